From an optimization exercise on the open Yosys and OpenROAD flow, aimed at small area; shortcuts taken in it are not production practice. Only simulation tests tie the RTL to the original design; equivalence was not proved. Runs are listed by start time; runs that overlapped did not see each other's results, and the first one shown may already differ from the original design. Some runs may be left out. An edit can pass the tests and still lose a function that they never use. The clock port is modelled as an ideal driver; clocking choices that lean on that would not hold on a real chip.

<file path="design/flow/run.sh">
#!/bin/bash
# synth_recipe.tcl (not shown) runs the flow's synth.tcl, then flattens the netlist and writes it again
# the make line also repeats each setting of config.mk as NAME=value (left out here)
make -C /OpenROAD-flow-scripts/flow DESIGN_CONFIG=/design/flow/config.mk WORK_HOME=/design/flow/orfs CLKGATE_MAP_FILE= SYNTH_SCRIPT=/design/flow/synth_recipe.tcl finish
</file>
<file path="design/flow/config.mk">
export PLATFORM = sky130hd
export DESIGN_NAME = cordic
export DESIGN_NICKNAME = cordic
export VERILOG_FILES = /design/flow/design.v
export SDC_FILE = /design/flow/constraint.sdc
export NUM_CORES = 4
export LEC_CHECK = 0
export CAP_MARGIN = 20
export CORE_MARGIN = 2
export CORE_UTILIZATION = 40
export SLEW_MARGIN = 20
</file>
<file path="design/flow/constraint.sdc">
create_clock -name core_clock -period 10.0 [get_ports {clk}]
set_input_delay 2.0000 -clock core_clock [delete_from_list [all_inputs] [get_ports {clk}]]
set_output_delay 2.0000 -clock core_clock [all_outputs]
set_load 0.01 [all_outputs]
</file>
<file path="design/flow/design.v">
`timescale 1ns / 1ps
module cordic(input clk ,
              input signed [7:0] x_in ,
              input signed [7:0] y_in ,
              output signed [31:0] r ,
              output signed [31:0] phi , 
              output signed [31:0] dummy1,
              output signed [31:0] dummy2,
              output signed [31:0] dummy3);
    wire signed [31:0] xc [15:0];
    wire signed [31:0] yc [15:0];
    wire signed [31:0] zc [15:0];
    wire signed [31:0] x_sh ,y_sh;
    wire signed [31:0] x_s,z_s;
    reg signed [7:0] x,y;
    wire signed [31:0] x_rot,y_rot,z_rot;          
    wire signed [31:0] atan0, atan1, atan2, atan3, atan4, atan5, atan6, atan7;
    wire signed [31:0] atan8, atan9, atan10, atan11, atan12, atan13, atan14, atan15;
      assign atan0 = 32'd450000;
	  assign atan1 = 32'd265650;
	  assign atan2 = 32'd140362;
	  assign atan3 = 32'd71250;
	  assign atan4 = 32'd35763;
	  assign atan5 = 32'd17899;
	  assign atan6 = 32'd8951;
	  assign atan7 = 32'd4476;
	  assign atan8 = 32'd2238;
	  assign atan9 = 32'd1119;
	  assign atan10 = 32'd559;
	  assign atan11 = 32'd279;
	  assign atan12 = 32'd140;
	  assign atan13 = 32'd70;
	  assign atan14 = 32'd35;
	  assign atan15 = 32'd17;
	always @(posedge clk)
	   begin
	       x <= x_in;
	       y <= y_in;
	   end
    reg signed [7:0] x_d [16:0];
    reg signed [7:0] y_d [16:0];
    integer k;
    always @(posedge clk)
	   begin
	       x_d[0] <= x;
	       y_d[0] <= y;
	       for (k = 1; k < 17; k = k + 1)
	           begin
	               x_d[k] <= x_d[k-1];
	               y_d[k] <= y_d[k-1];
	           end
	   end
	cordic_rotate rotation(.clk(clk), .x(x), .y(y), .x_rot(x_rot), .y_rot(y_rot), .z_rot(z_rot));   
	cordic_update  cordic0(.clk(clk), .i(5'd0), .x(x_rot), .y(y_rot), .z(z_rot), .atan(atan0), .x_next(xc[0]), .y_next(yc[0]), .z_next(zc[0]));
	cordic_update  cordic1(.clk(clk), .i(5'd1), .x(xc[0]), .y(yc[0]), .z(zc[0]), .atan(atan1), .x_next(xc[1]), .y_next(yc[1]), .z_next(zc[1]));
	cordic_update  cordic2(.clk(clk), .i(5'd2), .x(xc[1]), .y(yc[1]), .z(zc[1]), .atan(atan2), .x_next(xc[2]), .y_next(yc[2]), .z_next(zc[2]));
	cordic_update  cordic3(.clk(clk), .i(5'd3), .x(xc[2]), .y(yc[2]), .z(zc[2]), .atan(atan3), .x_next(xc[3]), .y_next(yc[3]), .z_next(zc[3]));
	cordic_update  cordic4(.clk(clk), .i(5'd4), .x(xc[3]), .y(yc[3]), .z(zc[3]), .atan(atan4), .x_next(xc[4]), .y_next(yc[4]), .z_next(zc[4]));
	cordic_update  cordic5(.clk(clk), .i(5'd5), .x(xc[4]), .y(yc[4]), .z(zc[4]), .atan(atan5), .x_next(xc[5]), .y_next(yc[5]), .z_next(zc[5]));
	cordic_update  cordic6(.clk(clk), .i(5'd6), .x(xc[5]), .y(yc[5]), .z(zc[5]), .atan(atan6), .x_next(xc[6]), .y_next(yc[6]), .z_next(zc[6]));
	cordic_update  cordic7(.clk(clk), .i(5'd7), .x(xc[6]), .y(yc[6]), .z(zc[6]), .atan(atan7), .x_next(xc[7]), .y_next(yc[7]), .z_next(zc[7]));
	cordic_update  cordic8(.clk(clk), .i(5'd8), .x(xc[7]), .y(yc[7]), .z(zc[7]), .atan(atan8), .x_next(xc[8]), .y_next(yc[8]), .z_next(zc[8]));
	cordic_update  cordic9(.clk(clk), .i(5'd9), .x(xc[8]), .y(yc[8]), .z(zc[8]), .atan(atan9), .x_next(xc[9]), .y_next(yc[9]), .z_next(zc[9]));
	cordic_update  cordic10(.clk(clk), .i(5'd10), .x(xc[9]), .y(yc[9]), .z(zc[9]), .atan(atan10), .x_next(xc[10]), .y_next(yc[10]), .z_next(zc[10]));
	cordic_update  cordic11(.clk(clk), .i(5'd11), .x(xc[10]), .y(yc[10]), .z(zc[10]), .atan(atan11), .x_next(xc[11]), .y_next(yc[11]), .z_next(zc[11]));
	cordic_update  cordic12(.clk(clk), .i(5'd12), .x(xc[11]), .y(yc[11]), .z(zc[11]), .atan(atan12), .x_next(xc[12]), .y_next(yc[12]), .z_next(zc[12]));
	cordic_update  cordic13(.clk(clk), .i(5'd13), .x(xc[12]), .y(yc[12]), .z(zc[12]), .atan(atan13), .x_next(xc[13]), .y_next(yc[13]), .z_next(zc[13]));
	cordic_update  cordic14(.clk(clk), .i(5'd14), .x(xc[13]), .y(yc[13]), .z(zc[13]), .atan(atan14), .x_next(xc[14]), .y_next(yc[14]), .z_next(zc[14]));
    cordic_update  cordic15(.clk(clk), .i(5'd15), .x(xc[14]), .y(yc[14]), .z(zc[14]), .atan(atan15), .x_next(xc[15]), .y_next(yc[15]), .z_next(zc[15]));
    multiplier m1(.clk(clk), .x(xc[15]), .x_s(x_s));
    angle_adder a1(.clk(clk), .x(x_d[16]), .y(y_d[16]), .z(zc[15]), .z_s(z_s));
    assign dummy1 = xc[15];
    assign dummy2 = yc[15];
    assign dummy3 = zc[15];
    assign r = x_s;
	assign phi = z_s;
endmodule
module cordic_rotate(input clk ,
                     input signed [7:0] x,
                     input signed [7:0] y,
                     output reg signed [31:0] x_rot,
                     output reg signed [31:0] y_rot,
                     output reg signed [31:0] z_rot);
    always @(posedge clk)
        begin
            if( x < 0 && y >= 0 )
                begin
                    x_rot <= y*10000;
                    y_rot <= -x*10000;
                    z_rot <= -900000;
                end
            else if( x < 0 && y < 0 )
                begin
                    x_rot <= -y*10000;
                    y_rot <= x*10000;
                    z_rot <= 900000;                    
                end
            else
                begin
                    x_rot <= x*10000;
                    y_rot <= y*10000;
                    z_rot <= 0;                                        
                end
        end
endmodule
module cordic_update(input clk ,
                     input signed [4:0] i,
                     input signed [31:0] x,
                     input signed [31:0] y,
                     input signed [31:0] z,
                     input signed [31:0] atan,
                     output reg signed [31:0] x_next,
                     output reg signed [31:0] y_next,
                     output reg signed [31:0] z_next);
    always @(posedge clk)
        begin
            x_next <= x +{ y > 0 ? (y >>> i) : -(y >>> i)};
            y_next <= y +{ y > 0 ? -(x >>> i) : (x >>> i)};
            z_next <= z +{ y > 0 ? atan : -atan};
        end
endmodule
module multiplier(input clk,
                  input signed [31:0] x, 
                  output reg signed [31:0] x_s);
    always @(*) 
        begin
            x_s = {x[31],x[31:1]} + {{3{x[31]}},x[31:3]} - {{6{x[31]}},x[31:6]} - {{9{x[31]}},x[31:9]};
        end
endmodule
module angle_adder(input clk ,
             input signed [7:0] x,
             input signed [7:0] y,
             input signed [31:0] z,
             output reg signed [31:0] z_s);
    always @(*)
        begin
            if( x < 0 && y >= 0 )
                begin
                    z_s = z+1800000;
                end
            else if( x < 0 && y < 0 )
                begin
                    z_s = z-1800000;                    
                end
            else
                begin
                    z_s = z;                                        
                end
        end
endmodule
</file>
==> impl_metrics.py, run 1 <==
metrics = {
    "status": {
        "outcome": "no timing/DRC/antenna violations",
    },
    "global_routing": {
        "grt_overflow": 0,
        "grt_max_degree": 64,
        "use_met1": 0.2679,
        "grt_pass1_vias": 100300,
        "grtUsageMet2": 0.3490,
        "grt_pass1_wl_um": 538600,
        "antenna_found_initial": 14,
        "use_met3": 0.01965,
        "grt_usage": 0.2025,
        "grt_busiest_layer": "met2",
    },
    "floorplan": {
        "die_w_um": 567.8,
        "coreArea_mm2": 0.3155,
        "io_pins": 177,
        "start_util": 0.4030,
        "die_h_um": 567.8,
        "die-area_mm2": 0.3223,
        "std_cell_rows": 206,
    },
    "synth": {
        "synth_warnings": 9,
        "synth.ff_latch_count": 1600,
        "synth_edf_count": 0,
        "synthCells": 14710,
        "ys_types": 99,
        "async_reset_ff_frac": 0,
        "yosysTopAreaCellShare": 0.2520,
        "syn_area_mm2": 0.1271,
        "ys_top_cells_by_area": "dfxtp_1 (25%), ha_1 (18%), xnor2_1 (10%), a21oi_1 (5.5%), xor2_1 (4.5%)",
        "syn_area_per_cell_um2": 8.641,
        "yosysTopAreaCell": "dfxtp_1",
        "synthFlopType": "dfxtp_1",
        "yosysSeqAreaShare": 0.2520,
    },
    "worst_setup_path": {
        "cp.depth": 18,
        "path_buf_inv": 4,
        "crit_type": "reg -> out",
        "startpoint": "cordic15.x_next[9]$_DFF_P_",
        "r2r_start": "y[0]$_DFF_P_",
        "worstSetupEndpointType": "output pin",
        "rrSetupSlack_ns": 2.48,
        "cp_slowest_cell": "a2111oi_1",
        "crit_chain": "inv_1, fa_1, inv_1, fa_1, inv_1, ha_1, a21o_1, a21oi_1, o21bai_1, a2111oi_1, nor4_1, o41ai_1, o21ai_0, a41o_1, nor2_1, o21ai_0, a21oi_1, clkdlybuf4s50_1",
        "endpoint": "r[31]",
        "cp_common_cell": "inv_1",
        "ff2ff_path_depth": 26,
        "critical-path-max-stage-delay_ns": 0.86,
        "reg2reg_to": "rotation.x_rot[30]$_DFF_P_",
        "critPathTopFamily": "compound AO/OA/AOI/OAI gates",
        "worstSetupStartpointType": "flop",
        "cp.arrival_ns": 6.22,
        "crit_required_ns": 8.00,
        "cp_max_fo": 4,
    },
    "cts": {
        "numClockSinks": 1600,
        "clock_latency_ns": 0.90,
        "cts_resized": 0,
        "cts_root_buffer": "clkbuf_16",
        "htreeDepth": 4,
        "cts_tree": "built",
        "post-cts-setup-buffers": 0,
        "clk_path_buf_depth": 4,
        "cts_hold_buf": 0,
        "clkSlewWorstSetupHoldPaths_ns": 0.06,
        "numCtsBuffers": 196,
    },
    "layout": {
        "multi_input_area_mm2": 0.09151,
        "fillers": 31210,
        "final_layout_size_suffix_gt1_frac": 0.03616,
        "layout_commonest_cell": "ha_1",
        "syn2layout_area_growth_pct": 10.58,
        "regArea_mm2": 0.03203,
        "layout_common_cells": "ha_1 (1794), dfxtp_1 (1598), xnor2_1 (1486), a21oi_1 (1394), nor2_1 (1021)",
        "finalNetCount": 17050,
    },
    "timing": {
        "finalSetupViolCount": 0,
        "slew_headroom": 0.2425,
        "finalCritPeriodShare": 0.8218,
        "rsz0062_at_grt": "no",
        "slew_violations": 0,
        "tns_ns": 0,
        "hold_viol_final": 0,
        "worstMarginPinSlew_ns": 1.126,
        "fmax_mhz": 121.7,
        "period_needed_ns": 8.218,
        "skew_ns": 0.08883,
    },
    "place": {
        "io_buffers": 174,
        "hpwl_um": 273000,
        "place.gp.congestion": 0.9238,
    },
    "route": {
        "drt-total-wl_um": 335500,
        "first_pass_iters": 6,
        "ant_nets": 0,
        "wire_per_inst_um": 17.37,
        "vias_per_cell": 5.382,
        "num_vias": 104000,
        "drc_errors": 0,
        "initialDrtViolationCount": 6423,
    },
    "hold_path": {
        "hp-class": "reg -> reg",
    },
    "flow_run": {
        "drv_cap": 0,
    },
}
[worst min path at each step]
stage                     cells after the start  slack, ns                  startpoint                          to
final                                         0       0.32           y_d[7][7]$_DFF_P_           y_d[8][7]$_DFF_P_
after global routing                          0       0.33           x_d[4][7]$_DFF_P_           x_d[5][7]$_DFF_P_
after CTS                                     0       0.32           y_d[7][7]$_DFF_P_           y_d[8][7]$_DFF_P_
after detailed placement                      0       0.31           y_d[6][7]$_DFF_P_           y_d[7][7]$_DFF_P_
after global placement                        0       0.31          y_d[15][7]$_DFF_P_          y_d[16][7]$_DFF_P_
after floorplan                               0       0.31  cordic11.z_next[1]$_DFF_P_  cordic12.z_next[1]$_DFF_P_
[synth_stat cells, types with 18 or more instances]
cell type,n
a211oi_1,108
o21a_1,216
nand4_1,73
nand3_1,259
ha_1,1794
a21oi_1,1394
nand3b_1,22
or2_2,51
a211o_1,30
a31o_2,31
nand2_1,873
o31a_1,33
xor2_1,648
and4_1,30
o31ai_1,196
o211ai_1,55
or4_1,73
and2_1,68
buf_2,28
nand2b_1,224
a221oi_1,32
a21boi_0,43
o21ai_0,825
a41oi_1,18
a21o_1,642
fa_1,239
o21bai_1,230
a31oi_1,107
mux2_2,23
nor3_1,330
a221o_1,18
dfxtp_1,1600
o41ai_1,88
inv_1,789
a2111oi_0,25
xnor2_1,1486
nor4_1,104
nor2_1,1021
clkbuf_1,128
or3_1,109
and3_1,115
nor2b_1,197
[through the flow]
| step | std cells | setup WS, ns | cell area, um2 | hold WS, ns | utilization |
|---|---|---|---|---|---|
| floorplan | 14770 | 3.134 | 127300 | 0.3096 | - |
| global placement | 18960 | 2.403 | 133800 | 0.3106 | 0.4240 |
| detailed placement | 18960 | 2.419 | 133800 | 0.3121 | 0.4240 |
| CTS | 19310 | 1.612 | 140600 | 0.3177 | 0.4456 |
| global route | 19310 | 1.389 | 140600 | 0.3256 | 0.4456 |
| finish | 19320 | 1.782 | 140600 | 0.3165 | 0.4456 |
[layout make-up]
cell class	count	share of cell area
multi-input cells	12190	0.6509
flip-flops and latches	1600	0.2279
clock buffers	252	0.03833
well taps	4160	0.03702
inverters	802	0.02141
repair buffers	211	0.01436
clock inverters	102	0.009986
diodes	5	0.00008900
[layer usage]
layer	share of wire	routed length, um
met5	0.00013	45
met4	0.026	8743
met3	0.041	13680
met2	0.47	156400
met1	0.47	156600
[kinds of logic (layout without fill, tap and decap cells)]
logic type               Yosys count  in the layout  share of synthesized area
other                              1             63                 0.00002950
multiplexers                      40             40                   0.003376
flip-flops                      1600           1600                     0.2520
AND/OR/NAND/NOR                 3635           3635                     0.1394
XOR/XNOR                        2134           2134                     0.1470
adder cells (fa/ha/maj)         2033           2033                     0.2142
AO/OA/AOI/OAI                   4286           4286                     0.2141
buffers and inverters            984           1367                    0.02998
Power of run 1 is not shown: default switching activity piles up to over one toggle a cycle in this logic, so the estimate is an artifact.
==> run 2: too many edits to list; what changed since run 1 <==
design/flow/design.v: 150 -> 2923 lines; modules unchanged: 0
  cordic: edited, 76 -> 2923 lines, shown in part
  removed: cordic_rotate, cordic_update, multiplier, angle_adder
  code outside the modules changed too, not shown
==> module cordic, changes in run 2, first 56 of 2996 lines <==
@@ -1,6 +1,6 @@
-module cordic(input clk ,
-              input signed [7:0] x_in ,
-              input signed [7:0] y_in ,
-              output signed [31:0] r ,
-              output signed [31:0] phi , 
+module cordic(input clk,
+              input signed [7:0] x_in,
+              input signed [7:0] y_in,
+              output signed [31:0] r,
+              output signed [31:0] phi,
               output signed [31:0] dummy1,
@@ -8,69 +8,2916 @@
               output signed [31:0] dummy3);
-    wire signed [31:0] xc [15:0];
-    wire signed [31:0] yc [15:0];
-    wire signed [31:0] zc [15:0];
-    wire signed [31:0] x_sh ,y_sh;
-    wire signed [31:0] x_s,z_s;
-    reg signed [7:0] x,y;
-    wire signed [31:0] x_rot,y_rot,z_rot;          
-    wire signed [31:0] atan0, atan1, atan2, atan3, atan4, atan5, atan6, atan7;
-    wire signed [31:0] atan8, atan9, atan10, atan11, atan12, atan13, atan14, atan15;
-      assign atan0 = 32'd450000;
-	  assign atan1 = 32'd265650;
-	  assign atan2 = 32'd140362;
-	  assign atan3 = 32'd71250;
-	  assign atan4 = 32'd35763;
-	  assign atan5 = 32'd17899;
-	  assign atan6 = 32'd8951;
-	  assign atan7 = 32'd4476;
-	  assign atan8 = 32'd2238;
-	  assign atan9 = 32'd1119;
-	  assign atan10 = 32'd559;
-	  assign atan11 = 32'd279;
-	  assign atan12 = 32'd140;
-	  assign atan13 = 32'd70;
-	  assign atan14 = 32'd35;
-	  assign atan15 = 32'd17;
-	always @(posedge clk)
-	   begin
-	       x <= x_in;
-	       y <= y_in;
-	   end
-    reg signed [7:0] x_d [16:0];
-    reg signed [7:0] y_d [16:0];
-    integer k;
-    always @(posedge clk)
-	   begin
-	       x_d[0] <= x;
-	       y_d[0] <= y;
-	       for (k = 1; k < 17; k = k + 1)
-	           begin
-	               x_d[k] <= x_d[k-1];
-	               y_d[k] <= y_d[k-1];
-	           end
==> run 2 against run 1 <==
  * Via count is 83% lower
  * Critical path depth is 6 higher
  * Cell area is 71% lower
  * Clock skew is 0.061 ns lower
  * Setup slack worse by 0.59 ns
  * Sequential share of layout area is 16 points higher
  * Flip-flop and latch count is 800 lower
  * Area after synthesis is 71% lower
  * Non-clock buffer count is 42 lower
  * Critical path type is now reg -> reg
==> impl_metrics.py, run 2 <==
metrics = {
    "worst_setup_path": {
        "cp_max_fo": 22,
        "crit_chain": "buf_4, fa_1, inv_1, fa_1, fa_1, inv_1, fa_1, fa_1, fa_1, fa_1, fa_1, fa_1, or4_1, nor3_1, a31o_2, xor2_1, fa_1, fa_1, fa_1, fa_1, fa_1, fa_1, inv_1, fa_1",
        "worstSetupEndpointType": "flop",
        "crit_type": "reg -> reg",
        "worstSetupStartpointType": "flop",
        "critical-path-max-stage-delay_ns": 0.57,
        "cp.arrival_ns": 9.33,
        "cp_common_cell": "fa_1",
        "crit_required_ns": 10.52,
        "cp_slowest_cell": "fa_1",
    },
    "timing": {
        "tns_ns": 0,
        "worstMarginPinSlew_ns": 0.9766,
        "fmax_mhz": 113.5,
        "hold_viol_final": 0,
        "skew_ns": 0.02760,
        "worst_slack_ns": 1.190,
        "finalSetupViolCount": 0,
        "slew_violations": 0,
        "slew_headroom": 0.3489,
        "period_needed_ns": 8.810,
        "finalCritPeriodShare": 0.8810,
        "rsz0062_at_grt": "no",
    },
    "global_routing": {
        "grt_usage": 0.1341,
        "antenna_found_initial": 0,
        "grt_pass1_vias": 19160,
        "grt_overflow": 0,
        "grt_pass1_wl_um": 99280,
        "grt_max_degree": 26,
    },
    "cts": {
        "cts_resized": 0,
        "cts_hold_buf": 0,
        "post-cts-setup-buffers": 0,
        "clkSlewWorstSetupHoldPaths_ns": 0.06,
        "clock_latency_ns": 0.64,
        "cts_root_buffer": "clkbuf_16",
        "htreeDepth": 3,
        "clk_path_buf_depth": 3,
        "cts_tree": "built",
        "numCtsBuffers": 82,
        "numClockSinks": 800,
    },
    "place": {
        "place.gp.congestion": 0.8076,
        "post-place-ws_ns": 0.9510,
        "io_buffers": 153,
        "hpwl_um": 48750,
    },
    "floorplan": {
        "die-area_mm2": 0.09411,
        "io_pins": 177,
        "start_util": 0.4019,
        "die_w_um": 306.8,
        "die_h_um": 306.8,
        "std_cell_rows": 111,
        "coreArea_mm2": 0.09125,
    },
    "layout": {
        "regArea_mm2": 0.01602,
        "fillers": 8343,
        "multi_input_area_mm2": 0.01699,
        "antenna_cells": 0,
        "layout_common_cells": "dfxtp_1 (800), inv_1 (633), fa_1 (464), ha_1 (220), xnor2_1 (212)",
        "layout_commonest_cell": "dfxtp_1",
        "finalNetCount": 3689,
        "syn2layout_area_growth_pct": 12.96,
        "final_layout_size_suffix_gt1_frac": 0.05599,
    },
    "synth": {
        "yosysTopAreaCellShare": 0.4368,
        "yosysTopAreaCell": "dfxtp_1",
        "syn_area_mm2": 0.03667,
        "synth.ff_latch_count": 800,
        "synthCells": 2909,
        "ys_types": 52,
        "yosysSeqAreaShare": 0.4368,
        "synthFlopType": "dfxtp_1",
        "yosys-top-cells-count": "dfxtp_1 (800), inv_1 (633), fa_1 (464)",
        "synth_edf_count": 0,
        "syn_area_per_cell_um2": 12.61,
        "async_reset_ff_frac": 0,
        "yosysMostFrequentCell": "dfxtp_1",
        "synth_warnings": 1,
        "ys_top_cells_by_area": "dfxtp_1 (44%), fa_1 (25%), ha_1 (7.5%), inv_1 (6.5%), xnor2_1 (5.1%)",
    },
    "hold_path": {
        "hp-class": "reg -> reg",
    },
    "route": {
        "first_pass_iters": 4,
        "ant_nets": 0,
        "drt-total-wl_um": 59850,
        "vias_per_cell": 4.102,
        "num_vias": 17390,
        "drc_errors": 0,
        "initialDrtViolationCount": 549,
        "wire_per_inst_um": 14.12,
    },
    "flow_run": {
        "drv_cap": 0,
    },
    "status": {
        "outcome": "no timing/DRC/antenna violations",
    },
}
run 2: changes by cell type after synthesis, sizes merged, moves of 828 or more:
cell / previous run / this run
xnor2: 1486 / 214
o21ai: 834 / 6
ha: 1794 / 220
nor2: 1022 / 17
a21oi: 1398 / 11
nand2: 873 / 16
run 2: critical path: cells and delay by family, from the launching register on:
family | cells | cell delay, ns
adders and majority gates | 16 | 6.64
and+or+nand+nor | 2 | 0.68
buffers and inverters | 4 | 0.54
AOI/OAI and AO/OA | 1 | 0.37
DFF | 1 | 0.30
xor gates and xnor gates | 1 | 0.14
run 2: worst paths after layout:
| path | startpoint | end | slack (ns) | cells after the start |
|---|---|---|---|---|
| worst max register to register | n321_s3$_DFF_P_ | n871_s4$_DFF_P_ | 1.19 | 24 |
| worst max-delay path | n321_s3$_DFF_P_ | n871_s4$_DFF_P_ | 1.19 | 24 |
| worst min register to register | n149_s7$_DFF_P_ | n149_s8$_DFF_P_ | 0.32 | 0 |
| worst min-delay path | n149_s7$_DFF_P_ | n149_s8$_DFF_P_ | 0.32 | 0 |
run 2: kinds of logic after synthesis:
family	share of synthesized area
buffers and inverters	0.1025
flip-flops	0.4368
adder cells (fa/ha/maj)	0.3284
XOR/XNOR	0.09810
AND/OR/NAND/NOR	0.02088
AO/OA/AOI/OAI	0.006108
multiplexers	0.007131
other	0.0001023
run 2: metal layers:
layer  routed length [um]  share of wire  vias up  global-route usage
li1                     -              -     8567                   -
met1                24890           0.42     8512              0.1592
met2                31560           0.53      221              0.2457
met3                 1896          0.032       93             0.02488
met4                 1503          0.025        0             0.03933
met5                    0              0        -                   0
run 2: layout make-up:
| cell class | instances | share of cell area |
|---|---|---|
| clock inverter | 34 | 0.01362 |
| tap | 1186 | 0.03583 |
| clock buffer | 116 | 0.05625 |
| inverter | 636 | 0.05764 |
| sequential | 800 | 0.3867 |
| timing repair buffer | 169 | 0.03987 |
| multi-input combinational | 1299 | 0.4101 |
run 2: stage by stage:
stage	instances	area (um2)	utilization	hold slack [ns]
final	4240	41420	0.4539	0.3215
after floorplan	2931	36750	-	0.3096
after global placement	4090	38520	0.4222	0.3097
after global routing	4240	41420	0.4539	0.3291
after detailed placement	4090	38520	0.4222	0.3121
after CTS	4240	41420	0.4539	0.3259
Power of run 2 is left out for the same reason.
==> run 3, diff against run 2 <==
--- a/design/flow/config.mk
+++ b/design/flow/config.mk
@@ -10,2 +10,3 @@
 export CORE_UTILIZATION = 40
+export CTS_BUF_LIST = sky130_fd_sc_hd__clkbuf_2 sky130_fd_sc_hd__clkbuf_4 sky130_fd_sc_hd__clkbuf_8
 export SLEW_MARGIN = 20
==> run 3 against run 2 <==
  * Still clean
  * Setup slack worse by 0.029 ns
  * Area after synthesis is the same
  * Fmax decreased by 0.33%
  * Die area did not move
  * Clock-buffer cell count grew 80
  * Via count increased by 2.0%
  * Cell count increased by 1.7%
  * Flip-flop and latch count stayed put
  * Register-to-register slack got worse by 0.03 ns
==> impl_metrics.py, run 3 <==
metrics = {
    "place": {
        "placed_area_mm2": 0.03852,
        "hpwl_um": 48750,
        "io_buffers": 153,
        "dp.cells": 4090,
        "place.gp.congestion": 0.8076,
    },
    "status": {
        "outcome": "no timing/DRC/antenna violations",
    },
    "floorplan": {
        "start_util": 0.4019,
        "coreArea_mm2": 0.09125,
        "die_w_um": 306.8,
        "io_pins": 177,
        "std_cell_rows": 111,
        "die-area_mm2": 0.09411,
        "die_h_um": 306.8,
    },
    "synth": {
        "yosysTopAreaCell": "dfxtp_1",
        "ys_types": 52,
        "syn_area_mm2": 0.03667,
        "synth_warnings": 1,
        "syn_area_per_cell_um2": 12.61,
        "ys_top_cells_by_area": "dfxtp_1 (44%), fa_1 (25%), ha_1 (7.5%), inv_1 (6.5%), xnor2_1 (5.1%)",
        "async_reset_ff_frac": 0,
        "synthCells": 2909,
        "synthFlopType": "dfxtp_1",
        "synth.ff_latch_count": 800,
        "yosysTopAreaCellShare": 0.4368,
        "yosysSeqAreaShare": 0.4368,
        "synth_edf_count": 0,
        "yosysMostFrequentCell": "dfxtp_1",
        "yosys-top-cells-count": "dfxtp_1 (800), inv_1 (633), fa_1 (464)",
    },
    "layout": {
        "fillers": 8411,
        "syn2layout_area_growth_pct": 12.47,
        "fin_cells": 4314,
        "layout_common_cells": "dfxtp_1 (800), inv_1 (633), fa_1 (464), ha_1 (220), xnor2_1 (212)",
        "layout_commonest_cell": "dfxtp_1",
        "finalNetCount": 3740,
        "final_layout_size_suffix_gt1_frac": 0.08411,
        "design_area_mm2": 0.04124,
    },
    "route": {
        "ant_nets": 0,
        "num_vias": 17740,
        "vias_per_cell": 4.111,
        "wire_per_inst_um": 14.05,
        "drc_errors": 0,
        "drt-total-wl_um": 60610,
        "initialDrtViolationCount": 556,
        "first_pass_iters": 4,
    },
    "cts": {
        "cts_resized": 0,
        "clkSlewWorstSetupHoldPaths_ns": 0.06,
        "numCtsBuffers": 133,
        "htreeDepth": 4,
        "cts_root_buffer": "clkbuf_8",
        "clock_latency_ns": 0.78,
        "post-cts-setup-buffers": 0,
        "numClockSinks": 800,
        "cts_tree": "built",
        "cts_hold_buf": 0,
        "clk_path_buf_depth": 3,
    },
    "worst_setup_path": {
        "ff2ff_path_depth": 24,
        "cp.arrival_ns": 9.47,
        "reg2reg_to": "n871_s4$_DFF_P_",
        "r2r_start": "n321_s3$_DFF_P_",
        "worstSetupEndpointType": "flop",
        "crit_required_ns": 10.64,
        "crit_type": "reg -> reg",
        "cp_max_fo": 22,
        "rrSetupSlack_ns": 1.16,
        "worstSetupStartpointType": "flop",
    },
    "global_routing": {
        "antenna_found_initial": 1,
        "grt_max_degree": 26,
        "grt_usage": 0.1371,
        "grt_pass1_wl_um": 100700,
        "grt_pass1_vias": 19690,
        "grt_overflow": 0,
    },
    "timing": {
        "slew_violations": 0,
        "finalCritPeriodShare": 0.8839,
        "finalSetupViolCount": 0,
        "period_needed_ns": 8.839,
        "fmax_mhz": 113.1,
        "rsz0062_at_grt": "no",
        "slew_headroom": 0.3443,
        "hold_viol_final": 0,
        "skew_ns": 0.04649,
        "tns_ns": 0,
        "worstMarginPinSlew_ns": 0.9836,
    },
    "hold_path": {
        "hp-class": "reg -> reg",
        "hp-start": "n1514_s10$_DFF_P_",
        "holdPathStages": 0,
        "min_to": "n1514_s11$_DFF_P_",
    },
    "flow_run": {
        "drv_cap": 0,
    },
}
[run 3: cell counts after synthesis]
No cell type changed its count.
[run 3: worst max-delay path: stages, from the launching register on]
cell,delay (ns)
dfxtp_1,0.30
buf_4,0.31
fa_1,0.47
inv_1,0.08
fa_1,0.43
fa_1,0.57
inv_1,0.08
fa_1,0.43
fa_1,0.40
fa_1,0.40
fa_1,0.39
fa_1,0.39
fa_1,0.46
or4_1,0.49
nor3_1,0.20
a31o_2,0.37
xor2_1,0.14
fa_1,0.42
fa_1,0.39
fa_1,0.38
fa_1,0.38
fa_1,0.38
fa_1,0.37
inv_1,0.07
fa_1,0.39
[run 3: area by class of cell]
cell class / count / area, um2 / share of cell area
well taps: 1186 / 1484 / 0.03598
inverters: 636 / 2387 / 0.05788
multi-input cells: 1299 / 16990 / 0.4119
repair buffers: 169 / 1652 / 0.04004
clock buffers: 196 / 2454 / 0.05949
flip-flops and latches: 800 / 16020 / 0.3883
clock inverters: 27 / 261.5 / 0.006340
diodes: 1 / 2.502 / 0.00006067
[run 3: logic make-up after synthesis]
family	count (synthesis)	synth area share
other cells	1	0.0001023
flops	800	0.4368
buf+inv	832	0.1025
fa+ha+maj	684	0.3284
mux	25	0.007131
simple gates	131	0.02088
compound gates	33	0.006108
xor+xnor	403	0.09810
[run 3: worst max path at each step]
stage | from | end | slack (ns) | cells after the start
floorplan | n40_s1$_DFF_P_ | n281_s2$_DFF_P_ | 1.51 | 28
global placement | n40_s1$_DFF_P_ | n280_s2$_DFF_P_ | 1.13 | 24
detailed placement | n9_s1$_DFF_P_ | n282_s2$_DFF_P_ | 0.95 | 25
CTS | n9_s1$_DFF_P_ | n281_s2$_DFF_P_ | 0.93 | 25
global route | n1360_s8$_DFF_P_ | n1708_s9$_DFF_P_ | 0.71 | 21
finish | n321_s3$_DFF_P_ | n871_s4$_DFF_P_ | 1.16 | 24
[run 3: metal layers]
layer,share of wire,GRT usage,vias up
li1,-,-,8673
met1,0.41,0.1574,8660
met2,0.53,0.2493,295
met3,0.038,0.02991,108
met4,0.024,0.04993,0
met5,0,0,-
[run 3: through the flow]
stage	utilization	setup slack [ns]	hold slack, ns
2_1_floorplan	-	1.513	0.3096
3_3_place_gp	0.4222	1.132	0.3097
3_5_place_dp	0.4222	0.9510	0.3121
4_1_cts	0.4519	0.9300	0.2994
5_1_grt	0.4520	0.7103	0.3172
6_report	0.4520	1.161	0.3042
Power of run 3 is left out for the same reason.
==> run 4, diff against run 3 <==
--- a/design/flow/config.mk
+++ b/design/flow/config.mk
@@ -10,3 +10,3 @@
 export CORE_UTILIZATION = 40
-export CTS_BUF_LIST = sky130_fd_sc_hd__clkbuf_2 sky130_fd_sc_hd__clkbuf_4 sky130_fd_sc_hd__clkbuf_8
+export CTS_BUF_LIST = sky130_fd_sc_hd__clkbuf_4
 export SLEW_MARGIN = 20
==> run 4 against run 3 <==
  * Area after synthesis is the same
  * Via count grew 2.1%
  * Critical endpoint unchanged
  * Critical path depth is the same
  * Setup slack gained 0.035 ns
  * Hold slack lost 0.0045 ns
  * Core utilization shrank 0.15 points
  * Clock-buffer cell count grew 88
  * Cell area shrank 0.34%
  * Non-clock buffer count is the same
  * Die area is the same
  * First-iteration DRC count shrank 19%
==> impl_metrics.py, run 4 <==
metrics = {
    "status": {
        "outcome": "no timing/DRC/antenna violations",
    },
    "timing": {
        "hold_viol_final": 0,
        "slew_violations": 0,
        "rsz0062_at_grt": "no",
        "skew_ns": 0.06920,
        "period_needed_ns": 8.804,
        "fmax_mhz": 113.6,
        "worstMarginPinSlew_ns": 0.9834,
        "slew_headroom": 0.3444,
        "finalCritPeriodShare": 0.8804,
        "tns_ns": 0,
        "finalSetupViolCount": 0,
    },
    "floorplan": {
        "start_util": 0.4019,
        "io_pins": 177,
        "die-area_mm2": 0.09411,
        "std_cell_rows": 111,
        "die_h_um": 306.8,
        "coreArea_mm2": 0.09125,
        "die_w_um": 306.8,
    },
    "cts": {
        "cts_hold_buf": 0,
        "clk_path_buf_depth": 3,
        "post-cts-setup-buffers": 0,
        "clkSlewWorstSetupHoldPaths_ns": 0.06,
        "cts_root_buffer": "clkbuf_4",
        "cts_tree": "built",
        "cts_resized": 0,
        "numClockSinks": 800,
        "clock_latency_ns": 1.07,
        "htreeDepth": 4,
        "numCtsBuffers": 197,
    },
    "worst_setup_path": {
        "ff2ff_path_depth": 24,
        "rrSetupSlack_ns": 1.20,
        "crit_required_ns": 10.95,
        "reg2reg_to": "n871_s4$_DFF_P_",
        "cp_max_fo": 22,
        "worstSetupStartpointType": "flop",
        "cp.arrival_ns": 9.75,
        "worstSetupEndpointType": "flop",
        "crit_type": "reg -> reg",
        "r2r_start": "n321_s3$_DFF_P_",
    },
    "hold_path": {
        "holdPathStages": 0,
        "hp-start": "n1514_s10$_DFF_P_",
        "hp-class": "reg -> reg",
        "min_to": "n1514_s11$_DFF_P_",
    },
    "synth": {
        "synth_warnings": 1,
        "ys_top_cells_by_area": "dfxtp_1 (44%), fa_1 (25%), ha_1 (7.5%), inv_1 (6.5%), xnor2_1 (5.1%)",
        "syn_area_mm2": 0.03667,
        "yosysTopAreaCell": "dfxtp_1",
        "synth.ff_latch_count": 800,
        "syn_area_per_cell_um2": 12.61,
        "async_reset_ff_frac": 0,
        "synthFlopType": "dfxtp_1",
        "yosysSeqAreaShare": 0.4368,
        "yosysTopAreaCellShare": 0.4368,
        "ys_types": 52,
        "yosysMostFrequentCell": "dfxtp_1",
        "synthCells": 2909,
        "synth_edf_count": 0,
        "yosys-top-cells-count": "dfxtp_1 (800), inv_1 (633), fa_1 (464)",
    },
    "global_routing": {
        "grt_overflow": 0,
        "use_met3": 0.03046,
        "grt_busiest_layer": "met2",
        "use_met1": 0.1551,
        "antenna_found_initial": 2,
        "grt_pass1_wl_um": 101000,
        "grt_usage": 0.1373,
        "grt_pass1_vias": 20130,
        "grtUsageMet2": 0.2466,
        "grt_max_degree": 26,
    },
    "route": {
        "num_vias": 18120,
        "drc_errors": 0,
        "drt-total-wl_um": 60650,
        "vias_per_cell": 4.086,
        "wire_per_inst_um": 13.68,
        "ant_nets": 0,
        "initialDrtViolationCount": 453,
        "first_pass_iters": 4,
    },
    "layout": {
        "finalNetCount": 3804,
        "fillers": 8493,
        "layout_common_cells": "dfxtp_1 (800), inv_1 (633), fa_1 (464), clkbuf_4 (284), ha_1 (220)",
        "fin_cells": 4434,
        "syn2layout_area_growth_pct": 12.09,
        "layout_commonest_cell": "dfxtp_1",
        "final_layout_size_suffix_gt1_frac": 0.1075,
    },
    "place": {
        "place.gp.congestion": 0.8076,
        "hpwl_um": 48750,
        "io_buffers": 153,
        "dp.cells": 4090,
    },
    "flow_run": {
        "drv_cap": 0,
    },
}
==> run 4: cell counts after synthesis <==
Identical to the previous run, type by type.
==> run 4: cell type report <==
class / instances / area (um2) / share of cell area
diodes: 2 / 5.005 / 0.0001218
clock buffers: 284 / 2132 / 0.05187
clock inverters: 58 / 440.4 / 0.01072
inverters: 636 / 2387 / 0.05808
multi-input cells: 1299 / 16990 / 0.4133
flip-flops and latches: 800 / 16020 / 0.3896
well taps: 1186 / 1484 / 0.03610
repair buffers: 169 / 1652 / 0.04018
==> run 4: layer usage <==
| layer | wire, um | part of all wire | up-vias |
|---|---|---|---|
| li1 | - | - | 8917 |
| met1 | 24540 | 0.40 | 8784 |
| met2 | 32180 | 0.53 | 305 |
| met3 | 2374 | 0.039 | 111 |
| met4 | 1554 | 0.026 | 0 |
| met5 | 0 | 0 | - |
==> run 4: cell families after synthesis <==
group	Yosys count	synth area share
multiplexers	25	0.007131
other	1	0.0001023
buffers and inverters	832	0.1025
AND/OR/NAND/NOR	131	0.02088
adder cells (fa/ha/maj)	684	0.3284
AO/OA/AOI/OAI	33	0.006108
flip-flops	800	0.4368
XOR/XNOR	403	0.09810
==> run 4: per-stage QoR <==
stage                       util  hold WS (ns)  setup WS (ns)  instance area (um2)
after floorplan                -        0.3096          1.513                36750
after global placement    0.4222        0.3097          1.132                38520
after detailed placement  0.4222        0.3121         0.9510                38520
after CTS                 0.4504        0.2665         0.9258                41090
after global routing      0.4505        0.2792         0.6844                41100
final                     0.4505        0.2998          1.196                41100
==> run 4: worst max-delay path by stage <==
stage	slack [ns]	from	endpoint	cells past startpoint
finish	1.20	n321_s3$_DFF_P_	n871_s4$_DFF_P_	24
global route	0.68	n1360_s8$_DFF_P_	n1708_s9$_DFF_P_	21
global placement	1.13	n40_s1$_DFF_P_	n280_s2$_DFF_P_	24
detailed placement	0.95	n9_s1$_DFF_P_	n282_s2$_DFF_P_	25
floorplan	1.51	n40_s1$_DFF_P_	n281_s2$_DFF_P_	28
CTS	0.93	n9_s1$_DFF_P_	n282_s2$_DFF_P_	25
==> run 4: worst max-delay path, stage by stage, from the launching register on <==
cell	delay, ns
dfxtp_1	0.30
buf_4	0.31
fa_1	0.47
inv_1	0.08
fa_1	0.43
fa_1	0.57
inv_1	0.08
fa_1	0.43
fa_1	0.39
fa_1	0.39
fa_1	0.39
fa_1	0.39
fa_1	0.46
or4_1	0.49
nor3_1	0.20
a31o_2	0.37
xor2_1	0.14
fa_1	0.42
fa_1	0.39
fa_1	0.38
fa_1	0.38
fa_1	0.38
fa_1	0.37
inv_1	0.07
fa_1	0.39
Power of run 4 is left out for the same reason.
==> run 5: too many edits to list; what changed since run 4 <==
design/flow/design.v: 2923 -> 2842 lines; modules unchanged: 0
  cordic: edited, 2923 -> 2842 lines, shown in part
==> module cordic as of run 5, first 8 of 2842 lines <==
module cordic(input clk,
              input signed [7:0] x_in,
              input signed [7:0] y_in,
              output signed [31:0] r,
              output signed [31:0] phi,
              output signed [31:0] dummy1,
              output signed [31:0] dummy2,
              output signed [31:0] dummy3);
==> run 5 against run 4 <==
  * Hold slack better by 0.013 ns
  * Synthesized cell count down 5.0%
  * Critical path type is now reg -> out
  * Sequential share of layout area down 4.3 points
  * Cell count down 7.0%
  * Wire length down 4.1%
  * Core utilization about the same
  * Fmax down 8.8%
  * Die area down 7.9%
==> impl_metrics.py, run 5 <==
metrics = {
    "status": {
        "outcome": "no timing/DRC/antenna violations",
    },
    "floorplan": {
        "coreArea_mm2": 0.08356,
        "io_pins": 177,
        "die_h_um": 294.4,
        "start_util": 0.4037,
        "die-area_mm2": 0.08666,
        "std_cell_rows": 106,
        "die_w_um": 294.4,
    },
    "global_routing": {
        "grt_overflow": 0,
        "grt_max_degree": 26,
        "grt_pass1_vias": 20210,
        "antenna_found_initial": 3,
        "grt_pass1_wl_um": 98770,
        "grt_usage": 0.1446,
    },
    "layout": {
        "final_layout_size_suffix_gt1_frac": 0.09908,
        "utilization": 0.4503,
        "layout_common_cells": "inv_1 (675), dfxtp_1 (650), fa_1 (461), ha_1 (267), clkbuf_4 (235)",
        "finalNetCount": 3669,
        "syn2layout_area_growth_pct": 11.54,
        "fin_cells": 4122,
        "layout_commonest_cell": "inv_1",
    },
    "cts": {
        "clkSlewWorstSetupHoldPaths_ns": 0.06,
        "clk_path_buf_depth": 3,
        "cts_root_buffer": "clkbuf_4",
        "htreeDepth": 4,
        "cts_tree": "built",
        "numCtsBuffers": 167,
        "clock_latency_ns": 1.02,
        "numClockSinks": 651,
    },
    "route": {
        "num_vias": 17250,
        "wl_met3_um": 2503,
        "ant_nets": 0,
        "vias_per_cell": 4.184,
        "dr.max_layer_used": "met4",
        "drt-total-wl_um": 58190,
        "initialDrtViolationCount": 361,
        "wire_per_inst_um": 14.12,
        "drc_errors": 0,
        "first_pass_iters": 4,
        "m1WireLength_um": 23270,
        "wl_met2_um": 30800,
    },
    "synth": {
        "yosysTopAreaCell": "dfxtp_1",
        "synth_edf_count": 0,
        "syn_area_mm2": 0.03373,
        "yosys-top-cells-count": "inv_1 (677), dfxtp_1 (651), fa_1 (462)",
        "yosysTopAreaCellShare": 0.3864,
        "syn_area_per_cell_um2": 12.21,
        "synthFlopType": "dfxtp_1",
        "ys_top_cells_by_area": "dfxtp_1 (39%), fa_1 (27%), ha_1 (9.9%), inv_1 (7.5%), xnor2_1 (5.5%)",
        "async_reset_ff_frac": 0,
        "yosysMostFrequentCell": "inv_1",
        "synth_warnings": 1,
        "yosysSeqAreaShare": 0.3864,
        "synth.ff_latch_count": 651,
        "synthCells": 2763,
        "ys_types": 51,
    },
    "timing": {
        "slew_headroom": 0.3191,
        "worstMarginPinSlew_ns": 1.021,
        "period_needed_ns": 9.651,
        "slew_violations": 0,
        "finalCritPeriodShare": 0.9651,
        "skew_ns": 0.04930,
        "tns_ns": 0,
        "hold_viol_final": 0,
        "fmax_mhz": 103.6,
        "finalSetupViolCount": 0,
        "holdWs_ns": 0.3129,
    },
    "place": {
        "io_buffers": 153,
        "place.gp.congestion": 0.8504,
        "dp.cells": 3833,
        "hpwl_um": 48020,
    },
    "worst_setup_path": {
        "crit_required_ns": 8.00,
        "worstSetupEndpointType": "output pin",
        "cp_max_fo": 2,
        "crit_type": "reg -> out",
        "worstSetupStartpointType": "flop",
        "cp.arrival_ns": 7.65,
    },
    "hold_path": {
        "hp-class": "reg -> reg",
    },
    "flow_run": {
        "drv_cap": 0,
    },
}
[run 5: cell types whose count changed after synthesis, moves of 4 or more]
cell and change:
a21oi_1 +5, a41oi_1 +4, and2_1 -18, and3_1 -14, dfxtp_1 -149, ha_1 +47, inv_1 +44, maj3_1 +5
nand3_1 -4, nor4_1 +7, xor2_1 -50
[run 5: cell type report]
class                   instances  area (um2)
inverters                     679        2557
flip-flops and latches        651       13040
multi-input cells            1259       16900
repair buffers                165        1622
well taps                    1080        1351
clock buffers                 235        1764
fillers                      7759       45930
diodes                          4       10.01
clock inverters                49       379.1
[run 5: worst max-delay path: stages (launching register included)]
cell	delay, ns
dfxtp_1	0.33
fa_1	0.55
fa_1	0.45
fa_2	0.39
fa_1	0.46
fa_1	0.46
fa_1	0.46
fa_1	0.46
fa_1	0.42
inv_1	0.08
fa_1	0.20
fa_1	0.21
fa_1	0.18
inv_1	0.06
fa_1	0.41
inv_1	0.09
fa_1	0.17
inv_1	0.06
fa_1	0.41
ha_1	0.29
clkdlybuf4s50_1	0.53
[run 5: through the flow]
stage,worst slack [ns],area (um2)
5_1_grt,-0.01203,37620
3_3_place_gp,0.7827,35440
6_report,0.3489,37620
4_1_cts,0.006600,37580
2_1_floorplan,1.132,33810
3_5_place_dp,0.4239,35440
[run 5: layer usage]
metal | global-route usage | vias up
li1 | - | 8364
met1 | 0.1604 | 8450
met2 | 0.2634 | 315
met3 | 0.03469 | 119
met4 | 0.06023 | 0
met5 | 0 | -
[run 5: logic make-up (layout without fill, tap and decap cells)]
kind of cell	count (synthesis)	count (layout)	share of synthesized area
buffers and inverters	875	1128	0.1169
adders and majority gates	734	734	0.3747
DFF	651	651	0.3864
xor gates and xnor gates	351	351	0.09185
and+or+nand+nor	90	90	0.01502
AOI/OAI and AO/OA	40	40	0.008420
muxes	21	21	0.006529
other	1	27	0.0001112
[run 5: repair_timing]
item                       4_1_cts  5_1_grt
hold endpoints to repair         0        0
hold buffers                     0        0
setup buffers                    0        1
gates resized for setup          3        5
setup endpoints to repair       25       25
cloned                           0        0
[run 5: final timing paths]
kind	slack (ns)	to	depth (start not counted)	startpoint
setup / recovery	0.35	r[19]	20	n2164_r17$_DFF_P_
hold / removal	0.31	n239_r15$_DFF_P_	0	n239_r14$_DFF_P_
setup reg to reg	0.68	n225_r6$_DFF_P_	29	n40_r5$_DFF_P_
hold reg to reg	0.31	n239_r15$_DFF_P_	0	n239_r14$_DFF_P_
Power of run 5 is left out for the same reason.
==> run 6, diff against run 5 <==
--- a/design/flow/config.mk
+++ b/design/flow/config.mk
@@ -10,3 +10,5 @@
 export CORE_UTILIZATION = 40
-export CTS_BUF_LIST = sky130_fd_sc_hd__clkbuf_4
+export CTS_BUF_LIST = sky130_fd_sc_hd__clkbuf_8
+export CTS_CLUSTER_DIAMETER = 60
+export CTS_CLUSTER_SIZE = 20
 export SLEW_MARGIN = 20
==> run 6 against run 5 <==
  * Global-route usage fell by 0.51 points
  * Cell area down 2.3%
  * Via count shrank 4.4%
  * Setup slack better by 0.16 ns
  * Cell count shrank 4.7%
  * Critical path depth rose by 4
  * Clock-buffer cell count down 179
  * Still clean on timing, DRC and antenna
  * Die area unchanged
  * Synthesized cell count unchanged
  * Clock skew fell by 0.0040 ns
  * First-iteration DRC count fell by 5.0%
  * Critical path type unchanged
==> impl_metrics.py, run 6 <==
metrics = {
    "status": {
        "outcome": "no timing/DRC/antenna violations",
    },
    "place": {
        "io_buffers": 153,
        "place.gp.congestion": 0.8504,
        "hpwl_um": 48020,
    },
    "synth": {
        "ys_top_cells_by_area": "dfxtp_1 (39%), fa_1 (27%), ha_1 (9.9%), inv_1 (7.5%), xnor2_1 (5.5%)",
        "yosys-top-cells-count": "inv_1 (677), dfxtp_1 (651), fa_1 (462)",
        "synth_warnings": 1,
        "synth_edf_count": 0,
        "yosysMostFrequentCell": "inv_1",
        "syn_area_per_cell_um2": 12.21,
        "yosysTopAreaCellShare": 0.3864,
        "synthCells": 2763,
        "synth.ff_latch_count": 651,
        "synthFlopType": "dfxtp_1",
        "async_reset_ff_frac": 0,
        "yosysSeqAreaShare": 0.3864,
        "yosysTopAreaCell": "dfxtp_1",
        "ys_types": 51,
        "syn_area_mm2": 0.03373,
    },
    "worst_setup_path": {
        "worstSetupEndpointType": "output pin",
        "cp_max_fo": 12,
        "cp.arrival_ns": 7.49,
        "worstSetupStartpointType": "flop",
        "crit_type": "reg -> out",
        "crit_required_ns": 8.00,
    },
    "timing": {
        "fmax_mhz": 105.4,
        "finalCritPeriodShare": 0.9491,
        "rsz0062_at_grt": "no",
        "finalSetupViolCount": 0,
        "tns_ns": 0,
        "slew_violations": 0,
        "slew_headroom": 0.3230,
        "hold_viol_final": 0,
        "period_needed_ns": 9.491,
        "worstMarginPinSlew_ns": 1.016,
        "skew_ns": 0.04532,
    },
    "route": {
        "drt-total-wl_um": 56780,
        "vias_per_cell": 4.196,
        "first_pass_iters": 4,
        "ant_nets": 0,
        "num_vias": 16490,
        "wire_per_inst_um": 14.45,
        "drc_errors": 0,
        "initialDrtViolationCount": 343,
    },
    "layout": {
        "layout_common_cells": "inv_1 (678), dfxtp_1 (650), fa_1 (462), ha_1 (267), xnor2_1 (211)",
        "finalNetCount": 3556,
        "syn2layout_area_growth_pct": 9.014,
        "final_layout_size_suffix_gt1_frac": 0.04739,
        "fillers": 7773,
        "layout_commonest_cell": "inv_1",
    },
    "floorplan": {
        "die_h_um": 294.4,
        "die-area_mm2": 0.08666,
        "io_pins": 177,
        "die_w_um": 294.4,
        "coreArea_mm2": 0.08356,
        "std_cell_rows": 106,
        "start_util": 0.4037,
    },
    "global_routing": {
        "grt_max_degree": 26,
        "antenna_found_initial": 1,
        "grt_usage": 0.1394,
        "grt_overflow": 0,
        "grt_pass1_vias": 19110,
        "grt_pass1_wl_um": 96370,
    },
    "cts": {
        "cts_tree": "built",
        "cts_root_buffer": "clkbuf_8",
        "clkSlewWorstSetupHoldPaths_ns": 0.11,
        "clk_path_buf_depth": 3,
        "post-cts-setup-buffers": 0,
        "htreeDepth": 2,
        "numClockSinks": 651,
        "numCtsBuffers": 55,
        "clock_latency_ns": 0.71,
    },
    "hold_path": {
        "hp-class": "reg -> reg",
    },
    "flow_run": {
        "drv_cap": 0,
    },
}
run 6: cell counts after synthesis:
Identical to the previous run, type by type.
run 6: area by class of cell:
class / count / area, um2 / area share
Clock buffer: 56 / 770.7 / 0.02096
Tap cell: 1080 / 1351 / 0.03675
Inverter: 679 / 2554 / 0.06945
Clock inverter: 40 / 541.8 / 0.01473
Sequential cell: 651 / 13030 / 0.3545
Antenna cell: 1 / 2.502 / 0.00006806
Timing Repair Buffer: 164 / 1617 / 0.04397
Multi-Input combinational cell: 1259 / 16900 / 0.4596
run 6: worst paths after layout:
path         cells past startpoint       startpoint  slack [ns]               to
max                             24  n40_r17$_DFF_P_        0.51       dummy3[25]
max reg2reg                     29   n40_r5$_DFF_P_        0.67  n225_r6$_DFF_P_
min reg2reg                      0   n16_r1$_DFF_P_        0.31   n16_r2$_DFF_P_
min                              0   n16_r1$_DFF_P_        0.31   n16_r2$_DFF_P_
run 6: cells by family (layout without fill, tap and decap cells):
family | after synthesis | after routing | synth area share
flops | 651 | 651 | 0.3864
compound gates | 40 | 40 | 0.008420
buf+inv | 875 | 939 | 0.1169
xor+xnor | 351 | 351 | 0.09185
fa+ha+maj | 734 | 734 | 0.3747
simple gates | 90 | 90 | 0.01502
mux | 21 | 21 | 0.006529
other cells | 1 | 24 | 0.0001112
run 6: timing repair:
item | CTS | global route
hold buffers | 0 | 0
endpoints found under the setup margin | 0 | 25
resized for setup | 0 | 3
run 6: layer usage:
metal,vias to the layer above,wire length (um),track usage
met5,-,0,0
met4,0,1457,0.04131
met3,89,2061,0.02240
met2,224,30070,0.2614
met1,8156,23190,0.1623
li1,8020,-,-
run 6: critical path: stages (launching register included):
cell and delay [ns]:
dfxtp_2 0.54, inv_1 0.26, fa_1 0.46, inv_1 0.11
fa_1 0.18, inv_1 0.05, fa_1 0.37, fa_1 0.38
ha_1 0.23, fa_1 0.38, inv_1 0.08, fa_1 0.16
inv_1 0.06, fa_1 0.44, fa_1 0.44, ha_1 0.20
inv_1 0.07, fa_1 0.19, fa_1 0.17, inv_1 0.05
fa_1 0.38, fa_1 0.39, fa_1 0.36, inv_1 0.25
clkdlybuf4s50_1 0.61
run 6: through the flow:
step | area, um2 | cells | util | setup slack (ns) | hold WS (ns)
floorplan | 33810 | 2785 | - | 1.132 | 0.3096
global placement | 35440 | 3833 | 0.4241 | 0.7827 | 0.3106
detailed placement | 35440 | 3833 | 0.4241 | 0.4239 | 0.3121
CTS | 36750 | 3929 | 0.4398 | 0.02888 | 0.3204
global route | 36770 | 3930 | 0.4401 | 0.05196 | 0.3193
finish | 36770 | 3930 | 0.4401 | 0.5089 | 0.3127
Power of run 6 is left out for the same reason.
==> run 7, diff against run 6 <==
--- a/design/flow/config.mk
+++ b/design/flow/config.mk
@@ -10,5 +10,5 @@
 export CORE_UTILIZATION = 40
-export CTS_BUF_LIST = sky130_fd_sc_hd__clkbuf_8
-export CTS_CLUSTER_DIAMETER = 60
-export CTS_CLUSTER_SIZE = 20
+export CTS_BUF_LIST = sky130_fd_sc_hd__clkbuf_16
+export CTS_CLUSTER_DIAMETER = 80
+export CTS_CLUSTER_SIZE = 30
 export SLEW_MARGIN = 20
==> run 7 against run 6 <==
  * Setup slack got worse by 0.092 ns
  * Critical path depth fell by 2
  * Via count fell by 0.65%
  * Die area unchanged
  * Wire length decreased by 0.80%
  * Cell count fell by 0.84%
  * Core utilization is the same
  * Sequential share of layout area unchanged
  * First-iteration DRC count grew 14%
  * Synthesized cell count stayed put
  * Cell area stayed put
  * Non-clock buffer count did not move
  * Largest cell class unchanged
==> impl_metrics.py, run 7 <==
metrics = {
    "timing": {
        "skew_ns": 0.04270,
        "finalCritPeriodShare": 0.9583,
        "fmax_mhz": 104.4,
        "rsz0062_at_grt": "no",
        "period_needed_ns": 9.583,
        "worstMarginPinSlew_ns": 1.036,
        "tns_ns": 0,
        "slew_headroom": 0.3093,
        "finalSetupViolCount": 0,
        "hold_viol_final": 0,
        "slew_violations": 0,
    },
    "layout": {
        "layout_commonest_cell": "inv_1",
        "final_layout_size_suffix_gt1_frac": 0.03550,
        "antenna_cells": 0,
        "layout_common_cells": "inv_1 (679), dfxtp_1 (650), fa_1 (462), ha_1 (267), xnor2_1 (212)",
        "finalNetCount": 3538,
        "syn2layout_area_growth_pct": 9.014,
        "fin_cells": 3897,
    },
    "synth": {
        "syn_area_per_cell_um2": 12.21,
        "yosys-top-cells-count": "inv_1 (677), dfxtp_1 (651), fa_1 (462)",
        "yosysTopAreaCell": "dfxtp_1",
        "ys_types": 51,
        "async_reset_ff_frac": 0,
        "synth_edf_count": 0,
        "ys_top_cells_by_area": "dfxtp_1 (39%), fa_1 (27%), ha_1 (9.9%), inv_1 (7.5%), xnor2_1 (5.5%)",
        "synthCells": 2763,
        "synth.ff_latch_count": 651,
        "yosysMostFrequentCell": "inv_1",
        "syn_area_mm2": 0.03373,
        "synth_warnings": 1,
        "yosysTopAreaCellShare": 0.3864,
        "synthFlopType": "dfxtp_1",
        "yosysSeqAreaShare": 0.3864,
    },
    "worst_setup_path": {
        "cp_common_cell": "fa_1",
        "crit_required_ns": 8.00,
        "cp_slowest_cell": "fa_1",
        "cp_max_fo": 2,
        "crit_chain": "fa_1, fa_1, fa_1, fa_1, fa_1, fa_1, fa_1, fa_1, inv_1, fa_1, fa_1, fa_1, inv_1, fa_1, inv_1, fa_1, inv_1, fa_1, ha_1, xnor2_1, xnor2_1, clkdlybuf4s50_1",
        "critical-path-max-stage-delay_ns": 0.55,
        "worstSetupEndpointType": "output pin",
        "cp.arrival_ns": 7.58,
        "crit_type": "reg -> out",
        "worstSetupStartpointType": "flop",
    },
    "cts": {
        "htreeDepth": 2,
        "clkSlewWorstSetupHoldPaths_ns": 0.10,
        "cts_hold_buf": 0,
        "cts_tree": "built",
        "cts_resized": 0,
        "numCtsBuffers": 37,
        "cts_root_buffer": "clkbuf_16",
        "clock_latency_ns": 0.59,
        "clk_path_buf_depth": 3,
        "numClockSinks": 651,
        "post-cts-setup-buffers": 0,
    },
    "global_routing": {
        "grt_pass1_wl_um": 95790,
        "antenna_found_initial": 0,
        "grt_max_degree": 31,
        "grt_overflow": 0,
        "grt_pass1_vias": 19010,
        "grt_usage": 0.1383,
    },
    "route": {
        "ant_nets": 0,
        "num_vias": 16380,
        "drc_errors": 0,
        "drt-total-wl_um": 56330,
        "vias_per_cell": 4.203,
        "initialDrtViolationCount": 391,
        "wire_per_inst_um": 14.45,
        "first_pass_iters": 4,
    },
    "floorplan": {
        "die_w_um": 294.4,
        "std_cell_rows": 106,
        "die-area_mm2": 0.08666,
        "die_h_um": 294.4,
        "start_util": 0.4037,
        "io_pins": 177,
        "coreArea_mm2": 0.08356,
    },
    "hold_path": {
        "hp-class": "reg -> reg",
    },
    "flow_run": {
        "drv_cap": 0,
    },
    "status": {
        "outcome": "no timing/DRC/antenna violations",
    },
    "place": {
        "io_buffers": 153,
        "hpwl_um": 48020,
        "place.gp.congestion": 0.8504,
        "dp.cells": 3833,
    },
}
-- run 7: cell types whose count changed in the layout (fill, tap and decap cells not counted), sizes merged --
cell           before  now
clkinvlp            4    0
clkinv             14   17
dlymetal6s2s        1    0
inv               698  687
bufinv              3    2
diode               1    0
clkbuf             56   37
clkdlybuf4s50     152  153
-- run 7: cell type report --
cell class	count	area, um2
Fill cell	7736	46790
Multi-Input combinational cell	1259	16890
Sequential cell	651	13030
Inverter	679	2554
Timing Repair Buffer	164	1614
Tap cell	1080	1351
Clock buffer	37	925.9
Clock inverter	27	399.1
-- run 7: cells by family (layout without fill, tap and decap cells) --
family | after synthesis | after routing | share of synthesized area
and+or+nand+nor | 90 | 90 | 0.01502
other | 1 | 23 | 0.0001112
AOI/OAI and AO/OA | 40 | 40 | 0.008420
buffers and inverters | 875 | 907 | 0.1169
adders and majority gates | 734 | 734 | 0.3747
xor gates and xnor gates | 351 | 351 | 0.09185
DFF | 651 | 651 | 0.3864
muxes | 21 | 21 | 0.006529
-- run 7: per-layer routing --
layer / up-vias / wire [um] / GRT usage
met3: 72 / 2095 / 0.01946
met5: - / 0 / 0
li1: 7966 / - / -
met2: 232 / 30040 / 0.2616
met1: 8111 / 22910 / 0.1624
met4: 0 / 1287 / 0.03708
-- run 7: worst paths after layout --
check / end / slack [ns] / cells past startpoint / from
worst max-delay path: r[20] / 0.42 / 22 / n2164_r17$_DFF_P_
worst min-delay path: n13_r2$_DFF_P_ / 0.33 / 0 / n13_r1$_DFF_P_
worst max register to register: n225_r6$_DFF_P_ / 0.66 / 29 / n40_r5$_DFF_P_
worst min register to register: n13_r2$_DFF_P_ / 0.33 / 0 / n13_r1$_DFF_P_
-- run 7: critical path: cells and delay by family (launching register included) --
kind                     cells  cell delay, ns
adder cells (fa/ha/maj)     15            5.51
XOR/XNOR                     2            0.33
flip-flops                   1            0.33
buffers and inverters        5            0.84
-- run 7: per-stage QoR --
stage / instance area (um2) / setup WS [ns] / hold WS (ns) / util
after global placement: 35440 / 0.7827 / 0.3106 / 0.4241
after global routing: 36770 / 0.06583 / 0.3333 / 0.4401
after floorplan: 33810 / 1.132 / 0.3096 / -
after detailed placement: 35440 / 0.4239 / 0.3121 / 0.4241
after CTS: 36760 / 0.1664 / 0.3334 / 0.4400
final: 36770 / 0.4170 / 0.3286 / 0.4401
Power of run 7 is left out for the same reason.
## Run 8: large edit since run 7, in outline
design/flow/design.v: 2842 -> 2842 lines; modules unchanged: 0
  cordic: edited, 2842 -> 2842 lines, shown in part
==> module cordic, changes in run 8, first 46 of 2319 lines <==
@@ -206,7 +206,7 @@
     assign n228 = n141 ^ n149 ^ n226;
-    assign n230 = ~n228_r6;
-    assign n231 = n201 | n204_r6;
-    assign n232 = n207_r6 | n210_r6;
-    assign n233 = n213_r6 | n216_r6;
-    assign n234 = n219_r6 | n222_r6;
+    assign n230 = ~(~n228_r6);
+    assign n231 = n201 | (~n204_r6);
+    assign n232 = (~n207_r6) | (~n210_r6);
+    assign n233 = (~n213_r6) | (~n216_r6);
+    assign n234 = (~n219_r6) | (~n222_r6);
     assign n235 = n231 | n232;
@@ -214,15 +214,15 @@
     assign n237 = n235 | n236;
-    assign n238 = n225_r6 | n237;
+    assign n238 = (~n225_r6) | n237;
     assign n239 = n230 & n238;
-    assign n240 = n201 ^ n228_r6;
-    assign n241 = n204_r6 ^ n228_r6;
-    assign n242 = n207_r6 ^ n228_r6;
-    assign n243 = n210_r6 ^ n228_r6;
-    assign n244 = n213_r6 ^ n228_r6;
-    assign n245 = n216_r6 ^ n228_r6;
-    assign n246 = n219_r6 ^ n228_r6;
-    assign n247 = n222_r6 ^ n228_r6;
-    assign n248 = n225_r6 ^ n228_r6;
-    assign n249 = n228_r6 ^ n240;
-    assign n250 = n228_r6 & n240;
+    assign n240 = n201 ^ (~n228_r6);
+    assign n241 = (~n204_r6) ^ (~n228_r6);
+    assign n242 = (~n207_r6) ^ (~n228_r6);
+    assign n243 = (~n210_r6) ^ (~n228_r6);
+    assign n244 = (~n213_r6) ^ (~n228_r6);
+    assign n245 = (~n216_r6) ^ (~n228_r6);
+    assign n246 = (~n219_r6) ^ (~n228_r6);
+    assign n247 = (~n222_r6) ^ (~n228_r6);
+    assign n248 = (~n225_r6) ^ (~n228_r6);
+    assign n249 = (~n228_r6) ^ n240;
+    assign n250 = (~n228_r6) & n240;
     assign n251 = n241 ^ n250;
@@ -231,16 +231,16 @@
     assign n255 = (n165 & n242) | (n165 & n252) | (n242 & n252);
-    assign n257 = n168_r6 ^ n243 ^ n255;
-    assign n258 = (n168_r6 & n243) | (n168_r6 & n255) | (n243 & n255);
-    assign n260 = n171_r6 ^ n244 ^ n258;
==> run 8 against run 7 <==
  * Critical endpoint is now phi[30]
  * Hold slack got worse by 0.0037 ns
  * Setup slack improved by 0.23 ns
  * Largest cell class unchanged
  * Die area fell by 2.8%
  * Global-route usage fell by 0.090 points
  * Fmax rose by 2.4%
  * Via count fell by 5.2%
  * Area after synthesis fell by 2.9%
  * Clock skew fell by 0.010 ns
  * Core utilization rose by 0.20 points
  * Critical path type unchanged
  * Highest routed layer unchanged
==> impl_metrics.py, run 8 <==
metrics = {
    "status": {
        "outcome": "no timing/DRC/antenna violations",
    },
    "route": {
        "drt-total-wl_um": 54960,
        "vias_per_cell": 4.271,
        "first_pass_iters": 4,
        "initialDrtViolationCount": 409,
        "num_vias": 15530,
        "wire_per_inst_um": 15.11,
        "drc_errors": 0,
        "ant_nets": 0,
    },
    "cts": {
        "cts_tree": "built",
        "clk_path_buf_depth": 3,
        "numClockSinks": 651,
        "numCtsBuffers": 34,
        "clkSlewWorstSetupHoldPaths_ns": 0.10,
        "cts_root_buffer": "clkbuf_16",
        "clock_latency_ns": 0.57,
        "htreeDepth": 2,
    },
    "worst_setup_path": {
        "cp_max_fo": 11,
        "crit_required_ns": 8.00,
        "crit_type": "reg -> out",
        "worstSetupStartpointType": "flop",
        "worstSetupEndpointType": "output pin",
        "ff2ff_path_depth": 33,
        "cp.arrival_ns": 7.36,
    },
    "synth": {
        "yosysTopAreaCell": "dfxtp_1",
        "ys_types": 48,
        "synth.ff_latch_count": 651,
        "synth_warnings": 1,
        "synth_edf_count": 0,
        "synthCells": 2518,
        "syn_area_mm2": 0.03276,
        "synthFlopType": "dfxtp_1",
        "yosysSeqAreaShare": 0.3978,
        "syn_area_per_cell_um2": 13.01,
        "yosys-top-cells-count": "dfxtp_1 (651), fa_1 (462), inv_1 (427)",
        "yosysMostFrequentCell": "dfxtp_1",
        "yosysTopAreaCellShare": 0.3978,
        "async_reset_ff_frac": 0,
        "ys_top_cells_by_area": "dfxtp_1 (40%), fa_1 (28%), ha_1 (10%), xnor2_1 (5.2%), inv_1 (4.9%)",
    },
    "layout": {
        "syn2layout_area_growth_pct": 9.028,
        "finalNetCount": 3303,
        "antenna_cells": 0,
        "final_layout_size_suffix_gt1_frac": 0.03725,
        "layout_common_cells": "dfxtp_1 (651), fa_1 (462), inv_1 (429), ha_1 (268), xnor2_1 (193)",
        "layout_commonest_cell": "dfxtp_1",
    },
    "place": {
        "hpwl_um": 46840,
        "io_buffers": 153,
        "place.gp.congestion": 0.8503,
    },
    "timing": {
        "skew_ns": 0.03241,
        "hold_viol_final": 0,
        "rsz0062_at_grt": "no",
        "finalSetupViolCount": 0,
        "fmax_mhz": 106.9,
        "slew_violations": 0,
        "tns_ns": 0,
        "finalCritPeriodShare": 0.9356,
        "slew_headroom": 0.5752,
        "worstMarginPinSlew_ns": 0.6363,
        "period_needed_ns": 9.356,
    },
    "global_routing": {
        "grt_max_degree": 31,
        "grt_usage": 0.1374,
        "grt_overflow": 0,
        "grt_pass1_wl_um": 93100,
        "antenna_found_initial": 1,
        "grt_pass1_vias": 17900,
    },
    "hold_path": {
        "hp-class": "reg -> reg",
        "holdPathStages": 0,
    },
    "flow_run": {
        "drv_cap": 0,
    },
    "floorplan": {
        "std_cell_rows": 104,
        "die_w_um": 290.2,
        "die_h_um": 290.2,
        "io_pins": 177,
        "die-area_mm2": 0.08421,
        "coreArea_mm2": 0.08081,
        "start_util": 0.4054,
    },
}
[run 8: changes by cell type in the layout (fill, tap and decap cells not counted), moves of 3 or more]
cell / before / now
inv_12: 3 / 0
xor2_1: 136 / 156
inv_1: 679 / 429
or4_1: 4 / 0
inv_2: 0 / 11
nor3_1: 4 / 8
and4_1: 0 / 4
nand4_1: 6 / 27
clkinv_8: 6 / 1
nor4_1: 33 / 6
xnor2_1: 212 / 193
nand3_1: 2 / 7
[run 8: worst paths after layout]
path                      from  slack [ns]                 to
min             n15_r3$_DFF_P_        0.32     n15_r4$_DFF_P_
min reg2reg     n15_r3$_DFF_P_        0.32     n15_r4$_DFF_P_
max reg2reg  n2044_r16$_DFF_P_        0.89  n2370_r17$_DFF_P_
max            n40_r17$_DFF_P_        0.64            phi[30]
[run 8: cell type report]
cell class              count  area (um2)
clock inverters            21       250.2
repair buffers            166        1629
flip-flops and latches    651       13030
clock buffers              37       925.9
well taps                1060        1326
inverters                 439        1653
fillers                  7308       45090
multi-input cells        1263       16900
[run 8: kinds of logic after synthesis]
logic type	count (synthesis)	share of synthesized area
adders and majority gates	736	0.3866
DFF	651	0.3978
buffers and inverters	626	0.09013
xor gates and xnor gates	352	0.09452
and+or+nand+nor	92	0.01543
AOI/OAI and AO/OA	39	0.008745
muxes	21	0.006721
other	1	0.0001145
[run 8: critical path, cell delays in order (launching register included)]
cell and delay, ns:
dfxtp_1 0.60, inv_1 0.35, ha_2 0.54, inv_1 0.10, fa_1 0.37, ha_1 0.19, inv_1 0.06, fa_1 0.15
inv_1 0.05, fa_1 0.37, fa_1 0.39, fa_1 0.39, fa_1 0.38, fa_1 0.37, ha_1 0.19, inv_1 0.07
fa_1 0.16, inv_1 0.04, ha_1 0.17, ha_1 0.18, ha_1 0.18, ha_1 0.18, inv_1 0.06, fa_1 0.21
xor2_2 0.38, clkdlybuf4s50_1 0.63
[run 8: routing by layer]
| metal | share of wire | vias up | global-route usage |
|---|---|---|---|
| li1 | - | 7483 | - |
| met1 | 0.42 | 7802 | 0.1642 |
| met2 | 0.53 | 185 | 0.2579 |
| met3 | 0.029 | 62 | 0.01790 |
| met4 | 0.021 | 0 | 0.03697 |
| met5 | 0 | - | 0 |
[run 8: metrics by stage]
stage | hold slack, ns | setup slack [ns] | cell area (um2) | cells | utilization
6_report | 0.3249 | 0.6443 | 35720 | 3637 | 0.4420
5_1_grt | 0.3330 | 0.1031 | 35720 | 3637 | 0.4420
4_1_cts | 0.3261 | 0.2118 | 35710 | 3637 | 0.4419
3_5_place_dp | 0.3121 | 0.8529 | 34530 | 3579 | 0.4274
3_3_place_gp | 0.3103 | 1.040 | 34530 | 3579 | 0.4274
2_1_floorplan | 0.3096 | 1.361 | 32850 | 2540 | -
[run 8: timing repair]
action / 4_1_cts / 5_1_grt
hold buffers: 0 / 0
gates resized for setup: 0 / 2
setup endpoints to repair: 0 / 11
setup buffers: 0 / 0
Power of run 8 is left out for the same reason.
==> run 9, diff against run 8 <==
==> design/flow/flow/run.sh (new file) <==
#!/bin/bash
set -euo pipefail
export BUFFER_PORTS_ARGS="-buffer_cell sky130_fd_sc_hd__buf_1"
bash standard.sh > standard_flow.log 2>&1
==> design/flow/standard.sh (new file) <==
#!/bin/bash
# synth_recipe.tcl (not shown) runs the flow's synth.tcl, then flattens the netlist and writes it again
# the make line also repeats each setting of config.mk as NAME=value (left out here)
make -C /OpenROAD-flow-scripts/flow DESIGN_CONFIG=/design/flow/config.mk WORK_HOME=/design/flow/orfs CLKGATE_MAP_FILE= SYNTH_SCRIPT=/design/flow/synth_recipe.tcl "${@:-finish}"
removed: design/flow/run.sh
==> run 9 against run 8 <==
  * Still clean
  * Critical path type unchanged
  * Core utilization shrank 1.1 points
  * Highest routed layer unchanged
  * Area after synthesis is the same
  * Register-to-register slack lost 0.04 ns
  * Setup slack gained 0.17 ns
  * Cell area shrank 2.4%
==> impl_metrics.py, run 9 <==
metrics = {
    "status": {
        "outcome": "no timing/DRC/antenna violations",
    },
    "cts": {
        "numClockSinks": 651,
        "clkSlewWorstSetupHoldPaths_ns": 0.10,
        "clock_latency_ns": 0.59,
        "cts_resized": 0,
        "htreeDepth": 2,
        "cts_root_buffer": "clkbuf_16",
        "post-cts-setup-buffers": 0,
        "numCtsBuffers": 35,
        "clk_path_buf_depth": 3,
        "cts_tree": "built",
        "cts_hold_buf": 0,
    },
    "place": {
        "hpwl_um": 47080,
        "place.gp.congestion": 0.8414,
        "io_buffers": 153,
        "placed_area_mm2": 0.03358,
    },
    "worst_setup_path": {
        "rrSetupSlack_ns": 0.85,
        "crit_type": "reg -> out",
        "worstSetupStartpointType": "flop",
        "cp_max_fo": 11,
        "crit_required_ns": 8.00,
        "reg2reg_to": "n2370_r17$_DFF_P_",
        "cp.arrival_ns": 7.19,
        "r2r_start": "n2044_r16$_DFF_P_",
        "worstSetupEndpointType": "output pin",
        "endpoint": "phi[22]",
        "ff2ff_path_depth": 33,
        "startpoint": "n40_r17$_DFF_P_",
    },
    "layout": {
        "antenna_cells": 0,
        "layout_commonest_cell": "dfxtp_1",
        "final_layout_size_suffix_gt1_frac": 0.03876,
        "syn2layout_area_growth_pct": 6.397,
        "regArea_mm2": 0.01303,
        "layout_common_cells": "dfxtp_1 (651), fa_1 (462), inv_1 (427), ha_1 (269), xnor2_1 (193)",
        "multi_input_area_mm2": 0.01689,
        "fillers": 7440,
        "design_area_mm2": 0.03486,
        "finalNetCount": 3304,
    },
    "global_routing": {
        "grt_usage": 0.1394,
        "antenna_found_initial": 1,
        "grt_pass1_wl_um": 94030,
        "grt_max_degree": 31,
        "grt_overflow": 0,
        "grt_pass1_vias": 18020,
    },
    "synth": {
        "yosys.area_share.simple": 0.01543,
        "ys_top_cells_by_area": "dfxtp_1 (40%), fa_1 (28%), ha_1 (10%), xnor2_1 (5.2%), inv_1 (4.9%)",
        "synth_compound_area_frac": 0.008745,
        "yosysSeqAreaShare": 0.3978,
        "synth_warnings": 1,
        "synthCells": 2518,
        "syn_area_per_cell_um2": 13.01,
        "yosysMostFrequentCell": "dfxtp_1",
        "synth_edf_count": 0,
        "synthAdderAreaFrac": 0.3866,
        "async_reset_ff_frac": 0,
        "yosysTopAreaCellShare": 0.3978,
        "syn_area_mm2": 0.03276,
        "synthFlopType": "dfxtp_1",
        "yosysTopAreaCell": "dfxtp_1",
        "synth_xor_area_frac": 0.09452,
        "yosys-top-cells-count": "dfxtp_1 (651), fa_1 (462), inv_1 (427)",
        "synth_top_family_by_area": "adder cells",
        "ys_types": 48,
        "synth.ff_latch_count": 651,
        "synth.area.mux_share": 0.006721,
    },
    "timing": {
        "hold_viol_final": 0,
        "period_needed_ns": 9.188,
        "slew_headroom": 0.5405,
        "tns_ns": 0,
        "fmax_mhz": 108.8,
        "finalSetupViolCount": 0,
        "skew_ns": 0.03021,
        "rsz0062_at_grt": "no",
        "slew_violations": 0,
        "worstMarginPinSlew_ns": 0.6883,
        "finalCritPeriodShare": 0.9188,
    },
    "route": {
        "drc_errors": 0,
        "dr.max_layer_used": "met4",
        "first_pass_iters": 4,
        "initialDrtViolationCount": 471,
        "wire_per_inst_um": 15.27,
        "m1WireLength_um": 22790,
        "vias_per_cell": 4.283,
        "wl_met2_um": 29850,
        "wl_met3_um": 1563,
        "drt-total-wl_um": 55580,
        "ant_nets": 0,
        "num_vias": 15590,
    },
    "floorplan": {
        "std_cell_rows": 104,
        "die_w_um": 290.2,
        "coreArea_mm2": 0.08081,
        "start_util": 0.4054,
        "die_h_um": 290.2,
        "die-area_mm2": 0.08421,
        "io_pins": 177,
    },
    "hold_path": {
        "hp-class": "reg -> reg",
    },
    "flow_run": {
        "drv_cap": 0,
    },
}
-- run 9: cell counts after synthesis --
No cell type changed its count.
-- run 9: how the worst min path moves through the flow --
stage,endpoint,cells past startpoint,from
after floorplan,n1085_r12$_DFF_P_,0,n1085_r11$_DFF_P_
after global placement,n239_r8$_DFF_P_,0,n239_r7$_DFF_P_
after detailed placement,n149_r16$_DFF_P_,0,n149_r15$_DFF_P_
after CTS,n22_r4$_DFF_P_,0,n22_r3$_DFF_P_
after global routing,n239_r12$_DFF_P_,0,n239_r11$_DFF_P_
final,n22_r3$_DFF_P_,0,n22_r2$_DFF_P_
-- run 9: cells by family after synthesis --
group	after synthesis
simple gates	92
mux	21
other cells	1
xor+xnor	352
buf+inv	626
flops	651
fa+ha+maj	736
compound gates	39
-- run 9: final cells by class --
cell class | instances | area share
clock inverter | 25 | 0.01091
inverter | 439 | 0.04742
sequential | 651 | 0.3739
multi-input combinational | 1263 | 0.4846
timing repair buffer | 166 | 0.01927
clock buffer | 36 | 0.02584
tap | 1060 | 0.03805
-- run 9: critical path: stages (launching register included) --
cell and delay, ns:
dfxtp_1 0.61, inv_1 0.35, ha_1 0.60, inv_1 0.10, fa_1 0.38, ha_1 0.19, inv_1 0.06, fa_1 0.16
inv_1 0.05, fa_1 0.39, fa_1 0.40, fa_1 0.39, fa_1 0.38, fa_1 0.37, ha_1 0.19, inv_1 0.06
fa_1 0.15, inv_1 0.05, ha_1 0.18, ha_1 0.20, ha_1 0.20, ha_1 0.18, inv_1 0.06, fa_1 0.17
xor2_1 0.53, buf_1 0.22
-- run 9: per-stage QoR --
step / utilization / hold slack, ns / instances / setup WS [ns]
4_1_cts: 0.4314 / 0.3349 / 3640 / 0.6272
6_report: 0.4314 / 0.3324 / 3640 / 0.8118
3_5_place_dp: 0.4155 / 0.3121 / 3579 / 0.8310
3_3_place_gp: 0.4155 / 0.3103 / 3579 / 1.060
2_1_floorplan: - / 0.3096 / 2540 / 1.361
5_1_grt: 0.4314 / 0.3392 / 3640 / 0.1385
-- run 9: per-layer routing --
layer	global-route usage	vias to the layer above
li1	-	7485
met1	0.1636	7818
met2	0.2634	200
met3	0.01881	88
met4	0.03976	0
met5	0	-
Power of run 9 is left out for the same reason.
==> run 10, diff against run 9 <==
==> design/flow/flow/run.sh (replaced) <==
#!/bin/bash
set -euo pipefail
export BUFFER_PORTS_ARGS="-buffer_cell sky130_fd_sc_hd__buf_1"
export CTS_ARGS="-sink_clustering_enable -repair_clock_nets -dont_use_dummy_load -buf_list sky130_fd_sc_hd__clkbuf_16 -sink_clustering_size 30 -sink_clustering_max_diameter 80"
bash standard.sh > standard_flow.log 2>&1
==> run 10 against run 9 <==
  * Area after synthesis stayed put
  * Critical path depth stayed put
  * Critical path type unchanged
  * Flip-flop and latch count stayed put
  * Synthesized cell count stayed put
  * Still clean
  * Critical endpoint unchanged
==> impl_metrics.py, run 10 <==
metrics = {
    "synth": {
        "yosysSeqAreaShare": 0.3978,
        "synth_warnings": 1,
        "yosys-top-cells-count": "dfxtp_1 (651), fa_1 (462), inv_1 (427)",
        "syn_area_mm2": 0.03276,
        "synth_edf_count": 0,
        "yosysTopAreaCell": "dfxtp_1",
        "ys_types": 48,
        "synthCells": 2518,
        "syn_area_per_cell_um2": 13.01,
        "synth.ff_latch_count": 651,
        "yosysMostFrequentCell": "dfxtp_1",
        "async_reset_ff_frac": 0,
        "synthFlopType": "dfxtp_1",
        "ys_top_cells_by_area": "dfxtp_1 (40%), fa_1 (28%), ha_1 (10%), xnor2_1 (5.2%), inv_1 (4.9%)",
        "yosysTopAreaCellShare": 0.3978,
    },
    "layout": {
        "syn2layout_area_growth_pct": 5.159,
        "layout_common_cells": "dfxtp_1 (651), fa_1 (462), inv_1 (427), ha_1 (269), xnor2_1 (193)",
        "layout_commonest_cell": "dfxtp_1",
        "design_area_mm2": 0.03445,
        "antenna_cells": 0,
        "fillers": 7474,
        "final_layout_size_suffix_gt1_frac": 0.02937,
        "finalNetCount": 3304,
    },
    "hold_path": {
        "min_to": "n12_r4$_DFF_P_",
        "hp-start": "n12_r3$_DFF_P_",
        "holdPathStages": 0,
        "hp-class": "reg -> reg",
    },
    "route": {
        "vias_per_cell": 4.296,
        "num_vias": 15530,
        "drc_errors": 0,
        "ant_nets": 0,
        "first_pass_iters": 5,
        "wire_per_inst_um": 15.33,
        "initialDrtViolationCount": 506,
        "drt-total-wl_um": 55410,
    },
    "global_routing": {
        "use_met3": 0.01843,
        "grt_pass1_wl_um": 93580,
        "grt_usage": 0.1388,
        "grt_pass1_vias": 17990,
        "grt_overflow": 0,
        "use_met1": 0.1625,
        "grt_busiest_layer": "met2",
        "antenna_found_initial": 1,
        "grtUsageMet2": 0.2626,
        "grt_max_degree": 31,
    },
    "worst_setup_path": {
        "reg2reg_to": "n2370_r17$_DFF_P_",
        "cp.arrival_ns": 7.16,
        "worstSetupStartpointType": "flop",
        "worstSetupEndpointType": "output pin",
        "rrSetupSlack_ns": 0.86,
        "r2r_start": "n2044_r16$_DFF_P_",
        "crit_required_ns": 8.00,
        "startpoint": "n40_r17$_DFF_P_",
        "cp_max_fo": 11,
        "ff2ff_path_depth": 33,
        "crit_type": "reg -> out",
    },
    "floorplan": {
        "start_util": 0.4054,
        "die-area_mm2": 0.08421,
        "io_pins": 177,
        "die_h_um": 290.2,
        "std_cell_rows": 104,
        "coreArea_mm2": 0.08081,
        "die_w_um": 290.2,
    },
    "timing": {
        "slew_violations": 0,
        "skew_ns": 0.08634,
        "holdWs_ns": 0.3035,
        "rsz0062_at_grt": "no",
        "slew_headroom": 0.5406,
        "finalCritPeriodShare": 0.9155,
        "finalSetupViolCount": 0,
        "fmax_mhz": 109.2,
        "period_needed_ns": 9.155,
        "worstMarginPinSlew_ns": 0.6881,
        "tns_ns": 0,
        "hold_viol_final": 0,
    },
    "cts": {
        "numClockSinks": 651,
        "cts_hold_buf": 0,
        "htreeDepth": 2,
        "clkSlewWorstSetupHoldPaths_ns": 0.09,
        "clock_latency_ns": 0.59,
        "numCtsBuffers": 35,
        "cts_root_buffer": "clkbuf_16",
        "cts_resized": 0,
        "post-cts-setup-buffers": 0,
        "cts_tree": "built",
        "clk_path_buf_depth": 3,
    },
    "place": {
        "hpwl_um": 47080,
        "placed_area_mm2": 0.03358,
        "place.gp.congestion": 0.8414,
        "io_buffers": 153,
    },
    "flow_run": {
        "drv_cap": 0,
    },
    "status": {
        "outcome": "no timing/DRC/antenna violations",
    },
}
## run 10: final cells by class
cell class	count	area [um2]	share of cell area
inverter	439	1653	0.04797
tap	1060	1326	0.03850
clock buffer	35	875.8	0.02542
timing repair buffer	166	671.9	0.01950
multi-input combinational	1263	16890	0.4903
sequential	651	13030	0.3783
## run 10: worst max path at each step
stage | slack (ns) | end
detailed placement | 0.83 | n2370_r17$_DFF_P_
finish | 0.84 | phi[22]
global placement | 1.06 | n2370_r17$_DFF_P_
CTS | 0.68 | phi[22]
global route | 0.19 | phi[22]
floorplan | 1.36 | n2370_r17$_DFF_P_
## run 10: per-stage QoR
| stage | std cells | worst slack, ns | util |
|---|---|---|---|
| after floorplan | 2540 | 1.361 | - |
| after global placement | 3579 | 1.060 | 0.4155 |
| after detailed placement | 3579 | 0.8310 | 0.4155 |
| after CTS | 3614 | 0.6759 | 0.4264 |
| after global routing | 3614 | 0.1913 | 0.4264 |
| final | 3614 | 0.8449 | 0.4264 |
## run 10: cells by family after synthesis
family / synth area share
AOI/OAI and AO/OA: 0.008745
xor gates and xnor gates: 0.09452
adders and majority gates: 0.3866
buffers and inverters: 0.09013
DFF: 0.3978
muxes: 0.006721
other: 0.0001145
and+or+nand+nor: 0.01543
## run 10: worst max-delay path: stages, from the launching register on
cell and delay (ns):
dfxtp_1 0.61, inv_1 0.36, ha_1 0.61, inv_1 0.10, fa_1 0.38, ha_1 0.19, inv_1 0.06, fa_1 0.16
inv_1 0.05, fa_1 0.39, fa_1 0.40, fa_1 0.38, fa_1 0.38, fa_1 0.37, ha_1 0.19, inv_1 0.06
fa_1 0.15, inv_1 0.05, ha_1 0.18, ha_1 0.20, ha_1 0.20, ha_1 0.18, inv_1 0.06, fa_1 0.17
xor2_1 0.53, buf_1 0.22
## run 10: metal layers
metal  up-vias  wire [um]
li1       7456          -
met1      7778      22740
met2       211      29710
met3        81       1513
met4         0       1441
met5         -          0
Power of run 10 is left out for the same reason.
==> run 11, diff against run 10 <==
==> design/flow/flow/run.sh (replaced) <==
#!/bin/bash
set -euo pipefail
export BUFFER_PORTS_ARGS="-buffer_cell sky130_fd_sc_hd__buf_1"
export CTS_ARGS='-sink_clustering_enable -repair_clock_nets -dont_use_dummy_load -buf_list {sky130_fd_sc_hd__clkbuf_8 sky130_fd_sc_hd__clkbuf_16} -sink_clustering_size 20 -sink_clustering_max_diameter 60'
bash standard.sh > standard_flow.log 2>&1
==> run 11 against run 10 <==
  * Via count rose by 0.46%
  * First-iteration DRC count fell by 0.40%
  * Area after synthesis did not move
  * Non-clock buffer count did not move
  * Die area did not move
  * Global-route usage rose by 0.12 points
  * Hold slack got worse by 0.024 ns
  * Critical path depth rose by 8
  * Clock skew fell by 0.0022 ns
  * Setup slack got worse by 0.028 ns
  * Largest cell class unchanged
==> impl_metrics.py, run 11 <==
metrics = {
    "status": {
        "outcome": "no timing/DRC/antenna violations",
    },
    "synth": {
        "synthFlopType": "dfxtp_1",
        "yosys-top-cells-count": "dfxtp_1 (651), fa_1 (462), inv_1 (427)",
        "synth_warnings": 1,
        "synth.ff_latch_count": 651,
        "yosysMostFrequentCell": "dfxtp_1",
        "yosysSeqAreaShare": 0.3978,
        "yosysTopAreaCellShare": 0.3978,
        "synthCells": 2518,
        "syn_area_per_cell_um2": 13.01,
        "synth_edf_count": 0,
        "async_reset_ff_frac": 0,
        "syn_area_mm2": 0.03276,
        "yosysTopAreaCell": "dfxtp_1",
        "ys_types": 48,
        "ys_top_cells_by_area": "dfxtp_1 (40%), fa_1 (28%), ha_1 (10%), xnor2_1 (5.2%), inv_1 (4.9%)",
    },
    "layout": {
        "antenna_cells": 0,
        "finalNetCount": 3321,
        "utilization": 0.4316,
        "fillers": 7436,
        "layout_commonest_cell": "dfxtp_1",
        "final_layout_size_suffix_gt1_frac": 0.03578,
        "layout_common_cells": "dfxtp_1 (651), fa_1 (462), inv_1 (427), ha_1 (269), xnor2_1 (193)",
        "syn2layout_area_growth_pct": 6.458,
    },
    "worst_setup_path": {
        "cp_max_fo": 10,
        "r2r_start": "n2044_r16$_DFF_P_",
        "worstSetupEndpointType": "flop",
        "cp_common_cell": "ha_1",
        "worstSetupStartpointType": "flop",
        "cp_slowest_cell": "fa_1",
        "crit_required_ns": 10.44,
        "critical-path-max-stage-delay_ns": 0.55,
        "startpoint": "n2044_r16$_DFF_P_",
        "cp.arrival_ns": 9.62,
        "crit_type": "reg -> reg",
    },
    "route": {
        "num_vias": 15600,
        "ant_nets": 0,
        "drt-total-wl_um": 55720,
        "first_pass_iters": 4,
        "vias_per_cell": 4.296,
        "initialDrtViolationCount": 504,
        "wire_per_inst_um": 15.35,
        "drc_errors": 0,
    },
    "cts": {
        "clock_latency_ns": 0.61,
        "numClockSinks": 651,
        "post-cts-setup-buffers": 0,
        "clk_path_buf_depth": 3,
        "cts_tree": "built",
        "cts_resized": 0,
        "clkSlewWorstSetupHoldPaths_ns": 0.07,
        "numCtsBuffers": 52,
        "cts_hold_buf": 0,
        "cts_root_buffer": "clkbuf_16",
        "htreeDepth": 2,
    },
    "floorplan": {
        "die-area_mm2": 0.08421,
        "start_util": 0.4054,
        "die_h_um": 290.2,
        "coreArea_mm2": 0.08081,
        "die_w_um": 290.2,
        "std_cell_rows": 104,
        "io_pins": 177,
    },
    "timing": {
        "skew_ns": 0.08411,
        "period_needed_ns": 9.183,
        "worstMarginPinSlew_ns": 0.6846,
        "finalSetupViolCount": 0,
        "tns_ns": 0,
        "rsz0062_at_grt": "no",
        "fmax_mhz": 108.9,
        "slew_headroom": 0.5430,
        "hold_viol_final": 0,
        "slew_violations": 0,
        "finalCritPeriodShare": 0.9183,
    },
    "global_routing": {
        "grt_max_degree": 26,
        "grt_overflow": 0,
        "grt_pass1_vias": 18200,
        "grt_usage": 0.1400,
        "grt_pass1_wl_um": 94410,
        "antenna_found_initial": 1,
    },
    "hold_path": {
        "hp-start": "n40_r6$_DFF_P_",
        "hp-class": "reg -> reg",
    },
    "place": {
        "hpwl_um": 47080,
        "place.gp.congestion": 0.8414,
        "io_buffers": 153,
    },
    "flow_run": {
        "drv_cap": 0,
    },
}
[run 11: cell counts after synthesis]
No cell type changed its count.
[run 11: final timing paths]
check                       to  slack (ns)  cells after the start
max          n2370_r17$_DFF_P_        0.82                     33
min             n40_r7$_DFF_P_        0.28                      0
max reg2reg  n2370_r17$_DFF_P_        0.82                     33
min reg2reg     n40_r7$_DFF_P_        0.28                      0
[run 11: cell type report]
| cell class | instances | area, um2 | share of cell area |
|---|---|---|---|
| multi-input cells | 1263 | 16890 | 0.4844 |
| inverters | 439 | 1653 | 0.04739 |
| repair buffers | 166 | 671.9 | 0.01926 |
| well taps | 1060 | 1326 | 0.03803 |
| flip-flops and latches | 651 | 13030 | 0.3737 |
| clock buffers | 52 | 1301 | 0.03731 |
[run 11: per-layer routing]
layer  routed length (um)  global-route usage
met2                29830              0.2638
met1                22640              0.1632
met4                 1463             0.04332
met3                 1787             0.01973
met5                    0                   0
[run 11: logic make-up (layout without fill, tap and decap cells)]
| logic type | count (synthesis) | count (layout) | synth area share |
|---|---|---|---|
| AND/OR/NAND/NOR | 92 | 92 | 0.01543 |
| flip-flops | 651 | 651 | 0.3978 |
| buffers and inverters | 626 | 657 | 0.09013 |
| other | 1 | 23 | 0.0001145 |
| XOR/XNOR | 352 | 352 | 0.09452 |
| AO/OA/AOI/OAI | 39 | 39 | 0.008745 |
| adder cells (fa/ha/maj) | 736 | 736 | 0.3866 |
| multiplexers | 21 | 21 | 0.006721 |
[run 11: critical path: cells and delay by family (launching register included)]
family | cells | cell delay, ns
adder cells (fa/ha/maj) | 23 | 6.93
buffers and inverters | 5 | 0.53
XOR/XNOR | 1 | 0.45
flip-flops | 1 | 0.32
AO/OA/AOI/OAI | 2 | 0.29
multiplexers | 1 | 0.27
AND/OR/NAND/NOR | 1 | 0.25
[run 11: through the flow]
| step | area (um2) | hold slack, ns | std cells | setup WS (ns) |
|---|---|---|---|---|
| final | 34880 | 0.2794 | 3631 | 0.8170 |
| after floorplan | 32850 | 0.3096 | 2540 | 1.361 |
| after CTS | 34880 | 0.2751 | 3631 | 0.6227 |
| after global placement | 33580 | 0.3103 | 3579 | 1.060 |
| after detailed placement | 33580 | 0.3121 | 3579 | 0.8310 |
| after global routing | 34880 | 0.2699 | 3631 | 0.1399 |
Power of run 11 is left out for the same reason.
==> run 12: too many edits to list; what changed since run 11 <==
design/flow/design.v: 2842 -> 2824 lines; modules unchanged: 0
  cordic: edited, 2842 -> 2824 lines, shown in part
==> module cordic as of run 12, first 8 of 2824 lines <==
module cordic(input clk,
              input signed [7:0] x_in,
              input signed [7:0] y_in,
              output signed [31:0] r,
              output signed [31:0] phi,
              output signed [31:0] dummy1,
              output signed [31:0] dummy2,
              output signed [31:0] dummy3);
==> design/flow/flow/run.sh (replaced) <==
#!/bin/bash
set -euo pipefail
export BUFFER_PORTS_ARGS="-buffer_cell sky130_fd_sc_hd__buf_1"
export CTS_ARGS="-sink_clustering_enable -repair_clock_nets -dont_use_dummy_load -buf_list sky130_fd_sc_hd__clkbuf_16 -sink_clustering_size 30 -sink_clustering_max_diameter 80"
bash standard.sh > standard_flow.log 2>&1
==> run 12 against run 11 <==
  * Critical endpoint is now n1861_r15$_DFF_P_
  * Critical path depth down 10
  * Cell count down 1.1%
  * Largest cell class unchanged
  * Non-clock buffer count grew 1
  * Setup slack got worse by 0.26 ns
  * Register-to-register slack worse by 0.26 ns
  * Core utilization shrank 0.72 points
==> impl_metrics.py, run 12 <==
metrics = {
    "status": {
        "outcome": "no timing/DRC/antenna violations",
    },
    "worst_setup_path": {
        "endpoint": "n1861_r15$_DFF_P_",
        "critical-path-max-stage-delay_ns": 0.60,
        "cp.depth": 23,
        "worstSetupEndpointType": "flop",
        "startpoint": "n1639_r14$_DFF_P_",
        "crit_chain": "xnor2_1, fa_1, fa_1, fa_1, fa_1, fa_1, fa_1, fa_1, nand4_1, o31ai_2, xor2_1, fa_1, fa_1, fa_1, fa_1, fa_1, fa_1, fa_1, fa_1, fa_1, fa_1, nand2_1, or4_1",
        "crit_required_ns": 10.48,
        "cp.arrival_ns": 9.92,
        "cp_max_fo": 9,
        "path_buf_inv": 0,
        "reg2reg_to": "n1861_r15$_DFF_P_",
        "cp_slowest_cell": "dfxtp_1",
        "r2r_start": "n1639_r14$_DFF_P_",
        "rrSetupSlack_ns": 0.55,
        "crit_type": "reg -> reg",
        "critPathTopFamily": "adder cells",
        "ff2ff_path_depth": 23,
        "cp_common_cell": "fa_1",
        "worstSetupStartpointType": "flop",
    },
    "route": {
        "ant_nets": 0,
        "num_vias": 15300,
        "wire_per_inst_um": 15.59,
        "first_pass_iters": 4,
        "drc_errors": 0,
        "drt-total-wl_um": 55980,
        "initialDrtViolationCount": 406,
        "vias_per_cell": 4.260,
    },
    "cts": {
        "cts_root_buffer": "clkbuf_16",
        "cts_tree": "built",
        "htreeDepth": 2,
        "clkSlewWorstSetupHoldPaths_ns": 0.10,
        "clock_latency_ns": 0.59,
        "post-cts-setup-buffers": 0,
        "clk_path_buf_depth": 3,
        "numClockSinks": 632,
        "cts_hold_buf": 0,
        "cts_resized": 0,
        "numCtsBuffers": 34,
    },
    "floorplan": {
        "start_util": 0.4031,
        "die_w_um": 288.7,
        "die-area_mm2": 0.08334,
        "std_cell_rows": 104,
        "die_h_um": 288.7,
        "io_pins": 177,
        "coreArea_mm2": 0.08042,
    },
    "synth": {
        "yosysMostFrequentCell": "dfxtp_1",
        "yosysSeqAreaShare": 0.3903,
        "synth.ff_latch_count": 632,
        "synthCells": 2490,
        "synth_edf_count": 0,
        "async_reset_ff_frac": 0,
        "synthFlopType": "dfxtp_1",
        "synth_warnings": 1,
        "yosys-top-cells-count": "dfxtp_1 (632), fa_1 (463), inv_1 (451)",
        "ys_top_cells_by_area": "dfxtp_1 (39%), fa_1 (29%), ha_1 (10%), inv_1 (5.2%), xnor2_1 (5.2%)",
        "yosysTopAreaCellShare": 0.3903,
        "ys_types": 50,
        "syn_area_per_cell_um2": 13.02,
        "syn_area_mm2": 0.03242,
        "yosysTopAreaCell": "dfxtp_1",
    },
    "timing": {
        "finalSetupViolCount": 0,
        "skew_ns": 0.1043,
        "rsz0062_at_grt": "no",
        "fmax_mhz": 105.9,
        "worstMarginPinSlew_ns": 0.8081,
        "hold_viol_final": 0,
        "worst_slack_ns": 0.5541,
        "slew_violations": 0,
        "slew_headroom": 0.4605,
        "tns_ns": 0,
        "finalCritPeriodShare": 0.9446,
        "period_needed_ns": 9.446,
    },
    "global_routing": {
        "grt_usage": 0.1403,
        "antenna_found_initial": 0,
        "grt_max_degree": 31,
        "grt_pass1_wl_um": 92140,
        "grt_pass1_vias": 17700,
        "grt_overflow": 0,
    },
    "flow_run": {
        "drv_cap": 0,
    },
    "layout": {
        "fin_cells": 3592,
        "layout_commonest_cell": "dfxtp_1",
        "layout_common_cells": "dfxtp_1 (632), fa_1 (463), inv_1 (451), ha_1 (270), xnor2_1 (191)",
        "syn2layout_area_growth_pct": 5.295,
        "final_layout_size_suffix_gt1_frac": 0.02962,
        "fillers": 7454,
        "finalNetCount": 3284,
        "antenna_cells": 0,
    },
    "place": {
        "post-place-ws_ns": 0.5839,
        "hpwl_um": 47930,
        "place.gp.congestion": 0.8564,
        "io_buffers": 153,
        "dp.cells": 3558,
    },
    "hold_path": {
        "hp-class": "reg -> reg",
    },
}
[run 12: cell type report]
class / instances / area, um2 / share of cell area
repair buffers: 167 / 679.4 / 0.01990
clock buffers: 34 / 850.8 / 0.02493
flip-flops and latches: 632 / 12650 / 0.3707
well taps: 1060 / 1326 / 0.03885
inverters: 452 / 1702 / 0.04985
multi-input cells: 1247 / 16920 / 0.4958
[run 12: how the worst min path moves through the flow]
stage | from | end | slack [ns] | cells after the start
finish | n14_r0$_DFF_P_ | n14_r1$_DFF_P_ | 0.26 | 0
global route | n14_r0$_DFF_P_ | n14_r1$_DFF_P_ | 0.26 | 0
CTS | n14_r0$_DFF_P_ | n14_r1$_DFF_P_ | 0.27 | 0
detailed placement | n149_r8$_DFF_P_ | n149_r9$_DFF_P_ | 0.31 | 0
global placement | n9_r16$_DFF_P_ | n9_r17$_DFF_P_ | 0.31 | 0
floorplan | n1085_r12$_DFF_P_ | n1085_r13$_DFF_P_ | 0.31 | 0
[run 12: stage by stage]
| step | hold slack, ns | utilization | area, um2 |
|---|---|---|---|
| 2_1_floorplan | 0.3096 | - | 32500 |
| 3_3_place_gp | 0.3097 | 0.4138 | 33270 |
| 3_5_place_dp | 0.3121 | 0.4138 | 33270 |
| 4_1_cts | 0.2682 | 0.4244 | 34130 |
| 5_1_grt | 0.2570 | 0.4245 | 34130 |
| 6_report | 0.2627 | 0.4245 | 34130 |
[run 12: worst reg2reg max path, cell delays in order (launching register included)]
cell     delay (ns)
dfxtp_1        0.60
xnor2_1        0.17
fa_1           0.43
fa_1           0.41
fa_1           0.40
fa_1           0.41
fa_1           0.39
fa_1           0.39
fa_1           0.60
nand4_1        0.14
o31ai_2        0.55
xor2_1         0.19
fa_1           0.45
fa_1           0.39
fa_1           0.41
fa_1           0.39
fa_1           0.40
fa_1           0.39
fa_1           0.40
fa_1           0.39
fa_1           0.40
fa_1           0.51
nand2_1        0.05
or4_1          0.50
[run 12: cell families (layout without fill, tap and decap cells)]
logic type,after synthesis,in the layout,synth area share
buffers and inverters,633,653,0.09136
other,1,23,0.0001157
AOI/OAI and AO/OA,26,26,0.006021
xor gates and xnor gates,352,352,0.09680
adders and majority gates,738,738,0.3917
and+or+nand+nor,79,79,0.01424
muxes,29,29,0.009495
DFF,632,632,0.3903
[run 12: per-layer routing]
layer,global-route usage,share of wire,vias to the layer above
met5,0,0,-
met3,0.02196,0.030,70
met2,0.2555,0.52,196
li1,-,-,7368
met4,0.03376,0.021,0
met1,0.1737,0.43,7667
Power of run 12 is left out for the same reason.
==> run 13, diff against run 12 <==
--- a/design/flow/design.v
+++ b/design/flow/design.v
@@ -8,4 +8,4 @@
               output signed [31:0] dummy3);
-    wire n2, n3, n4, n5, n6, n7, n8, n9, n10, n11, n12, n13, n14, n15, n16, n17, n18, n19, n20, n21, n22, n23, n24, n25, n26, n27, n28, n29, n30, n31, n32, n33, n34, n35, n36, n37, n38, n39, n40, n42, n43, n45, n46, n48, n49, n51, n52, n54, n55, n57, n58, n60, n61, n62, n63, n64, n65, n66, n67, n68, n69, n70, n71, n72, n73, n74, n75, n76, n77, n78, n79, n80, n81, n82, n83, n84, n85, n86, n87, n88, n89, n90, n91, n92, n93, n94, n95, n96, n97, n98, n99, n100, n101, n103, n104, n106, n107, n109, n110, n112, n113, n115, n116, n118, n119, n121, n122, n123, n124, n125, n126, n127, n128, n129, n130, n131, n132, n133, n134, n135, n136, n137, n138, n139, n140, n141, n142, n143, n144, n145, n146, n147, n148, n149, n150, n151, n152, n153, n154, n155, n156, n157, n158, n159, n160, n161, n162, n163, n164, n165, n166, n168, n169, n171, n172, n174, n175, n177, n178, n180, n181, n183, n184, n186, n187, n188, n189, n190, n192, n193, n194, n195, n196, n197, n198, n199, n200, n201, n202, n204, n205, n207, n208, n210, n211, n213, n214, n216, n217, n219, n220, n222, n223, n225, n226, n228, n230, n231, n232, n233, n234, n235, n236, n237, n238, n239, n240, n241, n242, n243, n244, n245, n246, n247, n248, n249, n250, n251, n252, n254, n255, n257, n258, n260, n261, n263, n264, n266, n267, n269, n270, n272, n273, n274, n275, n276, n277, n278, n280, n281, n282, n283, n284, n285, n286, n287, n288, n289, n290, n291, n292, n293, n294, n295, n297, n298, n300, n301, n303, n304, n306, n307, n309, n310, n312, n313, n315, n316, n318, n319, n321, n323, n324, n325, n326, n327, n328, n329, n330, n331, n332, n333, n334, n335, n336, n337, n338, n339, n340, n341, n342, n343, n344, n345, n346, n348, n350, n351, n353, n354, n356, n357, n359, n360, n362, n363, n365, n366, n368, n369, n371, n372, n374, n375, n376, n377, n378, n379, n380, n381, n382, n383, n384, n386, n387, n389, n390, n392, n393, n395, n396, n397, n398, n399, n401, n402, n404, n405, n406, n410, n411, n413, n414, n416, n417, n419, n420, n422, n423, n425, n426, n427, n428, n430, n431, n432, n433, n435, n436, n438, n439, n440, n441, n442, n443, n444, n445, n446, n447, n448, n449, n450, n451, n452, n453, n455, n456, n457, n460, n461, n462, n463, n464, n465, n466, n467, n468, n469, n470, n471, n473, n474, n476, n477, n479, n480, n482, n483, n485, n486, n488, n489, n491, n492, n494, n495, n497, n498, n500, n501, n503, n504, n506, n507, n509, n510, n512, n513, n515, n516, n518, n519, n521, n522, n524, n525, n527, n528, n530, n531, n533, n534, n536, n537, n538, n539, n541, n542, n543, n544, n546, n547, n549, n550, n552, n553, n555, n556, n558, n559, n561, n562, n564, n565, n567, n568, n570, n571, n573, n575, n576, n577, n578, n579, n580, n581, n582, n583, n584, n585, n586, n587, n588, n589, n590, n591, n592, n593, n594, n595, n597, n598, n600, n601, n603, n604, n606, n607, n609, n610, n612, n613, n615, n616, n618, n619, n621, n622, n624, n625, n627, n628, n630, n631, n633, n634, n636, n637, n639, n640, n642, n643, n645, n646, n647, n648, n649, n650, n651, n652, n653, n656, n657, n658, n659, n660, n661, n662, n663, n664, n665, n666, n667, n668, n669, n670, n671, n672, n673, n674, n675, n676, n677, n679, n680, n682, n683, n685, n686, n688, n689, n691, n692, n694, n695, n697, n698, n700, n701, n703, n704, n706, n707, n709, n710, n712, n713, n715, n716, n718, n719, n721, n722, n724, n725, n727, n728, n730, n731, n733, n735, n736, n737, n738, n739, n740, n741, n742, n743, n744, n745, n746, n747, n748, n749, n750, n751, n752, n753, n754, n755, n756, n757, n758, n759, n760, n761, n762, n763, n764, n765, n766, n767, n768, n769, n771, n772, n774, n775, n777, n778, n780, n781, n783, n784, n786, n787, n789, n790, n792, n793, n795, n796, n798, n799, n801, n802, n804, n805, n807, n808, n810, n811, n813, n814, n815, n816, n817, n818, n819, n820, n821, n822, n823, n824, n825, n826, n827, n830, n831, n832, n833, n834, n835, n836, n837, n838, n839, n840, n841, n842, n843, n844, n845, n846, n847, n848, n850, n851, n853, n854, n856, n857, n859, n860, n862, n863, n865, n866, n868, n869, n871, n872, n874, n875, n877, n878, n880, n881, n883, n884, n886, n887, n889, n890, n892, n893, n895, n896, n898, n899, n901, n902, n904, n906, n907, n908, n909, n910, n911, n912, n913, n914, n915, n916, n917, n918, n919, n920, n921, n922, n923, n924, n925, n926, n927, n928, n929, n930, n931, n932, n933, n934, n935, n936, n937, n939, n940, n942, n943, n945, n946, n948, n949, n951, n952, n954, n955, n957, n958, n960, n961, n963, n964, n966, n967, n969, n970, n972, n973, n975, n976, n977, n978, n979, n980, n981, n982, n983, n984, n985, n986, n987, n988, n989, n990, n991, n992, n993, n996, n997, n998, n999, n1000, n1001, n1002, n1003, n1004, n1005, n1006, n1007, n1008, n1009, n1010, n1011, n1012, n1013, n1015, n1016, n1018, n1019, n1021, n1022, n1024, n1025, n1027, n1028, n1030, n1031, n1033, n1034, n1036, n1037, n1039, n1040, n1042, n1043, n1045, n1046, n1048, n1049, n1051, n1052, n1054, n1055, n1057, n1058, n1060, n1061, n1063, n1064, n1066, n1068, n1069, n1070, n1071, n1072, n1073, n1074, n1075, n1076, n1077, n1078, n1079, n1080, n1081, n1082, n1083, n1084, n1085, n1086, n1087, n1088, n1089, n1090, n1091, n1092, n1093, n1094, n1095, n1096, n1098, n1099, n1101, n1102, n1104, n1105, n1107, n1108, n1110, n1111, n1113, n1114, n1116, n1117, n1119, n1120, n1122, n1123, n1125, n1126, n1128, n1129, n1130, n1131, n1132, n1133, n1134, n1135, n1136, n1137, n1138, n1139, n1140, n1141, n1142, n1143, n1144, n1145, n1146, n1147, n1148, n1149, n1150, n1153, n1154, n1155, n1156, n1157, n1158, n1159, n1160, n1161, n1162, n1163, n1164, n1165, n1166, n1167, n1168, n1169, n1171, n1172, n1174, n1175, n1177, n1178, n1180, n1181, n1183, n1184, n1186, n1187, n1189, n1190, n1192, n1193, n1195, n1196, n1198, n1199, n1201, n1202, n1204, n1205, n1207, n1208, n1210, n1211, n1213, n1214, n1216, n1217, n1219, n1221, n1222, n1223, n1224, n1225, n1226, n1227, n1228, n1229, n1230, n1231, n1232, n1233, n1234, n1235, n1236, n1237, n1238, n1239, n1240, n1241, n1242, n1243, n1244, n1245, n1246, n1248, n1249, n1251, n1252, n1254, n1255, n1257, n1258, n1260, n1261, n1263, n1264, n1266, n1267, n1269, n1270, n1272, n1273, n1274, n1275, n1276, n1277, n1278, n1279, n1280, n1281, n1282, n1283, n1284, n1285, n1286, n1287, n1288, n1289, n1290, n1291, n1292, n1293, n1294, n1295, n1296, n1297, n1298, n1301, n1302, n1303, n1304, n1305, n1306, n1307, n1308, n1309, n1310, n1311, n1312, n1313, n1314, n1315, n1316, n1318, n1319, n1321, n1322, n1324, n1325, n1327, n1328, n1330, n1331, n1333, n1334, n1336, n1337, n1339, n1340, n1342, n1343, n1345, n1346, n1348, n1349, n1351, n1352, n1354, n1355, n1357, n1358, n1360, n1361, n1363, n1365, n1366, n1367, n1368, n1369, n1370, n1371, n1372, n1373, n1374, n1375, n1376, n1377, n1378, n1379, n1380, n1381, n1382, n1383, n1384, n1385, n1386, n1387, n1389, n1390, n1392, n1393, n1395, n1396, n1398, n1399, n1401, n1402, n1404, n1405, n1407, n1408, n1409, n1410, n1411, n1412, n1413, n1414, n1415, n1416, n1417, n1418, n1419, n1420, n1421, n1422, n1423, n1424, n1425, n1426, n1427, n1428, n1429, n1430, n1431, n1432, n1433, n1434, n1435, n1436, n1437, n1440, n1441, n1442, n1443, n1444, n1445, n1446, n1447, n1448, n1449, n1450, n1451, n1452, n1453, n1454, n1456, n1457, n1459, n1460, n1462, n1463, n1465, n1466, n1468, n1469, n1471, n1472, n1474, n1475, n1477, n1478, n1480, n1481, n1483, n1484, n1486, n1487, n1489, n1490, n1492, n1493, n1495, n1496, n1498, n1500, n1501, n1502, n1503, n1504, n1505, n1506, n1507, n1508, n1509, n1510, n1511, n1512, n1513, n1514, n1515, n1516, n1517, n1518, n1519, n1521, n1522, n1524, n1525, n1527, n1528, n1530, n1531, n1533, n1534, n1535, n1536, n1537, n1538, n1539, n1540, n1541, n1542, n1543, n1544, n1545, n1546, n1547, n1548, n1549, n1550, n1551, n1552, n1553, n1554, n1555, n1556, n1557, n1558, n1559, n1560, n1561, n1562, n1563, n1564, n1565, n1566, n1567, n1570, n1571, n1572, n1573, n1574, n1575, n1576, n1577, n1578, n1579, n1580, n1581, n1582, n1583, n1585, n1586, n1588, n1589, n1591, n1592, n1594, n1595, n1597, n1598, n1600, n1601, n1603, n1604, n1606, n1607, n1609, n1610, n1612, n1613, n1615, n1616, n1618, n1619, n1621, n1622, n1624, n1626, n1627, n1628, n1629, n1630, n1631, n1632, n1633, n1634, n1635, n1636, n1637, n1638, n1639, n1640, n1641, n1642, n1644, n1645, n1647, n1648, n1650, n1651, n1652, n1653, n1654, n1655, n1656, n1657, n1658, n1659, n1660, n1661, n1662, n1663, n1664, n1665, n1666, n1667, n1668, n1669, n1670, n1671, n1672, n1673, n1674, n1675, n1676, n1677, n1678, n1679, n1680, n1681, n1682, n1683, n1684, n1685, n1686, n1687, n1688, n1691, n1692, n1693, n1694, n1695, n1696, n1697, n1698, n1699, n1700, n1701, n1702, n1703, n1705, n1706, n1708, n1709, n1711, n1712, n1714, n1715, n1717, n1718, n1720, n1721, n1723, n1724, n1726, n1727, n1729, n1730, n1732, n1733, n1735, n1736, n1738, n1739, n1741, n1743, n1744, n1745, n1746, n1747, n1748, n1749, n1750, n1751, n1752, n1753, n1754, n1755, n1756, n1758, n1759, n1760, n1761, n1762, n1763, n1764, n1765, n1766, n1767, n1768, n1769, n1770, n1771, n1772, n1773, n1774, n1775, n1776, n1777, n1778, n1779, n1780, n1781, n1782, n1783, n1784, n1785, n1786, n1787, n1788, n1789, n1790, n1791, n1792, n1793, n1794, n1795, n1796, n1797, n1798, n1799, n1800, n1803, n1804, n1805, n1806, n1807, n1808, n1809, n1810, n1811, n1812, n1813, n1814, n1816, n1817, n1819, n1820, n1822, n1823, n1825, n1826, n1828, n1829, n1831, n1832, n1834, n1835, n1837, n1838, n1840, n1841, n1843, n1844, n1846, n1847, n1849, n1851, n1852, n1853, n1854, n1855, n1856, n1857, n1858, n1859, n1860, n1861, n1862, n1863, n1864, n1865, n1866, n1867, n1868, n1869, n1870, n1871, n1872, n1873, n1874, n1875, n1876, n1877, n1878, n1879, n1880, n1881, n1882, n1883, n1884, n1885, n1886, n1887, n1888, n1889, n1890, n1891, n1892, n1893, n1894, n1895, n1896, n1897, n1898, n1899, n1900, n1901, n1902, n1903, n1904, n1905, n1908, n1909, n1910, n1911, n1912, n1913, n1914, n1915, n1916, n1917, n1918, n1920, n1921, n1923, n1924, n1926, n1927, n1929, n1930, n1932, n1933, n1935, n1936, n1938, n1939, n1941, n1942, n1944, n1945, n1947, n1948, n1950, n1952, n1953, n1954, n1955, n1956, n1957, n1958, n1959, n1960, n1961, n1962, n1963, n1964, n1965, n1966, n1967, n1968, n1969, n1970, n1971, n1972, n1973, n1974, n1975, n1976, n1977, n1978, n1979, n1980, n1981, n1982, n1983, n1984, n1985, n1986, n1987, n1988, n1989, n1990, n1991, n1992, n1993, n1994, n1995, n1996, n1997, n1998, n1999, n2000, n2001, n2002, n2003, n2004, n2005, n2008, n2009, n2010, n2011, n2012, n2013, n2014, n2015, n2016, n2017, n2019, n2020, n2022, n2023, n2025, n2026, n2028, n2029, n2031, n2032, n2034, n2035, n2037, n2038, n2040, n2041, n2043, n2044, n2046, n2048, n2049, n2050, n2051, n2052, n2053, n2054, n2055, n2056, n2057, n2058, n2059, n2060, n2061, n2062, n2063, n2064, n2065, n2066, n2067, n2068, n2069, n2070, n2071, n2072, n2073, n2074, n2075, n2076, n2077, n2078, n2079, n2080, n2081, n2082, n2083, n2084, n2085, n2086, n2087, n2088, n2089, n2090, n2091, n2092, n2093, n2094, n2095, n2096, n2097, n2098, n2099, n2100, n2103, n2104, n2105, n2106, n2107, n2108, n2109, n2110, n2111, n2113, n2114, n2116, n2117, n2119, n2120, n2122, n2123, n2125, n2126, n2128, n2129, n2131, n2132, n2134, n2135, n2137, n2139, n2140, n2141, n2142, n2143, n2144, n2145, n2146, n2147, n2148, n2149, n2150, n2151, n2152, n2153, n2154, n2155, n2156, n2157, n2158, n2159, n2160, n2161, n2162, n2163, n2164, n2165, n2166, n2167, n2168, n2169, n2170, n2171, n2172, n2173, n2174, n2175, n2176, n2177, n2178, n2179, n2180, n2181, n2182, n2183, n2184, n2185, n2186, n2187, n2188, n2189, n2190, n2191, n2193, n2194, n2195, n2196, n2197, n2198, n2199, n2200, n2202, n2203, n2205, n2206, n2208, n2209, n2211, n2212, n2214, n2215, n2217, n2218, n2220, n2221, n2223, n2234, n2235, n2236, n2237, n2238, n2239, n2240, n2241, n2242, n2243, n2244, n2245, n2246, n2247, n2248, n2250, n2251, n2253, n2254, n2256, n2257, n2259, n2260, n2262, n2263, n2265, n2266, n2268, n2269, n2271, n2272, n2274, n2275, n2277, n2278, n2280, n2281, n2283, n2284, n2286, n2287, n2289, n2290, n2292, n2293, n2295, n2296, n2297, n2298, n2299, n2300, n2302, n2304, n2305, n2307, n2308, n2310, n2311, n2313, n2314, n2316, n2317, n2319, n2320, n2322, n2323, n2325, n2326, n2328, n2329, n2331, n2332, n2334, n2335, n2337, n2338, n2339, n2340, n2341, n2342, n2343, n2344, n2345, n2346, n2347, n2349, n2350, n2351, n2352, n2353, n2354, n2357, n2358, n2359, n2360, n2361, n2362, n2364, n2365, n2367, n2368, n2370, n2371, n2373, n2374, n2376, n2377, n2379, n2380, n2382, n2383, n2385, n2386, n2388, n2389, n2391, n2392, n2394, n2395, n2397, n2398, n2400, n2401, n2403, n2404, n2406, n2407, n2409, n2410, n2412, n2413, n2414, n2415, n2416, n2417, n2420, n2421, n2423, n2424, n2426, n2427, n2429, n2430, n2432, n2433, n2435, n2436, n2438, n2439, n2441, n2442, n2444, n2445, n2447, n2448, n2450, n2451, n2453, n2454, n2456, n2457, n2459, n2460, n2462, n2463, n2465, n2466, n2468, n2469, n2471, n2472, n2474, n2475, n2477, n2478, n2480, n2481, n2483, n2484, n2486, n2487, n2489, n2490, n2492, n2493, n2495, n2496, n2498, n2499, n2501, n2502, n2504, n2505, n2507, n2508, n2510, n2511, n2513, n2514, n2516, n2517, n2519, n2520, n2522, n2523, n2525, n2526, n2528, n2529, n2531, n2532, n2534, n2535, n2537, n2538, n2540, n2541, n2543, n2544, n2546, n2547, n2549, n2550, n2552, n2553, n2555, n2556, n2558, n2559, n2561, n2562, n2564, n2565, n2567, n2568, n2570, n2571, n2573, n2574, n2576, n2577, n2579, n2580, n2581, n2582, n2583, n2584, n2586, n2587, n2589, n2590, n2592, n2593, n2595, n2596, n2598, n2599, n2600, n2601, n2602, n2603, n2604, n2605, n2606, n2607, n2608, n2609, n2611, n2612, n2614, n2615, n2617, n2618, n2620, n2621, n2623, n2624, n2625, n2626, n2627, n2629, n2630, n2632, n2633, n2635, n2636, n2638, n2639, n2640, n2641, n2642, n2644, n2645, n2647, n2648, n2650, n2651, n2653, n2654, n2656, n2657, n2658, n2659, n2660, n2661, n2662, n2663, n2664, n2665, n2667, n2668, n2670, n2671, n2673, n2674, n2676, n2677, n2679, n2680, n2682, n2683, n2685, n2686, n2688, n2689, n2691, n2692, n2694, n2695, n2697, n2698, n2700, n2701, n2703, n2704, n2705, n2706, n2708, n2709, n2711, n2712, n2714, n2715, n2717, n2718, n2720, n2721, n2723, n2724, n2725, n2726, n2728, n2729, n2730, n2731, n2732, n2733, n2734, n2735, n2736, n2737, n2739, n2740, n2741;
-    reg n9_r0, n9_r1, n9_r2, n9_r3, n9_r4, n9_r5, n9_r6, n9_r7, n9_r8, n9_r9, n9_r10, n9_r11, n9_r12, n9_r13, n9_r14, n9_r15, n9_r16, n9_r17, n10_r0, n10_r1, n10_r2, n10_r3, n10_r4, n10_r5, n11_r0, n11_r1, n11_r2, n11_r3, n11_r4, n11_r5, n11_r6, n12_r0, n12_r1, n12_r2, n12_r3, n12_r4, n12_r5, n13_r0, n13_r1, n13_r2, n13_r3, n13_r4, n13_r5, n14_r0, n14_r1, n14_r2, n14_r3, n14_r4, n14_r5, n15_r0, n15_r1, n15_r2, n15_r3, n15_r4, n15_r5, n15_r6, n16_r0, n16_r1, n16_r2, n16_r3, n16_r4, n16_r5, n17_r0, n17_r1, n17_r2, n17_r3, n17_r4, n17_r5, n17_r6, n18_r0, n18_r1, n18_r2, n18_r3, n18_r4, n18_r5, n18_r6, n19_r0, n19_r1, n19_r2, n19_r3, n19_r4, n19_r5, n19_r6, n20_r0, n20_r1, n20_r2, n20_r3, n20_r4, n20_r5, n20_r6, n21_r0, n21_r1, n21_r2, n21_r3, n21_r4, n21_r5, n21_r6, n22_r0, n22_r1, n22_r2, n22_r3, n22_r4, n22_r5, n22_r6, n23_r0, n23_r1, n23_r2, n23_r3, n23_r4, n23_r5, n23_r6, n24_r0, n24_r1, n24_r2, n24_r3, n24_r4, n24_r5, n24_r6, n25_r6, n27_r6, n28_r6, n29_r6, n31_r6, n40_r6, n40_r7, n40_r8, n40_r9, n40_r10, n40_r11, n40_r12, n40_r13, n40_r14, n40_r15, n40_r16, n40_r17, n149_r7, n149_r8, n149_r9, n149_r10, n149_r11, n149_r12, n149_r13, n149_r14, n149_r15, n149_r16, n149_r17, n164_r7, n168_r7, n171_r7, n174_r7, n177_r7, n180_r7, n183_r7, n186_r7, n188_r7, n190_r7, n192_r7, n204_r7, n207_r7, n210_r7, n213_r7, n216_r7, n219_r7, n222_r7, n225_r7, n228_r7, n239_r8, n239_r9, n239_r10, n239_r11, n239_r12, n239_r13, n239_r14, n239_r15, n239_r16, n239_r17, n249_r8, n251_r8, n254_r8, n257_r8, n260_r8, n263_r8, n266_r8, n269_r8, n272_r8, n274_r8, n276_r8, n278_r8, n291_r8, n292_r8, n294_r8, n297_r8, n300_r8, n303_r8, n306_r8, n309_r8, n312_r8, n315_r8, n318_r8, n321_r8, n323_r8, n333_r8, n333_r9, n333_r10, n333_r11, n333_r12, n333_r13, n333_r14, n333_r15, n333_r16, n333_r17, n594_r9, n597_r9, n600_r9, n603_r9, n606_r9, n609_r9, n612_r9, n615_r9, n618_r9, n621_r9, n624_r9, n627_r9, n630_r9, n633_r9, n636_r9, n639_r9, n642_r9, n645_r9, n647_r9, n649_r9, n651_r9, n653_r9, n656_r8, n679_r9, n682_r9, n685_r9, n688_r9, n691_r9, n694_r9, n697_r9, n700_r9, n703_r9, n706_r9, n709_r9, n712_r9, n715_r9, n718_r9, n721_r9, n724_r9, n727_r9, n730_r9, n733_r9, n754_r9, n754_r10, n754_r11, n754_r12, n754_r13, n754_r14, n754_r15, n754_r16, n754_r17, n771_r10, n774_r10, n777_r10, n780_r10, n783_r10, n786_r10, n789_r10, n792_r10, n795_r10, n798_r10, n801_r10, n804_r10, n807_r10, n810_r10, n813_r10, n815_r10, n817_r10, n819_r10, n821_r10, n823_r10, n825_r10, n827_r10, n831_r9, n850_r9, n851_r9, n859_r10, n862_r10, n865_r10, n868_r10, n871_r10, n874_r10, n877_r10, n880_r10, n883_r10, n886_r10, n889_r10, n892_r10, n895_r10, n898_r10, n901_r10, n904_r10, n924_r10, n924_r11, n924_r12, n924_r13, n924_r14, n924_r15, n924_r16, n924_r17, n939_r11, n942_r11, n945_r11, n948_r11, n951_r11, n954_r11, n957_r11, n960_r11, n963_r11, n966_r11, n969_r11, n972_r11, n975_r11, n977_r11, n979_r11, n981_r11, n983_r11, n985_r11, n987_r11, n989_r11, n991_r11, n993_r11, n999_r10, n1015_r10, n1018_r10, n1021_r10, n1022_r10, n1033_r11, n1036_r11, n1039_r11, n1042_r11, n1045_r11, n1048_r11, n1051_r11, n1054_r11, n1057_r11, n1060_r11, n1063_r11, n1066_r11, n1085_r11, n1085_r12, n1085_r13, n1085_r14, n1085_r15, n1085_r16, n1130_r12, n1132_r12, n1134_r12, n1136_r12, n1138_r12, n1140_r12, n1142_r12, n1144_r12, n1146_r12, n1148_r12, n1150_r12, n1171_r11, n1174_r11, n1177_r11, n1180_r11, n1183_r11, n1186_r11, n1187_r11, n1198_r12, n1201_r12, n1204_r12, n1207_r12, n1210_r12, n1213_r12, n1216_r12, n1237_r12, n1237_r13, n1237_r14, n1237_r15, n1237_r16, n1248_r12, n1251_r12, n1254_r12, n1257_r12, n1260_r12, n1263_r12, n1266_r12, n1269_r12, n1272_r12, n1274_r12, n1276_r12, n1277_r12, n1310_r12, n1318_r12, n1321_r12, n1324_r12, n1327_r12, n1330_r12, n1333_r12, n1336_r12, n1339_r12, n1342_r12, n1343_r12, n1360_r13, n1380_r13, n1380_r14, n1380_r15, n1380_r16, n1389_r13, n1392_r13, n1395_r13, n1398_r13, n1401_r13, n1404_r13, n1407_r13, n1409_r13, n1411_r13, n1413_r13, n1415_r13, n1417_r13, n1419_r13, n1421_r13, n1423_r13, n1425_r13, n1427_r13, n1429_r13, n1431_r13, n1433_r13, n1435_r13, n1437_r13, n1456_r13, n1459_r13, n1462_r13, n1465_r13, n1468_r13, n1471_r13, n1474_r13, n1477_r13, n1480_r13, n1483_r13, n1486_r13, n1489_r13, n1492_r13, n1495_r13, n1496_r13, n1514_r14, n1514_r15, n1514_r16, n1530_r14, n1533_r14, n1535_r14, n1537_r14, n1539_r14, n1541_r14, n1543_r14, n1545_r14, n1547_r14, n1549_r14, n1551_r14, n1553_r14, n1555_r14, n1557_r14, n1559_r14, n1561_r14, n1563_r14, n1565_r14, n1567_r14, n1597_r14, n1600_r14, n1603_r14, n1606_r14, n1609_r14, n1612_r14, n1615_r14, n1618_r14, n1621_r14, n1639_r14, n1639_r15, n1639_r16, n1644_r14, n1647_r14, n1650_r14, n1651_r14, n1695_r14, n1705_r14, n1708_r14, n1711_r14, n1714_r14, n1715_r14, n1755_r15, n1755_r16, n1758_r15, n1760_r15, n1762_r15, n1764_r15, n1766_r15, n1768_r15, n1770_r15, n1772_r15, n1774_r15, n1776_r15, n1778_r15, n1780_r15, n1782_r15, n1784_r15, n1786_r15, n1788_r15, n1790_r15, n1792_r15, n1794_r15, n1796_r15, n1798_r15, n1800_r15, n1816_r15, n1819_r15, n1822_r15, n1825_r15, n1828_r15, n1831_r15, n1834_r15, n1837_r15, n1840_r15, n1843_r15, n1846_r15, n1849_r15, n1861_r15, n1862_r16, n1947_r16, n1962_r16, n1963_r16, n1965_r16, n1967_r16, n1969_r16, n1971_r16, n1973_r16, n1975_r16, n1977_r16, n1979_r16, n1981_r16, n1983_r16, n1985_r16, n1987_r16, n1989_r16, n1991_r16, n1993_r16, n1995_r16, n1997_r16, n1999_r16, n2001_r16, n2003_r16, n2005_r16, n2019_r16, n2022_r16, n2025_r16, n2028_r16, n2031_r16, n2034_r16, n2037_r16, n2040_r16, n2043_r16, n2044_r16, n2148_r17, n2150_r17, n2152_r17, n2154_r17, n2156_r17, n2158_r17, n2160_r17, n2162_r17, n2164_r17, n2166_r17, n2168_r17, n2170_r17, n2172_r17, n2174_r17, n2176_r17, n2178_r17, n2180_r17, n2182_r17, n2184_r17, n2186_r17, n2188_r17, n2190_r17, n2202_r17, n2205_r17, n2208_r17, n2211_r17, n2214_r17, n2217_r17, n2220_r17, n2223_r17, n2241_r17, n2242_r17, n2266_r17, n2268_r17, n2269_r17, n2317_r17, n2358_r17, n2361_r17, n2364_r17, n2367_r17, n2370_r17, n2373_r17, n2374_r17, n2507_r17, n2537_r17, n2538_r17, n2540_r17, n2541_r17, n2543_r17, n2544_r17, n2561_r17, n2565_r17, n2570_r17, n2571_r17, n2573_r17, n2574_r17, n2576_r17, n2579_r17, n2580_r17, n2586_r17, n2587_r17, n2603_r17, n2605_r17, n2608_r17, n2611_r17, n2612_r17;
+    wire n2, n3, n4, n5, n6, n7, n8, n9, n10, n11, n12, n13, n14, n15, n16, n17, n18, n19, n20, n21, n22, n23, n24, n25, n26, n27, n28, n29, n30, n31, n32, n33, n34, n35, n36, n37, n38, n39, n40, n42, n43, n45, n46, n48, n49, n51, n52, n54, n55, n57, n58, n60, n61, n62, n63, n64, n65, n66, n67, n68, n69, n70, n71, n72, n73, n74, n75, n76, n77, n78, n79, n80, n81, n82, n83, n84, n85, n86, n87, n88, n89, n90, n91, n92, n93, n94, n95, n96, n97, n98, n99, n100, n101, n103, n104, n106, n107, n109, n110, n112, n113, n115, n116, n118, n119, n121, n122, n123, n124, n125, n126, n127, n128, n129, n130, n131, n132, n133, n134, n135, n136, n137, n138, n139, n140, n141, n142, n143, n144, n145, n146, n147, n148, n149, n150, n151, n152, n153, n154, n155, n156, n157, n158, n159, n160, n161, n162, n163, n164, n165, n166, n168, n169, n171, n172, n174, n175, n177, n178, n180, n181, n183, n184, n186, n187, n188, n189, n190, n192, n193, n194, n195, n196, n197, n198, n199, n200, n201, n202, n204, n205, n207, n208, n210, n211, n213, n214, n216, n217, n219, n220, n222, n223, n225, n226, n228, n230, n231, n232, n233, n234, n235, n236, n237, n238, n239, n240, n241, n242, n243, n244, n245, n246, n247, n248, n249, n250, n251, n252, n254, n255, n257, n258, n260, n261, n263, n264, n266, n267, n269, n270, n272, n273, n274, n275, n276, n277, n278, n280, n281, n282, n283, n284, n285, n286, n287, n288, n289, n290, n291, n292, n293, n294, n295, n297, n298, n300, n301, n303, n304, n306, n307, n309, n310, n312, n313, n315, n316, n318, n319, n321, n323, n324, n325, n326, n327, n328, n329, n330, n331, n332, n333, n334, n335, n336, n337, n338, n339, n340, n341, n342, n343, n344, n345, n346, n348, n350, n351, n353, n354, n356, n357, n359, n360, n362, n363, n365, n366, n368, n369, n371, n372, n374, n375, n376, n377, n378, n379, n380, n381, n382, n383, n384, n386, n387, n389, n390, n392, n393, n395, n396, n397, n398, n399, n401, n402, n404, n405, n406, n410, n411, n413, n414, n416, n417, n419, n420, n422, n423, n425, n426, n427, n428, n430, n431, n432, n433, n435, n436, n438, n439, n440, n441, n442, n443, n444, n445, n446, n447, n448, n449, n450, n451, n452, n453, n455, n456, n457, n460, n461, n462, n463, n464, n465, n466, n467, n468, n469, n470, n471, n473, n474, n476, n477, n479, n480, n482, n483, n485, n486, n488, n489, n491, n492, n494, n495, n497, n498, n500, n501, n503, n504, n506, n507, n509, n510, n512, n513, n515, n516, n518, n519, n521, n522, n524, n525, n527, n528, n530, n531, n533, n534, n536, n537, n538, n539, n541, n542, n543, n544, n546, n547, n549, n550, n552, n553, n555, n556, n558, n559, n561, n562, n564, n565, n567, n568, n570, n571, n573, n575, n576, n577, n578, n579, n580, n581, n582, n583, n584, n585, n586, n587, n588, n589, n590, n591, n592, n593, n594, n595, n597, n598, n600, n601, n603, n604, n606, n607, n609, n610, n612, n613, n615, n616, n618, n619, n621, n622, n624, n625, n627, n628, n630, n631, n633, n634, n636, n637, n639, n640, n642, n643, n645, n646, n647, n648, n649, n650, n651, n652, n653, n656, n657, n658, n659, n660, n661, n662, n663, n664, n665, n666, n667, n668, n669, n670, n671, n672, n673, n674, n675, n676, n677, n679, n680, n682, n683, n685, n686, n688, n689, n691, n692, n694, n695, n697, n698, n700, n701, n703, n704, n706, n707, n709, n710, n712, n713, n715, n716, n718, n719, n721, n722, n724, n725, n727, n728, n730, n731, n733, n735, n736, n737, n738, n739, n740, n741, n742, n743, n744, n745, n746, n747, n748, n749, n750, n751, n752, n753, n754, n755, n756, n757, n758, n759, n760, n761, n762, n763, n764, n765, n766, n767, n768, n769, n771, n772, n774, n775, n777, n778, n780, n781, n783, n784, n786, n787, n789, n790, n792, n793, n795, n796, n798, n799, n801, n802, n804, n805, n807, n808, n810, n811, n813, n814, n815, n816, n817, n818, n819, n820, n821, n822, n823, n824, n825, n826, n827, n830, n831, n832, n833, n834, n835, n836, n837, n838, n839, n840, n841, n842, n843, n844, n845, n846, n847, n848, n850, n851, n853, n854, n856, n857, n859, n860, n862, n863, n865, n866, n868, n869, n871, n872, n874, n875, n877, n878, n880, n881, n883, n884, n886, n887, n889, n890, n892, n893, n895, n896, n898, n899, n901, n902, n904, n906, n907, n908, n909, n910, n911, n912, n913, n914, n915, n916, n917, n918, n919, n920, n921, n922, n923, n924, n925, n926, n927, n928, n929, n930, n931, n932, n933, n934, n935, n936, n937, n939, n940, n942, n943, n945, n946, n948, n949, n951, n952, n954, n955, n957, n958, n960, n961, n963, n964, n966, n967, n969, n970, n972, n973, n975, n976, n977, n978, n979, n980, n981, n982, n983, n984, n985, n986, n987, n988, n989, n990, n991, n992, n993, n996, n997, n998, n999, n1000, n1001, n1002, n1003, n1004, n1005, n1006, n1007, n1008, n1009, n1010, n1011, n1012, n1013, n1015, n1016, n1018, n1019, n1021, n1022, n1024, n1025, n1027, n1028, n1030, n1031, n1033, n1034, n1036, n1037, n1039, n1040, n1042, n1043, n1045, n1046, n1048, n1049, n1051, n1052, n1054, n1055, n1057, n1058, n1060, n1061, n1063, n1064, n1066, n1068, n1069, n1070, n1071, n1072, n1073, n1074, n1075, n1076, n1077, n1078, n1079, n1080, n1081, n1082, n1083, n1084, n1085, n1086, n1087, n1088, n1089, n1090, n1091, n1092, n1093, n1094, n1095, n1096, n1098, n1099, n1101, n1102, n1104, n1105, n1107, n1108, n1110, n1111, n1113, n1114, n1116, n1117, n1119, n1120, n1122, n1123, n1125, n1126, n1128, n1129, n1130, n1131, n1132, n1133, n1134, n1135, n1136, n1137, n1138, n1139, n1140, n1141, n1142, n1143, n1144, n1145, n1146, n1147, n1148, n1149, n1150, n1153, n1154, n1155, n1156, n1157, n1158, n1159, n1160, n1161, n1162, n1163, n1164, n1165, n1166, n1167, n1168, n1169, n1171, n1172, n1174, n1175, n1177, n1178, n1180, n1181, n1183, n1184, n1186, n1187, n1189, n1190, n1192, n1193, n1195, n1196, n1198, n1199, n1201, n1202, n1204, n1205, n1207, n1208, n1210, n1211, n1213, n1214, n1216, n1217, n1219, n1221, n1222, n1223, n1224, n1225, n1226, n1227, n1228, n1229, n1230, n1231, n1232, n1233, n1234, n1235, n1236, n1237, n1238, n1239, n1240, n1241, n1242, n1243, n1244, n1245, n1246, n1248, n1249, n1251, n1252, n1254, n1255, n1257, n1258, n1260, n1261, n1263, n1264, n1266, n1267, n1269, n1270, n1272, n1273, n1274, n1275, n1276, n1277, n1278, n1279, n1280, n1281, n1282, n1283, n1284, n1285, n1286, n1287, n1288, n1289, n1290, n1291, n1292, n1293, n1294, n1295, n1296, n1297, n1298, n1301, n1302, n1303, n1304, n1305, n1306, n1307, n1308, n1309, n1310, n1311, n1312, n1313, n1314, n1315, n1316, n1318, n1319, n1321, n1322, n1324, n1325, n1327, n1328, n1330, n1331, n1333, n1334, n1336, n1337, n1339, n1340, n1342, n1343, n1345, n1346, n1348, n1349, n1351, n1352, n1354, n1355, n1357, n1358, n1360, n1361, n1363, n1365, n1366, n1367, n1368, n1369, n1370, n1371, n1372, n1373, n1374, n1375, n1376, n1377, n1378, n1379, n1380, n1381, n1382, n1383, n1384, n1385, n1386, n1387, n1389, n1390, n1392, n1393, n1395, n1396, n1398, n1399, n1401, n1402, n1404, n1405, n1407, n1408, n1409, n1410, n1411, n1412, n1413, n1414, n1415, n1416, n1417, n1418, n1419, n1420, n1421, n1422, n1423, n1424, n1425, n1426, n1427, n1428, n1429, n1430, n1431, n1432, n1433, n1434, n1435, n1436, n1437, n1440, n1441, n1442, n1443, n1444, n1445, n1446, n1447, n1448, n1449, n1450, n1451, n1452, n1453, n1454, n1456, n1457, n1459, n1460, n1462, n1463, n1465, n1466, n1468, n1469, n1471, n1472, n1474, n1475, n1477, n1478, n1480, n1481, n1483, n1484, n1486, n1487, n1489, n1490, n1492, n1493, n1495, n1496, n1498, n1500, n1501, n1502, n1503, n1504, n1505, n1506, n1507, n1508, n1509, n1510, n1511, n1512, n1513, n1514, n1515, n1516, n1517, n1518, n1519, n1521, n1522, n1524, n1525, n1527, n1528, n1530, n1531, n1533, n1534, n1535, n1536, n1537, n1538, n1539, n1540, n1541, n1542, n1543, n1544, n1545, n1546, n1547, n1548, n1549, n1550, n1551, n1552, n1553, n1554, n1555, n1556, n1557, n1558, n1559, n1560, n1561, n1562, n1563, n1564, n1565, n1566, n1567, n1570, n1571, n1572, n1573, n1574, n1575, n1576, n1577, n1578, n1579, n1580, n1581, n1582, n1583, n1585, n1586, n1588, n1589, n1591, n1592, n1594, n1595, n1597, n1598, n1600, n1601, n1603, n1604, n1606, n1607, n1609, n1610, n1612, n1613, n1615, n1616, n1618, n1619, n1621, n1622, n1624, n1626, n1627, n1628, n1629, n1630, n1631, n1632, n1633, n1634, n1635, n1636, n1637, n1638, n1639, n1640, n1641, n1642, n1644, n1645, n1647, n1648, n1650, n1651, n1652, n1653, n1654, n1655, n1656, n1657, n1658, n1659, n1660, n1661, n1662, n1663, n1664, n1665, n1666, n1667, n1668, n1669, n1670, n1671, n1672, n1673, n1674, n1675, n1676, n1677, n1678, n1679, n1680, n1681, n1682, n1683, n1684, n1685, n1686, n1687, n1688, n1691, n1692, n1693, n1694, n1695, n1696, n1697, n1698, n1699, n1700, n1701, n1702, n1703, n1705, n1706, n1708, n1709, n1711, n1712, n1714, n1715, n1717, n1718, n1720, n1721, n1723, n1724, n1726, n1727, n1729, n1730, n1732, n1733, n1735, n1736, n1738, n1739, n1741, n1743, n1744, n1745, n1746, n1747, n1748, n1749, n1750, n1751, n1752, n1753, n1754, n1755, n1756, n1758, n1759, n1760, n1761, n1762, n1763, n1764, n1765, n1766, n1767, n1768, n1769, n1770, n1771, n1772, n1773, n1774, n1775, n1776, n1777, n1778, n1779, n1780, n1781, n1782, n1783, n1784, n1785, n1786, n1787, n1788, n1789, n1790, n1791, n1792, n1793, n1794, n1795, n1796, n1797, n1798, n1799, n1800, n1803, n1804, n1805, n1806, n1807, n1808, n1809, n1810, n1811, n1812, n1813, n1814, n1816, n1817, n1819, n1820, n1822, n1823, n1825, n1826, n1828, n1829, n1831, n1832, n1834, n1835, n1837, n1838, n1840, n1841, n1843, n1844, n1846, n1847, n1849, n1851, n1852, n1853, n1854, n1855, n1856, n1857, n1858, n1859, n1860, n1861, n1862, n1863, n1864, n1865, n1866, n1867, n1868, n1869, n1870, n1871, n1872, n1873, n1874, n1875, n1876, n1877, n1878, n1879, n1880, n1881, n1882, n1883, n1884, n1885, n1886, n1887, n1888, n1889, n1890, n1891, n1892, n1893, n1894, n1895, n1896, n1897, n1898, n1899, n1900, n1901, n1902, n1903, n1904, n1905, n1908, n1909, n1910, n1911, n1912, n1913, n1914, n1915, n1916, n1917, n1918, n1920, n1921, n1923, n1924, n1926, n1927, n1929, n1930, n1932, n1933, n1935, n1936, n1938, n1939, n1941, n1942, n1944, n1945, n1947, n1948, n1950, n1952, n1953, n1954, n1955, n1956, n1957, n1958, n1959, n1960, n1961, n1962, n1963, n1964, n1965, n1966, n1967, n1968, n1969, n1970, n1971, n1972, n1973, n1974, n1975, n1976, n1977, n1978, n1979, n1980, n1981, n1982, n1983, n1984, n1985, n1986, n1987, n1988, n1989, n1990, n1991, n1992, n1993, n1994, n1995, n1996, n1997, n1998, n1999, n2000, n2001, n2002, n2003, n2004, n2005, n2008, n2009, n2010, n2011, n2012, n2013, n2014, n2015, n2016, n2017, n2019, n2020, n2022, n2023, n2025, n2026, n2028, n2029, n2031, n2032, n2034, n2035, n2037, n2038, n2040, n2041, n2043, n2044, n2046, n2048, n2049, n2050, n2051, n2052, n2053, n2054, n2055, n2056, n2057, n2058, n2059, n2060, n2061, n2062, n2063, n2064, n2065, n2066, n2067, n2068, n2069, n2070, n2071, n2072, n2073, n2074, n2075, n2076, n2077, n2078, n2079, n2080, n2081, n2082, n2083, n2084, n2085, n2086, n2087, n2088, n2089, n2090, n2091, n2092, n2093, n2094, n2095, n2096, n2097, n2098, n2099, n2100, n2103, n2104, n2105, n2106, n2107, n2108, n2109, n2110, n2111, n2113, n2114, n2116, n2117, n2119, n2120, n2122, n2123, n2125, n2126, n2128, n2129, n2131, n2132, n2134, n2135, n2137, n2139, n2140, n2141, n2142, n2143, n2144, n2145, n2146, n2147, n2148, n2149, n2150, n2151, n2152, n2153, n2154, n2155, n2156, n2157, n2158, n2159, n2160, n2161, n2162, n2163, n2164, n2165, n2166, n2167, n2168, n2169, n2170, n2171, n2172, n2173, n2174, n2175, n2176, n2177, n2178, n2179, n2180, n2181, n2182, n2183, n2184, n2185, n2186, n2187, n2188, n2189, n2190, n2191, n2193, n2194, n2195, n2196, n2197, n2198, n2199, n2200, n2202, n2203, n2205, n2206, n2208, n2209, n2211, n2212, n2214, n2215, n2217, n2218, n2220, n2221, n2223, n2234, n2235, n2236, n2237, n2238, n2239, n2240, n2241, n2242, n2243, n2244, n2245, n2246, n2247, n2248, n2250, n2251, n2253, n2254, n2256, n2257, n2259, n2260, n2262, n2263, n2265, n2266, n2268, n2269, n2271, n2272, n2274, n2275, n2277, n2278, n2280, n2281, n2283, n2284, n2286, n2287, n2289, n2290, n2292, n2293, n2295, n2296, n2297, n2298, n2299, n2300, n2302, n2304, n2305, n2307, n2308, n2310, n2311, n2313, n2314, n2316, n2317, n2319, n2320, n2322, n2323, n2325, n2326, n2328, n2329, n2331, n2332, n2334, n2335, n2337, n2338, n2339, n2340, n2341, n2342, n2343, n2344, n2345, n2346, n2347, n2349, n2350, n2351, n2352, n2353, n2354, n2357, n2358, n2359, n2360, n2361, n2362, n2364, n2365, n2367, n2368, n2370, n2371, n2373, n2374, n2376, n2377, n2379, n2380, n2382, n2383, n2385, n2386, n2388, n2389, n2391, n2392, n2394, n2395, n2397, n2398, n2400, n2401, n2403, n2404, n2406, n2407, n2409, n2410, n2412, n2413, n2414, n2415, n2416, n2417, n2419, n2420, n2421, n2422, n2423, n2424, n2425, n2426, n2427, n2428, n2429, n2430, n2431, n2433, n2434, n2436, n2437, n2439, n2440, n2442, n2443, n2445, n2446, n2448, n2449, n2451, n2452, n2454, n2455, n2457, n2458, n2460, n2461, n2463, n2464, n2466, n2467, n2469, n2470, n2472, n2473, n2475, n2476, n2478, n2479, n2481, n2482, n2484, n2485, n2487, n2488, n2490, n2491, n2493, n2494, n2496, n2497, n2499, n2500, n2502, n2503, n2505, n2506, n2508, n2509, n2511, n2512, n2514, n2515, n2517, n2518, n2520, n2521, n2523, n2524, n2526, n2527, n2529, n2530, n2532, n2533, n2535, n2536, n2538, n2539, n2541, n2542, n2544, n2545, n2547, n2548, n2550, n2551, n2553, n2554, n2555, n2556, n2557, n2558, n2559, n2560, n2561, n2563, n2564, n2566, n2567, n2568, n2569, n2570, n2572, n2573, n2574, n2575, n2576, n2577, n2578, n2579, n2580, n2581, n2582, n2583, n2584, n2585, n2587, n2588, n2589, n2590, n2591, n2593, n2594, n2596, n2597, n2599, n2600, n2602, n2603, n2605, n2606, n2607, n2608, n2609, n2611, n2612, n2614, n2615, n2617, n2618, n2620, n2621, n2623, n2624, n2626, n2627, n2629, n2630, n2631, n2632, n2633, n2634, n2635, n2636, n2637, n2639, n2640, n2642, n2643, n2645, n2646, n2648, n2649, n2651, n2652, n2654, n2655, n2656, n2657, n2659, n2660, n2661, n2662, n2663, n2664, n2665, n2666, n2667, n2668, n2670, n2671, n2673, n2674, n2676, n2677, n2679, n2680, n2682, n2683, n2685, n2686, n2688, n2689, n2691, n2692, n2693, n2694, n2695, n2696;
+    reg n9_r0, n9_r1, n9_r2, n9_r3, n9_r4, n9_r5, n9_r6, n9_r7, n9_r8, n9_r9, n9_r10, n9_r11, n9_r12, n9_r13, n9_r14, n9_r15, n9_r16, n9_r17, n10_r0, n10_r1, n10_r2, n10_r3, n10_r4, n10_r5, n11_r0, n11_r1, n11_r2, n11_r3, n11_r4, n11_r5, n12_r0, n12_r1, n12_r2, n12_r3, n12_r4, n12_r5, n12_r6, n13_r0, n13_r1, n13_r2, n13_r3, n13_r4, n13_r5, n13_r6, n14_r0, n14_r1, n14_r2, n14_r3, n14_r4, n14_r5, n14_r6, n15_r0, n15_r1, n15_r2, n15_r3, n15_r4, n15_r5, n15_r6, n16_r0, n16_r1, n16_r2, n16_r3, n16_r4, n16_r5, n16_r6, n17_r0, n17_r1, n17_r2, n17_r3, n17_r4, n17_r5, n17_r6, n18_r0, n18_r1, n18_r2, n18_r3, n18_r4, n18_r5, n18_r6, n19_r0, n19_r1, n19_r2, n19_r3, n19_r4, n19_r5, n19_r6, n20_r0, n20_r1, n20_r2, n20_r3, n20_r4, n20_r5, n20_r6, n21_r0, n21_r1, n21_r2, n21_r3, n21_r4, n21_r5, n21_r6, n22_r0, n22_r1, n22_r2, n22_r3, n22_r4, n22_r5, n22_r6, n23_r0, n23_r1, n23_r2, n23_r3, n23_r4, n23_r5, n23_r6, n24_r0, n24_r1, n24_r2, n24_r3, n24_r4, n24_r5, n24_r6, n25_r6, n26_r6, n40_r6, n40_r7, n40_r8, n40_r9, n40_r10, n40_r11, n40_r12, n40_r13, n40_r14, n40_r15, n40_r16, n40_r17, n149_r7, n149_r8, n149_r9, n149_r10, n149_r11, n149_r12, n149_r13, n149_r14, n149_r15, n149_r16, n149_r17, n164_r7, n168_r7, n171_r7, n174_r7, n177_r7, n180_r7, n183_r7, n186_r7, n188_r7, n190_r7, n201_r7, n204_r7, n207_r7, n210_r7, n213_r7, n216_r7, n219_r7, n222_r7, n225_r7, n228_r7, n239_r8, n239_r9, n239_r10, n239_r11, n239_r12, n239_r13, n239_r14, n239_r15, n239_r16, n239_r17, n249_r8, n251_r8, n254_r8, n257_r8, n260_r8, n263_r8, n266_r8, n269_r8, n272_r8, n274_r8, n276_r8, n278_r8, n291_r8, n292_r8, n294_r8, n297_r8, n300_r8, n303_r8, n306_r8, n309_r8, n312_r8, n315_r8, n318_r8, n321_r8, n323_r8, n333_r8, n333_r9, n333_r10, n333_r11, n333_r12, n333_r13, n333_r14, n333_r15, n333_r16, n333_r17, n594_r9, n597_r9, n600_r9, n603_r9, n606_r9, n609_r9, n612_r9, n615_r9, n618_r9, n621_r9, n624_r9, n627_r9, n630_r9, n633_r9, n636_r9, n639_r9, n642_r9, n645_r9, n647_r9, n649_r9, n651_r9, n653_r9, n656_r8, n679_r9, n682_r9, n685_r9, n688_r9, n691_r9, n694_r9, n697_r9, n700_r9, n703_r9, n706_r9, n709_r9, n712_r9, n715_r9, n718_r9, n721_r9, n724_r9, n727_r9, n730_r9, n733_r9, n754_r9, n754_r10, n754_r11, n754_r12, n754_r13, n754_r14, n754_r15, n754_r16, n754_r17, n771_r10, n774_r10, n777_r10, n780_r10, n783_r10, n786_r10, n789_r10, n792_r10, n795_r10, n798_r10, n801_r10, n804_r10, n807_r10, n810_r10, n813_r10, n815_r10, n817_r10, n819_r10, n821_r10, n823_r10, n825_r10, n827_r10, n831_r9, n850_r9, n851_r9, n859_r10, n862_r10, n865_r10, n868_r10, n871_r10, n874_r10, n877_r10, n880_r10, n883_r10, n886_r10, n889_r10, n892_r10, n895_r10, n898_r10, n901_r10, n904_r10, n924_r10, n924_r11, n924_r12, n924_r13, n924_r14, n924_r15, n924_r16, n939_r11, n942_r11, n945_r11, n948_r11, n951_r11, n954_r11, n957_r11, n960_r11, n963_r11, n966_r11, n969_r11, n972_r11, n975_r11, n977_r11, n979_r11, n981_r11, n983_r11, n985_r11, n987_r11, n989_r11, n991_r11, n993_r11, n999_r10, n1015_r10, n1018_r10, n1021_r10, n1022_r10, n1033_r11, n1036_r11, n1039_r11, n1042_r11, n1045_r11, n1048_r11, n1051_r11, n1054_r11, n1057_r11, n1060_r11, n1063_r11, n1066_r11, n1085_r11, n1085_r12, n1085_r13, n1085_r14, n1085_r15, n1085_r16, n1130_r12, n1132_r12, n1134_r12, n1136_r12, n1138_r12, n1140_r12, n1142_r12, n1144_r12, n1146_r12, n1148_r12, n1150_r12, n1171_r11, n1174_r11, n1177_r11, n1180_r11, n1183_r11, n1186_r11, n1187_r11, n1198_r12, n1201_r12, n1204_r12, n1207_r12, n1210_r12, n1213_r12, n1216_r12, n1237_r12, n1237_r13, n1237_r14, n1237_r15, n1237_r16, n1248_r12, n1251_r12, n1254_r12, n1257_r12, n1260_r12, n1263_r12, n1266_r12, n1269_r12, n1272_r12, n1274_r12, n1276_r12, n1277_r12, n1310_r12, n1318_r12, n1321_r12, n1324_r12, n1327_r12, n1330_r12, n1333_r12, n1336_r12, n1339_r12, n1342_r12, n1343_r12, n1360_r13, n1380_r13, n1380_r14, n1380_r15, n1380_r16, n1389_r13, n1392_r13, n1395_r13, n1398_r13, n1401_r13, n1404_r13, n1407_r13, n1409_r13, n1411_r13, n1413_r13, n1415_r13, n1417_r13, n1419_r13, n1421_r13, n1423_r13, n1425_r13, n1427_r13, n1429_r13, n1431_r13, n1433_r13, n1435_r13, n1437_r13, n1456_r13, n1459_r13, n1462_r13, n1465_r13, n1468_r13, n1471_r13, n1474_r13, n1477_r13, n1480_r13, n1483_r13, n1486_r13, n1489_r13, n1492_r13, n1495_r13, n1496_r13, n1514_r14, n1514_r15, n1514_r16, n1530_r14, n1533_r14, n1535_r14, n1537_r14, n1539_r14, n1541_r14, n1543_r14, n1545_r14, n1547_r14, n1549_r14, n1551_r14, n1553_r14, n1555_r14, n1557_r14, n1559_r14, n1561_r14, n1563_r14, n1565_r14, n1567_r14, n1597_r14, n1600_r14, n1603_r14, n1606_r14, n1609_r14, n1612_r14, n1615_r14, n1618_r14, n1621_r14, n1639_r14, n1639_r15, n1639_r16, n1644_r14, n1647_r14, n1650_r14, n1651_r14, n1695_r14, n1705_r14, n1708_r14, n1711_r14, n1714_r14, n1715_r14, n1755_r15, n1755_r16, n1758_r15, n1760_r15, n1762_r15, n1764_r15, n1766_r15, n1768_r15, n1770_r15, n1772_r15, n1774_r15, n1776_r15, n1778_r15, n1780_r15, n1782_r15, n1784_r15, n1786_r15, n1788_r15, n1790_r15, n1792_r15, n1794_r15, n1796_r15, n1798_r15, n1800_r15, n1816_r15, n1819_r15, n1822_r15, n1825_r15, n1828_r15, n1831_r15, n1834_r15, n1837_r15, n1840_r15, n1843_r15, n1846_r15, n1849_r15, n1861_r15, n1862_r16, n1947_r16, n1962_r16, n1963_r16, n1965_r16, n1967_r16, n1969_r16, n1971_r16, n1973_r16, n1975_r16, n1977_r16, n1979_r16, n1981_r16, n1983_r16, n1985_r16, n1987_r16, n1989_r16, n1991_r16, n1993_r16, n1995_r16, n1997_r16, n1999_r16, n2001_r16, n2003_r16, n2005_r16, n2019_r16, n2022_r16, n2025_r16, n2028_r16, n2031_r16, n2034_r16, n2037_r16, n2040_r16, n2043_r16, n2044_r16, n2148_r17, n2150_r17, n2152_r17, n2154_r17, n2156_r17, n2158_r17, n2160_r17, n2162_r17, n2164_r17, n2166_r17, n2168_r17, n2170_r17, n2172_r17, n2174_r17, n2176_r17, n2178_r17, n2180_r17, n2182_r17, n2184_r17, n2186_r17, n2188_r17, n2190_r17, n2202_r17, n2205_r17, n2208_r17, n2211_r17, n2214_r17, n2217_r17, n2220_r17, n2223_r17, n2241_r17, n2242_r17, n2266_r17, n2268_r17, n2269_r17, n2317_r17, n2358_r17, n2360_r17, n2364_r17, n2367_r17, n2370_r17, n2373_r17, n2374_r17, n2523_r17, n2526_r17, n2529_r17, n2535_r17, n2536_r17, n2538_r17, n2539_r17, n2541_r17, n2544_r17, n2547_r17, n2548_r17, n2550_r17, n2553_r17, n2554_r17, n2556_r17, n2564_r17, n2572_r17, n2580_r17, n2583_r17, n2587_r17, n2588_r17;
     assign n2 = x_in[0];
@@ -34,8 +34,8 @@
     assign n25 = n10_r5 ^ n17_r5;
-    assign n26 = n11_r6 ^ n17_r6;
-    assign n27 = n12_r5 ^ n17_r5;
-    assign n28 = n13_r5 ^ n17_r5;
-    assign n29 = n14_r5 ^ n17_r5;
+    assign n26 = n11_r5 ^ n17_r5;
+    assign n27 = n12_r6 ^ n17_r6;
+    assign n28 = n13_r6 ^ n17_r6;
+    assign n29 = n14_r6 ^ n17_r6;
     assign n30 = n15_r6 ^ n17_r6;
-    assign n31 = n16_r5 ^ n17_r5;
+    assign n31 = n16_r6 ^ n17_r6;
     assign n32 = ~n17_r5;
@@ -51,14 +51,14 @@
     assign n43 = (n9_r6 & n18_r6) | (n9_r6 & n25_r6) | (n18_r6 & n25_r6);
-    assign n45 = n19_r6 ^ n26 ^ n43;
-    assign n46 = (n19_r6 & n26) | (n19_r6 & n43) | (n26 & n43);
-    assign n48 = n20_r6 ^ n27_r6 ^ n46;
-    assign n49 = (n20_r6 & n27_r6) | (n20_r6 & n46) | (n27_r6 & n46);
-    assign n51 = n21_r6 ^ n28_r6 ^ n49;
-    assign n52 = (n21_r6 & n28_r6) | (n21_r6 & n49) | (n28_r6 & n49);
-    assign n54 = n22_r6 ^ n29_r6 ^ n52;
-    assign n55 = (n22_r6 & n29_r6) | (n22_r6 & n52) | (n29_r6 & n52);
+    assign n45 = n19_r6 ^ n26_r6 ^ n43;
+    assign n46 = (n19_r6 & n26_r6) | (n19_r6 & n43) | (n26_r6 & n43);
+    assign n48 = n20_r6 ^ n27 ^ n46;
+    assign n49 = (n20_r6 & n27) | (n20_r6 & n46) | (n27 & n46);
+    assign n51 = n21_r6 ^ n28 ^ n49;
+    assign n52 = (n21_r6 & n28) | (n21_r6 & n49) | (n28 & n49);
+    assign n54 = n22_r6 ^ n29 ^ n52;
+    assign n55 = (n22_r6 & n29) | (n22_r6 & n52) | (n29 & n52);
     assign n57 = n23_r6 ^ n30 ^ n55;
     assign n58 = (n23_r6 & n30) | (n23_r6 & n55) | (n30 & n55);
-    assign n60 = n24_r6 ^ n31_r6 ^ n58;
-    assign n61 = (n24_r6 & n31_r6) | (n24_r6 & n58) | (n31_r6 & n58);
+    assign n60 = n24_r6 ^ n31 ^ n58;
+    assign n61 = (n24_r6 & n31) | (n24_r6 & n58) | (n31 & n58);
     assign n62 = n17_r6 ^ n42;
@@ -80,15 +80,15 @@
     assign n78 = n40_r6 ? n25_r6 : n18_r6;
-    assign n79 = n40_r6 ? n26 : n19_r6;
-    assign n80 = n40_r6 ? n27_r6 : n20_r6;
-    assign n81 = n40_r6 ? n28_r6 : n21_r6;
-    assign n82 = n40_r6 ? n29_r6 : n22_r6;
+    assign n79 = n40_r6 ? n26_r6 : n19_r6;
+    assign n80 = n40_r6 ? n27 : n20_r6;
+    assign n81 = n40_r6 ? n28 : n21_r6;
+    assign n82 = n40_r6 ? n29 : n22_r6;
     assign n83 = n40_r6 ? n30 : n23_r6;
-    assign n84 = n40_r6 ? n31_r6 : n24_r6;
+    assign n84 = n40_r6 ? n31 : n24_r6;
     assign n85 = n40_r6 ? n18_r6 : n25_r6;
-    assign n86 = n40_r6 ? n19_r6 : n26;
-    assign n87 = n40_r6 ? n20_r6 : n27_r6;
-    assign n88 = n40_r6 ? n21_r6 : n28_r6;
-    assign n89 = n40_r6 ? n22_r6 : n29_r6;
+    assign n86 = n40_r6 ? n19_r6 : n26_r6;
+    assign n87 = n40_r6 ? n20_r6 : n27;
+    assign n88 = n40_r6 ? n21_r6 : n28;
+    assign n89 = n40_r6 ? n22_r6 : n29;
     assign n90 = n40_r6 ? n23_r6 : n30;
-    assign n91 = n40_r6 ? n24_r6 : n31_r6;
+    assign n91 = n40_r6 ? n24_r6 : n31;
     assign n92 = n40_r6 ? n17_r6 : n9_r6;
@@ -187,3 +187,3 @@
     assign n200 = n77 ^ n149;
-    assign n201 = n149_r7 ^ n192_r7;
+    assign n201 = n149 ^ n192;
     assign n202 = n149 & n192;
@@ -207,3 +207,3 @@
     assign n230 = ~(~n228_r7);
-    assign n231 = n201 | (~n204_r7);
+    assign n231 = n201_r7 | (~n204_r7);
     assign n232 = (~n207_r7) | (~n210_r7);
@@ -216,3 +216,3 @@
     assign n239 = n230 & n238;
-    assign n240 = n201 ^ (~n228_r7);
+    assign n240 = n201_r7 ^ (~n228_r7);
     assign n241 = (~n204_r7) ^ (~n228_r7);
@@ -264,4 +264,4 @@
     assign n295 = n282 & n293;
-    assign n297 = n201 ^ n283 ^ n295;
-    assign n298 = (n201 & n283) | (n201 & n295) | (n283 & n295);
+    assign n297 = n201_r7 ^ n283 ^ n295;
+    assign n298 = (n201_r7 & n283) | (n201_r7 & n295) | (n283 & n295);
     assign n300 = (~n204_r7) ^ n284 ^ n298;
@@ -1420,4 +1420,4 @@
     assign n1761 = (~n1647_r14) & n1759;
-    assign n1762 = n1650_r14 ^ n1761;
-    assign n1763 = n1650_r14 & n1761;
+    assign n1762 = (~n1650_r14) ^ n1761;
+    assign n1763 = (~n1650_r14) & n1761;
     assign n1764 = n1652 ^ n1763;
@@ -1914,3 +1914,3 @@
     assign n2360 = n2304 ^ n2359;
-    assign n2361 = ~n2360;
+    assign n2361 = ~n2360_r17;
     assign n2362 = n2304 | n2359;
@@ -1954,231 +1954,208 @@
     assign n2417 = n2354 ^ n2416;
-    assign n2420 = n754_r16 ^ n924_r16 ^ n1085_r16;
-    assign n2421 = (n754_r16 & n924_r16) | (n754_r16 & n1085_r16) | (n924_r16 & n1085_r16);
-    assign n2423 = n1514_r16 ^ n1639_r16 ^ n1755_r16;
-    assign n2424 = (n1514_r16 & n1639_r16) | (n1514_r16 & n1755_r16) | (n1639_r16 & n1755_r16);
-    assign n2426 = n149_r16 ^ n239_r16 ^ n333_r16;
-    assign n2427 = (n149_r16 & n239_r16) | (n149_r16 & n333_r16) | (n239_r16 & n333_r16);
-    assign n2429 = n1380_r16 ^ n1514_r16 ^ n1639_r16;
-    assign n2430 = (n1380_r16 & n1514_r16) | (n1380_r16 & n1639_r16) | (n1514_r16 & n1639_r16);
-    assign n2432 = n1755_r16 ^ n1962_r16 ^ n2057;
-    assign n2433 = (n1755_r16 & n1962_r16) | (n1755_r16 & n2057) | (n1962_r16 & n2057);
-    assign n2435 = n1085_r16 ^ n1237_r16 ^ n1380_r16;
-    assign n2436 = (n1085_r16 & n1237_r16) | (n1085_r16 & n1380_r16) | (n1237_r16 & n1380_r16);
-    assign n2438 = n239_r16 ^ n924_r16 ^ n1237_r16;
-    assign n2439 = (n239_r16 & n924_r16) | (n239_r16 & n1237_r16) | (n924_r16 & n1237_r16);
-    assign n2441 = n149_r16 ^ n333_r16 ^ n754_r16;
-    assign n2442 = (n149_r16 & n333_r16) | (n149_r16 & n754_r16) | (n333_r16 & n754_r16);
-    assign n2444 = n1514_r16 ^ n1755_r16 ^ n2147;
-    assign n2445 = (n1514_r16 & n1755_r16) | (n1514_r16 & n2147) | (n1755_r16 & n2147);
-    assign n2447 = n149_r16 ^ n754_r16 ^ n924_r16;
-    assign n2448 = (n149_r16 & n754_r16) | (n149_r16 & n924_r16) | (n754_r16 & n924_r16);
-    assign n2450 = n239_r16 ^ n333_r16 ^ n924_r16;
-    assign n2451 = (n239_r16 & n333_r16) | (n239_r16 & n924_r16) | (n333_r16 & n924_r16);
-    assign n2453 = n1085_r16 ^ n1237_r16 ^ n1514_r16;
-    assign n2454 = (n1085_r16 & n1237_r16) | (n1085_r16 & n1514_r16) | (n1237_r16 & n1514_r16);
-    assign n2456 = n1085_r16 ^ n1380_r16 ^ (~n1862_r16);
-    assign n2457 = (n1085_r16 & n1380_r16) | (n1085_r16 & (~n1862_r16)) | (n1380_r16 & (~n1862_r16));
-    assign n2459 = n333_r16 ^ n754_r16 ^ n1085_r16;
-    assign n2460 = (n333_r16 & n754_r16) | (n333_r16 & n1085_r16) | (n754_r16 & n1085_r16);
-    assign n2462 = n149_r16 ^ n754_r16 ^ n1380_r16;
-    assign n2463 = (n149_r16 & n754_r16) | (n149_r16 & n1380_r16) | (n754_r16 & n1380_r16);
-    assign n2465 = n2057 ^ n2420 ^ n2423;
-    assign n2466 = (n2057 & n2420) | (n2057 & n2423) | (n2420 & n2423);
-    assign n2468 = n2421 ^ n2424 ^ n2426;
-    assign n2469 = (n2421 & n2424) | (n2421 & n2426) | (n2424 & n2426);
-    assign n2471 = n2420 ^ n2429 ^ n2432;
-    assign n2472 = (n2420 & n2429) | (n2420 & n2432) | (n2429 & n2432);
-    assign n2474 = n2421 ^ n2427 ^ n2430;
-    assign n2475 = (n2421 & n2427) | (n2421 & n2430) | (n2427 & n2430);
-    assign n2477 = n2423 ^ n2433 ^ n2435;
-    assign n2478 = (n2423 & n2433) | (n2423 & n2435) | (n2433 & n2435);
-    assign n2480 = n2424 ^ n2436 ^ n2438;
-    assign n2481 = (n2424 & n2436) | (n2424 & n2438) | (n2436 & n2438);
-    assign n2483 = n2430 ^ n2439 ^ n2441;
-    assign n2484 = (n2430 & n2439) | (n2430 & n2441) | (n2439 & n2441);
-    assign n2486 = n2436 ^ n2442 ^ n2445;
-    assign n2487 = (n2436 & n2442) | (n2436 & n2445) | (n2442 & n2445);
-    assign n2489 = n1639_r16 ^ n2435 ^ n2447;
-    assign n2490 = (n1639_r16 & n2435) | (n1639_r16 & n2447) | (n2435 & n2447);
-    assign n2492 = n2436 ^ n2448 ^ n2450;
-    assign n2493 = (n2436 & n2448) | (n2436 & n2450) | (n2448 & n2450);
-    assign n2495 = n2447 ^ n2451 ^ n2454;
-    assign n2496 = (n2447 & n2451) | (n2447 & n2454) | (n2451 & n2454);
-    assign n2498 = n2447 ^ n2448 ^ n2457;
-    assign n2499 = (n2447 & n2448) | (n2447 & n2457) | (n2448 & n2457);
-    assign n2501 = n1639_r16 ^ n2448 ^ n2459;
-    assign n2502 = (n1639_r16 & n2448) | (n1639_r16 & n2459) | (n2448 & n2459);
-    assign n2504 = n924_r16 ^ n2426 ^ n2460;
-    assign n2505 = (n924_r16 & n2426) | (n924_r16 & n2460) | (n2426 & n2460);
-    assign n2507 = n333_r16 ^ n1237_r16 ^ n2463;
-    assign n2508 = (n333_r16 & n1237_r16) | (n333_r16 & n2463) | (n1237_r16 & n2463);
-    assign n2510 = n2466 ^ n2468 ^ n2471;
-    assign n2511 = (n2466 & n2468) | (n2466 & n2471) | (n2468 & n2471);
-    assign n2513 = n2469 ^ n2472 ^ n2474;
-    assign n2514 = (n2469 & n2472) | (n2469 & n2474) | (n2472 & n2474);
-    assign n2516 = (~n1862_r16) ^ n1962_r16 ^ n2477;
-    assign n2517 = ((~n1862_r16) & n1962_r16) | ((~n1862_r16) & n2477) | (n1962_r16 & n2477);
-    assign n2519 = n2475 ^ n2478 ^ n2480;
-    assign n2520 = (n2475 & n2478) | (n2475 & n2480) | (n2478 & n2480);
-    assign n2522 = n2435 ^ n2481 ^ n2483;
-    assign n2523 = (n2435 & n2481) | (n2435 & n2483) | (n2481 & n2483);
-    assign n2525 = n2484 ^ n2486 ^ n2489;
-    assign n2526 = (n2484 & n2486) | (n2484 & n2489) | (n2486 & n2489);
-    assign n2528 = n2487 ^ n2490 ^ n2492;
-    assign n2529 = (n2487 & n2490) | (n2487 & n2492) | (n2490 & n2492);
-    assign n2531 = n2456 ^ n2493 ^ n2495;
-    assign n2532 = (n2456 & n2493) | (n2456 & n2495) | (n2493 & n2495);
-    assign n2534 = n1237_r16 ^ n2496 ^ n2498;
-    assign n2535 = (n1237_r16 & n2496) | (n1237_r16 & n2498) | (n2496 & n2498);
-    assign n2537 = n1514_r16 ^ n2502 ^ n2504;
-    assign n2538 = (n1514_r16 & n2502) | (n1514_r16 & n2504) | (n2502 & n2504);
-    assign n2540 = n2427 ^ n2462 ^ n2505;
-    assign n2541 = (n2427 & n2462) | (n2427 & n2505) | (n2462 & n2505);
-    assign n2543 = n239_r16 ^ n1085_r16 ^ n2508;
-    assign n2544 = (n239_r16 & n1085_r16) | (n239_r16 & n2508) | (n1085_r16 & n2508);
-    assign n2546 = n2511 ^ n2513 ^ n2516;
-    assign n2547 = (n2511 & n2513) | (n2511 & n2516) | (n2513 & n2516);
-    assign n2549 = n2514 ^ n2517 ^ n2519;
-    assign n2550 = (n2514 & n2517) | (n2514 & n2519) | (n2517 & n2519);
-    assign n2552 = n2444 ^ n2520 ^ n2522;
-    assign n2553 = (n2444 & n2520) | (n2444 & n2522) | (n2520 & n2522);
-    assign n2555 = n2057 ^ n2523 ^ n2525;
-    assign n2556 = (n2057 & n2523) | (n2057 & n2525) | (n2523 & n2525);
-    assign n2558 = n2453 ^ n2526 ^ n2528;
-    assign n2559 = (n2453 & n2526) | (n2453 & n2528) | (n2526 & n2528);
-    assign n2561 = n1755_r16 ^ n2532 ^ n2534;
-    assign n2562 = (n1755_r16 & n2532) | (n1755_r16 & n2534) | (n2532 & n2534);
-    assign n2564 = n2499 ^ n2501 ^ n2535;
-    assign n2565 = (n2499 & n2501) | (n2499 & n2535) | (n2501 & n2535);
-    assign n2567 = n2429 ^ n2547 ^ n2549;
-    assign n2568 = (n2429 & n2547) | (n2429 & n2549) | (n2547 & n2549);
-    assign n2570 = n1962_r16 ^ n2556 ^ n2558;
-    assign n2571 = (n1962_r16 & n2556) | (n1962_r16 & n2558) | (n2556 & n2558);
-    assign n2573 = n2529 ^ n2531 ^ n2559;
-    assign n2574 = (n2529 & n2531) | (n2529 & n2559) | (n2531 & n2559);
-    assign n2576 = n2550 ^ n2552 ^ n2568;
-    assign n2577 = (n2550 & n2552) | (n2550 & n2568) | (n2552 & n2568);
-    assign n2579 = n2553 ^ n2555 ^ n2577;
-    assign n2580 = (n2553 & n2555) | (n2553 & n2577) | (n2555 & n2577);
-    assign n2581 = ~n40_r17;
-    assign n2582 = (~n2561_r17) ^ n2574_r17;
-    assign n2583 = ~n2582;
-    assign n2584 = (~n2561_r17) | n2574_r17;
-    assign n2586 = n40_r16 ^ n2562 ^ n2564;
-    assign n2587 = (n40_r16 & n2562) | (n40_r16 & n2564) | (n2562 & n2564);
-    assign n2589 = n40_r17 ^ (~n2537_r17) ^ n2565_r17;
-    assign n2590 = (n40_r17 & (~n2537_r17)) | (n40_r17 & n2565_r17) | ((~n2537_r17) & n2565_r17);
-    assign n2592 = n40_r17 ^ n2538_r17 ^ (~n2540_r17);
-    assign n2593 = (n40_r17 & n2538_r17) | (n40_r17 & (~n2540_r17)) | (n2538_r17 & (~n2540_r17));
-    assign n2595 = n40_r17 ^ (~n2507_r17) ^ n2541_r17;
-    assign n2596 = (n40_r17 & (~n2507_r17)) | (n40_r17 & n2541_r17) | ((~n2507_r17) & n2541_r17);
-    assign n2598 = n924_r17 ^ n2544_r17 ^ n2581;
-    assign n2599 = (n924_r17 & n2544_r17) | (n924_r17 & n2581) | (n2544_r17 & n2581);
-    assign n2600 = (~n2543_r17) ^ n2596;
-    assign n2601 = ~n2600;
-    assign n2602 = (~n2543_r17) | n2596;
-    assign n2603 = n2147 ^ n2465;
-    assign n2604 = n2147 & n2465;
-    assign n2605 = n2510 ^ n2604;
-    assign n2606 = n2510 & n2604;
-    assign n2607 = n2546 ^ n2606;
+    assign n2419 = ~n149_r16;
+    assign n2420 = ~n333_r16;
+    assign n2421 = ~n754_r16;
+    assign n2422 = ~n924_r16;
+    assign n2423 = ~n1085_r16;
+    assign n2424 = ~n1237_r16;
+    assign n2425 = ~n1380_r16;
+    assign n2426 = ~n1514_r16;
+    assign n2427 = ~n1639_r16;
+    assign n2428 = ~n1755_r16;
+    assign n2429 = ~n1862_r16;
+    assign n2430 = ~n1962_r16;
+    assign n2431 = ~n2057;
+    assign n2433 = n2421 ^ n2422 ^ n2423;
+    assign n2434 = (n2421 & n2422) | (n2421 & n2423) | (n2422 & n2423);
+    assign n2436 = n2426 ^ n2427 ^ n2428;
+    assign n2437 = (n2426 & n2427) | (n2426 & n2428) | (n2427 & n2428);
+    assign n2439 = n149_r16 ^ n239_r16 ^ n333_r16;
+    assign n2440 = (n149_r16 & n239_r16) | (n149_r16 & n333_r16) | (n239_r16 & n333_r16);
+    assign n2442 = n754_r16 ^ n2422 ^ n2424;
+    assign n2443 = (n754_r16 & n2422) | (n754_r16 & n2424) | (n2422 & n2424);
+    assign n2445 = n239_r16 ^ n2423 ^ n2428;
+    assign n2446 = (n239_r16 & n2423) | (n239_r16 & n2428) | (n2423 & n2428);
+    assign n2448 = n333_r16 ^ n2419 ^ n2421;
+    assign n2449 = (n333_r16 & n2419) | (n333_r16 & n2421) | (n2419 & n2421);
+    assign n2451 = n1862_r16 ^ n2422 ^ n2427;
+    assign n2452 = (n1862_r16 & n2422) | (n1862_r16 & n2427) | (n2422 & n2427);
+    assign n2454 = n1755_r16 ^ n2057 ^ n2426;
+    assign n2455 = (n1755_r16 & n2057) | (n1755_r16 & n2426) | (n2057 & n2426);
+    assign n2457 = n239_r16 ^ n333_r16 ^ n2419;
+    assign n2458 = (n239_r16 & n333_r16) | (n239_r16 & n2419) | (n333_r16 & n2419);
+    assign n2460 = n1639_r16 ^ n2421 ^ n2425;
+    assign n2461 = (n1639_r16 & n2421) | (n1639_r16 & n2425) | (n2421 & n2425);
+    assign n2463 = n1514_r16 ^ n1862_r16 ^ n2424;
+    assign n2464 = (n1514_r16 & n1862_r16) | (n1514_r16 & n2424) | (n1862_r16 & n2424);
+    assign n2466 = n1380_r16 ^ n1755_r16 ^ n2423;
+    assign n2467 = (n1380_r16 & n1755_r16) | (n1380_r16 & n2423) | (n1755_r16 & n2423);
+    assign n2469 = n2419 ^ n2420 ^ n2422;
+    assign n2470 = (n2419 & n2420) | (n2419 & n2422) | (n2420 & n2422);
+    assign n2472 = n239_r16 ^ n1085_r16 ^ n2421;
+    assign n2473 = (n239_r16 & n1085_r16) | (n239_r16 & n2421) | (n1085_r16 & n2421);
+    assign n2475 = n924_r16 ^ n1380_r16 ^ n2420;
+    assign n2476 = (n924_r16 & n1380_r16) | (n924_r16 & n2420) | (n1380_r16 & n2420);
+    assign n2478 = n149_r16 ^ n754_r16 ^ n1237_r16;
+    assign n2479 = (n149_r16 & n754_r16) | (n149_r16 & n1237_r16) | (n754_r16 & n1237_r16);
+    assign n2481 = n239_r16 ^ n333_r16 ^ n1085_r16;
+    assign n2482 = (n239_r16 & n333_r16) | (n239_r16 & n1085_r16) | (n333_r16 & n1085_r16);
+    assign n2484 = n2431 ^ n2433 ^ n2436;
+    assign n2485 = (n2431 & n2433) | (n2431 & n2436) | (n2433 & n2436);
+    assign n2487 = n2434 ^ n2437 ^ n2439;
+    assign n2488 = (n2434 & n2437) | (n2434 & n2439) | (n2437 & n2439);
+    assign n2490 = n2429 ^ n2440 ^ n2442;
+    assign n2491 = (n2429 & n2440) | (n2429 & n2442) | (n2440 & n2442);
+    assign n2493 = n1962_r16 ^ n2443 ^ n2445;
+    assign n2494 = (n1962_r16 & n2443) | (n1962_r16 & n2445) | (n2443 & n2445);
+    assign n2496 = n2446 ^ n2448 ^ n2451;
+    assign n2497 = (n2446 & n2448) | (n2446 & n2451) | (n2448 & n2451);
+    assign n2499 = n2449 ^ n2452 ^ n2454;
+    assign n2500 = (n2449 & n2452) | (n2449 & n2454) | (n2452 & n2454);
+    assign n2502 = n2455 ^ n2457 ^ n2460;
+    assign n2503 = (n2455 & n2457) | (n2455 & n2460) | (n2457 & n2460);
+    assign n2505 = n2458 ^ n2461 ^ n2463;
+    assign n2506 = (n2458 & n2461) | (n2458 & n2463) | (n2461 & n2463);
+    assign n2508 = n1237_r16 ^ n2467 ^ n2469;
+    assign n2509 = (n1237_r16 & n2467) | (n1237_r16 & n2469) | (n2467 & n2469);
+    assign n2511 = n1514_r16 ^ n2470 ^ n2472;
+    assign n2512 = (n1514_r16 & n2470) | (n1514_r16 & n2472) | (n2470 & n2472);
+    assign n2514 = n2425 ^ n2485 ^ n2487;
+    assign n2515 = (n2425 & n2485) | (n2425 & n2487) | (n2485 & n2487);
+    assign n2517 = n2057 ^ n2488 ^ n2490;
+    assign n2518 = (n2057 & n2488) | (n2057 & n2490) | (n2488 & n2490);
+    assign n2520 = n2147 ^ n2494 ^ n2496;
+    assign n2521 = (n2147 & n2494) | (n2147 & n2496) | (n2494 & n2496);
+    assign n2523 = n1962_r16 ^ n2500 ^ n2502;
+    assign n2524 = (n1962_r16 & n2500) | (n1962_r16 & n2502) | (n2500 & n2502);
+    assign n2526 = n2464 ^ n2466 ^ n2506;
+    assign n2527 = (n2464 & n2466) | (n2464 & n2506) | (n2466 & n2506);
+    assign n2529 = n2473 ^ n2475 ^ n2512;
+    assign n2530 = (n2473 & n2475) | (n2473 & n2512) | (n2475 & n2512);
+    assign n2532 = n2491 ^ n2493 ^ n2518;
+    assign n2533 = (n2491 & n2493) | (n2491 & n2518) | (n2493 & n2518);
+    assign n2535 = n2497 ^ n2499 ^ n2521;
+    assign n2536 = (n2497 & n2499) | (n2497 & n2521) | (n2499 & n2521);
+    assign n2538 = n2503 ^ n2505 ^ n2524;
+    assign n2539 = (n2503 & n2505) | (n2503 & n2524) | (n2505 & n2524);
+    assign n2541 = n1639_r16 ^ n2508 ^ n2527;
+    assign n2542 = (n1639_r16 & n2508) | (n1639_r16 & n2527) | (n2508 & n2527);
+    assign n2544 = n2476 ^ n2478 ^ n2530;
+    assign n2545 = (n2476 & n2478) | (n2476 & n2530) | (n2478 & n2530);
+    assign n2547 = n2509 ^ n2511 ^ n2542;
+    assign n2548 = (n2509 & n2511) | (n2509 & n2542) | (n2511 & n2542);
+    assign n2550 = n2479 ^ n2481 ^ n2545;
+    assign n2551 = (n2479 & n2481) | (n2479 & n2545) | (n2481 & n2545);
+    assign n2553 = n924_r16 ^ n2482 ^ n2551;
+    assign n2554 = (n924_r16 & n2482) | (n924_r16 & n2551) | (n2482 & n2551);
+    assign n2555 = ~n40_r17;
+    assign n2556 = n2147 ^ n2484;
+    assign n2557 = ~n2556_r17;
+    assign n2558 = n2147 | n2484;
+    assign n2559 = n2515 ^ n2517;
+    assign n2560 = ~n2559;
+    assign n2561 = n2515 | n2517;
+    assign n2563 = n40_r16 ^ n2520 ^ n2533;
+    assign n2564 = (n40_r16 & n2520) | (n40_r16 & n2533) | (n2520 & n2533);
+    assign n2566 = (~n2523_r17) ^ n2536_r17 ^ n2555;
+    assign n2567 = ((~n2523_r17) & n2536_r17) | ((~n2523_r17) & n2555) | (n2536_r17 & n2555);
+    assign n2568 = (~n2529_r17) ^ n2548_r17;
+    assign n2569 = ~n2568;
+    assign n2570 = (~n2529_r17) | n2548_r17;
+    assign n2572 = n2430 ^ n2514 ^ n2558;
+    assign n2573 = (n2430 & n2514) | (n2430 & n2558) | (n2514 & n2558);
+    assign n2574 = n2532 ^ n2561;
+    assign n2575 = ~n2574;
+    assign n2576 = n2532 | n2561;
+    assign n2577 = (~n2535_r17) ^ n2564_r17;
+    assign n2578 = ~n2577;
+    assign n2579 = (~n2535_r17) | n2564_r17;
+    assign n2580 = n2559 ^ n2573;
+    assign n2581 = ~n2580_r17;
+    assign n2582 = n2560 & n2573;
+    assign n2583 = n2574 ^ n2582;
+    assign n2584 = ~n2583_r17;
+    assign n2585 = n2575 & n2582;
+    assign n2587 = n2563 ^ n2576 ^ n2585;
+    assign n2588 = (n2563 & n2576) | (n2563 & n2585) | (n2576 & n2585);
+    assign n2589 = n2577 ^ n2588_r17;
+    assign n2590 = ~n2589;
+    assign n2591 = n2578 & n2588_r17;
+    assign n2593 = n2566 ^ n2579 ^ n2591;
+    assign n2594 = (n2566 & n2579) | (n2566 & n2591) | (n2579 & n2591);
+    assign n2596 = (~n2538_r17) ^ n2567 ^ n2594;
+    assign n2597 = ((~n2538_r17) & n2567) | ((~n2538_r17) & n2594) | (n2567 & n2594);
+    assign n2599 = (~n2526_r17) ^ n2539_r17 ^ n2597;
+    assign n2600 = ((~n2526_r17) & n2539_r17) | ((~n2526_r17) & n2597) | (n2539_r17 & n2597);
+    assign n2602 = n40_r17 ^ (~n2541_r17) ^ n2600;
+    assign n2603 = (n40_r17 & (~n2541_r17)) | (n40_r17 & n2600) | ((~n2541_r17) & n2600);
+    assign n2605 = (~n2547_r17) ^ n2555 ^ n2603;
+    assign n2606 = ((~n2547_r17) & n2555) | ((~n2547_r17) & n2603) | (n2555 & n2603);
+    assign n2607 = n2568 ^ n2606;
     assign n2608 = ~n2607;
-    assign n2609 = n2546 | n2606;
-    assign n2611 = (~n1862_r16) ^ n2567 ^ n2609;
-    assign n2612 = ((~n1862_r16) & n2567) | ((~n1862_r16) & n2609) | (n2567 & n2609);
-    assign n2614 = (~n2576_r17) ^ n2581 ^ (~n2612_r17);
-    assign n2615 = ((~n2576_r17) & n2581) | ((~n2576_r17) & (~n2612_r17)) | (n2581 & (~n2612_r17));
-    assign n2617 = (~n2579_r17) ^ n2581 ^ n2615;
-    assign n2618 = ((~n2579_r17) & n2581) | ((~n2579_r17) & n2615) | (n2581 & n2615);
-    assign n2620 = (~n2570_r17) ^ (~n2580_r17) ^ n2618;
-    assign n2621 = ((~n2570_r17) & (~n2580_r17)) | ((~n2570_r17) & n2618) | ((~n2580_r17) & n2618);
-    assign n2623 = (~n2571_r17) ^ (~n2573_r17) ^ n2621;
-    assign n2624 = ((~n2571_r17) & (~n2573_r17)) | ((~n2571_r17) & n2621) | ((~n2573_r17) & n2621);
-    assign n2625 = n2582 ^ n2624;
-    assign n2626 = ~n2625;
-    assign n2627 = n2583 & n2624;
-    assign n2629 = n2584 ^ (~n2586_r17) ^ n2627;
-    assign n2630 = (n2584 & (~n2586_r17)) | (n2584 & n2627) | ((~n2586_r17) & n2627);
-    assign n2632 = (~n2587_r17) ^ n2589 ^ n2630;
-    assign n2633 = ((~n2587_r17) & n2589) | ((~n2587_r17) & n2630) | (n2589 & n2630);
-    assign n2635 = n2590 ^ n2592 ^ n2633;
-    assign n2636 = (n2590 & n2592) | (n2590 & n2633) | (n2592 & n2633);
-    assign n2638 = n2593 ^ n2595 ^ n2636;
-    assign n2639 = (n2593 & n2595) | (n2593 & n2636) | (n2595 & n2636);
-    assign n2640 = n2600 ^ n2639;
-    assign n2641 = ~n2640;
-    assign n2642 = n2601 & n2639;
-    assign n2644 = n2598 ^ n2602 ^ n2642;
-    assign n2645 = (n2598 & n2602) | (n2598 & n2642) | (n2602 & n2642);
-    assign n2647 = n754_r17 ^ n2599 ^ n2645;
-    assign n2648 = (n754_r17 & n2599) | (n754_r17 & n2645) | (n2599 & n2645);
-    assign n2650 = n40_r17 ^ n333_r17 ^ n2648;
-    assign n2651 = (n40_r17 & n333_r17) | (n40_r17 & n2648) | (n333_r17 & n2648);
-    assign n2653 = n40_r17 ^ n239_r17 ^ n2651;
-    assign n2654 = (n40_r17 & n239_r17) | (n40_r17 & n2651) | (n239_r17 & n2651);
-    assign n2656 = n40_r17 ^ n149_r17 ^ n2654;
-    assign n2657 = (n40_r17 & n149_r17) | (n40_r17 & n2654) | (n149_r17 & n2654);
-    assign n2658 = ~n2657;
-    assign n2659 = n9_r17 ? n40_r17 : n2581;
-    assign n2660 = n9_r17 & n2581;
-    assign n2661 = ~n9_r17;
-    assign n2662 = n40_r17 | n2661;
-    assign n2663 = n9_r17 ? n2581 : n40_r17;
-    assign n2664 = n2581 & n2661;
-    assign n2665 = n9_r17 & n40_r17;
-    assign n2667 = n9_r17 ^ (~n2570_r17) ^ (~n2580_r17);
-    assign n2668 = (n9_r17 & (~n2570_r17)) | (n9_r17 & (~n2580_r17)) | ((~n2570_r17) & (~n2580_r17));
-    assign n2670 = (~n2571_r17) ^ (~n2573_r17) ^ n2660;
-    assign n2671 = ((~n2571_r17) & (~n2573_r17)) | ((~n2571_r17) & n2660) | ((~n2573_r17) & n2660);
-    assign n2673 = (~n2561_r17) ^ n2574_r17 ^ n2662;
-    assign n2674 = ((~n2561_r17) & n2574_r17) | ((~n2561_r17) & n2662) | (n2574_r17 & n2662);
-    assign n2676 = (~n2537_r17) ^ n2565_r17 ^ n2663;
-    assign n2677 = ((~n2537_r17) & n2565_r17) | ((~n2537_r17) & n2663) | (n2565_r17 & n2663);
-    assign n2679 = n2538_r17 ^ (~n2540_r17) ^ n2663;
-    assign n2680 = (n2538_r17 & (~n2540_r17)) | (n2538_r17 & n2663) | ((~n2540_r17) & n2663);
-    assign n2682 = (~n2507_r17) ^ n2541_r17 ^ n2663;
-    assign n2683 = ((~n2507_r17) & n2541_r17) | ((~n2507_r17) & n2663) | (n2541_r17 & n2663);
-    assign n2685 = n924_r17 ^ n2544_r17 ^ n2664;
-    assign n2686 = (n924_r17 & n2544_r17) | (n924_r17 & n2664) | (n2544_r17 & n2664);
-    assign n2688 = (~n2543_r17) ^ n2661 ^ n2683;
-    assign n2689 = ((~n2543_r17) & n2661) | ((~n2543_r17) & n2683) | (n2661 & n2683);
-    assign n2691 = n754_r17 ^ n2665 ^ n2686;
-    assign n2692 = (n754_r17 & n2665) | (n754_r17 & n2686) | (n2665 & n2686);
-    assign n2694 = n40_r17 ^ n333_r17 ^ n2692;
-    assign n2695 = (n40_r17 & n333_r17) | (n40_r17 & n2692) | (n333_r17 & n2692);
-    assign n2697 = n239_r17 ^ n2663 ^ n2695;
-    assign n2698 = (n239_r17 & n2663) | (n239_r17 & n2695) | (n2663 & n2695);
-    assign n2700 = n149_r17 ^ n2663 ^ n2698;
-    assign n2701 = (n149_r17 & n2663) | (n149_r17 & n2698) | (n2663 & n2698);
-    assign n2703 = (~n2579_r17) ^ n2615 ^ n2659;
-    assign n2704 = ((~n2579_r17) & n2615) | ((~n2579_r17) & n2659) | (n2615 & n2659);
-    assign n2705 = n2667 ^ n2704;
-    assign n2706 = n2667 & n2704;
-    assign n2708 = n2668 ^ n2670 ^ n2706;
-    assign n2709 = (n2668 & n2670) | (n2668 & n2706) | (n2670 & n2706);
-    assign n2711 = n2671 ^ n2673 ^ n2709;
-    assign n2712 = (n2671 & n2673) | (n2671 & n2709) | (n2673 & n2709);
-    assign n2714 = (~n2586_r17) ^ n2674 ^ n2712;
-    assign n2715 = ((~n2586_r17) & n2674) | ((~n2586_r17) & n2712) | (n2674 & n2712);
-    assign n2717 = (~n2587_r17) ^ n2676 ^ n2715;
-    assign n2718 = ((~n2587_r17) & n2676) | ((~n2587_r17) & n2715) | (n2676 & n2715);
-    assign n2720 = n2677 ^ n2679 ^ n2718;
-    assign n2721 = (n2677 & n2679) | (n2677 & n2718) | (n2679 & n2718);
-    assign n2723 = n2680 ^ n2682 ^ n2721;
-    assign n2724 = (n2680 & n2682) | (n2680 & n2721) | (n2682 & n2721);
-    assign n2725 = n2688 ^ n2724;
-    assign n2726 = n2688 & n2724;
-    assign n2728 = n2685 ^ n2689 ^ n2726;
-    assign n2729 = (n2685 & n2689) | (n2685 & n2726) | (n2689 & n2726);
-    assign n2730 = n2691 ^ n2729;
-    assign n2731 = n2691 & n2729;
-    assign n2732 = n2694 ^ n2731;
-    assign n2733 = n2694 & n2731;
-    assign n2734 = n2697 ^ n2733;
-    assign n2735 = n2697 & n2733;
-    assign n2736 = n2700 ^ n2735;
-    assign n2737 = n2700 & n2735;
-    assign n2739 = n2661 ^ n2701 ^ n2737;
-    assign n2740 = (n2661 & n2701) | (n2661 & n2737) | (n2701 & n2737);
-    assign n2741 = n2662 ^ n2740;
+    assign n2609 = n2569 & n2606;
+    assign n2611 = (~n2544_r17) ^ n2570 ^ n2609;
+    assign n2612 = ((~n2544_r17) & n2570) | ((~n2544_r17) & n2609) | (n2570 & n2609);
+    assign n2614 = n40_r17 ^ (~n2550_r17) ^ n2612;
+    assign n2615 = (n40_r17 & (~n2550_r17)) | (n40_r17 & n2612) | ((~n2550_r17) & n2612);
+    assign n2617 = (~n2553_r17) ^ n2555 ^ n2615;
+    assign n2618 = ((~n2553_r17) & n2555) | ((~n2553_r17) & n2615) | (n2555 & n2615);
+    assign n2620 = n754_r17 ^ n2554_r17 ^ n2618;
+    assign n2621 = (n754_r17 & n2554_r17) | (n754_r17 & n2618) | (n2554_r17 & n2618);
+    assign n2623 = n40_r17 ^ n333_r17 ^ n2621;
+    assign n2624 = (n40_r17 & n333_r17) | (n40_r17 & n2621) | (n333_r17 & n2621);
+    assign n2626 = n40_r17 ^ n239_r17 ^ n2624;
+    assign n2627 = (n40_r17 & n239_r17) | (n40_r17 & n2624) | (n239_r17 & n2624);
+    assign n2629 = n40_r17 ^ n149_r17 ^ n2627;
+    assign n2630 = (n40_r17 & n149_r17) | (n40_r17 & n2627) | (n149_r17 & n2627);
+    assign n2631 = ~n2630;
+    assign n2632 = ~n9_r17;
+    assign n2633 = n2555 & n2632;
+    assign n2634 = n9_r17 & n40_r17;
+    assign n2635 = n9_r17 ? n40_r17 : n2555;
+    assign n2636 = n9_r17 ? n2555 : n40_r17;
+    assign n2637 = n40_r17 | n2632;
+    assign n2639 = (~n2523_r17) ^ n2536_r17 ^ n2633;
+    assign n2640 = ((~n2523_r17) & n2536_r17) | ((~n2523_r17) & n2633) | (n2536_r17 & n2633);
+    assign n2642 = (~n2535_r17) ^ n2564_r17 ^ n2632;
+    assign n2643 = ((~n2535_r17) & n2564_r17) | ((~n2535_r17) & n2632) | (n2564_r17 & n2632);
+    assign n2645 = (~n2538_r17) ^ n2634 ^ n2640;
+    assign n2646 = ((~n2538_r17) & n2634) | ((~n2538_r17) & n2640) | (n2634 & n2640);
+    assign n2648 = (~n2526_r17) ^ n2539_r17 ^ n2646;
+    assign n2649 = ((~n2526_r17) & n2539_r17) | ((~n2526_r17) & n2646) | (n2539_r17 & n2646);
+    assign n2651 = n40_r17 ^ (~n2541_r17) ^ n2649;
+    assign n2652 = (n40_r17 & (~n2541_r17)) | (n40_r17 & n2649) | ((~n2541_r17) & n2649);
+    assign n2654 = (~n2547_r17) ^ n2635 ^ n2652;
+    assign n2655 = ((~n2547_r17) & n2635) | ((~n2547_r17) & n2652) | (n2635 & n2652);
+    assign n2656 = n2588_r17 ^ n2642;
+    assign n2657 = n2588_r17 & n2642;
+    assign n2659 = n2639 ^ n2643 ^ n2657;
+    assign n2660 = (n2639 & n2643) | (n2639 & n2657) | (n2643 & n2657);
+    assign n2661 = n2645 ^ n2660;
+    assign n2662 = n2645 & n2660;
+    assign n2663 = n2648 ^ n2662;
+    assign n2664 = n2648 & n2662;
+    assign n2665 = n2651 ^ n2664;
+    assign n2666 = n2651 & n2664;
+    assign n2667 = n2654 ^ n2666;
+    assign n2668 = n2654 & n2666;
+    assign n2670 = n2569 ^ n2655 ^ n2668;
+    assign n2671 = (n2569 & n2655) | (n2569 & n2668) | (n2655 & n2668);
+    assign n2673 = (~n2544_r17) ^ n2570 ^ n2671;
+    assign n2674 = ((~n2544_r17) & n2570) | ((~n2544_r17) & n2671) | (n2570 & n2671);
+    assign n2676 = n40_r17 ^ (~n2550_r17) ^ n2674;
+    assign n2677 = (n40_r17 & (~n2550_r17)) | (n40_r17 & n2674) | ((~n2550_r17) & n2674);
+    assign n2679 = (~n2553_r17) ^ n2635 ^ n2677;
+    assign n2680 = ((~n2553_r17) & n2635) | ((~n2553_r17) & n2677) | (n2635 & n2677);
+    assign n2682 = n754_r17 ^ n2554_r17 ^ n2680;
+    assign n2683 = (n754_r17 & n2554_r17) | (n754_r17 & n2680) | (n2554_r17 & n2680);
+    assign n2685 = n40_r17 ^ n333_r17 ^ n2683;
+    assign n2686 = (n40_r17 & n333_r17) | (n40_r17 & n2683) | (n333_r17 & n2683);
+    assign n2688 = n239_r17 ^ n2636 ^ n2686;
+    assign n2689 = (n239_r17 & n2636) | (n239_r17 & n2686) | (n2636 & n2686);
+    assign n2691 = n149_r17 ^ n2636 ^ n2689;
+    assign n2692 = (n149_r17 & n2636) | (n149_r17 & n2689) | (n2636 & n2689);
+    assign n2693 = n9_r17 ^ n2692;
+    assign n2694 = ~n2693;
+    assign n2695 = n2632 & n2692;
+    assign n2696 = n2637 ^ n2695;
     always @(posedge clk) begin
@@ -2214,3 +2191,2 @@
         n11_r5 <= n11_r4;
-        n11_r6 <= n11_r5;
         n12_r0 <= n12;
@@ -2221,2 +2197,3 @@
         n12_r5 <= n12_r4;
+        n12_r6 <= n12_r5;
         n13_r0 <= n13;
@@ -2227,2 +2204,3 @@
         n13_r5 <= n13_r4;
+        n13_r6 <= n13_r5;
         n14_r0 <= n14;
@@ -2233,2 +2211,3 @@
         n14_r5 <= n14_r4;
+        n14_r6 <= n14_r5;
         n15_r0 <= n15;
@@ -2246,2 +2225,3 @@
         n16_r5 <= n16_r4;
+        n16_r6 <= n16_r5;
         n17_r0 <= n17;
@@ -2303,6 +2283,3 @@
         n25_r6 <= n25;
-        n27_r6 <= n27;
-        n28_r6 <= n28;
-        n29_r6 <= n29;
-        n31_r6 <= n31;
+        n26_r6 <= n26;
         n40_r6 <= n40;
@@ -2340,3 +2317,3 @@
         n190_r7 <= n190;
-        n192_r7 <= n192;
+        n201_r7 <= n201;
         n204_r7 <= ~n204;
@@ -2494,3 +2471,2 @@
         n924_r16 <= n924_r15;
-        n924_r17 <= n924_r16;
         n939_r11 <= ~n939;
@@ -2671,3 +2647,3 @@
         n1647_r14 <= ~n1647;
-        n1650_r14 <= n1650;
+        n1650_r14 <= ~n1650;
         n1651_r14 <= n1651;
@@ -2716,3 +2692,3 @@
         n1861_r15 <= n1861;
-        n1862_r16 <= ~n1862;
+        n1862_r16 <= n1862;
         n1947_r16 <= ~n1947;
@@ -2779,3 +2755,3 @@
         n2217_r17 <= ~n2217;
-        n2220_r17 <= n2220;
+        n2220_r17 <= ~n2220;
         n2223_r17 <= ~n2223;
@@ -2788,3 +2764,3 @@
         n2358_r17 <= n2358;
-        n2361_r17 <= n2361;
+        n2360_r17 <= n2360;
         n2364_r17 <= ~n2364;
@@ -2792,33 +2768,31 @@
         n2370_r17 <= ~n2370;
-        n2373_r17 <= n2373;
+        n2373_r17 <= ~n2373;
         n2374_r17 <= n2374;
-        n2507_r17 <= ~n2507;
-        n2537_r17 <= ~n2537;
-        n2538_r17 <= n2538;
-        n2540_r17 <= ~n2540;
-        n2541_r17 <= n2541;
-        n2543_r17 <= ~n2543;
-        n2544_r17 <= n2544;
-        n2561_r17 <= ~n2561;
-        n2565_r17 <= n2565;
-        n2570_r17 <= ~n2570;
-        n2571_r17 <= ~n2571;
-        n2573_r17 <= ~n2573;
-        n2574_r17 <= n2574;
-        n2576_r17 <= ~n2576;
-        n2579_r17 <= ~n2579;
-        n2580_r17 <= ~n2580;
-        n2586_r17 <= ~n2586;
+        n2523_r17 <= ~n2523;
+        n2526_r17 <= ~n2526;
+        n2529_r17 <= ~n2529;
+        n2535_r17 <= ~n2535;
+        n2536_r17 <= n2536;
+        n2538_r17 <= ~n2538;
+        n2539_r17 <= n2539;
+        n2541_r17 <= ~n2541;
+        n2544_r17 <= ~n2544;
+        n2547_r17 <= ~n2547;
+        n2548_r17 <= n2548;
+        n2550_r17 <= ~n2550;
+        n2553_r17 <= ~n2553;
+        n2554_r17 <= n2554;
+        n2556_r17 <= n2556;
+        n2564_r17 <= n2564;
+        n2572_r17 <= ~n2572;
+        n2580_r17 <= n2580;
+        n2583_r17 <= n2583;
         n2587_r17 <= ~n2587;
-        n2603_r17 <= n2603;
-        n2605_r17 <= n2605;
-        n2608_r17 <= n2608;
-        n2611_r17 <= ~n2611;
-        n2612_r17 <= ~n2612;
+        n2588_r17 <= n2588;
     end
     assign dummy1 = {1'b0, 1'b0, 1'b0, 1'b0, 1'b0, 1'b0, 1'b0, 1'b0, 1'b0, 1'b0, n2191, n2188_r17, n2186_r17, n2184_r17, n2182_r17, n2180_r17, n2178_r17, n2176_r17, n2174_r17, n2172_r17, n2170_r17, n2168_r17, n2166_r17, n2164_r17, n2162_r17, n2160_r17, n2158_r17, n2156_r17, n2154_r17, n2152_r17, n2150_r17, n2148_r17};
-    assign dummy2 = {(~n2223_r17), (~n2223_r17), (~n2223_r17), (~n2223_r17), (~n2223_r17), (~n2223_r17), (~n2223_r17), (~n2223_r17), (~n2223_r17), (~n2223_r17), (~n2223_r17), (~n2223_r17), (~n2223_r17), (~n2223_r17), (~n2223_r17), (~n2223_r17), (~n2223_r17), (~n2223_r17), (~n2223_r17), (~n2223_r17), (~n2223_r17), (~n2223_r17), (~n2223_r17), (~n2223_r17), (~n2223_r17), n2220_r17, (~n2217_r17), (~n2214_r17), (~n2211_r17), (~n2208_r17), (~n2205_r17), (~n2202_r17)};
-    assign r = {1'b0, 1'b0, 1'b0, 1'b0, 1'b0, 1'b0, 1'b0, 1'b0, 1'b0, 1'b0, 1'b0, n2417, n2415, n2412, n2409, n2406, n2403, n2400, n2397, n2394, n2391, n2388, n2385, n2382, n2379, n2376, n2373_r17, (~n2370_r17), (~n2367_r17), (~n2364_r17), n2361_r17, n2358_r17};
-    assign dummy3 = {n2658, n2658, n2658, n2658, n2658, n2658, n2658, n2658, n2658, n2658, n2658, n2658, n2656, n2653, n2650, n2647, n2644, n2641, n2638, n2635, n2632, n2629, n2626, n2623, n2620, n2617, n2614, (~n2611_r17), n2608_r17, n2605_r17, n2603_r17, 1'b0};
-    assign phi = {n2741, n2741, n2741, n2741, n2741, n2741, n2741, n2741, n2741, n2741, n2741, n2739, n2736, n2734, n2732, n2730, n2728, n2725, n2723, n2720, n2717, n2714, n2711, n2708, n2705, n2703, n2614, (~n2611_r17), n2608_r17, n2605_r17, n2603_r17, 1'b0};
+    assign dummy2 = {(~n2223_r17), (~n2223_r17), (~n2223_r17), (~n2223_r17), (~n2223_r17), (~n2223_r17), (~n2223_r17), (~n2223_r17), (~n2223_r17), (~n2223_r17), (~n2223_r17), (~n2223_r17), (~n2223_r17), (~n2223_r17), (~n2223_r17), (~n2223_r17), (~n2223_r17), (~n2223_r17), (~n2223_r17), (~n2223_r17), (~n2223_r17), (~n2223_r17), (~n2223_r17), (~n2223_r17), (~n2223_r17), (~n2220_r17), (~n2217_r17), (~n2214_r17), (~n2211_r17), (~n2208_r17), (~n2205_r17), (~n2202_r17)};
+    assign r = {1'b0, 1'b0, 1'b0, 1'b0, 1'b0, 1'b0, 1'b0, 1'b0, 1'b0, 1'b0, 1'b0, n2417, n2415, n2412, n2409, n2406, n2403, n2400, n2397, n2394, n2391, n2388, n2385, n2382, n2379, n2376, (~n2373_r17), (~n2370_r17), (~n2367_r17), (~n2364_r17), n2361, n2358_r17};
+    assign dummy3 = {n2631, n2631, n2631, n2631, n2631, n2631, n2631, n2631, n2631, n2631, n2631, n2631, n2629, n2626, n2623, n2620, n2617, n2614, n2611, n2608, n2605, n2602, n2599, n2596, n2593, n2590, (~n2587_r17), n2584, n2581, (~n2572_r17), n2557, 1'b0};
+    assign phi = {n2696, n2696, n2696, n2696, n2696, n2696, n2696, n2696, n2696, n2696, n2696, n2694, n2691, n2688, n2685, n2682, n2679, n2676, n2673, n2670, n2667, n2665, n2663, n2661, n2659, n2656, (~n2587_r17), n2584, n2581, (~n2572_r17), n2557, 1'b0};
 endmodule
==> run 13 against run 12 <==
  * Still clean
  * Hold slack better by 0.049 ns
  * Cell area down 2.0%
  * Register-to-register slack worse by 0.05 ns
  * Via count down 1.3%
  * Setup slack worse by 0.050 ns
  * Critical endpoint is now n2373_r17$_DFF_P_
  * Largest cell class unchanged
==> impl_metrics.py, run 13 <==
metrics = {
    "cts": {
        "numCtsBuffers": 31,
        "htreeDepth": 1,
        "post-cts-setup-buffers": 0,
        "numClockSinks": 629,
        "clk_path_buf_depth": 3,
        "clkSlewWorstSetupHoldPaths_ns": 0.10,
        "cts_tree": "built",
        "cts_root_buffer": "clkbuf_16",
        "cts_resized": 0,
        "clock_latency_ns": 0.62,
        "cts_hold_buf": 0,
    },
    "layout": {
        "layout_common_cells": "dfxtp_1 (629), fa_1 (444), inv_1 (427), ha_1 (267), xnor2_1 (187)",
        "syn2layout_area_growth_pct": 5.105,
        "final_layout_size_suffix_gt1_frac": 0.03025,
        "layout_commonest_cell": "dfxtp_1",
        "finalNetCount": 3209,
        "antenna_cells": 0,
        "fillers": 7286,
    },
    "route": {
        "ant_nets": 0,
        "wl_met3_um": 1568,
        "drt-total-wl_um": 53380,
        "initialDrtViolationCount": 443,
        "m1WireLength_um": 23930,
        "wire_per_inst_um": 15.13,
        "first_pass_iters": 4,
        "vias_per_cell": 4.279,
        "wl_met2_um": 26650,
        "drc_errors": 0,
        "dr.max_layer_used": "met4",
        "num_vias": 15100,
    },
    "floorplan": {
        "coreArea_mm2": 0.07887,
        "io_pins": 177,
        "std_cell_rows": 103,
        "die_h_um": 286.1,
        "start_util": 0.4037,
        "die-area_mm2": 0.08187,
        "die_w_um": 286.1,
    },
    "synth": {
        "synth_top_family_by_area": "adder cells",
        "yosysTopAreaCell": "dfxtp_1",
        "yosysMostFrequentCell": "dfxtp_1",
        "syn_area_mm2": 0.03184,
        "synth.ff_latch_count": 629,
        "async_reset_ff_frac": 0,
        "synth_warnings": 1,
        "yosys.area_share.simple": 0.01368,
        "syn_area_per_cell_um2": 13.06,
        "synth.area.mux_share": 0.01171,
        "synth_compound_area_frac": 0.007035,
        "ys_top_cells_by_area": "dfxtp_1 (40%), fa_1 (28%), ha_1 (10%), xnor2_1 (5.1%), inv_1 (5.0%)",
        "yosys-top-cells-count": "dfxtp_1 (629), fa_1 (444), inv_1 (427)",
        "yosysTopAreaCellShare": 0.3955,
        "synthAdderAreaFrac": 0.3841,
        "yosysSeqAreaShare": 0.3955,
        "synth_edf_count": 0,
        "synth_xor_area_frac": 0.09801,
        "synthCells": 2438,
        "ys_types": 45,
        "synthFlopType": "dfxtp_1",
    },
    "worst_setup_path": {
        "worstSetupEndpointType": "flop",
        "critical-path-max-stage-delay_ns": 0.54,
        "rrSetupSlack_ns": 0.50,
        "path_buf_inv": 5,
        "critPathTopFamily": "adder cells",
        "cp_max_fo": 6,
        "worstSetupStartpointType": "flop",
        "r2r_start": "n1962_r16$_DFF_P_",
        "reg2reg_to": "n2373_r17$_DFF_P_",
        "ff2ff_path_depth": 35,
        "crit_required_ns": 10.52,
        "cp.arrival_ns": 10.02,
        "cp_slowest_cell": "fa_1",
        "crit_type": "reg -> reg",
    },
    "global_routing": {
        "grt_pass1_vias": 17230,
        "grt_max_degree": 31,
        "antenna_found_initial": 1,
        "grt_usage": 0.1355,
        "grt_pass1_wl_um": 89240,
        "grt_overflow": 0,
    },
    "timing": {
        "finalSetupViolCount": 0,
        "slew_headroom": 0.4099,
        "period_needed_ns": 9.496,
        "fmax_mhz": 105.3,
        "holdWs_ns": 0.3116,
        "worst_slack_ns": 0.5037,
        "hold_viol_final": 0,
        "worstMarginPinSlew_ns": 0.8851,
        "skew_ns": 0.06001,
        "rsz0062_at_grt": "no",
        "tns_ns": 0,
        "slew_violations": 0,
        "finalCritPeriodShare": 0.9496,
    },
    "place": {
        "hpwl_um": 46140,
        "io_buffers": 153,
        "post-place-ws_ns": 0.4994,
        "place.gp.congestion": 0.8538,
    },
    "hold_path": {
        "hp-start": "n40_r7$_DFF_P_",
        "min_to": "n40_r8$_DFF_P_",
        "hp-class": "reg -> reg",
        "holdPathStages": 0,
    },
    "status": {
        "outcome": "no timing/DRC/antenna violations",
    },
    "flow_run": {
        "drv_cap": 0,
    },
}
run 13: cell count changes after synthesis, sizes merged, moves of 3 or more:
cell    before  now
nor2         6   10
mux2        14   18
ha         270  267
fa         463  444
a21oi        6   11
nor3         8    2
maj3         5    0
a21boi       4    1
xnor2      193  190
dfxtp      632  629
inv        451  427
run 13: per-stage QoR:
step                      area, um2  cells    util
after floorplan               31920   2460       -
after global placement        32690   3498  0.4144
after detailed placement      32690   3498  0.4144
after CTS                     33460   3529  0.4243
after global routing          33460   3529  0.4243
final                         33460   3529  0.4243
run 13: worst register-to-register path, delay by kind of cell (launching register included):
kind                       cells  cell delay, ns
xor gates and xnor gates       1            0.37
DFF                            1            0.48
adders and majority gates     24            7.36
AOI/OAI and AO/OA              3            0.47
and+or+nand+nor                1            0.08
muxes                          1            0.28
buffers and inverters          5            0.39
run 13: layout make-up:
class / instances / area, um2 / share of cell area
multi-input cells: 1224 / 16490 / 0.4928
flip-flops and latches: 629 / 12590 / 0.3763
inverters: 427 / 1603 / 0.04790
well taps: 1050 / 1314 / 0.03926
clock buffers: 31 / 775.7 / 0.02318
repair buffers: 168 / 686.9 / 0.02053
run 13: routing by layer:
| metal | up-vias | global-route usage |
|---|---|---|
| met1 | 7592 | 0.1786 |
| met3 | 67 | 0.01542 |
| met2 | 205 | 0.2391 |
| met5 | - | 0 |
| met4 | 0 | 0.03102 |
| li1 | 7236 | - |
run 13: kinds of logic (layout without fill, tap and decap cells):
kind of cell | after synthesis | in the layout
AND/OR/NAND/NOR | 75 | 75
multiplexers | 35 | 35
flip-flops | 629 | 629
XOR/XNOR | 349 | 349
buffers and inverters | 607 | 626
other | 1 | 23
AO/OA/AOI/OAI | 31 | 31
adder cells (fa/ha/maj) | 711 | 711
run 13: worst max-delay path by stage:
stage | from | end | slack, ns | cells past startpoint
after global placement | n1962_r16$_DFF_P_ | n2373_r17$_DFF_P_ | 0.62 | 35
after detailed placement | n1962_r16$_DFF_P_ | n2373_r17$_DFF_P_ | 0.50 | 35
final | n1962_r16$_DFF_P_ | n2373_r17$_DFF_P_ | 0.50 | 35
after floorplan | n323_r8$_DFF_P_ | n653_r9$_DFF_P_ | 0.87 | 27
after global routing | n1962_r16$_DFF_P_ | n2373_r17$_DFF_P_ | 0.05 | 35
after CTS | n1962_r16$_DFF_P_ | n2373_r17$_DFF_P_ | 0.46 | 35
Power of run 13 is left out for the same reason.
--- run 14: outline of the changes from run 13 ---
design/flow/design.v: 2798 -> 2630 lines; modules unchanged: 0
  cordic: edited, 2798 -> 2630 lines, shown in part
==> module cordic as of run 14, first 8 of 2630 lines <==
module cordic(input clk,
              input signed [7:0] x_in,
              input signed [7:0] y_in,
              output signed [31:0] r,
              output signed [31:0] phi,
              output signed [31:0] dummy1,
              output signed [31:0] dummy2,
              output signed [31:0] dummy3);
==> run 14 against run 13 <==
  * Via count down 3.6%
  * Still clean on timing, DRC and antenna
  * First-iteration DRC count is 7.4% lower
  * Core utilization shrank 0.14 points
  * Die area fell by 2.4%
  * Setup slack worse by 0.13 ns
  * Critical path type unchanged
  * Critical endpoint is now n1760_r15$_DFF_P_
  * Highest routed layer unchanged
  * Non-clock buffer count is the same
==> impl_metrics.py, run 14 <==
metrics = {
    "cts": {
        "clock_latency_ns": 0.61,
        "htreeDepth": 1,
        "cts_resized": 0,
        "post-cts-setup-buffers": 0,
        "cts_hold_buf": 0,
        "cts_root_buffer": "clkbuf_16",
        "numCtsBuffers": 29,
        "clkSlewWorstSetupHoldPaths_ns": 0.11,
        "cts_tree": "built",
        "clk_path_buf_depth": 3,
        "numClockSinks": 636,
    },
    "worst_setup_path": {
        "worstSetupStartpointType": "flop",
        "reg2reg_to": "n1760_r15$_DFF_P_",
        "path_buf_inv": 0,
        "crit_type": "reg -> reg",
        "rrSetupSlack_ns": 0.37,
        "cp_slowest_cell": "dfxtp_1",
        "critPathTopFamily": "adder cells",
        "r2r_start": "n1594_r14$_DFF_P_",
        "worstSetupEndpointType": "flop",
        "cp_max_fo": 9,
        "ff2ff_path_depth": 25,
        "crit_required_ns": 10.49,
        "cp.arrival_ns": 10.12,
        "critical-path-max-stage-delay_ns": 0.61,
        "cp_common_cell": "fa_1",
    },
    "timing": {
        "finalCritPeriodShare": 0.9627,
        "tns_ns": 0,
        "slew_violations": 0,
        "finalSetupViolCount": 0,
        "period_needed_ns": 9.627,
        "slew_headroom": 0.4160,
        "rsz0062_at_grt": "no",
        "fmax_mhz": 103.9,
        "hold_viol_final": 0,
        "skew_ns": 0.05306,
        "worstMarginPinSlew_ns": 0.8748,
    },
    "synth": {
        "synth_edf_count": 0,
        "ys_types": 64,
        "ys_top_cells_by_area": "dfxtp_1 (41%), fa_1 (29%), ha_1 (6.9%), xnor2_1 (5.7%), inv_1 (5.2%)",
        "synthFlopType": "dfxtp_1",
        "synth_warnings": 1,
        "yosys-top-cells-count": "dfxtp_1 (636), fa_1 (448), inv_1 (432)",
        "syn_area_per_cell_um2": 12.99,
        "yosysSeqAreaShare": 0.4099,
        "synth.ff_latch_count": 636,
        "synthCells": 2392,
        "yosysTopAreaCell": "dfxtp_1",
        "yosysMostFrequentCell": "dfxtp_1",
        "async_reset_ff_frac": 0,
        "yosysTopAreaCellShare": 0.4099,
        "syn_area_mm2": 0.03106,
    },
    "route": {
        "vias_per_cell": 4.195,
        "ant_nets": 0,
        "drt-total-wl_um": 51350,
        "first_pass_iters": 4,
        "wire_per_inst_um": 14.81,
        "drc_errors": 0,
        "initialDrtViolationCount": 410,
        "num_vias": 14550,
    },
    "global_routing": {
        "use_met3": 0.01553,
        "grt_pass1_vias": 16350,
        "grt_max_degree": 31,
        "grtUsageMet2": 0.2503,
        "grt_pass1_wl_um": 83630,
        "use_met1": 0.1593,
        "antenna_found_initial": 0,
        "grt_overflow": 0,
        "grt_busiest_layer": "met2",
        "grt_usage": 0.1321,
    },
    "hold_path": {
        "hp-start": "n1237_r15$_DFF_P_",
        "holdPathStages": 0,
        "hp-class": "reg -> reg",
        "min_to": "n1237_r16$_DFF_P_",
    },
    "layout": {
        "final_layout_size_suffix_gt1_frac": 0.02883,
        "antenna_cells": 0,
        "regArea_mm2": 0.01273,
        "multi_input_area_mm2": 0.01556,
        "layout_commonest_cell": "dfxtp_1",
        "fillers": 7089,
        "finalNetCount": 3066,
        "syn2layout_area_growth_pct": 5.115,
        "layout_common_cells": "dfxtp_1 (636), fa_1 (448), inv_1 (432), xnor2_1 (201), ha_1 (170)",
    },
    "flow_run": {
        "drv_cap": 0,
    },
    "place": {
        "hpwl_um": 44050,
        "io_buffers": 153,
        "place.gp.congestion": 0.8679,
    },
    "floorplan": {
        "io_pins": 177,
        "die_h_um": 282.7,
        "die_w_um": 282.7,
        "die-area_mm2": 0.07991,
        "coreArea_mm2": 0.07721,
        "start_util": 0.4023,
        "std_cell_rows": 102,
    },
    "status": {
        "outcome": "no timing/DRC/antenna violations",
    },
}
## run 14: cell types whose count changed in the layout (fill, tap and decap cells not counted), moves of 4 or more
cell / delta
a21oi_1: -4
dfxtp_1: +7
fa_1: +4
ha_1: -97
inv_1: +5
mux2_2: -11
mux2i_1: -5
nand4_1: -4
nor2_1: +4
o21ai_0: +7
xnor2_1: +14
xor2_1: -8
## run 14: final cells by class
type	instances	share of cell area
Inverter	435	0.05039
Clock buffer	29	0.02222
Timing Repair Buffer	168	0.02104
Sequential cell	636	0.3899
Multi-Input combinational cell	1160	0.4766
Tap cell	1040	0.03985
## run 14: layer usage
layer | vias to the layer above | routed length, um
li1 | 6996 | -
met1 | 7317 | 21290
met2 | 174 | 27500
met3 | 62 | 1456
met4 | 0 | 1103
met5 | - | 0
## run 14: logic make-up (layout without fill, tap and decap cells)
family / Yosys count / count (layout) / share of synthesized area
DFF: 636 / 636 / 0.4099
adders and majority gates: 620 / 620 / 0.3579
buffers and inverters: 618 / 632 / 0.09385
xor gates and xnor gates: 356 / 356 / 0.1020
and+or+nand+nor: 98 / 98 / 0.01865
AOI/OAI and AO/OA: 42 / 42 / 0.01003
muxes: 21 / 21 / 0.007572
other: 1 / 23 / 0.0001207
## run 14: worst max path at each step
stage	slack (ns)	start	cells past startpoint	endpoint
after floorplan	0.61	n1458_r13$_DFF_P_	30	n1623_r14$_DFF_P_
final	0.37	n1594_r14$_DFF_P_	25	n1760_r15$_DFF_P_
after global placement	0.40	n1458_r13$_DFF_P_	28	n1623_r14$_DFF_P_
after global routing	0.01	n1594_r14$_DFF_P_	25	n1760_r15$_DFF_P_
after CTS	0.21	n1458_r13$_DFF_P_	28	n1623_r14$_DFF_P_
after detailed placement	0.24	n1458_r13$_DFF_P_	28	n1623_r14$_DFF_P_
## run 14: through the flow
step,instances,setup WS (ns),utilization,instance area [um2],hold WS (ns)
4_1_cts,3468,0.2061,0.4221,32590,0.3204
3_5_place_dp,3439,0.2385,0.4127,31860,0.3121
2_1_floorplan,2414,0.6086,-,31150,0.3096
3_3_place_gp,3439,0.4035,0.4127,31860,0.3095
6_report,3468,0.3730,0.4229,32650,0.3181
5_1_grt,3468,0.01232,0.4229,32650,0.3222
Power of run 14 is left out for the same reason.
--- run 15: outline of the changes from run 14 ---
design/flow/design.v: 2630 -> 2636 lines; modules unchanged: 0
  cordic: edited, 2630 -> 2636 lines, shown in part
==> module cordic as of run 15, first 8 of 2636 lines <==
module cordic(input clk,
              input signed [7:0] x_in,
              input signed [7:0] y_in,
              output signed [31:0] r,
              output signed [31:0] phi,
              output signed [31:0] dummy1,
              output signed [31:0] dummy2,
              output signed [31:0] dummy3);
==> run 15 against run 14 <==
  * Still clean on timing, DRC and antenna
  * Fmax up 0.58%
  * Cell count down 1.3%
  * Setup slack better by 0.056 ns
  * Clock-buffer cell count unchanged
  * Register-to-register slack better by 0.06 ns
  * Via count down 2.5%
  * Core utilization up 0.14 points
==> impl_metrics.py, run 15 <==
metrics = {
    "floorplan": {
        "die_h_um": 281.3,
        "coreArea_mm2": 0.07608,
        "std_cell_rows": 101,
        "die-area_mm2": 0.07912,
        "io_pins": 177,
        "die_w_um": 281.3,
        "start_util": 0.4043,
    },
    "worst_setup_path": {
        "crit_type": "reg -> reg",
        "worstSetupEndpointType": "flop",
        "r2r_start": "n1888_r16$_DFF_P_",
        "critical-path-max-stage-delay_ns": 0.53,
        "worstSetupStartpointType": "flop",
        "cp_slowest_cell": "fa_1",
        "startpoint": "n1888_r16$_DFF_P_",
        "crit_required_ns": 10.51,
        "cp.arrival_ns": 10.08,
        "cp_max_fo": 6,
        "rrSetupSlack_ns": 0.43,
    },
    "synth": {
        "yosys-top-cells-count": "dfxtp_1 (629), fa_1 (452), inv_1 (433)",
        "syn_area_mm2": 0.03075,
        "syn_area_per_cell_um2": 13.06,
        "async_reset_ff_frac": 0,
        "yosysSeqAreaShare": 0.4094,
        "ys_top_cells_by_area": "dfxtp_1 (41%), fa_1 (29%), ha_1 (6.6%), xnor2_1 (5.9%), inv_1 (5.3%)",
        "ys_types": 55,
        "synth_edf_count": 0,
        "synthFlopType": "dfxtp_1",
        "yosysTopAreaCell": "dfxtp_1",
        "synth.ff_latch_count": 629,
        "yosysTopAreaCellShare": 0.4094,
        "synth_warnings": 1,
        "yosysMostFrequentCell": "dfxtp_1",
        "synthCells": 2355,
    },
    "flow_run": {
        "drv_cap": 0,
    },
    "global_routing": {
        "antenna_found_initial": 0,
        "grt_max_degree": 31,
        "grt_usage": 0.1325,
        "grt_overflow": 0,
        "grt_pass1_vias": 16070,
        "grt_pass1_wl_um": 83490,
    },
    "timing": {
        "finalCritPeriodShare": 0.9571,
        "period_needed_ns": 9.571,
        "skew_ns": 0.05197,
        "rsz0062_at_grt": "no",
        "finalSetupViolCount": 0,
        "slew_headroom": 0.5002,
        "worstMarginPinSlew_ns": 0.7487,
        "tns_ns": 0,
        "hold_viol_final": 0,
        "fmax_mhz": 104.5,
        "holdWs_ns": 0.3218,
        "slew_violations": 0,
    },
    "cts": {
        "cts_tree": "built",
        "cts_hold_buf": 0,
        "clk_path_buf_depth": 3,
        "clkSlewWorstSetupHoldPaths_ns": 0.10,
        "cts_root_buffer": "clkbuf_16",
        "numCtsBuffers": 29,
        "clock_latency_ns": 0.61,
        "numClockSinks": 629,
        "htreeDepth": 1,
        "post-cts-setup-buffers": 0,
    },
    "place": {
        "hpwl_um": 43330,
        "io_buffers": 153,
        "place.gp.congestion": 0.8454,
    },
    "route": {
        "num_vias": 14180,
        "initialDrtViolationCount": 479,
        "drt-total-wl_um": 50370,
        "vias_per_cell": 4.144,
        "wire_per_inst_um": 14.72,
        "drc_errors": 0,
        "first_pass_iters": 4,
        "ant_nets": 0,
    },
    "layout": {
        "final_layout_size_suffix_gt1_frac": 0.03219,
        "layout_common_cells": "dfxtp_1 (629), fa_1 (452), inv_1 (433), xnor2_1 (208), ha_1 (162)",
        "finalNetCount": 3025,
        "syn2layout_area_growth_pct": 4.964,
        "antenna_cells": 0,
        "layout_commonest_cell": "dfxtp_1",
    },
    "hold_path": {
        "hp-class": "reg -> reg",
        "hp-start": "n752_r14$_DFF_P_",
    },
    "status": {
        "outcome": "no timing/DRC/antenna violations",
    },
}
[run 15: cell types whose count changed after synthesis, moves of 4 or more]
cell      change
ha_1          -9
clkbuf_1      -4
mux2_2        +4
inv_2         +5
dfxtp_1       -7
o21ai_0       -8
nand4b_1      -4
xor2_1       -16
buf_2         +7
fa_1          +4
buf_1         -4
xnor2_1       +7
[run 15: path summary, 6_finish.rpt]
check	end	cells past startpoint
hold reg to reg	n752_r15$_DFF_P_	0
setup / recovery	n2204_r17$_DFF_P_	34
hold / removal	n752_r15$_DFF_P_	0
setup reg to reg	n2204_r17$_DFF_P_	34
[run 15: final cells by class]
type | count | area, um2
Tap cell | 1030 | 1289
Multi-Input combinational cell | 1122 | 15310
Fill cell | 7152 | 43790
Inverter | 442 | 1664
Timing Repair Buffer | 170 | 701.9
Clock buffer | 29 | 725.7
Sequential cell | 629 | 12590
[run 15: metal layers]
| layer | global-route usage | vias to the layer above | wire [um] |
|---|---|---|---|
| met5 | 0 | - | 0 |
| li1 | - | 6862 | - |
| met1 | 0.1649 | 7120 | 21350 |
| met2 | 0.2467 | 142 | 26730 |
| met4 | 0.02960 | 0 | 1196 |
| met3 | 0.01330 | 58 | 1095 |
[run 15: cells by family after synthesis]
family                   share of synthesized area
buffers and inverters                      0.09630
adder cells (fa/ha/maj)                     0.3601
XOR/XNOR                                    0.1012
multiplexers                               0.01037
AO/OA/AOI/OAI                             0.006428
flip-flops                                  0.4094
other                                    0.0001219
AND/OR/NAND/NOR                            0.01599
[run 15: worst max-delay path: cells and delay by family (launching register included)]
family                     cells  cell delay [ns]
buffers and inverters          4             0.27
adders and majority gates     24             7.26
AOI/OAI and AO/OA              1             0.32
and+or+nand+nor                1             0.36
xor gates and xnor gates       4             0.97
DFF                            1             0.32
[run 15: timing repair]
item,4_1_cts,5_1_grt
endpoints found under the setup margin,0,2
endpoints found under the hold margin,0,0
resized for setup,0,3
[run 15: metrics by stage]
stage | util | instance area (um2) | setup WS [ns] | std cells
floorplan | - | 30840 | 0.7133 | 2377
global placement | 0.4146 | 31540 | 0.5276 | 3393
detailed placement | 0.4146 | 31540 | 0.4270 | 3393
CTS | 0.4241 | 32260 | 0.3594 | 3422
global route | 0.4243 | 32280 | 0.04356 | 3422
finish | 0.4243 | 32280 | 0.4286 | 3422
Power of run 15 is left out for the same reason.
==> run 16, diff against run 15 <==
==> design/flow/flow/run.sh (replaced) <==
#!/bin/bash
set -euo pipefail
export BUFFER_PORTS_ARGS="-buffer_cell sky130_fd_sc_hd__buf_1"
export CTS_ARGS="-sink_clustering_enable -repair_clock_nets -dont_use_dummy_load -buf_list sky130_fd_sc_hd__clkbuf_16 -sink_clustering_size 35 -sink_clustering_max_diameter 80"
bash standard.sh > standard_flow.log 2>&1
==> run 16 against run 15 <==
  * Still clean on timing, DRC and antenna
  * Wire length shrank 0.16%
  * Critical path depth is the same
  * Cell area barely moved
  * Flip-flop and latch count unchanged
  * Setup slack got worse by 0.0065 ns
  * Critical path type unchanged
==> impl_metrics.py, run 16 <==
metrics = {
    "synth": {
        "synth_warnings": 1,
        "yosysMostFrequentCell": "dfxtp_1",
        "yosysTopAreaCell": "dfxtp_1",
        "ys_top_cells_by_area": "dfxtp_1 (41%), fa_1 (29%), ha_1 (6.6%), xnor2_1 (5.9%), inv_1 (5.3%)",
        "synth_edf_count": 0,
        "syn_area_mm2": 0.03075,
        "synth.ff_latch_count": 629,
        "yosysSeqAreaShare": 0.4094,
        "yosys-top-cells-count": "dfxtp_1 (629), fa_1 (452), inv_1 (433)",
        "yosysTopAreaCellShare": 0.4094,
        "synthCells": 2355,
        "synthFlopType": "dfxtp_1",
        "async_reset_ff_frac": 0,
        "syn_area_per_cell_um2": 13.06,
        "ys_types": 55,
    },
    "cts": {
        "cts_root_buffer": "clkbuf_16",
        "cts_resized": 0,
        "post-cts-setup-buffers": 0,
        "htreeDepth": 1,
        "clock_latency_ns": 0.64,
        "clk_path_buf_depth": 3,
        "numCtsBuffers": 28,
        "numClockSinks": 629,
        "cts_hold_buf": 0,
        "clkSlewWorstSetupHoldPaths_ns": 0.12,
        "cts_tree": "built",
    },
    "layout": {
        "final_layout_size_suffix_gt1_frac": 0.03179,
        "antenna_cells": 0,
        "layout_commonest_cell": "dfxtp_1",
        "layout_common_cells": "dfxtp_1 (629), fa_1 (452), inv_1 (433), xnor2_1 (208), ha_1 (162)",
        "design_area_mm2": 0.03226,
        "finalNetCount": 3024,
        "syn2layout_area_growth_pct": 4.882,
        "regArea_mm2": 0.01259,
        "multi_input_area_mm2": 0.01531,
        "fillers": 7155,
    },
    "timing": {
        "hold_viol_final": 0,
        "slew_violations": 0,
        "tns_ns": 0,
        "skew_ns": 0.1011,
        "worstMarginPinSlew_ns": 0.7485,
        "finalSetupViolCount": 0,
        "period_needed_ns": 9.578,
        "finalCritPeriodShare": 0.9578,
        "slew_headroom": 0.5003,
        "worst_slack_ns": 0.4221,
        "fmax_mhz": 104.4,
        "rsz0062_at_grt": "no",
    },
    "global_routing": {
        "antenna_found_initial": 0,
        "grt_usage": 0.1324,
        "grt_pass1_vias": 16020,
        "grt_pass1_wl_um": 83440,
        "grt_max_degree": 36,
        "grt_overflow": 0,
    },
    "worst_setup_path": {
        "cp_max_fo": 6,
        "r2r_start": "n1888_r16$_DFF_P_",
        "worstSetupStartpointType": "flop",
        "critical-path-max-stage-delay_ns": 0.53,
        "crit_required_ns": 10.49,
        "cp.arrival_ns": 10.07,
        "cp_slowest_cell": "fa_1",
        "worstSetupEndpointType": "flop",
        "critPathTopFamily": "adder cells",
        "path_buf_inv": 4,
        "startpoint": "n1888_r16$_DFF_P_",
        "crit_type": "reg -> reg",
    },
    "place": {
        "post-place-ws_ns": 0.4270,
        "placed_area_mm2": 0.03154,
        "io_buffers": 153,
        "hpwl_um": 43330,
        "place.gp.congestion": 0.8454,
    },
    "hold_path": {
        "hp-start": "n149_r13$_DFF_P_",
        "hp-class": "reg -> reg",
    },
    "floorplan": {
        "die_h_um": 281.3,
        "die_w_um": 281.3,
        "die-area_mm2": 0.07912,
        "std_cell_rows": 101,
        "start_util": 0.4043,
        "coreArea_mm2": 0.07608,
        "io_pins": 177,
    },
    "route": {
        "drt-total-wl_um": 50290,
        "drc_errors": 0,
        "initialDrtViolationCount": 451,
        "ant_nets": 0,
        "first_pass_iters": 4,
        "vias_per_cell": 4.145,
        "num_vias": 14180,
        "wire_per_inst_um": 14.70,
    },
    "flow_run": {
        "drv_cap": 0,
    },
    "status": {
        "outcome": "no timing/DRC/antenna violations",
    },
}
[run 16: cell counts after synthesis]
Identical to the previous run, type by type.
[run 16: final cells by class]
type,instances,share of cell area
multi-input combinational,1122,0.4746
sequential,629,0.3904
inverter,442,0.05159
tap,1030,0.03995
timing repair buffer,170,0.02176
clock buffer,28,0.02172
[run 16: routing by layer]
| metal | vias up | GRT usage | share of wire |
|---|---|---|---|
| met4 | 0 | 0.02782 | 0.022 |
| met2 | 140 | 0.2475 | 0.53 |
| met1 | 7133 | 0.1643 | 0.42 |
| li1 | 6856 | - | - |
| met3 | 50 | 0.01380 | 0.021 |
| met5 | - | 0 | 0 |
[run 16: cells by family (layout without fill, tap and decap cells)]
logic type      after synthesis  after routing  share of synthesized area
flops                       629            629                     0.4094
buf+inv                     626            640                    0.09630
fa+ha+maj                   614            614                     0.3601
xor+xnor                    348            348                     0.1012
simple gates                 84             84                    0.01599
mux                          28             28                    0.01037
compound gates               25             25                   0.006428
other cells                   1             23                  0.0001219
[run 16: through the flow]
stage	util	hold WS, ns	std cells
detailed placement	0.4146	0.3121	3393
global placement	0.4146	0.3101	3393
finish	0.4240	0.3003	3421
floorplan	-	0.3096	2377
global route	0.4240	0.3143	3421
CTS	0.4238	0.3066	3421
[run 16: final timing paths]
kind	to	slack [ns]	cells past startpoint
setup reg to reg	n2204_r17$_DFF_P_	0.42	34
setup / recovery	n2204_r17$_DFF_P_	0.42	34
hold / removal	n149_r14$_DFF_P_	0.30	0
hold reg to reg	n149_r14$_DFF_P_	0.30	0
Power of run 16 is left out for the same reason.
==> run 17, diff against run 16 <==
==> design/flow/flow/run.sh (replaced) <==
#!/bin/bash
set -euo pipefail
export BUFFER_PORTS_ARGS="-buffer_cell sky130_fd_sc_hd__buf_1"
export CTS_ARGS="-sink_clustering_enable -repair_clock_nets -dont_use_dummy_load -buf_list sky130_fd_sc_hd__clkbuf_16 -sink_clustering_size 30 -sink_clustering_max_diameter 110"
bash standard.sh > standard_flow.log 2>&1
==> run 17 against run 16 <==
  * Still clean
  * Sequential share of layout area grew 0.093 points
  * Global-route usage is essentially flat
  * Fmax is essentially flat
  * Via count shrank 0.25%
  * Cell area shrank 0.24%
  * Largest cell class unchanged
==> impl_metrics.py, run 17 <==
metrics = {
    "global_routing": {
        "grt_usage": 0.1324,
        "antenna_found_initial": 0,
        "grt_max_degree": 31,
        "grt_overflow": 0,
        "grt_pass1_vias": 16070,
        "grt_pass1_wl_um": 83430,
    },
    "floorplan": {
        "die_w_um": 281.3,
        "die_h_um": 281.3,
        "start_util": 0.4043,
        "io_pins": 177,
        "die-area_mm2": 0.07912,
        "std_cell_rows": 101,
        "coreArea_mm2": 0.07608,
    },
    "timing": {
        "finalCritPeriodShare": 0.9585,
        "period_needed_ns": 9.585,
        "skew_ns": 0.06528,
        "worstMarginPinSlew_ns": 0.7643,
        "hold_viol_final": 0,
        "slew_violations": 0,
        "slew_headroom": 0.4898,
        "finalSetupViolCount": 0,
        "tns_ns": 0,
        "fmax_mhz": 104.3,
        "rsz0062_at_grt": "no",
    },
    "synth": {
        "yosysTopAreaCellShare": 0.4094,
        "syn_area_mm2": 0.03075,
        "synth_edf_count": 0,
        "synthFlopType": "dfxtp_1",
        "yosysMostFrequentCell": "dfxtp_1",
        "async_reset_ff_frac": 0,
        "ys_top_cells_by_area": "dfxtp_1 (41%), fa_1 (29%), ha_1 (6.6%), xnor2_1 (5.9%), inv_1 (5.3%)",
        "syn_area_per_cell_um2": 13.06,
        "ys_types": 55,
        "synthCells": 2355,
        "synth.ff_latch_count": 629,
        "yosysSeqAreaShare": 0.4094,
        "synth_warnings": 1,
        "yosys-top-cells-count": "dfxtp_1 (629), fa_1 (452), inv_1 (433)",
        "yosysTopAreaCell": "dfxtp_1",
    },
    "layout": {
        "layout_commonest_cell": "dfxtp_1",
        "finalNetCount": 3021,
        "fillers": 7171,
        "syn2layout_area_growth_pct": 4.634,
        "final_layout_size_suffix_gt1_frac": 0.03015,
        "layout_common_cells": "dfxtp_1 (629), fa_1 (452), inv_1 (433), xnor2_1 (208), ha_1 (162)",
        "antenna_cells": 0,
        "utilization": 0.4230,
    },
    "cts": {
        "numClockSinks": 629,
        "cts_root_buffer": "clkbuf_16",
        "clk_path_buf_depth": 3,
        "post-cts-setup-buffers": 0,
        "numCtsBuffers": 25,
        "cts_hold_buf": 0,
        "cts_resized": 0,
        "htreeDepth": 1,
        "cts_tree": "built",
        "clkSlewWorstSetupHoldPaths_ns": 0.11,
        "clock_latency_ns": 0.62,
    },
    "route": {
        "drc_errors": 0,
        "vias_per_cell": 4.138,
        "num_vias": 14140,
        "ant_nets": 0,
        "drt-total-wl_um": 50230,
        "initialDrtViolationCount": 426,
        "wire_per_inst_um": 14.69,
        "first_pass_iters": 4,
    },
    "worst_setup_path": {
        "path_buf_inv": 4,
        "worstSetupEndpointType": "flop",
        "crit_required_ns": 10.52,
        "ff2ff_path_depth": 34,
        "cp.arrival_ns": 10.11,
        "rrSetupSlack_ns": 0.41,
        "cp_slowest_cell": "fa_1",
        "critical-path-max-stage-delay_ns": 0.53,
        "endpoint": "n2204_r17$_DFF_P_",
        "cp_max_fo": 6,
        "worstSetupStartpointType": "flop",
        "critPathTopFamily": "adder cells",
        "cp.depth": 34,
        "r2r_start": "n1888_r16$_DFF_P_",
        "startpoint": "n1888_r16$_DFF_P_",
        "reg2reg_to": "n2204_r17$_DFF_P_",
        "crit_type": "reg -> reg",
    },
    "flow_run": {
        "drv_cap": 0,
    },
    "place": {
        "io_buffers": 153,
        "hpwl_um": 43330,
        "place.gp.congestion": 0.8454,
    },
    "status": {
        "outcome": "no timing/DRC/antenna violations",
    },
    "hold_path": {
        "hp-class": "reg -> reg",
        "holdPathStages": 0,
    },
}
## run 17: how the worst min path moves through the flow
| stage | slack [ns] | end | from |
|---|---|---|---|
| 5_1_grt | 0.33 | n16_r6$_DFF_P_ | n16_r5$_DFF_P_ |
| 3_3_place_gp | 0.31 | n24_r6$_DFF_P_ | n24_r5$_DFF_P_ |
| 3_5_place_dp | 0.31 | n13_r4$_DFF_P_ | n13_r3$_DFF_P_ |
| 6_report | 0.33 | n16_r6$_DFF_P_ | n16_r5$_DFF_P_ |
| 4_1_cts | 0.33 | n16_r6$_DFF_P_ | n16_r5$_DFF_P_ |
| 2_1_floorplan | 0.31 | n1091_r13$_DFF_P_ | n1091_r12$_DFF_P_ |
## run 17: metal layers
layer  share of wire  vias up  global-route usage
met5               0        -                   0
met4           0.023        0             0.02891
met3           0.021       59             0.01397
met2            0.53      138              0.2475
met1            0.42     7104              0.1636
li1                -     6842                   -
## run 17: final cells by class
type / instances / area (um2) / area share
well taps: 1030 / 1289 / 0.04005
flip-flops and latches: 629 / 12590 / 0.3913
inverters: 442 / 1664 / 0.05171
repair buffers: 170 / 701.9 / 0.02181
multi-input cells: 1122 / 15310 / 0.4757
clock buffers: 25 / 625.6 / 0.01944
## run 17: metrics by stage
stage	instance area (um2)	setup slack, ns	instances	hold WS [ns]
after floorplan	30840	0.7133	2377	0.3096
after global placement	31540	0.5276	3393	0.3101
after detailed placement	31540	0.4270	3393	0.3121
after CTS	32160	0.3864	3418	0.3288
after global routing	32180	0.02496	3418	0.3331
final	32180	0.4149	3418	0.3282
## run 17: cell families (layout without fill, tap and decap cells)
group / after synthesis / in the layout / synth area share
flops: 629 / 629 / 0.4094
simple gates: 84 / 84 / 0.01599
mux: 28 / 28 / 0.01037
other cells: 1 / 23 / 0.0001219
xor+xnor: 348 / 348 / 0.1012
compound gates: 25 / 25 / 0.006428
buf+inv: 626 / 637 / 0.09630
fa+ha+maj: 614 / 614 / 0.3601
Power of run 17 is left out for the same reason.
==> run 18, diff against run 17 <==
==> design/flow/flow/run.sh (replaced) <==
#!/bin/bash
set -euo pipefail
export BUFFER_PORTS_ARGS="-buffer_cell sky130_fd_sc_hd__buf_1"
export CTS_ARGS="-sink_clustering_enable -repair_clock_nets -dont_use_dummy_load -buf_list sky130_fd_sc_hd__clkbuf_16 -sink_clustering_size 30 -sink_clustering_max_diameter 160"
bash standard.sh > standard_flow.log 2>&1
==> run 18 against run 17 <==
  * Wire length fell by 0.18%
  * Flip-flop and latch count did not move
  * Hold slack improved by 0.0015 ns
  * Sequential share of layout area barely moved
  * Clock skew fell by 0.025 ns
  * First-iteration DRC count rose by 11%
  * Clock-buffer cell count fell by 1
  * Core utilization barely moved
  * Die area did not move
  * Register-to-register slack improved by 0.02 ns
  * Area after synthesis did not move
==> impl_metrics.py, run 18 <==
metrics = {
    "status": {
        "outcome": "no timing/DRC/antenna violations",
    },
    "timing": {
        "slew_headroom": 0.4965,
        "slew_violations": 0,
        "period_needed_ns": 9.564,
        "worstMarginPinSlew_ns": 0.7543,
        "fmax_mhz": 104.6,
        "finalCritPeriodShare": 0.9564,
        "tns_ns": 0,
        "skew_ns": 0.03986,
        "rsz0062_at_grt": "no",
        "finalSetupViolCount": 0,
        "hold_viol_final": 0,
    },
    "floorplan": {
        "die_h_um": 281.3,
        "die-area_mm2": 0.07912,
        "die_w_um": 281.3,
        "io_pins": 177,
        "std_cell_rows": 101,
        "coreArea_mm2": 0.07608,
        "start_util": 0.4043,
    },
    "layout": {
        "antenna_cells": 0,
        "finalNetCount": 3020,
        "fin_cells": 3417,
        "layout_common_cells": "dfxtp_1 (629), fa_1 (452), inv_1 (433), xnor2_1 (208), ha_1 (162)",
        "final_layout_size_suffix_gt1_frac": 0.03016,
        "syn2layout_area_growth_pct": 4.556,
        "layout_commonest_cell": "dfxtp_1",
    },
    "route": {
        "wire_per_inst_um": 14.67,
        "initialDrtViolationCount": 472,
        "ant_nets": 0,
        "drt-total-wl_um": 50140,
        "vias_per_cell": 4.132,
        "drc_errors": 0,
        "num_vias": 14120,
        "first_pass_iters": 4,
    },
    "synth": {
        "synthCells": 2355,
        "ys_types": 55,
        "synthFlopType": "dfxtp_1",
        "yosysSeqAreaShare": 0.4094,
        "synth_warnings": 1,
        "syn_area_mm2": 0.03075,
        "yosysTopAreaCell": "dfxtp_1",
        "synth.ff_latch_count": 629,
        "synth_edf_count": 0,
        "async_reset_ff_frac": 0,
        "syn_area_per_cell_um2": 13.06,
        "yosys-top-cells-count": "dfxtp_1 (629), fa_1 (452), inv_1 (433)",
        "yosysTopAreaCellShare": 0.4094,
        "yosysMostFrequentCell": "dfxtp_1",
        "ys_top_cells_by_area": "dfxtp_1 (41%), fa_1 (29%), ha_1 (6.6%), xnor2_1 (5.9%), inv_1 (5.3%)",
    },
    "global_routing": {
        "use_met3": 0.01430,
        "grt_usage": 0.1322,
        "antenna_found_initial": 0,
        "use_met1": 0.1638,
        "grt_pass1_wl_um": 83340,
        "grt_pass1_vias": 16020,
        "grt_busiest_layer": "met2",
        "grt_max_degree": 31,
        "grt_overflow": 0,
        "grtUsageMet2": 0.2480,
    },
    "cts": {
        "clkSlewWorstSetupHoldPaths_ns": 0.11,
        "htreeDepth": 1,
        "cts_root_buffer": "clkbuf_16",
        "post-cts-setup-buffers": 0,
        "clock_latency_ns": 0.59,
        "cts_tree": "built",
        "numCtsBuffers": 24,
        "cts_hold_buf": 0,
        "numClockSinks": 629,
        "clk_path_buf_depth": 3,
    },
    "worst_setup_path": {
        "critical-path-max-stage-delay_ns": 0.53,
        "r2r_start": "n1888_r16$_DFF_P_",
        "cp.arrival_ns": 10.08,
        "cp_max_fo": 6,
        "worstSetupEndpointType": "flop",
        "crit_required_ns": 10.51,
        "startpoint": "n1888_r16$_DFF_P_",
        "rrSetupSlack_ns": 0.44,
        "worstSetupStartpointType": "flop",
        "crit_type": "reg -> reg",
        "cp_slowest_cell": "fa_1",
    },
    "place": {
        "io_buffers": 153,
        "hpwl_um": 43330,
        "dp.cells": 3393,
        "place.gp.congestion": 0.8454,
    },
    "hold_path": {
        "hp-class": "reg -> reg",
        "hp-start": "n16_r5$_DFF_P_",
    },
    "flow_run": {
        "drv_cap": 0,
    },
}
run 18: cell counts after synthesis:
Identical to the previous run, type by type.
run 18: path summary, 6_finish.rpt:
check	end	cells past startpoint
setup / recovery	n2204_r17$_DFF_P_	34
hold / removal	n16_r6$_DFF_P_	0
setup reg to reg	n2204_r17$_DFF_P_	34
hold reg to reg	n16_r6$_DFF_P_	0
run 18: cell type report:
cell class	count	area, um2
fill	7176	43920
multi-input combinational	1122	15310
sequential	629	12590
inverter	442	1664
tap	1030	1289
timing repair buffer	170	701.9
clock buffer	24	600.6
run 18: repair_timing:
action | in CTS | in global routing
setup endpoints to repair | 0 | 2
endpoints found under the hold margin | 0 | 0
gates resized for setup | 0 | 3
run 18: layer usage:
layer | wire length, um | part of all wire
met5 | 0 | 0
met4 | 935 | 0.019
met3 | 1090 | 0.022
met2 | 26760 | 0.53
met1 | 21350 | 0.43
run 18: stage by stage:
step / utilization / area, um2 / worst slack [ns] / hold WS [ns]
final: 0.4227 / 32160 / 0.4359 / 0.3297
after global routing: 0.4227 / 32160 / 0.03705 / 0.3320
after CTS: 0.4225 / 32140 / 0.3554 / 0.3265
after detailed placement: 0.4146 / 31540 / 0.4270 / 0.3121
after global placement: 0.4146 / 31540 / 0.5276 / 0.3101
after floorplan: - / 30840 / 0.7133 / 0.3096
run 18: cells by family (layout without fill, tap and decap cells):
kind of cell	Yosys count	after routing	synth area share
DFF	629	629	0.4094
AOI/OAI and AO/OA	25	25	0.006428
adders and majority gates	614	614	0.3601
other	1	23	0.0001219
muxes	28	28	0.01037
and+or+nand+nor	84	84	0.01599
xor gates and xnor gates	348	348	0.1012
buffers and inverters	626	636	0.09630
run 18: worst max-delay path: cells and delay by family, from the launching register on:
kind / cells / cell delay (ns)
AOI/OAI and AO/OA: 1 / 0.32
xor gates and xnor gates: 4 / 0.97
adders and majority gates: 24 / 7.28
buffers and inverters: 4 / 0.28
DFF: 1 / 0.33
and+or+nand+nor: 1 / 0.36
Power of run 18 is left out for the same reason.
==> run 19, diff against run 18 <==
==> design/flow/flow/run.sh (replaced) <==
#!/bin/bash
set -euo pipefail
export BUFFER_PORTS_ARGS="-buffer_cell sky130_fd_sc_hd__buf_1"
export CTS_ARGS="-sink_clustering_enable -repair_clock_nets -dont_use_dummy_load -buf_list sky130_fd_sc_hd__clkbuf_16 -sink_clustering_size 30 -sink_clustering_max_diameter 110"
bash standard.sh > standard_flow.log 2>&1
==> run 19 against run 18 <==
  * Setup slack got worse by 0.021 ns
  * Via count rose by 0.16%
  * Non-clock buffer count did not move
  * Cell count barely moved
  * Hold slack got worse by 0.0015 ns
  * Register-to-register slack got worse by 0.02 ns
  * Sequential share of layout area barely moved
  * Cell area barely moved
  * Still clean
  * Global-route usage barely moved
  * Area after synthesis did not move
==> impl_metrics.py, run 19 <==
metrics = {
    "worst_setup_path": {
        "crit_required_ns": 10.52,
        "cp.arrival_ns": 10.11,
        "worstSetupStartpointType": "flop",
        "worstSetupEndpointType": "flop",
        "critical-path-max-stage-delay_ns": 0.53,
        "rrSetupSlack_ns": 0.41,
        "ff2ff_path_depth": 34,
        "cp_max_fo": 6,
        "reg2reg_to": "n2204_r17$_DFF_P_",
        "crit_type": "reg -> reg",
        "cp_slowest_cell": "fa_1",
        "r2r_start": "n1888_r16$_DFF_P_",
    },
    "route": {
        "vias_per_cell": 4.138,
        "drc_errors": 0,
        "initialDrtViolationCount": 426,
        "first_pass_iters": 4,
        "drt-total-wl_um": 50230,
        "wire_per_inst_um": 14.69,
        "num_vias": 14140,
        "ant_nets": 0,
    },
    "global_routing": {
        "use_met3": 0.01397,
        "grt_usage": 0.1324,
        "grt_pass1_vias": 16070,
        "grtUsageMet2": 0.2475,
        "grt_pass1_wl_um": 83430,
        "grt_overflow": 0,
        "antenna_found_initial": 0,
        "grt_busiest_layer": "met2",
        "use_met1": 0.1636,
        "grt_max_degree": 31,
    },
    "floorplan": {
        "die_w_um": 281.3,
        "die_h_um": 281.3,
        "io_pins": 177,
        "std_cell_rows": 101,
        "coreArea_mm2": 0.07608,
        "die-area_mm2": 0.07912,
        "start_util": 0.4043,
    },
    "timing": {
        "finalCritPeriodShare": 0.9585,
        "finalSetupViolCount": 0,
        "slew_headroom": 0.4898,
        "worstMarginPinSlew_ns": 0.7643,
        "period_needed_ns": 9.585,
        "tns_ns": 0,
        "hold_viol_final": 0,
        "fmax_mhz": 104.3,
        "skew_ns": 0.06528,
        "rsz0062_at_grt": "no",
        "slew_violations": 0,
    },
    "synth": {
        "ys_top_cells_by_area": "dfxtp_1 (41%), fa_1 (29%), ha_1 (6.6%), xnor2_1 (5.9%), inv_1 (5.3%)",
        "syn_area_per_cell_um2": 13.06,
        "yosysTopAreaCell": "dfxtp_1",
        "yosysSeqAreaShare": 0.4094,
        "synthCells": 2355,
        "synth_edf_count": 0,
        "ys_types": 55,
        "syn_area_mm2": 0.03075,
        "async_reset_ff_frac": 0,
        "yosysTopAreaCellShare": 0.4094,
        "synth_warnings": 1,
        "yosys-top-cells-count": "dfxtp_1 (629), fa_1 (452), inv_1 (433)",
        "synth.ff_latch_count": 629,
        "yosysMostFrequentCell": "dfxtp_1",
        "synthFlopType": "dfxtp_1",
    },
    "cts": {
        "numCtsBuffers": 25,
        "clkSlewWorstSetupHoldPaths_ns": 0.11,
        "post-cts-setup-buffers": 0,
        "cts_tree": "built",
        "numClockSinks": 629,
        "htreeDepth": 1,
        "clk_path_buf_depth": 3,
        "clock_latency_ns": 0.62,
        "cts_root_buffer": "clkbuf_16",
    },
    "layout": {
        "fillers": 7171,
        "layout_commonest_cell": "dfxtp_1",
        "finalNetCount": 3021,
        "antenna_cells": 0,
        "final_layout_size_suffix_gt1_frac": 0.03015,
        "design_area_mm2": 0.03218,
        "syn2layout_area_growth_pct": 4.634,
        "layout_common_cells": "dfxtp_1 (629), fa_1 (452), inv_1 (433), xnor2_1 (208), ha_1 (162)",
    },
    "place": {
        "io_buffers": 153,
        "placed_area_mm2": 0.03154,
        "hpwl_um": 43330,
        "place.gp.congestion": 0.8454,
    },
    "hold_path": {
        "min_to": "n16_r6$_DFF_P_",
        "hp-class": "reg -> reg",
        "holdPathStages": 0,
        "hp-start": "n16_r5$_DFF_P_",
    },
    "flow_run": {
        "drv_cap": 0,
    },
    "status": {
        "outcome": "no timing/DRC/antenna violations",
    },
}
[run 19: critical path: cells and delay by family (launching register included)]
| kind | cells | cell delay, ns |
|---|---|---|
| AO/OA/AOI/OAI | 1 | 0.33 |
| XOR/XNOR | 4 | 0.99 |
| adder cells (fa/ha/maj) | 24 | 7.29 |
| AND/OR/NAND/NOR | 1 | 0.36 |
| buffers and inverters | 4 | 0.28 |
| flip-flops | 1 | 0.32 |
[run 19: area by class of cell]
cell class                      instances  area (um2)  area share
Timing Repair Buffer                  170       701.9     0.02181
Clock buffer                           25       625.6     0.01944
Tap cell                             1030        1289     0.04005
Multi-Input combinational cell       1122       15310      0.4757
Sequential cell                       629       12590      0.3913
Inverter                              442        1664     0.05171
[run 19: metrics by stage]
step / std cells / util / hold WS, ns / worst slack [ns]
4_1_cts: 3418 / 0.4228 / 0.3288 / 0.3864
6_report: 3418 / 0.4230 / 0.3282 / 0.4149
3_3_place_gp: 3393 / 0.4146 / 0.3101 / 0.5276
3_5_place_dp: 3393 / 0.4146 / 0.3121 / 0.4270
5_1_grt: 3418 / 0.4230 / 0.3331 / 0.02496
2_1_floorplan: 2377 / - / 0.3096 / 0.7133
[run 19: cell families after synthesis]
family                   after synthesis  share of synthesized area
multiplexers                          28                    0.01037
AND/OR/NAND/NOR                       84                    0.01599
flip-flops                           629                     0.4094
buffers and inverters                626                    0.09630
adder cells (fa/ha/maj)              614                     0.3601
other                                  1                  0.0001219
AO/OA/AOI/OAI                         25                   0.006428
XOR/XNOR                             348                     0.1012
[run 19: worst max path at each step]
stage                                  from           endpoint
final                     n1888_r16$_DFF_P_  n2204_r17$_DFF_P_
after global routing      n1888_r16$_DFF_P_  n2204_r17$_DFF_P_
after CTS                 n1888_r16$_DFF_P_  n2204_r17$_DFF_P_
after detailed placement  n1888_r16$_DFF_P_  n2204_r17$_DFF_P_
after global placement    n1888_r16$_DFF_P_  n2204_r17$_DFF_P_
after floorplan           n1849_r16$_DFF_P_  n2204_r17$_DFF_P_
[run 19: per-layer routing]
metal	vias up	wire length (um)	share of wire
met3	59	1071	0.021
met2	138	26720	0.53
li1	6842	-	-
met5	-	0	0
met4	0	1149	0.023
met1	7104	21280	0.42
[run 19: what timing repair did]
item | CTS | global route
hold buffers | 0 | 0
resized for setup | 0 | 2
endpoints found under the setup margin | 0 | 2
Power of run 19 is left out for the same reason.
==> run 20, diff against run 19 <==
--- a/design/flow/flow/run.sh
+++ b/design/flow/flow/run.sh
@@ -4,2 +4,8 @@
 export CTS_ARGS="-sink_clustering_enable -repair_clock_nets -dont_use_dummy_load -buf_list sky130_fd_sc_hd__clkbuf_16 -sink_clustering_size 30 -sink_clustering_max_diameter 110"
+bash standard.sh synth > synth_flow.log 2>&1
+R=orfs/results/sky130hd/cordic/base
+cp "$R/1_2_yosys.v" "$R/1_2_yosys_standard.v"
+python3 flow/runflip.py "$R/1_2_yosys_standard.v" "$R/1_2_yosys_flipped.v" > flip.log 2>&1
+sleep 1
+cp "$R/1_2_yosys_flipped.v" "$R/1_2_yosys.v"
 bash standard.sh > standard_flow.log 2>&1
==> design/flow/flow/flip.py (new file) <==
import sys
from nl import Netlist
INV = 'sky130_fd_sc_hd__inv_1'
def is_inv(nl, c): return nl.cells[c][0].startswith('sky130_fd_sc_hd__inv_') or nl.cells[c][0].startswith('sky130_fd_sc_hd__clkinv_')
def count_inv(nl): return sum(1 for c in nl.cells if is_inv(nl, c))

def inv_of(nl, n):
    """existing inverter cell whose input is n"""
    for (c, p) in nl.loads.get(n, []):
        if is_inv(nl, c) and p == 'A': return c
    return None

def gain(nl, f):
    typ, pm = nl.cells[f]
    g = 0
    for p in ('A', 'B', 'CIN'):
        n = pm[p]
        d = nl.drv.get(n)
        if d and is_inv(nl, d[0]):
            # can use inverter input; inverter removable if this is its only load
            if len(nl.loads[n]) == 1: g += 1
        else:
            if inv_of(nl, n) is None: g -= 1
    for p in ('SUM', 'COUT'):
        n = pm[p]
        ls = nl.loads.get(n, [])
        invl = [c for c, q in ls if is_inv(nl, c)]
        other = [c for c, q in ls if not is_inv(nl, c)]
        if n in nl.ports_out: other.append('PORT')
        g += len(invl)          # those inverters disappear (their loads take new net)
        if other: g -= 1        # one new inverter for the rest
    return g

def flip(nl, f):
    typ, pm = nl.cells[f]
    for p in ('A', 'B', 'CIN'):
        n = pm[p]
        d = nl.drv.get(n)
        if d and is_inv(nl, d[0]):
            src = nl.cells[d[0]][1]['A']
            pm[p] = src
            if len(nl.loads[n]) == 1:
                del nl.cells[d[0]]
        else:
            e = inv_of(nl, n)
            if e is not None:
                pm[p] = nl.cells[e][1]['Y']
            else:
                nn = nl.newnet()
                nl.newcell(INV, {'A': n, 'Y': nn})
                pm[p] = nn
        nl.rebuild()
    for p in ('SUM', 'COUT'):
        n = pm[p]
        ls = list(nl.loads.get(n, []))
        invl = [c for c, q in ls if is_inv(nl, c)]
        other = [(c, q) for c, q in ls if not is_inv(nl, c)]
        newn = nl.newnet()
        pm[p] = newn       # fa now drives ~old value on newn
        # inverter loads: their output nets now driven by ... they computed ~old = new value
        for c in invl:
            y = nl.cells[c][1]['Y']
            # reconnect loads of y to newn ; if y is a port net, keep a buffer-free alias not possible -> keep inverter as buffer? handle: if port, skip
            for (c2, q2) in list(nl.loads.get(y, [])):
                nl.cells[c2][1][q2] = newn
            if y in nl.ports_out:
                raise Exception('port')
            del nl.cells[c]
        if other or n in nl.ports_out:
            nl.newcell(INV, {'A': newn, 'Y': n})   # n keeps its name, now driven by inverter
        nl.rebuild()

def run(nl, maxit=20):
    for it in range(maxit):
        changed = 0
        fas = [c for c in list(nl.cells) if c in nl.cells and nl.cells[c][0].startswith('sky130_fd_sc_hd__fa_')]
        for f in fas:
            if f not in nl.cells: continue
            if gain(nl, f) > 0:
                try:
                    flip(nl, f); changed += 1
                except Exception as e:
                    pass
        print('iter', it, 'flipped', changed, 'inverters', count_inv(nl), file=sys.stderr)
        if not changed: break

if __name__ == '__main__':
    nl = Netlist(open(sys.argv[1]).read())
    print('inverters before', count_inv(nl), file=sys.stderr)
    run(nl)
    open(sys.argv[2], 'w').write(nl.write())

COMP = {'sky130_fd_sc_hd__xor2_1': 'sky130_fd_sc_hd__xnor2_1', 'sky130_fd_sc_hd__xnor2_1': 'sky130_fd_sc_hd__xor2_1',
        'sky130_fd_sc_hd__xor3_1': 'sky130_fd_sc_hd__xnor3_1', 'sky130_fd_sc_hd__xnor3_1': 'sky130_fd_sc_hd__xor3_1'}
XORT = ('sky130_fd_sc_hd__xor2_1', 'sky130_fd_sc_hd__xnor2_1')
OPIN = {'sky130_fd_sc_hd__xor2_1': 'X', 'sky130_fd_sc_hd__xnor2_1': 'Y', 'sky130_fd_sc_hd__xor3_1': 'X', 'sky130_fd_sc_hd__xnor3_1': 'X'}
def swap(nl, c):
    t = nl.cells[c][0]; nt = COMP[t]
    pm = nl.cells[c][1]
    o = pm.pop(OPIN[t])
    pm[OPIN[nt]] = o
    nl.cells[c][0] = nt

def absorb(nl):
    """remove inverters: (a) driver is xor/xnor with the inverter as its only load -> swap driver type;
    (b) inverter whose loads are all xor2/xnor2 inputs -> swap those gates; (c) inv->inv pairs."""
    n_rm = 0
    for c in list(nl.cells):
        if c not in nl.cells or not is_inv(nl, c): continue
        a = nl.cells[c][1]['A']; y = nl.cells[c][1]['Y']
        if y in nl.ports_out or a in nl.ports_in and False: continue
        d = nl.drv.get(a)
        if d and d[0] in nl.cells and nl.cells[d[0]][0] in COMP and len(nl.loads[a]) == 1 and a not in nl.ports_out:
            swap(nl, d[0])
            nl.cells[d[0]][1][OPIN[nl.cells[d[0]][0]]] = y
            del nl.cells[c]; nl.rebuild(); n_rm += 1; continue
        ls = nl.loads.get(y, [])
        if ls and all(nl.cells[l][0] in XORT for l, p in ls) and y not in nl.ports_out:
            for l, p in ls:
                swap(nl, l)
                nl.cells[l][1][p] = a
            del nl.cells[c]; nl.rebuild(); n_rm += 1; continue
        if d and d[0] in nl.cells and is_inv(nl, d[0]) and y not in nl.ports_out:
            src = nl.cells[d[0]][1]['A']
            for l, p in list(ls):
                nl.cells[l][1][p] = src
            del nl.cells[c]
            nl.rebuild()
            if not nl.loads.get(a) and a not in nl.ports_out:
                del nl.cells[d[0]]
            nl.rebuild(); n_rm += 1; continue
    return n_rm

def run2(nl):
    for r in range(5):
        run(nl)
        k = absorb(nl)
        print('absorbed', k, 'inverters', count_inv(nl), file=sys.stderr)
        if k == 0: break

if __name__ == '__main__' and len(sys.argv) > 3:
    pass
==> design/flow/flow/nl.py (new file) <==
import re, sys
from collections import defaultdict

OUTPINS = {'X', 'Y', 'Q', 'SUM', 'COUT', 'HI', 'LO'}

class Netlist:
    def __init__(self, text):
        self.text = text
        m = re.search(r'module\s+(\w+)\s*\((.*?)\);', text, re.S)
        self.modname = m.group(1)
        self.header_end = m.end()
        body = text[m.end():text.rindex('endmodule')]
        self.decls = []
        self.cells = {}   # name -> [type, {pin: net}]
        self.order = []
        # declarations
        for d in re.finditer(r'^\s*(input|output|wire)\s+(\[\d+:\d+\]\s*)?([^;]+);', body, re.M):
            self.decls.append((d.group(1), (d.group(2) or '').strip(), d.group(3).strip()))
        for c in re.finditer(r'(sky130_fd_sc_hd__\w+)\s+(\S+)\s*\((.*?)\);', body, re.S):
            typ, name, pins = c.group(1), c.group(2), c.group(3)
            pm = {}
            for p, n in re.findall(r'\.(\w+)\(([^()]*)\)', pins):
                pm[p] = n.strip()
            self.cells[name] = [typ, pm]
            self.order.append(name)
        self.assigns = re.findall(r'^\s*assign\s+(.*?);', body, re.M)
        self.nid = 0
        self.ports_in = set(); self.ports_out = set()
        for kind, rng, names in self.decls:
            if kind in ('input', 'output'):
                for nm in names.split(','):
                    nm = nm.strip()
                    if rng:
                        hi, lo = map(int, re.findall(r'\d+', rng))
                        for i in range(lo, hi + 1):
                            (self.ports_in if kind == 'input' else self.ports_out).add('%s[%d]' % (nm, i))
                    else:
                        (self.ports_in if kind == 'input' else self.ports_out).add(nm)
        self.rebuild()

    def rebuild(self):
        self.drv = {}; self.loads = defaultdict(list)
        for name, (typ, pm) in self.cells.items():
            for p, n in pm.items():
                if p in OUTPINS: self.drv[n] = (name, p)
                else: self.loads[n].append((name, p))

    def newnet(self):
        self.nid += 1
        n = '_nopt%d_' % self.nid
        self.decls.append(('wire', '', n))
        return n

    def newcell(self, typ, pm):
        self.nid += 1
        name = '_noptc%d_' % self.nid
        self.cells[name] = [typ, pm]
        self.order.append(name)
        return name

    def write(self):
        out = [self.text[:self.header_end], '']
        for kind, rng, names in self.decls:
            out.append('  %s %s%s;' % (kind, (rng + ' ') if rng else '', names))
        for a in self.assigns:
            out.append('  assign %s;' % a)
        for name in self.order:
            if name not in self.cells: continue
            typ, pm = self.cells[name]
            out.append('  %s %s (' % (typ, name))
            out.append(',\n'.join('    .%s(%s)' % (p, n) for p, n in pm.items()))
            out.append('  );')
        out.append('endmodule')
        return '\n'.join(out) + '\n'
==> design/flow/flow/runflip.py (new file) <==
import sys
sys.path.insert(0, __import__("os").path.dirname(__import__("os").path.abspath(__file__)))
import flip
from nl import Netlist
nl = Netlist(open(sys.argv[1]).read())
b = flip.count_inv(nl)
flip.run2(nl)
print('inverters %d -> %d' % (b, flip.count_inv(nl)))
open(sys.argv[2], 'w').write(nl.write())
==> run 20 against run 19 <==
  * Wire length fell by 1.2%
  * Core utilization about the same
  * Die area fell by 1.8%
  * Clock skew rose by 0.017 ns
  * First-iteration DRC count grew 18%
==> impl_metrics.py, run 20 <==
metrics = {
    "timing": {
        "slew_headroom": 0.5190,
        "fmax_mhz": 104.3,
        "tns_ns": 0,
        "hold_viol_final": 0,
        "rsz0062_at_grt": "no",
        "worst_slack_ns": 0.4081,
        "finalSetupViolCount": 0,
        "finalCritPeriodShare": 0.9592,
        "worstMarginPinSlew_ns": 0.7205,
        "period_needed_ns": 9.592,
        "skew_ns": 0.08237,
        "slew_violations": 0,
    },
    "worst_setup_path": {
        "crit_type": "reg -> reg",
        "cp_max_fo": 6,
        "cp.arrival_ns": 10.04,
        "ff2ff_path_depth": 26,
        "worstSetupEndpointType": "flop",
        "rrSetupSlack_ns": 0.41,
        "reg2reg_to": "n1776_r15$_DFF_P_",
        "crit_required_ns": 10.45,
        "r2r_start": "n1619_r14$_DFF_P_",
        "worstSetupStartpointType": "flop",
    },
    "synth": {
        "synthCells": 2206,
        "syn_area_mm2": 0.03020,
        "synth_warnings": 1,
        "syn_area_per_cell_um2": 13.69,
    },
    "floorplan": {
        "std_cell_rows": 100,
        "start_util": 0.4049,
        "coreArea_mm2": 0.07457,
        "io_pins": 177,
        "die-area_mm2": 0.07770,
        "die_w_um": 278.8,
        "die_h_um": 278.8,
    },
    "hold_path": {
        "holdPathStages": 0,
        "min_to": "n9_r16$_DFF_P_",
        "hp-start": "n9_r15$_DFF_P_",
        "hp-class": "reg -> reg",
    },
    "cts": {
        "htreeDepth": 1,
        "clkSlewWorstSetupHoldPaths_ns": 0.11,
        "clock_latency_ns": 0.61,
        "cts_tree": "built",
        "post-cts-setup-buffers": 0,
        "numClockSinks": 629,
        "cts_root_buffer": "clkbuf_16",
        "numCtsBuffers": 25,
        "clk_path_buf_depth": 3,
    },
    "place": {
        "io_buffers": 153,
        "post-place-ws_ns": 0.3849,
        "place.gp.congestion": 0.8447,
        "hpwl_um": 43020,
    },
    "global_routing": {
        "grt_pass1_vias": 15620,
        "grt_overflow": 0,
        "antenna_found_initial": 0,
        "grt_pass1_wl_um": 82680,
        "grt_max_degree": 31,
        "grt_usage": 0.1333,
    },
    "layout": {
        "layout_common_cells": "dfxtp_1 (628), fa_1 (452), inv_1 (284), xnor2_1 (200), ha_1 (162)",
        "fillers": 6951,
        "final_layout_size_suffix_gt1_frac": 0.03262,
        "syn2layout_area_growth_pct": 4.442,
        "antenna_cells": 0,
        "layout_commonest_cell": "dfxtp_1",
        "finalNetCount": 2871,
    },
    "status": {
        "outcome": "no timing/DRC/antenna violations",
    },
    "route": {
        "num_vias": 13680,
        "first_pass_iters": 4,
        "vias_per_cell": 4.266,
        "ant_nets": 0,
        "wire_per_inst_um": 15.48,
        "drc_errors": 0,
        "drt-total-wl_um": 49640,
        "initialDrtViolationCount": 503,
    },
    "flow_run": {
        "drv_cap": 0,
    },
}
## run 20: how the worst max path moves through the flow
stage | from | to | cells after the start
floorplan | n1619_r14$_DFF_P_ | n1776_r15$_DFF_P_ | 27
global placement | n1474_r13$_DFF_P_ | n1639_r14$_DFF_P_ | 26
detailed placement | n1474_r13$_DFF_P_ | n1639_r14$_DFF_P_ | 26
CTS | n40_r17$_DFF_P_ | phi[22] | 19
global route | n1619_r14$_DFF_P_ | n1776_r15$_DFF_P_ | 26
finish | n1619_r14$_DFF_P_ | n1776_r15$_DFF_P_ | 26
## run 20: critical path, stage by stage (launching register included)
cell and delay [ns]:
dfxtp_1 0.32, inv_1 0.05, fa_1 0.40, fa_1 0.39
fa_1 0.39, fa_1 0.39, fa_1 0.40, fa_1 0.39
fa_1 0.40, fa_1 0.61, nand4_1 0.14, o31ai_2 0.53
xor2_1 0.19, fa_1 0.46, fa_1 0.41, fa_1 0.41
fa_1 0.42, fa_1 0.40, fa_1 0.39, fa_1 0.39
fa_1 0.40, fa_1 0.40, fa_1 0.40, fa_1 0.53
nand4_1 0.08, nor2_1 0.11, nand4_1 0.09
## run 20: metal layers
layer,routed length (um),global-route usage,up-vias
met5,0,0,-
met4,1065,0.02826,0
met3,1132,0.01481,57
met2,26670,0.2482,133
met1,20770,0.1659,6946
li1,-,-,6545
## run 20: final cells by class
type	instances	area, um2	share of cell area
Multi-Input combinational cell	1122	15310	0.4853
Tap cell	969	1212	0.03844
Clock buffer	25	625.6	0.01984
Timing Repair Buffer	169	694.4	0.02202
Sequential cell	629	12590	0.3993
Inverter	293	1105	0.03503
## run 20: per-stage QoR
stage | hold slack, ns | cells | instance area [um2] | util
6_report | 0.3095 | 3207 | 31540 | 0.4229
4_1_cts | 0.3109 | 3207 | 31520 | 0.4227
2_1_floorplan | 0.3096 | 2228 | 30280 | -
3_5_place_dp | 0.3121 | 3182 | 30890 | 0.4143
3_3_place_gp | 0.3100 | 3182 | 30890 | 0.4143
5_1_grt | 0.3184 | 3207 | 31540 | 0.4229
## run 20: what timing repair did
| item | 4_1_cts | 5_1_grt |
|---|---|---|
| resized for setup | 0 | 3 |
| hold buffers | 0 | 0 |
| endpoints found under the setup margin | 0 | 14 |
Power of run 20 is left out for the same reason.
==> run 21, diff against run 20 <==
--- a/design/flow/flow/flip.py
+++ b/design/flow/flow/flip.py
@@ -142 +142,62 @@
     pass
+
+def dedupe(nl):
+    """merge inverters that share the same input net"""
+    k = 0
+    for n in list(nl.loads):
+        invs = [c for c, p in nl.loads.get(n, []) if c in nl.cells and is_inv(nl, c) and p == 'A']
+        if len(invs) < 2: continue
+        keep = invs[0]; ky = nl.cells[keep][1]['Y']
+        for c in invs[1:]:
+            y = nl.cells[c][1]['Y']
+            if y in nl.ports_out: continue
+            for (c2, q2) in list(nl.loads.get(y, [])):
+                nl.cells[c2][1][q2] = ky
+            del nl.cells[c]; k += 1
+        nl.rebuild()
+    return k
+
+def run3(nl, rounds=8, seed=1):
+    import random
+    rnd = random.Random(seed)
+    run2(nl)
+    for r in range(rounds):
+        fas = sorted(c for c in nl.cells if nl.cells[c][0].startswith('sky130_fd_sc_hd__fa_'))
+        rnd.shuffle(fas)
+        for f in fas:
+            if f in nl.cells and gain(nl, f) == 0 and rnd.random() < 0.5:
+                try:
+                    flip(nl, f)
+                except Exception:
+                    pass
+        run2(nl)
+        print('round', r, 'inverters', count_inv(nl), file=sys.stderr)
+
+def cleanup(nl):
+    """(1) remove dead inverters; (2) ha(~a,~b) -> xor2(a,b) + nor2(a,b) when both input inverters
+    are present (the inverters stay if they have other loads)."""
+    k = 0
+    for c in list(nl.cells):
+        if c in nl.cells and is_inv(nl, c):
+            y = nl.cells[c][1]['Y']
+            if not nl.loads.get(y) and y not in nl.ports_out:
+                del nl.cells[c]; k += 1
+    nl.rebuild()
+    for c in list(nl.cells):
+        if c not in nl.cells or not nl.cells[c][0].startswith('sky130_fd_sc_hd__ha_1'): continue
+        pm = nl.cells[c][1]
+        da = nl.drv.get(pm['A']); db = nl.drv.get(pm['B'])
+        if not (da and db and is_inv(nl, da[0]) and is_inv(nl, db[0])): continue
+        a = nl.cells[da[0]][1]['A']; b = nl.cells[db[0]][1]['A']
+        s, co = pm.get('SUM'), pm.get('COUT')
+        del nl.cells[c]
+        if s is not None:
+            nl.newcell('sky130_fd_sc_hd__xor2_1', {'A': a, 'B': b, 'X': s})
+        if co is not None:
+            nl.newcell('sky130_fd_sc_hd__nor2_1', {'A': a, 'B': b, 'Y': co})
+        nl.rebuild()
+        for d in (da[0], db[0]):
+            if d in nl.cells and not nl.loads.get(nl.cells[d][1]['Y']) and nl.cells[d][1]['Y'] not in nl.ports_out:
+                del nl.cells[d]
+        nl.rebuild(); k += 1
+    return k
==> design/flow/flow/runflip.py (replaced) <==
import sys
sys.path.insert(0, __import__('os').path.dirname(__import__('os').path.abspath(__file__)))
import flip
from nl import Netlist
nl = Netlist(open(sys.argv[1]).read())
b = flip.count_inv(nl)
flip.run3(nl)
print("cleanup", flip.cleanup(nl), file=sys.stderr)
print('inverters %d -> %d' % (b, flip.count_inv(nl)))
open(sys.argv[2], 'w').write(nl.write())
==> run 21 against run 20 <==
  * Still clean
  * Non-clock buffer count rose by 4
  * Register-to-register slack got worse by 0.03 ns
  * Area after synthesis fell by 0.65%
  * Critical endpoint is now n1639_r14$_DFF_P_
  * Largest cell class unchanged
==> impl_metrics.py, run 21 <==
metrics = {
    "status": {
        "outcome": "no timing/DRC/antenna violations",
    },
    "floorplan": {
        "die_w_um": 277.9,
        "coreArea_mm2": 0.07432,
        "die_h_um": 277.9,
        "start_util": 0.4037,
        "die-area_mm2": 0.07721,
        "std_cell_rows": 100,
        "io_pins": 177,
    },
    "cts": {
        "numCtsBuffers": 25,
        "clkSlewWorstSetupHoldPaths_ns": 0.11,
        "post-cts-setup-buffers": 0,
        "cts_root_buffer": "clkbuf_16",
        "htreeDepth": 1,
        "clock_latency_ns": 0.61,
        "numClockSinks": 629,
        "clk_path_buf_depth": 3,
        "cts_tree": "built",
    },
    "route": {
        "vias_per_cell": 4.282,
        "drt-total-wl_um": 49400,
        "first_pass_iters": 4,
        "initialDrtViolationCount": 388,
        "wire_per_inst_um": 15.55,
        "num_vias": 13600,
        "ant_nets": 0,
        "drc_errors": 0,
    },
    "timing": {
        "slew_headroom": 0.5012,
        "period_needed_ns": 9.627,
        "slew_violations": 0,
        "fmax_mhz": 103.9,
        "worstMarginPinSlew_ns": 0.7472,
        "holdWs_ns": 0.2923,
        "finalCritPeriodShare": 0.9627,
        "hold_viol_final": 0,
        "finalSetupViolCount": 0,
        "skew_ns": 0.08786,
    },
    "layout": {
        "antenna_cells": 0,
        "regArea_mm2": 0.01259,
        "final_layout_size_suffix_gt1_frac": 0.03442,
        "layout_commonest_cell": "dfxtp_1",
        "multi_input_area_mm2": 0.01529,
        "finalNetCount": 2823,
        "layout_common_cells": "dfxtp_1 (629), fa_1 (452), inv_1 (237), xnor2_1 (201), xor2_1 (159)",
        "fillers": 6904,
        "syn2layout_area_growth_pct": 4.567,
    },
    "global_routing": {
        "grt_overflow": 0,
        "grt_pass1_wl_um": 81430,
        "grt_usage": 0.1318,
        "grt_max_degree": 31,
        "antenna_found_initial": 0,
        "grt_pass1_vias": 15490,
    },
    "worst_setup_path": {
        "cp_max_fo": 14,
        "worstSetupStartpointType": "flop",
        "cp.arrival_ns": 10.06,
        "crit_type": "reg -> reg",
        "cp_slowest_cell": "xnor3_2",
        "path_buf_inv": 2,
        "worstSetupEndpointType": "flop",
        "critPathTopFamily": "adder cells",
        "cp_common_cell": "fa_1",
        "cp.depth": 26,
        "critical-path-max-stage-delay_ns": 0.50,
        "ff2ff_path_depth": 26,
        "crit_required_ns": 10.44,
    },
    "hold_path": {
        "hp-class": "reg -> reg",
        "holdPathStages": 0,
    },
    "place": {
        "hpwl_um": 42570,
        "place.gp.congestion": 0.8788,
        "io_buffers": 153,
    },
    "synth": {
        "syn_area_per_cell_um2": 13.81,
        "synthCells": 2172,
        "syn_area_mm2": 0.03000,
        "synth_warnings": 1,
    },
    "flow_run": {
        "drv_cap": 0,
    },
}
run 21: repair_timing:
item                       in CTS  in global routing
hold buffers                    0                  0
setup endpoints to repair       0                  2
resized for setup               0                  2
run 21: final cells by class:
cell class / count / area share
Timing Repair Buffer: 173 / 0.02309
Multi-Input combinational cell: 1135 / 0.4873
Clock buffer: 25 / 0.01994
Sequential cell: 629 / 0.4014
Inverter: 246 / 0.02959
Tap cell: 969 / 0.03865
run 21: worst paths after layout:
kind                     startpoint                end  slack (ns)
setup / recovery  n1474_r13$_DFF_P_  n1639_r14$_DFF_P_        0.37
hold / removal    n1247_r15$_DFF_P_  n1247_r16$_DFF_P_        0.29
hold reg to reg   n1247_r15$_DFF_P_  n1247_r16$_DFF_P_        0.29
setup reg to reg  n1474_r13$_DFF_P_  n1639_r14$_DFF_P_        0.37
run 21: worst register-to-register path, cell delays in order, from the launching register on:
cell       delay (ns)
dfxtp_1          0.33
xnor3_2          0.50
a41o_4           0.33
inv_6            0.16
xnor2_1          0.11
fa_1             0.42
fa_1             0.40
fa_1             0.39
fa_1             0.39
fa_1             0.39
fa_1             0.39
fa_1             0.39
fa_1             0.39
fa_1             0.40
fa_1             0.40
fa_1             0.39
fa_1             0.37
inv_1            0.07
fa_1             0.45
nand4bb_1        0.28
o41ai_2          0.47
mux2i_4          0.21
xnor2_1          0.19
fa_1             0.41
fa_1             0.39
fa_1             0.39
fa_1             0.43
run 21: per-layer routing:
layer / GRT usage / wire length (um) / vias up
met2: 0.2505 / 26740 / 125
met5: 0 / 0 / -
li1: - / - / 6488
met1: 0.1588 / 20570 / 6933
met4: 0.02966 / 1137 / 0
met3: 0.01423 / 957 / 57
run 21: through the flow:
step	cell area [um2]	worst slack, ns	utilization	instances	TNS, ns
finish	31370	0.3733	0.4221	3177	0
CTS	31360	0.2525	0.4219	3177	0
global route	31370	-0.03300	0.4221	3177	-0.03300
global placement	30730	0.5986	0.4135	3152	0
floorplan	30080	0.4623	-	2194	0
detailed placement	30730	0.3364	0.4135	3152	0
Power of run 21 is left out for the same reason.
==> run 22, diff against run 21 <==
--- a/design/flow/design.v
+++ b/design/flow/design.v
@@ -9,3 +9,3 @@
     wire n2, n3, n4, n5, n6, n7, n8, n9, n10, n11, n12, n13, n14, n15, n16, n17, n18, n19, n20, n21, n22, n23, n24, n25, n26, n27, n28, n29, n30, n31, n32, n33, n34, n35, n36, n37, n38, n39, n40, n42, n43, n45, n46, n48, n49, n51, n52, n54, n55, n57, n58, n60, n61, n62, n63, n64, n65, n66, n67, n68, n69, n70, n71, n72, n73, n74, n75, n76, n77, n78, n79, n80, n81, n82, n83, n84, n85, n86, n87, n88, n89, n90, n91, n92, n93, n94, n95, n96, n97, n98, n99, n100, n101, n103, n104, n106, n107, n109, n110, n112, n113, n115, n116, n118, n119, n121, n122, n123, n124, n125, n126, n127, n128, n129, n130, n131, n132, n133, n134, n135, n136, n137, n138, n139, n140, n141, n142, n143, n144, n145, n146, n147, n148, n149, n150, n151, n152, n153, n154, n155, n156, n157, n158, n159, n160, n161, n162, n163, n164, n165, n166, n168, n169, n171, n172, n174, n175, n177, n178, n180, n181, n183, n184, n186, n187, n188, n189, n190, n192, n193, n194, n195, n196, n197, n198, n199, n200, n201, n202, n204, n205, n207, n208, n210, n211, n213, n214, n216, n217, n219, n220, n222, n223, n225, n226, n228, n230, n231, n232, n233, n234, n235, n236, n237, n238, n239, n240, n241, n242, n243, n244, n245, n246, n247, n248, n249, n250, n251, n252, n254, n255, n257, n258, n260, n261, n263, n264, n266, n267, n269, n270, n272, n273, n274, n275, n276, n277, n278, n280, n281, n282, n283, n284, n285, n286, n287, n288, n289, n290, n291, n292, n293, n294, n295, n297, n298, n300, n301, n303, n304, n306, n307, n309, n310, n312, n313, n315, n316, n318, n319, n321, n323, n324, n325, n326, n327, n328, n329, n330, n331, n332, n333, n334, n335, n336, n337, n338, n339, n340, n341, n342, n343, n344, n345, n346, n348, n350, n351, n353, n354, n356, n357, n359, n360, n362, n363, n365, n366, n368, n369, n371, n372, n374, n375, n376, n377, n378, n379, n380, n381, n382, n383, n384, n386, n387, n389, n390, n392, n393, n395, n396, n397, n398, n399, n401, n402, n404, n405, n406, n410, n411, n413, n414, n416, n417, n419, n420, n422, n423, n425, n426, n427, n428, n430, n431, n432, n433, n435, n436, n438, n439, n440, n441, n442, n443, n444, n445, n446, n447, n448, n449, n450, n451, n452, n453, n455, n456, n457, n460, n461, n462, n463, n464, n465, n466, n467, n468, n469, n470, n471, n473, n474, n476, n477, n479, n480, n482, n483, n485, n486, n488, n489, n491, n492, n494, n495, n497, n498, n500, n501, n503, n504, n506, n507, n509, n510, n512, n513, n515, n516, n518, n519, n521, n522, n524, n525, n527, n528, n530, n531, n533, n534, n536, n537, n538, n539, n541, n542, n543, n544, n546, n547, n549, n550, n552, n553, n555, n556, n558, n559, n561, n562, n564, n565, n567, n568, n570, n571, n573, n576, n577, n578, n579, n580, n581, n582, n583, n584, n585, n586, n587, n588, n589, n590, n591, n592, n593, n594, n596, n597, n599, n600, n602, n603, n605, n606, n608, n609, n611, n612, n614, n615, n617, n618, n620, n621, n623, n624, n626, n627, n629, n630, n632, n633, n635, n636, n638, n639, n641, n642, n644, n645, n646, n647, n648, n649, n650, n651, n652, n656, n657, n658, n659, n660, n661, n662, n663, n664, n665, n666, n667, n668, n669, n670, n671, n672, n673, n674, n675, n677, n678, n680, n681, n683, n684, n686, n687, n689, n690, n692, n693, n695, n696, n698, n699, n701, n702, n704, n705, n707, n708, n710, n711, n713, n714, n716, n717, n719, n720, n722, n723, n725, n726, n728, n729, n731, n733, n734, n735, n736, n737, n738, n739, n740, n741, n742, n743, n744, n745, n746, n747, n748, n749, n750, n751, n752, n754, n755, n756, n757, n758, n759, n760, n761, n762, n763, n764, n765, n766, n767, n768, n769, n770, n771, n772, n774, n775, n777, n778, n780, n781, n783, n784, n786, n787, n789, n790, n792, n793, n795, n796, n798, n799, n801, n802, n804, n805, n807, n808, n810, n811, n813, n814, n815, n816, n817, n818, n819, n820, n821, n822, n823, n824, n825, n826, n827, n831, n832, n833, n834, n835, n836, n837, n838, n839, n840, n841, n842, n843, n844, n845, n846, n847, n848, n849, n850, n851, n852, n853, n855, n856, n858, n859, n861, n862, n864, n865, n867, n868, n870, n871, n873, n874, n876, n877, n879, n880, n882, n883, n885, n886, n888, n889, n891, n892, n894, n895, n897, n898, n900, n901, n903, n904, n906, n908, n909, n910, n911, n912, n913, n914, n915, n916, n917, n918, n919, n920, n921, n922, n923, n924, n925, n926, n928, n929, n930, n931, n932, n933, n934, n935, n936, n937, n938, n939, n940, n941, n942, n943, n944, n946, n947, n949, n950, n952, n953, n955, n956, n958, n959, n961, n962, n964, n965, n967, n968, n970, n971, n973, n974, n976, n977, n979, n980, n981, n982, n983, n984, n985, n986, n987, n988, n989, n990, n991, n992, n993, n994, n995, n996, n997, n1001, n1002, n1003, n1004, n1005, n1006, n1007, n1008, n1009, n1010, n1011, n1012, n1013, n1014, n1015, n1016, n1017, n1018, n1019, n1020, n1021, n1022, n1024, n1025, n1027, n1028, n1030, n1031, n1033, n1034, n1036, n1037, n1039, n1040, n1042, n1043, n1045, n1046, n1048, n1049, n1051, n1052, n1054, n1055, n1057, n1058, n1060, n1061, n1063, n1064, n1066, n1067, n1069, n1070, n1072, n1074, n1075, n1076, n1077, n1078, n1079, n1080, n1081, n1082, n1083, n1084, n1085, n1086, n1087, n1088, n1089, n1090, n1091, n1093, n1094, n1095, n1096, n1097, n1098, n1099, n1100, n1101, n1102, n1103, n1104, n1105, n1106, n1107, n1109, n1110, n1112, n1113, n1115, n1116, n1118, n1119, n1121, n1122, n1124, n1125, n1127, n1128, n1130, n1131, n1133, n1134, n1136, n1137, n1138, n1139, n1140, n1141, n1142, n1143, n1144, n1145, n1146, n1147, n1148, n1149, n1150, n1151, n1152, n1153, n1154, n1155, n1156, n1157, n1158, n1162, n1163, n1164, n1165, n1166, n1167, n1168, n1169, n1170, n1171, n1172, n1173, n1174, n1175, n1176, n1177, n1178, n1179, n1180, n1181, n1182, n1184, n1185, n1187, n1188, n1190, n1191, n1193, n1194, n1196, n1197, n1199, n1200, n1202, n1203, n1205, n1206, n1208, n1209, n1211, n1212, n1214, n1215, n1217, n1218, n1220, n1221, n1223, n1224, n1226, n1227, n1229, n1231, n1232, n1233, n1234, n1235, n1236, n1237, n1238, n1239, n1240, n1241, n1242, n1243, n1244, n1245, n1246, n1247, n1249, n1250, n1251, n1252, n1253, n1254, n1255, n1256, n1257, n1258, n1259, n1260, n1261, n1263, n1264, n1266, n1267, n1269, n1270, n1272, n1273, n1275, n1276, n1278, n1279, n1281, n1282, n1284, n1285, n1286, n1287, n1288, n1289, n1290, n1291, n1292, n1293, n1294, n1295, n1296, n1297, n1298, n1299, n1300, n1301, n1302, n1303, n1304, n1305, n1306, n1307, n1308, n1309, n1310, n1314, n1315, n1316, n1317, n1318, n1319, n1320, n1321, n1322, n1323, n1324, n1325, n1326, n1327, n1328, n1329, n1330, n1331, n1332, n1333, n1335, n1336, n1338, n1339, n1341, n1342, n1344, n1345, n1347, n1348, n1350, n1351, n1353, n1354, n1356, n1357, n1359, n1360, n1362, n1363, n1365, n1366, n1368, n1369, n1371, n1372, n1374, n1375, n1377, n1379, n1380, n1381, n1382, n1383, n1384, n1385, n1386, n1387, n1388, n1389, n1390, n1391, n1392, n1393, n1394, n1395, n1396, n1397, n1398, n1399, n1400, n1401, n1402, n1403, n1404, n1405, n1406, n1407, n1408, n1417, n1418, n1419, n1420, n1421, n1422, n1423, n1424, n1425, n1426, n1427, n1428, n1429, n1430, n1431, n1432, n1433, n1434, n1435, n1437, n1438, n1440, n1441, n1443, n1444, n1446, n1447, n1449, n1450, n1452, n1453, n1455, n1456, n1458, n1459, n1461, n1462, n1464, n1465, n1467, n1468, n1470, n1471, n1473, n1474, n1476, n1479, n1480, n1482, n1483, n1485, n1486, n1488, n1489, n1491, n1492, n1494, n1495, n1497, n1498, n1499, n1500, n1501, n1502, n1503, n1504, n1505, n1506, n1507, n1508, n1509, n1510, n1511, n1512, n1513, n1514, n1515, n1516, n1517, n1518, n1519, n1520, n1521, n1522, n1523, n1524, n1525, n1526, n1527, n1528, n1529, n1530, n1531, n1532, n1533, n1534, n1536, n1537, n1539, n1540, n1542, n1543, n1545, n1546, n1548, n1549, n1551, n1552, n1554, n1555, n1557, n1558, n1560, n1561, n1563, n1564, n1566, n1567, n1569, n1570, n1572, n1573, n1575, n1578, n1579, n1581, n1582, n1584, n1585, n1587, n1588, n1590, n1591, n1592, n1593, n1594, n1595, n1596, n1597, n1598, n1599, n1600, n1601, n1602, n1603, n1604, n1605, n1606, n1607, n1608, n1609, n1610, n1611, n1612, n1613, n1614, n1615, n1616, n1617, n1618, n1619, n1620, n1621, n1622, n1623, n1624, n1625, n1626, n1627, n1628, n1630, n1631, n1633, n1634, n1636, n1637, n1639, n1640, n1642, n1643, n1645, n1646, n1648, n1649, n1651, n1652, n1654, n1655, n1657, n1658, n1660, n1661, n1663, n1664, n1666, n1669, n1670, n1672, n1673, n1675, n1676, n1677, n1678, n1679, n1680, n1681, n1682, n1683, n1684, n1685, n1686, n1687, n1688, n1689, n1690, n1691, n1692, n1693, n1694, n1695, n1696, n1697, n1698, n1699, n1700, n1701, n1702, n1703, n1704, n1705, n1706, n1707, n1708, n1709, n1710, n1711, n1712, n1713, n1715, n1716, n1718, n1719, n1721, n1722, n1724, n1725, n1727, n1728, n1730, n1731, n1733, n1734, n1736, n1737, n1739, n1740, n1742, n1743, n1745, n1746, n1748, n1751, n1752, n1753, n1754, n1755, n1756, n1757, n1758, n1759, n1760, n1761, n1762, n1763, n1764, n1765, n1766, n1767, n1768, n1769, n1770, n1771, n1772, n1773, n1774, n1775, n1776, n1777, n1778, n1779, n1780, n1781, n1782, n1783, n1784, n1785, n1786, n1787, n1788, n1789, n1790, n1792, n1793, n1795, n1796, n1798, n1799, n1801, n1802, n1804, n1805, n1807, n1808, n1810, n1811, n1813, n1814, n1816, n1817, n1819, n1820, n1822, n1824, n1825, n1826, n1827, n1828, n1829, n1830, n1831, n1832, n1833, n1834, n1835, n1836, n1837, n1838, n1839, n1840, n1841, n1842, n1843, n1844, n1845, n1846, n1847, n1848, n1849, n1850, n1851, n1852, n1853, n1854, n1855, n1856, n1857, n1858, n1859, n1860, n1861, n1863, n1864, n1866, n1867, n1869, n1870, n1872, n1873, n1875, n1876, n1878, n1879, n1881, n1882, n1884, n1885, n1887, n1888, n1890, n1892, n1893, n1894, n1895, n1896, n1897, n1898, n1899, n1900, n1901, n1902, n1903, n1904, n1905, n1906, n1907, n1908, n1909, n1910, n1911, n1912, n1913, n1914, n1915, n1916, n1917, n1918, n1919, n1920, n1921, n1922, n1923, n1924, n1925, n1926, n1927, n1929, n1930, n1932, n1933, n1935, n1936, n1938, n1939, n1941, n1942, n1944, n1945, n1947, n1948, n1950, n1951, n1953, n1955, n1956, n1957, n1958, n1959, n1960, n1961, n1962, n1963, n1964, n1965, n1966, n1967, n1968, n1969, n1970, n1971, n1972, n1973, n1974, n1975, n1976, n1977, n1978, n1979, n1980, n1981, n1982, n1983, n1984, n1985, n1986, n1987, n1988, n1990, n1991, n1993, n1994, n1996, n1997, n1999, n2000, n2002, n2003, n2005, n2006, n2008, n2009, n2011, n2013, n2014, n2015, n2016, n2017, n2018, n2019, n2020, n2021, n2022, n2023, n2024, n2025, n2026, n2027, n2036, n2037, n2038, n2039, n2040, n2041, n2042, n2043, n2044, n2045, n2046, n2047, n2048, n2049, n2050, n2051, n2052, n2053, n2054, n2055, n2056, n2057, n2058, n2059, n2060, n2061, n2062, n2063, n2064, n2065, n2068, n2069, n2070, n2071, n2072, n2073, n2074, n2075, n2076, n2077, n2078, n2079, n2080, n2081, n2082, n2084, n2085, n2087, n2088, n2090, n2091, n2093, n2094, n2096, n2097, n2099, n2100, n2102, n2103, n2105, n2106, n2108, n2109, n2111, n2112, n2114, n2115, n2117, n2118, n2120, n2121, n2123, n2124, n2126, n2127, n2129, n2130, n2131, n2132, n2133, n2134, n2136, n2138, n2139, n2141, n2142, n2144, n2145, n2147, n2148, n2150, n2151, n2153, n2154, n2156, n2157, n2159, n2160, n2162, n2163, n2165, n2166, n2168, n2169, n2171, n2172, n2173, n2174, n2175, n2176, n2177, n2178, n2179, n2180, n2181, n2183, n2184, n2185, n2186, n2187, n2188, n2191, n2192, n2193, n2194, n2195, n2196, n2198, n2199, n2201, n2202, n2204, n2205, n2207, n2208, n2210, n2211, n2213, n2214, n2216, n2217, n2219, n2220, n2222, n2223, n2225, n2226, n2228, n2229, n2231, n2232, n2234, n2235, n2237, n2238, n2240, n2241, n2243, n2244, n2246, n2247, n2248, n2249, n2250, n2251, n2253, n2254, n2255, n2256, n2257, n2258, n2259, n2260, n2261, n2262, n2263, n2264, n2265, n2267, n2268, n2270, n2271, n2273, n2274, n2276, n2277, n2279, n2280, n2282, n2283, n2285, n2286, n2288, n2289, n2291, n2292, n2294, n2295, n2297, n2298, n2300, n2301, n2303, n2304, n2306, n2307, n2309, n2310, n2312, n2313, n2315, n2316, n2318, n2319, n2321, n2322, n2324, n2325, n2327, n2328, n2330, n2331, n2333, n2334, n2336, n2337, n2339, n2340, n2342, n2343, n2345, n2346, n2348, n2349, n2351, n2352, n2354, n2355, n2357, n2358, n2360, n2361, n2363, n2364, n2366, n2367, n2369, n2370, n2372, n2373, n2375, n2376, n2378, n2379, n2381, n2382, n2384, n2385, n2387, n2388, n2389, n2390, n2391, n2392, n2393, n2394, n2395, n2397, n2398, n2400, n2401, n2402, n2403, n2404, n2406, n2407, n2408, n2409, n2410, n2411, n2412, n2413, n2414, n2415, n2416, n2417, n2418, n2419, n2421, n2422, n2423, n2424, n2425, n2427, n2428, n2430, n2431, n2433, n2434, n2436, n2437, n2439, n2440, n2441, n2442, n2443, n2445, n2446, n2448, n2449, n2451, n2452, n2454, n2455, n2457, n2458, n2460, n2461, n2463, n2464, n2465, n2466, n2467, n2468, n2469, n2470, n2471, n2473, n2474, n2476, n2477, n2479, n2480, n2482, n2483, n2485, n2486, n2488, n2489, n2490, n2491, n2493, n2494, n2495, n2496, n2497, n2498, n2499, n2500, n2501, n2502, n2504, n2505, n2507, n2508, n2510, n2511, n2513, n2514, n2516, n2517, n2519, n2520, n2522, n2523, n2525, n2526, n2527, n2528, n2529, n2530;
-    reg n9_r0, n9_r1, n9_r2, n9_r3, n9_r4, n9_r5, n9_r6, n9_r7, n9_r8, n9_r9, n9_r10, n9_r11, n9_r12, n9_r13, n9_r14, n9_r15, n9_r16, n9_r17, n10_r0, n10_r1, n10_r2, n10_r3, n10_r4, n10_r5, n10_r6, n11_r0, n11_r1, n11_r2, n11_r3, n11_r4, n11_r5, n11_r6, n12_r0, n12_r1, n12_r2, n12_r3, n12_r4, n12_r5, n12_r6, n13_r0, n13_r1, n13_r2, n13_r3, n13_r4, n13_r5, n13_r6, n14_r0, n14_r1, n14_r2, n14_r3, n14_r4, n14_r5, n14_r6, n15_r0, n15_r1, n15_r2, n15_r3, n15_r4, n15_r5, n15_r6, n16_r0, n16_r1, n16_r2, n16_r3, n16_r4, n16_r5, n16_r6, n17_r0, n17_r1, n17_r2, n17_r3, n17_r4, n17_r5, n17_r6, n18_r0, n18_r1, n18_r2, n18_r3, n18_r4, n18_r5, n18_r6, n19_r0, n19_r1, n19_r2, n19_r3, n19_r4, n19_r5, n19_r6, n20_r0, n20_r1, n20_r2, n20_r3, n20_r4, n20_r5, n20_r6, n21_r0, n21_r1, n21_r2, n21_r3, n21_r4, n21_r5, n21_r6, n22_r0, n22_r1, n22_r2, n22_r3, n22_r4, n22_r5, n22_r6, n23_r0, n23_r1, n23_r2, n23_r3, n23_r4, n23_r5, n23_r6, n24_r0, n24_r1, n24_r2, n24_r3, n24_r4, n24_r5, n24_r6, n40_r7, n40_r8, n40_r9, n40_r10, n40_r11, n40_r12, n40_r13, n40_r14, n40_r15, n40_r16, n40_r17, n45_r7, n48_r7, n51_r7, n54_r7, n57_r7, n60_r7, n61_r7, n62_r7, n63_r7, n123_r7, n124_r7, n126_r7, n128_r7, n130_r7, n132_r7, n134_r7, n136_r7, n138_r7, n139_r7, n140_r7, n149_r7, n149_r8, n149_r9, n149_r10, n149_r11, n149_r12, n149_r13, n149_r14, n149_r15, n149_r16, n149_r17, n239_r8, n239_r9, n239_r10, n239_r11, n239_r12, n239_r13, n239_r14, n239_r15, n239_r16, n239_r17, n249_r8, n251_r8, n254_r8, n254_r9, n257_r8, n260_r8, n263_r8, n266_r8, n269_r8, n272_r8, n274_r8, n276_r8, n278_r8, n291_r8, n294_r8, n297_r8, n297_r9, n300_r8, n303_r8, n306_r8, n309_r8, n312_r8, n315_r8, n318_r8, n321_r8, n333_r9, n333_r10, n333_r11, n333_r12, n333_r13, n333_r14, n333_r15, n333_r16, n333_r17, n596_r9, n599_r9, n602_r9, n605_r9, n608_r9, n611_r9, n614_r9, n617_r9, n620_r9, n623_r9, n626_r9, n629_r9, n632_r9, n635_r9, n638_r9, n641_r9, n644_r9, n646_r9, n648_r9, n650_r9, n652_r9, n677_r9, n680_r9, n683_r9, n686_r9, n689_r9, n692_r9, n695_r9, n698_r9, n701_r9, n704_r9, n707_r9, n710_r9, n713_r9, n716_r9, n719_r9, n722_r9, n725_r9, n728_r9, n731_r9, n751_r9, n752_r10, n752_r11, n752_r12, n752_r13, n752_r14, n752_r15, n752_r16, n752_r17, n768_r10, n774_r10, n777_r10, n780_r10, n783_r10, n786_r10, n789_r10, n792_r10, n795_r10, n798_r10, n801_r10, n804_r10, n807_r10, n810_r10, n813_r10, n815_r10, n817_r10, n819_r10, n821_r10, n823_r10, n825_r10, n827_r10, n849_r10, n855_r10, n858_r10, n861_r10, n864_r10, n867_r10, n870_r10, n873_r10, n876_r10, n879_r10, n882_r10, n885_r10, n888_r10, n891_r10, n894_r10, n897_r10, n900_r10, n903_r10, n906_r10, n926_r10, n926_r11, n926_r12, n926_r13, n926_r14, n926_r15, n926_r16, n940_r11, n946_r11, n949_r11, n952_r11, n955_r11, n958_r11, n961_r11, n964_r11, n967_r11, n970_r11, n973_r11, n976_r11, n979_r11, n981_r11, n983_r11, n985_r11, n987_r11, n989_r11, n991_r11, n993_r11, n995_r11, n997_r11, n1001_r10, n1018_r11, n1022_r10, n1036_r11, n1039_r11, n1042_r11, n1045_r11, n1048_r11, n1051_r11, n1054_r11, n1057_r11, n1060_r11, n1063_r11, n1066_r11, n1069_r11, n1072_r11, n1091_r11, n1091_r12, n1091_r13, n1091_r14, n1091_r15, n1091_r16, n1133_r12, n1136_r12, n1138_r12, n1140_r12, n1142_r12, n1144_r12, n1146_r12, n1148_r12, n1150_r12, n1152_r12, n1154_r12, n1156_r12, n1158_r12, n1184_r11, n1187_r11, n1190_r11, n1193_r11, n1194_r11, n1208_r12, n1211_r12, n1214_r12, n1217_r12, n1220_r12, n1223_r12, n1226_r12, n1247_r12, n1247_r13, n1247_r14, n1247_r15, n1247_r16, n1257_r12, n1263_r12, n1266_r12, n1269_r12, n1272_r12, n1275_r12, n1278_r12, n1281_r12, n1281_r13, n1281_r14, n1281_r15, n1281_r16, n1284_r12, n1284_r13, n1284_r14, n1284_r15, n1284_r16, n1285_r12, n1286_r13, n1286_r14, n1286_r15, n1286_r16, n1288_r13, n1288_r14, n1288_r15, n1288_r16, n1290_r13, n1290_r14, n1290_r15, n1290_r16, n1292_r13, n1292_r14, n1292_r15, n1292_r16, n1294_r13, n1294_r14, n1294_r15, n1294_r16, n1296_r13, n1296_r14, n1296_r15, n1296_r16, n1298_r13, n1298_r14, n1298_r15, n1298_r16, n1300_r13, n1300_r14, n1300_r15, n1300_r16, n1302_r13, n1302_r14, n1302_r15, n1302_r16, n1304_r13, n1304_r14, n1304_r15, n1304_r16, n1306_r13, n1306_r14, n1306_r15, n1306_r16, n1308_r13, n1308_r14, n1308_r15, n1308_r16, n1310_r13, n1310_r14, n1310_r15, n1310_r16, n1329_r12, n1335_r12, n1338_r12, n1341_r12, n1344_r12, n1347_r12, n1350_r12, n1353_r12, n1356_r12, n1357_r12, n1374_r13, n1394_r13, n1394_r14, n1394_r15, n1394_r16, n1404_r14, n1404_r15, n1407_r16, n1431_r13, n1437_r13, n1440_r13, n1443_r13, n1446_r13, n1449_r13, n1452_r13, n1455_r13, n1458_r13, n1461_r13, n1464_r13, n1467_r13, n1470_r13, n1473_r13, n1474_r13, n1479_r13, n1482_r13, n1485_r13, n1488_r13, n1491_r13, n1494_r13, n1497_r13, n1498_r13, n1513_r14, n1513_r15, n1513_r16, n1548_r14, n1551_r14, n1554_r14, n1557_r14, n1560_r14, n1563_r14, n1566_r14, n1569_r14, n1572_r14, n1610_r14, n1610_r15, n1610_r16, n1619_r14, n1630_r14, n1633_r14, n1636_r14, n1639_r14, n1640_r14, n1669_r14, n1672_r14, n1675_r14, n1677_r14, n1679_r14, n1681_r14, n1683_r14, n1685_r14, n1698_r15, n1698_r16, n1715_r15, n1718_r15, n1721_r15, n1724_r15, n1727_r15, n1730_r15, n1733_r15, n1736_r15, n1739_r15, n1742_r15, n1745_r15, n1748_r15, n1751_r15, n1753_r15, n1755_r15, n1757_r15, n1759_r15, n1761_r15, n1763_r15, n1765_r15, n1776_r15, n1777_r16, n1819_r16, n1849_r16, n1863_r16, n1866_r16, n1869_r16, n1872_r16, n1875_r16, n1878_r16, n1881_r16, n1884_r16, n1887_r16, n1888_r16, n1892_r16, n1894_r16, n1896_r16, n1898_r16, n1900_r16, n1902_r16, n1904_r16, n1906_r16, n1990_r17, n1993_r17, n1996_r17, n1999_r17, n2002_r17, n2005_r17, n2008_r17, n2011_r17, n2013_r17, n2015_r17, n2017_r17, n2019_r17, n2021_r17, n2023_r17, n2025_r17, n2036_r17, n2038_r17, n2040_r17, n2042_r17, n2044_r17, n2046_r17, n2048_r17, n2050_r17, n2052_r17, n2054_r17, n2056_r17, n2058_r17, n2060_r17, n2062_r17, n2064_r17, n2075_r17, n2076_r17, n2100_r17, n2102_r17, n2103_r17, n2148_r17, n2150_r17, n2151_r17, n2192_r17, n2194_r17, n2198_r17, n2201_r17, n2204_r17, n2205_r17, n2357_r17, n2360_r17, n2363_r17, n2369_r17, n2370_r17, n2372_r17, n2373_r17, n2375_r17, n2378_r17, n2381_r17, n2382_r17, n2384_r17, n2387_r17, n2388_r17, n2391_r17, n2398_r17, n2406_r17, n2415_r17, n2418_r17, n2421_r17, n2422_r17;
+    reg n9_r0, n9_r1, n9_r2, n9_r3, n9_r4, n9_r5, n9_r6, n9_r7, n9_r8, n9_r9, n9_r10, n9_r11, n9_r12, n9_r13, n9_r14, n9_r15, n9_r16, n9_r17, n10_r0, n10_r1, n10_r2, n10_r3, n10_r4, n10_r5, n10_r6, n11_r0, n11_r1, n11_r2, n11_r3, n11_r4, n11_r5, n11_r6, n12_r0, n12_r1, n12_r2, n12_r3, n12_r4, n12_r5, n12_r6, n13_r0, n13_r1, n13_r2, n13_r3, n13_r4, n13_r5, n13_r6, n14_r0, n14_r1, n14_r2, n14_r3, n14_r4, n14_r5, n14_r6, n15_r0, n15_r1, n15_r2, n15_r3, n15_r4, n15_r5, n15_r6, n16_r0, n16_r1, n16_r2, n16_r3, n16_r4, n16_r5, n16_r6, n17_r0, n17_r1, n17_r2, n17_r3, n17_r4, n17_r5, n17_r6, n18_r0, n18_r1, n18_r2, n18_r3, n18_r4, n18_r5, n18_r6, n19_r0, n19_r1, n19_r2, n19_r3, n19_r4, n19_r5, n19_r6, n20_r0, n20_r1, n20_r2, n20_r3, n20_r4, n20_r5, n20_r6, n21_r0, n21_r1, n21_r2, n21_r3, n21_r4, n21_r5, n21_r6, n22_r0, n22_r1, n22_r2, n22_r3, n22_r4, n22_r5, n22_r6, n23_r0, n23_r1, n23_r2, n23_r3, n23_r4, n23_r5, n23_r6, n24_r0, n24_r1, n24_r2, n24_r3, n24_r4, n24_r5, n24_r6, n40_r7, n40_r8, n40_r9, n40_r10, n40_r11, n40_r12, n40_r13, n40_r14, n40_r15, n40_r16, n40_r17, n62_r7, n64_r7, n66_r7, n68_r7, n70_r7, n72_r7, n74_r7, n76_r7, n77_r7, n124_r7, n126_r7, n128_r7, n130_r7, n132_r7, n134_r7, n136_r7, n139_r7, n140_r7, n149_r7, n149_r8, n149_r9, n149_r10, n149_r11, n149_r12, n149_r13, n149_r14, n149_r15, n149_r16, n149_r17, n150_r7, n163_r7, n239_r8, n239_r9, n239_r10, n239_r11, n239_r12, n239_r13, n239_r14, n239_r15, n239_r16, n239_r17, n249_r8, n251_r8, n254_r8, n254_r9, n257_r8, n260_r8, n263_r8, n266_r8, n269_r8, n272_r8, n274_r8, n276_r8, n278_r8, n291_r8, n294_r8, n297_r8, n297_r9, n300_r8, n303_r8, n306_r8, n309_r8, n312_r8, n315_r8, n318_r8, n321_r8, n333_r9, n333_r10, n333_r11, n333_r12, n333_r13, n333_r14, n333_r15, n333_r16, n333_r17, n596_r9, n599_r9, n602_r9, n605_r9, n608_r9, n611_r9, n614_r9, n617_r9, n620_r9, n623_r9, n626_r9, n629_r9, n632_r9, n635_r9, n638_r9, n641_r9, n644_r9, n646_r9, n648_r9, n650_r9, n652_r9, n677_r9, n680_r9, n683_r9, n686_r9, n689_r9, n692_r9, n695_r9, n698_r9, n701_r9, n704_r9, n707_r9, n710_r9, n713_r9, n716_r9, n719_r9, n722_r9, n725_r9, n728_r9, n731_r9, n751_r9, n752_r10, n752_r11, n752_r12, n752_r13, n752_r14, n752_r15, n752_r16, n752_r17, n768_r10, n774_r10, n777_r10, n780_r10, n783_r10, n786_r10, n789_r10, n792_r10, n795_r10, n798_r10, n801_r10, n804_r10, n807_r10, n810_r10, n813_r10, n815_r10, n817_r10, n819_r10, n821_r10, n823_r10, n825_r10, n827_r10, n849_r10, n858_r10, n861_r10, n864_r10, n867_r10, n870_r10, n873_r10, n876_r10, n879_r10, n882_r10, n885_r10, n888_r10, n891_r10, n894_r10, n897_r10, n900_r10, n903_r10, n906_r10, n926_r10, n926_r11, n926_r12, n926_r13, n926_r14, n926_r15, n926_r16, n940_r11, n946_r11, n949_r11, n952_r11, n955_r11, n958_r11, n961_r11, n964_r11, n967_r11, n970_r11, n973_r11, n976_r11, n979_r11, n981_r11, n983_r11, n985_r11, n987_r11, n989_r11, n991_r11, n993_r11, n995_r11, n997_r11, n1002_r10, n1024_r10, n1025_r10, n1039_r11, n1042_r11, n1045_r11, n1048_r11, n1051_r11, n1054_r11, n1057_r11, n1060_r11, n1063_r11, n1066_r11, n1069_r11, n1072_r11, n1091_r11, n1091_r12, n1091_r13, n1091_r14, n1091_r15, n1091_r16, n1146_r12, n1148_r12, n1150_r12, n1152_r12, n1154_r12, n1156_r12, n1158_r12, n1178_r11, n1184_r11, n1187_r11, n1190_r11, n1193_r11, n1196_r11, n1197_r11, n1211_r12, n1214_r12, n1217_r12, n1220_r12, n1223_r12, n1226_r12, n1247_r12, n1247_r13, n1247_r14, n1247_r15, n1247_r16, n1257_r12, n1263_r12, n1266_r12, n1269_r12, n1272_r12, n1275_r12, n1278_r12, n1281_r12, n1281_r13, n1281_r14, n1281_r15, n1281_r16, n1284_r12, n1284_r13, n1284_r14, n1284_r15, n1284_r16, n1286_r12, n1286_r13, n1286_r14, n1286_r15, n1286_r16, n1288_r12, n1288_r13, n1288_r14, n1288_r15, n1288_r16, n1290_r12, n1290_r13, n1290_r14, n1290_r15, n1290_r16, n1292_r12, n1292_r13, n1292_r14, n1292_r15, n1292_r16, n1294_r12, n1294_r13, n1294_r14, n1294_r15, n1294_r16, n1296_r12, n1296_r13, n1296_r14, n1296_r15, n1296_r16, n1297_r12, n1298_r13, n1298_r14, n1298_r15, n1298_r16, n1300_r13, n1300_r14, n1300_r15, n1300_r16, n1302_r13, n1302_r14, n1302_r15, n1302_r16, n1304_r13, n1304_r14, n1304_r15, n1304_r16, n1306_r13, n1306_r14, n1306_r15, n1306_r16, n1308_r13, n1308_r14, n1308_r15, n1308_r16, n1310_r13, n1310_r14, n1310_r15, n1310_r16, n1329_r12, n1329_r13, n1335_r12, n1338_r12, n1341_r12, n1344_r12, n1347_r12, n1350_r12, n1353_r12, n1356_r12, n1359_r12, n1360_r12, n1394_r13, n1394_r14, n1394_r15, n1394_r16, n1404_r14, n1404_r15, n1406_r16, n1437_r13, n1440_r13, n1443_r13, n1446_r13, n1449_r13, n1452_r13, n1455_r13, n1458_r13, n1461_r13, n1464_r13, n1467_r13, n1470_r13, n1473_r13, n1476_r13, n1479_r13, n1482_r13, n1485_r13, n1488_r13, n1491_r13, n1494_r13, n1497_r13, n1498_r13, n1513_r14, n1513_r15, n1513_r16, n1548_r14, n1551_r14, n1554_r14, n1557_r14, n1560_r14, n1563_r14, n1566_r14, n1569_r14, n1572_r14, n1610_r14, n1610_r15, n1610_r16, n1630_r14, n1633_r14, n1636_r14, n1639_r14, n1640_r14, n1669_r14, n1672_r14, n1675_r14, n1677_r14, n1679_r14, n1681_r14, n1683_r14, n1685_r14, n1698_r15, n1698_r16, n1715_r15, n1718_r15, n1721_r15, n1724_r15, n1727_r15, n1730_r15, n1733_r15, n1736_r15, n1739_r15, n1742_r15, n1745_r15, n1748_r15, n1751_r15, n1753_r15, n1755_r15, n1757_r15, n1759_r15, n1761_r15, n1763_r15, n1765_r15, n1776_r15, n1777_r16, n1819_r16, n1849_r16, n1863_r16, n1866_r16, n1869_r16, n1872_r16, n1875_r16, n1878_r16, n1881_r16, n1884_r16, n1887_r16, n1888_r16, n1892_r16, n1894_r16, n1896_r16, n1898_r16, n1900_r16, n1902_r16, n1904_r16, n1906_r16, n1914_r16, n1990_r17, n1993_r17, n1996_r17, n1999_r17, n2002_r17, n2005_r17, n2008_r17, n2011_r17, n2013_r17, n2015_r17, n2017_r17, n2019_r17, n2021_r17, n2023_r17, n2025_r17, n2036_r17, n2038_r17, n2040_r17, n2042_r17, n2044_r17, n2046_r17, n2048_r17, n2050_r17, n2052_r17, n2054_r17, n2056_r17, n2058_r17, n2060_r17, n2062_r17, n2064_r17, n2075_r17, n2076_r17, n2084_r17, n2100_r17, n2102_r17, n2103_r17, n2151_r17, n2195_r17, n2198_r17, n2201_r17, n2204_r17, n2207_r17, n2208_r17, n2357_r17, n2360_r17, n2369_r17, n2370_r17, n2372_r17, n2373_r17, n2375_r17, n2378_r17, n2381_r17, n2384_r17, n2387_r17, n2388_r17, n2390_r17, n2398_r17, n2402_r17, n2404_r17, n2406_r17, n2415_r17, n2418_r17, n2421_r17, n2422_r17;
     assign n2 = x_in[0];
@@ -65,16 +65,16 @@
     assign n63 = n17_r6 & n42;
-    assign n64 = (~n45_r7) ^ n63_r7;
-    assign n65 = (~n45_r7) & n63_r7;
-    assign n66 = (~n48_r7) ^ n65;
-    assign n67 = (~n48_r7) & n65;
-    assign n68 = (~n51_r7) ^ n67;
-    assign n69 = (~n51_r7) & n67;
-    assign n70 = (~n54_r7) ^ n69;
-    assign n71 = (~n54_r7) & n69;
-    assign n72 = (~n57_r7) ^ n71;
-    assign n73 = (~n57_r7) & n71;
-    assign n74 = (~n60_r7) ^ n73;
-    assign n75 = (~n60_r7) & n73;
-    assign n76 = n61_r7 ^ n75;
-    assign n77 = n61_r7 & n75;
+    assign n64 = n45 ^ n63;
+    assign n65 = n45 & n63;
+    assign n66 = n48 ^ n65;
+    assign n67 = n48 & n65;
+    assign n68 = n51 ^ n67;
+    assign n69 = n51 & n67;
+    assign n70 = n54 ^ n69;
+    assign n71 = n54 & n69;
+    assign n72 = n57 ^ n71;
+    assign n73 = n57 & n71;
+    assign n74 = n60 ^ n73;
+    assign n75 = n60 & n73;
+    assign n76 = n61 ^ n75;
+    assign n77 = n61 & n75;
     assign n78 = n40 ? n25 : n18_r6;
@@ -144,3 +144,3 @@
     assign n149 = n140 & n148;
-    assign n150 = n123_r7 ^ n140_r7;
+    assign n150 = n123 ^ n140;
     assign n151 = n126_r7 ^ n140_r7;
@@ -157,32 +157,32 @@
     assign n162 = ~n161;
-    assign n163 = n138_r7 ^ n140_r7;
-    assign n164 = n140_r7 ^ n150;
+    assign n163 = n138 ^ n140;
+    assign n164 = n140_r7 ^ n150_r7;
     assign n165 = ~n164;
-    assign n166 = n141 & n150;
+    assign n166 = n141 & n150_r7;
     assign n168 = n62_r7 ^ n152 ^ n166;
     assign n169 = (n62_r7 & n152) | (n62_r7 & n166) | (n152 & n166);
-    assign n171 = n64 ^ n154 ^ n169;
-    assign n172 = (n64 & n154) | (n64 & n169) | (n154 & n169);
-    assign n174 = n66 ^ n156 ^ n172;
-    assign n175 = (n66 & n156) | (n66 & n172) | (n156 & n172);
-    assign n177 = n68 ^ n158 ^ n175;
-    assign n178 = (n68 & n158) | (n68 & n175) | (n158 & n175);
-    assign n180 = n70 ^ n160 ^ n178;
-    assign n181 = (n70 & n160) | (n70 & n178) | (n160 & n178);
-    assign n183 = n72 ^ n162 ^ n181;
-    assign n184 = (n72 & n162) | (n72 & n181) | (n162 & n181);
-    assign n186 = n74 ^ n163 ^ n184;
-    assign n187 = (n74 & n163) | (n74 & n184) | (n163 & n184);
-    assign n188 = n76 ^ n187;
-    assign n189 = n76 & n187;
-    assign n190 = n77 ^ n189;
+    assign n171 = n64_r7 ^ n154 ^ n169;
+    assign n172 = (n64_r7 & n154) | (n64_r7 & n169) | (n154 & n169);
+    assign n174 = n66_r7 ^ n156 ^ n172;
+    assign n175 = (n66_r7 & n156) | (n66_r7 & n172) | (n156 & n172);
+    assign n177 = n68_r7 ^ n158 ^ n175;
+    assign n178 = (n68_r7 & n158) | (n68_r7 & n175) | (n158 & n175);
+    assign n180 = n70_r7 ^ n160 ^ n178;
+    assign n181 = (n70_r7 & n160) | (n70_r7 & n178) | (n160 & n178);
+    assign n183 = n72_r7 ^ n162 ^ n181;
+    assign n184 = (n72_r7 & n162) | (n72_r7 & n181) | (n162 & n181);
+    assign n186 = n74_r7 ^ n163_r7 ^ n184;
+    assign n187 = (n74_r7 & n163_r7) | (n74_r7 & n184) | (n163_r7 & n184);
+    assign n188 = n76_r7 ^ n187;
+    assign n189 = n76_r7 & n187;
+    assign n190 = n77_r7 ^ n189;
     assign n192 = n62_r7 ^ n149_r7;
-    assign n193 = n64 ^ n149_r7;
-    assign n194 = n66 ^ n149_r7;
-    assign n195 = n68 ^ n149_r7;
-    assign n196 = n70 ^ n149_r7;
-    assign n197 = n72 ^ n149_r7;
-    assign n198 = n74 ^ n149_r7;
-    assign n199 = n76 ^ n149_r7;
-    assign n200 = n77 ^ n149_r7;
+    assign n193 = n64_r7 ^ n149_r7;
+    assign n194 = n66_r7 ^ n149_r7;
+    assign n195 = n68_r7 ^ n149_r7;
+    assign n196 = n70_r7 ^ n149_r7;
+    assign n197 = n72_r7 ^ n149_r7;
+    assign n198 = n74_r7 ^ n149_r7;
+    assign n199 = n76_r7 ^ n149_r7;
+    assign n200 = n77_r7 ^ n149_r7;
     assign n201 = n149_r7 ^ n192;
@@ -802,3 +802,3 @@
     assign n1001 = n789 ^ n926;
-    assign n1002 = (~n792_r10) ^ n926_r10;
+    assign n1002 = n792 ^ n926;
     assign n1003 = (~n795_r10) ^ n926_r10;
@@ -823,6 +823,6 @@
     assign n1022 = n926 ? n1021 : n1019;
-    assign n1024 = (~n855_r10) ^ n1001_r10 ^ n1022_r10;
-    assign n1025 = ((~n855_r10) & n1001_r10) | ((~n855_r10) & n1022_r10) | (n1001_r10 & n1022_r10);
-    assign n1027 = (~n858_r10) ^ n1002 ^ n1025;
-    assign n1028 = ((~n858_r10) & n1002) | ((~n858_r10) & n1025) | (n1002 & n1025);
+    assign n1024 = n855 ^ n1001 ^ n1022;
+    assign n1025 = (n855 & n1001) | (n855 & n1022) | (n1001 & n1022);
+    assign n1027 = (~n858_r10) ^ n1002_r10 ^ n1025_r10;
+    assign n1028 = ((~n858_r10) & n1002_r10) | ((~n858_r10) & n1025_r10) | (n1002_r10 & n1025_r10);
     assign n1030 = (~n861_r10) ^ n1003 ^ n1028;
@@ -857,3 +857,3 @@
     assign n1074 = ~n1072;
-    assign n1075 = n1018 | n1024;
+    assign n1075 = n1018 | (~n1024_r10);
     assign n1076 = n1027 | n1030;
@@ -934,3 +934,3 @@
     assign n1165 = n973 ^ n1091;
-    assign n1166 = (~n976_r11) ^ n1091_r11;
+    assign n1166 = n976 ^ n1091;
     assign n1167 = (~n979_r11) ^ n1091_r11;
@@ -946,3 +946,3 @@
     assign n1177 = ~n1176;
-    assign n1178 = (~n961_r11) ^ n1018_r11;
+    assign n1178 = n961 ^ n1018;
     assign n1179 = n961 & n1018;
@@ -951,4 +951,4 @@
     assign n1182 = n1091 ? n1181 : n1179;
-    assign n1184 = n1024 ^ n1162 ^ n1182;
-    assign n1185 = (n1024 & n1162) | (n1024 & n1182) | (n1162 & n1182);
+    assign n1184 = (~n1024_r10) ^ n1162 ^ n1182;
+    assign n1185 = ((~n1024_r10) & n1162) | ((~n1024_r10) & n1182) | (n1162 & n1182);
     assign n1187 = n1027 ^ n1163 ^ n1185;
@@ -959,6 +959,6 @@
     assign n1194 = (n1033 & n1165) | (n1033 & n1191) | (n1165 & n1191);
-    assign n1196 = (~n1036_r11) ^ n1166 ^ n1194_r11;
-    assign n1197 = ((~n1036_r11) & n1166) | ((~n1036_r11) & n1194_r11) | (n1166 & n1194_r11);
-    assign n1199 = (~n1039_r11) ^ n1167 ^ n1197;
-    assign n1200 = ((~n1039_r11) & n1167) | ((~n1039_r11) & n1197) | (n1167 & n1197);
+    assign n1196 = n1036 ^ n1166 ^ n1194;
+    assign n1197 = (n1036 & n1166) | (n1036 & n1194) | (n1166 & n1194);
+    assign n1199 = (~n1039_r11) ^ n1167 ^ n1197_r11;
+    assign n1200 = ((~n1039_r11) & n1167) | ((~n1039_r11) & n1197_r11) | (n1167 & n1197_r11);
     assign n1202 = (~n1042_r11) ^ n1168 ^ n1200;
@@ -983,5 +983,5 @@
     assign n1231 = ~n1229;
-    assign n1232 = n1178 | (~n1184_r11);
+    assign n1232 = n1178_r11 | (~n1184_r11);
     assign n1233 = (~n1187_r11) | (~n1190_r11);
-    assign n1234 = (~n1193_r11) | n1196;
+    assign n1234 = (~n1193_r11) | (~n1196_r11);
     assign n1235 = n1199 | n1202;
@@ -1028,16 +1028,16 @@
     assign n1285 = (n1130 & n1256) | (n1130 & n1282) | (n1256 & n1282);
-    assign n1286 = (~n1133_r12) ^ n1285_r12;
-    assign n1287 = (~n1133_r12) & n1285_r12;
-    assign n1288 = (~n1136_r12) ^ n1287;
-    assign n1289 = (~n1136_r12) & n1287;
-    assign n1290 = n1138_r12 ^ n1289;
-    assign n1291 = n1138_r12 & n1289;
-    assign n1292 = n1140_r12 ^ n1291;
-    assign n1293 = n1140_r12 & n1291;
-    assign n1294 = n1142_r12 ^ n1293;
-    assign n1295 = n1142_r12 & n1293;
-    assign n1296 = n1144_r12 ^ n1295;
-    assign n1297 = n1144_r12 & n1295;
-    assign n1298 = n1146_r12 ^ n1297;
-    assign n1299 = n1146_r12 & n1297;
+    assign n1286 = n1133 ^ n1285;
+    assign n1287 = n1133 & n1285;
+    assign n1288 = n1136 ^ n1287;
+    assign n1289 = n1136 & n1287;
+    assign n1290 = n1138 ^ n1289;
+    assign n1291 = n1138 & n1289;
+    assign n1292 = n1140 ^ n1291;
+    assign n1293 = n1140 & n1291;
+    assign n1294 = n1142 ^ n1293;
+    assign n1295 = n1142 & n1293;
+    assign n1296 = n1144 ^ n1295;
+    assign n1297 = n1144 & n1295;
+    assign n1298 = n1146_r12 ^ n1297_r12;
+    assign n1299 = n1146_r12 & n1297_r12;
     assign n1300 = n1148_r12 ^ n1299;
@@ -1061,3 +1061,3 @@
     assign n1321 = n1146 ^ n1247;
-    assign n1322 = n1148_r12 ^ n1247_r12;
+    assign n1322 = n1148 ^ n1247;
     assign n1323 = n1150_r12 ^ n1247_r12;
@@ -1068,6 +1068,6 @@
     assign n1328 = ~n1327;
-    assign n1329 = n1127 ^ n1178;
-    assign n1330 = n1127 & n1178;
+    assign n1329 = n1127 ^ n1178_r11;
+    assign n1330 = n1127 & n1178_r11;
     assign n1331 = ~n1127;
-    assign n1332 = n1178 | n1331;
+    assign n1332 = n1178_r11 | n1331;
     assign n1333 = n1247 ? n1332 : n1330;
@@ -1081,4 +1081,4 @@
     assign n1345 = ((~n1193_r11) & n1317) | ((~n1193_r11) & n1342) | (n1317 & n1342);
-    assign n1347 = n1196 ^ n1318 ^ n1345;
-    assign n1348 = (n1196 & n1318) | (n1196 & n1345) | (n1318 & n1345);
+    assign n1347 = (~n1196_r11) ^ n1318 ^ n1345;
+    assign n1348 = ((~n1196_r11) & n1318) | ((~n1196_r11) & n1345) | (n1318 & n1345);
     assign n1350 = n1199 ^ n1319 ^ n1348;
@@ -1089,6 +1089,6 @@
     assign n1357 = (n1205 & n1321) | (n1205 & n1354) | (n1321 & n1354);
-    assign n1359 = (~n1208_r12) ^ n1322 ^ n1357_r12;
-    assign n1360 = ((~n1208_r12) & n1322) | ((~n1208_r12) & n1357_r12) | (n1322 & n1357_r12);
-    assign n1362 = (~n1211_r12) ^ n1323 ^ n1360;
-    assign n1363 = ((~n1211_r12) & n1323) | ((~n1211_r12) & n1360) | (n1323 & n1360);
+    assign n1359 = n1208 ^ n1322 ^ n1357;
+    assign n1360 = (n1208 & n1322) | (n1208 & n1357) | (n1322 & n1357);
+    assign n1362 = (~n1211_r12) ^ n1323 ^ n1360_r12;
+    assign n1363 = ((~n1211_r12) & n1323) | ((~n1211_r12) & n1360_r12) | (n1323 & n1360_r12);
     assign n1365 = (~n1214_r12) ^ n1324 ^ n1363;
@@ -1107,3 +1107,3 @@
     assign n1383 = (~n1350_r12) | (~n1353_r12);
-    assign n1384 = (~n1356_r12) | n1359;
+    assign n1384 = (~n1356_r12) | (~n1359_r12);
     assign n1385 = n1362 | n1365;
@@ -1119,3 +1119,3 @@
     assign n1395 = (~n1356_r12) ^ n1377;
-    assign n1396 = n1359 ^ n1377;
+    assign n1396 = (~n1359_r12) ^ n1377;
     assign n1397 = n1362 ^ n1377;
@@ -1130,10 +1130,10 @@
     assign n1406 = n1292_r15 & n1405;
-    assign n1407 = n1294_r15 & n1406;
-    assign n1408 = n1296_r16 & n1407_r16;
-    assign n1417 = n1286 ^ n1394;
-    assign n1418 = n1288 ^ n1394;
-    assign n1419 = n1290 ^ n1394;
-    assign n1420 = n1292 ^ n1394;
-    assign n1421 = n1294 ^ n1394;
-    assign n1422 = n1296 ^ n1394;
+    assign n1407 = n1294_r16 & n1406_r16;
+    assign n1408 = n1296_r16 & n1407;
+    assign n1417 = n1286_r12 ^ n1394;
+    assign n1418 = n1288_r12 ^ n1394;
+    assign n1419 = n1290_r12 ^ n1394;
+    assign n1420 = n1292_r12 ^ n1394;
+    assign n1421 = n1294_r12 ^ n1394;
+    assign n1422 = n1296_r12 ^ n1394;
     assign n1423 = n1298 ^ n1394;
@@ -1146,3 +1146,3 @@
     assign n1430 = ~n1429;
-    assign n1431 = (~n1284_r12) ^ n1329_r12;
+    assign n1431 = (~n1284_r13) ^ n1329_r13;
     assign n1432 = (~n1284_r12) & n1329_r12;
@@ -1167,4 +1167,4 @@
     assign n1459 = ((~n1356_r12) & n1424) | ((~n1356_r12) & n1456) | (n1424 & n1456);
-    assign n1461 = n1359 ^ n1425 ^ n1459;
-    assign n1462 = (n1359 & n1425) | (n1359 & n1459) | (n1425 & n1459);
+    assign n1461 = (~n1359_r12) ^ n1425 ^ n1459;
+    assign n1462 = ((~n1359_r12) & n1425) | ((~n1359_r12) & n1459) | (n1425 & n1459);
     assign n1464 = n1362 ^ n1426 ^ n1462;
@@ -1177,3 +1177,3 @@
     assign n1474 = (n1371 & n1430) | (n1371 & n1471) | (n1430 & n1471);
-    assign n1476 = (~n1374_r13) ^ n1394_r13 ^ n1474_r13;
+    assign n1476 = n1374 ^ n1394 ^ n1474;
     assign n1479 = n1257_r12 ^ n1377 ^ n1395;
@@ -1192,4 +1192,4 @@
     assign n1498 = ((~n1278_r12) & n1401) | ((~n1278_r12) & n1495) | (n1401 & n1495);
-    assign n1499 = ~n1476;
-    assign n1500 = n1431_r13 | (~n1437_r13);
+    assign n1499 = ~(~n1476_r13);
+    assign n1500 = n1431 | (~n1437_r13);
     assign n1501 = (~n1440_r13) | (~n1443_r13);
@@ -1207,7 +1207,7 @@
     assign n1513 = n1499 & n1512;
-    assign n1514 = (~n1461_r13) ^ n1476;
-    assign n1515 = (~n1464_r13) ^ n1476;
-    assign n1516 = (~n1467_r13) ^ n1476;
-    assign n1517 = (~n1470_r13) ^ n1476;
-    assign n1518 = (~n1473_r13) ^ n1476;
+    assign n1514 = (~n1461_r13) ^ (~n1476_r13);
+    assign n1515 = (~n1464_r13) ^ (~n1476_r13);
+    assign n1516 = (~n1467_r13) ^ (~n1476_r13);
+    assign n1517 = (~n1470_r13) ^ (~n1476_r13);
+    assign n1518 = (~n1473_r13) ^ (~n1476_r13);
     assign n1519 = n1402 & n1498_r13;
@@ -1228,4 +1228,4 @@
     assign n1534 = n1513 ^ n1519;
-    assign n1536 = n1431_r13 ^ n1520 ^ n1534;
-    assign n1537 = (n1431_r13 & n1520) | (n1431_r13 & n1534) | (n1520 & n1534);
+    assign n1536 = n1431 ^ n1520 ^ n1534;
+    assign n1537 = (n1431 & n1520) | (n1431 & n1534) | (n1520 & n1534);
     assign n1539 = (~n1437_r13) ^ n1521 ^ n1537;
@@ -1255,4 +1255,4 @@
     assign n1575 = (~n1473_r13) ^ n1513 ^ n1573;
-    assign n1578 = n1476 ^ (~n1479_r13) ^ n1514;
-    assign n1579 = (n1476 & (~n1479_r13)) | (n1476 & n1514) | ((~n1479_r13) & n1514);
+    assign n1578 = (~n1476_r13) ^ (~n1479_r13) ^ n1514;
+    assign n1579 = ((~n1476_r13) & (~n1479_r13)) | ((~n1476_r13) & n1514) | ((~n1479_r13) & n1514);
     assign n1581 = (~n1482_r13) ^ n1515 ^ n1579;
@@ -1292,3 +1292,3 @@
     assign n1618 = n1294_r13 ^ n1610;
-    assign n1619 = n1296_r13 ^ n1610;
+    assign n1619 = n1296_r14 ^ n1610_r14;
     assign n1620 = n1298_r14 ^ n1610_r14;
@@ -1310,4 +1310,4 @@
     assign n1640 = (n1545 & n1618) | (n1545 & n1637) | (n1618 & n1637);
-    assign n1642 = (~n1548_r14) ^ n1619_r14 ^ n1640_r14;
-    assign n1643 = ((~n1548_r14) & n1619_r14) | ((~n1548_r14) & n1640_r14) | (n1619_r14 & n1640_r14);
+    assign n1642 = (~n1548_r14) ^ n1619 ^ n1640_r14;
+    assign n1643 = ((~n1548_r14) & n1619) | ((~n1548_r14) & n1640_r14) | (n1619 & n1640_r14);
     assign n1645 = (~n1551_r14) ^ n1620 ^ n1643;
@@ -1527,6 +1527,6 @@
     assign n1907 = ~n1890;
-    assign n1908 = (~n1863_r16) | (~n1866_r16);
-    assign n1909 = (~n1869_r16) | (~n1872_r16);
-    assign n1910 = (~n1875_r16) | (~n1878_r16);
-    assign n1911 = (~n1881_r16) | (~n1884_r16);
+    assign n1908 = n1863 | n1866;
+    assign n1909 = n1869 | n1872;
+    assign n1910 = n1875 | n1878;
+    assign n1911 = n1881 | n1884;
     assign n1912 = n1908 | n1909;
@@ -1534,5 +1534,5 @@
     assign n1914 = n1912 | n1913;
-    assign n1915 = (~n1887_r16) | n1914;
+    assign n1915 = (~n1887_r16) | n1914_r16;
     assign n1916 = n1907 & n1915;
-    assign n1917 = n1407_r16 & n1906_r16;
+    assign n1917 = n1407 & n1906_r16;
     assign n1918 = n1296_r16 ^ n1916;
@@ -1749,3 +1749,3 @@
     assign n2188 = n2064_r17 ^ n2187;
-    assign n2191 = n2040 ^ n2084;
+    assign n2191 = n2040_r17 ^ (~n2084_r17);
     assign n2192 = ~n2191;
@@ -1753,3 +1753,3 @@
     assign n2194 = n2138 ^ n2193;
-    assign n2195 = ~n2194_r17;
+    assign n2195 = ~n2194;
     assign n2196 = n2138 | n2193;
@@ -1761,6 +1761,6 @@
     assign n2205 = (n2145 & n2147) | (n2145 & n2202) | (n2147 & n2202);
-    assign n2207 = n2148_r17 ^ (~n2150_r17) ^ n2205_r17;
-    assign n2208 = (n2148_r17 & (~n2150_r17)) | (n2148_r17 & n2205_r17) | ((~n2150_r17) & n2205_r17);
-    assign n2210 = n2151_r17 ^ n2153 ^ n2208;
-    assign n2211 = (n2151_r17 & n2153) | (n2151_r17 & n2208) | (n2153 & n2208);
+    assign n2207 = n2148 ^ n2150 ^ n2205;
+    assign n2208 = (n2148 & n2150) | (n2148 & n2205) | (n2150 & n2205);
+    assign n2210 = n2151_r17 ^ n2153 ^ n2208_r17;
+    assign n2211 = (n2151_r17 & n2153) | (n2151_r17 & n2208_r17) | (n2153 & n2208_r17);
     assign n2213 = n2154 ^ n2156 ^ n2211;
@@ -1890,3 +1890,3 @@
     assign n2390 = n1978 ^ n2318;
-    assign n2391 = ~n2390;
+    assign n2391 = ~n2390_r17;
     assign n2392 = n1978 | n2318;
@@ -1899,5 +1899,5 @@
     assign n2401 = ((~n2357_r17) & n2370_r17) | ((~n2357_r17) & n2389) | (n2370_r17 & n2389);
-    assign n2402 = (~n2363_r17) ^ n2382_r17;
-    assign n2403 = ~n2402;
-    assign n2404 = (~n2363_r17) | n2382_r17;
+    assign n2402 = n2363 ^ n2382;
+    assign n2403 = ~n2402_r17;
+    assign n2404 = n2363 | n2382;
     assign n2406 = n2264 ^ n2348 ^ n2392;
@@ -1931,7 +1931,7 @@
     assign n2440 = ((~n2381_r17) & n2389) | ((~n2381_r17) & n2437) | (n2389 & n2437);
-    assign n2441 = n2402 ^ n2440;
+    assign n2441 = n2402_r17 ^ n2440;
     assign n2442 = ~n2441;
     assign n2443 = n2403 & n2440;
-    assign n2445 = (~n2378_r17) ^ n2404 ^ n2443;
-    assign n2446 = ((~n2378_r17) & n2404) | ((~n2378_r17) & n2443) | (n2404 & n2443);
+    assign n2445 = (~n2378_r17) ^ n2404_r17 ^ n2443;
+    assign n2446 = ((~n2378_r17) & n2404_r17) | ((~n2378_r17) & n2443) | (n2404_r17 & n2443);
     assign n2448 = n40_r17 ^ (~n2384_r17) ^ n2446;
@@ -1981,4 +1981,4 @@
     assign n2505 = (n2403 & n2489) | (n2403 & n2502) | (n2489 & n2502);
-    assign n2507 = (~n2378_r17) ^ n2404 ^ n2505;
-    assign n2508 = ((~n2378_r17) & n2404) | ((~n2378_r17) & n2505) | (n2404 & n2505);
+    assign n2507 = (~n2378_r17) ^ n2404_r17 ^ n2505;
+    assign n2508 = ((~n2378_r17) & n2404_r17) | ((~n2378_r17) & n2505) | (n2404_r17 & n2505);
     assign n2510 = n40_r17 ^ (~n2384_r17) ^ n2508;
@@ -2134,12 +2134,11 @@
         n40_r17 <= n40_r16;
-        n45_r7 <= ~n45;
-        n48_r7 <= ~n48;
-        n51_r7 <= ~n51;
-        n54_r7 <= ~n54;
-        n57_r7 <= ~n57;
-        n60_r7 <= ~n60;
-        n61_r7 <= n61;
         n62_r7 <= n62;
-        n63_r7 <= n63;
-        n123_r7 <= n123;
+        n64_r7 <= n64;
+        n66_r7 <= n66;
+        n68_r7 <= n68;
+        n70_r7 <= n70;
+        n72_r7 <= n72;
+        n74_r7 <= n74;
+        n76_r7 <= n76;
+        n77_r7 <= n77;
         n124_r7 <= n124;
@@ -2151,3 +2150,2 @@
         n136_r7 <= n136;
-        n138_r7 <= n138;
         n139_r7 <= n139;
@@ -2165,2 +2163,4 @@
         n149_r17 <= n149_r16;
+        n150_r7 <= n150;
+        n163_r7 <= n163;
         n239_r8 <= n239;
@@ -2281,3 +2281,2 @@
         n849_r10 <= n849;
-        n855_r10 <= ~n855;
         n858_r10 <= ~n858;
@@ -2328,6 +2327,5 @@
         n997_r11 <= n997;
-        n1001_r10 <= n1001;
-        n1018_r11 <= n1018;
-        n1022_r10 <= n1022;
-        n1036_r11 <= ~n1036;
+        n1002_r10 <= n1002;
+        n1024_r10 <= ~n1024;
+        n1025_r10 <= n1025;
         n1039_r11 <= ~n1039;
@@ -2350,8 +2348,2 @@
         n1091_r16 <= n1091_r15;
-        n1133_r12 <= ~n1133;
-        n1136_r12 <= ~n1136;
-        n1138_r12 <= n1138;
-        n1140_r12 <= n1140;
-        n1142_r12 <= n1142;
-        n1144_r12 <= n1144;
         n1146_r12 <= n1146;
@@ -2363,2 +2355,3 @@
         n1158_r12 <= n1158;
+        n1178_r11 <= n1178;
         n1184_r11 <= ~n1184;
@@ -2367,4 +2360,4 @@
         n1193_r11 <= ~n1193;
-        n1194_r11 <= n1194;
-        n1208_r12 <= ~n1208;
+        n1196_r11 <= ~n1196;
+        n1197_r11 <= n1197;
         n1211_r12 <= ~n1211;
@@ -2397,4 +2390,4 @@
         n1284_r16 <= n1284_r15;
-        n1285_r12 <= n1285;
-        n1286_r13 <= n1286;
+        n1286_r12 <= n1286;
+        n1286_r13 <= n1286_r12;
         n1286_r14 <= n1286_r13;
@@ -2402,3 +2395,4 @@
         n1286_r16 <= n1286_r15;
-        n1288_r13 <= n1288;
+        n1288_r12 <= n1288;
+        n1288_r13 <= n1288_r12;
         n1288_r14 <= n1288_r13;
@@ -2406,3 +2400,4 @@
         n1288_r16 <= n1288_r15;
-        n1290_r13 <= n1290;
+        n1290_r12 <= n1290;
+        n1290_r13 <= n1290_r12;
         n1290_r14 <= n1290_r13;
@@ -2410,3 +2405,4 @@
         n1290_r16 <= n1290_r15;
-        n1292_r13 <= n1292;
+        n1292_r12 <= n1292;
+        n1292_r13 <= n1292_r12;
         n1292_r14 <= n1292_r13;
@@ -2414,3 +2410,4 @@
         n1292_r16 <= n1292_r15;
-        n1294_r13 <= n1294;
+        n1294_r12 <= n1294;
+        n1294_r13 <= n1294_r12;
         n1294_r14 <= n1294_r13;
@@ -2418,3 +2415,4 @@
         n1294_r16 <= n1294_r15;
-        n1296_r13 <= n1296;
+        n1296_r12 <= n1296;
+        n1296_r13 <= n1296_r12;
         n1296_r14 <= n1296_r13;
@@ -2422,2 +2420,3 @@
         n1296_r16 <= n1296_r15;
+        n1297_r12 <= n1297;
         n1298_r13 <= n1298;
@@ -2451,2 +2450,3 @@
         n1329_r12 <= n1329;
+        n1329_r13 <= n1329_r12;
         n1335_r12 <= ~n1335;
@@ -2459,4 +2459,4 @@
         n1356_r12 <= ~n1356;
-        n1357_r12 <= n1357;
-        n1374_r13 <= ~n1374;
+        n1359_r12 <= ~n1359;
+        n1360_r12 <= n1360;
         n1394_r13 <= n1394;
@@ -2467,4 +2467,3 @@
         n1404_r15 <= n1404_r14;
-        n1407_r16 <= n1407;
-        n1431_r13 <= n1431;
+        n1406_r16 <= n1406;
         n1437_r13 <= ~n1437;
@@ -2482,3 +2481,3 @@
         n1473_r13 <= ~n1473;
-        n1474_r13 <= n1474;
+        n1476_r13 <= ~n1476;
         n1479_r13 <= ~n1479;
@@ -2506,3 +2505,2 @@
         n1610_r16 <= n1610_r15;
-        n1619_r14 <= n1619;
         n1630_r14 <= ~n1630;
@@ -2564,2 +2562,3 @@
         n1906_r16 <= n1906;
+        n1914_r16 <= n1914;
         n1990_r17 <= ~n1990;
@@ -2596,2 +2595,3 @@
         n2076_r17 <= n2076;
+        n2084_r17 <= ~n2084;
         n2100_r17 <= n2100;
@@ -2599,7 +2599,4 @@
         n2103_r17 <= n2103;
-        n2148_r17 <= n2148;
-        n2150_r17 <= ~n2150;
         n2151_r17 <= n2151;
-        n2192_r17 <= n2192;
-        n2194_r17 <= n2194;
+        n2195_r17 <= n2195;
         n2198_r17 <= ~n2198;
@@ -2607,6 +2604,6 @@
         n2204_r17 <= ~n2204;
-        n2205_r17 <= n2205;
+        n2207_r17 <= ~n2207;
+        n2208_r17 <= n2208;
         n2357_r17 <= ~n2357;
         n2360_r17 <= ~n2360;
-        n2363_r17 <= ~n2363;
         n2369_r17 <= ~n2369;
@@ -2618,3 +2615,2 @@
         n2381_r17 <= ~n2381;
-        n2382_r17 <= n2382;
         n2384_r17 <= ~n2384;
@@ -2622,4 +2618,6 @@
         n2388_r17 <= n2388;
-        n2391_r17 <= n2391;
+        n2390_r17 <= n2390;
         n2398_r17 <= n2398;
+        n2402_r17 <= n2402;
+        n2404_r17 <= n2404;
         n2406_r17 <= ~n2406;
@@ -2632,5 +2630,5 @@
     assign dummy2 = {(~n2011_r17), (~n2011_r17), (~n2011_r17), (~n2011_r17), (~n2011_r17), (~n2011_r17), (~n2011_r17), (~n2011_r17), (~n2011_r17), (~n2011_r17), (~n2011_r17), (~n2011_r17), (~n2011_r17), (~n2011_r17), (~n2011_r17), (~n2011_r17), (~n2011_r17), (~n2011_r17), (~n2011_r17), (~n2011_r17), (~n2011_r17), (~n2011_r17), (~n2011_r17), (~n2011_r17), (~n2011_r17), (~n2008_r17), (~n2005_r17), (~n2002_r17), (~n1999_r17), (~n1996_r17), (~n1993_r17), (~n1990_r17)};
-    assign r = {1'b0, 1'b0, 1'b0, 1'b0, 1'b0, 1'b0, 1'b0, 1'b0, 1'b0, 1'b0, 1'b0, n2251, n2249, n2246, n2243, n2240, n2237, n2234, n2231, n2228, n2225, n2222, n2219, n2216, n2213, n2210, n2207, (~n2204_r17), (~n2201_r17), (~n2198_r17), n2195, n2192_r17};
-    assign dummy3 = {n2465, n2465, n2465, n2465, n2465, n2465, n2465, n2465, n2465, n2465, n2465, n2465, n2463, n2460, n2457, n2454, n2451, n2448, n2445, n2442, n2439, n2436, n2433, n2430, n2427, n2424, (~n2421_r17), n2418_r17, n2415_r17, (~n2406_r17), n2391_r17, 1'b0};
-    assign phi = {n2530, n2530, n2530, n2530, n2530, n2530, n2530, n2530, n2530, n2530, n2530, n2528, n2525, n2522, n2519, n2516, n2513, n2510, n2507, n2504, n2501, n2499, n2497, n2495, n2493, n2490, (~n2421_r17), n2418_r17, n2415_r17, (~n2406_r17), n2391_r17, 1'b0};
+    assign r = {1'b0, 1'b0, 1'b0, 1'b0, 1'b0, 1'b0, 1'b0, 1'b0, 1'b0, 1'b0, 1'b0, n2251, n2249, n2246, n2243, n2240, n2237, n2234, n2231, n2228, n2225, n2222, n2219, n2216, n2213, n2210, (~n2207_r17), (~n2204_r17), (~n2201_r17), (~n2198_r17), n2195_r17, n2192};
+    assign dummy3 = {n2465, n2465, n2465, n2465, n2465, n2465, n2465, n2465, n2465, n2465, n2465, n2465, n2463, n2460, n2457, n2454, n2451, n2448, n2445, n2442, n2439, n2436, n2433, n2430, n2427, n2424, (~n2421_r17), n2418_r17, n2415_r17, (~n2406_r17), n2391, 1'b0};
+    assign phi = {n2530, n2530, n2530, n2530, n2530, n2530, n2530, n2530, n2530, n2530, n2530, n2528, n2525, n2522, n2519, n2516, n2513, n2510, n2507, n2504, n2501, n2499, n2497, n2495, n2493, n2490, (~n2421_r17), n2418_r17, n2415_r17, (~n2406_r17), n2391, 1'b0};
 endmodule
==> run 22 against run 21 <==
  * Critical endpoint is now n1359_r12$_DFF_P_
  * Fmax up 0.61%
  * First-iteration DRC count increased by 4.6%
  * Critical path depth unchanged
  * Hold slack worse by 0.0050 ns
  * Via count is essentially flat
  * Cell area fell by 0.19%
  * Cell count down 0.28%
  * Clock skew shrank 0.029 ns
  * Still clean on timing, DRC and antenna
  * Synthesized cell count shrank 0.64%
  * Highest routed layer unchanged
  * Sequential share of layout area shrank 0.053 points
==> impl_metrics.py, run 22 <==
metrics = {
    "cts": {
        "numClockSinks": 627,
        "cts_tree": "built",
        "clk_path_buf_depth": 3,
        "htreeDepth": 1,
        "clock_latency_ns": 0.59,
        "post-cts-setup-buffers": 0,
        "cts_root_buffer": "clkbuf_16",
        "numCtsBuffers": 25,
        "clkSlewWorstSetupHoldPaths_ns": 0.11,
    },
    "timing": {
        "period_needed_ns": 9.569,
        "tns_ns": 0,
        "slew_violations": 0,
        "rsz0062_at_grt": "no",
        "slew_headroom": 0.4265,
        "worstMarginPinSlew_ns": 0.8602,
        "hold_viol_final": 0,
        "finalSetupViolCount": 0,
        "fmax_mhz": 104.5,
        "finalCritPeriodShare": 0.9569,
        "worst_slack_ns": 0.4312,
        "skew_ns": 0.05848,
    },
    "floorplan": {
        "die_h_um": 277.2,
        "std_cell_rows": 100,
        "coreArea_mm2": 0.07420,
        "die-area_mm2": 0.07684,
        "io_pins": 177,
        "die_w_um": 277.2,
        "start_util": 0.4024,
    },
    "place": {
        "io_buffers": 153,
        "place.gp.congestion": 0.8684,
        "placed_area_mm2": 0.03064,
        "hpwl_um": 42380,
        "post-place-ws_ns": 0.3546,
    },
    "global_routing": {
        "grt_overflow": 0,
        "grt_usage": 0.1329,
        "grt_pass1_vias": 15540,
        "use_met1": 0.1642,
        "grt_max_degree": 31,
        "grt_pass1_wl_um": 81780,
        "use_met3": 0.01620,
        "antenna_found_initial": 0,
        "grt_busiest_layer": "met2",
        "grtUsageMet2": 0.2446,
    },
    "worst_setup_path": {
        "worstSetupEndpointType": "flop",
        "cp_common_cell": "fa_1",
        "crit_type": "reg -> reg",
        "cp.arrival_ns": 10.03,
        "worstSetupStartpointType": "flop",
        "crit_required_ns": 10.46,
        "critical-path-max-stage-delay_ns": 0.44,
        "cp_max_fo": 10,
        "cp_slowest_cell": "fa_1",
        "rrSetupSlack_ns": 0.43,
    },
    "hold_path": {
        "hp-class": "reg -> reg",
    },
    "status": {
        "outcome": "no timing/DRC/antenna violations",
    },
    "route": {
        "drc_errors": 0,
        "drt-total-wl_um": 49370,
        "first_pass_iters": 4,
        "num_vias": 13590,
        "vias_per_cell": 4.291,
        "wire_per_inst_um": 15.58,
        "ant_nets": 0,
        "initialDrtViolationCount": 406,
    },
    "synth": {
        "synth_warnings": 1,
        "syn_area_mm2": 0.02986,
        "synthCells": 2158,
        "syn_area_per_cell_um2": 13.84,
    },
    "layout": {
        "final_layout_size_suffix_gt1_frac": 0.03547,
        "antenna_cells": 0,
        "layout_commonest_cell": "dfxtp_1",
        "layout_common_cells": "dfxtp_1 (627), fa_1 (450), inv_1 (227), xnor2_1 (201), xor2_1 (161)",
        "finalNetCount": 2816,
        "design_area_mm2": 0.03131,
        "syn2layout_area_growth_pct": 4.874,
    },
    "flow_run": {
        "drv_cap": 0,
    },
}
==> run 22: worst paths after layout <==
path	start	to	depth (start not counted)
worst min-delay path	n1281_r14$_DFF_P_	n1281_r15$_DFF_P_	0
worst max-delay path	n979_r11$_DFF_P_	n1359_r12$_DFF_P_	26
worst max register to register	n979_r11$_DFF_P_	n1359_r12$_DFF_P_	26
worst min register to register	n1281_r14$_DFF_P_	n1281_r15$_DFF_P_	0
==> run 22: what timing repair did <==
| item | CTS | global route |
|---|---|---|
| setup endpoints to repair | 0 | 4 |
| hold buffers | 0 | 0 |
| gates resized for setup | 0 | 7 |
==> run 22: critical path, delay by kind of cell, from the launching register on <==
family	cells	cell delay (ns)
buf+inv	2	0.33
compound gates	1	0.09
flops	1	0.34
fa+ha+maj	19	7.65
mux	1	0.29
xor+xnor	3	0.73
==> run 22: area by class of cell <==
| cell class | count | area [um2] |
|---|---|---|
| inverter | 228 | 855.8 |
| sequential | 627 | 12550 |
| fill | 6823 | 42880 |
| timing repair buffer | 174 | 732.0 |
| multi-input combinational | 1145 | 15330 |
| tap | 969 | 1212 |
| clock buffer | 25 | 625.6 |
==> run 22: routing by layer <==
layer	share of wire	wire length [um]	up-vias
li1	-	-	6478
met1	0.42	20780	6889
met2	0.52	25920	163
met3	0.026	1298	63
met4	0.028	1376	0
met5	0	0	-
==> run 22: stage by stage <==
stage	utilization	std cells	hold WS, ns
after floorplan	-	2180	0.3096
after global placement	0.4129	3143	0.3097
after detailed placement	0.4129	3143	0.3121
after CTS	0.4213	3168	0.2950
after global routing	0.4220	3168	0.2948
final	0.4220	3168	0.2872
Power of run 22 is left out for the same reason.
==> run 23, diff against run 22 <==
--- a/design/flow/flow/flip.py
+++ b/design/flow/flow/flip.py
@@ -203 +203,61 @@
     return k
+
+def harewrite(nl):
+    """re-implement half adders as xor/xnor + a 2-input gate when that absorbs inverters on their
+    inputs (sole-load inverters) or outputs (inverters that are the output's only load) and is smaller."""
+    AREA = {'ha': 12.512, 'inv': 3.7536, 'x': 8.7584}
+    k = 0
+    for c in list(nl.cells):
+        if c not in nl.cells or not nl.cells[c][0].startswith('sky130_fd_sc_hd__ha_1'): continue
+        pm = nl.cells[c][1]
+        ins = {}
+        rm_inv = []
+        for p in ('A', 'B'):
+            n = pm[p]; d = nl.drv.get(n)
+            if d and is_inv(nl, d[0]) and len(nl.loads[n]) == 1 and n not in nl.ports_out:
+                ins[p] = (nl.cells[d[0]][1]['A'], 1); rm_inv.append(d[0])
+            else:
+                ins[p] = (n, 0)
+        outs = {}
+        for p in ('SUM', 'COUT'):
+            n = pm.get(p)
+            if n is None or (not nl.loads.get(n) and n not in nl.ports_out):
+                outs[p] = None; continue
+            ls = nl.loads.get(n, [])
+            if len(ls) == 1 and is_inv(nl, ls[0][0]) and n not in nl.ports_out:
+                outs[p] = (nl.cells[ls[0][0]][1]['Y'], 1); rm_inv.append(ls[0][0])
+            else:
+                outs[p] = (n, 0)
+        (a, pa), (b, pb) = ins['A'], ins['B']
+        new = []
+        cost = 0.0
+        if outs['SUM'] is not None:
+            sn, qs = outs['SUM']
+            if (pa ^ pb ^ qs) == 0:
+                new.append(('sky130_fd_sc_hd__xor2_1', {'A': a, 'B': b, 'X': sn}))
+            else:
+                new.append(('sky130_fd_sc_hd__xnor2_1', {'A': a, 'B': b, 'Y': sn}))
+            cost += 8.7584
+        if outs['COUT'] is not None:
+            cn, qc = outs['COUT']
+            key = (pa, pb, qc)
+            tab = {(0, 0, 0): ('sky130_fd_sc_hd__and2_1', {'A': a, 'B': b, 'X': cn}, 6.256),
+                   (0, 0, 1): ('sky130_fd_sc_hd__nand2_1', {'A': a, 'B': b, 'Y': cn}, 3.7536),
+                   (1, 0, 0): ('sky130_fd_sc_hd__nor2b_1', {'A': a, 'B_N': b, 'Y': cn}, 6.256),
+                   (0, 1, 0): ('sky130_fd_sc_hd__nor2b_1', {'A': b, 'B_N': a, 'Y': cn}, 6.256),
+                   (1, 0, 1): ('sky130_fd_sc_hd__nand2b_1', {'A_N': a, 'B': b, 'Y': cn}, 6.256),
+                   (0, 1, 1): ('sky130_fd_sc_hd__nand2b_1', {'A_N': b, 'B': a, 'Y': cn}, 6.256),
+                   (1, 1, 0): ('sky130_fd_sc_hd__nor2_1', {'A': a, 'B': b, 'Y': cn}, 3.7536),
+                   (1, 1, 1): ('sky130_fd_sc_hd__or2_1', {'A': a, 'B': b, 'X': cn}, 6.256)}
+            t, pmn, ar = tab[key]
+            new.append((t, pmn)); cost += ar
+        old = AREA['ha'] + AREA['inv'] * len(rm_inv)
+        if cost + 0.01 >= old:
+            continue
+        del nl.cells[c]
+        for i in rm_inv:
+            if i in nl.cells: del nl.cells[i]
+        for t, pmn in new:
+            nl.newcell(t, pmn)
+        nl.rebuild(); k += 1
+    return k
--- a/design/flow/flow/runflip.py
+++ b/design/flow/flow/runflip.py
@@ -8,2 +8,5 @@
 print("cleanup", flip.cleanup(nl), file=sys.stderr)
+print("ha rewrite", flip.harewrite(nl), file=sys.stderr)
+flip.run2(nl)
+print("cleanup", flip.cleanup(nl), "ha rewrite", flip.harewrite(nl), file=sys.stderr)
 print('inverters %d -> %d' % (b, flip.count_inv(nl)))
==> run 23 against run 22 <==
  * Still clean on timing, DRC and antenna
  * Global-route usage increased by 0.29 points
  * Clock skew up 0.014 ns
  * Cell count is 0.85% lower
  * Sequential share of layout area grew 0.19 points
  * Critical endpoint is now n1296_r12$_DFF_P_
  * First-iteration DRC count rose by 6.7%
  * Fmax down 1.1%
  * Cell area fell by 0.48%
  * Die area decreased by 0.47%
  * Setup slack lost 0.11 ns
  * Synthesized cell count decreased by 0.79%
==> impl_metrics.py, run 23 <==
metrics = {
    "worst_setup_path": {
        "crit_required_ns": 10.49,
        "cp.arrival_ns": 10.17,
        "startpoint": "n979_r11$_DFF_P_",
        "worstSetupStartpointType": "flop",
        "crit_type": "reg -> reg",
        "cp_slowest_cell": "fa_1",
        "cp_max_fo": 10,
        "cp_common_cell": "fa_1",
        "critical-path-max-stage-delay_ns": 0.43,
        "worstSetupEndpointType": "flop",
        "r2r_start": "n979_r11$_DFF_P_",
        "rrSetupSlack_ns": 0.32,
    },
    "layout": {
        "antenna_cells": 0,
        "final_layout_size_suffix_gt1_frac": 0.03529,
        "syn2layout_area_growth_pct": 4.872,
        "fillers": 6705,
        "layout_commonest_cell": "dfxtp_1",
        "design_area_mm2": 0.03116,
        "finalNetCount": 2757,
        "regArea_mm2": 0.01255,
        "multi_input_area_mm2": 0.01540,
        "layout_common_cells": "dfxtp_1 (627), fa_1 (451), xnor2_1 (230), inv_1 (172), xor2_1 (170)",
    },
    "floorplan": {
        "start_util": 0.4059,
        "std_cell_rows": 99,
        "die-area_mm2": 0.07648,
        "die_h_um": 276.6,
        "io_pins": 177,
        "coreArea_mm2": 0.07321,
        "die_w_um": 276.6,
    },
    "hold_path": {
        "hp-start": "n1281_r12$_DFF_P_",
        "hp-class": "reg -> reg",
    },
    "timing": {
        "worstMarginPinSlew_ns": 0.8441,
        "skew_ns": 0.07200,
        "slew_violations": 0,
        "fmax_mhz": 103.3,
        "period_needed_ns": 9.680,
        "slew_headroom": 0.4372,
        "rsz0062_at_grt": "yes",
        "finalSetupViolCount": 0,
        "finalCritPeriodShare": 0.9680,
        "hold_viol_final": 0,
    },
    "global_routing": {
        "use_met1": 0.1652,
        "grt_max_degree": 31,
        "grt_pass1_vias": 15770,
        "grt_busiest_layer": "met2",
        "grtUsageMet2": 0.2586,
        "grt_usage": 0.1358,
        "use_met3": 0.01529,
        "grt_pass1_wl_um": 83550,
        "antenna_found_initial": 0,
        "grt_overflow": 0,
    },
    "flow_run": {
        "drv_cap": 0,
    },
    "route": {
        "first_pass_iters": 4,
        "drt-total-wl_um": 50310,
        "wire_per_inst_um": 16.02,
        "initialDrtViolationCount": 433,
        "ant_nets": 0,
        "vias_per_cell": 4.337,
        "num_vias": 13620,
        "drc_errors": 0,
    },
    "cts": {
        "post-cts-setup-buffers": 0,
        "numCtsBuffers": 25,
        "clk_path_buf_depth": 3,
        "htreeDepth": 1,
        "numClockSinks": 627,
        "cts_hold_buf": 0,
        "clock_latency_ns": 0.61,
        "cts_tree": "built",
        "clkSlewWorstSetupHoldPaths_ns": 0.12,
        "cts_root_buffer": "clkbuf_16",
    },
    "synth": {
        "syn_area_per_cell_um2": 13.88,
        "synthCells": 2141,
        "synth_warnings": 1,
        "syn_area_mm2": 0.02971,
    },
    "place": {
        "io_buffers": 153,
        "hpwl_um": 42740,
        "placed_area_mm2": 0.03048,
        "place.gp.congestion": 0.8554,
    },
    "status": {
        "outcome": "no timing/DRC/antenna violations",
    },
}
==> run 23: final timing paths <==
path | cells past startpoint | end
max reg2reg | 28 | n1296_r12$_DFF_P_
min reg2reg | 0 | n1281_r13$_DFF_P_
max | 28 | n1296_r12$_DFF_P_
min | 0 | n1281_r13$_DFF_P_
==> run 23: area by class of cell <==
| type | count | area share |
|---|---|---|
| Tap cell | 959 | 0.03850 |
| Clock buffer | 25 | 0.02008 |
| Inverter | 173 | 0.02084 |
| Timing Repair Buffer | 174 | 0.02349 |
| Multi-Input combinational cell | 1183 | 0.4943 |
| Sequential cell | 627 | 0.4028 |
==> run 23: timing repair <==
item,4_1_cts,5_1_grt
setup endpoints to repair,0,8
gates resized for setup,0,6
hold endpoints to repair,0,0
==> run 23: metrics by stage <==
step	hold WS [ns]	setup TNS (ns)	cells	util	worst slack (ns)
2_1_floorplan	0.3096	0	2163	-	0.3889
3_3_place_gp	0.3097	0	3116	0.4164	0.4663
3_5_place_dp	0.3121	0	3116	0.4164	0.2440
4_1_cts	0.3167	0	3141	0.4249	0.2126
5_1_grt	0.3100	-0.04078	3141	0.4257	-0.04078
6_report	0.3091	0	3141	0.4257	0.3205
==> run 23: metal layers <==
metal / vias to the layer above / share of wire / wire [um]
met5: - / 0 / 0
met4: 0 / 0.019 / 956
met3: 59 / 0.024 / 1212
met2: 135 / 0.54 / 27140
met1: 6982 / 0.42 / 21000
li1: 6448 / - / -
==> run 23: worst max-delay path: cells and delay by family (launching register included) <==
kind | cells | cell delay [ns]
xor+xnor | 4 | 0.89
simple gates | 2 | 0.35
fa+ha+maj | 22 | 7.99
flops | 1 | 0.36
Power of run 23 is left out for the same reason.
--- run 24: outline of the changes from run 23 ---
design/flow/design.v: 2634 -> 2613 lines; modules unchanged: 0
  cordic: edited, 2634 -> 2613 lines, not shown
--- a/design/flow/flow/flip.py
+++ b/design/flow/flow/flip.py
@@ -12,4 +12,15 @@
 
+def flippable(nl, f):
+    typ, pm = nl.cells[f]
+    for p in ('SUM', 'COUT'):
+        n = pm.get(p)
+        if n is None: return False
+        for c, q in nl.loads.get(n, []):
+            if is_inv(nl, c) and nl.cells[c][1]['Y'] in nl.ports_out:
+                return False
+    return True
+
 def gain(nl, f):
     typ, pm = nl.cells[f]
+    if not flippable(nl, f): return -99
     g = 0
@@ -20,3 +31,3 @@
             # can use inverter input; inverter removable if this is its only load
-            if len(nl.loads[n]) == 1: g += 1
+            if len(nl.loads[n]) == 1 and n not in nl.ports_out: g += 1
         else:
@@ -35,2 +46,3 @@
     typ, pm = nl.cells[f]
+    if not flippable(nl, f): return
     for p in ('A', 'B', 'CIN'):
@@ -41,3 +53,3 @@
             pm[p] = src
-            if len(nl.loads[n]) == 1:
+            if len(nl.loads[n]) == 1 and n not in nl.ports_out:
                 del nl.cells[d[0]]
==> design/flow/flow/runflip.py (replaced) <==
import sys, os
sys.path.insert(0, os.path.dirname(os.path.abspath(__file__)))
import flip
from nl import Netlist

def sane(nl, regs0):
    nl.rebuild()
    drivers = {}
    for name, (typ, pm) in nl.cells.items():
        for p, n in pm.items():
            if p in ('X', 'Y', 'Q', 'SUM', 'COUT', 'HI', 'LO'):
                if n in drivers: return 'net %s has two drivers' % n
                drivers[n] = name
    for n in nl.ports_out:
        if n not in drivers and n not in nl.ports_in: return 'output %s undriven' % n
    for n, ls in nl.loads.items():
        if ls and n not in drivers and n not in nl.ports_in and n not in ("1'b0", "1'b1"):
            return 'net %s has loads but no driver' % n
    regs = {c: t for c, (t, pm) in nl.cells.items() if 'dfxtp' in t}
    if regs != regs0: return 'registers changed'
    return None

src = open(sys.argv[1]).read()
nl = Netlist(src)
regs0 = {c: t for c, (t, pm) in nl.cells.items() if 'dfxtp' in t}
err = sane(nl, regs0)
if err:
    print('input netlist not handled (%s); left unchanged' % err)
    open(sys.argv[2], 'w').write(src); sys.exit(0)
b = flip.count_inv(nl)
flip.run3(nl)
print("cleanup", flip.cleanup(nl), file=sys.stderr)
print("ha rewrite", flip.harewrite(nl), file=sys.stderr)
flip.run2(nl)
print("cleanup", flip.cleanup(nl), "ha rewrite", flip.harewrite(nl), file=sys.stderr)
err = sane(nl, regs0)
if err:
    print('check failed (%s); netlist left unchanged' % err)
    open(sys.argv[2], 'w').write(src); sys.exit(0)
print('inverters %d -> %d' % (b, flip.count_inv(nl)))
open(sys.argv[2], 'w').write(nl.write())
==> run 24 against run 23 <==
  * First-iteration DRC count down 14%
  * Critical path depth down 8
  * Sequential share of layout area up 0.056 points
  * Register-to-register slack better by 0.07 ns
  * Wire length up 2.6%
  * Core utilization about the same
  * Critical path type is now reg -> out
  * Critical endpoint is now phi[25]
  * Highest routed layer unchanged
==> impl_metrics.py, run 24 <==
metrics = {
    "worst_setup_path": {
        "critPathTopFamily": "adder cells",
        "reg2reg_to": "n1645_r14$_DFF_P_",
        "cp_common_cell": "fa_1",
        "worstSetupEndpointType": "output pin",
        "worstSetupStartpointType": "flop",
        "r2r_start": "n1499_r13$_DFF_P_",
        "rrSetupSlack_ns": 0.39,
        "cp_slowest_cell": "fa_1",
        "cp_max_fo": 11,
        "critical-path-max-stage-delay_ns": 0.45,
        "path_buf_inv": 3,
        "crit_chain": "nand2_1, inv_1, fa_1, fa_1, fa_1, fa_1, fa_1, fa_1, fa_1, fa_1, fa_1, fa_1, fa_1, fa_1, fa_1, fa_1, xor2_1, xnor2_2, buf_4, buf_1",
        "ff2ff_path_depth": 25,
        "cp.arrival_ns": 7.62,
        "crit_type": "reg -> out",
        "crit_required_ns": 8.00,
    },
    "hold_path": {
        "min_to": "n926_r12$_DFF_P_",
        "hp-start": "n926_r11$_DFF_P_",
        "holdPathStages": 0,
        "hp-class": "reg -> reg",
    },
    "cts": {
        "numClockSinks": 626,
        "cts_tree": "built",
        "clk_path_buf_depth": 3,
        "htreeDepth": 1,
        "clock_latency_ns": 0.60,
        "numCtsBuffers": 25,
        "cts_root_buffer": "clkbuf_16",
        "clkSlewWorstSetupHoldPaths_ns": 0.11,
    },
    "route": {
        "ant_nets": 0,
        "initialDrtViolationCount": 372,
        "drt-total-wl_um": 51610,
        "num_vias": 13530,
        "vias_per_cell": 4.319,
        "drc_errors": 0,
        "first_pass_iters": 4,
        "wire_per_inst_um": 16.47,
    },
    "place": {
        "hpwl_um": 44270,
        "post-place-ws_ns": 0.1440,
        "io_buffers": 153,
        "place.gp.congestion": 0.8830,
    },
    "layout": {
        "finalNetCount": 2745,
        "utilization": 0.4252,
        "antenna_cells": 0,
        "final_layout_size_suffix_gt1_frac": 0.03588,
        "layout_commonest_cell": "dfxtp_1",
        "syn2layout_area_growth_pct": 4.913,
        "layout_common_cells": "dfxtp_1 (624), fa_1 (450), xnor2_1 (229), inv_1 (178), xor2_1 (167)",
    },
    "floorplan": {
        "die_w_um": 276.1,
        "std_cell_rows": 99,
        "coreArea_mm2": 0.07308,
        "die-area_mm2": 0.07625,
        "start_util": 0.4053,
        "die_h_um": 276.1,
        "io_pins": 177,
    },
    "timing": {
        "hold_viol_final": 0,
        "finalCritPeriodShare": 0.9616,
        "worstMarginPinSlew_ns": 0.7353,
        "worst_slack_ns": 0.3839,
        "finalSetupViolCount": 0,
        "skew_ns": 0.05499,
        "rsz0062_at_grt": "no",
        "fmax_mhz": 104.0,
        "holdWs_ns": 0.3075,
        "period_needed_ns": 9.616,
        "tns_ns": 0,
        "slew_violations": 0,
        "slew_headroom": 0.5092,
    },
    "flow_run": {
        "drv_cap": 0,
    },
    "global_routing": {
        "grt_overflow": 0,
        "grt_usage": 0.1408,
        "grt_pass1_vias": 15640,
        "grt_pass1_wl_um": 85110,
        "antenna_found_initial": 1,
        "grt_max_degree": 31,
    },
    "synth": {
        "syn_area_per_cell_um2": 13.93,
        "synth_warnings": 1,
        "synthCells": 2127,
        "syn_area_mm2": 0.02962,
    },
    "status": {
        "outcome": "no timing/DRC/antenna violations",
    },
}
run 24: worst reg2reg max path, cell delays in order, from the launching register on:
cell and delay, ns:
dfxtp_2 0.45, nand2_4 0.20, xor2_1 0.22, fa_1 0.43, fa_1 0.41, fa_1 0.41
fa_1 0.40, fa_1 0.41, fa_1 0.39, fa_1 0.41, fa_1 0.40, fa_1 0.40
fa_1 0.39, fa_1 0.39, fa_1 0.40, fa_1 0.51, inv_1 0.08, nor4_4 0.31
a41oi_4 0.25, xor2_1 0.24, fa_1 0.40, fa_1 0.39, fa_1 0.39, fa_1 0.39
fa_1 0.39, fa_1 0.44
run 24: layout make-up:
type	count	area (um2)
Sequential cell	626	12530
Timing Repair Buffer	174	732.0
Tap cell	959	1200
Multi-Input combinational cell	1170	15310
Fill cell	6771	42010
Inverter	179	671.9
Clock buffer	25	625.6
run 24: what timing repair did:
item	CTS	global route
endpoints found under the hold margin	0	0
setup buffers	0	1
setup endpoints to repair	0	15
hold buffers	0	0
gates resized for setup	0	6
run 24: worst max path at each step:
stage | depth (start not counted) | from | end | slack (ns)
after global placement | 25 | n1499_r13$_DFF_P_ | n1645_r14$_DFF_P_ | 0.36
after CTS | 19 | n40_r17$_DFF_P_ | phi[25] | 0.11
final | 20 | n40_r17$_DFF_P_ | phi[25] | 0.38
after detailed placement | 25 | n1499_r13$_DFF_P_ | n1645_r14$_DFF_P_ | 0.14
after floorplan | 28 | n1777_r15$_DFF_P_ | n1915_r16$_DFF_P_ | 0.11
after global routing | 24 | n312_r8$_DFF_P_ | n751_r9$_DFF_P_ | 0.007
run 24: layer usage:
layer / up-vias / GRT usage / routed length (um)
met5: - / 0 / 0
li1: 6411 / - / -
met3: 65 / 0.01546 / 1273
met2: 194 / 0.2602 / 26910
met1: 6862 / 0.1745 / 21990
met4: 0 / 0.03699 / 1444
run 24: metrics by stage:
step / instances / instance area (um2)
after floorplan: 2149 / 29700
after global routing: 3133 / 31080
after global placement: 3107 / 30410
after CTS: 3132 / 31040
final: 3133 / 31080
after detailed placement: 3107 / 30410
Power of run 24 is left out for the same reason.
==> run 25, diff against run 24 <==
--- a/design/flow/design.v
+++ b/design/flow/design.v
@@ -1948,16 +1948,16 @@
     assign n2466 = n9_r17 & n2422_r17;
-    assign n2468 = (~n2425_r17) ^ n2463 ^ n2466;
-    assign n2469 = ((~n2425_r17) & n2463) | ((~n2425_r17) & n2466) | (n2463 & n2466);
-    assign n2471 = (~n2428_r17) ^ n2464 ^ n2469;
-    assign n2472 = ((~n2428_r17) & n2464) | ((~n2428_r17) & n2469) | (n2464 & n2469);
-    assign n2474 = (~n2431_r17) ^ n2464 ^ n2472;
-    assign n2475 = ((~n2431_r17) & n2464) | ((~n2431_r17) & n2472) | (n2464 & n2472);
-    assign n2477 = (~n2434_r17) ^ n2464 ^ n2475;
-    assign n2478 = ((~n2434_r17) & n2464) | ((~n2434_r17) & n2475) | (n2464 & n2475);
-    assign n2480 = (~n2437_r17) ^ n2463 ^ n2478;
-    assign n2481 = ((~n2437_r17) & n2463) | ((~n2437_r17) & n2478) | (n2463 & n2478);
+    assign n2468 = n2425_r17 ^ n2463 ^ n2466;
+    assign n2469 = (n2425_r17 & n2463) | (n2425_r17 & n2466) | (n2463 & n2466);
+    assign n2471 = n2428_r17 ^ n2464 ^ n2469;
+    assign n2472 = (n2428_r17 & n2464) | (n2428_r17 & n2469) | (n2464 & n2469);
+    assign n2474 = n2431_r17 ^ n2464 ^ n2472;
+    assign n2475 = (n2431_r17 & n2464) | (n2431_r17 & n2472) | (n2464 & n2472);
+    assign n2477 = n2434_r17 ^ n2464 ^ n2475;
+    assign n2478 = (n2434_r17 & n2464) | (n2434_r17 & n2475) | (n2464 & n2475);
+    assign n2480 = n2437_r17 ^ n2463 ^ n2478;
+    assign n2481 = (n2437_r17 & n2463) | (n2437_r17 & n2478) | (n2463 & n2478);
     assign n2483 = n2439_r17 ^ n2464 ^ n2481;
     assign n2484 = (n2439_r17 & n2464) | (n2439_r17 & n2481) | (n2464 & n2481);
-    assign n2486 = (~n2442_r17) ^ n2464 ^ n2484;
-    assign n2487 = ((~n2442_r17) & n2464) | ((~n2442_r17) & n2484) | (n2464 & n2484);
+    assign n2486 = n2442_r17 ^ n2464 ^ n2484;
+    assign n2487 = (n2442_r17 & n2464) | (n2442_r17 & n2484) | (n2464 & n2484);
     assign n2489 = n2445 ^ n2464 ^ n2487;
@@ -2546,10 +2546,10 @@
         n1915_r16 <= n1915;
-        n1990_r17 <= ~n1990;
-        n1993_r17 <= ~n1993;
-        n1996_r17 <= ~n1996;
-        n1999_r17 <= ~n1999;
-        n2002_r17 <= ~n2002;
-        n2005_r17 <= ~n2005;
-        n2008_r17 <= ~n2008;
-        n2011_r17 <= ~n2011;
+        n1990_r17 <= n1990;
+        n1993_r17 <= n1993;
+        n1996_r17 <= n1996;
+        n1999_r17 <= n1999;
+        n2002_r17 <= n2002;
+        n2005_r17 <= n2005;
+        n2008_r17 <= n2008;
+        n2011_r17 <= n2011;
         n2013_r17 <= n2013;
@@ -2583,7 +2583,7 @@
         n2194_r17 <= n2194;
-        n2198_r17 <= ~n2198;
-        n2201_r17 <= ~n2201;
-        n2204_r17 <= ~n2204;
-        n2207_r17 <= ~n2207;
-        n2210_r17 <= ~n2210;
+        n2198_r17 <= n2198;
+        n2201_r17 <= n2201;
+        n2204_r17 <= n2204;
+        n2207_r17 <= n2207;
+        n2210_r17 <= n2210;
         n2211_r17 <= n2211;
@@ -2591,4 +2591,4 @@
         n2323_r17 <= n2323;
-        n2328_r17 <= ~n2328;
-        n2370_r17 <= ~n2370;
+        n2328_r17 <= n2328;
+        n2370_r17 <= n2370;
         n2395_r17 <= n2395;
@@ -2596,11 +2596,11 @@
         n2416_r17 <= n2416;
-        n2420_r17 <= ~n2420;
+        n2420_r17 <= n2420;
         n2422_r17 <= n2422;
-        n2425_r17 <= ~n2425;
-        n2428_r17 <= ~n2428;
-        n2431_r17 <= ~n2431;
-        n2434_r17 <= ~n2434;
-        n2437_r17 <= ~n2437;
+        n2425_r17 <= n2425;
+        n2428_r17 <= n2428;
+        n2431_r17 <= n2431;
+        n2434_r17 <= n2434;
+        n2437_r17 <= n2437;
         n2439_r17 <= n2439;
-        n2442_r17 <= ~n2442;
+        n2442_r17 <= n2442;
         n2443_r17 <= n2443;
@@ -2608,6 +2608,6 @@
     assign dummy1 = {1'b0, 1'b0, 1'b0, 1'b0, 1'b0, 1'b0, 1'b0, 1'b0, 1'b0, 1'b0, n2065, n2062_r17, n2060_r17, n2058_r17, n2056_r17, n2054_r17, n2052_r17, n2050_r17, n2048_r17, n2046_r17, n2044_r17, n2042_r17, n2040_r17, n2038_r17, n2036_r17, n2025_r17, n2023_r17, n2021_r17, n2019_r17, n2017_r17, n2015_r17, n2013_r17};
-    assign dummy2 = {(~n2011_r17), (~n2011_r17), (~n2011_r17), (~n2011_r17), (~n2011_r17), (~n2011_r17), (~n2011_r17), (~n2011_r17), (~n2011_r17), (~n2011_r17), (~n2011_r17), (~n2011_r17), (~n2011_r17), (~n2011_r17), (~n2011_r17), (~n2011_r17), (~n2011_r17), (~n2011_r17), (~n2011_r17), (~n2011_r17), (~n2011_r17), (~n2011_r17), (~n2011_r17), (~n2011_r17), (~n2011_r17), (~n2008_r17), (~n2005_r17), (~n2002_r17), (~n1999_r17), (~n1996_r17), (~n1993_r17), (~n1990_r17)};
-    assign r = {1'b0, 1'b0, 1'b0, 1'b0, 1'b0, 1'b0, 1'b0, 1'b0, 1'b0, 1'b0, 1'b0, n2251, n2249, n2246, n2243, n2240, n2237, n2234, n2231, n2228, n2225, n2222, n2219, n2216, n2213, (~n2210_r17), (~n2207_r17), (~n2204_r17), (~n2201_r17), (~n2198_r17), n2195, n2192};
-    assign dummy3 = {n2462, n2462, n2462, n2462, n2462, n2462, n2462, n2462, n2462, n2462, n2462, n2462, n2460, n2457, n2454, n2451, n2448, n2445, (~n2442_r17), n2439_r17, (~n2437_r17), (~n2434_r17), (~n2431_r17), (~n2428_r17), (~n2425_r17), n2422_r17, (~n2420_r17), n2417, n2414_r17, (~n2370_r17), (~n2328_r17), 1'b0};
-    assign phi = {n2510, n2510, n2510, n2510, n2510, n2510, n2510, n2510, n2510, n2510, n2510, n2507, n2504, n2501, n2498, n2495, n2492, n2489, n2486, n2483, n2480, n2477, n2474, n2471, n2468, n2465, (~n2420_r17), n2417, n2414_r17, (~n2370_r17), (~n2328_r17), 1'b0};
+    assign dummy2 = {n2011_r17, n2011_r17, n2011_r17, n2011_r17, n2011_r17, n2011_r17, n2011_r17, n2011_r17, n2011_r17, n2011_r17, n2011_r17, n2011_r17, n2011_r17, n2011_r17, n2011_r17, n2011_r17, n2011_r17, n2011_r17, n2011_r17, n2011_r17, n2011_r17, n2011_r17, n2011_r17, n2011_r17, n2011_r17, n2008_r17, n2005_r17, n2002_r17, n1999_r17, n1996_r17, n1993_r17, n1990_r17};
+    assign r = {1'b0, 1'b0, 1'b0, 1'b0, 1'b0, 1'b0, 1'b0, 1'b0, 1'b0, 1'b0, 1'b0, n2251, n2249, n2246, n2243, n2240, n2237, n2234, n2231, n2228, n2225, n2222, n2219, n2216, n2213, n2210_r17, n2207_r17, n2204_r17, n2201_r17, n2198_r17, n2195, n2192};
+    assign dummy3 = {n2462, n2462, n2462, n2462, n2462, n2462, n2462, n2462, n2462, n2462, n2462, n2462, n2460, n2457, n2454, n2451, n2448, n2445, n2442_r17, n2439_r17, n2437_r17, n2434_r17, n2431_r17, n2428_r17, n2425_r17, n2422_r17, n2420_r17, n2417, n2414_r17, n2370_r17, n2328_r17, 1'b0};
+    assign phi = {n2510, n2510, n2510, n2510, n2510, n2510, n2510, n2510, n2510, n2510, n2510, n2507, n2504, n2501, n2498, n2495, n2492, n2489, n2486, n2483, n2480, n2477, n2474, n2471, n2468, n2465, n2420_r17, n2417, n2414_r17, n2370_r17, n2328_r17, 1'b0};
 endmodule
==> run 25 against run 24 <==
  * Still clean
  * Clock-buffer cell count stayed put
  * Via count is 0.84% lower
  * Die area is 0.21% higher
  * Global-route usage is 0.51 points lower
  * Core utilization is 0.23 points lower
  * Critical path type unchanged
  * Largest cell class unchanged
==> impl_metrics.py, run 25 <==
metrics = {
    "status": {
        "outcome": "no timing/DRC/antenna violations",
    },
    "route": {
        "wl_met3_um": 1378,
        "first_pass_iters": 4,
        "ant_nets": 0,
        "initialDrtViolationCount": 487,
        "m1WireLength_um": 21870,
        "dr.max_layer_used": "met4",
        "wl_met2_um": 25450,
        "num_vias": 13420,
        "drc_errors": 0,
        "vias_per_cell": 4.314,
        "drt-total-wl_um": 49820,
        "wire_per_inst_um": 16.02,
    },
    "layout": {
        "layout_commonest_cell": "dfxtp_1",
        "multi_input_area_mm2": 0.01530,
        "antenna_cells": 0,
        "design_area_mm2": 0.03096,
        "finalNetCount": 2719,
        "fillers": 6744,
        "syn2layout_area_growth_pct": 4.291,
        "regArea_mm2": 0.01254,
        "final_layout_size_suffix_gt1_frac": 0.03719,
        "layout_common_cells": "dfxtp_1 (621), fa_1 (447), xnor2_1 (231), xor2_1 (169), inv_1 (156)",
    },
    "timing": {
        "period_needed_ns": 9.649,
        "hold_viol_final": 0,
        "fmax_mhz": 103.6,
        "slew_violations": 0,
        "finalCritPeriodShare": 0.9649,
        "skew_ns": 0.05410,
        "finalSetupViolCount": 0,
        "worstMarginPinSlew_ns": 0.7504,
        "slew_headroom": 0.4990,
    },
    "global_routing": {
        "grt_max_degree": 31,
        "grt_pass1_vias": 15580,
        "grt_overflow": 0,
        "grt_usage": 0.1357,
        "grt_pass1_wl_um": 83280,
        "antenna_found_initial": 0,
    },
    "cts": {
        "numCtsBuffers": 25,
        "htreeDepth": 1,
        "cts_hold_buf": 0,
        "clkSlewWorstSetupHoldPaths_ns": 0.11,
        "numClockSinks": 626,
        "cts_tree": "built",
        "clock_latency_ns": 0.59,
        "clk_path_buf_depth": 3,
        "cts_root_buffer": "clkbuf_16",
    },
    "floorplan": {
        "die-area_mm2": 0.07641,
        "io_pins": 177,
        "die_h_um": 276.4,
        "coreArea_mm2": 0.07321,
        "die_w_um": 276.4,
        "start_util": 0.4055,
        "std_cell_rows": 99,
    },
    "place": {
        "io_buffers": 153,
        "place.gp.congestion": 0.8360,
        "hpwl_um": 42520,
        "placed_area_mm2": 0.03028,
    },
    "worst_setup_path": {
        "critPathTopFamily": "adder cells",
        "crit_chain": "nand2_1, inv_1, fa_1, fa_1, fa_1, fa_1, fa_1, fa_1, fa_1, fa_1, fa_1, fa_1, fa_1, fa_1, fa_1, fa_1, xor2_1, xnor2_2, buf_4, buf_1",
        "crit_type": "reg -> out",
        "worstSetupEndpointType": "output pin",
        "crit_required_ns": 8.00,
        "path_buf_inv": 3,
        "worstSetupStartpointType": "flop",
        "cp.arrival_ns": 7.65,
        "cp_max_fo": 11,
        "cp_slowest_cell": "fa_1",
        "cp_common_cell": "fa_1",
        "critical-path-max-stage-delay_ns": 0.44,
    },
    "flow_run": {
        "drv_cap": 0,
    },
    "synth": {
        "syn_area_mm2": 0.02968,
        "syn_area_per_cell_um2": 13.95,
        "synthCells": 2128,
        "synth_warnings": 1,
    },
    "hold_path": {
        "hp-class": "reg -> reg",
    },
}
-- run 25: timing repair --
| item | in CTS | in global routing |
|---|---|---|
| resized for setup | 1 | 11 |
| buffers inserted | 0 | 1 |
| pin swaps | 0 | 2 |
| endpoints found under the setup margin | 4 | 16 |
| gates cloned | 0 | 0 |
-- run 25: area by class of cell --
| cell class | instances | share of cell area |
|---|---|---|
| Clock buffer | 25 | 0.02021 |
| Inverter | 157 | 0.01904 |
| Multi-Input combinational cell | 1172 | 0.4941 |
| Sequential cell | 626 | 0.4050 |
| Tap cell | 959 | 0.03876 |
| Timing Repair Buffer | 171 | 0.02292 |
-- run 25: stage by stage --
step	TNS (ns)	util	std cells	setup WS, ns	hold WS (ns)
finish	0	0.4229	3110	0.3514	0.3009
global route	-0.01468	0.4229	3110	-0.01360	0.2883
CTS	0	0.4223	3109	0.1947	0.2920
detailed placement	0	0.4137	3084	0.2392	0.3121
global placement	0	0.4137	3084	0.4185	0.3099
floorplan	0	-	2150	0.1135	0.3096
-- run 25: final timing paths --
kind	startpoint	end	slack, ns	cells after the start
worst min-delay path	n333_r9$_DFF_P_	n333_r10$_DFF_P_	0.30	0
worst max-delay path	n40_r17$_DFF_P_	phi[25]	0.35	20
worst min register to register	n333_r9$_DFF_P_	n333_r10$_DFF_P_	0.30	0
worst max register to register	n1499_r13$_DFF_P_	n1645_r14$_DFF_P_	0.42	26
-- run 25: worst register-to-register path: cells and delay by family (launching register included) --
family	cells	cell delay, ns
flops	1	0.44
simple gates	4	0.82
xor+xnor	2	0.40
buf+inv	1	0.07
fa+ha+maj	19	7.75
-- run 25: routing by layer --
layer,GRT usage,up-vias
met5,0,-
li1,-,6359
met4,0.03279,0
met3,0.01648,57
met2,0.2451,193
met1,0.1725,6809
Power of run 25 is left out for the same reason.

## re-timing with driven ports
Ports are ideal in the flow. The routed layouts listed here were re-timed in OpenROAD. Step 1: set_driving_cell puts a clkbuf_16 on clk and a buf_2 on each other input, an assumption about the parent block. Step 2 adds t to the input delays and takes it off the output delays; t is the mean of the earliest and latest rising clock arrival at the registers after step 1. Input paths then give back, and output paths get back, about the clock's delay inside the block. Three values: ideal ports, drivers, drivers and shift; two values: the first two.
| run | shift t [ns] | slack for setup (ns) | clock arrival spread, ns | worst data-port slew with drivers (ns) |
|---|---|---|---|---|
| run 1 | 0.966 | 1.782 / 1.685 / 2.477 | 0.109 / 0.108 | 0.05 |
| run 2 | 0.701 | 1.190 / 1.190 / 1.190 | 0.039 / 0.039 | 0.04 |
| run 3 | 0.818 | 1.161 / 1.161 / 1.161 | 0.047 / 0.048 | 0.04 |
| run 4 | 1.098 | 1.196 / 1.196 / 1.196 | 0.076 / 0.076 | 0.04 |
| run 5 | 1.048 | 0.349 / 0.287 / 0.682 | 0.065 / 0.065 | 0.05 |
| run 6 | 0.742 | 0.509 / 0.452 / 0.672 | 0.047 / 0.047 | 0.05 |
| run 7 | 0.635 | 0.417 / 0.357 / 0.659 | 0.056 / 0.056 | 0.05 |
| run 8 | 0.619 | 0.644 / 0.585 / 0.886 | 0.037 / 0.037 | 0.04 |
| run 9 | 0.638 | 0.812 / 0.748 / 0.852 | 0.036 / 0.036 | 0.04 |
| run 10 | 0.607 | 0.845 / 0.783 / 0.858 | 0.089 / 0.089 | 0.04 |
| run 11 | 0.633 | 0.817 / 0.774 / 0.817 | 0.088 / 0.088 | 0.04 |
| run 12 | 0.604 | 0.554 / 0.554 / 0.554 | 0.104 / 0.104 | 0.04 |
| run 13 | 0.649 | 0.504 / 0.504 / 0.504 | 0.061 / 0.061 | 0.04 |
| run 14 | 0.646 | 0.373 / 0.373 / 0.373 | 0.060 / 0.060 | 0.03 |
| run 15 | 0.645 | 0.429 / 0.429 / 0.429 | 0.060 / 0.059 | 0.03 |
| run 16 | 0.648 | 0.422 / 0.422 / 0.422 | 0.108 / 0.109 | 0.03 |
| run 17 | 0.627 | 0.415 / 0.415 / 0.415 | 0.112 / 0.111 | 0.03 |
| run 18 | 0.632 | 0.436 / 0.436 / 0.436 | 0.052 / 0.052 | 0.03 |
| run 19 | 0.627 | 0.415 / 0.415 / 0.415 | 0.112 / 0.111 | 0.03 |
| run 20 | 0.625 | 0.408 / 0.408 / 0.408 | 0.083 / 0.083 | 0.03 |
| run 21 | 0.621 | 0.373 / 0.373 / 0.373 | 0.089 / 0.089 | 0.04 |
| run 22 | 0.623 | 0.431 / 0.431 / 0.431 | 0.070 / 0.071 | 0.03 |
| run 23 | 0.627 | 0.320 / 0.320 / 0.320 | 0.073 / 0.073 | 0.04 |
| run 24 | 0.628 | 0.384 / 0.325 / 0.393 | 0.057 / 0.058 | 0.05 |
| run 25 | 0.632 | 0.351 / 0.287 / 0.419 | 0.054 / 0.054 | 0.03 |
After both steps every run listed still meets setup and hold.
